From an optimization exercise on the open Yosys and OpenROAD flow, aimed at small area; shortcuts taken in it are not production practice. RTL that was checked went through simulation tests only; none was proved equivalent to the original. The runs stand in the order in which they began. Some may have run side by side, so a run need not build on the results above it, and the first need not be the original design. Not every run is shown, and edits may drop behaviour that the tests do not exercise. No functional check of the RTL was part of runs 4 to 6, 16 and 17. Power and IR drop assume default switching activity.

==> flow/design.v <==
module UIController (
  input wire         Clock,
  input wire         Reset_n,
  input  wire [6:0]  REG,
  input  wire [9:0]  VALUE_D,
  output reg  [9:0]  VALUE_Q,
  input  wire        SET,
  input  wire        CLR,
  input  wire        INC,
  input  wire        DEC,
  output wire [8:0]  DISP_VMRK1,
  output wire [8:0]  DISP_VMRK2,
  output wire [8:0]  DISP_HMRK1,
  output wire [8:0]  DISP_HMRK2,
  output wire [1:0]  INPUT_SELECT,
  output wire [0:0]  ADC1_TDIV,
  output wire [1:0]  ADC1_VDIV,
  output wire [7:0]  ADC1_VSHIFT,
  output wire [13:0] ADC1_TRG_LVL,
  output wire [2:0]  ADC1_TRG_MODE,
  output wire [0:0]  ADC2_TDIV,
  output wire [1:0]  ADC2_VDIV,
  output wire [7:0]  ADC2_VSHIFT,
  output wire [13:0] ADC2_TRG_LVL,
  output wire [2:0]  ADC2_TRG_MODE,
  output wire [0:0]  DIG1_TDIV,
  output wire [7:0]  DIG1_VSHIFT,
  output wire [9:0]  DIG1_PAT,
  output wire [9:0]  DIG1_PDCC,
  output reg         DIG1_CFG,
  output wire [0:0] DIG1_TRG_LVL,
  output wire [2:0]  DIG1_TRG_MODE,
  output wire [0:0]  DIG2_TDIV,
  output wire [7:0]  DIG2_VSHIFT,
  output wire [9:0]  DIG2_PAT,
  output wire [9:0]  DIG2_PDCC,
  output reg         DIG2_CFG,
  output wire [0:0]  DIG2_TRG_LVL,
  output wire [2:0]  DIG2_TRG_MODE,
  output wire [0:0]  DIG3_TDIV,
  output wire [7:0]  DIG3_VSHIFT,
  output wire [9:0]  DIG3_PAT,
  output wire [9:0]  DIG3_PDCC,
  output reg         DIG3_CFG,
  output wire [0:0]  DIG3_TRG_LVL,
  output wire [2:0]  DIG3_TRG_MODE,
  output wire [0:0]  DIG4_TDIV,
  output wire [7:0]  DIG4_VSHIFT,
  output wire [9:0]  DIG4_PAT,
  output wire [9:0]  DIG4_PDCC,
  output reg         DIG4_CFG,
  output wire [0:0]  DIG4_TRG_LVL,
  output wire [2:0]  DIG4_TRG_MODE
);
  parameter NOREG             = 0,   
            DISP_VMRK1_REG    = 1,   
            DISP_VMRK2_REG    = 2,   
            DISP_VMRK_DIFF    = 3,   
            DISP_HMRK1_REG    = 4,   
            DISP_HMRK2_REG    = 5,   
            DISP_HMRK_DIFF    = 6,   
            INPUT_SELECT_REG  = 7,   
            ADC1_TDIV_REG     = 8,   
            ADC1_VDIV_REG     = 9,   
            ADC1_VSHIFT_REG   = 10,  
            ADC1_TRG_LVL_REG  = 11,  
            ADC1_TRG_MODE_REG = 12,  
            ADC2_TDIV_REG     = 13,  
            ADC2_VDIV_REG     = 14,  
            ADC2_VSHIFT_REG   = 15,  
            ADC2_TRG_LVL_REG  = 16,  
            ADC2_TRG_MODE_REG = 17,  
            DIG1_TDIV_REG     = 18,  
            DIG1_VSHIFT_REG   = 19,  
            DIG1_PAT_REG      = 20,  
            DIG1_PDCC_REG     = 21,  
            DIG1_TRG_LVL_REG  = 22,  
            DIG1_TRG_MODE_REG = 23,  
            DIG2_TDIV_REG     = 24,  
            DIG2_VSHIFT_REG   = 25,  
            DIG2_PAT_REG      = 26,  
            DIG2_PDCC_REG     = 27,  
            DIG2_TRG_LVL_REG  = 28,  
            DIG2_TRG_MODE_REG = 29,  
            DIG3_TDIV_REG     = 30,  
            DIG3_VSHIFT_REG   = 31,  
            DIG3_PAT_REG      = 32,  
            DIG3_PDCC_REG     = 33,  
            DIG3_TRG_LVL_REG  = 34,  
            DIG3_TRG_MODE_REG = 35,  
            DIG4_TDIV_REG     = 36,  
            DIG4_VSHIFT_REG   = 37,  
            DIG4_PAT_REG      = 38,  
            DIG4_PDCC_REG     = 39,  
            DIG4_TRG_LVL_REG  = 40,  
            DIG4_TRG_MODE_REG = 41;  
  reg INC_q, INC_d;
  reg INC_p;  
  reg DEC_q, DEC_d;
  reg DEC_p;  
  always @ ( INC, INC_q, DEC, DEC_q ) begin
    INC_p <= 1'b0;
    INC_d <= INC_q;
    if ( INC == 1'b1 )
      INC_d <= 1'b1;
    else if ( INC_q == 1'b1 ) begin
      INC_p <= 1;
      INC_d <= 1'b0;
    end
    DEC_p <= 1'b0;
    DEC_d <= DEC_q;
    if ( DEC == 1'b1 )
      DEC_d <= 1'b1;
    else if ( DEC_q == 1'b1 ) begin
      DEC_p <= 1'b1;
      DEC_d <= 1'b0;
    end
  end
  reg [8:0]  DISP_VMRK1_q, DISP_VMRK1_d;
  reg [8:0]  DISP_VMRK2_q, DISP_VMRK2_d;
  reg [8:0]  DISP_HMRK1_q, DISP_HMRK1_d;
  reg [8:0]  DISP_HMRK2_q, DISP_HMRK2_d;
  reg [1:0]  INPUT_SELECT_q, INPUT_SELECT_d;
  reg [0:0]  ADC1_TDIV_q, ADC1_TDIV_d;
  reg [1:0]  ADC1_VDIV_q, ADC1_VDIV_d;
  reg [7:0]  ADC1_VSHIFT_q, ADC1_VSHIFT_d;
  reg [9:0]  ADC1_TRG_LVL_q, ADC1_TRG_LVL_d;
  reg [2:0]  ADC1_TRG_MODE_q, ADC1_TRG_MODE_d;
  reg [0:0]  ADC2_TDIV_q, ADC2_TDIV_d;
  reg [1:0]  ADC2_VDIV_q, ADC2_VDIV_d;
  reg [7:0]  ADC2_VSHIFT_q, ADC2_VSHIFT_d;
  reg [9:0]  ADC2_TRG_LVL_q, ADC2_TRG_LVL_d;
  reg [2:0]  ADC2_TRG_MODE_q, ADC2_TRG_MODE_d;
  reg [0:0]  DIG1_TDIV_q, DIG1_TDIV_d;
  reg [7:0]  DIG1_VSHIFT_q, DIG1_VSHIFT_d;
  reg [9:0]  DIG1_PAT_q, DIG1_PAT_d;
  reg [9:0]  DIG1_PDCC_q, DIG1_PDCC_d;
  reg [0:0]  DIG1_TRG_LVL_q, DIG1_TRG_LVL_d;
  reg [2:0]  DIG1_TRG_MODE_q, DIG1_TRG_MODE_d;
  reg [0:0]  DIG2_TDIV_q, DIG2_TDIV_d;
  reg [7:0]  DIG2_VSHIFT_q, DIG2_VSHIFT_d;
  reg [9:0]  DIG2_PAT_q, DIG2_PAT_d;
  reg [9:0]  DIG2_PDCC_q, DIG2_PDCC_d;
  reg [0:0]  DIG2_TRG_LVL_q, DIG2_TRG_LVL_d;
  reg [2:0]  DIG2_TRG_MODE_q, DIG2_TRG_MODE_d;
  reg [0:0]  DIG3_TDIV_q, DIG3_TDIV_d;
  reg [7:0]  DIG3_VSHIFT_q, DIG3_VSHIFT_d;
  reg [9:0]  DIG3_PAT_q, DIG3_PAT_d;
  reg [9:0]  DIG3_PDCC_q, DIG3_PDCC_d;
  reg [0:0]  DIG3_TRG_LVL_q, DIG3_TRG_LVL_d;
  reg [2:0]  DIG3_TRG_MODE_q, DIG3_TRG_MODE_d;
  reg [0:0]  DIG4_TDIV_q, DIG4_TDIV_d;
  reg [7:0]  DIG4_VSHIFT_q, DIG4_VSHIFT_d;
  reg [9:0]  DIG4_PAT_q, DIG4_PAT_d;
  reg [9:0]  DIG4_PDCC_q, DIG4_PDCC_d;
  reg [0:0]  DIG4_TRG_LVL_q, DIG4_TRG_LVL_d;
  reg [2:0]  DIG4_TRG_MODE_q, DIG4_TRG_MODE_d;
  assign DISP_VMRK1 = DISP_VMRK1_q,
         DISP_VMRK2 = DISP_VMRK2_q,
         DISP_HMRK1 = DISP_HMRK1_q,
         DISP_HMRK2 = DISP_HMRK2_q,
         INPUT_SELECT = INPUT_SELECT_q,
         ADC1_TDIV = ADC1_TDIV_q,
         ADC1_VDIV = ADC1_VDIV_q,
         ADC1_VSHIFT = ADC1_VSHIFT_q,
         ADC1_TRG_LVL = { ADC1_TRG_LVL_q, 4'hF },
         ADC1_TRG_MODE = ADC1_TRG_MODE_q,
         ADC2_TDIV = ADC2_TDIV_q,
         ADC2_VDIV = ADC2_VDIV_q,
         ADC2_VSHIFT = ADC2_VSHIFT_q,
         ADC2_TRG_LVL = { ADC2_TRG_LVL_q, 4'hF },
         ADC2_TRG_MODE = ADC2_TRG_MODE_q,
         DIG1_TDIV = DIG1_TDIV_q,
         DIG1_VSHIFT = DIG1_VSHIFT_q,
         DIG1_PAT = DIG1_PAT_q,
         DIG1_PDCC = DIG1_PDCC_q,
         DIG1_TRG_LVL = DIG1_TRG_LVL_q,
         DIG1_TRG_MODE = DIG1_TRG_MODE_q,
         DIG2_TDIV = DIG2_TDIV_q,
         DIG2_VSHIFT = DIG2_VSHIFT_q,
         DIG2_PAT = DIG2_PAT_q,
         DIG2_PDCC = DIG2_PDCC_q,
         DIG2_TRG_LVL = DIG2_TRG_LVL_q,
         DIG2_TRG_MODE = DIG2_TRG_MODE_q,
         DIG3_TDIV = DIG3_TDIV_q,
         DIG3_VSHIFT = DIG3_VSHIFT_q,
         DIG3_PAT = DIG3_PAT_q,
         DIG3_PDCC = DIG3_PDCC_q,
         DIG3_TRG_LVL = DIG3_TRG_LVL_q,
         DIG3_TRG_MODE = DIG3_TRG_MODE_q,
         DIG4_TDIV = DIG4_TDIV_q,
         DIG4_VSHIFT = DIG4_VSHIFT_q,
         DIG4_PAT = DIG4_PAT_q,
         DIG4_PDCC = DIG4_PDCC_q,
         DIG4_TRG_LVL = DIG4_TRG_LVL_q,
         DIG4_TRG_MODE = DIG4_TRG_MODE_q;
  always @ (REG, VALUE_D, SET, CLR, INC_p, DEC_p,
            DISP_VMRK1_q, DISP_VMRK2_q, DISP_HMRK1_q, DISP_HMRK2_q,
            INPUT_SELECT_q,
            ADC1_TDIV_q, ADC1_VDIV_q, ADC1_VSHIFT_q, ADC1_TRG_LVL_q,
            ADC1_TRG_MODE_q,
            ADC2_TDIV_q, ADC2_VDIV_q, ADC2_VSHIFT_q, ADC2_TRG_LVL_q,
            ADC2_TRG_MODE_q,
            DIG1_TDIV_q, DIG1_VSHIFT_q, DIG1_PAT_q, DIG1_PDCC_q,
            DIG1_TRG_LVL_q, DIG1_TRG_MODE_q,
            DIG2_TDIV_q, DIG2_VSHIFT_q, DIG2_PAT_q, DIG2_PDCC_q,
            DIG2_TRG_LVL_q, DIG2_TRG_MODE_q,
            DIG3_TDIV_q, DIG3_VSHIFT_q, DIG3_PAT_q, DIG3_PDCC_q,
            DIG3_TRG_LVL_q, DIG3_TRG_MODE_q,
            DIG4_TDIV_q, DIG4_VSHIFT_q, DIG4_PAT_q, DIG4_PDCC_q,
            DIG4_TRG_LVL_q, DIG4_TRG_MODE_q ) begin
    VALUE_Q <= 'b0;
    DISP_VMRK1_d <= DISP_VMRK1_q;
    DISP_VMRK2_d <= DISP_VMRK2_q;
    DISP_HMRK1_d <= DISP_HMRK1_q;
    DISP_HMRK2_d <= DISP_HMRK2_q;
    INPUT_SELECT_d <= INPUT_SELECT_q;
    ADC1_TDIV_d <= ADC1_TDIV_q;
    ADC1_VDIV_d <= ADC1_VDIV_q;
    ADC1_VSHIFT_d <= ADC1_VSHIFT_q;
    ADC1_TRG_LVL_d <= ADC1_TRG_LVL_q;
    ADC1_TRG_MODE_d <= ADC1_TRG_MODE_q;
    ADC2_TDIV_d <= ADC2_TDIV_q;
    ADC2_VDIV_d <= ADC2_VDIV_q;
    ADC2_VSHIFT_d <= ADC2_VSHIFT_q;
    ADC2_TRG_LVL_d <= ADC2_TRG_LVL_q;
    ADC2_TRG_MODE_d <= ADC2_TRG_MODE_q;
    DIG1_TDIV_d <= DIG1_TDIV_q;
    DIG1_VSHIFT_d <= DIG1_VSHIFT_q;
    DIG1_PAT_d <= DIG1_PAT_q;
    DIG1_PDCC_d <= DIG1_PDCC_q;
    DIG1_TRG_LVL_d <= DIG1_TRG_LVL_q;
    DIG1_CFG <= 1'b0;
    DIG1_TRG_MODE_d <= DIG1_TRG_MODE_q;
    DIG2_TDIV_d <= DIG2_TDIV_q;
    DIG2_VSHIFT_d <= DIG2_VSHIFT_q;
    DIG2_PAT_d <= DIG2_PAT_q;
    DIG2_PDCC_d <= DIG2_PDCC_q;
    DIG2_TRG_LVL_d <= DIG2_TRG_LVL_q;
    DIG2_CFG <= 1'b0;
    DIG2_TRG_MODE_d <= DIG2_TRG_MODE_q;
    DIG3_TDIV_d <= DIG3_TDIV_q;
    DIG3_VSHIFT_d <= DIG3_VSHIFT_q;
    DIG3_PAT_d <= DIG3_PAT_q;
    DIG3_PDCC_d <= DIG3_PDCC_q;
    DIG3_TRG_LVL_d <= DIG3_TRG_LVL_q;
    DIG3_CFG <= 1'b0;
    DIG3_TRG_MODE_d <= DIG3_TRG_MODE_q;
    DIG4_TDIV_d <= DIG4_TDIV_q;
    DIG4_VSHIFT_d <= DIG4_VSHIFT_q;
    DIG4_PAT_d <= DIG4_PAT_q;
    DIG4_PDCC_d <= DIG4_PDCC_q;
    DIG4_TRG_LVL_d <= DIG4_TRG_LVL_q;
    DIG4_CFG <= 1'b0;
    DIG4_TRG_MODE_d <= DIG4_TRG_MODE_q;
    case ( REG )
      DISP_VMRK1_REG : begin
        VALUE_Q <= { 1'b0, DISP_VMRK1_q };
        if ( SET == 1'b1 )
          DISP_VMRK1_d <= VALUE_D[8:0];
        if ( CLR == 1'b1 )
          DISP_VMRK1_d <= 'b0;
        if ( INC_p == 1'b1 )
          DISP_VMRK1_d <= DISP_VMRK1_q + 1; 
        if ( DEC_p == 1'b1 )
          DISP_VMRK1_d <= DISP_VMRK1_q - 1; 
      end
      DISP_VMRK2_REG : begin
        VALUE_Q <= { 1'b0, DISP_VMRK2_q };
        if ( SET == 1'b1 )
          DISP_VMRK2_d <= VALUE_D[8:0];
        if ( CLR == 1'b1 )
          DISP_VMRK2_d <= 'b0;
        if ( INC_p == 1'b1 )
          DISP_VMRK2_d <= DISP_VMRK2_q + 1; 
        if ( DEC_p == 1'b1 )
          DISP_VMRK2_d <= DISP_VMRK2_q - 1;
      end
      DISP_VMRK_DIFF : begin
        VALUE_Q <= { 1'b0, DISP_VMRK2_q - DISP_VMRK1_q };
      end
      DISP_HMRK1_REG : begin
        VALUE_Q <= { 1'b0, DISP_HMRK1_q };
        if ( SET == 1'b1 )
          DISP_HMRK1_d <= VALUE_D[8:0];
        if ( CLR == 1'b1 )
          DISP_HMRK1_d <= 'b0;
        if ( INC_p == 1'b1 )
          DISP_HMRK1_d <= DISP_HMRK1_q + 1; 
        if ( DEC_p == 1'b1 )
          DISP_HMRK1_d <= DISP_HMRK1_q - 1;
      end
      DISP_HMRK2_REG : begin
        VALUE_Q <= { 1'b0, DISP_HMRK2_q };
        if ( SET == 1'b1 )
          DISP_HMRK2_d <= VALUE_D[8:0];
        if ( CLR == 1'b1 )
          DISP_HMRK2_d <= 'b0;
        if ( INC_p == 1'b1 )
          DISP_HMRK2_d <= DISP_HMRK2_q + 1; 
        if ( DEC_p == 1'b1 )
          DISP_HMRK2_d <= DISP_HMRK2_q - 1;
      end
      DISP_HMRK_DIFF : begin
        VALUE_Q <= { 1'b0, DISP_HMRK2_q - DISP_HMRK1_q };
      end
      INPUT_SELECT_REG : begin
        VALUE_Q <= { 8'b0, INPUT_SELECT_q };
        if ( SET == 1'b1 )
          INPUT_SELECT_d <= VALUE_D[1:0];
        if ( CLR == 1'b1 )
          INPUT_SELECT_d <= 'b0;
        if ( INC_p == 1'b1 )
          INPUT_SELECT_d <= INPUT_SELECT_q + 1; 
        if ( DEC_p == 1'b1 )
          INPUT_SELECT_d <= INPUT_SELECT_q - 1;
      end
      ADC1_TDIV_REG : begin
        VALUE_Q <= { 9'b0, ADC1_TDIV_q };
        if ( SET == 1'b1 )
          ADC1_TDIV_d <= VALUE_D[0:0];
        if ( CLR == 1'b1 )
          ADC1_TDIV_d <= 'b0;
        if ( INC_p == 1'b1 )
          ADC1_TDIV_d <= ADC1_TDIV_q + 1; 
        if ( DEC_p == 1'b1 )
          ADC1_TDIV_d <= ADC1_TDIV_q - 1;
      end
      ADC1_VDIV_REG : begin
        VALUE_Q <= { 8'b0, ADC1_VDIV_q };
        if ( SET == 1'b1 )
          ADC1_VDIV_d <= VALUE_D[1:0];
        if ( CLR == 1'b1 )
          ADC1_VDIV_d <= 'b0;
        if ( INC_p == 1'b1 )
          ADC1_VDIV_d <= ADC1_VDIV_q + 1; 
        if ( DEC_p == 1'b1 )
          ADC1_VDIV_d <= ADC1_VDIV_q - 1;
      end
      ADC1_VSHIFT_REG : begin
        VALUE_Q <= { 2'b0, ADC1_VSHIFT_q };
        if ( SET == 1'b1 )
          ADC1_VSHIFT_d <= VALUE_D[7:0];
        if ( CLR == 1'b1 )
          ADC1_VSHIFT_d <= 120;
        if ( INC_p == 1'b1 )
          ADC1_VSHIFT_d <= ADC1_VSHIFT_q + 1; 
        if ( DEC_p == 1'b1 )
          ADC1_VSHIFT_d <= ADC1_VSHIFT_q - 1;
      end
      ADC1_TRG_LVL_REG : begin
        VALUE_Q <= { ADC1_TRG_LVL_q };
        if ( SET == 1'b1 )
          ADC1_TRG_LVL_d <= VALUE_D[9:0];
        if ( CLR == 1'b1 )
          ADC1_TRG_LVL_d <= 'b0;
        if ( INC_p == 1'b1 )
          ADC1_TRG_LVL_d <= ADC1_TRG_LVL_q + 4'h3; 
        if ( DEC_p == 1'b1 )
          ADC1_TRG_LVL_d <= ADC1_TRG_LVL_q - 4'h3;
      end
      ADC1_TRG_MODE_REG : begin
        VALUE_Q <= { 7'b0, ADC1_TRG_MODE_q };
        if ( SET == 1'b1 )
          ADC1_TRG_MODE_d <= VALUE_D[2:0];
        if ( CLR == 1'b1 )
          ADC1_TRG_MODE_d <= 'b0;
        if ( INC_p == 1'b1 )
          ADC1_TRG_MODE_d <= ADC1_TRG_MODE_q + 1; 
        if ( DEC_p == 1'b1 )
          ADC1_TRG_MODE_d <= ADC1_TRG_MODE_q - 1;
      end
      ADC2_TDIV_REG : begin
        VALUE_Q <= { 9'b0, ADC2_TDIV_q };
        if ( SET == 1'b1 )
          ADC2_TDIV_d <= VALUE_D[0:0];
        if ( CLR == 1'b1 )
          ADC2_TDIV_d <= 'b0;
        if ( INC_p == 1'b1 )
          ADC2_TDIV_d <= ADC2_TDIV_q + 1; 
        if ( DEC_p == 1'b1 )
          ADC2_TDIV_d <= ADC2_TDIV_q - 1;
      end
      ADC2_VDIV_REG : begin
        VALUE_Q <= { 8'b0, ADC2_VDIV_q };
        if ( SET == 1'b1 )
          ADC2_VDIV_d <= VALUE_D[1:0];
        if ( CLR == 1'b1 )
          ADC2_VDIV_d <= 'b0;
        if ( INC_p == 1'b1 )
          ADC2_VDIV_d <= ADC2_VDIV_q + 1; 
        if ( DEC_p == 1'b1 )
          ADC2_VDIV_d <= ADC2_VDIV_q - 1;
      end
      ADC2_VSHIFT_REG : begin
        VALUE_Q <= { 2'b0, ADC2_VSHIFT_q };
        if ( SET == 1'b1 )
          ADC2_VSHIFT_d <= VALUE_D[7:0];
        if ( CLR == 1'b1 )
          ADC2_VSHIFT_d <= 120;
        if ( INC_p == 1'b1 )
          ADC2_VSHIFT_d <= ADC2_VSHIFT_q + 1; 
        if ( DEC_p == 1'b1 )
          ADC2_VSHIFT_d <= ADC2_VSHIFT_q - 1;
      end
      ADC2_TRG_LVL_REG : begin
        VALUE_Q <= { ADC2_TRG_LVL_q };
        if ( SET == 1'b1 )
          ADC2_TRG_LVL_d <= VALUE_D[9:0];
        if ( CLR == 1'b1 )
          ADC2_TRG_LVL_d <= 'b0;
        if ( INC_p == 1'b1 )
          ADC2_TRG_LVL_d <= ADC2_TRG_LVL_q + 4'h3; 
        if ( DEC_p == 1'b1 )
          ADC2_TRG_LVL_d <= ADC2_TRG_LVL_q - 4'h3;
      end
      ADC2_TRG_MODE_REG : begin
        VALUE_Q <= { 7'b0, ADC2_TRG_MODE_q };
        if ( SET == 1'b1 )
          ADC2_TRG_MODE_d <= VALUE_D[2:0];
        if ( CLR == 1'b1 )
          ADC2_TRG_MODE_d <= 'b0;
        if ( INC_p == 1'b1 )
          ADC2_TRG_MODE_d <= ADC2_TRG_MODE_q + 1; 
        if ( DEC_p == 1'b1 )
          ADC2_TRG_MODE_d <= ADC2_TRG_MODE_q - 1;
      end
      DIG1_TDIV_REG : begin
        VALUE_Q <= { 9'b0, DIG1_TDIV_q };
        if ( SET == 1'b1 )
          DIG1_TDIV_d <= VALUE_D[0:0];
        if ( CLR == 1'b1 )
          DIG1_TDIV_d <= 'b0;
        if ( INC_p == 1'b1 )
          DIG1_TDIV_d <= DIG1_TDIV_q + 1; 
        if ( DEC_p == 1'b1 )
          DIG1_TDIV_d <= DIG1_TDIV_q - 1;
      end
      DIG1_VSHIFT_REG : begin
        VALUE_Q <= { 2'b0, DIG1_VSHIFT_q };
        if ( SET == 1'b1 )
          DIG1_VSHIFT_d <= VALUE_D[7:0];
        if ( CLR == 1'b1 )
          DIG1_VSHIFT_d <= 120;
        if ( INC_p == 1'b1 )
          DIG1_VSHIFT_d <= DIG1_VSHIFT_q + 1; 
        if ( DEC_p == 1'b1 )
          DIG1_VSHIFT_d <= DIG1_VSHIFT_q - 1;
      end
      DIG1_PAT_REG : begin
        VALUE_Q <= { DIG1_PAT_q };
        if ( SET == 1'b1 ) begin
          DIG1_PAT_d <= VALUE_D[9:0];
          DIG1_CFG <= 1'b1;
        end
        if ( CLR == 1'b1 ) begin
          DIG1_PAT_d <= 'b0;
          DIG1_CFG <= 1'b1;
        end
        if ( INC_p == 1'b1 )
          DIG1_PAT_d <= DIG1_PAT_q + 1; 
        if ( DEC_p == 1'b1 )
          DIG1_PAT_d <= DIG1_PAT_q - 1;
      end
      DIG1_PDCC_REG : begin
        VALUE_Q <= { DIG1_PDCC_q };
        if ( SET == 1'b1 ) begin
          DIG1_PDCC_d <= VALUE_D[9:0];
          DIG1_CFG <= 1'b1;
        end
        if ( CLR == 1'b1 ) begin
          DIG1_PDCC_d <= 'b0;
          DIG1_CFG <= 1'b1;
        end
        if ( INC_p == 1'b1 )
          DIG1_PDCC_d <= DIG1_PDCC_q + 1; 
        if ( DEC_p == 1'b1 )
          DIG1_PDCC_d <= DIG1_PDCC_q - 1;
      end
      DIG1_TRG_LVL_REG : begin
        VALUE_Q <= { 9'b0, DIG1_TRG_LVL_q };
        if ( SET == 1'b1 )
          DIG1_TRG_LVL_d <= VALUE_D[0];
        if ( CLR == 1'b1 )
          DIG1_TRG_LVL_d <= 'b0;
        if ( INC_p == 1'b1 )
          DIG1_TRG_LVL_d <= DIG1_TRG_LVL_q + 1; 
        if ( DEC_p == 1'b1 )
          DIG1_TRG_LVL_d <= DIG1_TRG_LVL_q - 1;
      end
      DIG1_TRG_MODE_REG : begin
        VALUE_Q <= { 7'b0, DIG1_TRG_MODE_q };
        if ( SET == 1'b1 )
          DIG1_TRG_MODE_d <= VALUE_D[2:0];
        if ( CLR == 1'b1 )
          DIG1_TRG_MODE_d <= 'b0;
        if ( INC_p == 1'b1 )
          DIG1_TRG_MODE_d <= DIG1_TRG_MODE_q + 1; 
        if ( DEC_p == 1'b1 )
          DIG1_TRG_MODE_d <= DIG1_TRG_MODE_q - 1;
      end
      DIG2_TDIV_REG : begin
        VALUE_Q <= { 9'b0, DIG2_TDIV_q };
        if ( SET == 1'b1 )
          DIG2_TDIV_d <= VALUE_D[0:0];
        if ( CLR == 1'b1 )
          DIG2_TDIV_d <= 'b0;
        if ( INC_p == 1'b1 )
          DIG2_TDIV_d <= DIG2_TDIV_q + 1; 
        if ( DEC_p == 1'b1 )
          DIG2_TDIV_d <= DIG2_TDIV_q - 1;
      end
      DIG2_VSHIFT_REG : begin
        VALUE_Q <= { 2'b0, DIG2_VSHIFT_q };
        if ( SET == 1'b1 )
          DIG2_VSHIFT_d <= VALUE_D[7:0];
        if ( CLR == 1'b1 )
          DIG2_VSHIFT_d <= 120;
        if ( INC_p == 1'b1 )
          DIG2_VSHIFT_d <= DIG2_VSHIFT_q + 1; 
        if ( DEC_p == 1'b1 )
          DIG2_VSHIFT_d <= DIG2_VSHIFT_q - 1;
      end
      DIG2_PAT_REG : begin
        VALUE_Q <= { DIG2_PAT_q };
        if ( SET == 1'b1 ) begin
          DIG2_PAT_d <= VALUE_D[9:0];
          DIG2_CFG <= 1'b1;
        end
        if ( CLR == 1'b1 ) begin
          DIG2_PAT_d <= 'b0;
          DIG2_CFG <= 1'b1;
        end
        if ( INC_p == 1'b1 )
          DIG2_PAT_d <= DIG2_PAT_q + 1; 
        if ( DEC_p == 1'b1 )
          DIG2_PAT_d <= DIG2_PAT_q - 1;
      end
      DIG2_PDCC_REG : begin
        VALUE_Q <= { DIG2_PDCC_q };
        if ( SET == 1'b1 ) begin
          DIG2_PDCC_d <= VALUE_D[9:0];
          DIG2_CFG <= 1'b1;
        end
        if ( CLR == 1'b1 ) begin
          DIG2_PDCC_d <= 'b0;
          DIG2_CFG <= 1'b1;
        end
        if ( INC_p == 1'b1 )
          DIG2_PDCC_d <= DIG2_PDCC_q + 1; 
        if ( DEC_p == 1'b1 )
          DIG2_PDCC_d <= DIG2_PDCC_q - 1;
      end
      DIG2_TRG_LVL_REG : begin
        VALUE_Q <= { 9'b0, DIG2_TRG_LVL_q };
        if ( SET == 1'b1 )
          DIG2_TRG_LVL_d <= VALUE_D[0];
        if ( CLR == 1'b1 )
          DIG2_TRG_LVL_d <= 'b0;
        if ( INC_p == 1'b1 )
          DIG2_TRG_LVL_d <= DIG2_TRG_LVL_q + 1; 
        if ( DEC_p == 1'b1 )
          DIG2_TRG_LVL_d <= DIG2_TRG_LVL_q - 1;
      end
      DIG2_TRG_MODE_REG : begin
        VALUE_Q <= { 7'b0, DIG2_TRG_MODE_q };
        if ( SET == 1'b1 )
          DIG2_TRG_MODE_d <= VALUE_D[2:0];
        if ( CLR == 1'b1 )
          DIG2_TRG_MODE_d <= 'b0;
        if ( INC_p == 1'b1 )
          DIG2_TRG_MODE_d <= DIG2_TRG_MODE_q + 1; 
        if ( DEC_p == 1'b1 )
          DIG2_TRG_MODE_d <= DIG2_TRG_MODE_q - 1;
      end
      DIG3_TDIV_REG : begin
        VALUE_Q <= { 9'b0, DIG3_TDIV_q };
        if ( SET == 1'b1 )
          DIG3_TDIV_d <= VALUE_D[0:0];
        if ( CLR == 1'b1 )
          DIG3_TDIV_d <= 'b0;
        if ( INC_p == 1'b1 )
          DIG3_TDIV_d <= DIG3_TDIV_q + 1; 
        if ( DEC_p == 1'b1 )
          DIG3_TDIV_d <= DIG3_TDIV_q - 1;
      end
      DIG3_VSHIFT_REG : begin
        VALUE_Q <= { 2'b0, DIG3_VSHIFT_q };
        if ( SET == 1'b1 )
          DIG3_VSHIFT_d <= VALUE_D[7:0];
        if ( CLR == 1'b1 )
          DIG3_VSHIFT_d <= 120;
        if ( INC_p == 1'b1 )
          DIG3_VSHIFT_d <= DIG3_VSHIFT_q + 1; 
        if ( DEC_p == 1'b1 )
          DIG3_VSHIFT_d <= DIG3_VSHIFT_q - 1;
      end
      DIG3_PAT_REG : begin
        VALUE_Q <= { DIG3_PAT_q };
        if ( SET == 1'b1 ) begin
          DIG3_PAT_d <= VALUE_D[9:0];
          DIG3_CFG <= 1'b1;
        end
        if ( CLR == 1'b1 ) begin
          DIG3_PAT_d <= 'b0;
          DIG3_CFG <= 1'b1;
        end
        if ( INC_p == 1'b1 )
          DIG3_PAT_d <= DIG3_PAT_q + 1; 
        if ( DEC_p == 1'b1 )
          DIG3_PAT_d <= DIG3_PAT_q - 1;
      end
      DIG3_PDCC_REG : begin
        VALUE_Q <= { DIG3_PDCC_q };
        if ( SET == 1'b1 ) begin
          DIG3_PDCC_d <= VALUE_D[9:0];
          DIG3_CFG <= 1'b1;
        end
        if ( CLR == 1'b1 ) begin
          DIG3_PDCC_d <= 'b0;
          DIG3_CFG <= 1'b1;
        end
        if ( INC_p == 1'b1 )
          DIG3_PDCC_d <= DIG3_PDCC_q + 1; 
        if ( DEC_p == 1'b1 )
          DIG3_PDCC_d <= DIG3_PDCC_q - 1;
      end
      DIG3_TRG_LVL_REG : begin
        VALUE_Q <= { 9'b0, DIG3_TRG_LVL_q };
        if ( SET == 1'b1 )
          DIG3_TRG_LVL_d <= VALUE_D[0];
        if ( CLR == 1'b1 )
          DIG3_TRG_LVL_d <= 'b0;
        if ( INC_p == 1'b1 )
          DIG3_TRG_LVL_d <= DIG3_TRG_LVL_q + 1; 
        if ( DEC_p == 1'b1 )
          DIG3_TRG_LVL_d <= DIG3_TRG_LVL_q - 1;
      end
      DIG3_TRG_MODE_REG : begin
        VALUE_Q <= { 7'b0, DIG3_TRG_MODE_q };
        if ( SET == 1'b1 )
          DIG3_TRG_MODE_d <= VALUE_D[2:0];
        if ( CLR == 1'b1 )
          DIG3_TRG_MODE_d <= 'b0;
        if ( INC_p == 1'b1 )
          DIG3_TRG_MODE_d <= DIG3_TRG_MODE_q + 1; 
        if ( DEC_p == 1'b1 )
          DIG3_TRG_MODE_d <= DIG3_TRG_MODE_q - 1;
      end
      DIG4_TDIV_REG : begin
        VALUE_Q <= { 9'b0, DIG4_TDIV_q };
        if ( SET == 1'b1 )
          DIG4_TDIV_d <= VALUE_D[0:0];
        if ( CLR == 1'b1 )
          DIG4_TDIV_d <= 'b0;
        if ( INC_p == 1'b1 )
          DIG4_TDIV_d <= DIG4_TDIV_q + 1; 
        if ( DEC_p == 1'b1 )
          DIG4_TDIV_d <= DIG4_TDIV_q - 1;
      end
      DIG4_VSHIFT_REG : begin
        VALUE_Q <= { 2'b0, DIG4_VSHIFT_q };
        if ( SET == 1'b1 )
          DIG4_VSHIFT_d <= VALUE_D[7:0];
        if ( CLR == 1'b1 )
          DIG4_VSHIFT_d <= 120;
        if ( INC_p == 1'b1 )
          DIG4_VSHIFT_d <= DIG4_VSHIFT_q + 1; 
        if ( DEC_p == 1'b1 )
          DIG4_VSHIFT_d <= DIG4_VSHIFT_q - 1;
      end
      DIG4_PAT_REG : begin
        VALUE_Q <= { DIG4_PAT_q };
        if ( SET == 1'b1 ) begin
          DIG4_PAT_d <= VALUE_D[9:0];
          DIG4_CFG <= 1'b1;
        end
        if ( CLR == 1'b1 )begin
          DIG4_PAT_d <= 'b0;
          DIG4_CFG <= 1'b1;
        end
        if ( INC_p == 1'b1 )
          DIG4_PAT_d <= DIG4_PAT_q + 1; 
        if ( DEC_p == 1'b1 )
          DIG4_PAT_d <= DIG4_PAT_q - 1;
      end
      DIG4_PDCC_REG : begin
        VALUE_Q <= { DIG4_PDCC_q };
        if ( SET == 1'b1 ) begin
          DIG4_PDCC_d <= VALUE_D[9:0];
          DIG4_CFG <= 1'b1;
        end
        if ( CLR == 1'b1 ) begin
          DIG4_PDCC_d <= 'b0;
          DIG4_CFG <= 1'b1;
        end
        if ( INC_p == 1'b1 )
          DIG4_PDCC_d <= DIG4_PDCC_q + 1; 
        if ( DEC_p == 1'b1 )
          DIG4_PDCC_d <= DIG4_PDCC_q - 1;
      end
      DIG4_TRG_LVL_REG : begin
        VALUE_Q <= { 9'b0, DIG4_TRG_LVL_q };
        if ( SET == 1'b1 )
          DIG4_TRG_LVL_d <= VALUE_D[0];
        if ( CLR == 1'b1 )
          DIG4_TRG_LVL_d <= 'b0;
        if ( INC_p == 1'b1 )
          DIG4_TRG_LVL_d <= DIG4_TRG_LVL_q + 1; 
        if ( DEC_p == 1'b1 )
          DIG4_TRG_LVL_d <= DIG4_TRG_LVL_q - 1;
      end
      DIG4_TRG_MODE_REG : begin
        VALUE_Q <= { 7'b0, DIG4_TRG_MODE_q };
        if ( SET == 1'b1 )
          DIG4_TRG_MODE_d <= VALUE_D[2:0];
        if ( CLR == 1'b1 )
          DIG4_TRG_MODE_d <= 'b0;
        if ( INC_p == 1'b1 )
          DIG4_TRG_MODE_d <= DIG4_TRG_MODE_q + 1; 
        if ( DEC_p == 1'b1 )
          DIG4_TRG_MODE_d <= DIG4_TRG_MODE_q - 1;
      end
      default : begin
      end
    endcase
  end
  always @ (posedge Clock or negedge Reset_n) begin
    if ( Reset_n == 1'b0 ) begin
      INC_q <= 1'b0;
      DEC_q <= 1'b0;
      DISP_VMRK1_q <= 'b0;
      DISP_VMRK2_q <= 'b0;
      DISP_HMRK1_q <= 'b0;
      DISP_HMRK2_q <= 'b0;
      INPUT_SELECT_q <= 'b0;
      ADC1_TDIV_q <= 'b0;
      ADC1_VDIV_q <= 'b0;
      ADC1_VSHIFT_q <= 120;
      ADC1_TRG_LVL_q <= 'b0;
      ADC1_TRG_MODE_q <= 'b0;
      ADC2_TDIV_q <= 'b0;
      ADC2_VDIV_q <= 'b0;
      ADC2_VSHIFT_q <= 120;
      ADC2_TRG_LVL_q <= 'b0;
      ADC2_TRG_MODE_q <= 'b0;
      DIG1_TDIV_q <= 'b0;
      DIG1_VSHIFT_q <= 120;
      DIG1_PAT_q <= 'b0;
      DIG1_PDCC_q <= 'b0;
      DIG1_TRG_LVL_q <= 'b0;
      DIG1_TRG_MODE_q <= 'b0;
      DIG2_TDIV_q <= 'b0;
      DIG2_VSHIFT_q <= 120;
      DIG2_PAT_q <= 'b0;
      DIG2_PDCC_q <= 'b0;
      DIG2_TRG_LVL_q <= 'b0;
      DIG2_TRG_MODE_q <= 'b0;
      DIG3_TDIV_q <= 'b0;
      DIG3_VSHIFT_q <= 120;
      DIG3_PAT_q <= 'b0;
      DIG3_PDCC_q <= 'b0;
      DIG3_TRG_LVL_q <= 'b0;
      DIG3_TRG_MODE_q <= 'b0;
      DIG4_TDIV_q <= 'b0;
      DIG4_VSHIFT_q <= 120;
      DIG4_PAT_q <= 'b0;
      DIG4_PDCC_q <= 'b0;
      DIG4_TRG_LVL_q <= 'b0;
      DIG4_TRG_MODE_q <= 'b0;
    end
    else begin
      INC_q <= INC_d;
      DEC_q <= DEC_d;
      DISP_VMRK1_q <= DISP_VMRK1_d;
      DISP_VMRK2_q <= DISP_VMRK2_d;
      DISP_HMRK1_q <= DISP_HMRK1_d;
      DISP_HMRK2_q <= DISP_HMRK2_d;
      INPUT_SELECT_q <= INPUT_SELECT_d;
      ADC1_TDIV_q <= ADC1_TDIV_d;
      ADC1_VDIV_q <= ADC1_VDIV_d;
      ADC1_VSHIFT_q <= ADC1_VSHIFT_d;
      ADC1_TRG_LVL_q <= ADC1_TRG_LVL_d;
      ADC1_TRG_MODE_q <= ADC1_TRG_MODE_d;
      ADC2_TDIV_q <= ADC2_TDIV_d;
      ADC2_VDIV_q <= ADC2_VDIV_d;
      ADC2_VSHIFT_q <= ADC2_VSHIFT_d;
      ADC2_TRG_LVL_q <= ADC2_TRG_LVL_d;
      ADC2_TRG_MODE_q <= ADC2_TRG_MODE_d;
      DIG1_TDIV_q <= DIG1_TDIV_d;
      DIG1_VSHIFT_q <= DIG1_VSHIFT_d;
      DIG1_PAT_q <= DIG1_PAT_d;
      DIG1_PDCC_q <= DIG1_PDCC_d;
      DIG1_TRG_LVL_q <= DIG1_TRG_LVL_d;
      DIG1_TRG_MODE_q <= DIG1_TRG_MODE_d;
      DIG2_TDIV_q <= DIG2_TDIV_d;
      DIG2_VSHIFT_q <= DIG2_VSHIFT_d;
      DIG2_PAT_q <= DIG2_PAT_d;
      DIG2_PDCC_q <= DIG2_PDCC_d;
      DIG2_TRG_LVL_q <= DIG2_TRG_LVL_d;
      DIG2_TRG_MODE_q <= DIG2_TRG_MODE_d;
      DIG3_TDIV_q <= DIG3_TDIV_d;
      DIG3_VSHIFT_q <= DIG3_VSHIFT_d;
      DIG3_PAT_q <= DIG3_PAT_d;
      DIG3_PDCC_q <= DIG3_PDCC_d;
      DIG3_TRG_LVL_q <= DIG3_TRG_LVL_d;
      DIG3_TRG_MODE_q <= DIG3_TRG_MODE_d;
      DIG4_TDIV_q <= DIG4_TDIV_d;
      DIG4_VSHIFT_q <= DIG4_VSHIFT_d;
      DIG4_PAT_q <= DIG4_PAT_d;
      DIG4_PDCC_q <= DIG4_PDCC_d;
      DIG4_TRG_LVL_q <= DIG4_TRG_LVL_d;
      DIG4_TRG_MODE_q <= DIG4_TRG_MODE_d;
    end
  end
endmodule
==> flow/run.sh <==
#!/bin/bash
# synth_recipe.tcl (not shown) runs the flow's synth.tcl, then flattens the netlist and writes it again
# the make line also repeats each setting of config.mk as NAME=value (left out here)
make -C /OpenROAD-flow-scripts/flow DESIGN_CONFIG=/design/flow/config.mk WORK_HOME=/design/flow/orfs CLKGATE_MAP_FILE= SYNTH_SCRIPT=/design/flow/synth_recipe.tcl finish
==> flow/config.mk <==
export PLATFORM = sky130hd
export DESIGN_NAME = UIController
export DESIGN_NICKNAME = UIController
export VERILOG_FILES = /design/flow/design.v
export SDC_FILE = /design/flow/constraint.sdc
export NUM_CORES = 4
export LEC_CHECK = 0
export CAP_MARGIN = 20
export CORE_MARGIN = 2
export CORE_UTILIZATION = 40
export PLACE_DENSITY = 0.6
export SLEW_MARGIN = 20
==> flow/constraint.sdc <==
create_clock -name core_clock -period 10.0 [get_ports {Clock}]
set_input_delay 2.0000 -clock core_clock [delete_from_list [all_inputs] [get_ports {Clock}]]
set_output_delay 2.0000 -clock core_clock [all_outputs]
set_load 0.01 [all_outputs]
==> reports/results.txt, run 1 <==
Result of the run: timing/DRC/antenna clean
Core outline area: 47,800 um2
Post-placement worst setup slack: 2370 ps
Input/output buffers: 254
Worst-Skew Late Latency: 590 ps
Fraction of layout cells with a size suffix above 1: 0.0640
Xor-xnor portion of the synthesized cell area: 0.0519
Clock power frac: 0.288
Element type at the critical path end: primary output
Relative max-transition margin: 0.179
CTS-repair resized insts: 0
Dpl hpwl: 66.8 mm
Clock tree root driver cell: sky130_fd_sc_hd__clkbuf_16
Final Hold Slack: 562 ps
Number of warnings reported in the yosys synthesis log: 1
Reported max-cap violation count: 0
Worst setup SP type: primary input
Count of placed standard cells in the final layout, fillers left out: 3,322
Share of the core filled with cells: 0.484
Adder-cell share of the synthesized area: 0.0459
Netlist area before placement: 19,400 um2
Number of top-level design ports: 263
Leakage power: 9.04 nW
Count of hold buffers inserted by post-cts repair: 0
Post-DR wirelength/cell: 28.7 um
Maximum frequency from static timing analysis: 127 MHz
Power, Total: 3.85 mW
Slowest cell on crit path: sky130_fd_sc_hd__nor4bb_4
Detailed-route DRC error count: 0
Number of antenna-violating nets in the routed design: 0
H-tree level count: 1
Sequential cell area in the final layout: 5540 um2
Main combinational cell family by area after synthesis: compound AO/OA/AOI/OAI gates
Distinct cells, synth: 85
Cell chain of the critical path: buf_2 -> buf_4 -> nor4bb_4 -> a22oi_1 -> a2111oi_0 -> a2111oi_0 -> nand3_1 -> clkdlybuf4s50_1
Synthesized area divided by synthesized cell count: 7.48 um2
Top delay family on crit path: buffers and inverters
Logic pwr share: 0.333
Number of synthesized register bits: 220
Post-route cell area: 23,200 um2
Flop pwr share: 0.379
Fraction of the yosys area taken by sequential cells: 0.285
Number of setup buffers added after CTS: 0
Critical Path RT: 8000 ps
Nets: 2,773
Final number of max-transition violations: 0
Post-layout minimum cycle time: 7850 ps
Share of the cycle needed by the critical path after routing: 0.785
Layout overhead on the synthesized area: 19.3%
Switching component of the power: 1.58 mW
Final-layout setup total negative slack: 0 ps
Number of enable flip-flop cells after synthesis: 0
Initial Util: 0.406
Cell type with the highest occurrence count on the critical path: sky130_fd_sc_hd__a2111oi_0
Average vias per placed instance: 6.77
Final wirelength: 95.4 mm
Number of global-route vias before repair: 20,224
Crit path buffers/inverters: 3
First-pass GRT wire length: 139 mm
Setup violation total in the final timing report: 0
Maximum single-stage delay on the critical path: 1030 ps
Gp weighted congestion: 0.994
Starting DRC count in detailed routing: 2,889
Total Die Area: 50,300 um2
Multi-input gate area: 12,600 um2
Power Internal: 2.27 mW
Antenna violations before repair: 3
Peak supply drop: 0.110 mV
Hold/Removal Path Class: reg2reg
Placed Area: 22,100 um2
Slew at the pin closest to its max-slew limit: 1230 ps
Die boundary height: 224 um
Overall track demand over capacity in global routing: 0.368
Prevailing post-synth register cell: sky130_fd_sc_hd__dfrtp_1
Number of failing hold endpoints at the final stage: 0
Simple-Gate Fraction of Synth Area: 0.219
Synthesized-area fraction occupied by ao, oa, aoi and oai cells: 0.312
Critical Path Fanout Max: 25
Post-route worst setup slack: 2150 ps
Width of the die: 224 um
Total power divided by cell area: 166 nW/um2
Clock skew after layout: 13.3 ps
Worst-path clk slew: 60 ps
Signal arrival time at the worst endpoint: 5850 ps
Overflow left after global routing: 0
CTS tree: yes
Number of optimization iterations in the first detailed-route pass: 9
Inserted Clock Buffers: 30
Layout filler cell count: 4,652
Via count: 22,475
Maximum root-to-sink buffer count: 3
Largest net degree at the start of global routing: 151
Share of synthesized area spent on multiplexers: 0.0144
Row Count: 80
Sinks on the clock net: 220
Switching Fraction: 0.410
Placed cell count: 3,263
Synthesized instance count: 2,597
Unrepaired setup endpoints after global routing: false
Share of async-settable or async-resettable flops after synthesis: 1.00
Critical path type: in2out
==> cells in the final DEF (no fill, tap or decap), types with 21 or more instances in the layout <==
| cell type | instances |
|---|---|
| sky130_fd_sc_hd__o22ai_1 | 24 |
| sky130_fd_sc_hd__nand3_1 | 117 |
| sky130_fd_sc_hd__xnor2_1 | 63 |
| sky130_fd_sc_hd__a22o_1 | 32 |
| sky130_fd_sc_hd__nor2_1 | 202 |
| sky130_fd_sc_hd__nor4_1 | 22 |
| sky130_fd_sc_hd__clkdlybuf4s50_1 | 249 |
| sky130_fd_sc_hd__xor2_1 | 52 |
| sky130_fd_sc_hd__o31ai_1 | 45 |
| sky130_fd_sc_hd__o21ai_0 | 242 |
| sky130_fd_sc_hd__o22a_1 | 36 |
| sky130_fd_sc_hd__and3_1 | 53 |
| sky130_fd_sc_hd__inv_1 | 103 |
| sky130_fd_sc_hd__buf_4 | 31 |
| sky130_fd_sc_hd__nor3_1 | 102 |
| sky130_fd_sc_hd__ha_1 | 68 |
| sky130_fd_sc_hd__dfrtp_1 | 196 |
| sky130_fd_sc_hd__nand2_1 | 226 |
| sky130_fd_sc_hd__or3_1 | 28 |
| sky130_fd_sc_hd__dfstp_2 | 24 |
| sky130_fd_sc_hd__a21oi_1 | 219 |
| sky130_fd_sc_hd__a22oi_1 | 49 |
| sky130_fd_sc_hd__o21a_1 | 21 |
| sky130_fd_sc_hd__a31oi_1 | 72 |
| sky130_fd_sc_hd__nand4_1 | 26 |
| sky130_fd_sc_hd__clkbuf_16 | 30 |
==> synthesized netlist by cell type (all sizes together), types with 52 or more instances <==
cell type    n  area [um2]
o21ai      246        1230
nand2      227         852
a21oi      222        1110
nor2       206         776
dfrtp      196        4900
clkbuf     184         692
nand3      117         586
inv        103         387
nor3       102         510
a31oi       77         497
ha          68         851
xnor2       63         552
buf         60         309
and3        53         332
xor2        52         455
==> power groups by stage <==
stage / Combinational (mW) / Sequential [mW] / Clock [mW]
after floorplan: 0.773 / 1.25 / 0
after global placement: 1.23 / 1.46 / 0
after detailed placement: 1.25 / 1.46 / 0
after CTS: 1.26 / 1.44 / 1.12
after global routing: 1.39 / 1.47 / 1.16
final: 1.28 / 1.46 / 1.11
==> final timing paths <==
check	start	end	slack, ps	cells past startpoint
min in group asynchronous	Reset_n	DIG1_PAT_q[4]$_DFFE_PN0P_	1390	1
setup / recovery	REG[2]	VALUE_Q[0]	2150	8
hold reg to reg	DIG3_TRG_MODE_q[1]$_DFFE_PN0P_	DIG3_TRG_MODE_q[1]$_DFFE_PN0P_	560	1
max in group asynchronous	Reset_n	DIG4_VSHIFT_q[1]$_DFFE_PN0P_	7350	2
setup reg to reg	DEC_q$_DFF_PN0_	DIG1_PDCC_q[7]$_DFFE_PN0P_	6580	7
hold / removal	DIG3_TRG_MODE_q[1]$_DFFE_PN0P_	DIG3_TRG_MODE_q[1]$_DFFE_PN0P_	560	1
==> kinds of logic (layout without fill, tap and decap cells) <==
logic type      after synthesis  after routing
fa+ha+maj                    70             70
other cells                   1             12
buf+inv                     348            447
xor+xnor                    115            115
simple gates                879            879
compound gates              938            938
flops                       220            220
mux                          26             26
==> state kept, by name, summed over array words and instances (netlist names), 9 cells and up <==
signal / cells
ADC1_TRG_LVL_q: 10
DISP_HMRK1_q: 9
DIG1_PAT_q: 10
ADC2_TRG_LVL_q: 10
DISP_HMRK2_q: 9
DIG3_PAT_q: 10
DIG2_PDCC_q: 10
DIG2_PAT_q: 10
DISP_VMRK2_q: 9
DISP_VMRK1_q: 9
DIG4_PDCC_q: 10
DIG3_PDCC_q: 10
DIG1_PDCC_q: 10
DIG4_PAT_q: 10
==> final cells by class <==
| cell class | instances | share of cell area |
|---|---|---|
| multi-input combinational | 2036 | 0.546 |
| tap | 615 | 0.0332 |
| antenna | 4 | 0.000432 |
| clock buffer | 49 | 0.0402 |
| inverter | 104 | 0.0168 |
| timing repair buffer | 288 | 0.122 |
| clock inverter | 6 | 0.00308 |
| sequential | 220 | 0.239 |
==> routing by layer <==
| layer | track usage | vias up | share of wire |
|---|---|---|---|
| li1 | - | 9737 | - |
| met1 | 0.529 | 11164 | 0.42 |
| met2 | 0.546 | 1362 | 0.43 |
| met3 | 0.0656 | 206 | 0.11 |
| met4 | 0.143 | 6 | 0.042 |
| met5 | 0 | - | 0.00037 |
==> run 2, diff against run 1 <==
==> flow/design.v (replaced) <==
module UIController (
  input wire         Clock,
  input wire         Reset_n,
  input  wire [6:0]  REG,
  input  wire [9:0]  VALUE_D,
  output reg  [9:0]  VALUE_Q,
  input  wire        SET,
  input  wire        CLR,
  input  wire        INC,
  input  wire        DEC,
  output wire [8:0]  DISP_VMRK1,
  output wire [8:0]  DISP_VMRK2,
  output wire [8:0]  DISP_HMRK1,
  output wire [8:0]  DISP_HMRK2,
  output wire [1:0]  INPUT_SELECT,
  output wire [0:0]  ADC1_TDIV,
  output wire [1:0]  ADC1_VDIV,
  output wire [7:0]  ADC1_VSHIFT,
  output wire [13:0] ADC1_TRG_LVL,
  output wire [2:0]  ADC1_TRG_MODE,
  output wire [0:0]  ADC2_TDIV,
  output wire [1:0]  ADC2_VDIV,
  output wire [7:0]  ADC2_VSHIFT,
  output wire [13:0] ADC2_TRG_LVL,
  output wire [2:0]  ADC2_TRG_MODE,
  output wire [0:0]  DIG1_TDIV,
  output wire [7:0]  DIG1_VSHIFT,
  output wire [9:0]  DIG1_PAT,
  output wire [9:0]  DIG1_PDCC,
  output reg         DIG1_CFG,
  output wire [0:0]  DIG1_TRG_LVL,
  output wire [2:0]  DIG1_TRG_MODE,
  output wire [0:0]  DIG2_TDIV,
  output wire [7:0]  DIG2_VSHIFT,
  output wire [9:0]  DIG2_PAT,
  output wire [9:0]  DIG2_PDCC,
  output reg         DIG2_CFG,
  output wire [0:0]  DIG2_TRG_LVL,
  output wire [2:0]  DIG2_TRG_MODE,
  output wire [0:0]  DIG3_TDIV,
  output wire [7:0]  DIG3_VSHIFT,
  output wire [9:0]  DIG3_PAT,
  output wire [9:0]  DIG3_PDCC,
  output reg         DIG3_CFG,
  output wire [0:0]  DIG3_TRG_LVL,
  output wire [2:0]  DIG3_TRG_MODE,
  output wire [0:0]  DIG4_TDIV,
  output wire [7:0]  DIG4_VSHIFT,
  output wire [9:0]  DIG4_PAT,
  output wire [9:0]  DIG4_PDCC,
  output reg         DIG4_CFG,
  output wire [0:0]  DIG4_TRG_LVL,
  output wire [2:0]  DIG4_TRG_MODE
);
  reg INC_q, DEC_q;
  wire INC_p = INC_q & ~INC;
  wire DEC_p = DEC_q & ~DEC;
  wire step  = INC_p | DEC_p;
  reg [8:0] DISP_VMRK1_q;
  reg [8:0] DISP_VMRK2_q;
  reg [8:0] DISP_HMRK1_q;
  reg [8:0] DISP_HMRK2_q;
  reg [1:0] INPUT_SELECT_q;
  reg [0:0] ADC1_TDIV_q;
  reg [1:0] ADC1_VDIV_q;
  reg [7:0] ADC1_VSHIFT_q;
  reg [9:0] ADC1_TRG_LVL_q;
  reg [2:0] ADC1_TRG_MODE_q;
  reg [0:0] ADC2_TDIV_q;
  reg [1:0] ADC2_VDIV_q;
  reg [7:0] ADC2_VSHIFT_q;
  reg [9:0] ADC2_TRG_LVL_q;
  reg [2:0] ADC2_TRG_MODE_q;
  reg [0:0] DIG1_TDIV_q;
  reg [7:0] DIG1_VSHIFT_q;
  reg [9:0] DIG1_PAT_q;
  reg [9:0] DIG1_PDCC_q;
  reg [0:0] DIG1_TRG_LVL_q;
  reg [2:0] DIG1_TRG_MODE_q;
  reg [0:0] DIG2_TDIV_q;
  reg [7:0] DIG2_VSHIFT_q;
  reg [9:0] DIG2_PAT_q;
  reg [9:0] DIG2_PDCC_q;
  reg [0:0] DIG2_TRG_LVL_q;
  reg [2:0] DIG2_TRG_MODE_q;
  reg [0:0] DIG3_TDIV_q;
  reg [7:0] DIG3_VSHIFT_q;
  reg [9:0] DIG3_PAT_q;
  reg [9:0] DIG3_PDCC_q;
  reg [0:0] DIG3_TRG_LVL_q;
  reg [2:0] DIG3_TRG_MODE_q;
  reg [0:0] DIG4_TDIV_q;
  reg [7:0] DIG4_VSHIFT_q;
  reg [9:0] DIG4_PAT_q;
  reg [9:0] DIG4_PDCC_q;
  reg [0:0] DIG4_TRG_LVL_q;
  reg [2:0] DIG4_TRG_MODE_q;
  assign DISP_VMRK1 = DISP_VMRK1_q;
  assign DISP_VMRK2 = DISP_VMRK2_q;
  assign DISP_HMRK1 = DISP_HMRK1_q;
  assign DISP_HMRK2 = DISP_HMRK2_q;
  assign INPUT_SELECT = INPUT_SELECT_q;
  assign ADC1_TDIV = ADC1_TDIV_q;
  assign ADC1_VDIV = ADC1_VDIV_q;
  assign ADC1_VSHIFT = ADC1_VSHIFT_q;
  assign ADC1_TRG_LVL = { ADC1_TRG_LVL_q, 4'hF };
  assign ADC1_TRG_MODE = ADC1_TRG_MODE_q;
  assign ADC2_TDIV = ADC2_TDIV_q;
  assign ADC2_VDIV = ADC2_VDIV_q;
  assign ADC2_VSHIFT = ADC2_VSHIFT_q;
  assign ADC2_TRG_LVL = { ADC2_TRG_LVL_q, 4'hF };
  assign ADC2_TRG_MODE = ADC2_TRG_MODE_q;
  assign DIG1_TDIV = DIG1_TDIV_q;
  assign DIG1_VSHIFT = DIG1_VSHIFT_q;
  assign DIG1_PAT = DIG1_PAT_q;
  assign DIG1_PDCC = DIG1_PDCC_q;
  assign DIG1_TRG_LVL = DIG1_TRG_LVL_q;
  assign DIG1_TRG_MODE = DIG1_TRG_MODE_q;
  assign DIG2_TDIV = DIG2_TDIV_q;
  assign DIG2_VSHIFT = DIG2_VSHIFT_q;
  assign DIG2_PAT = DIG2_PAT_q;
  assign DIG2_PDCC = DIG2_PDCC_q;
  assign DIG2_TRG_LVL = DIG2_TRG_LVL_q;
  assign DIG2_TRG_MODE = DIG2_TRG_MODE_q;
  assign DIG3_TDIV = DIG3_TDIV_q;
  assign DIG3_VSHIFT = DIG3_VSHIFT_q;
  assign DIG3_PAT = DIG3_PAT_q;
  assign DIG3_PDCC = DIG3_PDCC_q;
  assign DIG3_TRG_LVL = DIG3_TRG_LVL_q;
  assign DIG3_TRG_MODE = DIG3_TRG_MODE_q;
  assign DIG4_TDIV = DIG4_TDIV_q;
  assign DIG4_VSHIFT = DIG4_VSHIFT_q;
  assign DIG4_PAT = DIG4_PAT_q;
  assign DIG4_PDCC = DIG4_PDCC_q;
  assign DIG4_TRG_LVL = DIG4_TRG_LVL_q;
  assign DIG4_TRG_MODE = DIG4_TRG_MODE_q;
  reg [9:0] rd;
  reg       is_diff, lvl;
  reg [8:0] sub;
  always @(*) begin
    rd = 10'd0;
    is_diff = 1'b0;
    lvl = 1'b0;
    sub = 9'd0;
    case (REG)
      7'd1: rd = DISP_VMRK1_q;
      7'd2: rd = DISP_VMRK2_q;
      7'd4: rd = DISP_HMRK1_q;
      7'd5: rd = DISP_HMRK2_q;
      7'd7: rd = INPUT_SELECT_q;
      7'd8: rd = ADC1_TDIV_q;
      7'd9: rd = ADC1_VDIV_q;
      7'd10: rd = ADC1_VSHIFT_q;
      7'd11: begin rd = ADC1_TRG_LVL_q; lvl = 1'b1; end
      7'd12: rd = ADC1_TRG_MODE_q;
      7'd13: rd = ADC2_TDIV_q;
      7'd14: rd = ADC2_VDIV_q;
      7'd15: rd = ADC2_VSHIFT_q;
      7'd16: begin rd = ADC2_TRG_LVL_q; lvl = 1'b1; end
      7'd17: rd = ADC2_TRG_MODE_q;
      7'd18: rd = DIG1_TDIV_q;
      7'd19: rd = DIG1_VSHIFT_q;
      7'd20: rd = DIG1_PAT_q;
      7'd21: rd = DIG1_PDCC_q;
      7'd22: rd = DIG1_TRG_LVL_q;
      7'd23: rd = DIG1_TRG_MODE_q;
      7'd24: rd = DIG2_TDIV_q;
      7'd25: rd = DIG2_VSHIFT_q;
      7'd26: rd = DIG2_PAT_q;
      7'd27: rd = DIG2_PDCC_q;
      7'd28: rd = DIG2_TRG_LVL_q;
      7'd29: rd = DIG2_TRG_MODE_q;
      7'd30: rd = DIG3_TDIV_q;
      7'd31: rd = DIG3_VSHIFT_q;
      7'd32: rd = DIG3_PAT_q;
      7'd33: rd = DIG3_PDCC_q;
      7'd34: rd = DIG3_TRG_LVL_q;
      7'd35: rd = DIG3_TRG_MODE_q;
      7'd36: rd = DIG4_TDIV_q;
      7'd37: rd = DIG4_VSHIFT_q;
      7'd38: rd = DIG4_PAT_q;
      7'd39: rd = DIG4_PDCC_q;
      7'd40: rd = DIG4_TRG_LVL_q;
      7'd41: rd = DIG4_TRG_MODE_q;
      7'd3: begin rd = DISP_VMRK2_q; sub = DISP_VMRK1_q; is_diff = 1'b1; end
      7'd6: begin rd = DISP_HMRK2_q; sub = DISP_HMRK1_q; is_diff = 1'b1; end
      default: ;
    endcase
  end
  wire [9:0] kk  = is_diff ? {1'b1, ~sub} : (DEC_p ? ~{8'd0, lvl, 1'b1} : {8'd0, lvl, 1'b1});
  wire [9:0] sum = rd + kk + {9'd0, is_diff | DEC_p};
  always @(*) begin
    VALUE_Q = rd;
    if (is_diff) VALUE_Q[8:0] = sum[8:0];
  end
  wire [9:0] wd0 = step ? sum : (CLR ? 10'd0   : VALUE_D);
  wire [9:0] wd1 = step ? sum : (CLR ? 10'd120 : VALUE_D);
  wire       wr  = SET | CLR | step;
  always @(*) begin
    DIG1_CFG = (SET | CLR) & ((REG == 7'd20) | (REG == 7'd21));
    DIG2_CFG = (SET | CLR) & ((REG == 7'd26) | (REG == 7'd27));
    DIG3_CFG = (SET | CLR) & ((REG == 7'd32) | (REG == 7'd33));
    DIG4_CFG = (SET | CLR) & ((REG == 7'd38) | (REG == 7'd39));
  end
  always @(posedge Clock or negedge Reset_n) begin
    if (Reset_n == 1'b0) begin
      INC_q <= 1'b0;
      DEC_q <= 1'b0;
      DISP_VMRK1_q <= 9'd0;
      DISP_VMRK2_q <= 9'd0;
      DISP_HMRK1_q <= 9'd0;
      DISP_HMRK2_q <= 9'd0;
      INPUT_SELECT_q <= 2'd0;
      ADC1_TDIV_q <= 1'd0;
      ADC1_VDIV_q <= 2'd0;
      ADC1_VSHIFT_q <= 8'd120;
      ADC1_TRG_LVL_q <= 10'd0;
      ADC1_TRG_MODE_q <= 3'd0;
      ADC2_TDIV_q <= 1'd0;
      ADC2_VDIV_q <= 2'd0;
      ADC2_VSHIFT_q <= 8'd120;
      ADC2_TRG_LVL_q <= 10'd0;
      ADC2_TRG_MODE_q <= 3'd0;
      DIG1_TDIV_q <= 1'd0;
      DIG1_VSHIFT_q <= 8'd120;
      DIG1_PAT_q <= 10'd0;
      DIG1_PDCC_q <= 10'd0;
      DIG1_TRG_LVL_q <= 1'd0;
      DIG1_TRG_MODE_q <= 3'd0;
      DIG2_TDIV_q <= 1'd0;
      DIG2_VSHIFT_q <= 8'd120;
      DIG2_PAT_q <= 10'd0;
      DIG2_PDCC_q <= 10'd0;
      DIG2_TRG_LVL_q <= 1'd0;
      DIG2_TRG_MODE_q <= 3'd0;
      DIG3_TDIV_q <= 1'd0;
      DIG3_VSHIFT_q <= 8'd120;
      DIG3_PAT_q <= 10'd0;
      DIG3_PDCC_q <= 10'd0;
      DIG3_TRG_LVL_q <= 1'd0;
      DIG3_TRG_MODE_q <= 3'd0;
      DIG4_TDIV_q <= 1'd0;
      DIG4_VSHIFT_q <= 8'd120;
      DIG4_PAT_q <= 10'd0;
      DIG4_PDCC_q <= 10'd0;
      DIG4_TRG_LVL_q <= 1'd0;
      DIG4_TRG_MODE_q <= 3'd0;
    end else begin
      INC_q <= INC;
      DEC_q <= DEC;
      if (wr && REG == 7'd1) DISP_VMRK1_q <= wd0[8:0];
      if (wr && REG == 7'd2) DISP_VMRK2_q <= wd0[8:0];
      if (wr && REG == 7'd4) DISP_HMRK1_q <= wd0[8:0];
      if (wr && REG == 7'd5) DISP_HMRK2_q <= wd0[8:0];
      if (wr && REG == 7'd7) INPUT_SELECT_q <= wd0[1:0];
      if (wr && REG == 7'd8) ADC1_TDIV_q <= wd0[0:0];
      if (wr && REG == 7'd9) ADC1_VDIV_q <= wd0[1:0];
      if (wr && REG == 7'd10) ADC1_VSHIFT_q <= wd1[7:0];
      if (wr && REG == 7'd11) ADC1_TRG_LVL_q <= wd0[9:0];
      if (wr && REG == 7'd12) ADC1_TRG_MODE_q <= wd0[2:0];
      if (wr && REG == 7'd13) ADC2_TDIV_q <= wd0[0:0];
      if (wr && REG == 7'd14) ADC2_VDIV_q <= wd0[1:0];
      if (wr && REG == 7'd15) ADC2_VSHIFT_q <= wd1[7:0];
      if (wr && REG == 7'd16) ADC2_TRG_LVL_q <= wd0[9:0];
      if (wr && REG == 7'd17) ADC2_TRG_MODE_q <= wd0[2:0];
      if (wr && REG == 7'd18) DIG1_TDIV_q <= wd0[0:0];
      if (wr && REG == 7'd19) DIG1_VSHIFT_q <= wd1[7:0];
      if (wr && REG == 7'd20) DIG1_PAT_q <= wd0[9:0];
      if (wr && REG == 7'd21) DIG1_PDCC_q <= wd0[9:0];
      if (wr && REG == 7'd22) DIG1_TRG_LVL_q <= wd0[0:0];
      if (wr && REG == 7'd23) DIG1_TRG_MODE_q <= wd0[2:0];
      if (wr && REG == 7'd24) DIG2_TDIV_q <= wd0[0:0];
      if (wr && REG == 7'd25) DIG2_VSHIFT_q <= wd1[7:0];
      if (wr && REG == 7'd26) DIG2_PAT_q <= wd0[9:0];
      if (wr && REG == 7'd27) DIG2_PDCC_q <= wd0[9:0];
      if (wr && REG == 7'd28) DIG2_TRG_LVL_q <= wd0[0:0];
      if (wr && REG == 7'd29) DIG2_TRG_MODE_q <= wd0[2:0];
      if (wr && REG == 7'd30) DIG3_TDIV_q <= wd0[0:0];
      if (wr && REG == 7'd31) DIG3_VSHIFT_q <= wd1[7:0];
      if (wr && REG == 7'd32) DIG3_PAT_q <= wd0[9:0];
      if (wr && REG == 7'd33) DIG3_PDCC_q <= wd0[9:0];
      if (wr && REG == 7'd34) DIG3_TRG_LVL_q <= wd0[0:0];
      if (wr && REG == 7'd35) DIG3_TRG_MODE_q <= wd0[2:0];
      if (wr && REG == 7'd36) DIG4_TDIV_q <= wd0[0:0];
      if (wr && REG == 7'd37) DIG4_VSHIFT_q <= wd1[7:0];
      if (wr && REG == 7'd38) DIG4_PAT_q <= wd0[9:0];
      if (wr && REG == 7'd39) DIG4_PDCC_q <= wd0[9:0];
      if (wr && REG == 7'd40) DIG4_TRG_LVL_q <= wd0[0:0];
      if (wr && REG == 7'd41) DIG4_TRG_MODE_q <= wd0[2:0];
    end
  end
endmodule
==> run 2 against run 1 <==
Compared with the run above: critical path type unchanged; largest power group unchanged; register-to-register slack got worse by 1300 ps; highest routed layer is now met4; first-iteration DRC count fell by 63%; sequential power fell by 17%.
==> reports/results.txt, run 2 <==
Result of the run: timing/DRC/antenna clean
Nets: 1,469
Die boundary height: 170 um
Min-Delay Startpoint: DIG3_VSHIFT_q[6]$_DFFE_PN1P_
Worst-path clk slew: 60 ps
Number of antenna cells inserted: 0
Number of antenna-violating nets in the routed design: 0
Worst R2R Start: ADC2_TRG_MODE_q[0]$_DFFE_PN0P_
Clock skew after layout: 13.3 ps
CTS-repair resized insts: 0
Peak supply drop: 0.154 mV
Commonest cells post-synth: sky130_fd_sc_hd__dfrtp_1 (196), sky130_fd_sc_hd__nand2_1 (178), sky130_fd_sc_hd__o21ai_0 (144)
Share of the cycle needed by the critical path after routing: 0.944
Maximum root-to-sink buffer count: 3
Largest cells by area after synthesis: sky130_fd_sc_hd__dfrtp_1 (44%), sky130_fd_sc_hd__o21ai_0 (6.5%), sky130_fd_sc_hd__nand2_1 (6.1%)
Inserted Clock Buffers: 25
First-pass GRT wire length: 74.1 mm
Overall track demand over capacity in global routing: 0.352
Number of synthesized register bits: 220
Total power divided by cell area: 193 nW/um2
Most common cell after layout, fill and taps aside: sky130_fd_sc_hd__clkdlybuf4s50_1
Sinks on the clock net: 220
Critical path type: in2out
Most numerous cell in the Yosys netlist: sky130_fd_sc_hd__dfrtp_1
Critical Path Fanout Max: 16
Average vias per placed instance: 6.07
Share of the synthesized area in the top cell type: 0.445
Starting DRC count in detailed routing: 1,082
Dpl hpwl: 38.0 mm
Layout overhead on the synthesized area: 34.8%
Clock tree root driver cell: sky130_fd_sc_hd__clkbuf_16
Number of failing hold endpoints at the final stage: 0
Post-layout minimum cycle time: 9440 ps
Netlist area before placement: 11,000 um2
Signal arrival time at the worst endpoint: 7440 ps
Final wirelength: 51.0 mm
Final number of max-transition violations: 0
Post-DR wirelength/cell: 28.4 um
Setup violation total in the final timing report: 0
Number of global-route vias before repair: 10,570
Input/output buffers: 254
Post-placement worst setup slack: 699 ps
Maximum frequency from static timing analysis: 106 MHz
Overflow left after global routing: 0
Slew at the pin closest to its max-slew limit: 1150 ps
Initial Util: 0.408
Number of top-level design ports: 263
Core outline area: 27,000 um2
CTS tree: yes
Worst setup SP type: primary input
Share of async-settable or async-resettable flops after synthesis: 1.00
Fraction of layout cells with a size suffix above 1: 0.111
Final Hold Slack: 500 ps
Final-layout setup total negative slack: 0 ps
Unrepaired setup endpoints after global routing: false
Relative max-transition margin: 0.235
Width of the die: 170 um
Hold/Removal Path Class: reg2reg
Number of optimization iterations in the first detailed-route pass: 9
Gp weighted congestion: 0.992
Share of the core filled with cells: 0.550
Critical Path RT: 8000 ps
Row Count: 60
Distinct cells, synth: 77
Number of enable flip-flop cells after synthesis: 0
Number of warnings reported in the yosys synthesis log: 1
Leakage power: 6.07 nW
Antenna violations before repair: 1
Leading cell types in the layout, fill and taps excluded: sky130_fd_sc_hd__clkdlybuf4s50_1 (251), sky130_fd_sc_hd__dfrtp_1 (196), sky130_fd_sc_hd__nand2_1 (178), sky130_fd_sc_hd__o21ai_0 (143), sky130_fd_sc_hd__nor2_1 (110)
Total Die Area: 28,900 um2
Number of setup buffers added after CTS: 0
H-tree level count: 1
Count of hold buffers inserted by post-cts repair: 0
Biggest area consumer among synthesized cells: sky130_fd_sc_hd__dfrtp_1
Element type at the critical path end: primary output
Launching instance or port of the critical path: REG[4]
Detailed-route DRC error count: 0
Worst-Skew Late Latency: 540 ps
Largest net degree at the start of global routing: 97
Fraction of the yosys area taken by sequential cells: 0.502
Via count: 10,890
Synthesized area divided by synthesized cell count: 9.17 um2
Prevailing post-synth register cell: sky130_fd_sc_hd__dfrtp_1
Post-route worst setup slack: 559 ps
Reported max-cap violation count: 0
Synthesized instance count: 1,203
-- run 2: cell count changes after synthesis, sizes merged, moves of 40 or more --
| cell | before | now |
|---|---|---|
| xnor2 | 63 | 4 |
| ha | 68 | 8 |
| and3 | 53 | 13 |
| a21oi | 222 | 94 |
| o21ai | 246 | 151 |
| nand3 | 117 | 35 |
| nor3 | 102 | 28 |
| clkbuf | 184 | 59 |
| xor2 | 52 | 2 |
| nand2 | 227 | 178 |
| inv | 103 | 12 |
| nor2 | 206 | 115 |
| a31oi | 77 | 21 |
-- run 2: cell families after synthesis --
logic type	Yosys count	synth area share
muxes	31	0.0298
and+or+nand+nor	436	0.184
DFF	220	0.502
adders and majority gates	10	0.0127
AOI/OAI and AO/OA	389	0.220
other	1	0.000340
buffers and inverters	110	0.0468
xor gates and xnor gates	6	0.00476
-- run 2: final cells by class --
cell class / count / area [um2]
fillers: 2441 / 12200
well taps: 341 / 427
clock inverters: 12 / 169
multi-input cells: 880 / 5120
clock buffers: 33 / 726
flip-flops and latches: 220 / 5540
repair buffers: 296 / 2850
inverters: 13 / 48.8
-- run 2: report_power, final --
part	switching, mW	internal, mW
registers	0.179	1.03
logic	0.346	0.328
clock network	0.383	0.611
-- run 2: metal layers --
| metal | GRT usage | share of wire | vias up |
|---|---|---|---|
| li1 | - | - | 4810 |
| met1 | 0.502 | 0.43 | 5353 |
| met3 | 0.0579 | 0.084 | 89 |
| met2 | 0.554 | 0.46 | 638 |
| met4 | 0.103 | 0.028 | 0 |
| met5 | 0 | 0 | - |
-- run 2: critical path, cell delays in order --
cell	delay, ps
sky130_fd_sc_hd__clkdlybuf4s50_1	940
sky130_fd_sc_hd__or3b_1	550
sky130_fd_sc_hd__buf_4	230
sky130_fd_sc_hd__nor2_1	670
sky130_fd_sc_hd__nor2_1	140
sky130_fd_sc_hd__xnor2_1	160
sky130_fd_sc_hd__a222oi_1	450
sky130_fd_sc_hd__inv_1	130
sky130_fd_sc_hd__fa_1	460
sky130_fd_sc_hd__nor2b_1	130
sky130_fd_sc_hd__o21a_1	160
sky130_fd_sc_hd__o21ai_0	100
sky130_fd_sc_hd__a211oi_1	320
sky130_fd_sc_hd__o21ai_0	170
sky130_fd_sc_hd__and3_1	190
sky130_fd_sc_hd__a21o_1	150
sky130_fd_sc_hd__clkdlybuf4s50_1	470
-- run 2: worst paths after layout --
kind	cells past startpoint	slack, ps	endpoint
max	17	560	VALUE_Q[8]
min	2	500	DIG3_VSHIFT_q[6]$_DFFE_PN1P_
max reg2reg	15	5270	DIG3_VSHIFT_q[6]$_DFFE_PN1P_
min reg2reg	2	500	DIG3_VSHIFT_q[6]$_DFFE_PN1P_
max in group asynchronous	2	7090	DIG3_PAT_q[2]$_DFFE_PN0P_
min in group asynchronous	1	1480	ADC2_VSHIFT_q[2]$_DFFE_PN0P_
-- run 2: through the flow --
step / cells / cell area, um2 / power, mW
final: 1795 / 14900 / 2.88
after global routing: 1795 / 14900 / 2.98
after CTS: 1795 / 14900 / 2.88
after detailed placement: 1750 / 14000 / 1.89
after global placement: 1750 / 14000 / 1.88
after floorplan: 1210 / 11100 / 1.41
==> run 3, diff against run 2 <==
==> flow/flow/run.sh (new file) <==
#!/bin/bash
# Standard layout, with the port buffers made from the smallest buffer.
set -euo pipefail
export BUFFER_PORTS_ARGS="-buffer_cell sky130_fd_sc_hd__buf_1"
bash standard.sh finish > standard.log 2>&1
==> flow/standard.sh (new file) <==
#!/bin/bash
# synth_recipe.tcl (not shown) runs the flow's synth.tcl, then flattens the netlist and writes it again
# the make line also repeats each setting of config.mk as NAME=value (left out here)
make -C /OpenROAD-flow-scripts/flow DESIGN_CONFIG=/design/flow/config.mk WORK_HOME=/design/flow/orfs CLKGATE_MAP_FILE= SYNTH_SCRIPT=/design/flow/synth_recipe.tcl "${@:-finish}"
--- a/flow/config.mk
+++ b/flow/config.mk
@@ -8,5 +8,6 @@
 export CAP_MARGIN = 20
 export CORE_MARGIN = 2
-export CORE_UTILIZATION = 40
-export PLACE_DENSITY = 0.6
+export CORE_UTILIZATION = 60
+export CTS_BUF_LIST = sky130_fd_sc_hd__clkbuf_4
+export PLACE_DENSITY = 0.7
 export SLEW_MARGIN = 20
removed: flow/run.sh
==> run 3 against run 2 <==
Compared with the run above: fmax is 7.4% higher; synthesized cell count did not move; clock skew grew 39 ps.
==> reports/results.txt, run 3 <==
Result of the run: timing/DRC/antenna clean
Fraction of layout cells with a size suffix above 1: 0.131
Worst Hold Endpoint: DIG1_VSHIFT_q[6]$_DFFE_PN1P_
Inserted Clock Buffers: 55
Dpl hpwl: 31.4 mm
Relative max-transition margin: 0.247
Worst-path clk slew: 60 ps
Worst flop-to-flop path endpoint: DISP_HMRK1_q[6]$_DFFE_PN0P_
Number of optimization iterations in the first detailed-route pass: 8
Initial Util: 0.612
Biggest area consumer among synthesized cells: sky130_fd_sc_hd__dfrtp_1
Number of enable flip-flop cells after synthesis: 0
Final wirelength: 44.3 mm
Cell depth of the worst hold path: 2
Element type at the critical path end: primary output
Most numerous cell in the Yosys netlist: sky130_fd_sc_hd__dfrtp_1
Overflow left after global routing: 0
Maximum root-to-sink buffer count: 3
Commonest cells post-synth: sky130_fd_sc_hd__dfrtp_1 (196), sky130_fd_sc_hd__nand2_1 (178), sky130_fd_sc_hd__o21ai_0 (144)
Post-layout minimum cycle time: 8790 ps
Slew at the pin closest to its max-slew limit: 1120 ps
Worst setup SP type: primary input
Nets: 1,488
Final number of max-transition violations: 0
Min-Delay Startpoint: DIG1_VSHIFT_q[6]$_DFFE_PN1P_
Distinct cells, synth: 77
Critical Path RT: 8000 ps
Final-layout setup total negative slack: 0 ps
Overall track demand over capacity in global routing: 0.444
Peak supply drop: 0.178 mV
Worst-Skew Late Latency: 720 ps
Leading cell types in the layout, fill and taps excluded: sky130_fd_sc_hd__buf_1 (251), sky130_fd_sc_hd__dfrtp_1 (196), sky130_fd_sc_hd__nand2_1 (178), sky130_fd_sc_hd__o21ai_0 (143), sky130_fd_sc_hd__nor2_1 (110)
Number of setup buffers added after CTS: 0
Fraction of the yosys area taken by sequential cells: 0.502
Post-DR wirelength/cell: 25.6 um
Worst R2R Start: DIG4_PAT_q[0]$_DFFE_PN0P_
Number of antenna-violating nets in the routed design: 0
Netlist area before placement: 11,000 um2
Share of the core filled with cells: 0.717
Starting DRC count in detailed routing: 1,474
Layout overhead on the synthesized area: 17.1%
Hold/Removal Path Class: reg2reg
Core outline area: 18,000 um2
Sinks on the clock net: 220
Largest net degree at the start of global routing: 164
Reported max-cap violation count: 0
Layout filler cell count: 1,449
Total power divided by cell area: 193 nW/um2
Most common cell after layout, fill and taps aside: sky130_fd_sc_hd__buf_1
Antenna violations before repair: 2
Number of global-route vias before repair: 10,557
Setup violation total in the final timing report: 0
H-tree level count: 2
Detailed-route DRC error count: 0
Die boundary height: 140 um
Clock skew after layout: 52.2 ps
CTS tree: yes
Leakage power: 5.41 nW
Count of hold buffers inserted by post-cts repair: 0
Signal arrival time at the worst endpoint: 6790 ps
Input/output buffers: 254
Critical path type: in2out
FF-to-FF setup slack: 4880 ps
Critical Path Fanout Max: 18
Number of failing hold endpoints at the final stage: 0
Row Count: 49
CTS-repair resized insts: 0
Synthesized area divided by synthesized cell count: 9.17 um2
Gp weighted congestion: 1.07
Width of the die: 140 um
Number of synthesized register bits: 220
Number of warnings reported in the yosys synthesis log: 1
Total Die Area: 19,500 um2
Largest cells by area after synthesis: sky130_fd_sc_hd__dfrtp_1 (44%), sky130_fd_sc_hd__o21ai_0 (6.5%), sky130_fd_sc_hd__nand2_1 (6.1%)
Share of async-settable or async-resettable flops after synthesis: 1.00
Synthesized instance count: 1,203
Clock tree root driver cell: sky130_fd_sc_hd__clkbuf_4
Number of top-level design ports: 263
Average vias per placed instance: 6.54
Maximum frequency from static timing analysis: 114 MHz
Unrepaired setup endpoints after global routing: false
Via count: 11,342
Prevailing post-synth register cell: sky130_fd_sc_hd__dfrtp_1
First-pass GRT wire length: 64.8 mm
Number of cells on the worst reg-to-reg path: 16
Share of the cycle needed by the critical path after routing: 0.879
Share of the synthesized area in the top cell type: 0.445
==> run 3: how the worst max path moves through the flow <==
stage / startpoint / endpoint / slack (ps) / cells past startpoint
3_3_place_gp: REG[2] / VALUE_Q[8] / 1470 / 17
6_report: REG[4] / VALUE_Q[8] / 1210 / 17
5_1_grt: REG[4] / VALUE_Q[8] / 920 / 17
3_5_place_dp: REG[2] / VALUE_Q[8] / 1400 / 17
2_1_floorplan: REG[6] / VALUE_Q[8] / 2470 / 18
4_1_cts: REG[4] / VALUE_Q[8] / 1380 / 17
==> run 3: area by class of cell <==
type	count	area, um2	area share
Sequential cell	220	5540	0.428
Tap cell	229	287	0.0222
Timing Repair Buffer	285	1200	0.0933
Antenna cell	4	10.0	0.000775
Clock inverter	20	113	0.00872
Clock buffer	83	623	0.0482
Multi-Input combinational cell	880	5100	0.395
Inverter	13	48.8	0.00378
==> run 3: worst max-delay path, stage by stage <==
cell                       delay, ps
sky130_fd_sc_hd__buf_1           300
sky130_fd_sc_hd__or3_1           710
sky130_fd_sc_hd__nor2_2          790
sky130_fd_sc_hd__nand3_1         150
sky130_fd_sc_hd__a32o_1          290
sky130_fd_sc_hd__and3_1          190
sky130_fd_sc_hd__nor3b_1         180
sky130_fd_sc_hd__fa_1            430
sky130_fd_sc_hd__fa_1            490
sky130_fd_sc_hd__nor2b_1         130
sky130_fd_sc_hd__o21a_1          160
sky130_fd_sc_hd__o21ai_0          90
sky130_fd_sc_hd__a211oi_1        270
sky130_fd_sc_hd__o21ai_0         140
sky130_fd_sc_hd__and3_1          180
sky130_fd_sc_hd__a21o_1          150
sky130_fd_sc_hd__buf_1           130
==> run 3: metrics by stage <==
stage | power [mW] | worst slack [ps] | instances | area (um2) | hold slack (ps)
after floorplan | 1.41 | 2470 | 1210 | 11100 | 486
after global placement | 1.67 | 1470 | 1627 | 12100 | 477
after detailed placement | 1.68 | 1400 | 1627 | 12200 | 473
after CTS | 2.47 | 1380 | 1730 | 12900 | 483
after global routing | 2.58 | 921 | 1731 | 12900 | 503
final | 2.49 | 1210 | 1734 | 12900 | 482
==> run 3: cell families after synthesis <==
logic type,count (synthesis),synth area share
adders and majority gates,10,0.0127
muxes,31,0.0298
and+or+nand+nor,436,0.184
other,1,0.000340
AOI/OAI and AO/OA,389,0.220
buffers and inverters,110,0.0468
xor gates and xnor gates,6,0.00476
DFF,220,0.502
==> run 3: per-layer routing <==
layer  vias up  wire [um]  GRT usage
met4         0       2560      0.231
li1       4877          -          -
met3       170       5890      0.124
met2       913      19400      0.661
met5         -          0          0
met1      5382      16500      0.600
==> run 3: power breakdown <==
group / total (mW) / switching [mW] / internal, mW
combinational: 0.497 / 0.336 / 0.161
clock: 0.799 / 0.390 / 0.409
sequential: 1.19 / 0.163 / 1.03
total: 2.49 / 0.888 / 1.60
==> run 4, diff against run 3 <==
==> flow/design.v (replaced) <==
module UIController (
  input wire         Clock,
  input wire         Reset_n,
  input  wire [6:0]  REG,
  input  wire [9:0]  VALUE_D,
  output reg  [9:0]  VALUE_Q,
  input  wire        SET,
  input  wire        CLR,
  input  wire        INC,
  input  wire        DEC,
  output wire [8:0]  DISP_VMRK1,
  output wire [8:0]  DISP_VMRK2,
  output wire [8:0]  DISP_HMRK1,
  output wire [8:0]  DISP_HMRK2,
  output wire [1:0]  INPUT_SELECT,
  output wire [0:0]  ADC1_TDIV,
  output wire [1:0]  ADC1_VDIV,
  output wire [7:0]  ADC1_VSHIFT,
  output wire [13:0] ADC1_TRG_LVL,
  output wire [2:0]  ADC1_TRG_MODE,
  output wire [0:0]  ADC2_TDIV,
  output wire [1:0]  ADC2_VDIV,
  output wire [7:0]  ADC2_VSHIFT,
  output wire [13:0] ADC2_TRG_LVL,
  output wire [2:0]  ADC2_TRG_MODE,
  output wire [0:0]  DIG1_TDIV,
  output wire [7:0]  DIG1_VSHIFT,
  output wire [9:0]  DIG1_PAT,
  output wire [9:0]  DIG1_PDCC,
  output reg         DIG1_CFG,
  output wire [0:0]  DIG1_TRG_LVL,
  output wire [2:0]  DIG1_TRG_MODE,
  output wire [0:0]  DIG2_TDIV,
  output wire [7:0]  DIG2_VSHIFT,
  output wire [9:0]  DIG2_PAT,
  output wire [9:0]  DIG2_PDCC,
  output reg         DIG2_CFG,
  output wire [0:0]  DIG2_TRG_LVL,
  output wire [2:0]  DIG2_TRG_MODE,
  output wire [0:0]  DIG3_TDIV,
  output wire [7:0]  DIG3_VSHIFT,
  output wire [9:0]  DIG3_PAT,
  output wire [9:0]  DIG3_PDCC,
  output reg         DIG3_CFG,
  output wire [0:0]  DIG3_TRG_LVL,
  output wire [2:0]  DIG3_TRG_MODE,
  output wire [0:0]  DIG4_TDIV,
  output wire [7:0]  DIG4_VSHIFT,
  output wire [9:0]  DIG4_PAT,
  output wire [9:0]  DIG4_PDCC,
  output reg         DIG4_CFG,
  output wire [0:0]  DIG4_TRG_LVL,
  output wire [2:0]  DIG4_TRG_MODE
);
  reg INC_q, DEC_q;
  wire INC_p = INC_q & ~INC;
  wire DEC_p = DEC_q & ~DEC;
  wire step  = INC_p | DEC_p;
  wire wr    = SET | CLR | step;
  reg [8:0] DISP_VMRK1_q;
  reg [8:0] DISP_VMRK2_q;
  reg [8:0] DISP_HMRK1_q;
  reg [8:0] DISP_HMRK2_q;
  reg [1:0] INPUT_SELECT_q;
  reg [0:0] ADC1_TDIV_q;
  reg [1:0] ADC1_VDIV_q;
  reg [7:0] ADC1_VSHIFT_q;
  reg [9:0] ADC1_TRG_LVL_q;
  reg [2:0] ADC1_TRG_MODE_q;
  reg [0:0] ADC2_TDIV_q;
  reg [1:0] ADC2_VDIV_q;
  reg [7:0] ADC2_VSHIFT_q;
  reg [9:0] ADC2_TRG_LVL_q;
  reg [2:0] ADC2_TRG_MODE_q;
  reg [0:0] DIG1_TDIV_q;
  reg [7:0] DIG1_VSHIFT_q;
  reg [9:0] DIG1_PAT_q;
  reg [9:0] DIG1_PDCC_q;
  reg [0:0] DIG1_TRG_LVL_q;
  reg [2:0] DIG1_TRG_MODE_q;
  reg [0:0] DIG2_TDIV_q;
  reg [7:0] DIG2_VSHIFT_q;
  reg [9:0] DIG2_PAT_q;
  reg [9:0] DIG2_PDCC_q;
  reg [0:0] DIG2_TRG_LVL_q;
  reg [2:0] DIG2_TRG_MODE_q;
  reg [0:0] DIG3_TDIV_q;
  reg [7:0] DIG3_VSHIFT_q;
  reg [9:0] DIG3_PAT_q;
  reg [9:0] DIG3_PDCC_q;
  reg [0:0] DIG3_TRG_LVL_q;
  reg [2:0] DIG3_TRG_MODE_q;
  reg [0:0] DIG4_TDIV_q;
  reg [7:0] DIG4_VSHIFT_q;
  reg [9:0] DIG4_PAT_q;
  reg [9:0] DIG4_PDCC_q;
  reg [0:0] DIG4_TRG_LVL_q;
  reg [2:0] DIG4_TRG_MODE_q;
  assign DISP_VMRK1 = DISP_VMRK1_q;
  assign DISP_VMRK2 = DISP_VMRK2_q;
  assign DISP_HMRK1 = DISP_HMRK1_q;
  assign DISP_HMRK2 = DISP_HMRK2_q;
  assign INPUT_SELECT = INPUT_SELECT_q;
  assign ADC1_TDIV = ADC1_TDIV_q;
  assign ADC1_VDIV = ADC1_VDIV_q;
  assign ADC1_VSHIFT = ADC1_VSHIFT_q;
  assign ADC1_TRG_LVL = { ADC1_TRG_LVL_q, 4'hF };
  assign ADC1_TRG_MODE = ADC1_TRG_MODE_q;
  assign ADC2_TDIV = ADC2_TDIV_q;
  assign ADC2_VDIV = ADC2_VDIV_q;
  assign ADC2_VSHIFT = ADC2_VSHIFT_q;
  assign ADC2_TRG_LVL = { ADC2_TRG_LVL_q, 4'hF };
  assign ADC2_TRG_MODE = ADC2_TRG_MODE_q;
  assign DIG1_TDIV = DIG1_TDIV_q;
  assign DIG1_VSHIFT = DIG1_VSHIFT_q;
  assign DIG1_PAT = DIG1_PAT_q;
  assign DIG1_PDCC = DIG1_PDCC_q;
  assign DIG1_TRG_LVL = DIG1_TRG_LVL_q;
  assign DIG1_TRG_MODE = DIG1_TRG_MODE_q;
  assign DIG2_TDIV = DIG2_TDIV_q;
  assign DIG2_VSHIFT = DIG2_VSHIFT_q;
  assign DIG2_PAT = DIG2_PAT_q;
  assign DIG2_PDCC = DIG2_PDCC_q;
  assign DIG2_TRG_LVL = DIG2_TRG_LVL_q;
  assign DIG2_TRG_MODE = DIG2_TRG_MODE_q;
  assign DIG3_TDIV = DIG3_TDIV_q;
  assign DIG3_VSHIFT = DIG3_VSHIFT_q;
  assign DIG3_PAT = DIG3_PAT_q;
  assign DIG3_PDCC = DIG3_PDCC_q;
  assign DIG3_TRG_LVL = DIG3_TRG_LVL_q;
  assign DIG3_TRG_MODE = DIG3_TRG_MODE_q;
  assign DIG4_TDIV = DIG4_TDIV_q;
  assign DIG4_VSHIFT = DIG4_VSHIFT_q;
  assign DIG4_PAT = DIG4_PAT_q;
  assign DIG4_PDCC = DIG4_PDCC_q;
  assign DIG4_TRG_LVL = DIG4_TRG_LVL_q;
  assign DIG4_TRG_MODE = DIG4_TRG_MODE_q;
  wire [6:0] rn;
  UIC_inv g1 (REG[0], rn[0]);
  UIC_inv g2 (REG[1], rn[1]);
  UIC_inv g3 (REG[2], rn[2]);
  UIC_inv g4 (REG[3], rn[3]);
  UIC_inv g5 (REG[4], rn[4]);
  UIC_inv g6 (REG[5], rn[5]);
  UIC_inv g7 (REG[6], rn[6]);
  wire [7:0] an;   
  UIC_nand3 g8 (rn[0], rn[1], rn[2], an[0]);
  UIC_nand3 g9 (REG[0], rn[1], rn[2], an[1]);
  UIC_nand3 g10 (rn[0], REG[1], rn[2], an[2]);
  UIC_nand3 g11 (REG[0], REG[1], rn[2], an[3]);
  UIC_nand3 g12 (rn[0], rn[1], REG[2], an[4]);
  UIC_nand3 g13 (REG[0], rn[1], REG[2], an[5]);
  UIC_nand3 g14 (rn[0], REG[1], REG[2], an[6]);
  UIC_nand3 g15 (REG[0], REG[1], REG[2], an[7]);
  wire [5:0] bn;   
  UIC_nand4 g16 (rn[3], rn[4], rn[5], rn[6], bn[0]);
  UIC_nand4 g17 (REG[3], rn[4], rn[5], rn[6], bn[1]);
  UIC_nand4 g18 (rn[3], REG[4], rn[5], rn[6], bn[2]);
  UIC_nand4 g19 (REG[3], REG[4], rn[5], rn[6], bn[3]);
  UIC_nand4 g20 (rn[3], rn[4], REG[5], rn[6], bn[4]);
  UIC_nand4 g21 (REG[3], rn[4], REG[5], rn[6], bn[5]);
  wire [41:1] s;
  UIC_nor2 g22 (an[1], bn[0], s[1]);
  UIC_nor2 g23 (an[2], bn[0], s[2]);
  UIC_nor2 g24 (an[3], bn[0], s[3]);
  UIC_nor2 g25 (an[4], bn[0], s[4]);
  UIC_nor2 g26 (an[5], bn[0], s[5]);
  UIC_nor2 g27 (an[6], bn[0], s[6]);
  UIC_nor2 g28 (an[7], bn[0], s[7]);
  UIC_nor2 g29 (an[0], bn[1], s[8]);
  UIC_nor2 g30 (an[1], bn[1], s[9]);
  UIC_nor2 g31 (an[2], bn[1], s[10]);
  UIC_nor2 g32 (an[3], bn[1], s[11]);
  UIC_nor2 g33 (an[4], bn[1], s[12]);
  UIC_nor2 g34 (an[5], bn[1], s[13]);
  UIC_nor2 g35 (an[6], bn[1], s[14]);
  UIC_nor2 g36 (an[7], bn[1], s[15]);
  UIC_nor2 g37 (an[0], bn[2], s[16]);
  UIC_nor2 g38 (an[1], bn[2], s[17]);
  UIC_nor2 g39 (an[2], bn[2], s[18]);
  UIC_nor2 g40 (an[3], bn[2], s[19]);
  UIC_nor2 g41 (an[4], bn[2], s[20]);
  UIC_nor2 g42 (an[5], bn[2], s[21]);
  UIC_nor2 g43 (an[6], bn[2], s[22]);
  UIC_nor2 g44 (an[7], bn[2], s[23]);
  UIC_nor2 g45 (an[0], bn[3], s[24]);
  UIC_nor2 g46 (an[1], bn[3], s[25]);
  UIC_nor2 g47 (an[2], bn[3], s[26]);
  UIC_nor2 g48 (an[3], bn[3], s[27]);
  UIC_nor2 g49 (an[4], bn[3], s[28]);
  UIC_nor2 g50 (an[5], bn[3], s[29]);
  UIC_nor2 g51 (an[6], bn[3], s[30]);
  UIC_nor2 g52 (an[7], bn[3], s[31]);
  UIC_nor2 g53 (an[0], bn[4], s[32]);
  UIC_nor2 g54 (an[1], bn[4], s[33]);
  UIC_nor2 g55 (an[2], bn[4], s[34]);
  UIC_nor2 g56 (an[3], bn[4], s[35]);
  UIC_nor2 g57 (an[4], bn[4], s[36]);
  UIC_nor2 g58 (an[5], bn[4], s[37]);
  UIC_nor2 g59 (an[6], bn[4], s[38]);
  UIC_nor2 g60 (an[7], bn[4], s[39]);
  UIC_nor2 g61 (an[0], bn[5], s[40]);
  UIC_nor2 g62 (an[1], bn[5], s[41]);
  wire an23, s23, s56, is_diff, nodiff;
  UIC_nand2 g63 (rn[2], REG[1], an23);
  UIC_nor2 g64 (an23, bn[0], s23);
  UIC_or2 g65 (s[5], s[6], s56);
  UIC_or2 g66 (s[3], s[6], is_diff);
  UIC_inv g67 (is_diff, nodiff);
  wire [9:0] rd;
  wire rt0_0;
  UIC_aoi222 g68 (s[1], DISP_VMRK1_q[0], s23, DISP_VMRK2_q[0], s[4], DISP_HMRK1_q[0], rt0_0);
  wire rt0_1;
  UIC_aoi222 g69 (s56, DISP_HMRK2_q[0], s[7], INPUT_SELECT_q[0], s[8], ADC1_TDIV_q[0], rt0_1);
  wire rt0_2;
  UIC_aoi222 g70 (s[9], ADC1_VDIV_q[0], s[10], ADC1_VSHIFT_q[0], s[11], ADC1_TRG_LVL_q[0], rt0_2);
  wire rt0_3;
  UIC_aoi222 g71 (s[12], ADC1_TRG_MODE_q[0], s[13], ADC2_TDIV_q[0], s[14], ADC2_VDIV_q[0], rt0_3);
  wire rt0_4;
  UIC_aoi222 g72 (s[15], ADC2_VSHIFT_q[0], s[16], ADC2_TRG_LVL_q[0], s[17], ADC2_TRG_MODE_q[0], rt0_4);
  wire rt0_5;
  UIC_aoi222 g73 (s[18], DIG1_TDIV_q[0], s[19], DIG1_VSHIFT_q[0], s[20], DIG1_PAT_q[0], rt0_5);
  wire rt0_6;
  UIC_aoi222 g74 (s[21], DIG1_PDCC_q[0], s[22], DIG1_TRG_LVL_q[0], s[23], DIG1_TRG_MODE_q[0], rt0_6);
  wire rt0_7;
  UIC_aoi222 g75 (s[24], DIG2_TDIV_q[0], s[25], DIG2_VSHIFT_q[0], s[26], DIG2_PAT_q[0], rt0_7);
  wire rt0_8;
  UIC_aoi222 g76 (s[27], DIG2_PDCC_q[0], s[28], DIG2_TRG_LVL_q[0], s[29], DIG2_TRG_MODE_q[0], rt0_8);
  wire rt0_9;
  UIC_aoi222 g77 (s[30], DIG3_TDIV_q[0], s[31], DIG3_VSHIFT_q[0], s[32], DIG3_PAT_q[0], rt0_9);
  wire rt0_10;
  UIC_aoi222 g78 (s[33], DIG3_PDCC_q[0], s[34], DIG3_TRG_LVL_q[0], s[35], DIG3_TRG_MODE_q[0], rt0_10);
  wire rt0_11;
  UIC_aoi222 g79 (s[36], DIG4_TDIV_q[0], s[37], DIG4_VSHIFT_q[0], s[38], DIG4_PAT_q[0], rt0_11);
  wire rt0_12;
  UIC_aoi222 g80 (s[39], DIG4_PDCC_q[0], s[40], DIG4_TRG_LVL_q[0], s[41], DIG4_TRG_MODE_q[0], rt0_12);
  wire rp0_0;
  UIC_nand4 g81 (rt0_0, rt0_1, rt0_2, rt0_3, rp0_0);
  wire rp0_1;
  UIC_nand3 g82 (rt0_4, rt0_5, rt0_6, rp0_1);
  wire rp0_2;
  UIC_nand3 g83 (rt0_7, rt0_8, rt0_9, rp0_2);
  wire rp0_3;
  UIC_nand3 g84 (rt0_10, rt0_11, rt0_12, rp0_3);
  UIC_or4 g85 (rp0_0, rp0_1, rp0_2, rp0_3, rd[0]);
  wire rt1_0;
  UIC_aoi222 g86 (s[1], DISP_VMRK1_q[1], s23, DISP_VMRK2_q[1], s[4], DISP_HMRK1_q[1], rt1_0);
  wire rt1_1;
  UIC_aoi222 g87 (s56, DISP_HMRK2_q[1], s[7], INPUT_SELECT_q[1], s[9], ADC1_VDIV_q[1], rt1_1);
  wire rt1_2;
  UIC_aoi222 g88 (s[10], ADC1_VSHIFT_q[1], s[11], ADC1_TRG_LVL_q[1], s[12], ADC1_TRG_MODE_q[1], rt1_2);
  wire rt1_3;
  UIC_aoi222 g89 (s[14], ADC2_VDIV_q[1], s[15], ADC2_VSHIFT_q[1], s[16], ADC2_TRG_LVL_q[1], rt1_3);
  wire rt1_4;
  UIC_aoi222 g90 (s[17], ADC2_TRG_MODE_q[1], s[19], DIG1_VSHIFT_q[1], s[20], DIG1_PAT_q[1], rt1_4);
  wire rt1_5;
  UIC_aoi222 g91 (s[21], DIG1_PDCC_q[1], s[23], DIG1_TRG_MODE_q[1], s[25], DIG2_VSHIFT_q[1], rt1_5);
  wire rt1_6;
  UIC_aoi222 g92 (s[26], DIG2_PAT_q[1], s[27], DIG2_PDCC_q[1], s[29], DIG2_TRG_MODE_q[1], rt1_6);
  wire rt1_7;
  UIC_aoi222 g93 (s[31], DIG3_VSHIFT_q[1], s[32], DIG3_PAT_q[1], s[33], DIG3_PDCC_q[1], rt1_7);
  wire rt1_8;
  UIC_aoi222 g94 (s[35], DIG3_TRG_MODE_q[1], s[37], DIG4_VSHIFT_q[1], s[38], DIG4_PAT_q[1], rt1_8);
  wire rt1_9;
  UIC_nand2 g95 (s[39], DIG4_PDCC_q[1], rt1_9);
  wire rt1_10;
  UIC_nand2 g96 (s[41], DIG4_TRG_MODE_q[1], rt1_10);
  wire rp1_0;
  UIC_nand4 g97 (rt1_0, rt1_1, rt1_2, rt1_3, rp1_0);
  wire rp1_1;
  UIC_nand4 g98 (rt1_4, rt1_5, rt1_6, rt1_7, rp1_1);
  wire rp1_2;
  UIC_nand3 g99 (rt1_8, rt1_9, rt1_10, rp1_2);
  UIC_or3 g100 (rp1_0, rp1_1, rp1_2, rd[1]);
  wire rt2_0;
  UIC_aoi222 g101 (s[1], DISP_VMRK1_q[2], s23, DISP_VMRK2_q[2], s[4], DISP_HMRK1_q[2], rt2_0);
  wire rt2_1;
  UIC_aoi222 g102 (s56, DISP_HMRK2_q[2], s[10], ADC1_VSHIFT_q[2], s[11], ADC1_TRG_LVL_q[2], rt2_1);
  wire rt2_2;
  UIC_aoi222 g103 (s[12], ADC1_TRG_MODE_q[2], s[15], ADC2_VSHIFT_q[2], s[16], ADC2_TRG_LVL_q[2], rt2_2);
  wire rt2_3;
  UIC_aoi222 g104 (s[17], ADC2_TRG_MODE_q[2], s[19], DIG1_VSHIFT_q[2], s[20], DIG1_PAT_q[2], rt2_3);
  wire rt2_4;
  UIC_aoi222 g105 (s[21], DIG1_PDCC_q[2], s[23], DIG1_TRG_MODE_q[2], s[25], DIG2_VSHIFT_q[2], rt2_4);
  wire rt2_5;
  UIC_aoi222 g106 (s[26], DIG2_PAT_q[2], s[27], DIG2_PDCC_q[2], s[29], DIG2_TRG_MODE_q[2], rt2_5);
  wire rt2_6;
  UIC_aoi222 g107 (s[31], DIG3_VSHIFT_q[2], s[32], DIG3_PAT_q[2], s[33], DIG3_PDCC_q[2], rt2_6);
  wire rt2_7;
  UIC_aoi222 g108 (s[35], DIG3_TRG_MODE_q[2], s[37], DIG4_VSHIFT_q[2], s[38], DIG4_PAT_q[2], rt2_7);
  wire rt2_8;
  UIC_nand2 g109 (s[39], DIG4_PDCC_q[2], rt2_8);
  wire rt2_9;
  UIC_nand2 g110 (s[41], DIG4_TRG_MODE_q[2], rt2_9);
  wire rp2_0;
  UIC_nand4 g111 (rt2_0, rt2_1, rt2_2, rt2_3, rp2_0);
  wire rp2_1;
  UIC_nand3 g112 (rt2_4, rt2_5, rt2_6, rp2_1);
  wire rp2_2;
  UIC_nand3 g113 (rt2_7, rt2_8, rt2_9, rp2_2);
  UIC_or3 g114 (rp2_0, rp2_1, rp2_2, rd[2]);
  wire rt3_0;
  UIC_aoi222 g115 (s[1], DISP_VMRK1_q[3], s23, DISP_VMRK2_q[3], s[4], DISP_HMRK1_q[3], rt3_0);
  wire rt3_1;
  UIC_aoi222 g116 (s56, DISP_HMRK2_q[3], s[10], ADC1_VSHIFT_q[3], s[11], ADC1_TRG_LVL_q[3], rt3_1);
  wire rt3_2;
  UIC_aoi222 g117 (s[15], ADC2_VSHIFT_q[3], s[16], ADC2_TRG_LVL_q[3], s[19], DIG1_VSHIFT_q[3], rt3_2);
  wire rt3_3;
  UIC_aoi222 g118 (s[20], DIG1_PAT_q[3], s[21], DIG1_PDCC_q[3], s[25], DIG2_VSHIFT_q[3], rt3_3);
  wire rt3_4;
  UIC_aoi222 g119 (s[26], DIG2_PAT_q[3], s[27], DIG2_PDCC_q[3], s[31], DIG3_VSHIFT_q[3], rt3_4);
  wire rt3_5;
  UIC_aoi222 g120 (s[32], DIG3_PAT_q[3], s[33], DIG3_PDCC_q[3], s[37], DIG4_VSHIFT_q[3], rt3_5);
  wire rt3_6;
  UIC_nand2 g121 (s[38], DIG4_PAT_q[3], rt3_6);
  wire rt3_7;
  UIC_nand2 g122 (s[39], DIG4_PDCC_q[3], rt3_7);
  wire rp3_0;
  UIC_nand4 g123 (rt3_0, rt3_1, rt3_2, rt3_3, rp3_0);
  wire rp3_1;
  UIC_nand4 g124 (rt3_4, rt3_5, rt3_6, rt3_7, rp3_1);
  UIC_or2 g125 (rp3_0, rp3_1, rd[3]);
  wire rt4_0;
  UIC_aoi222 g126 (s[1], DISP_VMRK1_q[4], s23, DISP_VMRK2_q[4], s[4], DISP_HMRK1_q[4], rt4_0);
  wire rt4_1;
  UIC_aoi222 g127 (s56, DISP_HMRK2_q[4], s[10], ADC1_VSHIFT_q[4], s[11], ADC1_TRG_LVL_q[4], rt4_1);
  wire rt4_2;
  UIC_aoi222 g128 (s[15], ADC2_VSHIFT_q[4], s[16], ADC2_TRG_LVL_q[4], s[19], DIG1_VSHIFT_q[4], rt4_2);
  wire rt4_3;
  UIC_aoi222 g129 (s[20], DIG1_PAT_q[4], s[21], DIG1_PDCC_q[4], s[25], DIG2_VSHIFT_q[4], rt4_3);
  wire rt4_4;
  UIC_aoi222 g130 (s[26], DIG2_PAT_q[4], s[27], DIG2_PDCC_q[4], s[31], DIG3_VSHIFT_q[4], rt4_4);
  wire rt4_5;
  UIC_aoi222 g131 (s[32], DIG3_PAT_q[4], s[33], DIG3_PDCC_q[4], s[37], DIG4_VSHIFT_q[4], rt4_5);
  wire rt4_6;
  UIC_nand2 g132 (s[38], DIG4_PAT_q[4], rt4_6);
  wire rt4_7;
  UIC_nand2 g133 (s[39], DIG4_PDCC_q[4], rt4_7);
  wire rp4_0;
  UIC_nand4 g134 (rt4_0, rt4_1, rt4_2, rt4_3, rp4_0);
  wire rp4_1;
  UIC_nand4 g135 (rt4_4, rt4_5, rt4_6, rt4_7, rp4_1);
  UIC_or2 g136 (rp4_0, rp4_1, rd[4]);
  wire rt5_0;
  UIC_aoi222 g137 (s[1], DISP_VMRK1_q[5], s23, DISP_VMRK2_q[5], s[4], DISP_HMRK1_q[5], rt5_0);
  wire rt5_1;
  UIC_aoi222 g138 (s56, DISP_HMRK2_q[5], s[10], ADC1_VSHIFT_q[5], s[11], ADC1_TRG_LVL_q[5], rt5_1);
  wire rt5_2;
  UIC_aoi222 g139 (s[15], ADC2_VSHIFT_q[5], s[16], ADC2_TRG_LVL_q[5], s[19], DIG1_VSHIFT_q[5], rt5_2);
  wire rt5_3;
  UIC_aoi222 g140 (s[20], DIG1_PAT_q[5], s[21], DIG1_PDCC_q[5], s[25], DIG2_VSHIFT_q[5], rt5_3);
  wire rt5_4;
  UIC_aoi222 g141 (s[26], DIG2_PAT_q[5], s[27], DIG2_PDCC_q[5], s[31], DIG3_VSHIFT_q[5], rt5_4);
  wire rt5_5;
  UIC_aoi222 g142 (s[32], DIG3_PAT_q[5], s[33], DIG3_PDCC_q[5], s[37], DIG4_VSHIFT_q[5], rt5_5);
  wire rt5_6;
  UIC_nand2 g143 (s[38], DIG4_PAT_q[5], rt5_6);
  wire rt5_7;
  UIC_nand2 g144 (s[39], DIG4_PDCC_q[5], rt5_7);
  wire rp5_0;
  UIC_nand4 g145 (rt5_0, rt5_1, rt5_2, rt5_3, rp5_0);
  wire rp5_1;
  UIC_nand4 g146 (rt5_4, rt5_5, rt5_6, rt5_7, rp5_1);
  UIC_or2 g147 (rp5_0, rp5_1, rd[5]);
  wire rt6_0;
  UIC_aoi222 g148 (s[1], DISP_VMRK1_q[6], s23, DISP_VMRK2_q[6], s[4], DISP_HMRK1_q[6], rt6_0);
  wire rt6_1;
  UIC_aoi222 g149 (s56, DISP_HMRK2_q[6], s[10], ADC1_VSHIFT_q[6], s[11], ADC1_TRG_LVL_q[6], rt6_1);
  wire rt6_2;
  UIC_aoi222 g150 (s[15], ADC2_VSHIFT_q[6], s[16], ADC2_TRG_LVL_q[6], s[19], DIG1_VSHIFT_q[6], rt6_2);
  wire rt6_3;
  UIC_aoi222 g151 (s[20], DIG1_PAT_q[6], s[21], DIG1_PDCC_q[6], s[25], DIG2_VSHIFT_q[6], rt6_3);
  wire rt6_4;
  UIC_aoi222 g152 (s[26], DIG2_PAT_q[6], s[27], DIG2_PDCC_q[6], s[31], DIG3_VSHIFT_q[6], rt6_4);
  wire rt6_5;
  UIC_aoi222 g153 (s[32], DIG3_PAT_q[6], s[33], DIG3_PDCC_q[6], s[37], DIG4_VSHIFT_q[6], rt6_5);
  wire rt6_6;
  UIC_nand2 g154 (s[38], DIG4_PAT_q[6], rt6_6);
  wire rt6_7;
  UIC_nand2 g155 (s[39], DIG4_PDCC_q[6], rt6_7);
  wire rp6_0;
  UIC_nand4 g156 (rt6_0, rt6_1, rt6_2, rt6_3, rp6_0);
  wire rp6_1;
  UIC_nand4 g157 (rt6_4, rt6_5, rt6_6, rt6_7, rp6_1);
  UIC_or2 g158 (rp6_0, rp6_1, rd[6]);
  wire rt7_0;
  UIC_aoi222 g159 (s[1], DISP_VMRK1_q[7], s23, DISP_VMRK2_q[7], s[4], DISP_HMRK1_q[7], rt7_0);
  wire rt7_1;
  UIC_aoi222 g160 (s56, DISP_HMRK2_q[7], s[10], ADC1_VSHIFT_q[7], s[11], ADC1_TRG_LVL_q[7], rt7_1);
  wire rt7_2;
  UIC_aoi222 g161 (s[15], ADC2_VSHIFT_q[7], s[16], ADC2_TRG_LVL_q[7], s[19], DIG1_VSHIFT_q[7], rt7_2);
  wire rt7_3;
  UIC_aoi222 g162 (s[20], DIG1_PAT_q[7], s[21], DIG1_PDCC_q[7], s[25], DIG2_VSHIFT_q[7], rt7_3);
  wire rt7_4;
  UIC_aoi222 g163 (s[26], DIG2_PAT_q[7], s[27], DIG2_PDCC_q[7], s[31], DIG3_VSHIFT_q[7], rt7_4);
  wire rt7_5;
  UIC_aoi222 g164 (s[32], DIG3_PAT_q[7], s[33], DIG3_PDCC_q[7], s[37], DIG4_VSHIFT_q[7], rt7_5);
  wire rt7_6;
  UIC_nand2 g165 (s[38], DIG4_PAT_q[7], rt7_6);
  wire rt7_7;
  UIC_nand2 g166 (s[39], DIG4_PDCC_q[7], rt7_7);
  wire rp7_0;
  UIC_nand4 g167 (rt7_0, rt7_1, rt7_2, rt7_3, rp7_0);
  wire rp7_1;
  UIC_nand4 g168 (rt7_4, rt7_5, rt7_6, rt7_7, rp7_1);
  UIC_or2 g169 (rp7_0, rp7_1, rd[7]);
  wire rt8_0;
  UIC_aoi222 g170 (s[1], DISP_VMRK1_q[8], s23, DISP_VMRK2_q[8], s[4], DISP_HMRK1_q[8], rt8_0);
  wire rt8_1;
  UIC_aoi222 g171 (s56, DISP_HMRK2_q[8], s[11], ADC1_TRG_LVL_q[8], s[16], ADC2_TRG_LVL_q[8], rt8_1);
  wire rt8_2;
  UIC_aoi222 g172 (s[20], DIG1_PAT_q[8], s[21], DIG1_PDCC_q[8], s[26], DIG2_PAT_q[8], rt8_2);
  wire rt8_3;
  UIC_aoi222 g173 (s[27], DIG2_PDCC_q[8], s[32], DIG3_PAT_q[8], s[33], DIG3_PDCC_q[8], rt8_3);
  wire rt8_4;
  UIC_nand2 g174 (s[38], DIG4_PAT_q[8], rt8_4);
  wire rt8_5;
  UIC_nand2 g175 (s[39], DIG4_PDCC_q[8], rt8_5);
  wire rp8_0;
  UIC_nand3 g176 (rt8_0, rt8_1, rt8_2, rp8_0);
  wire rp8_1;
  UIC_nand3 g177 (rt8_3, rt8_4, rt8_5, rp8_1);
  UIC_or2 g178 (rp8_0, rp8_1, rd[8]);
  wire rt9_0;
  UIC_aoi222 g179 (s[11], ADC1_TRG_LVL_q[9], s[16], ADC2_TRG_LVL_q[9], s[20], DIG1_PAT_q[9], rt9_0);
  wire rt9_1;
  UIC_aoi222 g180 (s[21], DIG1_PDCC_q[9], s[26], DIG2_PAT_q[9], s[27], DIG2_PDCC_q[9], rt9_1);
  wire rt9_2;
  UIC_aoi222 g181 (s[32], DIG3_PAT_q[9], s[33], DIG3_PDCC_q[9], s[38], DIG4_PAT_q[9], rt9_2);
  wire rt9_3;
  UIC_nand2 g182 (s[39], DIG4_PDCC_q[9], rt9_3);
  UIC_nand4 g183 (rt9_0, rt9_1, rt9_2, rt9_3, rd[9]);
  wire lvl = s[11] | s[16];
  wire cin = is_diff | DEC_p;
  wire ncin;
  UIC_inv g184 (cin, ncin);
  wire [9:0] kk;
  wire [9:0] cy;
  wire [9:0] sum;
  assign kk[0] = is_diff ? ~((s[3] & DISP_VMRK1_q[0]) | (s[6] & DISP_HMRK1_q[0])) : ~DEC_p;
  assign kk[1] = is_diff ? ~((s[3] & DISP_VMRK1_q[1]) | (s[6] & DISP_HMRK1_q[1])) : (lvl ^ DEC_p);
  wire sub2;
  UIC_ao22 g185 (s[3], DISP_VMRK1_q[2], s[6], DISP_HMRK1_q[2], sub2);
  UIC_nor2 g186 (sub2, ncin, kk[2]);
  wire sub3;
  UIC_ao22 g187 (s[3], DISP_VMRK1_q[3], s[6], DISP_HMRK1_q[3], sub3);
  UIC_nor2 g188 (sub3, ncin, kk[3]);
  wire sub4;
  UIC_ao22 g189 (s[3], DISP_VMRK1_q[4], s[6], DISP_HMRK1_q[4], sub4);
  UIC_nor2 g190 (sub4, ncin, kk[4]);
  wire sub5;
  UIC_ao22 g191 (s[3], DISP_VMRK1_q[5], s[6], DISP_HMRK1_q[5], sub5);
  UIC_nor2 g192 (sub5, ncin, kk[5]);
  wire sub6;
  UIC_ao22 g193 (s[3], DISP_VMRK1_q[6], s[6], DISP_HMRK1_q[6], sub6);
  UIC_nor2 g194 (sub6, ncin, kk[6]);
  wire sub7;
  UIC_ao22 g195 (s[3], DISP_VMRK1_q[7], s[6], DISP_HMRK1_q[7], sub7);
  UIC_nor2 g196 (sub7, ncin, kk[7]);
  wire sub8;
  UIC_ao22 g197 (s[3], DISP_VMRK1_q[8], s[6], DISP_HMRK1_q[8], sub8);
  UIC_nor2 g198 (sub8, ncin, kk[8]);
  assign kk[9] = DEC_p;
  assign cy[0] = cin;
  UIC_fa a0 (.a(rd[0]), .b(kk[0]), .c(cy[0]), .s(sum[0]), .co(cy[1]));
  UIC_fa a1 (.a(rd[1]), .b(kk[1]), .c(cy[1]), .s(sum[1]), .co(cy[2]));
  UIC_fa a2 (.a(rd[2]), .b(kk[2]), .c(cy[2]), .s(sum[2]), .co(cy[3]));
  UIC_fa a3 (.a(rd[3]), .b(kk[3]), .c(cy[3]), .s(sum[3]), .co(cy[4]));
  UIC_fa a4 (.a(rd[4]), .b(kk[4]), .c(cy[4]), .s(sum[4]), .co(cy[5]));
  UIC_fa a5 (.a(rd[5]), .b(kk[5]), .c(cy[5]), .s(sum[5]), .co(cy[6]));
  UIC_fa a6 (.a(rd[6]), .b(kk[6]), .c(cy[6]), .s(sum[6]), .co(cy[7]));
  UIC_fa a7 (.a(rd[7]), .b(kk[7]), .c(cy[7]), .s(sum[7]), .co(cy[8]));
  UIC_fa a8 (.a(rd[8]), .b(kk[8]), .c(cy[8]), .s(sum[8]), .co(cy[9]));
  assign sum[9] = rd[9] ^ kk[9] ^ cy[9];
  always @(*) begin
    VALUE_Q[9] = rd[9];
  end
  wire vq0;
  UIC_ao22 g199 (is_diff, sum[0], nodiff, rd[0], vq0);
  wire vq1;
  UIC_ao22 g200 (is_diff, sum[1], nodiff, rd[1], vq1);
  wire vq2;
  UIC_ao22 g201 (is_diff, sum[2], nodiff, rd[2], vq2);
  wire vq3;
  UIC_ao22 g202 (is_diff, sum[3], nodiff, rd[3], vq3);
  wire vq4;
  UIC_ao22 g203 (is_diff, sum[4], nodiff, rd[4], vq4);
  wire vq5;
  UIC_ao22 g204 (is_diff, sum[5], nodiff, rd[5], vq5);
  wire vq6;
  UIC_ao22 g205 (is_diff, sum[6], nodiff, rd[6], vq6);
  wire vq7;
  UIC_ao22 g206 (is_diff, sum[7], nodiff, rd[7], vq7);
  wire vq8;
  UIC_ao22 g207 (is_diff, sum[8], nodiff, rd[8], vq8);
  always @(*) begin
    VALUE_Q[8:0] = {vq8, vq7, vq6, vq5, vq4, vq3, vq2, vq1, vq0};
  end
  wire nsc = ~(step | CLR);
  wire [9:0] wd0;
  UIC_ao22 g208 (step, sum[0], nsc, VALUE_D[0], wd0[0]);
  UIC_ao22 g209 (step, sum[1], nsc, VALUE_D[1], wd0[1]);
  UIC_ao22 g210 (step, sum[2], nsc, VALUE_D[2], wd0[2]);
  UIC_ao22 g211 (step, sum[3], nsc, VALUE_D[3], wd0[3]);
  UIC_ao22 g212 (step, sum[4], nsc, VALUE_D[4], wd0[4]);
  UIC_ao22 g213 (step, sum[5], nsc, VALUE_D[5], wd0[5]);
  UIC_ao22 g214 (step, sum[6], nsc, VALUE_D[6], wd0[6]);
  UIC_ao22 g215 (step, sum[7], nsc, VALUE_D[7], wd0[7]);
  UIC_ao22 g216 (step, sum[8], nsc, VALUE_D[8], wd0[8]);
  UIC_ao22 g217 (step, sum[9], nsc, VALUE_D[9], wd0[9]);
  wire [9:0] wd1 = step ? sum : (CLR ? 10'd120 : VALUE_D);
  always @(*) begin
    DIG1_CFG = (SET | CLR) & (s[20] | s[21]);
    DIG2_CFG = (SET | CLR) & (s[26] | s[27]);
    DIG3_CFG = (SET | CLR) & (s[32] | s[33]);
    DIG4_CFG = (SET | CLR) & (s[38] | s[39]);
  end
  wire DISP_VMRK1_wen, DISP_VMRK1_we;
  wire [8:0] DISP_VMRK1_d;
  UIC_nand2 g218 (s[1], wr, DISP_VMRK1_wen);
  UIC_inv g219 (DISP_VMRK1_wen, DISP_VMRK1_we);
  UIC_ao22 g220 (DISP_VMRK1_we, wd0[0], DISP_VMRK1_wen, DISP_VMRK1_q[0], DISP_VMRK1_d[0]);
  UIC_ao22 g221 (DISP_VMRK1_we, wd0[1], DISP_VMRK1_wen, DISP_VMRK1_q[1], DISP_VMRK1_d[1]);
  UIC_ao22 g222 (DISP_VMRK1_we, wd0[2], DISP_VMRK1_wen, DISP_VMRK1_q[2], DISP_VMRK1_d[2]);
  UIC_ao22 g223 (DISP_VMRK1_we, wd0[3], DISP_VMRK1_wen, DISP_VMRK1_q[3], DISP_VMRK1_d[3]);
  UIC_ao22 g224 (DISP_VMRK1_we, wd0[4], DISP_VMRK1_wen, DISP_VMRK1_q[4], DISP_VMRK1_d[4]);
  UIC_ao22 g225 (DISP_VMRK1_we, wd0[5], DISP_VMRK1_wen, DISP_VMRK1_q[5], DISP_VMRK1_d[5]);
  UIC_ao22 g226 (DISP_VMRK1_we, wd0[6], DISP_VMRK1_wen, DISP_VMRK1_q[6], DISP_VMRK1_d[6]);
  UIC_ao22 g227 (DISP_VMRK1_we, wd0[7], DISP_VMRK1_wen, DISP_VMRK1_q[7], DISP_VMRK1_d[7]);
  UIC_ao22 g228 (DISP_VMRK1_we, wd0[8], DISP_VMRK1_wen, DISP_VMRK1_q[8], DISP_VMRK1_d[8]);
  wire DISP_VMRK2_wen, DISP_VMRK2_we;
  wire [8:0] DISP_VMRK2_d;
  UIC_nand2 g229 (s[2], wr, DISP_VMRK2_wen);
  UIC_inv g230 (DISP_VMRK2_wen, DISP_VMRK2_we);
  UIC_ao22 g231 (DISP_VMRK2_we, wd0[0], DISP_VMRK2_wen, DISP_VMRK2_q[0], DISP_VMRK2_d[0]);
  UIC_ao22 g232 (DISP_VMRK2_we, wd0[1], DISP_VMRK2_wen, DISP_VMRK2_q[1], DISP_VMRK2_d[1]);
  UIC_ao22 g233 (DISP_VMRK2_we, wd0[2], DISP_VMRK2_wen, DISP_VMRK2_q[2], DISP_VMRK2_d[2]);
  UIC_ao22 g234 (DISP_VMRK2_we, wd0[3], DISP_VMRK2_wen, DISP_VMRK2_q[3], DISP_VMRK2_d[3]);
  UIC_ao22 g235 (DISP_VMRK2_we, wd0[4], DISP_VMRK2_wen, DISP_VMRK2_q[4], DISP_VMRK2_d[4]);
  UIC_ao22 g236 (DISP_VMRK2_we, wd0[5], DISP_VMRK2_wen, DISP_VMRK2_q[5], DISP_VMRK2_d[5]);
  UIC_ao22 g237 (DISP_VMRK2_we, wd0[6], DISP_VMRK2_wen, DISP_VMRK2_q[6], DISP_VMRK2_d[6]);
  UIC_ao22 g238 (DISP_VMRK2_we, wd0[7], DISP_VMRK2_wen, DISP_VMRK2_q[7], DISP_VMRK2_d[7]);
  UIC_ao22 g239 (DISP_VMRK2_we, wd0[8], DISP_VMRK2_wen, DISP_VMRK2_q[8], DISP_VMRK2_d[8]);
  wire DISP_HMRK1_wen, DISP_HMRK1_we;
  wire [8:0] DISP_HMRK1_d;
  UIC_nand2 g240 (s[4], wr, DISP_HMRK1_wen);
  UIC_inv g241 (DISP_HMRK1_wen, DISP_HMRK1_we);
  UIC_ao22 g242 (DISP_HMRK1_we, wd0[0], DISP_HMRK1_wen, DISP_HMRK1_q[0], DISP_HMRK1_d[0]);
  UIC_ao22 g243 (DISP_HMRK1_we, wd0[1], DISP_HMRK1_wen, DISP_HMRK1_q[1], DISP_HMRK1_d[1]);
  UIC_ao22 g244 (DISP_HMRK1_we, wd0[2], DISP_HMRK1_wen, DISP_HMRK1_q[2], DISP_HMRK1_d[2]);
  UIC_ao22 g245 (DISP_HMRK1_we, wd0[3], DISP_HMRK1_wen, DISP_HMRK1_q[3], DISP_HMRK1_d[3]);
  UIC_ao22 g246 (DISP_HMRK1_we, wd0[4], DISP_HMRK1_wen, DISP_HMRK1_q[4], DISP_HMRK1_d[4]);
  UIC_ao22 g247 (DISP_HMRK1_we, wd0[5], DISP_HMRK1_wen, DISP_HMRK1_q[5], DISP_HMRK1_d[5]);
  UIC_ao22 g248 (DISP_HMRK1_we, wd0[6], DISP_HMRK1_wen, DISP_HMRK1_q[6], DISP_HMRK1_d[6]);
  UIC_ao22 g249 (DISP_HMRK1_we, wd0[7], DISP_HMRK1_wen, DISP_HMRK1_q[7], DISP_HMRK1_d[7]);
  UIC_ao22 g250 (DISP_HMRK1_we, wd0[8], DISP_HMRK1_wen, DISP_HMRK1_q[8], DISP_HMRK1_d[8]);
  wire DISP_HMRK2_wen, DISP_HMRK2_we;
  wire [8:0] DISP_HMRK2_d;
  UIC_nand2 g251 (s[5], wr, DISP_HMRK2_wen);
  UIC_inv g252 (DISP_HMRK2_wen, DISP_HMRK2_we);
  UIC_ao22 g253 (DISP_HMRK2_we, wd0[0], DISP_HMRK2_wen, DISP_HMRK2_q[0], DISP_HMRK2_d[0]);
  UIC_ao22 g254 (DISP_HMRK2_we, wd0[1], DISP_HMRK2_wen, DISP_HMRK2_q[1], DISP_HMRK2_d[1]);
  UIC_ao22 g255 (DISP_HMRK2_we, wd0[2], DISP_HMRK2_wen, DISP_HMRK2_q[2], DISP_HMRK2_d[2]);
  UIC_ao22 g256 (DISP_HMRK2_we, wd0[3], DISP_HMRK2_wen, DISP_HMRK2_q[3], DISP_HMRK2_d[3]);
  UIC_ao22 g257 (DISP_HMRK2_we, wd0[4], DISP_HMRK2_wen, DISP_HMRK2_q[4], DISP_HMRK2_d[4]);
  UIC_ao22 g258 (DISP_HMRK2_we, wd0[5], DISP_HMRK2_wen, DISP_HMRK2_q[5], DISP_HMRK2_d[5]);
  UIC_ao22 g259 (DISP_HMRK2_we, wd0[6], DISP_HMRK2_wen, DISP_HMRK2_q[6], DISP_HMRK2_d[6]);
  UIC_ao22 g260 (DISP_HMRK2_we, wd0[7], DISP_HMRK2_wen, DISP_HMRK2_q[7], DISP_HMRK2_d[7]);
  UIC_ao22 g261 (DISP_HMRK2_we, wd0[8], DISP_HMRK2_wen, DISP_HMRK2_q[8], DISP_HMRK2_d[8]);
  wire INPUT_SELECT_wen, INPUT_SELECT_we;
  wire [1:0] INPUT_SELECT_d;
  UIC_nand2 g262 (s[7], wr, INPUT_SELECT_wen);
  UIC_inv g263 (INPUT_SELECT_wen, INPUT_SELECT_we);
  UIC_ao22 g264 (INPUT_SELECT_we, wd0[0], INPUT_SELECT_wen, INPUT_SELECT_q[0], INPUT_SELECT_d[0]);
  UIC_ao22 g265 (INPUT_SELECT_we, wd0[1], INPUT_SELECT_wen, INPUT_SELECT_q[1], INPUT_SELECT_d[1]);
  wire ADC1_TDIV_wen, ADC1_TDIV_we;
  wire [0:0] ADC1_TDIV_d;
  UIC_nand2 g266 (s[8], wr, ADC1_TDIV_wen);
  UIC_inv g267 (ADC1_TDIV_wen, ADC1_TDIV_we);
  UIC_ao22 g268 (ADC1_TDIV_we, wd0[0], ADC1_TDIV_wen, ADC1_TDIV_q[0], ADC1_TDIV_d[0]);
  wire ADC1_VDIV_wen, ADC1_VDIV_we;
  wire [1:0] ADC1_VDIV_d;
  UIC_nand2 g269 (s[9], wr, ADC1_VDIV_wen);
  UIC_inv g270 (ADC1_VDIV_wen, ADC1_VDIV_we);
  UIC_ao22 g271 (ADC1_VDIV_we, wd0[0], ADC1_VDIV_wen, ADC1_VDIV_q[0], ADC1_VDIV_d[0]);
  UIC_ao22 g272 (ADC1_VDIV_we, wd0[1], ADC1_VDIV_wen, ADC1_VDIV_q[1], ADC1_VDIV_d[1]);
  wire ADC1_VSHIFT_wen, ADC1_VSHIFT_we;
  wire [7:0] ADC1_VSHIFT_d;
  UIC_nand2 g273 (s[10], wr, ADC1_VSHIFT_wen);
  UIC_inv g274 (ADC1_VSHIFT_wen, ADC1_VSHIFT_we);
  UIC_ao22 g275 (ADC1_VSHIFT_we, wd1[0], ADC1_VSHIFT_wen, ADC1_VSHIFT_q[0], ADC1_VSHIFT_d[0]);
  UIC_ao22 g276 (ADC1_VSHIFT_we, wd1[1], ADC1_VSHIFT_wen, ADC1_VSHIFT_q[1], ADC1_VSHIFT_d[1]);
  UIC_ao22 g277 (ADC1_VSHIFT_we, wd1[2], ADC1_VSHIFT_wen, ADC1_VSHIFT_q[2], ADC1_VSHIFT_d[2]);
  UIC_ao22 g278 (ADC1_VSHIFT_we, wd1[3], ADC1_VSHIFT_wen, ADC1_VSHIFT_q[3], ADC1_VSHIFT_d[3]);
  UIC_ao22 g279 (ADC1_VSHIFT_we, wd1[4], ADC1_VSHIFT_wen, ADC1_VSHIFT_q[4], ADC1_VSHIFT_d[4]);
  UIC_ao22 g280 (ADC1_VSHIFT_we, wd1[5], ADC1_VSHIFT_wen, ADC1_VSHIFT_q[5], ADC1_VSHIFT_d[5]);
  UIC_ao22 g281 (ADC1_VSHIFT_we, wd1[6], ADC1_VSHIFT_wen, ADC1_VSHIFT_q[6], ADC1_VSHIFT_d[6]);
  UIC_ao22 g282 (ADC1_VSHIFT_we, wd1[7], ADC1_VSHIFT_wen, ADC1_VSHIFT_q[7], ADC1_VSHIFT_d[7]);
  wire ADC1_TRG_LVL_wen, ADC1_TRG_LVL_we;
  wire [9:0] ADC1_TRG_LVL_d;
  UIC_nand2 g283 (s[11], wr, ADC1_TRG_LVL_wen);
  UIC_inv g284 (ADC1_TRG_LVL_wen, ADC1_TRG_LVL_we);
  UIC_ao22 g285 (ADC1_TRG_LVL_we, wd0[0], ADC1_TRG_LVL_wen, ADC1_TRG_LVL_q[0], ADC1_TRG_LVL_d[0]);
  UIC_ao22 g286 (ADC1_TRG_LVL_we, wd0[1], ADC1_TRG_LVL_wen, ADC1_TRG_LVL_q[1], ADC1_TRG_LVL_d[1]);
  UIC_ao22 g287 (ADC1_TRG_LVL_we, wd0[2], ADC1_TRG_LVL_wen, ADC1_TRG_LVL_q[2], ADC1_TRG_LVL_d[2]);
  UIC_ao22 g288 (ADC1_TRG_LVL_we, wd0[3], ADC1_TRG_LVL_wen, ADC1_TRG_LVL_q[3], ADC1_TRG_LVL_d[3]);
  UIC_ao22 g289 (ADC1_TRG_LVL_we, wd0[4], ADC1_TRG_LVL_wen, ADC1_TRG_LVL_q[4], ADC1_TRG_LVL_d[4]);
  UIC_ao22 g290 (ADC1_TRG_LVL_we, wd0[5], ADC1_TRG_LVL_wen, ADC1_TRG_LVL_q[5], ADC1_TRG_LVL_d[5]);
  UIC_ao22 g291 (ADC1_TRG_LVL_we, wd0[6], ADC1_TRG_LVL_wen, ADC1_TRG_LVL_q[6], ADC1_TRG_LVL_d[6]);
  UIC_ao22 g292 (ADC1_TRG_LVL_we, wd0[7], ADC1_TRG_LVL_wen, ADC1_TRG_LVL_q[7], ADC1_TRG_LVL_d[7]);
  UIC_ao22 g293 (ADC1_TRG_LVL_we, wd0[8], ADC1_TRG_LVL_wen, ADC1_TRG_LVL_q[8], ADC1_TRG_LVL_d[8]);
  UIC_ao22 g294 (ADC1_TRG_LVL_we, wd0[9], ADC1_TRG_LVL_wen, ADC1_TRG_LVL_q[9], ADC1_TRG_LVL_d[9]);
  wire ADC1_TRG_MODE_wen, ADC1_TRG_MODE_we;
  wire [2:0] ADC1_TRG_MODE_d;
  UIC_nand2 g295 (s[12], wr, ADC1_TRG_MODE_wen);
  UIC_inv g296 (ADC1_TRG_MODE_wen, ADC1_TRG_MODE_we);
  UIC_ao22 g297 (ADC1_TRG_MODE_we, wd0[0], ADC1_TRG_MODE_wen, ADC1_TRG_MODE_q[0], ADC1_TRG_MODE_d[0]);
  UIC_ao22 g298 (ADC1_TRG_MODE_we, wd0[1], ADC1_TRG_MODE_wen, ADC1_TRG_MODE_q[1], ADC1_TRG_MODE_d[1]);
  UIC_ao22 g299 (ADC1_TRG_MODE_we, wd0[2], ADC1_TRG_MODE_wen, ADC1_TRG_MODE_q[2], ADC1_TRG_MODE_d[2]);
  wire ADC2_TDIV_wen, ADC2_TDIV_we;
  wire [0:0] ADC2_TDIV_d;
  UIC_nand2 g300 (s[13], wr, ADC2_TDIV_wen);
  UIC_inv g301 (ADC2_TDIV_wen, ADC2_TDIV_we);
  UIC_ao22 g302 (ADC2_TDIV_we, wd0[0], ADC2_TDIV_wen, ADC2_TDIV_q[0], ADC2_TDIV_d[0]);
  wire ADC2_VDIV_wen, ADC2_VDIV_we;
  wire [1:0] ADC2_VDIV_d;
  UIC_nand2 g303 (s[14], wr, ADC2_VDIV_wen);
  UIC_inv g304 (ADC2_VDIV_wen, ADC2_VDIV_we);
  UIC_ao22 g305 (ADC2_VDIV_we, wd0[0], ADC2_VDIV_wen, ADC2_VDIV_q[0], ADC2_VDIV_d[0]);
  UIC_ao22 g306 (ADC2_VDIV_we, wd0[1], ADC2_VDIV_wen, ADC2_VDIV_q[1], ADC2_VDIV_d[1]);
  wire ADC2_VSHIFT_wen, ADC2_VSHIFT_we;
  wire [7:0] ADC2_VSHIFT_d;
  UIC_nand2 g307 (s[15], wr, ADC2_VSHIFT_wen);
  UIC_inv g308 (ADC2_VSHIFT_wen, ADC2_VSHIFT_we);
  UIC_ao22 g309 (ADC2_VSHIFT_we, wd1[0], ADC2_VSHIFT_wen, ADC2_VSHIFT_q[0], ADC2_VSHIFT_d[0]);
  UIC_ao22 g310 (ADC2_VSHIFT_we, wd1[1], ADC2_VSHIFT_wen, ADC2_VSHIFT_q[1], ADC2_VSHIFT_d[1]);
  UIC_ao22 g311 (ADC2_VSHIFT_we, wd1[2], ADC2_VSHIFT_wen, ADC2_VSHIFT_q[2], ADC2_VSHIFT_d[2]);
  UIC_ao22 g312 (ADC2_VSHIFT_we, wd1[3], ADC2_VSHIFT_wen, ADC2_VSHIFT_q[3], ADC2_VSHIFT_d[3]);
  UIC_ao22 g313 (ADC2_VSHIFT_we, wd1[4], ADC2_VSHIFT_wen, ADC2_VSHIFT_q[4], ADC2_VSHIFT_d[4]);
  UIC_ao22 g314 (ADC2_VSHIFT_we, wd1[5], ADC2_VSHIFT_wen, ADC2_VSHIFT_q[5], ADC2_VSHIFT_d[5]);
  UIC_ao22 g315 (ADC2_VSHIFT_we, wd1[6], ADC2_VSHIFT_wen, ADC2_VSHIFT_q[6], ADC2_VSHIFT_d[6]);
  UIC_ao22 g316 (ADC2_VSHIFT_we, wd1[7], ADC2_VSHIFT_wen, ADC2_VSHIFT_q[7], ADC2_VSHIFT_d[7]);
  wire ADC2_TRG_LVL_wen, ADC2_TRG_LVL_we;
  wire [9:0] ADC2_TRG_LVL_d;
  UIC_nand2 g317 (s[16], wr, ADC2_TRG_LVL_wen);
  UIC_inv g318 (ADC2_TRG_LVL_wen, ADC2_TRG_LVL_we);
  UIC_ao22 g319 (ADC2_TRG_LVL_we, wd0[0], ADC2_TRG_LVL_wen, ADC2_TRG_LVL_q[0], ADC2_TRG_LVL_d[0]);
  UIC_ao22 g320 (ADC2_TRG_LVL_we, wd0[1], ADC2_TRG_LVL_wen, ADC2_TRG_LVL_q[1], ADC2_TRG_LVL_d[1]);
  UIC_ao22 g321 (ADC2_TRG_LVL_we, wd0[2], ADC2_TRG_LVL_wen, ADC2_TRG_LVL_q[2], ADC2_TRG_LVL_d[2]);
  UIC_ao22 g322 (ADC2_TRG_LVL_we, wd0[3], ADC2_TRG_LVL_wen, ADC2_TRG_LVL_q[3], ADC2_TRG_LVL_d[3]);
  UIC_ao22 g323 (ADC2_TRG_LVL_we, wd0[4], ADC2_TRG_LVL_wen, ADC2_TRG_LVL_q[4], ADC2_TRG_LVL_d[4]);
  UIC_ao22 g324 (ADC2_TRG_LVL_we, wd0[5], ADC2_TRG_LVL_wen, ADC2_TRG_LVL_q[5], ADC2_TRG_LVL_d[5]);
  UIC_ao22 g325 (ADC2_TRG_LVL_we, wd0[6], ADC2_TRG_LVL_wen, ADC2_TRG_LVL_q[6], ADC2_TRG_LVL_d[6]);
  UIC_ao22 g326 (ADC2_TRG_LVL_we, wd0[7], ADC2_TRG_LVL_wen, ADC2_TRG_LVL_q[7], ADC2_TRG_LVL_d[7]);
  UIC_ao22 g327 (ADC2_TRG_LVL_we, wd0[8], ADC2_TRG_LVL_wen, ADC2_TRG_LVL_q[8], ADC2_TRG_LVL_d[8]);
  UIC_ao22 g328 (ADC2_TRG_LVL_we, wd0[9], ADC2_TRG_LVL_wen, ADC2_TRG_LVL_q[9], ADC2_TRG_LVL_d[9]);
  wire ADC2_TRG_MODE_wen, ADC2_TRG_MODE_we;
  wire [2:0] ADC2_TRG_MODE_d;
  UIC_nand2 g329 (s[17], wr, ADC2_TRG_MODE_wen);
  UIC_inv g330 (ADC2_TRG_MODE_wen, ADC2_TRG_MODE_we);
  UIC_ao22 g331 (ADC2_TRG_MODE_we, wd0[0], ADC2_TRG_MODE_wen, ADC2_TRG_MODE_q[0], ADC2_TRG_MODE_d[0]);
  UIC_ao22 g332 (ADC2_TRG_MODE_we, wd0[1], ADC2_TRG_MODE_wen, ADC2_TRG_MODE_q[1], ADC2_TRG_MODE_d[1]);
  UIC_ao22 g333 (ADC2_TRG_MODE_we, wd0[2], ADC2_TRG_MODE_wen, ADC2_TRG_MODE_q[2], ADC2_TRG_MODE_d[2]);
  wire DIG1_TDIV_wen, DIG1_TDIV_we;
  wire [0:0] DIG1_TDIV_d;
  UIC_nand2 g334 (s[18], wr, DIG1_TDIV_wen);
  UIC_inv g335 (DIG1_TDIV_wen, DIG1_TDIV_we);
  UIC_ao22 g336 (DIG1_TDIV_we, wd0[0], DIG1_TDIV_wen, DIG1_TDIV_q[0], DIG1_TDIV_d[0]);
  wire DIG1_VSHIFT_wen, DIG1_VSHIFT_we;
  wire [7:0] DIG1_VSHIFT_d;
  UIC_nand2 g337 (s[19], wr, DIG1_VSHIFT_wen);
  UIC_inv g338 (DIG1_VSHIFT_wen, DIG1_VSHIFT_we);
  UIC_ao22 g339 (DIG1_VSHIFT_we, wd1[0], DIG1_VSHIFT_wen, DIG1_VSHIFT_q[0], DIG1_VSHIFT_d[0]);
  UIC_ao22 g340 (DIG1_VSHIFT_we, wd1[1], DIG1_VSHIFT_wen, DIG1_VSHIFT_q[1], DIG1_VSHIFT_d[1]);
  UIC_ao22 g341 (DIG1_VSHIFT_we, wd1[2], DIG1_VSHIFT_wen, DIG1_VSHIFT_q[2], DIG1_VSHIFT_d[2]);
  UIC_ao22 g342 (DIG1_VSHIFT_we, wd1[3], DIG1_VSHIFT_wen, DIG1_VSHIFT_q[3], DIG1_VSHIFT_d[3]);
  UIC_ao22 g343 (DIG1_VSHIFT_we, wd1[4], DIG1_VSHIFT_wen, DIG1_VSHIFT_q[4], DIG1_VSHIFT_d[4]);
  UIC_ao22 g344 (DIG1_VSHIFT_we, wd1[5], DIG1_VSHIFT_wen, DIG1_VSHIFT_q[5], DIG1_VSHIFT_d[5]);
  UIC_ao22 g345 (DIG1_VSHIFT_we, wd1[6], DIG1_VSHIFT_wen, DIG1_VSHIFT_q[6], DIG1_VSHIFT_d[6]);
  UIC_ao22 g346 (DIG1_VSHIFT_we, wd1[7], DIG1_VSHIFT_wen, DIG1_VSHIFT_q[7], DIG1_VSHIFT_d[7]);
  wire DIG1_PAT_wen, DIG1_PAT_we;
  wire [9:0] DIG1_PAT_d;
  UIC_nand2 g347 (s[20], wr, DIG1_PAT_wen);
  UIC_inv g348 (DIG1_PAT_wen, DIG1_PAT_we);
  UIC_ao22 g349 (DIG1_PAT_we, wd0[0], DIG1_PAT_wen, DIG1_PAT_q[0], DIG1_PAT_d[0]);
  UIC_ao22 g350 (DIG1_PAT_we, wd0[1], DIG1_PAT_wen, DIG1_PAT_q[1], DIG1_PAT_d[1]);
  UIC_ao22 g351 (DIG1_PAT_we, wd0[2], DIG1_PAT_wen, DIG1_PAT_q[2], DIG1_PAT_d[2]);
  UIC_ao22 g352 (DIG1_PAT_we, wd0[3], DIG1_PAT_wen, DIG1_PAT_q[3], DIG1_PAT_d[3]);
  UIC_ao22 g353 (DIG1_PAT_we, wd0[4], DIG1_PAT_wen, DIG1_PAT_q[4], DIG1_PAT_d[4]);
  UIC_ao22 g354 (DIG1_PAT_we, wd0[5], DIG1_PAT_wen, DIG1_PAT_q[5], DIG1_PAT_d[5]);
  UIC_ao22 g355 (DIG1_PAT_we, wd0[6], DIG1_PAT_wen, DIG1_PAT_q[6], DIG1_PAT_d[6]);
  UIC_ao22 g356 (DIG1_PAT_we, wd0[7], DIG1_PAT_wen, DIG1_PAT_q[7], DIG1_PAT_d[7]);
  UIC_ao22 g357 (DIG1_PAT_we, wd0[8], DIG1_PAT_wen, DIG1_PAT_q[8], DIG1_PAT_d[8]);
  UIC_ao22 g358 (DIG1_PAT_we, wd0[9], DIG1_PAT_wen, DIG1_PAT_q[9], DIG1_PAT_d[9]);
  wire DIG1_PDCC_wen, DIG1_PDCC_we;
  wire [9:0] DIG1_PDCC_d;
  UIC_nand2 g359 (s[21], wr, DIG1_PDCC_wen);
  UIC_inv g360 (DIG1_PDCC_wen, DIG1_PDCC_we);
  UIC_ao22 g361 (DIG1_PDCC_we, wd0[0], DIG1_PDCC_wen, DIG1_PDCC_q[0], DIG1_PDCC_d[0]);
  UIC_ao22 g362 (DIG1_PDCC_we, wd0[1], DIG1_PDCC_wen, DIG1_PDCC_q[1], DIG1_PDCC_d[1]);
  UIC_ao22 g363 (DIG1_PDCC_we, wd0[2], DIG1_PDCC_wen, DIG1_PDCC_q[2], DIG1_PDCC_d[2]);
  UIC_ao22 g364 (DIG1_PDCC_we, wd0[3], DIG1_PDCC_wen, DIG1_PDCC_q[3], DIG1_PDCC_d[3]);
  UIC_ao22 g365 (DIG1_PDCC_we, wd0[4], DIG1_PDCC_wen, DIG1_PDCC_q[4], DIG1_PDCC_d[4]);
  UIC_ao22 g366 (DIG1_PDCC_we, wd0[5], DIG1_PDCC_wen, DIG1_PDCC_q[5], DIG1_PDCC_d[5]);
  UIC_ao22 g367 (DIG1_PDCC_we, wd0[6], DIG1_PDCC_wen, DIG1_PDCC_q[6], DIG1_PDCC_d[6]);
  UIC_ao22 g368 (DIG1_PDCC_we, wd0[7], DIG1_PDCC_wen, DIG1_PDCC_q[7], DIG1_PDCC_d[7]);
  UIC_ao22 g369 (DIG1_PDCC_we, wd0[8], DIG1_PDCC_wen, DIG1_PDCC_q[8], DIG1_PDCC_d[8]);
  UIC_ao22 g370 (DIG1_PDCC_we, wd0[9], DIG1_PDCC_wen, DIG1_PDCC_q[9], DIG1_PDCC_d[9]);
  wire DIG1_TRG_LVL_wen, DIG1_TRG_LVL_we;
  wire [0:0] DIG1_TRG_LVL_d;
  UIC_nand2 g371 (s[22], wr, DIG1_TRG_LVL_wen);
  UIC_inv g372 (DIG1_TRG_LVL_wen, DIG1_TRG_LVL_we);
  UIC_ao22 g373 (DIG1_TRG_LVL_we, wd0[0], DIG1_TRG_LVL_wen, DIG1_TRG_LVL_q[0], DIG1_TRG_LVL_d[0]);
  wire DIG1_TRG_MODE_wen, DIG1_TRG_MODE_we;
  wire [2:0] DIG1_TRG_MODE_d;
  UIC_nand2 g374 (s[23], wr, DIG1_TRG_MODE_wen);
  UIC_inv g375 (DIG1_TRG_MODE_wen, DIG1_TRG_MODE_we);
  UIC_ao22 g376 (DIG1_TRG_MODE_we, wd0[0], DIG1_TRG_MODE_wen, DIG1_TRG_MODE_q[0], DIG1_TRG_MODE_d[0]);
  UIC_ao22 g377 (DIG1_TRG_MODE_we, wd0[1], DIG1_TRG_MODE_wen, DIG1_TRG_MODE_q[1], DIG1_TRG_MODE_d[1]);
  UIC_ao22 g378 (DIG1_TRG_MODE_we, wd0[2], DIG1_TRG_MODE_wen, DIG1_TRG_MODE_q[2], DIG1_TRG_MODE_d[2]);
  wire DIG2_TDIV_wen, DIG2_TDIV_we;
  wire [0:0] DIG2_TDIV_d;
  UIC_nand2 g379 (s[24], wr, DIG2_TDIV_wen);
  UIC_inv g380 (DIG2_TDIV_wen, DIG2_TDIV_we);
  UIC_ao22 g381 (DIG2_TDIV_we, wd0[0], DIG2_TDIV_wen, DIG2_TDIV_q[0], DIG2_TDIV_d[0]);
  wire DIG2_VSHIFT_wen, DIG2_VSHIFT_we;
  wire [7:0] DIG2_VSHIFT_d;
  UIC_nand2 g382 (s[25], wr, DIG2_VSHIFT_wen);
  UIC_inv g383 (DIG2_VSHIFT_wen, DIG2_VSHIFT_we);
  UIC_ao22 g384 (DIG2_VSHIFT_we, wd1[0], DIG2_VSHIFT_wen, DIG2_VSHIFT_q[0], DIG2_VSHIFT_d[0]);
  UIC_ao22 g385 (DIG2_VSHIFT_we, wd1[1], DIG2_VSHIFT_wen, DIG2_VSHIFT_q[1], DIG2_VSHIFT_d[1]);
  UIC_ao22 g386 (DIG2_VSHIFT_we, wd1[2], DIG2_VSHIFT_wen, DIG2_VSHIFT_q[2], DIG2_VSHIFT_d[2]);
  UIC_ao22 g387 (DIG2_VSHIFT_we, wd1[3], DIG2_VSHIFT_wen, DIG2_VSHIFT_q[3], DIG2_VSHIFT_d[3]);
  UIC_ao22 g388 (DIG2_VSHIFT_we, wd1[4], DIG2_VSHIFT_wen, DIG2_VSHIFT_q[4], DIG2_VSHIFT_d[4]);
  UIC_ao22 g389 (DIG2_VSHIFT_we, wd1[5], DIG2_VSHIFT_wen, DIG2_VSHIFT_q[5], DIG2_VSHIFT_d[5]);
  UIC_ao22 g390 (DIG2_VSHIFT_we, wd1[6], DIG2_VSHIFT_wen, DIG2_VSHIFT_q[6], DIG2_VSHIFT_d[6]);
  UIC_ao22 g391 (DIG2_VSHIFT_we, wd1[7], DIG2_VSHIFT_wen, DIG2_VSHIFT_q[7], DIG2_VSHIFT_d[7]);
  wire DIG2_PAT_wen, DIG2_PAT_we;
  wire [9:0] DIG2_PAT_d;
  UIC_nand2 g392 (s[26], wr, DIG2_PAT_wen);
  UIC_inv g393 (DIG2_PAT_wen, DIG2_PAT_we);
  UIC_ao22 g394 (DIG2_PAT_we, wd0[0], DIG2_PAT_wen, DIG2_PAT_q[0], DIG2_PAT_d[0]);
  UIC_ao22 g395 (DIG2_PAT_we, wd0[1], DIG2_PAT_wen, DIG2_PAT_q[1], DIG2_PAT_d[1]);
  UIC_ao22 g396 (DIG2_PAT_we, wd0[2], DIG2_PAT_wen, DIG2_PAT_q[2], DIG2_PAT_d[2]);
  UIC_ao22 g397 (DIG2_PAT_we, wd0[3], DIG2_PAT_wen, DIG2_PAT_q[3], DIG2_PAT_d[3]);
  UIC_ao22 g398 (DIG2_PAT_we, wd0[4], DIG2_PAT_wen, DIG2_PAT_q[4], DIG2_PAT_d[4]);
  UIC_ao22 g399 (DIG2_PAT_we, wd0[5], DIG2_PAT_wen, DIG2_PAT_q[5], DIG2_PAT_d[5]);
  UIC_ao22 g400 (DIG2_PAT_we, wd0[6], DIG2_PAT_wen, DIG2_PAT_q[6], DIG2_PAT_d[6]);
  UIC_ao22 g401 (DIG2_PAT_we, wd0[7], DIG2_PAT_wen, DIG2_PAT_q[7], DIG2_PAT_d[7]);
  UIC_ao22 g402 (DIG2_PAT_we, wd0[8], DIG2_PAT_wen, DIG2_PAT_q[8], DIG2_PAT_d[8]);
  UIC_ao22 g403 (DIG2_PAT_we, wd0[9], DIG2_PAT_wen, DIG2_PAT_q[9], DIG2_PAT_d[9]);
  wire DIG2_PDCC_wen, DIG2_PDCC_we;
  wire [9:0] DIG2_PDCC_d;
  UIC_nand2 g404 (s[27], wr, DIG2_PDCC_wen);
  UIC_inv g405 (DIG2_PDCC_wen, DIG2_PDCC_we);
  UIC_ao22 g406 (DIG2_PDCC_we, wd0[0], DIG2_PDCC_wen, DIG2_PDCC_q[0], DIG2_PDCC_d[0]);
  UIC_ao22 g407 (DIG2_PDCC_we, wd0[1], DIG2_PDCC_wen, DIG2_PDCC_q[1], DIG2_PDCC_d[1]);
  UIC_ao22 g408 (DIG2_PDCC_we, wd0[2], DIG2_PDCC_wen, DIG2_PDCC_q[2], DIG2_PDCC_d[2]);
  UIC_ao22 g409 (DIG2_PDCC_we, wd0[3], DIG2_PDCC_wen, DIG2_PDCC_q[3], DIG2_PDCC_d[3]);
  UIC_ao22 g410 (DIG2_PDCC_we, wd0[4], DIG2_PDCC_wen, DIG2_PDCC_q[4], DIG2_PDCC_d[4]);
  UIC_ao22 g411 (DIG2_PDCC_we, wd0[5], DIG2_PDCC_wen, DIG2_PDCC_q[5], DIG2_PDCC_d[5]);
  UIC_ao22 g412 (DIG2_PDCC_we, wd0[6], DIG2_PDCC_wen, DIG2_PDCC_q[6], DIG2_PDCC_d[6]);
  UIC_ao22 g413 (DIG2_PDCC_we, wd0[7], DIG2_PDCC_wen, DIG2_PDCC_q[7], DIG2_PDCC_d[7]);
  UIC_ao22 g414 (DIG2_PDCC_we, wd0[8], DIG2_PDCC_wen, DIG2_PDCC_q[8], DIG2_PDCC_d[8]);
  UIC_ao22 g415 (DIG2_PDCC_we, wd0[9], DIG2_PDCC_wen, DIG2_PDCC_q[9], DIG2_PDCC_d[9]);
  wire DIG2_TRG_LVL_wen, DIG2_TRG_LVL_we;
  wire [0:0] DIG2_TRG_LVL_d;
  UIC_nand2 g416 (s[28], wr, DIG2_TRG_LVL_wen);
  UIC_inv g417 (DIG2_TRG_LVL_wen, DIG2_TRG_LVL_we);
  UIC_ao22 g418 (DIG2_TRG_LVL_we, wd0[0], DIG2_TRG_LVL_wen, DIG2_TRG_LVL_q[0], DIG2_TRG_LVL_d[0]);
  wire DIG2_TRG_MODE_wen, DIG2_TRG_MODE_we;
  wire [2:0] DIG2_TRG_MODE_d;
  UIC_nand2 g419 (s[29], wr, DIG2_TRG_MODE_wen);
  UIC_inv g420 (DIG2_TRG_MODE_wen, DIG2_TRG_MODE_we);
  UIC_ao22 g421 (DIG2_TRG_MODE_we, wd0[0], DIG2_TRG_MODE_wen, DIG2_TRG_MODE_q[0], DIG2_TRG_MODE_d[0]);
  UIC_ao22 g422 (DIG2_TRG_MODE_we, wd0[1], DIG2_TRG_MODE_wen, DIG2_TRG_MODE_q[1], DIG2_TRG_MODE_d[1]);
  UIC_ao22 g423 (DIG2_TRG_MODE_we, wd0[2], DIG2_TRG_MODE_wen, DIG2_TRG_MODE_q[2], DIG2_TRG_MODE_d[2]);
  wire DIG3_TDIV_wen, DIG3_TDIV_we;
  wire [0:0] DIG3_TDIV_d;
  UIC_nand2 g424 (s[30], wr, DIG3_TDIV_wen);
  UIC_inv g425 (DIG3_TDIV_wen, DIG3_TDIV_we);
  UIC_ao22 g426 (DIG3_TDIV_we, wd0[0], DIG3_TDIV_wen, DIG3_TDIV_q[0], DIG3_TDIV_d[0]);
  wire DIG3_VSHIFT_wen, DIG3_VSHIFT_we;
  wire [7:0] DIG3_VSHIFT_d;
  UIC_nand2 g427 (s[31], wr, DIG3_VSHIFT_wen);
  UIC_inv g428 (DIG3_VSHIFT_wen, DIG3_VSHIFT_we);
  UIC_ao22 g429 (DIG3_VSHIFT_we, wd1[0], DIG3_VSHIFT_wen, DIG3_VSHIFT_q[0], DIG3_VSHIFT_d[0]);
  UIC_ao22 g430 (DIG3_VSHIFT_we, wd1[1], DIG3_VSHIFT_wen, DIG3_VSHIFT_q[1], DIG3_VSHIFT_d[1]);
  UIC_ao22 g431 (DIG3_VSHIFT_we, wd1[2], DIG3_VSHIFT_wen, DIG3_VSHIFT_q[2], DIG3_VSHIFT_d[2]);
  UIC_ao22 g432 (DIG3_VSHIFT_we, wd1[3], DIG3_VSHIFT_wen, DIG3_VSHIFT_q[3], DIG3_VSHIFT_d[3]);
  UIC_ao22 g433 (DIG3_VSHIFT_we, wd1[4], DIG3_VSHIFT_wen, DIG3_VSHIFT_q[4], DIG3_VSHIFT_d[4]);
  UIC_ao22 g434 (DIG3_VSHIFT_we, wd1[5], DIG3_VSHIFT_wen, DIG3_VSHIFT_q[5], DIG3_VSHIFT_d[5]);
  UIC_ao22 g435 (DIG3_VSHIFT_we, wd1[6], DIG3_VSHIFT_wen, DIG3_VSHIFT_q[6], DIG3_VSHIFT_d[6]);
  UIC_ao22 g436 (DIG3_VSHIFT_we, wd1[7], DIG3_VSHIFT_wen, DIG3_VSHIFT_q[7], DIG3_VSHIFT_d[7]);
  wire DIG3_PAT_wen, DIG3_PAT_we;
  wire [9:0] DIG3_PAT_d;
  UIC_nand2 g437 (s[32], wr, DIG3_PAT_wen);
  UIC_inv g438 (DIG3_PAT_wen, DIG3_PAT_we);
  UIC_ao22 g439 (DIG3_PAT_we, wd0[0], DIG3_PAT_wen, DIG3_PAT_q[0], DIG3_PAT_d[0]);
  UIC_ao22 g440 (DIG3_PAT_we, wd0[1], DIG3_PAT_wen, DIG3_PAT_q[1], DIG3_PAT_d[1]);
  UIC_ao22 g441 (DIG3_PAT_we, wd0[2], DIG3_PAT_wen, DIG3_PAT_q[2], DIG3_PAT_d[2]);
  UIC_ao22 g442 (DIG3_PAT_we, wd0[3], DIG3_PAT_wen, DIG3_PAT_q[3], DIG3_PAT_d[3]);
  UIC_ao22 g443 (DIG3_PAT_we, wd0[4], DIG3_PAT_wen, DIG3_PAT_q[4], DIG3_PAT_d[4]);
  UIC_ao22 g444 (DIG3_PAT_we, wd0[5], DIG3_PAT_wen, DIG3_PAT_q[5], DIG3_PAT_d[5]);
  UIC_ao22 g445 (DIG3_PAT_we, wd0[6], DIG3_PAT_wen, DIG3_PAT_q[6], DIG3_PAT_d[6]);
  UIC_ao22 g446 (DIG3_PAT_we, wd0[7], DIG3_PAT_wen, DIG3_PAT_q[7], DIG3_PAT_d[7]);
  UIC_ao22 g447 (DIG3_PAT_we, wd0[8], DIG3_PAT_wen, DIG3_PAT_q[8], DIG3_PAT_d[8]);
  UIC_ao22 g448 (DIG3_PAT_we, wd0[9], DIG3_PAT_wen, DIG3_PAT_q[9], DIG3_PAT_d[9]);
  wire DIG3_PDCC_wen, DIG3_PDCC_we;
  wire [9:0] DIG3_PDCC_d;
  UIC_nand2 g449 (s[33], wr, DIG3_PDCC_wen);
  UIC_inv g450 (DIG3_PDCC_wen, DIG3_PDCC_we);
  UIC_ao22 g451 (DIG3_PDCC_we, wd0[0], DIG3_PDCC_wen, DIG3_PDCC_q[0], DIG3_PDCC_d[0]);
  UIC_ao22 g452 (DIG3_PDCC_we, wd0[1], DIG3_PDCC_wen, DIG3_PDCC_q[1], DIG3_PDCC_d[1]);
  UIC_ao22 g453 (DIG3_PDCC_we, wd0[2], DIG3_PDCC_wen, DIG3_PDCC_q[2], DIG3_PDCC_d[2]);
  UIC_ao22 g454 (DIG3_PDCC_we, wd0[3], DIG3_PDCC_wen, DIG3_PDCC_q[3], DIG3_PDCC_d[3]);
  UIC_ao22 g455 (DIG3_PDCC_we, wd0[4], DIG3_PDCC_wen, DIG3_PDCC_q[4], DIG3_PDCC_d[4]);
  UIC_ao22 g456 (DIG3_PDCC_we, wd0[5], DIG3_PDCC_wen, DIG3_PDCC_q[5], DIG3_PDCC_d[5]);
  UIC_ao22 g457 (DIG3_PDCC_we, wd0[6], DIG3_PDCC_wen, DIG3_PDCC_q[6], DIG3_PDCC_d[6]);
  UIC_ao22 g458 (DIG3_PDCC_we, wd0[7], DIG3_PDCC_wen, DIG3_PDCC_q[7], DIG3_PDCC_d[7]);
  UIC_ao22 g459 (DIG3_PDCC_we, wd0[8], DIG3_PDCC_wen, DIG3_PDCC_q[8], DIG3_PDCC_d[8]);
  UIC_ao22 g460 (DIG3_PDCC_we, wd0[9], DIG3_PDCC_wen, DIG3_PDCC_q[9], DIG3_PDCC_d[9]);
  wire DIG3_TRG_LVL_wen, DIG3_TRG_LVL_we;
  wire [0:0] DIG3_TRG_LVL_d;
  UIC_nand2 g461 (s[34], wr, DIG3_TRG_LVL_wen);
  UIC_inv g462 (DIG3_TRG_LVL_wen, DIG3_TRG_LVL_we);
  UIC_ao22 g463 (DIG3_TRG_LVL_we, wd0[0], DIG3_TRG_LVL_wen, DIG3_TRG_LVL_q[0], DIG3_TRG_LVL_d[0]);
  wire DIG3_TRG_MODE_wen, DIG3_TRG_MODE_we;
  wire [2:0] DIG3_TRG_MODE_d;
  UIC_nand2 g464 (s[35], wr, DIG3_TRG_MODE_wen);
  UIC_inv g465 (DIG3_TRG_MODE_wen, DIG3_TRG_MODE_we);
  UIC_ao22 g466 (DIG3_TRG_MODE_we, wd0[0], DIG3_TRG_MODE_wen, DIG3_TRG_MODE_q[0], DIG3_TRG_MODE_d[0]);
  UIC_ao22 g467 (DIG3_TRG_MODE_we, wd0[1], DIG3_TRG_MODE_wen, DIG3_TRG_MODE_q[1], DIG3_TRG_MODE_d[1]);
  UIC_ao22 g468 (DIG3_TRG_MODE_we, wd0[2], DIG3_TRG_MODE_wen, DIG3_TRG_MODE_q[2], DIG3_TRG_MODE_d[2]);
  wire DIG4_TDIV_wen, DIG4_TDIV_we;
  wire [0:0] DIG4_TDIV_d;
  UIC_nand2 g469 (s[36], wr, DIG4_TDIV_wen);
  UIC_inv g470 (DIG4_TDIV_wen, DIG4_TDIV_we);
  UIC_ao22 g471 (DIG4_TDIV_we, wd0[0], DIG4_TDIV_wen, DIG4_TDIV_q[0], DIG4_TDIV_d[0]);
  wire DIG4_VSHIFT_wen, DIG4_VSHIFT_we;
  wire [7:0] DIG4_VSHIFT_d;
  UIC_nand2 g472 (s[37], wr, DIG4_VSHIFT_wen);
  UIC_inv g473 (DIG4_VSHIFT_wen, DIG4_VSHIFT_we);
  UIC_ao22 g474 (DIG4_VSHIFT_we, wd1[0], DIG4_VSHIFT_wen, DIG4_VSHIFT_q[0], DIG4_VSHIFT_d[0]);
  UIC_ao22 g475 (DIG4_VSHIFT_we, wd1[1], DIG4_VSHIFT_wen, DIG4_VSHIFT_q[1], DIG4_VSHIFT_d[1]);
  UIC_ao22 g476 (DIG4_VSHIFT_we, wd1[2], DIG4_VSHIFT_wen, DIG4_VSHIFT_q[2], DIG4_VSHIFT_d[2]);
  UIC_ao22 g477 (DIG4_VSHIFT_we, wd1[3], DIG4_VSHIFT_wen, DIG4_VSHIFT_q[3], DIG4_VSHIFT_d[3]);
  UIC_ao22 g478 (DIG4_VSHIFT_we, wd1[4], DIG4_VSHIFT_wen, DIG4_VSHIFT_q[4], DIG4_VSHIFT_d[4]);
  UIC_ao22 g479 (DIG4_VSHIFT_we, wd1[5], DIG4_VSHIFT_wen, DIG4_VSHIFT_q[5], DIG4_VSHIFT_d[5]);
  UIC_ao22 g480 (DIG4_VSHIFT_we, wd1[6], DIG4_VSHIFT_wen, DIG4_VSHIFT_q[6], DIG4_VSHIFT_d[6]);
  UIC_ao22 g481 (DIG4_VSHIFT_we, wd1[7], DIG4_VSHIFT_wen, DIG4_VSHIFT_q[7], DIG4_VSHIFT_d[7]);
  wire DIG4_PAT_wen, DIG4_PAT_we;
  wire [9:0] DIG4_PAT_d;
  UIC_nand2 g482 (s[38], wr, DIG4_PAT_wen);
  UIC_inv g483 (DIG4_PAT_wen, DIG4_PAT_we);
  UIC_ao22 g484 (DIG4_PAT_we, wd0[0], DIG4_PAT_wen, DIG4_PAT_q[0], DIG4_PAT_d[0]);
  UIC_ao22 g485 (DIG4_PAT_we, wd0[1], DIG4_PAT_wen, DIG4_PAT_q[1], DIG4_PAT_d[1]);
  UIC_ao22 g486 (DIG4_PAT_we, wd0[2], DIG4_PAT_wen, DIG4_PAT_q[2], DIG4_PAT_d[2]);
  UIC_ao22 g487 (DIG4_PAT_we, wd0[3], DIG4_PAT_wen, DIG4_PAT_q[3], DIG4_PAT_d[3]);
  UIC_ao22 g488 (DIG4_PAT_we, wd0[4], DIG4_PAT_wen, DIG4_PAT_q[4], DIG4_PAT_d[4]);
  UIC_ao22 g489 (DIG4_PAT_we, wd0[5], DIG4_PAT_wen, DIG4_PAT_q[5], DIG4_PAT_d[5]);
  UIC_ao22 g490 (DIG4_PAT_we, wd0[6], DIG4_PAT_wen, DIG4_PAT_q[6], DIG4_PAT_d[6]);
  UIC_ao22 g491 (DIG4_PAT_we, wd0[7], DIG4_PAT_wen, DIG4_PAT_q[7], DIG4_PAT_d[7]);
  UIC_ao22 g492 (DIG4_PAT_we, wd0[8], DIG4_PAT_wen, DIG4_PAT_q[8], DIG4_PAT_d[8]);
  UIC_ao22 g493 (DIG4_PAT_we, wd0[9], DIG4_PAT_wen, DIG4_PAT_q[9], DIG4_PAT_d[9]);
  wire DIG4_PDCC_wen, DIG4_PDCC_we;
  wire [9:0] DIG4_PDCC_d;
  UIC_nand2 g494 (s[39], wr, DIG4_PDCC_wen);
  UIC_inv g495 (DIG4_PDCC_wen, DIG4_PDCC_we);
  UIC_ao22 g496 (DIG4_PDCC_we, wd0[0], DIG4_PDCC_wen, DIG4_PDCC_q[0], DIG4_PDCC_d[0]);
  UIC_ao22 g497 (DIG4_PDCC_we, wd0[1], DIG4_PDCC_wen, DIG4_PDCC_q[1], DIG4_PDCC_d[1]);
  UIC_ao22 g498 (DIG4_PDCC_we, wd0[2], DIG4_PDCC_wen, DIG4_PDCC_q[2], DIG4_PDCC_d[2]);
  UIC_ao22 g499 (DIG4_PDCC_we, wd0[3], DIG4_PDCC_wen, DIG4_PDCC_q[3], DIG4_PDCC_d[3]);
  UIC_ao22 g500 (DIG4_PDCC_we, wd0[4], DIG4_PDCC_wen, DIG4_PDCC_q[4], DIG4_PDCC_d[4]);
  UIC_ao22 g501 (DIG4_PDCC_we, wd0[5], DIG4_PDCC_wen, DIG4_PDCC_q[5], DIG4_PDCC_d[5]);
  UIC_ao22 g502 (DIG4_PDCC_we, wd0[6], DIG4_PDCC_wen, DIG4_PDCC_q[6], DIG4_PDCC_d[6]);
  UIC_ao22 g503 (DIG4_PDCC_we, wd0[7], DIG4_PDCC_wen, DIG4_PDCC_q[7], DIG4_PDCC_d[7]);
  UIC_ao22 g504 (DIG4_PDCC_we, wd0[8], DIG4_PDCC_wen, DIG4_PDCC_q[8], DIG4_PDCC_d[8]);
  UIC_ao22 g505 (DIG4_PDCC_we, wd0[9], DIG4_PDCC_wen, DIG4_PDCC_q[9], DIG4_PDCC_d[9]);
  wire DIG4_TRG_LVL_wen, DIG4_TRG_LVL_we;
  wire [0:0] DIG4_TRG_LVL_d;
  UIC_nand2 g506 (s[40], wr, DIG4_TRG_LVL_wen);
  UIC_inv g507 (DIG4_TRG_LVL_wen, DIG4_TRG_LVL_we);
  UIC_ao22 g508 (DIG4_TRG_LVL_we, wd0[0], DIG4_TRG_LVL_wen, DIG4_TRG_LVL_q[0], DIG4_TRG_LVL_d[0]);
  wire DIG4_TRG_MODE_wen, DIG4_TRG_MODE_we;
  wire [2:0] DIG4_TRG_MODE_d;
  UIC_nand2 g509 (s[41], wr, DIG4_TRG_MODE_wen);
  UIC_inv g510 (DIG4_TRG_MODE_wen, DIG4_TRG_MODE_we);
  UIC_ao22 g511 (DIG4_TRG_MODE_we, wd0[0], DIG4_TRG_MODE_wen, DIG4_TRG_MODE_q[0], DIG4_TRG_MODE_d[0]);
  UIC_ao22 g512 (DIG4_TRG_MODE_we, wd0[1], DIG4_TRG_MODE_wen, DIG4_TRG_MODE_q[1], DIG4_TRG_MODE_d[1]);
  UIC_ao22 g513 (DIG4_TRG_MODE_we, wd0[2], DIG4_TRG_MODE_wen, DIG4_TRG_MODE_q[2], DIG4_TRG_MODE_d[2]);
  always @(posedge Clock or negedge Reset_n) begin
    if (Reset_n == 1'b0) begin
      INC_q <= 1'b0;
      DEC_q <= 1'b0;
      DISP_VMRK1_q <= 9'd0;
      DISP_VMRK2_q <= 9'd0;
      DISP_HMRK1_q <= 9'd0;
      DISP_HMRK2_q <= 9'd0;
      INPUT_SELECT_q <= 2'd0;
      ADC1_TDIV_q <= 1'd0;
      ADC1_VDIV_q <= 2'd0;
      ADC1_VSHIFT_q <= 8'd120;
      ADC1_TRG_LVL_q <= 10'd0;
      ADC1_TRG_MODE_q <= 3'd0;
      ADC2_TDIV_q <= 1'd0;
      ADC2_VDIV_q <= 2'd0;
      ADC2_VSHIFT_q <= 8'd120;
      ADC2_TRG_LVL_q <= 10'd0;
      ADC2_TRG_MODE_q <= 3'd0;
      DIG1_TDIV_q <= 1'd0;
      DIG1_VSHIFT_q <= 8'd120;
      DIG1_PAT_q <= 10'd0;
      DIG1_PDCC_q <= 10'd0;
      DIG1_TRG_LVL_q <= 1'd0;
      DIG1_TRG_MODE_q <= 3'd0;
      DIG2_TDIV_q <= 1'd0;
      DIG2_VSHIFT_q <= 8'd120;
      DIG2_PAT_q <= 10'd0;
      DIG2_PDCC_q <= 10'd0;
      DIG2_TRG_LVL_q <= 1'd0;
      DIG2_TRG_MODE_q <= 3'd0;
      DIG3_TDIV_q <= 1'd0;
      DIG3_VSHIFT_q <= 8'd120;
      DIG3_PAT_q <= 10'd0;
      DIG3_PDCC_q <= 10'd0;
      DIG3_TRG_LVL_q <= 1'd0;
      DIG3_TRG_MODE_q <= 3'd0;
      DIG4_TDIV_q <= 1'd0;
      DIG4_VSHIFT_q <= 8'd120;
      DIG4_PAT_q <= 10'd0;
      DIG4_PDCC_q <= 10'd0;
      DIG4_TRG_LVL_q <= 1'd0;
      DIG4_TRG_MODE_q <= 3'd0;
    end else begin
      INC_q <= INC;
      DEC_q <= DEC;
      DISP_VMRK1_q <= DISP_VMRK1_d;
      DISP_VMRK2_q <= DISP_VMRK2_d;
      DISP_HMRK1_q <= DISP_HMRK1_d;
      DISP_HMRK2_q <= DISP_HMRK2_d;
      INPUT_SELECT_q <= INPUT_SELECT_d;
      ADC1_TDIV_q <= ADC1_TDIV_d;
      ADC1_VDIV_q <= ADC1_VDIV_d;
      ADC1_VSHIFT_q <= ADC1_VSHIFT_d;
      ADC1_TRG_LVL_q <= ADC1_TRG_LVL_d;
      ADC1_TRG_MODE_q <= ADC1_TRG_MODE_d;
      ADC2_TDIV_q <= ADC2_TDIV_d;
      ADC2_VDIV_q <= ADC2_VDIV_d;
      ADC2_VSHIFT_q <= ADC2_VSHIFT_d;
      ADC2_TRG_LVL_q <= ADC2_TRG_LVL_d;
      ADC2_TRG_MODE_q <= ADC2_TRG_MODE_d;
      DIG1_TDIV_q <= DIG1_TDIV_d;
      DIG1_VSHIFT_q <= DIG1_VSHIFT_d;
      DIG1_PAT_q <= DIG1_PAT_d;
      DIG1_PDCC_q <= DIG1_PDCC_d;
      DIG1_TRG_LVL_q <= DIG1_TRG_LVL_d;
      DIG1_TRG_MODE_q <= DIG1_TRG_MODE_d;
      DIG2_TDIV_q <= DIG2_TDIV_d;
      DIG2_VSHIFT_q <= DIG2_VSHIFT_d;
      DIG2_PAT_q <= DIG2_PAT_d;
      DIG2_PDCC_q <= DIG2_PDCC_d;
      DIG2_TRG_LVL_q <= DIG2_TRG_LVL_d;
      DIG2_TRG_MODE_q <= DIG2_TRG_MODE_d;
      DIG3_TDIV_q <= DIG3_TDIV_d;
      DIG3_VSHIFT_q <= DIG3_VSHIFT_d;
      DIG3_PAT_q <= DIG3_PAT_d;
      DIG3_PDCC_q <= DIG3_PDCC_d;
      DIG3_TRG_LVL_q <= DIG3_TRG_LVL_d;
      DIG3_TRG_MODE_q <= DIG3_TRG_MODE_d;
      DIG4_TDIV_q <= DIG4_TDIV_d;
      DIG4_VSHIFT_q <= DIG4_VSHIFT_d;
      DIG4_PAT_q <= DIG4_PAT_d;
      DIG4_PDCC_q <= DIG4_PDCC_d;
      DIG4_TRG_LVL_q <= DIG4_TRG_LVL_d;
      DIG4_TRG_MODE_q <= DIG4_TRG_MODE_d;
    end
  end
endmodule
module UIC_fa (input wire a, input wire b, input wire c, output wire s, output wire co);
  assign {co, s} = a + b + c;
endmodule
module UIC_inv (input wire a, output wire y);
  assign y = ~a;
endmodule
module UIC_nand2 (input wire a, input wire b, output wire y);
  assign y = ~(a & b);
endmodule
module UIC_nand3 (input wire a, input wire b, input wire c, output wire y);
  assign y = ~(a & b & c);
endmodule
module UIC_nand4 (input wire a, input wire b, input wire c, input wire d, output wire y);
  assign y = ~(a & b & c & d);
endmodule
module UIC_nor2 (input wire a, input wire b, output wire y);
  assign y = ~(a | b);
endmodule
module UIC_or2 (input wire a, input wire b, output wire y);
  assign y = a | b;
endmodule
module UIC_or3 (input wire a, input wire b, input wire c, output wire y);
  assign y = a | b | c;
endmodule
module UIC_or4 (input wire a, input wire b, input wire c, input wire d, output wire y);
  assign y = a | b | c | d;
endmodule
module UIC_aoi222 (input wire a1, input wire a2, input wire b1, input wire b2, input wire c1, input wire c2, output wire y);
  assign y = ~((a1 & a2) | (b1 & b2) | (c1 & c2));
endmodule
module UIC_ao22 (input wire a1, input wire a2, input wire b1, input wire b2, output wire y);
  assign y = (a1 & a2) | (b1 & b2);
endmodule
==> flow/flow/run.sh (replaced) <==
#!/bin/bash
# Standard layout, with the port buffers made from the smallest buffer and
# a clock tree of fewer, larger clusters without dummy loads.
set -euo pipefail
export BUFFER_PORTS_ARGS="-buffer_cell sky130_fd_sc_hd__buf_1"
export CTS_ARGS="-sink_clustering_enable -sink_clustering_size 14 -sink_clustering_max_diameter 60 -buf_list sky130_fd_sc_hd__clkbuf_8 -dont_use_dummy_load -repair_clock_nets"
bash standard.sh finish > standard.log 2>&1
--- a/flow/config.mk
+++ b/flow/config.mk
@@ -9,5 +9,6 @@
 export CORE_MARGIN = 2
 export CORE_UTILIZATION = 60
-export CTS_BUF_LIST = sky130_fd_sc_hd__clkbuf_4
 export PLACE_DENSITY = 0.7
 export SLEW_MARGIN = 20
+export SYNTH_HIERARCHICAL = 1
+export SYNTH_MINIMUM_KEEP_SIZE = 0
==> run 4 against run 3 <==
Compared with the run above: wire length shrank 20%; via count decreased by 17%; sequential share of layout area increased by 5.2 points; synthesized cell count is 33% lower; clock skew down 21 ps; clock power is 44% lower; sequential cell count did not move; critical path type unchanged; largest power group unchanged.
==> reports/results.txt, run 4 <==
Synthesized-area fraction occupied by ao, oa, aoi and oai cells: 0.288
Cell type with the highest occurrence count on the critical path: sky130_fd_sc_hd__fa_1
Placed Area: 11,200 um2
Number of enable flip-flop cells after synthesis: 0
Most numerous cell in the Yosys netlist: sky130_fd_sc_hd__a22o_1
Relative max-transition margin: 0.171
Layout filler cell count: 1,216
Largest cells by area after synthesis: sky130_fd_sc_hd__dfrtp_1 (50%), sky130_fd_sc_hd__a22o_1 (22%), sky130_fd_sc_hd__a222oi_1 (6.8%)
Maximum single-stage delay on the critical path: 470 ps
Post-layout minimum cycle time: 9790 ps
Maximum frequency from static timing analysis: 102 MHz
Result of the run: timing/DRC/antenna clean
Final-layout setup total negative slack: 0 ps
Xor-xnor portion of the synthesized cell area: 0.00267
Leakage power: 5.52 nW
Total Die Area: 17,400 um2
Number of failing hold endpoints at the final stage: 0
Unrepaired setup endpoints after global routing: false
Number of setup buffers added after CTS: 0
Share of async-settable or async-resettable flops after synthesis: 1.00
Worst-path clk slew: 80 ps
Adder-cell share of the synthesized area: 0.0183
Fraction of the yosys area taken by sequential cells: 0.563
Overflow left after global routing: 0
Via count: 9,427
Reported max-cap violation count: 0
Layout overhead on the synthesized area: 17.2%
Slew at the pin closest to its max-slew limit: 1240 ps
Sinks on the clock net: 220
Power, Total: 1.85 mW
Critical Path RT: 8000 ps
Number of top-level design ports: 263
Synthesized instance count: 809
Antenna violations before repair: 0
Final wirelength: 35.5 mm
Count of hold buffers inserted by post-cts repair: 0
Cell chain of the critical path: clkbuf_2 -> inv_1 -> nand4_1 -> buf_4 -> nor2_1 -> a222oi_1 -> nand4_1 -> or4_4 -> fa_1 -> fa_1 -> fa_1 -> fa_1 -> fa_1 -> fa_1 -> fa_1 -> fa_1 -> fa_1 -> a22o_1 -> clkbuf_2
Multi-input gate area: 4000 um2
Distinct cells, synth: 27
Inserted Clock Buffers: 19
Input/output buffers: 254
Number of warnings reported in the yosys synthesis log: 7
Final number of max-transition violations: 0
H-tree level count: 1
Overall track demand over capacity in global routing: 0.398
First-pass GRT wire length: 52.7 mm
Netlist area before placement: 9830 um2
Detailed-route DRC error count: 0
Commonest cells post-synth: sky130_fd_sc_hd__a22o_1 (244), sky130_fd_sc_hd__dfrtp_1 (196), sky130_fd_sc_hd__a222oi_1 (67)
Final Hold Slack: 532 ps
Leading cell types in the layout, fill and taps excluded: sky130_fd_sc_hd__buf_1 (246), sky130_fd_sc_hd__a22o_1 (244), sky130_fd_sc_hd__dfrtp_1 (196), sky130_fd_sc_hd__a222oi_1 (67), sky130_fd_sc_hd__nor2_1 (64)
Main combinational cell family by area after synthesis: compound AO/OA/AOI/OAI gates
Clock skew after layout: 31.2 ps
Critical path type: in2out
Biggest area consumer among synthesized cells: sky130_fd_sc_hd__dfrtp_1
Critical Path Fanout Max: 5
Post-route worst setup slack: 215 ps
Worst setup SP type: primary input
Simple-Gate Fraction of Synth Area: 0.0811
Worst-Skew Late Latency: 530 ps
Core outline area: 15,900 um2
Nets: 1,141
CTS tree: yes
Total power divided by cell area: 160 nW/um2
Dpl hpwl: 25.4 mm
Hold/Removal Path Class: reg2reg
Most common cell after layout, fill and taps aside: sky130_fd_sc_hd__buf_1
Element type at the critical path end: primary output
Placed cell count: 1,304
Slowest cell on crit path: sky130_fd_sc_hd__or4_4
Row Count: 46
Peak supply drop: 0.126 mV
Post-DR wirelength/cell: 26.8 um
Share of the synthesized area in the top cell type: 0.499
Post-placement worst setup slack: 60.7 ps
Initial Util: 0.617
Fraction of layout cells with a size suffix above 1: 0.0912
Starting DRC count in detailed routing: 1,592
Sequential cell area in the final layout: 5540 um2
Share of synthesized area spent on multiplexers: 0.0102
Share of the core filled with cells: 0.723
Width of the die: 132 um
Clock tree root driver cell: sky130_fd_sc_hd__clkbuf_8
Count of placed standard cells in the final layout, fillers left out: 1,323
Number of antenna-violating nets in the routed design: 0
Number of antenna cells inserted: 0
Average vias per placed instance: 7.13
Number of synthesized register bits: 220
Share of the cycle needed by the critical path after routing: 0.979
Largest net degree at the start of global routing: 86
Number of optimization iterations in the first detailed-route pass: 7
Signal arrival time at the worst endpoint: 7790 ps
Setup violation total in the final timing report: 0
Post-route cell area: 11,500 um2
Synthesized area divided by synthesized cell count: 12.2 um2
Gp weighted congestion: 0.987
Maximum root-to-sink buffer count: 3
Prevailing post-synth register cell: sky130_fd_sc_hd__dfrtp_1
Die boundary height: 132 um
Number of global-route vias before repair: 8,546
## run 4: changes by cell type after synthesis, moves of 24 or more
cell	previous run	this run
sky130_fd_sc_hd__a21oi_1	93	0
sky130_fd_sc_hd__a22oi_1	28	2
sky130_fd_sc_hd__o21ai_0	144	1
sky130_fd_sc_hd__inv_1	12	54
sky130_fd_sc_hd__a222oi_1	6	67
sky130_fd_sc_hd__nand2_1	178	61
sky130_fd_sc_hd__a22o_1	5	244
sky130_fd_sc_hd__clkbuf_1	59	0
sky130_fd_sc_hd__nor3_1	24	0
sky130_fd_sc_hd__nor2_1	110	64
## run 4: final timing paths
path / from / end / slack, ps / cells past startpoint
min in group asynchronous: Reset_n / DIG1_TRG_MODE_q[1]$_DFF_PN0_ / 1600 / 1
max reg2reg: DIG1_PDCC_q[0]$_DFF_PN0_ / ADC2_TRG_LVL_q[9]$_DFF_PN0_ / 3510 / 16
max: REG[4] / VALUE_Q[8] / 210 / 19
max in group asynchronous: Reset_n / DISP_HMRK1_q[8]$_DFF_PN0_ / 6970 / 2
min: DISP_VMRK2_q[7]$_DFF_PN0_ / DISP_VMRK2_q[7]$_DFF_PN0_ / 530 / 1
min reg2reg: DISP_VMRK2_q[7]$_DFF_PN0_ / DISP_VMRK2_q[7]$_DFF_PN0_ / 530 / 1
## run 4: Yosys stat by module (local to each module, per instance)
module        area (um2)  cells inside  copies in the design  flip-flops and latches
UIC_ao22            8.76             1                   244                       0
UIC_aoi222          10.0             1                    67                       0
UIC_fa              20.0             1                     9                       0
UIC_inv             3.75             1                    48                       0
UIC_nand2           3.75             1                    57                       0
UIC_nand3           5.00             1                    16                       0
UIC_nand4           6.26             1                    21                       0
UIC_nor2            3.75             1                    49                       0
UIC_or2             6.26             1                     8                       0
UIC_or3             6.26             1                     2                       0
UIC_or4             7.51             1                     1                       0
UIController        5980           287                     1                     220
## run 4: cell type report
type / count / share of cell area
Clock buffer: 19 / 0.0227
Multi-Input combinational cell: 522 / 0.347
Tap cell: 216 / 0.0235
Sequential cell: 220 / 0.480
Inverter: 54 / 0.0176
Timing Repair Buffer: 292 / 0.109
## run 4: critical path, delay by kind of cell
kind                     cells  cell delay (ps)
AO/OA/AOI/OAI                2              680
adder cells (fa/ha/maj)      9             3680
buffers and inverters        4              520
AND/OR/NAND/NOR              4              910
## run 4: timing repair
item | CTS | global route
resized for setup | 0 | 12
setup endpoints to repair | 0 | 1
endpoints found under the hold margin | 0 | 0
## run 4: layer usage
| layer | GRT usage | part of all wire |
|---|---|---|
| met3 | 0.0750 | 0.13 |
| met4 | 0.152 | 0.038 |
| met2 | 0.567 | 0.43 |
| met1 | 0.610 | 0.40 |
| met5 | 0 | 0 |
## run 4: cell families after synthesis
| logic type | after synthesis |
|---|---|
| AOI/OAI and AO/OA | 315 |
| DFF | 220 |
| and+or+nand+nor | 179 |
| buffers and inverters | 74 |
| adders and majority gates | 9 |
| muxes | 8 |
| xor gates and xnor gates | 3 |
| other | 1 |
## run 4: power by group
group	total [mW]	internal, mW	switching [mW]	leakage (nW)
Combinational	0.318	0.115	0.203	2.46
Clock	0.449	0.171	0.278	0.137
Sequential	1.08	0.984	0.0940	2.92
==> run 5, diff against run 4 <==
==> flow/flow/run.sh (replaced) <==
#!/bin/bash
# Standard layout, with the port buffers made from the smallest buffer and
# a clock tree of fewer, larger clusters without dummy loads.
set -euo pipefail
export BUFFER_PORTS_ARGS="-buffer_cell sky130_fd_sc_hd__buf_1"
export CTS_ARGS="-sink_clustering_enable -sink_clustering_size 28 -sink_clustering_max_diameter 80 -buf_list sky130_fd_sc_hd__clkbuf_16 -dont_use_dummy_load -repair_clock_nets"
bash standard.sh finish > standard.log 2>&1
==> run 5 against run 4 <==
Compared with the run above: still clean; cell area grew 0.11%; sequential share of layout area shrank 0.052 points; register-to-register slack gained 60 ps; sequential power is essentially flat; cell count shrank 0.60%; wire length shrank 0.36%.
==> reports/results.txt, run 5 <==
Result of the run: timing/DRC/antenna clean
Number of top-level design ports: 263
Number of cells on the worst reg-to-reg path: 16
Dpl hpwl: 25.4 mm
Antenna violations before repair: 1
H-tree level count: 1
Final number of max-transition violations: 0
Total Die Area: 17,400 um2
Netlist area before placement: 9830 um2
Maximum single-stage delay on the critical path: 540 ps
Leakage power: 5.52 nW
Maximum frequency from static timing analysis: 102 MHz
Most common cell after layout, fill and taps aside: sky130_fd_sc_hd__buf_1
Multi-input gate area: 4000 um2
Cell type with the highest occurrence count on the critical path: sky130_fd_sc_hd__fa_1
Share of the cycle needed by the critical path after routing: 0.976
Biggest area consumer among synthesized cells: sky130_fd_sc_hd__dfrtp_1
Starting DRC count in detailed routing: 1,410
Peak supply drop: 0.104 mV
Top delay family on crit path: adder cells
Post-DR wirelength/cell: 26.9 um
Cell depth of the worst hold path: 1
Prevailing post-synth register cell: sky130_fd_sc_hd__dfrtp_1
Share of async-settable or async-resettable flops after synthesis: 1.00
Commonest cells post-synth: sky130_fd_sc_hd__a22o_1 (244), sky130_fd_sc_hd__dfrtp_1 (196), sky130_fd_sc_hd__a222oi_1 (67)
Number of failing hold endpoints at the final stage: 0
Fraction of layout cells with a size suffix above 1: 0.0837
Sequential cell area in the final layout: 5540 um2
Crit path buffers/inverters: 3
Number of synthesized register bits: 220
Detailed-route DRC error count: 0
Setup violation total in the final timing report: 0
Number of antenna cells inserted: 0
Synthesized instance count: 809
Cell chain of the critical path: buf_1 -> inv_1 -> nand4_1 -> nor2_1 -> a222oi_1 -> nand3_1 -> or4_4 -> fa_1 -> fa_1 -> fa_1 -> fa_1 -> fa_1 -> fa_1 -> fa_1 -> fa_1 -> fa_1 -> a22o_1 -> clkbuf_2
Leading cell types in the layout, fill and taps excluded: sky130_fd_sc_hd__buf_1 (247), sky130_fd_sc_hd__a22o_1 (244), sky130_fd_sc_hd__dfrtp_1 (196), sky130_fd_sc_hd__a222oi_1 (67), sky130_fd_sc_hd__nor2_1 (64)
Worst setup SP type: primary input
Average vias per placed instance: 7.07
Worst R2R Start: DIG1_PDCC_q[0]$_DFF_PN0_
Row Count: 46
Sinks on the clock net: 220
Worst Hold Endpoint: DIG3_PAT_q[4]$_DFF_PN0_
Inserted Clock Buffers: 11
Largest net degree at the start of global routing: 86
First-pass GRT wire length: 52.4 mm
CTS tree: yes
Signal arrival time at the worst endpoint: 7760 ps
Layout filler cell count: 1,215
Nets: 1,133
Number of optimization iterations in the first detailed-route pass: 9
Maximum root-to-sink buffer count: 3
Worst-Skew Late Latency: 480 ps
Worst-path clk slew: 90 ps
Most numerous cell in the Yosys netlist: sky130_fd_sc_hd__a22o_1
Relative max-transition margin: 0.187
Layout overhead on the synthesized area: 17.3%
Final Hold Slack: 534 ps
Slowest cell on crit path: sky130_fd_sc_hd__or4_4
Placed cell count: 1,304
Critical Path RT: 8000 ps
Slew at the pin closest to its max-slew limit: 1220 ps
Post-layout minimum cycle time: 9760 ps
Min-Delay Startpoint: DIG3_PAT_q[4]$_DFF_PN0_
Number of global-route vias before repair: 8,459
Core outline area: 15,900 um2
Number of warnings reported in the yosys synthesis log: 7
Reported max-cap violation count: 0
Element type at the critical path end: primary output
Final-layout setup total negative slack: 0 ps
Hold/Removal Path Class: reg2reg
Die boundary height: 132 um
Width of the die: 132 um
Number of enable flip-flop cells after synthesis: 0
Count of placed standard cells in the final layout, fillers left out: 1,315
Initial Util: 0.617
Fraction of the yosys area taken by sequential cells: 0.563
Largest cells by area after synthesis: sky130_fd_sc_hd__dfrtp_1 (50%), sky130_fd_sc_hd__a22o_1 (22%), sky130_fd_sc_hd__a222oi_1 (6.8%)
Launching instance or port of the critical path: REG[6]
Final wirelength: 35.3 mm
Worst flop-to-flop path endpoint: DIG3_PDCC_q[9]$_DFF_PN0_
Input/output buffers: 254
Critical Path Fanout Max: 8
Clock tree root driver cell: sky130_fd_sc_hd__clkbuf_16
Unrepaired setup endpoints after global routing: false
Total power divided by cell area: 162 nW/um2
Overall track demand over capacity in global routing: 0.397
Crit. path cell count: 18
FF-to-FF setup slack: 3570 ps
Distinct cells, synth: 27
Critical path type: in2out
Number of antenna-violating nets in the routed design: 0
Via count: 9,294
Clock skew after layout: 28.2 ps
Overflow left after global routing: 0
Number of setup buffers added after CTS: 0
Gp weighted congestion: 0.987
Synthesized area divided by synthesized cell count: 12.2 um2
Share of the synthesized area in the top cell type: 0.499
run 5: worst max path at each step:
stage / endpoint
finish: VALUE_Q[8]
global route: VALUE_Q[8]
CTS: VALUE_Q[8]
detailed placement: VALUE_Q[8]
global placement: VALUE_Q[8]
floorplan: VALUE_Q[8]
run 5: modules after synthesis, one instance, submodules excluded:
module,area [um2],copies in the design,flip-flops and latches
UIController,5980,1,220
UIC_fa,20.0,9,0
UIC_aoi222,10.0,67,0
UIC_ao22,8.76,244,0
UIC_or4,7.51,1,0
UIC_nand4,6.26,21,0
UIC_or2,6.26,8,0
UIC_or3,6.26,2,0
UIC_nand3,5.00,16,0
UIC_inv,3.75,48,0
UIC_nand2,3.75,57,0
UIC_nor2,3.75,49,0
run 5: timing repair:
item                                   CTS  global route
gates resized for setup                  0            11
hold buffers                             0             0
setup endpoints to repair                0             1
endpoints found under the hold margin    0             0
run 5: area by class of cell:
class,instances,area share
Multi-Input combinational cell,522,0.347
Tap cell,216,0.0234
Timing Repair Buffer,292,0.109
Clock buffer,11,0.0239
Sequential cell,220,0.480
Inverter,54,0.0176
run 5: worst register-to-register path: stages (launching register included):
cell                       delay [ps]
sky130_fd_sc_hd__dfrtp_1          460
sky130_fd_sc_hd__a222oi_1         370
sky130_fd_sc_hd__nand3_1          140
sky130_fd_sc_hd__or4_4            590
sky130_fd_sc_hd__fa_1             450
sky130_fd_sc_hd__fa_1             390
sky130_fd_sc_hd__fa_1             390
sky130_fd_sc_hd__fa_1             410
sky130_fd_sc_hd__fa_1             400
sky130_fd_sc_hd__fa_1             390
sky130_fd_sc_hd__fa_1             390
sky130_fd_sc_hd__fa_1             390
sky130_fd_sc_hd__fa_1             380
sky130_fd_sc_hd__xor2_1           170
sky130_fd_sc_hd__xnor2_1          140
sky130_fd_sc_hd__a22o_1           660
sky130_fd_sc_hd__a22o_1           270
run 5: power by group:
group / internal, mW / total, mW / switching [mW]
Sequential: 0.984 / 1.08 / 0.0941
Clock: 0.200 / 0.471 / 0.271
Combinational: 0.115 / 0.318 / 0.202
run 5: cells by family (layout without fill, tap and decap cells):
logic type               Yosys count  count (layout)  share of synthesized area
flip-flops                       220             220                      0.563
XOR/XNOR                           3               3                    0.00267
multiplexers                       8               8                     0.0102
adder cells (fa/ha/maj)            9               9                     0.0183
buffers and inverters             74             357                     0.0360
AO/OA/AOI/OAI                    315             315                      0.288
AND/OR/NAND/NOR                  179             179                     0.0811
other                              1               8                   0.000381
run 5: metal layers:
layer	global-route usage	share of wire	up-vias
met5	0	0	-
met4	0.150	0.039	0
met3	0.0857	0.14	90
met2	0.566	0.43	784
met1	0.600	0.39	4607
li1	-	-	3813
run 5: stage by stage:
stage	total power [mW]	cell area, um2	setup slack [ps]	utilization
after global routing	1.93	11500	16.6	0.724
final	1.87	11500	239	0.724
after floorplan	1.23	9860	316	-
after detailed placement	1.40	11200	60.7	0.704
after global placement	1.40	11200	204	0.704
after CTS	1.85	11500	24.5	0.721
==> run 6, diff against run 5 <==
==> flow/flow/run.sh (replaced) <==
#!/bin/bash
# Standard layout, with the port buffers made from the smallest buffer and
# a clock tree of fewer, larger clusters without dummy loads.
set -euo pipefail
export BUFFER_PORTS_ARGS="-buffer_cell sky130_fd_sc_hd__buf_1"
export CTS_ARGS="-sink_clustering_enable -sink_clustering_size 10 -sink_clustering_max_diameter 50 -buf_list sky130_fd_sc_hd__clkbuf_4 -dont_use_dummy_load -repair_clock_nets"
bash standard.sh finish > standard.log 2>&1
--- a/flow/config.mk
+++ b/flow/config.mk
@@ -9,4 +9,5 @@
 export CORE_MARGIN = 2
 export CORE_UTILIZATION = 60
+export GPL_TIMING_DRIVEN = 0
 export PLACE_DENSITY = 0.7
 export SLEW_MARGIN = 20
==> run 6 against run 5 <==
Compared with the run above: now fails the layout checks on negative setup slack; clock skew up 37 ps; global-route usage about the same; cell area up 1.6%; fmax down 2.7%; sequential power about the same; total power down 2.4%; critical endpoint unchanged.
==> reports/results.txt, run 6 <==
Leading cell types in the layout, fill and taps excluded: sky130_fd_sc_hd__buf_1 (245), sky130_fd_sc_hd__a22o_1 (242), sky130_fd_sc_hd__dfrtp_1 (196), sky130_fd_sc_hd__a222oi_1 (67), sky130_fd_sc_hd__nand2_1 (60)
Post-route worst setup slack: -28.2 ps
Share of the synthesized area in the top cell type: 0.499
Number of failing hold endpoints at the final stage: 0
Prevailing post-synth register cell: sky130_fd_sc_hd__dfrtp_1
Layout overhead on the synthesized area: 19.2%
Commonest cells post-synth: sky130_fd_sc_hd__a22o_1 (244), sky130_fd_sc_hd__dfrtp_1 (196), sky130_fd_sc_hd__a222oi_1 (67)
Distinct cells, synth: 27
Nets: 1,147
Largest net degree at the start of global routing: 38
Synthesized area divided by synthesized cell count: 12.2 um2
Maximum single-stage delay on the critical path: 620 ps
Worst flop-to-flop path endpoint: DIG2_PDCC_q[8]$_DFF_PN0_
CTS tree: yes
FF-to-FF setup slack: 3450 ps
Setup violation total in the final timing report: 1
Fraction of the yosys area taken by sequential cells: 0.563
Count of placed standard cells in the final layout, fillers left out: 1,331
Core outline area: 15,900 um2
Peak supply drop: 0.0894 mV
Most common cell after layout, fill and taps aside: sky130_fd_sc_hd__buf_1
Input/output buffers: 253
Slowest cell on crit path: sky130_fd_sc_hd__or4_4
Critical path type: in2out
Overflow left after global routing: 0
Starting DRC count in detailed routing: 1,515
Dpl hpwl: 25.1 mm
Detailed-route DRC error count: 0
Die boundary height: 132 um
Signal arrival time at the worst endpoint: 8030 ps
Result of the run: complete, but fails checks
Post-layout minimum cycle time: 10,030 ps
Final Hold Slack: 532 ps
Final number of max-transition violations: 0
Worst-path clk slew: 90 ps
Cell depth of the worst hold path: 1
Reported max-cap violation count: 0
Number of optimization iterations in the first detailed-route pass: 8
Largest cells by area after synthesis: sky130_fd_sc_hd__dfrtp_1 (50%), sky130_fd_sc_hd__a22o_1 (22%), sky130_fd_sc_hd__a222oi_1 (6.8%)
Share of async-settable or async-resettable flops after synthesis: 1.00
Initial Util: 0.617
First-pass GRT wire length: 52.6 mm
Number of global-route vias before repair: 8,652
Relative max-transition margin: 0.185
H-tree level count: 1
Critical Path Fanout Max: 10
Most numerous cell in the Yosys netlist: sky130_fd_sc_hd__a22o_1
Via count: 9,337
Placed cell count: 1,296
Number of synthesized register bits: 220
Fraction of layout cells with a size suffix above 1: 0.124
Final-layout setup total negative slack: -28.2 ps
Hold/Removal Path Class: reg2reg
Netlist area before placement: 9830 um2
Cell type with the highest occurrence count on the critical path: sky130_fd_sc_hd__fa_2
Number of top-level design ports: 263
Element type at the critical path end: primary output
Number of enable flip-flop cells after synthesis: 0
Min-Delay Startpoint: ADC2_TRG_LVL_q[1]$_DFF_PN0_
Number of warnings reported in the yosys synthesis log: 7
Final wirelength: 35.5 mm
Critical Path RT: 8000 ps
Synthesized instance count: 809
Worst setup SP type: primary input
Placed Area: 11,300 um2
Total Die Area: 17,400 um2
Worst-Skew Late Latency: 680 ps
Sinks on the clock net: 220
Number of antenna-violating nets in the routed design: 0
Count of hold buffers inserted by post-cts repair: 0
Number of cells on the worst reg-to-reg path: 15
Worst Hold Endpoint: ADC2_TRG_LVL_q[1]$_DFF_PN0_
Share of the core filled with cells: 0.735
Total power divided by cell area: 155 nW/um2
Maximum frequency from static timing analysis: 99.7 MHz
Clock skew after layout: 64.7 ps
Clock tree root driver cell: sky130_fd_sc_hd__clkbuf_4
Maximum root-to-sink buffer count: 3
Inserted Clock Buffers: 27
Average vias per placed instance: 7.02
Post-route cell area: 11,700 um2
Share of the cycle needed by the critical path after routing: 1.00
Overall track demand over capacity in global routing: 0.396
Row Count: 46
Width of the die: 132 um
Slew at the pin closest to its max-slew limit: 1190 ps
Worst R2R Start: DISP_VMRK1_q[0]$_DFF_PN0_
Biggest area consumer among synthesized cells: sky130_fd_sc_hd__dfrtp_1
Leakage power: 5.54 nW
Gp weighted congestion: 0.941
Antenna violations before repair: 3
Post-DR wirelength/cell: 26.7 um
Layout violations: negative setup slack
Cell chain of the critical path: buf_2 -> inv_1 -> nand3_2 -> nor2_2 -> a222oi_1 -> nand4_1 -> or4_4 -> fa_2 -> fa_2 -> fa_2 -> fa_2 -> fa_2 -> fa_2 -> fa_2 -> fa_2 -> fa_1 -> a22o_1 -> buf_4 -> buf_1
run 6: cell count changes in the layout (fill, tap and decap cells not counted), moves of 6 or more:
cell / delta
sky130_fd_sc_hd__clkbuf_4: +26
sky130_fd_sc_hd__buf_4: -14
sky130_fd_sc_hd__clkbuf_16: -11
sky130_fd_sc_hd__nor2_1: -9
sky130_fd_sc_hd__nor2_2: +9
sky130_fd_sc_hd__fa_1: -8
sky130_fd_sc_hd__fa_2: +8
sky130_fd_sc_hd__buf_12: +6
run 6: metal layers:
metal	share of wire	wire, um	track usage	up-vias
met4	0.048	1710	0.162	0
met3	0.13	4780	0.0930	119
met1	0.38	13600	0.575	4590
met2	0.43	15400	0.580	769
met5	0	0	0	-
li1	-	-	-	3859
run 6: kinds of logic after synthesis:
group           share of synthesized area
xor+xnor                          0.00267
other cells                      0.000381
mux                                0.0102
fa+ha+maj                          0.0183
buf+inv                            0.0360
compound gates                      0.288
simple gates                       0.0811
flops                               0.563
run 6: final cells by class:
class,count,area (um2)
Buffer,20,151
Tap cell,216,270
Inverter,54,203
Sequential cell,220,5540
Timing Repair Buffer,270,1270
Clock buffer,27,203
Antenna cell,2,5.00
Fill cell,1246,4230
Multi-Input combinational cell,522,4080
run 6: repair_timing:
action / CTS / global route
hold endpoints to repair: 0 / 0
setup endpoints to repair: 2 / 1
buffers inserted: 3 / 3
gates resized for setup: 22 / 19
pin swaps: 5 / 9
run 6: stage by stage:
step                      worst slack [ps]  power [mW]
after floorplan                        316        1.23
after global placement               -3400        1.39
after detailed placement              -731        1.41
after CTS                             21.3        1.80
after global routing                 -65.3        1.88
final                                -28.2        1.82
run 6: worst max-delay path by stage:
| stage | startpoint | to | slack [ps] | depth (start not counted) |
|---|---|---|---|---|
| after CTS | REG[6] | VALUE_Q[8] | 20 | 21 |
| after floorplan | REG[6] | VALUE_Q[8] | 320 | 18 |
| after global routing | REG[1] | VALUE_Q[8] | -70 | 20 |
| after detailed placement | REG[0] | VALUE_Q[8] | -730 | 20 |
| final | REG[1] | VALUE_Q[8] | -30 | 19 |
| after global placement | Reset_n | DISP_VMRK2_q[8]$_DFF_PN0_ | -3400 | 1 |
run 6: modules after synthesis, one instance, submodules excluded:
| module | cells | cell area (um2) |
|---|---|---|
| UIC_fa | 1 | 20.0 |
| UIC_or2 | 1 | 6.26 |
| UIC_or3 | 1 | 6.26 |
| UIC_nor2 | 1 | 3.75 |
| UIC_inv | 1 | 3.75 |
| UIC_aoi222 | 1 | 10.0 |
| UIC_nand4 | 1 | 6.26 |
| UIC_ao22 | 1 | 8.76 |
| UIController | 287 | 5980 |
| UIC_nand2 | 1 | 3.75 |
| UIC_or4 | 1 | 7.51 |
| UIC_nand3 | 1 | 5.00 |
run 6: critical path: cells and delay by family:
family,cells,cell delay (ps)
AOI/OAI and AO/OA,2,810
buffers and inverters,4,580
and+or+nand+nor,4,1270
adders and majority gates,9,3350
run 6: report_power, final:
group	switching (mW)	internal, mW	leakage, nW
sequential	0.0912	0.985	2.92
combinational	0.207	0.130	2.49
clock	0.285	0.124	0.124
total	0.583	1.24	5.54
==> run 7: too many edits to list; what changed since run 6 <==
flow/design.v: 1012 -> 1023 lines; modules unchanged: 11
  UIController: edited, 979 -> 990 lines, shown in part
==> module UIController, changes in run 7, first 34 of 691 lines <==
@@ -509,5 +509,16 @@
   UIC_ao22 g216 (step, sum[8], nsc, VALUE_D[8], wd0[8]);
   UIC_ao22 g217 (step, sum[9], nsc, VALUE_D[9], wd0[9]);
-  wire [9:0] wd1 = step ? sum : (CLR ? 10'd120 : VALUE_D);
+  wire clr1 = CLR & ~step;
+  wire [9:0] wd1;
+  assign wd1[0] = wd0[0];
+  assign wd1[1] = wd0[1];
+  assign wd1[2] = wd0[2];
+  UIC_or2 g218 (wd0[3], clr1, wd1[3]);
+  UIC_or2 g219 (wd0[4], clr1, wd1[4]);
+  UIC_or2 g220 (wd0[5], clr1, wd1[5]);
+  UIC_or2 g221 (wd0[6], clr1, wd1[6]);
+  assign wd1[7] = wd0[7];
+  assign wd1[8] = wd0[8];
+  assign wd1[9] = wd0[9];
   always @(*) begin
     DIG1_CFG = (SET | CLR) & (s[20] | s[21]);
@@ -518,376 +529,376 @@
   wire DISP_VMRK1_wen, DISP_VMRK1_we;
   wire [8:0] DISP_VMRK1_d;
-  UIC_nand2 g218 (s[1], wr, DISP_VMRK1_wen);
-  UIC_inv g219 (DISP_VMRK1_wen, DISP_VMRK1_we);
-  UIC_ao22 g220 (DISP_VMRK1_we, wd0[0], DISP_VMRK1_wen, DISP_VMRK1_q[0], DISP_VMRK1_d[0]);
-  UIC_ao22 g221 (DISP_VMRK1_we, wd0[1], DISP_VMRK1_wen, DISP_VMRK1_q[1], DISP_VMRK1_d[1]);
-  UIC_ao22 g222 (DISP_VMRK1_we, wd0[2], DISP_VMRK1_wen, DISP_VMRK1_q[2], DISP_VMRK1_d[2]);
-  UIC_ao22 g223 (DISP_VMRK1_we, wd0[3], DISP_VMRK1_wen, DISP_VMRK1_q[3], DISP_VMRK1_d[3]);
-  UIC_ao22 g224 (DISP_VMRK1_we, wd0[4], DISP_VMRK1_wen, DISP_VMRK1_q[4], DISP_VMRK1_d[4]);
-  UIC_ao22 g225 (DISP_VMRK1_we, wd0[5], DISP_VMRK1_wen, DISP_VMRK1_q[5], DISP_VMRK1_d[5]);
-  UIC_ao22 g226 (DISP_VMRK1_we, wd0[6], DISP_VMRK1_wen, DISP_VMRK1_q[6], DISP_VMRK1_d[6]);
-  UIC_ao22 g227 (DISP_VMRK1_we, wd0[7], DISP_VMRK1_wen, DISP_VMRK1_q[7], DISP_VMRK1_d[7]);
-  UIC_ao22 g228 (DISP_VMRK1_we, wd0[8], DISP_VMRK1_wen, DISP_VMRK1_q[8], DISP_VMRK1_d[8]);
+  UIC_nand2 g222 (s[1], wr, DISP_VMRK1_wen);
+  UIC_inv g223 (DISP_VMRK1_wen, DISP_VMRK1_we);
==> flow/flow/run.sh (replaced) <==
#!/bin/bash
# Standard layout, with the port buffers made from the smallest buffer and
# a clock tree of fewer, larger clusters without dummy loads.
set -euo pipefail
export BUFFER_PORTS_ARGS="-buffer_cell sky130_fd_sc_hd__buf_1"
export CTS_ARGS="-sink_clustering_enable -sink_clustering_size 14 -sink_clustering_max_diameter 60 -buf_list sky130_fd_sc_hd__clkbuf_8 -dont_use_dummy_load -repair_clock_nets"
bash standard.sh finish > standard.log 2>&1
--- a/flow/config.mk
+++ b/flow/config.mk
@@ -9,5 +9,4 @@
 export CORE_MARGIN = 2
 export CORE_UTILIZATION = 60
-export GPL_TIMING_DRIVEN = 0
 export PLACE_DENSITY = 0.7
 export SLEW_MARGIN = 20
==> run 7 against run 6 <==
Compared with the run above: fmax rose by 2.1%; sequential share of layout area grew 1.3 points; die area is 1.3% lower; now clean on timing, DRC and antenna; cell count shrank 1.8%; via count shrank 2.3%; setup slack improved by 210 ps; largest cell class unchanged; non-clock buffer count up 1; cell area down 2.7%; clock skew is 16 ps lower.
==> reports/results.txt, run 7 <==
Result of the run: timing/DRC/antenna clean
Largest cells by area after synthesis: sky130_fd_sc_hd__dfrtp_1 (51%), sky130_fd_sc_hd__a22o_1 (22%), sky130_fd_sc_hd__a222oi_1 (6.9%)
Layout overhead on the synthesized area: 17.6%
Number of antenna-violating nets in the routed design: 0
Largest net degree at the start of global routing: 170
Total power divided by cell area: 160 nW/um2
Overall track demand over capacity in global routing: 0.396
Switching component of the power: 0.562 mW
Final Hold Slack: 531 ps
Worst setup SP type: primary input
Dpl hpwl: 24.4 mm
Row Count: 46
Critical Path Fanout Max: 6
Reported max-cap violation count: 0
Input/output buffers: 254
Synthesized instance count: 792
Inserted Clock Buffers: 19
Core outline area: 15,800 um2
Slew at the pin closest to its max-slew limit: 1200 ps
Clock tree root driver cell: sky130_fd_sc_hd__clkbuf_8
Number of optimization iterations in the first detailed-route pass: 8
Final number of max-transition violations: 0
Commonest cells post-synth: sky130_fd_sc_hd__a22o_1 (244), sky130_fd_sc_hd__dfrtp_1 (196), sky130_fd_sc_hd__a222oi_1 (67)
Switching Fraction: 0.308
Synthesized area divided by synthesized cell count: 12.2 um2
Antenna violations before repair: 1
Netlist area before placement: 9700 um2
Critical path type: in2out
Power Internal: 1.26 mW
Number of antenna cells inserted: 0
Relative max-transition margin: 0.198
Overflow left after global routing: 0
Post-DR wirelength/cell: 26.7 um
Fraction of layout cells with a size suffix above 1: 0.0880
Number of top-level design ports: 263
Sinks on the clock net: 220
Initial Util: 0.613
Average vias per placed instance: 6.98
Clock power frac: 0.246
Share of async-settable or async-resettable flops after synthesis: 1.00
Fraction of the yosys area taken by sequential cells: 0.571
Setup violation total in the final timing report: 0
H-tree level count: 1
Maximum root-to-sink buffer count: 3
Starting DRC count in detailed routing: 1,514
Final-layout setup total negative slack: 0 ps
Nets: 1,125
Critical Path RT: 8000 ps
Number of enable flip-flop cells after synthesis: 0
Element type at the critical path end: primary output
Peak supply drop: 0.127 mV
Gp weighted congestion: 0.940
Total Die Area: 17,200 um2
Biggest area consumer among synthesized cells: sky130_fd_sc_hd__dfrtp_1
Number of global-route vias before repair: 8,423
Die boundary height: 131 um
Final wirelength: 34.8 mm
Number of warnings reported in the yosys synthesis log: 7
Distinct cells, synth: 24
Share of the synthesized area in the top cell type: 0.506
Signal arrival time at the worst endpoint: 7820 ps
Leading cell types in the layout, fill and taps excluded: sky130_fd_sc_hd__buf_1 (249), sky130_fd_sc_hd__a22o_1 (243), sky130_fd_sc_hd__dfrtp_1 (196), sky130_fd_sc_hd__a222oi_1 (67), sky130_fd_sc_hd__nand2_1 (61)
First-pass GRT wire length: 52.1 mm
Post-layout minimum cycle time: 9820 ps
Prevailing post-synth register cell: sky130_fd_sc_hd__dfrtp_1
Via count: 9,123
Maximum frequency from static timing analysis: 102 MHz
Count of hold buffers inserted by post-cts repair: 0
Logic pwr share: 0.163
Flop pwr share: 0.592
Clock skew after layout: 48.7 ps
CTS tree: yes
Hold/Removal Path Class: reg2reg
Number of synthesized register bits: 220
Worst-Skew Late Latency: 530 ps
Share of the cycle needed by the critical path after routing: 0.982
Leakage power: 5.44 nW
Detailed-route DRC error count: 0
Worst-path clk slew: 90 ps
Most numerous cell in the Yosys netlist: sky130_fd_sc_hd__a22o_1
Number of failing hold endpoints at the final stage: 0
Width of the die: 131 um
Most common cell after layout, fill and taps aside: sky130_fd_sc_hd__buf_1
[run 7: worst max-delay path, cell delays in order]
cell and delay, ps:
sky130_fd_sc_hd__buf_1 210, sky130_fd_sc_hd__inv_1 180, sky130_fd_sc_hd__nand3_2 200, sky130_fd_sc_hd__nor2_1 100
sky130_fd_sc_hd__a222oi_1 350, sky130_fd_sc_hd__nand3_1 150, sky130_fd_sc_hd__or4_4 600, sky130_fd_sc_hd__fa_1 450
sky130_fd_sc_hd__fa_1 400, sky130_fd_sc_hd__fa_1 390, sky130_fd_sc_hd__fa_1 390, sky130_fd_sc_hd__fa_1 390
sky130_fd_sc_hd__fa_1 390, sky130_fd_sc_hd__fa_1 380, sky130_fd_sc_hd__fa_1 410, sky130_fd_sc_hd__fa_1 480
sky130_fd_sc_hd__a22o_1 230, sky130_fd_sc_hd__clkbuf_2 120
[run 7: per-module statistics from Yosys (local to each module, per instance), excerpt]
module | cells inside | copies in the design
UIC_nand3 | 1 | 16
UIC_or2 | 1 | 12
UIC_aoi222 | 1 | 67
UIC_inv | 1 | 48
UIC_nand2 | 1 | 57
UIC_or4 | 1 | 1
UIC_nand4 | 1 | 21
UIC_nor2 | 1 | 49
UIC_ao22 | 1 | 244
[run 7: logic make-up after synthesis]
logic type / Yosys count / synth area share
flops: 220 / 0.571
xor+xnor: 3 / 0.00271
other cells: 1 / 0.000387
simple gates: 176 / 0.0812
compound gates: 315 / 0.293
buf+inv: 68 / 0.0333
fa+ha+maj: 9 / 0.0186
[run 7: per-stage QoR]
stage / setup WS (ps) / util / power [mW] / std cells / area [um2]
after floorplan: 316 / - / 1.22 / 799 / 9720
after global placement: 262 / 0.701 / 1.38 / 1287 / 11100
after detailed placement: 167 / 0.701 / 1.38 / 1287 / 11100
after CTS: 145 / 0.718 / 1.82 / 1306 / 11400
after global routing: -3.37 / 0.720 / 1.89 / 1307 / 11400
final: 180 / 0.720 / 1.82 / 1307 / 11400
[run 7: what timing repair did]
item	4_1_cts	5_1_grt
buffers inserted	0	1
setup endpoints to repair	0	1
hold endpoints to repair	0	0
resized for setup	0	11
[run 7: cell type report]
| class | count | area [um2] |
|---|---|---|
| sequential | 220 | 5540 |
| fill | 1225 | 4420 |
| multi-input combinational | 511 | 3900 |
| timing repair buffer | 291 | 1250 |
| tap | 216 | 270 |
| clock buffer | 19 | 262 |
| inverter | 50 | 188 |
[run 7: power by group through the flow]
stage	clock, mW	combinational (mW)	sequential [mW]
after floorplan	0	0.120	1.10
after global placement	0	0.288	1.09
after detailed placement	0	0.293	1.09
after CTS	0.448	0.294	1.07
after global routing	0.484	0.318	1.09
final	0.448	0.296	1.08
[run 7: path summary, 6_finish.rpt]
kind                                                    from                           end  slack (ps)  depth (start not counted)
worst max-delay path                                  REG[2]                    VALUE_Q[8]         180                         18
worst min-delay path            DIG1_TRG_MODE_q[2]$_DFF_PN0_  DIG1_TRG_MODE_q[2]$_DFF_PN0_         530                          1
worst max register to register      DIG1_PDCC_q[0]$_DFF_PN0_     DISP_VMRK1_q[8]$_DFF_PN0_        3540                         14
worst min register to register  DIG1_TRG_MODE_q[2]$_DFF_PN0_  DIG1_TRG_MODE_q[2]$_DFF_PN0_         530                          1
max in group asynchronous                            Reset_n     DISP_HMRK1_q[3]$_DFF_PN0_        7090                          2
min in group asynchronous                            Reset_n      DIG3_PDCC_q[5]$_DFF_PN0_        1550                          1
[run 7: routing by layer]
layer / global-route usage / vias to the layer above / routed length (um)
li1: - / 3773 / -
met1: 0.599 / 4479 / 13700
met2: 0.559 / 778 / 15000
met3: 0.106 / 93 / 4780
met4: 0.135 / 0 / 1360
met5: 0 / - / 0
==> run 8, diff against run 7 <==
--- a/flow/design.v
+++ b/flow/design.v
@@ -436,5 +436,4 @@
   UIC_inv g184 (cin, ncin);
   wire [9:0] kk;
-  wire [9:0] cy;
   wire [9:0] sum;
   assign kk[0] = is_diff ? ~((s[3] & DISP_VMRK1_q[0]) | (s[6] & DISP_HMRK1_q[0])) : ~DEC_p;
@@ -462,15 +461,5 @@
   UIC_nor2 g198 (sub8, ncin, kk[8]);
   assign kk[9] = DEC_p;
-  assign cy[0] = cin;
-  UIC_fa a0 (.a(rd[0]), .b(kk[0]), .c(cy[0]), .s(sum[0]), .co(cy[1]));
-  UIC_fa a1 (.a(rd[1]), .b(kk[1]), .c(cy[1]), .s(sum[1]), .co(cy[2]));
-  UIC_fa a2 (.a(rd[2]), .b(kk[2]), .c(cy[2]), .s(sum[2]), .co(cy[3]));
-  UIC_fa a3 (.a(rd[3]), .b(kk[3]), .c(cy[3]), .s(sum[3]), .co(cy[4]));
-  UIC_fa a4 (.a(rd[4]), .b(kk[4]), .c(cy[4]), .s(sum[4]), .co(cy[5]));
-  UIC_fa a5 (.a(rd[5]), .b(kk[5]), .c(cy[5]), .s(sum[5]), .co(cy[6]));
-  UIC_fa a6 (.a(rd[6]), .b(kk[6]), .c(cy[6]), .s(sum[6]), .co(cy[7]));
-  UIC_fa a7 (.a(rd[7]), .b(kk[7]), .c(cy[7]), .s(sum[7]), .co(cy[8]));
-  UIC_fa a8 (.a(rd[8]), .b(kk[8]), .c(cy[8]), .s(sum[8]), .co(cy[9]));
-  assign sum[9] = rd[9] ^ kk[9] ^ cy[9];
+  assign sum = rd + kk + {9'd0, cin};
   always @(*) begin
     VALUE_Q[9] = rd[9];
==> run 8 against run 7 <==
Compared with the run above: still clean; clock skew up 9.8 ps; via count up 2.4%; combinational power about the same; hold slack better by 2.7 ps; clock power up 2%; first-iteration DRC count up 4.8%; wire length up 0.44%; cell count up 1.5%; critical endpoint unchanged; largest cell class unchanged; largest power group unchanged; highest routed layer unchanged.
==> reports/results.txt, run 8 <==
Final number of max-transition violations: 0
Overall track demand over capacity in global routing: 0.392
Core outline area: 16,000 um2
Reported max-cap violation count: 0
Placed cell count: 1,305
Gp weighted congestion: 0.950
Width of the die: 132 um
Unrepaired setup endpoints after global routing: false
Distinct cells, synth: 29
First-pass GRT wire length: 52.6 mm
H-tree level count: 1
Count of placed standard cells in the final layout, fillers left out: 1,326
Share of the synthesized area in the top cell type: 0.497
Number of antenna-violating nets in the routed design: 0
Number of failing hold endpoints at the final stage: 0
Overflow left after global routing: 0
Commonest cells post-synth: sky130_fd_sc_hd__a22o_1 (244), sky130_fd_sc_hd__dfrtp_1 (196), sky130_fd_sc_hd__a222oi_1 (67)
Synthesized area divided by synthesized cell count: 11.9 um2
Biggest area consumer among synthesized cells: sky130_fd_sc_hd__dfrtp_1
Layout overhead on the synthesized area: 15.2%
Number of global-route vias before repair: 8,580
Most numerous cell in the Yosys netlist: sky130_fd_sc_hd__a22o_1
Number of enable flip-flop cells after synthesis: 0
Signal arrival time at the worst endpoint: 6080 ps
Critical path type: in2out
Total Die Area: 17,500 um2
Number of synthesized register bits: 220
Worst-Skew Late Latency: 540 ps
Final-layout setup total negative slack: 0 ps
CTS tree: yes
Leakage power: 5.39 nW
Top sig layer: met4
Detailed route wirelength on metal2: 15.5 mm
Antenna violations before repair: 1
Final Hold Slack: 534 ps
Clock skew after layout: 58.5 ps
Largest net degree at the start of global routing: 81
Number of optimization iterations in the first detailed-route pass: 10
Total power divided by cell area: 160 nW/um2
Critical Path Fanout Max: 11
Post-DR wirelength/cell: 26.4 um
Hold/Removal Path Class: reg2reg
Inserted Clock Buffers: 20
Relative max-transition margin: 0.211
Leading cell types in the layout, fill and taps excluded: sky130_fd_sc_hd__buf_1 (253), sky130_fd_sc_hd__a22o_1 (244), sky130_fd_sc_hd__dfrtp_1 (196), sky130_fd_sc_hd__a222oi_1 (67), sky130_fd_sc_hd__nor2_1 (64)
CTS-repair resized insts: 0
Result of the run: timing/DRC/antenna clean
Die boundary height: 132 um
Detailed-route DRC error count: 0
Fraction of the yosys area taken by sequential cells: 0.560
Row Count: 46
Via count: 9,339
Largest cells by area after synthesis: sky130_fd_sc_hd__dfrtp_1 (50%), sky130_fd_sc_hd__a22o_1 (22%), sky130_fd_sc_hd__a222oi_1 (6.8%)
Met1 Routed Length: 13.3 mm
Average vias per placed instance: 7.04
Setup violation total in the final timing report: 0
Maximum frequency from static timing analysis: 124 MHz
Dpl hpwl: 24.6 mm
Prevailing post-synth register cell: sky130_fd_sc_hd__dfrtp_1
Worst setup SP type: primary input
Worst-path clk slew: 80 ps
Count of hold buffers inserted by post-cts repair: 0
Slew at the pin closest to its max-slew limit: 1180 ps
Initial Util: 0.617
Peak supply drop: 0.127 mV
Routed wire length on met3: 4.89 mm
Maximum root-to-sink buffer count: 3
Critical Path RT: 8000 ps
Number of top-level design ports: 263
Input/output buffers: 254
Starting DRC count in detailed routing: 1,586
Number of warnings reported in the yosys synthesis log: 7
Post-layout minimum cycle time: 8080 ps
Sinks on the clock net: 220
Clock tree root driver cell: sky130_fd_sc_hd__clkbuf_8
Share of async-settable or async-resettable flops after synthesis: 1.00
Nets: 1,144
Final wirelength: 35.0 mm
Netlist area before placement: 9880 um2
Element type at the critical path end: primary output
Number of setup buffers added after CTS: 0
Synthesized instance count: 832
Power, Total: 1.83 mW
Most common cell after layout, fill and taps aside: sky130_fd_sc_hd__buf_1
Fraction of layout cells with a size suffix above 1: 0.0541
Share of the cycle needed by the critical path after routing: 0.808
## run 8: changes by cell type after synthesis, sizes merged, moves of 4 or more
cell,previous run,this run
a21oi,0,4
nand3,16,21
xnor2,2,9
ha,0,8
inv,50,56
nor2,60,64
fa,9,2
## run 8: worst paths after layout
| check | slack, ps | from | endpoint | depth (start not counted) |
|---|---|---|---|---|
| worst max-delay path | 1920 | REG[3] | VALUE_Q[8] | 17 |
| worst min-delay path | 530 | DIG4_PDCC_q[1]$_DFF_PN0_ | DIG4_PDCC_q[1]$_DFF_PN0_ | 1 |
| worst max register to register | 5520 | ADC1_TRG_MODE_q[0]$_DFF_PN0_ | DIG4_VSHIFT_q[5]$_DFF_PN1_ | 11 |
| worst min register to register | 530 | DIG4_PDCC_q[1]$_DFF_PN0_ | DIG4_PDCC_q[1]$_DFF_PN0_ | 1 |
| max in group asynchronous | 6760 | Reset_n | DIG2_TRG_MODE_q[1]$_DFF_PN0_ | 2 |
| min in group asynchronous | 1670 | Reset_n | DISP_HMRK2_q[4]$_DFF_PN0_ | 1 |
## run 8: area by class of cell
type                    instances  area, um2
multi-input cells             545       4020
clock buffers                  20        275
flip-flops and latches        220       5540
fillers                      1267       4620
diodes                          1       2.50
well taps                     216        270
repair buffers                268       1060
inverters                      56        210
## run 8: logic make-up (layout without fill, tap and decap cells)
kind of cell | count (synthesis) | in the layout | synth area share
other | 1 | 9 | 0.000380
buffers and inverters | 74 | 344 | 0.0350
DFF | 220 | 220 | 0.560
AOI/OAI and AO/OA | 328 | 328 | 0.296
adders and majority gates | 10 | 10 | 0.0142
xor gates and xnor gates | 10 | 10 | 0.00887
and+or+nand+nor | 189 | 189 | 0.0850
## run 8: worst max-delay path, cell delays in order
cell	delay, ps
sky130_fd_sc_hd__buf_1	150
sky130_fd_sc_hd__inv_1	90
sky130_fd_sc_hd__nand4_1	320
sky130_fd_sc_hd__nor2_1	270
sky130_fd_sc_hd__or2_1	410
sky130_fd_sc_hd__a222oi_1	380
sky130_fd_sc_hd__nand4_1	160
sky130_fd_sc_hd__or4_1	590
sky130_fd_sc_hd__fa_1	460
sky130_fd_sc_hd__inv_1	80
sky130_fd_sc_hd__fa_1	190
sky130_fd_sc_hd__nand2b_1	130
sky130_fd_sc_hd__a21oi_1	110
sky130_fd_sc_hd__a221oi_2	250
sky130_fd_sc_hd__xnor2_1	170
sky130_fd_sc_hd__a22o_1	170
sky130_fd_sc_hd__buf_1	150
## run 8: metrics by stage
| step | worst slack [ps] | util | cell area, um2 |
|---|---|---|---|
| 2_1_floorplan | 2650 | - | 9900 |
| 3_3_place_gp | 2080 | 0.694 | 11100 |
| 3_5_place_dp | 2000 | 0.694 | 11100 |
| 4_1_cts | 2000 | 0.711 | 11400 |
| 5_1_grt | 1690 | 0.711 | 11400 |
| 6_report | 1920 | 0.711 | 11400 |
## run 8: Yosys stat by module, one instance, submodules excluded, a selection
module,cells inside,cell area [um2],copies in the design
UIController,315,6190,1
UIC_aoi222,1,10.0,67
UIC_ao22,1,8.76,244
UIC_or4,1,7.51,1
UIC_or2,1,6.26,12
UIC_nand4,1,6.26,21
UIC_or3,1,6.26,2
UIC_nand3,1,5.00,16
UIC_inv,1,3.75,48
UIC_nor2,1,3.75,49
## run 8: per-layer routing
| metal | vias to the layer above | track usage |
|---|---|---|
| met2 | 791 | 0.576 |
| met4 | 0 | 0.130 |
| li1 | 3871 | - |
| met5 | - | 0 |
| met3 | 101 | 0.0938 |
| met1 | 4576 | 0.578 |
## run 8: where the power goes
part           switching (mW)  total [mW]  internal [mW]
sequential             0.0910        1.07          0.982
clock                   0.279       0.458          0.179
combinational           0.187       0.295          0.108
==> run 9, diff against run 8 <==
--- a/flow/config.mk
+++ b/flow/config.mk
@@ -9,4 +9,5 @@
 export CORE_MARGIN = 2
 export CORE_UTILIZATION = 60
+export GPL_TIMING_DRIVEN = 0
 export PLACE_DENSITY = 0.7
 export SLEW_MARGIN = 20
==> run 9 against run 8 <==
Compared with the run above: via count shrank 0.63%; die area is the same; hold slack lost 9.1 ps; sequential share of layout area shrank 0.95 points; cell count grew 0.90%; global-route usage shrank 0.60 points; clock-buffer cell count is the same; synthesized area is the same; largest power group unchanged.
==> reports/results.txt, run 9 <==
Gp weighted congestion: 0.900
Signal arrival time at the worst endpoint: 6510 ps
Leading cell types in the layout, fill and taps excluded: sky130_fd_sc_hd__buf_1 (253), sky130_fd_sc_hd__a22o_1 (240), sky130_fd_sc_hd__dfrtp_1 (196), sky130_fd_sc_hd__a222oi_1 (67), sky130_fd_sc_hd__nor2_1 (64)
Switching Fraction: 0.304
Largest net degree at the start of global routing: 35
Share of the synthesized area in the top cell type: 0.497
Share of synthesized area spent on multiplexers: 0
First-pass GRT wire length: 51.8 mm
Prevailing post-synth register cell: sky130_fd_sc_hd__dfrtp_1
Layout filler cell count: 1,270
Post-route worst setup slack: 1490 ps
Average vias per placed instance: 6.94
Nets: 1,157
Width of the die: 132 um
Number of synthesized register bits: 220
Met2 track demand over resource: 0.561
Commonest cells post-synth: sky130_fd_sc_hd__a22o_1 (244), sky130_fd_sc_hd__dfrtp_1 (196), sky130_fd_sc_hd__a222oi_1 (67)
Slew at the pin closest to its max-slew limit: 1130 ps
Fraction of layout cells with a size suffix above 1: 0.0695
Clock skew after layout: 31.3 ps
Overall track demand over capacity in global routing: 0.386
Main combinational cell family by area after synthesis: compound AO/OA/AOI/OAI gates
Distinct cells, synth: 29
CTS-repair resized insts: 0
Share of the cycle needed by the critical path after routing: 0.851
Placed Area: 11,300 um2
Final wirelength: 34.5 mm
Dpl hpwl: 24.4 mm
Largest cells by area after synthesis: sky130_fd_sc_hd__dfrtp_1 (50%), sky130_fd_sc_hd__a22o_1 (22%), sky130_fd_sc_hd__a222oi_1 (6.8%)
Core outline area: 16,000 um2
Maximum frequency from static timing analysis: 118 MHz
Result of the run: timing/DRC/antenna clean
Initial Util: 0.617
Most common cell after layout, fill and taps aside: sky130_fd_sc_hd__buf_1
Adder-cell share of the synthesized area: 0.0142
Sinks on the clock net: 220
Input/output buffers: 254
Number of warnings reported in the yosys synthesis log: 7
Final Hold Slack: 525 ps
Post-layout minimum cycle time: 8510 ps
Clock tree root driver cell: sky130_fd_sc_hd__clkbuf_8
Overflow left after global routing: 0
Number of enable flip-flop cells after synthesis: 0
Number of antenna-violating nets in the routed design: 0
GR met1 Demand/Resource: 0.577
Fraction of the yosys area taken by sequential cells: 0.560
Setup violation total in the final timing report: 0
Starting DRC count in detailed routing: 1,356
Simple-Gate Fraction of Synth Area: 0.0850
M3 GR Usage: 0.0711
Hold/Removal Path Class: reg2reg
Sequential cell area in the final layout: 5540 um2
Peak supply drop: 0.117 mV
Via count: 9,280
Die boundary height: 132 um
Logic pwr share: 0.169
Clock power frac: 0.251
Relative max-transition margin: 0.243
Element type at the critical path end: primary output
Layer with the highest usage after global routing: met1
Total Die Area: 17,500 um2
Xor-xnor portion of the synthesized cell area: 0.00887
Total power divided by cell area: 158 nW/um2
Reported max-cap violation count: 0
Number of failing hold endpoints at the final stage: 0
Critical Path RT: 8000 ps
Inserted Clock Buffers: 20
Number of optimization iterations in the first detailed-route pass: 10
H-tree level count: 1
Row Count: 46
Post-DR wirelength/cell: 25.8 um
Number of top-level design ports: 263
Biggest area consumer among synthesized cells: sky130_fd_sc_hd__dfrtp_1
Number of antenna cells inserted: 0
Post-route cell area: 11,600 um2
Final number of max-transition violations: 0
Maximum root-to-sink buffer count: 3
Critical path type: in2out
Synthesized instance count: 832
CTS tree: yes
Critical Path Fanout Max: 11
Flop pwr share: 0.580
Worst-path clk slew: 60 ps
Count of hold buffers inserted by post-cts repair: 0
Synthesized area divided by synthesized cell count: 11.9 um2
Leakage power: 5.50 nW
Number of global-route vias before repair: 8,576
Switching component of the power: 0.560 mW
Unrepaired setup endpoints after global routing: false
Worst-Skew Late Latency: 530 ps
Number of setup buffers added after CTS: 0
Netlist area before placement: 9880 um2
Power Internal: 1.28 mW
Share of async-settable or async-resettable flops after synthesis: 1.00
Most numerous cell in the Yosys netlist: sky130_fd_sc_hd__a22o_1
Multi-input gate area: 4030 um2
Layout overhead on the synthesized area: 17.5%
Worst setup SP type: primary input
Antenna violations before repair: 0
Synthesized-area fraction occupied by ao, oa, aoi and oai cells: 0.296
Post-placement worst setup slack: 1650 ps
Detailed-route DRC error count: 0
[run 9: changes by cell type in the layout (fill, tap and decap cells not counted), moves of 2 or more]
cell,delta
sky130_fd_sc_hd__buf_12,+7
sky130_fd_sc_hd__a22o_1,-4
sky130_fd_sc_hd__a22o_2,+4
sky130_fd_sc_hd__buf_4,+4
sky130_fd_sc_hd__buf_16,+2
[run 9: per-module statistics from Yosys, one instance, submodules excluded]
module	area [um2]	flip-flops and latches
UIC_nor2	3.75	0
UIC_nand3	5.00	0
UIC_inv	3.75	0
UIC_nand2	3.75	0
UIC_or2	6.26	0
UIC_ao22	8.76	0
UIC_or4	7.51	0
UIC_nand4	6.26	0
UIC_aoi222	10.0	0
UIController	6190	220
UIC_or3	6.26	0
[run 9: worst max-delay path: stages]
cell and delay, ps:
sky130_fd_sc_hd__buf_1 180, sky130_fd_sc_hd__inv_1 110, sky130_fd_sc_hd__nand3_1 320, sky130_fd_sc_hd__nor2_1 270
sky130_fd_sc_hd__or2_1 430, sky130_fd_sc_hd__a222oi_1 370, sky130_fd_sc_hd__nand4_1 180, sky130_fd_sc_hd__or4_1 640
sky130_fd_sc_hd__fa_1 480, sky130_fd_sc_hd__inv_1 90, sky130_fd_sc_hd__fa_1 210, sky130_fd_sc_hd__nand2b_1 150
sky130_fd_sc_hd__a21oi_1 110, sky130_fd_sc_hd__a221oi_2 270, sky130_fd_sc_hd__xnor2_1 210, sky130_fd_sc_hd__a22o_1 220
sky130_fd_sc_hd__buf_4 110, sky130_fd_sc_hd__buf_1 140
[run 9: metrics by stage]
| step | instances | total power, mW | util | TNS [ps] |
|---|---|---|---|---|
| finish | 1338 | 1.84 | 0.725 | 0 |
| global route | 1338 | 1.91 | 0.725 | 0 |
| CTS | 1338 | 1.83 | 0.725 | 0 |
| detailed placement | 1318 | 1.39 | 0.708 | 0 |
| global placement | 1309 | 1.37 | 0.695 | -650750 |
| floorplan | 839 | 1.22 | - | 0 |
[run 9: power groups by stage]
| stage | logic (mW) | registers (mW) | clock network [mW] |
|---|---|---|---|
| final | 0.311 | 1.07 | 0.462 |
| after global routing | 0.332 | 1.08 | 0.503 |
| after CTS | 0.309 | 1.06 | 0.462 |
| after detailed placement | 0.308 | 1.08 | 0 |
| after global placement | 0.290 | 1.08 | 0 |
| after floorplan | 0.124 | 1.10 | 0 |
[run 9: final timing paths]
| kind | start | end | slack, ps | cells after the start |
|---|---|---|---|---|
| setup / recovery | REG[0] | VALUE_Q[8] | 1490 | 18 |
| hold / removal | DIG2_PAT_q[7]$_DFF_PN0_ | DIG2_PAT_q[7]$_DFF_PN0_ | 520 | 1 |
| setup reg to reg | ADC2_VSHIFT_q[0]$_DFF_PN0_ | ADC1_VSHIFT_q[6]$_DFF_PN1_ | 5370 | 13 |
| hold reg to reg | DIG2_PAT_q[7]$_DFF_PN0_ | DIG2_PAT_q[7]$_DFF_PN0_ | 520 | 1 |
| max in group asynchronous | Reset_n | ADC2_VSHIFT_q[3]$_DFF_PN1_ | 7590 | 4 |
| min in group asynchronous | Reset_n | DIG4_PDCC_q[8]$_DFF_PN0_ | 1360 | 1 |
[run 9: area by class of cell]
cell class,instances,share of cell area
Buffer,18,0.0116
Clock buffer,20,0.0237
Inverter,56,0.0181
Multi-Input combinational cell,545,0.347
Sequential cell,220,0.477
Tap cell,216,0.0233
Timing Repair Buffer,263,0.0991
[run 9: cells by family (layout without fill, tap and decap cells)]
family,after synthesis,count (layout)
AOI/OAI and AO/OA,328,328
and+or+nand+nor,189,189
buffers and inverters,74,357
DFF,220,220
xor gates and xnor gates,10,10
other,1,8
adders and majority gates,10,10
[run 9: routing by layer]
| metal | vias up | wire length, um |
|---|---|---|
| met5 | - | 0 |
| met4 | 0 | 1520 |
| met3 | 97 | 4120 |
| met2 | 693 | 15000 |
| met1 | 4595 | 13800 |
| li1 | 3895 | - |
==> run 10, diff against run 9 <==
==> flow/flow/run.sh (replaced) <==
#!/bin/bash
# Standard layout, with the port buffers made from the smallest buffer,
# a clock tree of larger clusters without dummy loads, and one tie cell
# for the constant outputs.
set -euo pipefail
export BUFFER_PORTS_ARGS="-buffer_cell sky130_fd_sc_hd__buf_1"
export CTS_ARGS="-sink_clustering_enable -sink_clustering_size 9 -sink_clustering_max_diameter 45 -buf_list sky130_fd_sc_hd__clkbuf_4 -dont_use_dummy_load -repair_clock_nets"
export SKIP_REPAIR_TIE_FANOUT=1
bash standard.sh finish > standard.log 2>&1
--- a/flow/config.mk
+++ b/flow/config.mk
@@ -8,7 +8,7 @@
 export CAP_MARGIN = 20
 export CORE_MARGIN = 2
-export CORE_UTILIZATION = 60
+export CORE_UTILIZATION = 65
 export GPL_TIMING_DRIVEN = 0
-export PLACE_DENSITY = 0.7
+export PLACE_DENSITY = 0.75
 export SLEW_MARGIN = 20
 export SYNTH_HIERARCHICAL = 1
==> run 10 against run 9 <==
Compared with the run above: sequential share of layout area increased by 0.43 points; first-iteration DRC count grew 1.5%; via count rose by 2.2%; highest routed layer unchanged; largest power group unchanged; synthesized cell count unchanged; die area shrank 7.5%; critical path type unchanged; sequential cell count is the same.
==> reports/results.txt, run 10 <==
Nets: 1,160
Top delay family on crit path: simple AND/OR/NAND/NOR gates
Share of async-settable or async-resettable flops after synthesis: 1.00
Adder-cell share of the synthesized area: 0.0142
Placed Area: 11,300 um2
Count of hold buffers inserted by post-cts repair: 0
Xor-xnor portion of the synthesized cell area: 0.00887
Hold/Removal Path Class: reg2reg
Peak supply drop: 0.106 mV
Number of antenna-violating nets in the routed design: 0
Reported max-cap violation count: 0
Worst setup SP type: primary input
Relative max-transition margin: 0.191
Number of setup buffers added after CTS: 0
Share of the synthesized area in the top cell type: 0.497
H-tree level count: 1
Input/output buffers: 254
Crit path buffers/inverters: 5
Post-layout minimum cycle time: 8520 ps
Final wirelength: 34.5 mm
Width of the die: 127 um
Main combinational cell family by area after synthesis: compound AO/OA/AOI/OAI gates
Number of enable flip-flop cells after synthesis: 0
Number of top-level design ports: 263
CTS-repair resized insts: 0
Layout overhead on the synthesized area: 16.5%
Slew at the pin closest to its max-slew limit: 1210 ps
Starting DRC count in detailed routing: 1,376
Count of placed standard cells in the final layout, fillers left out: 1,314
Element type at the critical path end: primary output
Signal arrival time at the worst endpoint: 6520 ps
Critical Path RT: 8000 ps
Netlist area before placement: 9880 um2
Detailed-route DRC error count: 0
Fraction of the yosys area taken by sequential cells: 0.560
Setup violation total in the final timing report: 0
Synthesized area divided by synthesized cell count: 11.9 um2
Number of failing hold endpoints at the final stage: 0
Final-layout setup total negative slack: 0 ps
Distinct cells, synth: 29
Share of synthesized area spent on multiplexers: 0
Core outline area: 15,000 um2
Synthesized instance count: 832
Dpl hpwl: 24.4 mm
Final Hold Slack: 532 ps
Simple-Gate Fraction of Synth Area: 0.0850
Worst-path clk slew: 70 ps
CTS tree: yes
Antenna violations before repair: 1
Post-DR wirelength/cell: 26.3 um
Prevailing post-synth register cell: sky130_fd_sc_hd__dfrtp_1
Total power divided by cell area: 156 nW/um2
Maximum frequency from static timing analysis: 117 MHz
Share of the cycle needed by the critical path after routing: 0.852
Average vias per placed instance: 7.22
Critical Path Fanout Max: 11
Overall track demand over capacity in global routing: 0.416
Final number of max-transition violations: 0
Post-route cell area: 11,500 um2
First-pass GRT wire length: 51.2 mm
Total Die Area: 16,200 um2
Most common cell after layout, fill and taps aside: sky130_fd_sc_hd__buf_1
Layout filler cell count: 1,092
Synthesized-area fraction occupied by ao, oa, aoi and oai cells: 0.296
Inserted Clock Buffers: 30
Largest net degree at the start of global routing: 34
Clock tree root driver cell: sky130_fd_sc_hd__clkbuf_4
Leading cell types in the layout, fill and taps excluded: sky130_fd_sc_hd__buf_1 (253), sky130_fd_sc_hd__a22o_1 (241), sky130_fd_sc_hd__dfrtp_1 (196), sky130_fd_sc_hd__a222oi_1 (67), sky130_fd_sc_hd__nor2_1 (64)
Initial Util: 0.657
Maximum single-stage delay on the critical path: 640 ps
Gp weighted congestion: 0.937
Critical path type: in2out
Biggest area consumer among synthesized cells: sky130_fd_sc_hd__dfrtp_1
Result of the run: timing/DRC/antenna clean
Number of global-route vias before repair: 8,626
Row Count: 45
Worst-Skew Late Latency: 710 ps
Commonest cells post-synth: sky130_fd_sc_hd__a22o_1 (244), sky130_fd_sc_hd__dfrtp_1 (196), sky130_fd_sc_hd__a222oi_1 (67)
Leakage power: 5.47 nW
Number of synthesized register bits: 220
Placed cell count: 1,283
Largest cells by area after synthesis: sky130_fd_sc_hd__dfrtp_1 (50%), sky130_fd_sc_hd__a22o_1 (22%), sky130_fd_sc_hd__a222oi_1 (6.8%)
Fraction of layout cells with a size suffix above 1: 0.0773
Die boundary height: 127 um
Most numerous cell in the Yosys netlist: sky130_fd_sc_hd__a22o_1
Clock skew after layout: 93.0 ps
Cell chain of the critical path: buf_1 -> inv_1 -> nand4_1 -> nor2_1 -> or2_1 -> a222oi_1 -> nand4_1 -> or4_1 -> fa_1 -> inv_1 -> fa_1 -> nand2b_1 -> a21oi_1 -> a221oi_2 -> xnor2_1 -> a22o_1 -> buf_4 -> buf_1
Maximum root-to-sink buffer count: 3
Slowest cell on crit path: sky130_fd_sc_hd__or4_1
Sinks on the clock net: 220
Unrepaired setup endpoints after global routing: false
Number of warnings reported in the yosys synthesis log: 7
Overflow left after global routing: 0
Number of optimization iterations in the first detailed-route pass: 9
Via count: 9,483
Share of the core filled with cells: 0.765
[run 10: cell count changes in the layout (fill, tap and decap cells not counted)]
cell and change:
sky130_fd_sc_hd__clkbuf_4 +30, sky130_fd_sc_hd__diode_2 +1, sky130_fd_sc_hd__clkbuf_8 -20, sky130_fd_sc_hd__buf_12 -1, sky130_fd_sc_hd__a22o_2 -1, sky130_fd_sc_hd__conb_1 -7, sky130_fd_sc_hd__a22o_1 +1, sky130_fd_sc_hd__buf_16 +1
[run 10: Yosys stat by module, one instance, submodules excluded]
module | flip-flops and latches | cells
UIC_aoi222 | 0 | 1
UIC_nand4 | 0 | 1
UIC_or2 | 0 | 1
UIC_or3 | 0 | 1
UIC_ao22 | 0 | 1
UIC_nand3 | 0 | 1
UIC_inv | 0 | 1
UIC_or4 | 0 | 1
UIC_nor2 | 0 | 1
UIC_nand2 | 0 | 1
UIController | 220 | 315
[run 10: per-layer routing]
metal,part of all wire,up-vias,track usage
met2,0.44,794,0.587
met5,0,-,0
met1,0.38,4645,0.609
met4,0.050,0,0.189
li1,-,3919,-
met3,0.13,125,0.111
[run 10: worst reg2reg max path, stage by stage, from the launching register on]
cell and delay (ps):
sky130_fd_sc_hd__dfrtp_1 410, sky130_fd_sc_hd__a222oi_1 510, sky130_fd_sc_hd__nand3_1 250, sky130_fd_sc_hd__or4_1 660, sky130_fd_sc_hd__fa_1 480, sky130_fd_sc_hd__inv_1 80, sky130_fd_sc_hd__fa_1 190, sky130_fd_sc_hd__nand2b_1 140
sky130_fd_sc_hd__a21oi_1 100, sky130_fd_sc_hd__nor2_1 120, sky130_fd_sc_hd__xnor2_1 200, sky130_fd_sc_hd__a22o_1 790, sky130_fd_sc_hd__or2_1 440, sky130_fd_sc_hd__a22o_1 210
[run 10: through the flow]
step,setup WS [ps],power [mW]
global placement,-3160,1.37
CTS,1600,1.79
floorplan,2650,1.22
finish,1480,1.80
detailed placement,1610,1.39
global route,1200,1.86
[run 10: cell type report]
cell class,instances,area (um2),share of cell area
Multi-Input combinational cell,538,4000,0.348
Antenna cell,1,2.50,0.000218
Clock buffer,30,225,0.0196
Timing Repair Buffer,263,1160,0.101
Tap cell,188,235,0.0204
Buffer,18,135,0.0117
Inverter,56,210,0.0183
Sequential cell,220,5540,0.481
[run 10: cell families (layout without fill, tap and decap cells)]
logic type               Yosys count  in the layout
XOR/XNOR                          10             10
other                              1              2
flip-flops                       220            220
adder cells (fa/ha/maj)           10             10
AO/OA/AOI/OAI                    328            328
buffers and inverters             74            367
AND/OR/NAND/NOR                  189            189
[run 10: final timing paths]
path                                             from                          to  slack, ps  depth (start not counted)
setup / recovery                               REG[6]                  VALUE_Q[8]       1480                         18
hold / removal               DIG1_PDCC_q[1]$_DFF_PN0_    DIG1_PDCC_q[1]$_DFF_PN0_        530                          1
setup reg to reg           ADC2_VSHIFT_q[0]$_DFF_PN0_  ADC1_VSHIFT_q[6]$_DFF_PN1_       5300                         13
hold reg to reg              DIG1_PDCC_q[1]$_DFF_PN0_    DIG1_PDCC_q[1]$_DFF_PN0_        530                          1
max in group asynchronous                     Reset_n  DIG2_VSHIFT_q[3]$_DFF_PN1_       7370                          5
min in group asynchronous                     Reset_n  DIG4_VSHIFT_q[1]$_DFF_PN0_       1380                          1
[run 10: report_power, final]
part | total [mW] | internal, mW | leakage, nW | switching [mW]
Combinational | 0.310 | 0.118 | 2.41 | 0.192
Sequential | 1.07 | 0.982 | 2.92 | 0.0863
Clock | 0.420 | 0.137 | 0.138 | 0.283
==> run 11, diff against run 10 <==
--- a/flow/config.mk
+++ b/flow/config.mk
@@ -9,5 +9,4 @@
 export CORE_MARGIN = 2
 export CORE_UTILIZATION = 65
-export GPL_TIMING_DRIVEN = 0
 export PLACE_DENSITY = 0.75
 export SLEW_MARGIN = 20
==> run 11 against run 10 <==
Compared with the run above: clock power barely moved; sequential cell count is the same; via count shrank 0.35%; sequential power about the same.
==> reports/results.txt, run 11 <==
Result of the run: timing/DRC/antenna clean
Nets: 1,147
Signal arrival time at the worst endpoint: 6230 ps
Sinks on the clock net: 220
Input/output buffers: 254
Final wirelength: 34.5 mm
Gp weighted congestion: 0.933
Total power divided by cell area: 159 nW/um2
Placed cell count: 1,270
CTS tree: yes
Starting DRC count in detailed routing: 1,754
Number of antenna-violating nets in the routed design: 0
Share of the synthesized area in the top cell type: 0.497
Maximum frequency from static timing analysis: 122 MHz
Slowest cell on crit path: sky130_fd_sc_hd__or4_1
Prevailing post-synth register cell: sky130_fd_sc_hd__dfrtp_1
Inserted Clock Buffers: 30
Number of setup buffers added after CTS: 0
Fraction of layout cells with a size suffix above 1: 0.0638
Largest cells by area after synthesis: sky130_fd_sc_hd__dfrtp_1 (50%), sky130_fd_sc_hd__a22o_1 (22%), sky130_fd_sc_hd__a222oi_1 (6.8%)
Clock skew after layout: 46.7 ps
Initial Util: 0.657
Clock tree root driver cell: sky130_fd_sc_hd__clkbuf_4
Share of async-settable or async-resettable flops after synthesis: 1.00
Critical path type: in2out
Final number of max-transition violations: 0
Relative max-transition margin: 0.344
Overall track demand over capacity in global routing: 0.416
Number of synthesized register bits: 220
Power Internal: 1.23 mW
Worst-path clk slew: 90 ps
Element type at the critical path end: primary output
Flop pwr share: 0.599
Hold/Removal Path Class: reg2reg
Layout filler cell count: 1,121
Leakage power: 5.36 nW
Layout overhead on the synthesized area: 14.1%
Number of optimization iterations in the first detailed-route pass: 9
Commonest cells post-synth: sky130_fd_sc_hd__a22o_1 (244), sky130_fd_sc_hd__dfrtp_1 (196), sky130_fd_sc_hd__a222oi_1 (67)
Unrepaired setup endpoints after global routing: false
Reported max-cap violation count: 0
Critical Path RT: 8000 ps
Number of enable flip-flop cells after synthesis: 0
Number of warnings reported in the yosys synthesis log: 7
Critical Path Fanout Max: 11
Maximum single-stage delay on the critical path: 610 ps
Via count: 9,450
Average vias per placed instance: 7.26
Width of the die: 127 um
Slew at the pin closest to its max-slew limit: 984 ps
Leading cell types in the layout, fill and taps excluded: sky130_fd_sc_hd__buf_1 (253), sky130_fd_sc_hd__a22o_1 (243), sky130_fd_sc_hd__dfrtp_1 (196), sky130_fd_sc_hd__a222oi_1 (67), sky130_fd_sc_hd__nor2_1 (64)
Number of failing hold endpoints at the final stage: 0
Number of global-route vias before repair: 8,370
Clock power frac: 0.236
Worst-Skew Late Latency: 680 ps
Row Count: 45
Count of placed standard cells in the final layout, fillers left out: 1,301
Detailed-route DRC error count: 0
Switching component of the power: 0.565 mW
Biggest area consumer among synthesized cells: sky130_fd_sc_hd__dfrtp_1
Worst setup SP type: primary input
Core outline area: 15,000 um2
Number of top-level design ports: 263
Post-layout minimum cycle time: 8230 ps
Count of hold buffers inserted by post-cts repair: 0
Largest net degree at the start of global routing: 81
Switching Fraction: 0.315
Logic pwr share: 0.165
Distinct cells, synth: 29
Antenna violations before repair: 2
Cell chain of the critical path: buf_1 -> inv_1 -> nand4_1 -> nor2_1 -> or2_1 -> a222oi_1 -> nand4_1 -> or4_1 -> fa_1 -> inv_1 -> fa_1 -> nand2b_1 -> a21oi_1 -> a221oi_2 -> xnor2_1 -> a22o_1 -> buf_1
Share of the cycle needed by the critical path after routing: 0.823
Post-DR wirelength/cell: 26.5 um
Peak supply drop: 0.119 mV
Total Die Area: 16,200 um2
Synthesized area divided by synthesized cell count: 11.9 um2
Maximum root-to-sink buffer count: 3
Most common cell after layout, fill and taps aside: sky130_fd_sc_hd__buf_1
CTS-repair resized insts: 0
H-tree level count: 1
First-pass GRT wire length: 51.0 mm
Synthesized instance count: 832
Netlist area before placement: 9880 um2
Setup violation total in the final timing report: 0
Final Hold Slack: 525 ps
Die boundary height: 127 um
Most numerous cell in the Yosys netlist: sky130_fd_sc_hd__a22o_1
Overflow left after global routing: 0
Final-layout setup total negative slack: 0 ps
Dpl hpwl: 24.0 mm
Fraction of the yosys area taken by sequential cells: 0.560
Power, Total: 1.79 mW
-- run 11: per-layer routing --
layer  part of all wire  vias up  track usage
met2               0.44      847        0.596
li1                   -     3893            -
met3               0.15      121        0.100
met4              0.040        2        0.147
met5            0.00029        -            0
met1               0.38     4587        0.627
-- run 11: power by group through the flow --
stage | clock network [mW] | logic (mW) | registers, mW
after floorplan | 0 | 0.124 | 1.10
after global placement | 0 | 0.286 | 1.08
after detailed placement | 0 | 0.292 | 1.08
after CTS | 0.418 | 0.292 | 1.07
after global routing | 0.457 | 0.319 | 1.08
final | 0.422 | 0.296 | 1.07
-- run 11: modules after synthesis (local to each module, per instance) --
module | area [um2] | cells
UIC_inv | 3.75 | 1
UIC_aoi222 | 10.0 | 1
UIC_or2 | 6.26 | 1
UIC_nand2 | 3.75 | 1
UIC_ao22 | 8.76 | 1
UIC_nand4 | 6.26 | 1
UIC_nor2 | 3.75 | 1
UIC_nand3 | 5.00 | 1
UIC_or4 | 7.51 | 1
UIC_or3 | 6.26 | 1
UIController | 6190 | 315
-- run 11: stage by stage --
stage               utilization  setup WS, ps  cell area (um2)
finish                    0.750          1770            11300
global route              0.750          1560            11300
CTS                       0.749          1890            11300
detailed placement        0.734          1900            11000
global placement          0.734          2030            11000
floorplan                     -          2650             9880
-- run 11: cell families after synthesis --
| family | synth area share |
|---|---|
| compound gates | 0.296 |
| xor+xnor | 0.00887 |
| fa+ha+maj | 0.0142 |
| buf+inv | 0.0350 |
| flops | 0.560 |
| other cells | 0.000380 |
| simple gates | 0.0850 |
-- run 11: final timing paths --
kind | to | startpoint | cells past startpoint | slack (ps)
hold reg to reg | DIG4_PDCC_q[2]$_DFF_PN0_ | DIG4_PDCC_q[2]$_DFF_PN0_ | 1 | 520
hold / removal | DIG4_PDCC_q[2]$_DFF_PN0_ | DIG4_PDCC_q[2]$_DFF_PN0_ | 1 | 520
max in group asynchronous | ADC2_VDIV_q[1]$_DFF_PN0_ | Reset_n | 2 | 7010
setup / recovery | VALUE_Q[8] | REG[3] | 17 | 1770
min in group asynchronous | DIG3_PAT_q[6]$_DFF_PN0_ | Reset_n | 1 | 1460
setup reg to reg | ADC1_VSHIFT_q[4]$_DFF_PN1_ | ADC1_TRG_MODE_q[0]$_DFF_PN0_ | 13 | 5450
-- run 11: critical path, delay by kind of cell --
kind	cells	cell delay, ps
and+or+nand+nor	6	1940
AOI/OAI and AO/OA	4	950
adders and majority gates	2	660
buffers and inverters	4	490
xor gates and xnor gates	1	180
-- run 11: area by class of cell --
type                            count  area (um2)  share of cell area
Inverter                           56         210              0.0187
Sequential cell                   220        5540               0.491
Tap cell                          188         235              0.0209
Multi-Input combinational cell    538        4000               0.355
Timing Repair Buffer              268        1060              0.0943
Antenna cell                        1        2.50            0.000222
Clock buffer                       30         225              0.0200
==> run 12, diff against run 11 <==
--- a/flow/config.mk
+++ b/flow/config.mk
@@ -8,6 +8,6 @@
 export CAP_MARGIN = 20
 export CORE_MARGIN = 2
-export CORE_UTILIZATION = 65
-export PLACE_DENSITY = 0.75
+export CORE_UTILIZATION = 72
+export PLACE_DENSITY = 0.8
 export SLEW_MARGIN = 20
 export SYNTH_HIERARCHICAL = 1
==> run 12 against run 11 <==
Compared with the run above: sequential share of layout area increased by 0.24 points; still clean on timing, DRC and antenna; first-iteration DRC count up 19%; hold slack gained 14 ps; sequential power about the same; wire length rose by 7.4%; critical path type unchanged; critical path depth unchanged; die area down 9.4%; fmax rose by 0.27%; register-to-register slack got worse by 30 ps.
==> reports/results.txt, run 12 <==
Starting DRC count in detailed routing: 2,089
Dpl hpwl: 26.0 mm
Detailed route wirelength on metal2: 16.1 mm
Layout overhead on the synthesized area: 13.5%
CTS-repair resized insts: 0
Number of failing hold endpoints at the final stage: 0
Routed wire length on met3: 6.21 mm
Row Count: 42
Top sig layer: met4
Sinks on the clock net: 220
Clock tree root driver cell: sky130_fd_sc_hd__clkbuf_4
Synthesized area divided by synthesized cell count: 11.9 um2
Nets: 1,140
Average vias per placed instance: 7.83
H-tree level count: 1
Share of the synthesized area in the top cell type: 0.497
Synthesized-area fraction occupied by ao, oa, aoi and oai cells: 0.296
Largest net degree at the start of global routing: 159
Most common cell after layout, fill and taps aside: sky130_fd_sc_hd__buf_1
Slew at the pin closest to its max-slew limit: 1050 ps
Worst-Skew Late Latency: 710 ps
Synthesized instance count: 832
Die boundary height: 121 um
Most numerous cell in the Yosys netlist: sky130_fd_sc_hd__a22o_1
Result of the run: timing/DRC/antenna clean
Gp weighted congestion: 1.01
Critical Path RT: 8000 ps
Prevailing post-synth register cell: sky130_fd_sc_hd__dfrtp_1
Clock skew after layout: 118 ps
Number of top-level design ports: 263
Placed cell count: 1,253
Number of setup buffers added after CTS: 0
Setup violation total in the final timing report: 0
Core outline area: 13,300 um2
Overflow left after global routing: 0
Biggest area consumer among synthesized cells: sky130_fd_sc_hd__dfrtp_1
Number of synthesized register bits: 220
Maximum frequency from static timing analysis: 122 MHz
Reported max-cap violation count: 0
Number of warnings reported in the yosys synthesis log: 7
Peak supply drop: 0.150 mV
Leading cell types in the layout, fill and taps excluded: sky130_fd_sc_hd__buf_1 (253), sky130_fd_sc_hd__a22o_1 (243), sky130_fd_sc_hd__dfrtp_1 (196), sky130_fd_sc_hd__a222oi_1 (67), sky130_fd_sc_hd__nor2_1 (64)
Share of async-settable or async-resettable flops after synthesis: 1.00
Share of synthesized area spent on multiplexers: 0
Worst-path clk slew: 100 ps
CTS tree: yes
Overall track demand over capacity in global routing: 0.505
Post-layout minimum cycle time: 8210 ps
Commonest cells post-synth: sky130_fd_sc_hd__a22o_1 (244), sky130_fd_sc_hd__dfrtp_1 (196), sky130_fd_sc_hd__a222oi_1 (67)
Simple-Gate Fraction of Synth Area: 0.0850
Final number of max-transition violations: 0
Inserted Clock Buffers: 28
Xor-xnor portion of the synthesized cell area: 0.00887
Critical path type: in2out
Maximum root-to-sink buffer count: 3
Count of placed standard cells in the final layout, fillers left out: 1,282
Critical Path Fanout Max: 11
Post-route worst setup slack: 1790 ps
First-pass GRT wire length: 56.0 mm
Number of enable flip-flop cells after synthesis: 0
Placed Area: 11,000 um2
Main combinational cell family by area after synthesis: compound AO/OA/AOI/OAI gates
Total Die Area: 14,700 um2
Post-route cell area: 11,200 um2
Initial Util: 0.743
Hold/Removal Path Class: reg2reg
Unrepaired setup endpoints after global routing: false
Fraction of the yosys area taken by sequential cells: 0.560
Input/output buffers: 254
Post-placement worst setup slack: 1940 ps
Largest cells by area after synthesis: sky130_fd_sc_hd__dfrtp_1 (50%), sky130_fd_sc_hd__a22o_1 (22%), sky130_fd_sc_hd__a222oi_1 (6.8%)
Post-DR wirelength/cell: 28.9 um
Detailed-route DRC error count: 0
Width of the die: 121 um
Relative max-transition margin: 0.295
Worst setup SP type: primary input
Distinct cells, synth: 29
Netlist area before placement: 9880 um2
Via count: 10,041
Leakage power: 5.33 nW
Signal arrival time at the worst endpoint: 6210 ps
Number of global-route vias before repair: 9,534
Met1 Routed Length: 12.2 mm
Number of optimization iterations in the first detailed-route pass: 7
Final-layout setup total negative slack: 0 ps
Share of the cycle needed by the critical path after routing: 0.821
Total power divided by cell area: 161 nW/um2
Number of antenna-violating nets in the routed design: 0
Count of hold buffers inserted by post-cts repair: 0
Antenna violations before repair: 2
Adder-cell share of the synthesized area: 0.0142
Final wirelength: 37.1 mm
Fraction of layout cells with a size suffix above 1: 0.0579
Element type at the critical path end: primary output
## run 12: per-module statistics from Yosys (local to each module, per instance)
module | cells inside | times used
UIC_ao22 | 1 | 244
UIC_aoi222 | 1 | 67
UIC_inv | 1 | 48
UIC_nand2 | 1 | 57
UIC_nand3 | 1 | 16
UIC_nand4 | 1 | 21
UIC_nor2 | 1 | 49
UIC_or2 | 1 | 12
UIC_or3 | 1 | 2
UIC_or4 | 1 | 1
UIController | 315 | 1
## run 12: cells by family after synthesis
logic type | Yosys count
buffers and inverters | 74
AND/OR/NAND/NOR | 189
adder cells (fa/ha/maj) | 10
AO/OA/AOI/OAI | 328
flip-flops | 220
other | 1
XOR/XNOR | 10
## run 12: power by group
| part | switching [mW] | internal [mW] |
|---|---|---|
| Clock | 0.289 | 0.128 |
| Combinational | 0.197 | 0.109 |
| Sequential | 0.100 | 0.982 |
| Total | 0.587 | 1.22 |
## run 12: cell type report
type / count / area, um2
antenna: 1 / 2.50
timing repair buffer: 263 / 1040
fill: 752 / 2080
sequential: 220 / 5540
inverter: 56 / 210
clock buffer: 28 / 210
tap: 176 / 220
multi-input combinational: 538 / 4000
## run 12: per-layer routing
layer,track usage,vias up
li1,-,3877
met1,0.678,4738
met2,0.744,1170
met3,0.168,256
met4,0.254,0
met5,0,-
## run 12: worst max-delay path, stage by stage
cell	delay, ps
sky130_fd_sc_hd__buf_1	160
sky130_fd_sc_hd__inv_1	100
sky130_fd_sc_hd__nand4_1	340
sky130_fd_sc_hd__nor2_1	260
sky130_fd_sc_hd__or2_1	410
sky130_fd_sc_hd__a222oi_1	360
sky130_fd_sc_hd__nand4_1	180
sky130_fd_sc_hd__or4_1	620
sky130_fd_sc_hd__fa_1	470
sky130_fd_sc_hd__inv_1	80
sky130_fd_sc_hd__fa_1	200
sky130_fd_sc_hd__nand2b_1	130
sky130_fd_sc_hd__a21oi_1	110
sky130_fd_sc_hd__a221oi_2	250
sky130_fd_sc_hd__xnor2_1	180
sky130_fd_sc_hd__a22o_1	190
sky130_fd_sc_hd__buf_1	150
## run 12: metrics by stage
step	hold slack [ps]	power (mW)	utilization
6_report	538	1.81	0.843
5_1_grt	555	1.86	0.843
4_1_cts	534	1.78	0.843
3_5_place_dp	512	1.39	0.827
3_3_place_gp	506	1.37	0.827
2_1_floorplan	549	1.22	-
## run 12: worst paths after layout
kind	cells past startpoint	slack [ps]	endpoint	start
min in group asynchronous	1	1460	ADC1_TRG_LVL_q[2]$_DFF_PN0_	Reset_n
worst max-delay path	17	1790	VALUE_Q[8]	REG[3]
worst min-delay path	1	540	DIG2_VSHIFT_q[2]$_DFF_PN0_	DIG2_VSHIFT_q[2]$_DFF_PN0_
max in group asynchronous	2	7250	DIG1_PAT_q[1]$_DFF_PN0_	Reset_n
worst max register to register	13	5420	DIG4_VSHIFT_q[4]$_DFF_PN1_	ADC1_TRG_MODE_q[0]$_DFF_PN0_
worst min register to register	1	540	DIG2_VSHIFT_q[2]$_DFF_PN0_	DIG2_VSHIFT_q[2]$_DFF_PN0_
==> run 13, diff against run 12 <==
--- a/flow/design.v
+++ b/flow/design.v
@@ -461,5 +461,12 @@
   UIC_nor2 g198 (sub8, ncin, kk[8]);
   assign kk[9] = DEC_p;
-  assign sum = rd + kk + {9'd0, cin};
+  wire [5:0] cy;
+  assign cy[0] = cin;
+  UIC_fa a0 (.a(rd[0]), .b(kk[0]), .c(cy[0]), .s(sum[0]), .co(cy[1]));
+  UIC_fa a1 (.a(rd[1]), .b(kk[1]), .c(cy[1]), .s(sum[1]), .co(cy[2]));
+  UIC_fa a2 (.a(rd[2]), .b(kk[2]), .c(cy[2]), .s(sum[2]), .co(cy[3]));
+  UIC_fa a3 (.a(rd[3]), .b(kk[3]), .c(cy[3]), .s(sum[3]), .co(cy[4]));
+  UIC_fa a4 (.a(rd[4]), .b(kk[4]), .c(cy[4]), .s(sum[4]), .co(cy[5]));
+  assign sum[9:5] = rd[9:5] + kk[9:5] + {4'd0, cy[5]};
   always @(*) begin
     VALUE_Q[9] = rd[9];
--- a/flow/config.mk
+++ b/flow/config.mk
@@ -8,6 +8,6 @@
 export CAP_MARGIN = 20
 export CORE_MARGIN = 2
-export CORE_UTILIZATION = 72
-export PLACE_DENSITY = 0.8
+export CORE_UTILIZATION = 65
+export PLACE_DENSITY = 0.75
 export SLEW_MARGIN = 20
 export SYNTH_HIERARCHICAL = 1
==> run 13 against run 12 <==
Compared with the run above: register-to-register slack got worse by 1400 ps; sequential power is essentially flat; non-clock buffer count rose by 17.
==> reports/results.txt, run 13 <==
Dpl hpwl: 24.2 mm
Die boundary height: 127 um
Biggest area consumer among synthesized cells: sky130_fd_sc_hd__dfrtp_1
Post-route cell area: 11,200 um2
Overflow left after global routing: 0
Average vias per placed instance: 7.31
Number of synthesized register bits: 220
Signal arrival time at the worst endpoint: 7440 ps
Number of failing hold endpoints at the final stage: 0
Post-DR wirelength/cell: 26.8 um
Cell type with the highest occurrence count on the critical path: sky130_fd_sc_hd__fa_1
Min-Delay Startpoint: DIG3_PAT_q[7]$_DFF_PN0_
Gp weighted congestion: 0.940
Number of global-route vias before repair: 8,544
Number of setup buffers added after CTS: 0
Placed cell count: 1,251
Placed Area: 11,000 um2
Via count: 9,366
Maximum frequency from static timing analysis: 106 MHz
Synthesized instance count: 805
M3 GR Usage: 0.110
Clock tree root driver cell: sky130_fd_sc_hd__clkbuf_4
Met2 track demand over resource: 0.611
Setup violation total in the final timing report: 0
Critical Path RT: 8000 ps
Core outline area: 14,600 um2
Peak supply drop: 0.110 mV
Simple-Gate Fraction of Synth Area: 0.0820
Final wirelength: 34.3 mm
Unrepaired setup endpoints after global routing: false
Detailed-route DRC error count: 0
Slowest cell on crit path: sky130_fd_sc_hd__or4_1
Post-layout minimum cycle time: 9440 ps
Number of enable flip-flop cells after synthesis: 0
Maximum root-to-sink buffer count: 3
Maximum single-stage delay on the critical path: 610 ps
Synthesized area divided by synthesized cell count: 12.1 um2
Starting DRC count in detailed routing: 1,754
Share of synthesized area spent on multiplexers: 0
Largest net degree at the start of global routing: 65
Main combinational cell family by area after synthesis: compound AO/OA/AOI/OAI gates
Most numerous cell in the Yosys netlist: sky130_fd_sc_hd__a22o_1
Count of placed standard cells in the final layout, fillers left out: 1,282
Layout filler cell count: 1,049
Fraction of the yosys area taken by sequential cells: 0.567
Prevailing post-synth register cell: sky130_fd_sc_hd__dfrtp_1
Relative max-transition margin: 0.303
Most common cell after layout, fill and taps aside: sky130_fd_sc_hd__buf_1
Nets: 1,132
Total power divided by cell area: 160 nW/um2
Number of antenna-violating nets in the routed design: 0
Distinct cells, synth: 27
Leakage power: 5.38 nW
Critical Path Fanout Max: 9
Share of the core filled with cells: 0.771
Power, Total: 1.80 mW
CTS-repair resized insts: 0
Worst-Skew Late Latency: 730 ps
Netlist area before placement: 9770 um2
Worst-path clk slew: 100 ps
Final number of max-transition violations: 0
Inserted Clock Buffers: 30
Largest cells by area after synthesis: sky130_fd_sc_hd__dfrtp_1 (50%), sky130_fd_sc_hd__a22o_1 (22%), sky130_fd_sc_hd__a222oi_1 (6.9%)
Number of top-level design ports: 263
First-pass GRT wire length: 51.7 mm
Critical path type: in2out
Share of the synthesized area in the top cell type: 0.502
CTS tree: yes
Initial Util: 0.669
GR met1 Demand/Resource: 0.636
Overall track demand over capacity in global routing: 0.425
Total Die Area: 16,000 um2
Synthesized-area fraction occupied by ao, oa, aoi and oai cells: 0.293
Cell chain of the critical path: buf_1 -> inv_1 -> nand4_1 -> nor2_1 -> or2_1 -> a222oi_1 -> nand4_1 -> or4_1 -> fa_1 -> fa_1 -> fa_1 -> fa_1 -> fa_1 -> fa_1 -> a21o_1 -> a21oi_2 -> xnor2_1 -> a22o_1 -> buf_1
Post-placement worst setup slack: 598 ps
Number of optimization iterations in the first detailed-route pass: 10
Width of the die: 127 um
Slew at the pin closest to its max-slew limit: 1050 ps
Reported max-cap violation count: 0
Share of the cycle needed by the critical path after routing: 0.944
Number of warnings reported in the yosys synthesis log: 7
Final Hold Slack: 532 ps
Result of the run: timing/DRC/antenna clean
Leading cell types in the layout, fill and taps excluded: sky130_fd_sc_hd__buf_1 (253), sky130_fd_sc_hd__a22o_1 (243), sky130_fd_sc_hd__dfrtp_1 (196), sky130_fd_sc_hd__a222oi_1 (67), sky130_fd_sc_hd__nor2_1 (62)
Clock skew after layout: 129 ps
Input/output buffers: 254
Launching instance or port of the critical path: REG[3]
H-tree level count: 1
Layout overhead on the synthesized area: 15.1%
Fraction of layout cells with a size suffix above 1: 0.0784
Worst setup SP type: primary input
Worst R2R Start: ADC2_VSHIFT_q[0]$_DFF_PN0_
Antenna violations before repair: 2
Element type at the critical path end: primary output
Layer with the highest usage after global routing: met1
Final-layout setup total negative slack: 0 ps
Hold/Removal Path Class: reg2reg
Sinks on the clock net: 220
Xor-xnor portion of the synthesized cell area: 0.00525
Row Count: 44
Share of async-settable or async-resettable flops after synthesis: 1.00
Count of hold buffers inserted by post-cts repair: 0
Adder-cell share of the synthesized area: 0.0182
Post-route worst setup slack: 558 ps
Commonest cells post-synth: sky130_fd_sc_hd__a22o_1 (244), sky130_fd_sc_hd__dfrtp_1 (196), sky130_fd_sc_hd__a222oi_1 (67)
==> run 13: cell count changes after synthesis, sizes merged, moves of 5 or more <==
cell / before / now
fa: 2 / 7
ha: 8 / 3
nand3: 21 / 16
xnor2: 9 / 4
==> run 13: per-module statistics from Yosys (local to each module, per instance), a selection <==
module | cell area [um2] | times used
UIController | 5970 | 1
UIC_aoi222 | 10.0 | 67
UIC_ao22 | 8.76 | 244
UIC_or4 | 7.51 | 1
UIC_or3 | 6.26 | 2
UIC_or2 | 6.26 | 12
UIC_nand3 | 5.00 | 16
UIC_inv | 3.75 | 48
==> run 13: worst paths after layout <==
kind                                        endpoint  slack [ps]  depth (start not counted)
max                                       VALUE_Q[8]         560                         19
min                          DIG3_PAT_q[7]$_DFF_PN0_         530                          1
max reg2reg                DISP_HMRK2_q[8]$_DFF_PN0_        4060                         14
min reg2reg                  DIG3_PAT_q[7]$_DFF_PN0_         530                          1
max in group asynchronous      DIG3_TDIV_q$_DFF_PN0_        6800                          3
min in group asynchronous    DIG4_PAT_q[7]$_DFF_PN0_        1370                          1
==> run 13: cell type report <==
cell class	count	area (um2)	share of cell area
inverter	54	203	0.0180
multi-input combinational	513	3890	0.346
sequential	220	5540	0.492
clock buffer	30	225	0.0200
antenna	1	2.50	0.000223
timing repair buffer	280	1150	0.102
tap	184	230	0.0205
==> run 13: worst max-delay path: cells and delay by family <==
family | cells | cell delay, ps
AO/OA/AOI/OAI | 4 | 890
XOR/XNOR | 1 | 160
adder cells (fa/ha/maj) | 6 | 2490
buffers and inverters | 3 | 390
AND/OR/NAND/NOR | 5 | 1500
==> run 13: power by group <==
part	switching (mW)	internal (mW)	leakage [nW]	total [mW]
sequential	0.0962	0.982	2.92	1.08
clock	0.289	0.137	0.138	0.426
combinational	0.188	0.108	2.32	0.296
total	0.572	1.23	5.38	1.80
==> run 13: cell families after synthesis <==
logic type | count (synthesis)
XOR/XNOR | 5
AND/OR/NAND/NOR | 179
other | 1
buffers and inverters | 72
adder cells (fa/ha/maj) | 10
AO/OA/AOI/OAI | 318
flip-flops | 220
==> run 13: per-layer routing <==
layer	vias up	wire length, um
met1	4576	12800
met5	-	0
met2	877	15000
li1	3809	-
met3	104	5200
met4	0	1310
==> run 14, diff against run 13 <==
--- a/flow/design.v
+++ b/flow/design.v
@@ -461,12 +461,5 @@
   UIC_nor2 g198 (sub8, ncin, kk[8]);
   assign kk[9] = DEC_p;
-  wire [5:0] cy;
-  assign cy[0] = cin;
-  UIC_fa a0 (.a(rd[0]), .b(kk[0]), .c(cy[0]), .s(sum[0]), .co(cy[1]));
-  UIC_fa a1 (.a(rd[1]), .b(kk[1]), .c(cy[1]), .s(sum[1]), .co(cy[2]));
-  UIC_fa a2 (.a(rd[2]), .b(kk[2]), .c(cy[2]), .s(sum[2]), .co(cy[3]));
-  UIC_fa a3 (.a(rd[3]), .b(kk[3]), .c(cy[3]), .s(sum[3]), .co(cy[4]));
-  UIC_fa a4 (.a(rd[4]), .b(kk[4]), .c(cy[4]), .s(sum[4]), .co(cy[5]));
-  assign sum[9:5] = rd[9:5] + kk[9:5] + {4'd0, cy[5]};
+  assign sum = rd + kk + {9'd0, cin};
   always @(*) begin
     VALUE_Q[9] = rd[9];
--- a/flow/config.mk
+++ b/flow/config.mk
@@ -6,9 +6,9 @@
 export NUM_CORES = 4
 export LEC_CHECK = 0
-export CAP_MARGIN = 20
+export CAP_MARGIN = 5
 export CORE_MARGIN = 2
-export CORE_UTILIZATION = 65
-export PLACE_DENSITY = 0.75
-export SLEW_MARGIN = 20
+export CORE_UTILIZATION = 72
+export PLACE_DENSITY = 0.8
+export SLEW_MARGIN = 5
 export SYNTH_HIERARCHICAL = 1
 export SYNTH_MINIMUM_KEEP_SIZE = 0
==> run 14 against run 13 <==
Compared with the run above: first-iteration DRC count increased by 19%; largest power group unchanged; cell area decreased by 0.27%; still clean on timing, DRC and antenna; sequential share of layout area increased by 0.13 points; fmax increased by 15%; cell count unchanged; non-clock buffer count decreased by 17; utilization increased by 7.3 points; clock power decreased by 2%; synthesized cell count increased by 3.4%.
==> reports/results.txt, run 14 <==
Signal arrival time at the worst endpoint: 6210 ps
Dpl hpwl: 26.0 mm
Distinct cells, synth: 29
Prevailing post-synth register cell: sky130_fd_sc_hd__dfrtp_1
CTS-repair resized insts: 0
Worst-path clk slew: 100 ps
Worst-Skew Late Latency: 710 ps
Average vias per placed instance: 7.82
Maximum single-stage delay on the critical path: 610 ps
Number of antenna-violating nets in the routed design: 0
Maximum root-to-sink buffer count: 3
Main combinational cell family by area after synthesis: compound AO/OA/AOI/OAI gates
Number of synthesized register bits: 220
Hold/Removal Path Class: reg2reg
Number of top-level design ports: 263
Slew at the pin closest to its max-slew limit: 1350 ps
Relative max-transition margin: 0.101
Starting DRC count in detailed routing: 2,096
Via count: 10,030
Reported max-cap violation count: 0
Placed cell count: 1,253
Critical Path RT: 8000 ps
Result of the run: timing/DRC/antenna clean
Leading cell types in the layout, fill and taps excluded: sky130_fd_sc_hd__buf_1 (253), sky130_fd_sc_hd__a22o_1 (244), sky130_fd_sc_hd__dfrtp_1 (196), sky130_fd_sc_hd__a222oi_1 (67), sky130_fd_sc_hd__nor2_1 (64)
Synthesized area divided by synthesized cell count: 11.9 um2
Number of warnings reported in the yosys synthesis log: 7
Commonest cells post-synth: sky130_fd_sc_hd__a22o_1 (244), sky130_fd_sc_hd__dfrtp_1 (196), sky130_fd_sc_hd__a222oi_1 (67)
Overall track demand over capacity in global routing: 0.505
Input/output buffers: 254
Most common cell after layout, fill and taps aside: sky130_fd_sc_hd__buf_1
Post-layout minimum cycle time: 8210 ps
Total power divided by cell area: 161 nW/um2
Post-route worst setup slack: 1790 ps
Width of the die: 121 um
Initial Util: 0.743
Maximum frequency from static timing analysis: 122 MHz
Clock skew after layout: 116 ps
Inserted Clock Buffers: 28
Number of optimization iterations in the first detailed-route pass: 10
H-tree level count: 1
Adder-cell share of the synthesized area: 0.0142
Final wirelength: 37.0 mm
Largest net degree at the start of global routing: 159
Critical Path Fanout Max: 11
Post-DR wirelength/cell: 28.8 um
First-pass GRT wire length: 56.0 mm
Post-route cell area: 11,200 um2
Final number of max-transition violations: 0
Antenna violations before repair: 2
Final-layout setup total negative slack: 0 ps
Share of synthesized area spent on multiplexers: 0
Element type at the critical path end: primary output
Layout filler cell count: 753
Final Hold Slack: 535 ps
Detailed-route DRC error count: 0
Biggest area consumer among synthesized cells: sky130_fd_sc_hd__dfrtp_1
Largest cells by area after synthesis: sky130_fd_sc_hd__dfrtp_1 (50%), sky130_fd_sc_hd__a22o_1 (22%), sky130_fd_sc_hd__a222oi_1 (6.8%)
Netlist area before placement: 9880 um2
Total Die Area: 14,700 um2
Number of enable flip-flop cells after synthesis: 0
Leakage power: 5.33 nW
Critical path type: in2out
Fraction of layout cells with a size suffix above 1: 0.0570
Synthesized-area fraction occupied by ao, oa, aoi and oai cells: 0.296
Nets: 1,140
Layout overhead on the synthesized area: 13.5%
Number of global-route vias before repair: 9,534
Fraction of the yosys area taken by sequential cells: 0.560
Simple-Gate Fraction of Synth Area: 0.0850
Unrepaired setup endpoints after global routing: false
Count of hold buffers inserted by post-cts repair: 0
Count of placed standard cells in the final layout, fillers left out: 1,282
Multi-input gate area: 4000 um2
Gp weighted congestion: 1.01
CTS tree: yes
Row Count: 42
Worst setup SP type: primary input
Synthesized instance count: 832
Share of the core filled with cells: 0.843
Number of failing hold endpoints at the final stage: 0
Share of the synthesized area in the top cell type: 0.497
Placed Area: 11,000 um2
Number of setup buffers added after CTS: 0
Clock tree root driver cell: sky130_fd_sc_hd__clkbuf_4
Slowest cell on crit path: sky130_fd_sc_hd__or4_1
Setup violation total in the final timing report: 0
Overflow left after global routing: 0
Most numerous cell in the Yosys netlist: sky130_fd_sc_hd__a22o_1
Post-placement worst setup slack: 1940 ps
Power, Total: 1.81 mW
Core outline area: 13,300 um2
Cell chain of the critical path: buf_1 -> inv_1 -> nand4_1 -> nor2_1 -> or2_1 -> a222oi_1 -> nand4_1 -> or4_1 -> fa_1 -> inv_1 -> fa_1 -> nand2b_1 -> a21oi_1 -> a221oi_2 -> xnor2_1 -> a22o_1 -> buf_1
Peak supply drop: 0.150 mV
Sequential cell area in the final layout: 5540 um2
Share of async-settable or async-resettable flops after synthesis: 1.00
Share of the cycle needed by the critical path after routing: 0.821
Die boundary height: 121 um
Xor-xnor portion of the synthesized cell area: 0.00887
Sinks on the clock net: 220
-- run 14: cell types whose count changed in the layout (fill, tap and decap cells not counted), moves of 4 or more --
cell	previous run	this run
sky130_fd_sc_hd__a21oi_1	0	4
sky130_fd_sc_hd__nand3_1	16	21
sky130_fd_sc_hd__buf_4	26	8
sky130_fd_sc_hd__fa_1	7	2
sky130_fd_sc_hd__ha_1	3	8
sky130_fd_sc_hd__xnor2_1	3	9
-- run 14: cell families after synthesis --
group,count (synthesis)
compound gates,328
flops,220
simple gates,189
buf+inv,74
xor+xnor,10
fa+ha+maj,10
other cells,1
-- run 14: modules after synthesis, one instance, submodules excluded, a selection --
| module | copies in the design | area [um2] | flip-flops and latches | cells |
|---|---|---|---|---|
| UIC_nand4 | 21 | 6.26 | 0 | 1 |
| UIC_or3 | 2 | 6.26 | 0 | 1 |
| UIC_nor2 | 49 | 3.75 | 0 | 1 |
| UIC_aoi222 | 67 | 10.0 | 0 | 1 |
| UIC_ao22 | 244 | 8.76 | 0 | 1 |
| UIController | 1 | 6190 | 220 | 315 |
-- run 14: cell type report --
cell class                      instances  share of cell area
Antenna cell                            1            0.000223
Clock buffer                           28              0.0187
Multi-Input combinational cell        538               0.357
Inverter                               56              0.0187
Timing Repair Buffer                  263              0.0925
Tap cell                              176              0.0196
Sequential cell                       220               0.494
-- run 14: worst paths after layout --
path / from / to / slack, ps / depth (start not counted)
setup reg to reg: ADC2_VSHIFT_q[0]$_DFF_PN0_ / DIG4_VSHIFT_q[4]$_DFF_PN1_ / 5410 / 13
max in group asynchronous: Reset_n / ADC2_TRG_LVL_q[0]$_DFF_PN0_ / 7250 / 2
hold / removal: DIG4_TRG_MODE_q[2]$_DFF_PN0_ / DIG4_TRG_MODE_q[2]$_DFF_PN0_ / 540 / 1
setup / recovery: REG[3] / VALUE_Q[8] / 1790 / 17
hold reg to reg: DIG4_TRG_MODE_q[2]$_DFF_PN0_ / DIG4_TRG_MODE_q[2]$_DFF_PN0_ / 540 / 1
min in group asynchronous: Reset_n / ADC1_TRG_LVL_q[1]$_DFF_PN0_ / 1470 / 1
-- run 14: where the power goes --
group | switching (mW) | total (mW) | internal (mW)
Combinational | 0.197 | 0.306 | 0.109
Sequential | 0.100 | 1.08 | 0.982
Clock | 0.291 | 0.419 | 0.128
-- run 14: per-layer routing --
metal | track usage | vias to the layer above | wire length (um)
met3 | 0.168 | 248 | 6220
met2 | 0.744 | 1171 | 16000
met5 | 0 | - | 0
met1 | 0.678 | 4739 | 12100
met4 | 0.254 | 0 | 2590
li1 | - | 3872 | -
-- run 14: worst max-delay path, delay by kind of cell --
kind | cells | cell delay [ps]
buffers and inverters | 4 | 490
xor gates and xnor gates | 1 | 180
and+or+nand+nor | 6 | 1930
AOI/OAI and AO/OA | 4 | 910
adders and majority gates | 2 | 670
==> run 15, diff against run 14 <==
--- a/flow/design.v
+++ b/flow/design.v
@@ -461,5 +461,12 @@
   UIC_nor2 g198 (sub8, ncin, kk[8]);
   assign kk[9] = DEC_p;
-  assign sum = rd + kk + {9'd0, cin};
+  wire [5:0] cy;
+  assign cy[0] = cin;
+  UIC_fa a0 (.a(rd[0]), .b(kk[0]), .c(cy[0]), .s(sum[0]), .co(cy[1]));
+  UIC_fa a1 (.a(rd[1]), .b(kk[1]), .c(cy[1]), .s(sum[1]), .co(cy[2]));
+  UIC_fa a2 (.a(rd[2]), .b(kk[2]), .c(cy[2]), .s(sum[2]), .co(cy[3]));
+  UIC_fa a3 (.a(rd[3]), .b(kk[3]), .c(cy[3]), .s(sum[3]), .co(cy[4]));
+  UIC_fa a4 (.a(rd[4]), .b(kk[4]), .c(cy[4]), .s(sum[4]), .co(cy[5]));
+  assign sum[9:5] = rd[9:5] + kk[9:5] + {4'd0, cy[5]};
   always @(*) begin
     VALUE_Q[9] = rd[9];
==> run 15 against run 14 <==
Compared with the run above: still clean; via count shrank 4.4%; wire length shrank 7.2%; hold slack lost 2.7 ps; largest cell class unchanged; largest power group unchanged.
==> reports/results.txt, run 15 <==
Launching instance or port of the critical path: REG[6]
FF-to-FF setup slack: 4120 ps
Unrepaired setup endpoints after global routing: false
Number of warnings reported in the yosys synthesis log: 7
Synthesized instance count: 805
Netlist area before placement: 9770 um2
Share of async-settable or async-resettable flops after synthesis: 1.00
Result of the run: timing/DRC/antenna clean
Largest net degree at the start of global routing: 156
Fraction of layout cells with a size suffix above 1: 0.0724
Relative max-transition margin: 0.278
Setup violation total in the final timing report: 0
Synthesized area divided by synthesized cell count: 12.1 um2
Commonest cells post-synth: sky130_fd_sc_hd__a22o_1 (244), sky130_fd_sc_hd__dfrtp_1 (196), sky130_fd_sc_hd__a222oi_1 (67)
Largest cells by area after synthesis: sky130_fd_sc_hd__dfrtp_1 (50%), sky130_fd_sc_hd__a22o_1 (22%), sky130_fd_sc_hd__a222oi_1 (6.9%)
Layout filler cell count: 773
Dpl hpwl: 24.0 mm
Prevailing post-synth register cell: sky130_fd_sc_hd__dfrtp_1
Input/output buffers: 254
Clock tree root driver cell: sky130_fd_sc_hd__clkbuf_4
Final Hold Slack: 533 ps
Clock skew after layout: 35.5 ps
Detailed-route DRC error count: 0
Via count: 9,587
Worst flop-to-flop path endpoint: DIG4_VSHIFT_q[6]$_DFF_PN1_
Slew at the pin closest to its max-slew limit: 1080 ps
Placed cell count: 1,239
Final wirelength: 34.3 mm
Destination of the critical timing path: VALUE_Q[6]
Worst setup SP type: primary input
Biggest area consumer among synthesized cells: sky130_fd_sc_hd__dfrtp_1
CTS tree: yes
Starting DRC count in detailed routing: 2,144
Count of placed standard cells in the final layout, fillers left out: 1,268
Number of top-level design ports: 263
Layout overhead on the synthesized area: 14.7%
Initial Util: 0.738
Final number of max-transition violations: 0
Number of global-route vias before repair: 8,845
Critical path type: in2out
Row Count: 42
Total Die Area: 14,500 um2
Width of the die: 120 um
Distinct cells, synth: 27
Critical Path Fanout Max: 11
Number of failing hold endpoints at the final stage: 0
Total power divided by cell area: 159 nW/um2
Overall track demand over capacity in global routing: 0.469
Number of cells on the worst reg-to-reg path: 16
Hold/Removal Path Class: reg2reg
Share of the synthesized area in the top cell type: 0.502
First-pass GRT wire length: 51.3 mm
Leading cell types in the layout, fill and taps excluded: sky130_fd_sc_hd__buf_1 (253), sky130_fd_sc_hd__a22o_1 (244), sky130_fd_sc_hd__dfrtp_1 (196), sky130_fd_sc_hd__a222oi_1 (67), sky130_fd_sc_hd__nor2_1 (62)
Sequential cell area in the final layout: 5540 um2
Fraction of the yosys area taken by sequential cells: 0.567
Critical Path RT: 8000 ps
Number of setup buffers added after CTS: 0
Antenna violations before repair: 1
Worst-path clk slew: 100 ps
Nets: 1,126
Worst-Skew Late Latency: 680 ps
Count of hold buffers inserted by post-cts repair: 0
Die boundary height: 120 um
CTS-repair resized insts: 0
Number of synthesized register bits: 220
H-tree level count: 1
Signal arrival time at the worst endpoint: 7720 ps
Number of antenna-violating nets in the routed design: 0
Peak supply drop: 0.105 mV
Overflow left after global routing: 0
Sinks on the clock net: 220
Core outline area: 13,200 um2
Number of enable flip-flop cells after synthesis: 0
Inserted Clock Buffers: 28
Number of optimization iterations in the first detailed-route pass: 10
Leakage power: 5.35 nW
Average vias per placed instance: 7.56
Multi-input gate area: 3890 um2
Final-layout setup total negative slack: 0 ps
Element type at the critical path end: primary output
Worst R2R Start: ADC1_TRG_MODE_q[0]$_DFF_PN0_
Reported max-cap violation count: 0
Maximum root-to-sink buffer count: 3
Gp weighted congestion: 0.995
Most common cell after layout, fill and taps aside: sky130_fd_sc_hd__buf_1
Maximum frequency from static timing analysis: 103 MHz
Post-layout minimum cycle time: 9720 ps
Post-DR wirelength/cell: 27.1 um
Most numerous cell in the Yosys netlist: sky130_fd_sc_hd__a22o_1
Share of the cycle needed by the critical path after routing: 0.972
==> run 15: cell type report <==
cell class | instances | share of cell area
Multi-Input combinational cell | 513 | 0.348
Inverter | 54 | 0.0181
Antenna cell | 1 | 0.000223
Tap cell | 176 | 0.0197
Timing Repair Buffer | 276 | 0.101
Sequential cell | 220 | 0.494
Clock buffer | 28 | 0.0188
==> run 15: worst min-delay path by stage <==
stage	start	to	slack, ps	cells past startpoint
after global routing	DISP_HMRK2_q[2]$_DFF_PN0_	DISP_HMRK2_q[2]$_DFF_PN0_	550	1
after global placement	DIG1_VSHIFT_q[1]$_DFF_PN0_	DIG1_VSHIFT_q[1]$_DFF_PN0_	500	1
after detailed placement	DIG2_PAT_q[5]$_DFF_PN0_	DIG2_PAT_q[5]$_DFF_PN0_	510	1
after CTS	DIG2_PAT_q[5]$_DFF_PN0_	DIG2_PAT_q[5]$_DFF_PN0_	530	1
after floorplan	ADC1_VSHIFT_q[3]$_DFF_PN1_	ADC1_VSHIFT_q[3]$_DFF_PN1_	550	1
final	DIG1_VSHIFT_q[1]$_DFF_PN0_	DIG1_VSHIFT_q[1]$_DFF_PN0_	530	1
==> run 15: worst max-delay path: stages <==
cell and delay (ps):
sky130_fd_sc_hd__buf_1 140, sky130_fd_sc_hd__inv_1 130, sky130_fd_sc_hd__nand4_1 310, sky130_fd_sc_hd__nor2_1 240
sky130_fd_sc_hd__or2_1 410, sky130_fd_sc_hd__a222oi_1 370, sky130_fd_sc_hd__nand4_1 150, sky130_fd_sc_hd__or4_1 610
sky130_fd_sc_hd__fa_1 480, sky130_fd_sc_hd__fa_1 410, sky130_fd_sc_hd__fa_1 400, sky130_fd_sc_hd__fa_1 400
sky130_fd_sc_hd__fa_1 420, sky130_fd_sc_hd__fa_1 410, sky130_fd_sc_hd__inv_1 80, sky130_fd_sc_hd__fa_1 400
sky130_fd_sc_hd__inv_1 80, sky130_fd_sc_hd__a22o_1 130, sky130_fd_sc_hd__buf_1 150
==> run 15: modules after synthesis (local to each module, per instance) <==
| module | copies in the design | cells | area [um2] |
|---|---|---|---|
| UIC_or4 | 1 | 1 | 7.51 |
| UIC_nor2 | 49 | 1 | 3.75 |
| UIC_or2 | 12 | 1 | 6.26 |
| UIC_fa | 5 | 1 | 20.0 |
| UIController | 1 | 283 | 5970 |
| UIC_inv | 48 | 1 | 3.75 |
| UIC_or3 | 2 | 1 | 6.26 |
| UIC_aoi222 | 67 | 1 | 10.0 |
| UIC_ao22 | 244 | 1 | 8.76 |
| UIC_nand3 | 16 | 1 | 5.00 |
| UIC_nand4 | 21 | 1 | 6.26 |
| UIC_nand2 | 57 | 1 | 3.75 |
==> run 15: where the power goes <==
| part | switching [mW] | internal [mW] |
|---|---|---|
| clock network | 0.281 | 0.128 |
| logic | 0.190 | 0.108 |
| registers | 0.0965 | 0.982 |
| total | 0.568 | 1.22 |
==> run 15: metrics by stage <==
| stage | cell area [um2] | util | setup WS [ps] | power, mW |
|---|---|---|---|---|
| 2_1_floorplan | 9770 | - | 1100 | 1.22 |
| 3_3_place_gp | 11000 | 0.830 | 579 | 1.37 |
| 3_5_place_dp | 11000 | 0.830 | 427 | 1.38 |
| 4_1_cts | 11200 | 0.846 | 392 | 1.77 |
| 5_1_grt | 11200 | 0.846 | 58.0 | 1.84 |
| 6_report | 11200 | 0.846 | 282 | 1.79 |
==> run 15: logic make-up after synthesis <==
group,synth area share
DFF,0.567
adders and majority gates,0.0182
and+or+nand+nor,0.0820
other,0.000384
buffers and inverters,0.0346
xor gates and xnor gates,0.00525
AOI/OAI and AO/OA,0.293
==> run 15: layer usage <==
metal | GRT usage | part of all wire | vias to the layer above
li1 | - | - | 3799
met4 | 0.189 | 0.048 | 0
met1 | 0.668 | 0.34 | 4587
met2 | 0.688 | 0.44 | 1041
met3 | 0.138 | 0.17 | 160
met5 | 0 | 0 | -
--- run 16: outline of the changes from run 15 ---
flow/design.v: 1019 -> 1061 lines; modules unchanged: 11
  UIController: edited, 986 -> 1028 lines, shown in part
==> module UIController, changes in run 16, first 54 of 1183 lines <==
@@ -202,237 +202,279 @@
   UIC_nor2 g61 (an[0], bn[5], s[40]);
   UIC_nor2 g62 (an[1], bn[5], s[41]);
+  wire [41:1] sh;
+  UIC_nor2 g63 (an[1], bn[0], sh[1]);
+  UIC_nor2 g64 (an[2], bn[0], sh[2]);
+  assign sh[3] = s[3];
+  UIC_nor2 g65 (an[4], bn[0], sh[4]);
+  UIC_nor2 g66 (an[5], bn[0], sh[5]);
+  assign sh[6] = s[6];
+  assign sh[7] = s[7];
+  assign sh[8] = s[8];
+  assign sh[9] = s[9];
+  UIC_nor2 g67 (an[2], bn[1], sh[10]);
+  UIC_nor2 g68 (an[3], bn[1], sh[11]);
+  assign sh[12] = s[12];
+  assign sh[13] = s[13];
+  assign sh[14] = s[14];
+  UIC_nor2 g69 (an[7], bn[1], sh[15]);
+  UIC_nor2 g70 (an[0], bn[2], sh[16]);
+  assign sh[17] = s[17];
+  assign sh[18] = s[18];
+  UIC_nor2 g71 (an[3], bn[2], sh[19]);
+  UIC_nor2 g72 (an[4], bn[2], sh[20]);
+  UIC_nor2 g73 (an[5], bn[2], sh[21]);
+  assign sh[22] = s[22];
+  assign sh[23] = s[23];
+  assign sh[24] = s[24];
+  UIC_nor2 g74 (an[1], bn[3], sh[25]);
+  UIC_nor2 g75 (an[2], bn[3], sh[26]);
+  UIC_nor2 g76 (an[3], bn[3], sh[27]);
+  assign sh[28] = s[28];
+  assign sh[29] = s[29];
+  assign sh[30] = s[30];
+  UIC_nor2 g77 (an[7], bn[3], sh[31]);
+  UIC_nor2 g78 (an[0], bn[4], sh[32]);
+  UIC_nor2 g79 (an[1], bn[4], sh[33]);
+  assign sh[34] = s[34];
+  assign sh[35] = s[35];
+  assign sh[36] = s[36];
+  UIC_nor2 g80 (an[5], bn[4], sh[37]);
+  UIC_nor2 g81 (an[6], bn[4], sh[38]);
+  UIC_nor2 g82 (an[7], bn[4], sh[39]);
+  assign sh[40] = s[40];
+  assign sh[41] = s[41];
   wire an23, s23, s56, is_diff, nodiff;
-  UIC_nand2 g63 (rn[2], REG[1], an23);
-  UIC_nor2 g64 (an23, bn[0], s23);
-  UIC_or2 g65 (s[5], s[6], s56);
-  UIC_or2 g66 (s[3], s[6], is_diff);
-  UIC_inv g67 (is_diff, nodiff);
+  UIC_nand2 g83 (rn[2], REG[1], an23);
+  UIC_nor2 g84 (an23, bn[0], s23);
+  UIC_or2 g85 (s[5], s[6], s56);
==> run 16 against run 15 <==
Compared with the run above: fmax increased by 2.1%; clock skew grew 61 ps; non-clock buffer count fell by 9; cell area is 0.13% higher; sequential share of layout area fell by 0.066 points; largest power group unchanged; global-route usage is 1.5 points higher; clock-buffer cell count grew 2; sequential cell count did not move; largest cell class unchanged.
==> reports/results.txt, run 16 <==
Result of the run: timing/DRC/antenna clean
Clock skew after layout: 96.1 ps
Synthesized instance count: 823
Layout overhead on the synthesized area: 14.0%
Number of enable flip-flop cells after synthesis: 0
Clock power frac: 0.232
Post-route worst setup slack: 482 ps
Final Hold Slack: 541 ps
Most numerous cell in the Yosys netlist: sky130_fd_sc_hd__a22o_1
Final wirelength: 35.6 mm
Average vias per placed instance: 7.70
Placed Area: 11,000 um2
Overall track demand over capacity in global routing: 0.484
Switching component of the power: 0.582 mW
Post-layout minimum cycle time: 9520 ps
Input/output buffers: 254
Peak supply drop: 0.119 mV
Fraction of the yosys area taken by sequential cells: 0.563
Initial Util: 0.740
Worst-Skew Late Latency: 700 ps
Row Count: 42
Critical Path Fanout Max: 9
Final-layout setup total negative slack: 0 ps
Post-placement worst setup slack: 552 ps
Sequential cell area in the final layout: 5540 um2
Largest cells by area after synthesis: sky130_fd_sc_hd__dfrtp_1 (50%), sky130_fd_sc_hd__a22o_1 (22%), sky130_fd_sc_hd__a222oi_1 (6.8%)
Worst R2R Start: ADC1_TRG_MODE_q[0]$_DFF_PN0_
Reported max-cap violation count: 0
Fraction of layout cells with a size suffix above 1: 0.0653
Total power divided by cell area: 161 nW/um2
CTS-repair resized insts: 0
Number of setup buffers added after CTS: 0
Critical path type: in2out
Detailed-route DRC error count: 0
Netlist area before placement: 9830 um2
Critical Path RT: 8000 ps
Antenna violations before repair: 1
Final number of max-transition violations: 0
Number of synthesized register bits: 220
Setup violation total in the final timing report: 0
Commonest cells post-synth: sky130_fd_sc_hd__a22o_1 (244), sky130_fd_sc_hd__dfrtp_1 (196), sky130_fd_sc_hd__nor2_1 (80)
CTS tree: yes
Sinks on the clock net: 220
Leading cell types in the layout, fill and taps excluded: sky130_fd_sc_hd__buf_1 (253), sky130_fd_sc_hd__a22o_1 (244), sky130_fd_sc_hd__dfrtp_1 (196), sky130_fd_sc_hd__nor2_1 (80), sky130_fd_sc_hd__a222oi_1 (67)
Maximum frequency from static timing analysis: 105 MHz
Relative max-transition margin: 0.117
Prevailing post-synth register cell: sky130_fd_sc_hd__dfrtp_1
Post-route cell area: 11,200 um2
Distinct cells, synth: 27
Most common cell after layout, fill and taps aside: sky130_fd_sc_hd__buf_1
Multi-input gate area: 3960 um2
Post-DR wirelength/cell: 27.8 um
First-pass GRT wire length: 53.0 mm
Number of antenna-violating nets in the routed design: 0
Worst setup SP type: primary input
Unrepaired setup endpoints after global routing: false
Total Die Area: 14,600 um2
Die boundary height: 121 um
Width of the die: 121 um
Share of the cycle needed by the critical path after routing: 0.952
H-tree level count: 1
Count of hold buffers inserted by post-cts repair: 0
Starting DRC count in detailed routing: 2,057
Inserted Clock Buffers: 30
Biggest area consumer among synthesized cells: sky130_fd_sc_hd__dfrtp_1
Number of optimization iterations in the first detailed-route pass: 10
Hold/Removal Path Class: reg2reg
Switching Fraction: 0.322
Largest net degree at the start of global routing: 173
Power Internal: 1.23 mW
Share of async-settable or async-resettable flops after synthesis: 1.00
Core outline area: 13,300 um2
Number of warnings reported in the yosys synthesis log: 7
Share of the synthesized area in the top cell type: 0.499
Min-Delay Startpoint: DIG1_PDCC_q[6]$_DFF_PN0_
Gp weighted congestion: 1.04
Logic pwr share: 0.167
Number of failing hold endpoints at the final stage: 0
Slew at the pin closest to its max-slew limit: 1320 ps
Element type at the critical path end: primary output
Number of global-route vias before repair: 8,937
Overflow left after global routing: 0
Layout filler cell count: 779
Worst-path clk slew: 90 ps
Number of top-level design ports: 263
Launching instance or port of the critical path: REG[0]
Leakage power: 5.33 nW
Flop pwr share: 0.601
Dpl hpwl: 25.1 mm
Via count: 9,853
Signal arrival time at the worst endpoint: 7520 ps
Maximum root-to-sink buffer count: 3
Clock tree root driver cell: sky130_fd_sc_hd__clkbuf_4
Nets: 1,137
Synthesized area divided by synthesized cell count: 11.9 um2
==> run 16: cell count changes after synthesis, sizes merged <==
| cell | change |
|---|---|
| nor2 | +18 |
==> run 16: Yosys stat by module (local to each module, per instance), a selection <==
module | flip-flops and latches | cells inside
UIC_inv | 0 | 1
UIC_fa | 0 | 1
UIC_nand2 | 0 | 1
UIC_aoi222 | 0 | 1
UIC_or4 | 0 | 1
UIC_nand3 | 0 | 1
==> run 16: final timing paths <==
check	end	slack [ps]	cells after the start
max in group asynchronous	ADC1_TRG_LVL_q[7]$_DFF_PN0_	7220	2
max reg2reg	DISP_HMRK2_q[7]$_DFF_PN0_	3880	14
max	VALUE_Q[6]	480	19
min in group asynchronous	DIG3_TRG_MODE_q[0]$_DFF_PN0_	1400	1
min reg2reg	DIG1_PDCC_q[6]$_DFF_PN0_	540	1
min	DIG1_PDCC_q[6]$_DFF_PN0_	540	1
==> run 16: stage by stage <==
| stage | total power [mW] | instances | utilization |
|---|---|---|---|
| floorplan | 1.22 | 823 | - |
| global placement | 1.38 | 1248 | 0.826 |
| detailed placement | 1.39 | 1248 | 0.826 |
| CTS | 1.79 | 1278 | 0.843 |
| global route | 1.86 | 1279 | 0.843 |
| finish | 1.81 | 1279 | 0.843 |
==> run 16: power groups by stage <==
| stage | clock network [mW] | registers, mW | logic (mW) |
|---|---|---|---|
| CTS | 0.413 | 1.08 | 0.296 |
| floorplan | 0 | 1.10 | 0.122 |
| global placement | 0 | 1.09 | 0.285 |
| global route | 0.457 | 1.09 | 0.320 |
| finish | 0.420 | 1.09 | 0.302 |
| detailed placement | 0 | 1.09 | 0.295 |
==> run 16: metal layers <==
| layer | share of wire | up-vias | wire length (um) | global-route usage |
|---|---|---|---|---|
| met5 | 0 | - | 0 | 0 |
| met4 | 0.063 | 0 | 2240 | 0.220 |
| met1 | 0.33 | 4616 | 11700 | 0.671 |
| li1 | - | 3849 | - | - |
| met2 | 0.43 | 1164 | 15200 | 0.705 |
| met3 | 0.18 | 224 | 6420 | 0.156 |
==> run 16: final cells by class <==
cell class                      count  area share
Sequential cell                   220       0.494
Clock buffer                       30      0.0201
Timing Repair Buffer              267      0.0952
Inverter                           54      0.0181
Multi-Input combinational cell    531       0.353
Tap cell                          176      0.0196
Antenna cell                        1    0.000223
==> run 16: critical path, stage by stage <==
cell and delay [ps]:
sky130_fd_sc_hd__buf_1 210, sky130_fd_sc_hd__inv_1 130, sky130_fd_sc_hd__nand3_1 310, sky130_fd_sc_hd__nor2_1 100, sky130_fd_sc_hd__or2_1 360, sky130_fd_sc_hd__a222oi_1 360
sky130_fd_sc_hd__nand4_1 130, sky130_fd_sc_hd__or4_1 620, sky130_fd_sc_hd__fa_1 470, sky130_fd_sc_hd__fa_1 390, sky130_fd_sc_hd__fa_1 390, sky130_fd_sc_hd__fa_1 400
sky130_fd_sc_hd__fa_1 390, sky130_fd_sc_hd__fa_1 400, sky130_fd_sc_hd__inv_1 80, sky130_fd_sc_hd__fa_1 410, sky130_fd_sc_hd__inv_1 80, sky130_fd_sc_hd__a22o_1 140
sky130_fd_sc_hd__buf_1 150
==> run 16: cell families after synthesis <==
group / count (synthesis) / synth area share
XOR/XNOR: 5 / 0.00522
flip-flops: 220 / 0.563
other: 1 / 0.000381
AND/OR/NAND/NOR: 197 / 0.0883
AO/OA/AOI/OAI: 318 / 0.291
adder cells (fa/ha/maj): 10 / 0.0181
buffers and inverters: 72 / 0.0344
==> run 17, diff against run 16 <==
==> flow/design.v (replaced) <==
module UIController (
  input wire         Clock,
  input wire         Reset_n,
  input  wire [6:0]  REG,
  input  wire [9:0]  VALUE_D,
  output reg  [9:0]  VALUE_Q,
  input  wire        SET,
  input  wire        CLR,
  input  wire        INC,
  input  wire        DEC,
  output wire [8:0]  DISP_VMRK1,
  output wire [8:0]  DISP_VMRK2,
  output wire [8:0]  DISP_HMRK1,
  output wire [8:0]  DISP_HMRK2,
  output wire [1:0]  INPUT_SELECT,
  output wire [0:0]  ADC1_TDIV,
  output wire [1:0]  ADC1_VDIV,
  output wire [7:0]  ADC1_VSHIFT,
  output wire [13:0] ADC1_TRG_LVL,
  output wire [2:0]  ADC1_TRG_MODE,
  output wire [0:0]  ADC2_TDIV,
  output wire [1:0]  ADC2_VDIV,
  output wire [7:0]  ADC2_VSHIFT,
  output wire [13:0] ADC2_TRG_LVL,
  output wire [2:0]  ADC2_TRG_MODE,
  output wire [0:0]  DIG1_TDIV,
  output wire [7:0]  DIG1_VSHIFT,
  output wire [9:0]  DIG1_PAT,
  output wire [9:0]  DIG1_PDCC,
  output reg         DIG1_CFG,
  output wire [0:0]  DIG1_TRG_LVL,
  output wire [2:0]  DIG1_TRG_MODE,
  output wire [0:0]  DIG2_TDIV,
  output wire [7:0]  DIG2_VSHIFT,
  output wire [9:0]  DIG2_PAT,
  output wire [9:0]  DIG2_PDCC,
  output reg         DIG2_CFG,
  output wire [0:0]  DIG2_TRG_LVL,
  output wire [2:0]  DIG2_TRG_MODE,
  output wire [0:0]  DIG3_TDIV,
  output wire [7:0]  DIG3_VSHIFT,
  output wire [9:0]  DIG3_PAT,
  output wire [9:0]  DIG3_PDCC,
  output reg         DIG3_CFG,
  output wire [0:0]  DIG3_TRG_LVL,
  output wire [2:0]  DIG3_TRG_MODE,
  output wire [0:0]  DIG4_TDIV,
  output wire [7:0]  DIG4_VSHIFT,
  output wire [9:0]  DIG4_PAT,
  output wire [9:0]  DIG4_PDCC,
  output reg         DIG4_CFG,
  output wire [0:0]  DIG4_TRG_LVL,
  output wire [2:0]  DIG4_TRG_MODE
);
  reg INC_q, DEC_q;
  wire INC_p = INC_q & ~INC;
  wire DEC_p = DEC_q & ~DEC;
  wire step  = INC_p | DEC_p;
  wire wr    = SET | CLR | step;
  reg [8:0] DISP_VMRK1_q;
  reg [8:0] DISP_VMRK2_q;
  reg [8:0] DISP_HMRK1_q;
  reg [8:0] DISP_HMRK2_q;
  reg [1:0] INPUT_SELECT_q;
  reg [0:0] ADC1_TDIV_q;
  reg [1:0] ADC1_VDIV_q;
  reg [7:0] ADC1_VSHIFT_q;
  reg [9:0] ADC1_TRG_LVL_q;
  reg [2:0] ADC1_TRG_MODE_q;
  reg [0:0] ADC2_TDIV_q;
  reg [1:0] ADC2_VDIV_q;
  reg [7:0] ADC2_VSHIFT_q;
  reg [9:0] ADC2_TRG_LVL_q;
  reg [2:0] ADC2_TRG_MODE_q;
  reg [0:0] DIG1_TDIV_q;
  reg [7:0] DIG1_VSHIFT_q;
  reg [9:0] DIG1_PAT_q;
  reg [9:0] DIG1_PDCC_q;
  reg [0:0] DIG1_TRG_LVL_q;
  reg [2:0] DIG1_TRG_MODE_q;
  reg [0:0] DIG2_TDIV_q;
  reg [7:0] DIG2_VSHIFT_q;
  reg [9:0] DIG2_PAT_q;
  reg [9:0] DIG2_PDCC_q;
  reg [0:0] DIG2_TRG_LVL_q;
  reg [2:0] DIG2_TRG_MODE_q;
  reg [0:0] DIG3_TDIV_q;
  reg [7:0] DIG3_VSHIFT_q;
  reg [9:0] DIG3_PAT_q;
  reg [9:0] DIG3_PDCC_q;
  reg [0:0] DIG3_TRG_LVL_q;
  reg [2:0] DIG3_TRG_MODE_q;
  reg [0:0] DIG4_TDIV_q;
  reg [7:0] DIG4_VSHIFT_q;
  reg [9:0] DIG4_PAT_q;
  reg [9:0] DIG4_PDCC_q;
  reg [0:0] DIG4_TRG_LVL_q;
  reg [2:0] DIG4_TRG_MODE_q;
  assign DISP_VMRK1 = DISP_VMRK1_q;
  assign DISP_VMRK2 = DISP_VMRK2_q;
  assign DISP_HMRK1 = DISP_HMRK1_q;
  assign DISP_HMRK2 = DISP_HMRK2_q;
  assign INPUT_SELECT = INPUT_SELECT_q;
  assign ADC1_TDIV = ADC1_TDIV_q;
  assign ADC1_VDIV = ADC1_VDIV_q;
  assign ADC1_VSHIFT = ADC1_VSHIFT_q;
  assign ADC1_TRG_LVL = { ADC1_TRG_LVL_q, 4'hF };
  assign ADC1_TRG_MODE = ADC1_TRG_MODE_q;
  assign ADC2_TDIV = ADC2_TDIV_q;
  assign ADC2_VDIV = ADC2_VDIV_q;
  assign ADC2_VSHIFT = ADC2_VSHIFT_q;
  assign ADC2_TRG_LVL = { ADC2_TRG_LVL_q, 4'hF };
  assign ADC2_TRG_MODE = ADC2_TRG_MODE_q;
  assign DIG1_TDIV = DIG1_TDIV_q;
  assign DIG1_VSHIFT = DIG1_VSHIFT_q;
  assign DIG1_PAT = DIG1_PAT_q;
  assign DIG1_PDCC = DIG1_PDCC_q;
  assign DIG1_TRG_LVL = DIG1_TRG_LVL_q;
  assign DIG1_TRG_MODE = DIG1_TRG_MODE_q;
  assign DIG2_TDIV = DIG2_TDIV_q;
  assign DIG2_VSHIFT = DIG2_VSHIFT_q;
  assign DIG2_PAT = DIG2_PAT_q;
  assign DIG2_PDCC = DIG2_PDCC_q;
  assign DIG2_TRG_LVL = DIG2_TRG_LVL_q;
  assign DIG2_TRG_MODE = DIG2_TRG_MODE_q;
  assign DIG3_TDIV = DIG3_TDIV_q;
  assign DIG3_VSHIFT = DIG3_VSHIFT_q;
  assign DIG3_PAT = DIG3_PAT_q;
  assign DIG3_PDCC = DIG3_PDCC_q;
  assign DIG3_TRG_LVL = DIG3_TRG_LVL_q;
  assign DIG3_TRG_MODE = DIG3_TRG_MODE_q;
  assign DIG4_TDIV = DIG4_TDIV_q;
  assign DIG4_VSHIFT = DIG4_VSHIFT_q;
  assign DIG4_PAT = DIG4_PAT_q;
  assign DIG4_PDCC = DIG4_PDCC_q;
  assign DIG4_TRG_LVL = DIG4_TRG_LVL_q;
  assign DIG4_TRG_MODE = DIG4_TRG_MODE_q;
  wire [6:0] rn;
  UIC_inv g1 (REG[0], rn[0]);
  UIC_inv g2 (REG[1], rn[1]);
  UIC_inv g3 (REG[2], rn[2]);
  UIC_inv g4 (REG[3], rn[3]);
  UIC_inv g5 (REG[4], rn[4]);
  UIC_inv g6 (REG[5], rn[5]);
  UIC_inv g7 (REG[6], rn[6]);
  wire [7:0] an;   
  UIC_nand3 g8 (rn[0], rn[1], rn[2], an[0]);
  UIC_nand3 g9 (REG[0], rn[1], rn[2], an[1]);
  UIC_nand3 g10 (rn[0], REG[1], rn[2], an[2]);
  UIC_nand3 g11 (REG[0], REG[1], rn[2], an[3]);
  UIC_nand3 g12 (rn[0], rn[1], REG[2], an[4]);
  UIC_nand3 g13 (REG[0], rn[1], REG[2], an[5]);
  UIC_nand3 g14 (rn[0], REG[1], REG[2], an[6]);
  UIC_nand3 g15 (REG[0], REG[1], REG[2], an[7]);
  wire [5:0] bn;   
  UIC_nand4 g16 (rn[3], rn[4], rn[5], rn[6], bn[0]);
  UIC_nand4 g17 (REG[3], rn[4], rn[5], rn[6], bn[1]);
  UIC_nand4 g18 (rn[3], REG[4], rn[5], rn[6], bn[2]);
  UIC_nand4 g19 (REG[3], REG[4], rn[5], rn[6], bn[3]);
  UIC_nand4 g20 (rn[3], rn[4], REG[5], rn[6], bn[4]);
  UIC_nand4 g21 (REG[3], rn[4], REG[5], rn[6], bn[5]);
  wire [41:1] s;
  UIC_nor2 g22 (an[1], bn[0], s[1]);
  UIC_nor2 g23 (an[2], bn[0], s[2]);
  UIC_nor2 g24 (an[3], bn[0], s[3]);
  UIC_nor2 g25 (an[4], bn[0], s[4]);
  UIC_nor2 g26 (an[5], bn[0], s[5]);
  UIC_nor2 g27 (an[6], bn[0], s[6]);
  UIC_nor2 g28 (an[7], bn[0], s[7]);
  UIC_nor2 g29 (an[0], bn[1], s[8]);
  UIC_nor2 g30 (an[1], bn[1], s[9]);
  UIC_nor2 g31 (an[2], bn[1], s[10]);
  UIC_nor2 g32 (an[3], bn[1], s[11]);
  UIC_nor2 g33 (an[4], bn[1], s[12]);
  UIC_nor2 g34 (an[5], bn[1], s[13]);
  UIC_nor2 g35 (an[6], bn[1], s[14]);
  UIC_nor2 g36 (an[7], bn[1], s[15]);
  UIC_nor2 g37 (an[0], bn[2], s[16]);
  UIC_nor2 g38 (an[1], bn[2], s[17]);
  UIC_nor2 g39 (an[2], bn[2], s[18]);
  UIC_nor2 g40 (an[3], bn[2], s[19]);
  UIC_nor2 g41 (an[4], bn[2], s[20]);
  UIC_nor2 g42 (an[5], bn[2], s[21]);
  UIC_nor2 g43 (an[6], bn[2], s[22]);
  UIC_nor2 g44 (an[7], bn[2], s[23]);
  UIC_nor2 g45 (an[0], bn[3], s[24]);
  UIC_nor2 g46 (an[1], bn[3], s[25]);
  UIC_nor2 g47 (an[2], bn[3], s[26]);
  UIC_nor2 g48 (an[3], bn[3], s[27]);
  UIC_nor2 g49 (an[4], bn[3], s[28]);
  UIC_nor2 g50 (an[5], bn[3], s[29]);
  UIC_nor2 g51 (an[6], bn[3], s[30]);
  UIC_nor2 g52 (an[7], bn[3], s[31]);
  UIC_nor2 g53 (an[0], bn[4], s[32]);
  UIC_nor2 g54 (an[1], bn[4], s[33]);
  UIC_nor2 g55 (an[2], bn[4], s[34]);
  UIC_nor2 g56 (an[3], bn[4], s[35]);
  UIC_nor2 g57 (an[4], bn[4], s[36]);
  UIC_nor2 g58 (an[5], bn[4], s[37]);
  UIC_nor2 g59 (an[6], bn[4], s[38]);
  UIC_nor2 g60 (an[7], bn[4], s[39]);
  UIC_nor2 g61 (an[0], bn[5], s[40]);
  UIC_nor2 g62 (an[1], bn[5], s[41]);
  wire an23, s23, s56, is_diff, nodiff;
  UIC_nand2 g63 (rn[2], REG[1], an23);
  UIC_nor2 g64 (an23, bn[0], s23);
  UIC_or2 g65 (s[5], s[6], s56);
  UIC_or2 g66 (s[3], s[6], is_diff);
  UIC_inv g67 (is_diff, nodiff);
  wire [9:0] rd;
  wire rt0_0;
  UIC_aoi222 g68 (s[1], DISP_VMRK1_q[0], s23, DISP_VMRK2_q[0], s[4], DISP_HMRK1_q[0], rt0_0);
  wire rt0_1;
  UIC_aoi222 g69 (s56, DISP_HMRK2_q[0], s[7], INPUT_SELECT_q[0], s[8], ADC1_TDIV_q[0], rt0_1);
  wire rt0_2;
  UIC_aoi222 g70 (s[9], ADC1_VDIV_q[0], s[10], ADC1_VSHIFT_q[0], s[11], ADC1_TRG_LVL_q[0], rt0_2);
  wire rt0_3;
  UIC_aoi222 g71 (s[12], ADC1_TRG_MODE_q[0], s[13], ADC2_TDIV_q[0], s[14], ADC2_VDIV_q[0], rt0_3);
  wire rt0_4;
  UIC_aoi222 g72 (s[15], ADC2_VSHIFT_q[0], s[16], ADC2_TRG_LVL_q[0], s[17], ADC2_TRG_MODE_q[0], rt0_4);
  wire rt0_5;
  UIC_aoi222 g73 (s[18], DIG1_TDIV_q[0], s[19], DIG1_VSHIFT_q[0], s[20], DIG1_PAT_q[0], rt0_5);
  wire rt0_6;
  UIC_aoi222 g74 (s[21], DIG1_PDCC_q[0], s[22], DIG1_TRG_LVL_q[0], s[23], DIG1_TRG_MODE_q[0], rt0_6);
  wire rt0_7;
  UIC_aoi222 g75 (s[24], DIG2_TDIV_q[0], s[25], DIG2_VSHIFT_q[0], s[26], DIG2_PAT_q[0], rt0_7);
  wire rt0_8;
  UIC_aoi222 g76 (s[27], DIG2_PDCC_q[0], s[28], DIG2_TRG_LVL_q[0], s[29], DIG2_TRG_MODE_q[0], rt0_8);
  wire rt0_9;
  UIC_aoi222 g77 (s[30], DIG3_TDIV_q[0], s[31], DIG3_VSHIFT_q[0], s[32], DIG3_PAT_q[0], rt0_9);
  wire rt0_10;
  UIC_aoi222 g78 (s[33], DIG3_PDCC_q[0], s[34], DIG3_TRG_LVL_q[0], s[35], DIG3_TRG_MODE_q[0], rt0_10);
  wire rt0_11;
  UIC_aoi222 g79 (s[36], DIG4_TDIV_q[0], s[37], DIG4_VSHIFT_q[0], s[38], DIG4_PAT_q[0], rt0_11);
  wire rt0_12;
  UIC_aoi222 g80 (s[39], DIG4_PDCC_q[0], s[40], DIG4_TRG_LVL_q[0], s[41], DIG4_TRG_MODE_q[0], rt0_12);
  wire rp0_0;
  UIC_nand4 g81 (rt0_0, rt0_1, rt0_2, rt0_3, rp0_0);
  wire rp0_1;
  UIC_nand3 g82 (rt0_4, rt0_5, rt0_6, rp0_1);
  wire rp0_2;
  UIC_nand3 g83 (rt0_7, rt0_8, rt0_9, rp0_2);
  wire rp0_3;
  UIC_nand3 g84 (rt0_10, rt0_11, rt0_12, rp0_3);
  UIC_or4 g85 (rp0_0, rp0_1, rp0_2, rp0_3, rd[0]);
  wire rt1_0;
  UIC_aoi222 g86 (s[1], DISP_VMRK1_q[1], s23, DISP_VMRK2_q[1], s[4], DISP_HMRK1_q[1], rt1_0);
  wire rt1_1;
  UIC_aoi222 g87 (s56, DISP_HMRK2_q[1], s[7], INPUT_SELECT_q[1], s[9], ADC1_VDIV_q[1], rt1_1);
  wire rt1_2;
  UIC_aoi222 g88 (s[10], ADC1_VSHIFT_q[1], s[11], ADC1_TRG_LVL_q[1], s[12], ADC1_TRG_MODE_q[1], rt1_2);
  wire rt1_3;
  UIC_aoi222 g89 (s[14], ADC2_VDIV_q[1], s[15], ADC2_VSHIFT_q[1], s[16], ADC2_TRG_LVL_q[1], rt1_3);
  wire rt1_4;
  UIC_aoi222 g90 (s[17], ADC2_TRG_MODE_q[1], s[19], DIG1_VSHIFT_q[1], s[20], DIG1_PAT_q[1], rt1_4);
  wire rt1_5;
  UIC_aoi222 g91 (s[21], DIG1_PDCC_q[1], s[23], DIG1_TRG_MODE_q[1], s[25], DIG2_VSHIFT_q[1], rt1_5);
  wire rt1_6;
  UIC_aoi222 g92 (s[26], DIG2_PAT_q[1], s[27], DIG2_PDCC_q[1], s[29], DIG2_TRG_MODE_q[1], rt1_6);
  wire rt1_7;
  UIC_aoi222 g93 (s[31], DIG3_VSHIFT_q[1], s[32], DIG3_PAT_q[1], s[33], DIG3_PDCC_q[1], rt1_7);
  wire rt1_8;
  UIC_aoi222 g94 (s[35], DIG3_TRG_MODE_q[1], s[37], DIG4_VSHIFT_q[1], s[38], DIG4_PAT_q[1], rt1_8);
  wire rt1_9;
  UIC_nand2 g95 (s[39], DIG4_PDCC_q[1], rt1_9);
  wire rt1_10;
  UIC_nand2 g96 (s[41], DIG4_TRG_MODE_q[1], rt1_10);
  wire rp1_0;
  UIC_nand4 g97 (rt1_0, rt1_1, rt1_2, rt1_3, rp1_0);
  wire rp1_1;
  UIC_nand4 g98 (rt1_4, rt1_5, rt1_6, rt1_7, rp1_1);
  wire rp1_2;
  UIC_nand3 g99 (rt1_8, rt1_9, rt1_10, rp1_2);
  UIC_or3 g100 (rp1_0, rp1_1, rp1_2, rd[1]);
  wire rt2_0;
  UIC_aoi222 g101 (s[1], DISP_VMRK1_q[2], s23, DISP_VMRK2_q[2], s[4], DISP_HMRK1_q[2], rt2_0);
  wire rt2_1;
  UIC_aoi222 g102 (s56, DISP_HMRK2_q[2], s[10], ADC1_VSHIFT_q[2], s[11], ADC1_TRG_LVL_q[2], rt2_1);
  wire rt2_2;
  UIC_aoi222 g103 (s[12], ADC1_TRG_MODE_q[2], s[15], ADC2_VSHIFT_q[2], s[16], ADC2_TRG_LVL_q[2], rt2_2);
  wire rt2_3;
  UIC_aoi222 g104 (s[17], ADC2_TRG_MODE_q[2], s[19], DIG1_VSHIFT_q[2], s[20], DIG1_PAT_q[2], rt2_3);
  wire rt2_4;
  UIC_aoi222 g105 (s[21], DIG1_PDCC_q[2], s[23], DIG1_TRG_MODE_q[2], s[25], DIG2_VSHIFT_q[2], rt2_4);
  wire rt2_5;
  UIC_aoi222 g106 (s[26], DIG2_PAT_q[2], s[27], DIG2_PDCC_q[2], s[29], DIG2_TRG_MODE_q[2], rt2_5);
  wire rt2_6;
  UIC_aoi222 g107 (s[31], DIG3_VSHIFT_q[2], s[32], DIG3_PAT_q[2], s[33], DIG3_PDCC_q[2], rt2_6);
  wire rt2_7;
  UIC_aoi222 g108 (s[35], DIG3_TRG_MODE_q[2], s[37], DIG4_VSHIFT_q[2], s[38], DIG4_PAT_q[2], rt2_7);
  wire rt2_8;
  UIC_nand2 g109 (s[39], DIG4_PDCC_q[2], rt2_8);
  wire rt2_9;
  UIC_nand2 g110 (s[41], DIG4_TRG_MODE_q[2], rt2_9);
  wire rp2_0;
  UIC_nand4 g111 (rt2_0, rt2_1, rt2_2, rt2_3, rp2_0);
  wire rp2_1;
  UIC_nand3 g112 (rt2_4, rt2_5, rt2_6, rp2_1);
  wire rp2_2;
  UIC_nand3 g113 (rt2_7, rt2_8, rt2_9, rp2_2);
  UIC_or3 g114 (rp2_0, rp2_1, rp2_2, rd[2]);
  wire rt3_0;
  UIC_aoi222 g115 (s[1], DISP_VMRK1_q[3], s23, DISP_VMRK2_q[3], s[4], DISP_HMRK1_q[3], rt3_0);
  wire rt3_1;
  UIC_aoi222 g116 (s56, DISP_HMRK2_q[3], s[10], ADC1_VSHIFT_q[3], s[11], ADC1_TRG_LVL_q[3], rt3_1);
  wire rt3_2;
  UIC_aoi222 g117 (s[15], ADC2_VSHIFT_q[3], s[16], ADC2_TRG_LVL_q[3], s[19], DIG1_VSHIFT_q[3], rt3_2);
  wire rt3_3;
  UIC_aoi222 g118 (s[20], DIG1_PAT_q[3], s[21], DIG1_PDCC_q[3], s[25], DIG2_VSHIFT_q[3], rt3_3);
  wire rt3_4;
  UIC_aoi222 g119 (s[26], DIG2_PAT_q[3], s[27], DIG2_PDCC_q[3], s[31], DIG3_VSHIFT_q[3], rt3_4);
  wire rt3_5;
  UIC_aoi222 g120 (s[32], DIG3_PAT_q[3], s[33], DIG3_PDCC_q[3], s[37], DIG4_VSHIFT_q[3], rt3_5);
  wire rt3_6;
  UIC_nand2 g121 (s[38], DIG4_PAT_q[3], rt3_6);
  wire rt3_7;
  UIC_nand2 g122 (s[39], DIG4_PDCC_q[3], rt3_7);
  wire rp3_0;
  UIC_nand4 g123 (rt3_0, rt3_1, rt3_2, rt3_3, rp3_0);
  wire rp3_1;
  UIC_nand4 g124 (rt3_4, rt3_5, rt3_6, rt3_7, rp3_1);
  UIC_or2 g125 (rp3_0, rp3_1, rd[3]);
  wire rt4_0;
  UIC_aoi222 g126 (s[1], DISP_VMRK1_q[4], s23, DISP_VMRK2_q[4], s[4], DISP_HMRK1_q[4], rt4_0);
  wire rt4_1;
  UIC_aoi222 g127 (s56, DISP_HMRK2_q[4], s[10], ADC1_VSHIFT_q[4], s[11], ADC1_TRG_LVL_q[4], rt4_1);
  wire rt4_2;
  UIC_aoi222 g128 (s[15], ADC2_VSHIFT_q[4], s[16], ADC2_TRG_LVL_q[4], s[19], DIG1_VSHIFT_q[4], rt4_2);
  wire rt4_3;
  UIC_aoi222 g129 (s[20], DIG1_PAT_q[4], s[21], DIG1_PDCC_q[4], s[25], DIG2_VSHIFT_q[4], rt4_3);
  wire rt4_4;
  UIC_aoi222 g130 (s[26], DIG2_PAT_q[4], s[27], DIG2_PDCC_q[4], s[31], DIG3_VSHIFT_q[4], rt4_4);
  wire rt4_5;
  UIC_aoi222 g131 (s[32], DIG3_PAT_q[4], s[33], DIG3_PDCC_q[4], s[37], DIG4_VSHIFT_q[4], rt4_5);
  wire rt4_6;
  UIC_nand2 g132 (s[38], DIG4_PAT_q[4], rt4_6);
  wire rt4_7;
  UIC_nand2 g133 (s[39], DIG4_PDCC_q[4], rt4_7);
  wire rp4_0;
  UIC_nand4 g134 (rt4_0, rt4_1, rt4_2, rt4_3, rp4_0);
  wire rp4_1;
  UIC_nand4 g135 (rt4_4, rt4_5, rt4_6, rt4_7, rp4_1);
  UIC_or2 g136 (rp4_0, rp4_1, rd[4]);
  wire rt5_0;
  UIC_aoi222 g137 (s[1], DISP_VMRK1_q[5], s23, DISP_VMRK2_q[5], s[4], DISP_HMRK1_q[5], rt5_0);
  wire rt5_1;
  UIC_aoi222 g138 (s56, DISP_HMRK2_q[5], s[10], ADC1_VSHIFT_q[5], s[11], ADC1_TRG_LVL_q[5], rt5_1);
  wire rt5_2;
  UIC_aoi222 g139 (s[15], ADC2_VSHIFT_q[5], s[16], ADC2_TRG_LVL_q[5], s[19], DIG1_VSHIFT_q[5], rt5_2);
  wire rt5_3;
  UIC_aoi222 g140 (s[20], DIG1_PAT_q[5], s[21], DIG1_PDCC_q[5], s[25], DIG2_VSHIFT_q[5], rt5_3);
  wire rt5_4;
  UIC_aoi222 g141 (s[26], DIG2_PAT_q[5], s[27], DIG2_PDCC_q[5], s[31], DIG3_VSHIFT_q[5], rt5_4);
  wire rt5_5;
  UIC_aoi222 g142 (s[32], DIG3_PAT_q[5], s[33], DIG3_PDCC_q[5], s[37], DIG4_VSHIFT_q[5], rt5_5);
  wire rt5_6;
  UIC_nand2 g143 (s[38], DIG4_PAT_q[5], rt5_6);
  wire rt5_7;
  UIC_nand2 g144 (s[39], DIG4_PDCC_q[5], rt5_7);
  wire rp5_0;
  UIC_nand4 g145 (rt5_0, rt5_1, rt5_2, rt5_3, rp5_0);
  wire rp5_1;
  UIC_nand4 g146 (rt5_4, rt5_5, rt5_6, rt5_7, rp5_1);
  UIC_or2 g147 (rp5_0, rp5_1, rd[5]);
  wire rt6_0;
  UIC_aoi222 g148 (s[1], DISP_VMRK1_q[6], s23, DISP_VMRK2_q[6], s[4], DISP_HMRK1_q[6], rt6_0);
  wire rt6_1;
  UIC_aoi222 g149 (s56, DISP_HMRK2_q[6], s[10], ADC1_VSHIFT_q[6], s[11], ADC1_TRG_LVL_q[6], rt6_1);
  wire rt6_2;
  UIC_aoi222 g150 (s[15], ADC2_VSHIFT_q[6], s[16], ADC2_TRG_LVL_q[6], s[19], DIG1_VSHIFT_q[6], rt6_2);
  wire rt6_3;
  UIC_aoi222 g151 (s[20], DIG1_PAT_q[6], s[21], DIG1_PDCC_q[6], s[25], DIG2_VSHIFT_q[6], rt6_3);
  wire rt6_4;
  UIC_aoi222 g152 (s[26], DIG2_PAT_q[6], s[27], DIG2_PDCC_q[6], s[31], DIG3_VSHIFT_q[6], rt6_4);
  wire rt6_5;
  UIC_aoi222 g153 (s[32], DIG3_PAT_q[6], s[33], DIG3_PDCC_q[6], s[37], DIG4_VSHIFT_q[6], rt6_5);
  wire rt6_6;
  UIC_nand2 g154 (s[38], DIG4_PAT_q[6], rt6_6);
  wire rt6_7;
  UIC_nand2 g155 (s[39], DIG4_PDCC_q[6], rt6_7);
  wire rp6_0;
  UIC_nand4 g156 (rt6_0, rt6_1, rt6_2, rt6_3, rp6_0);
  wire rp6_1;
  UIC_nand4 g157 (rt6_4, rt6_5, rt6_6, rt6_7, rp6_1);
  UIC_or2 g158 (rp6_0, rp6_1, rd[6]);
  wire rt7_0;
  UIC_aoi222 g159 (s[1], DISP_VMRK1_q[7], s23, DISP_VMRK2_q[7], s[4], DISP_HMRK1_q[7], rt7_0);
  wire rt7_1;
  UIC_aoi222 g160 (s56, DISP_HMRK2_q[7], s[10], ADC1_VSHIFT_q[7], s[11], ADC1_TRG_LVL_q[7], rt7_1);
  wire rt7_2;
  UIC_aoi222 g161 (s[15], ADC2_VSHIFT_q[7], s[16], ADC2_TRG_LVL_q[7], s[19], DIG1_VSHIFT_q[7], rt7_2);
  wire rt7_3;
  UIC_aoi222 g162 (s[20], DIG1_PAT_q[7], s[21], DIG1_PDCC_q[7], s[25], DIG2_VSHIFT_q[7], rt7_3);
  wire rt7_4;
  UIC_aoi222 g163 (s[26], DIG2_PAT_q[7], s[27], DIG2_PDCC_q[7], s[31], DIG3_VSHIFT_q[7], rt7_4);
  wire rt7_5;
  UIC_aoi222 g164 (s[32], DIG3_PAT_q[7], s[33], DIG3_PDCC_q[7], s[37], DIG4_VSHIFT_q[7], rt7_5);
  wire rt7_6;
  UIC_nand2 g165 (s[38], DIG4_PAT_q[7], rt7_6);
  wire rt7_7;
  UIC_nand2 g166 (s[39], DIG4_PDCC_q[7], rt7_7);
  wire rp7_0;
  UIC_nand4 g167 (rt7_0, rt7_1, rt7_2, rt7_3, rp7_0);
  wire rp7_1;
  UIC_nand4 g168 (rt7_4, rt7_5, rt7_6, rt7_7, rp7_1);
  UIC_or2 g169 (rp7_0, rp7_1, rd[7]);
  wire rt8_0;
  UIC_aoi222 g170 (s[1], DISP_VMRK1_q[8], s23, DISP_VMRK2_q[8], s[4], DISP_HMRK1_q[8], rt8_0);
  wire rt8_1;
  UIC_aoi222 g171 (s56, DISP_HMRK2_q[8], s[11], ADC1_TRG_LVL_q[8], s[16], ADC2_TRG_LVL_q[8], rt8_1);
  wire rt8_2;
  UIC_aoi222 g172 (s[20], DIG1_PAT_q[8], s[21], DIG1_PDCC_q[8], s[26], DIG2_PAT_q[8], rt8_2);
  wire rt8_3;
  UIC_aoi222 g173 (s[27], DIG2_PDCC_q[8], s[32], DIG3_PAT_q[8], s[33], DIG3_PDCC_q[8], rt8_3);
  wire rt8_4;
  UIC_nand2 g174 (s[38], DIG4_PAT_q[8], rt8_4);
  wire rt8_5;
  UIC_nand2 g175 (s[39], DIG4_PDCC_q[8], rt8_5);
  wire rp8_0;
  UIC_nand3 g176 (rt8_0, rt8_1, rt8_2, rp8_0);
  wire rp8_1;
  UIC_nand3 g177 (rt8_3, rt8_4, rt8_5, rp8_1);
  UIC_or2 g178 (rp8_0, rp8_1, rd[8]);
  wire rt9_0;
  UIC_aoi222 g179 (s[11], ADC1_TRG_LVL_q[9], s[16], ADC2_TRG_LVL_q[9], s[20], DIG1_PAT_q[9], rt9_0);
  wire rt9_1;
  UIC_aoi222 g180 (s[21], DIG1_PDCC_q[9], s[26], DIG2_PAT_q[9], s[27], DIG2_PDCC_q[9], rt9_1);
  wire rt9_2;
  UIC_aoi222 g181 (s[32], DIG3_PAT_q[9], s[33], DIG3_PDCC_q[9], s[38], DIG4_PAT_q[9], rt9_2);
  wire rt9_3;
  UIC_nand2 g182 (s[39], DIG4_PDCC_q[9], rt9_3);
  UIC_nand4 g183 (rt9_0, rt9_1, rt9_2, rt9_3, rd[9]);
  wire lvl = s[11] | s[16];
  wire cin = is_diff | DEC_p;
  wire ncin;
  UIC_inv g184 (cin, ncin);
  wire [9:0] kk;
  wire [9:0] sum;
  assign kk[0] = is_diff ? ~((s[3] & DISP_VMRK1_q[0]) | (s[6] & DISP_HMRK1_q[0])) : ~DEC_p;
  assign kk[1] = is_diff ? ~((s[3] & DISP_VMRK1_q[1]) | (s[6] & DISP_HMRK1_q[1])) : (lvl ^ DEC_p);
  wire sub2;
  UIC_ao22 g185 (s[3], DISP_VMRK1_q[2], s[6], DISP_HMRK1_q[2], sub2);
  UIC_nor2 g186 (sub2, ncin, kk[2]);
  wire sub3;
  UIC_ao22 g187 (s[3], DISP_VMRK1_q[3], s[6], DISP_HMRK1_q[3], sub3);
  UIC_nor2 g188 (sub3, ncin, kk[3]);
  wire sub4;
  UIC_ao22 g189 (s[3], DISP_VMRK1_q[4], s[6], DISP_HMRK1_q[4], sub4);
  UIC_nor2 g190 (sub4, ncin, kk[4]);
  wire sub5;
  UIC_ao22 g191 (s[3], DISP_VMRK1_q[5], s[6], DISP_HMRK1_q[5], sub5);
  UIC_nor2 g192 (sub5, ncin, kk[5]);
  wire sub6;
  UIC_ao22 g193 (s[3], DISP_VMRK1_q[6], s[6], DISP_HMRK1_q[6], sub6);
  UIC_nor2 g194 (sub6, ncin, kk[6]);
  wire sub7;
  UIC_ao22 g195 (s[3], DISP_VMRK1_q[7], s[6], DISP_HMRK1_q[7], sub7);
  UIC_nor2 g196 (sub7, ncin, kk[7]);
  wire sub8;
  UIC_ao22 g197 (s[3], DISP_VMRK1_q[8], s[6], DISP_HMRK1_q[8], sub8);
  UIC_nor2 g198 (sub8, ncin, kk[8]);
  assign kk[9] = DEC_p;
  wire [7:0] cy;
  assign cy[0] = cin;
  UIC_fa a0 (.a(rd[0]), .b(kk[0]), .c(cy[0]), .s(sum[0]), .co(cy[1]));
  UIC_fa a1 (.a(rd[1]), .b(kk[1]), .c(cy[1]), .s(sum[1]), .co(cy[2]));
  UIC_fa a2 (.a(rd[2]), .b(kk[2]), .c(cy[2]), .s(sum[2]), .co(cy[3]));
  UIC_fa a3 (.a(rd[3]), .b(kk[3]), .c(cy[3]), .s(sum[3]), .co(cy[4]));
  UIC_fa a4 (.a(rd[4]), .b(kk[4]), .c(cy[4]), .s(sum[4]), .co(cy[5]));
  UIC_fa a5 (.a(rd[5]), .b(kk[5]), .c(cy[5]), .s(sum[5]), .co(cy[6]));
  UIC_fa a6 (.a(rd[6]), .b(kk[6]), .c(cy[6]), .s(sum[6]), .co(cy[7]));
  assign sum[9:7] = rd[9:7] + kk[9:7] + {2'd0, cy[7]};
  always @(*) begin
    VALUE_Q[9] = rd[9];
  end
  wire vq0;
  UIC_ao22 g199 (is_diff, sum[0], nodiff, rd[0], vq0);
  wire vq1;
  UIC_ao22 g200 (is_diff, sum[1], nodiff, rd[1], vq1);
  wire vq2;
  UIC_ao22 g201 (is_diff, sum[2], nodiff, rd[2], vq2);
  wire vq3;
  UIC_ao22 g202 (is_diff, sum[3], nodiff, rd[3], vq3);
  wire vq4;
  UIC_ao22 g203 (is_diff, sum[4], nodiff, rd[4], vq4);
  wire vq5;
  UIC_ao22 g204 (is_diff, sum[5], nodiff, rd[5], vq5);
  wire vq6;
  UIC_ao22 g205 (is_diff, sum[6], nodiff, rd[6], vq6);
  wire vq7;
  UIC_ao22 g206 (is_diff, sum[7], nodiff, rd[7], vq7);
  wire vq8;
  UIC_ao22 g207 (is_diff, sum[8], nodiff, rd[8], vq8);
  always @(*) begin
    VALUE_Q[8:0] = {vq8, vq7, vq6, vq5, vq4, vq3, vq2, vq1, vq0};
  end
  wire nsc = ~(step | CLR);
  wire [9:0] wd0;
  UIC_ao22 g208 (step, sum[0], nsc, VALUE_D[0], wd0[0]);
  UIC_ao22 g209 (step, sum[1], nsc, VALUE_D[1], wd0[1]);
  UIC_ao22 g210 (step, sum[2], nsc, VALUE_D[2], wd0[2]);
  UIC_ao22 g211 (step, sum[3], nsc, VALUE_D[3], wd0[3]);
  UIC_ao22 g212 (step, sum[4], nsc, VALUE_D[4], wd0[4]);
  UIC_ao22 g213 (step, sum[5], nsc, VALUE_D[5], wd0[5]);
  UIC_ao22 g214 (step, sum[6], nsc, VALUE_D[6], wd0[6]);
  UIC_ao22 g215 (step, sum[7], nsc, VALUE_D[7], wd0[7]);
  UIC_ao22 g216 (step, sum[8], nsc, VALUE_D[8], wd0[8]);
  UIC_ao22 g217 (step, sum[9], nsc, VALUE_D[9], wd0[9]);
  wire clr1 = CLR & ~step;
  wire [9:0] wd1;
  assign wd1[0] = wd0[0];
  assign wd1[1] = wd0[1];
  assign wd1[2] = wd0[2];
  UIC_or2 g218 (wd0[3], clr1, wd1[3]);
  UIC_or2 g219 (wd0[4], clr1, wd1[4]);
  UIC_or2 g220 (wd0[5], clr1, wd1[5]);
  UIC_or2 g221 (wd0[6], clr1, wd1[6]);
  assign wd1[7] = wd0[7];
  assign wd1[8] = wd0[8];
  assign wd1[9] = wd0[9];
  always @(*) begin
    DIG1_CFG = (SET | CLR) & (s[20] | s[21]);
    DIG2_CFG = (SET | CLR) & (s[26] | s[27]);
    DIG3_CFG = (SET | CLR) & (s[32] | s[33]);
    DIG4_CFG = (SET | CLR) & (s[38] | s[39]);
  end
  wire DISP_VMRK1_wen, DISP_VMRK1_we;
  wire [8:0] DISP_VMRK1_d;
  UIC_nand2 g222 (s[1], wr, DISP_VMRK1_wen);
  UIC_inv g223 (DISP_VMRK1_wen, DISP_VMRK1_we);
  UIC_ao22 g224 (DISP_VMRK1_we, wd0[0], DISP_VMRK1_wen, DISP_VMRK1_q[0], DISP_VMRK1_d[0]);
  UIC_ao22 g225 (DISP_VMRK1_we, wd0[1], DISP_VMRK1_wen, DISP_VMRK1_q[1], DISP_VMRK1_d[1]);
  UIC_ao22 g226 (DISP_VMRK1_we, wd0[2], DISP_VMRK1_wen, DISP_VMRK1_q[2], DISP_VMRK1_d[2]);
  UIC_ao22 g227 (DISP_VMRK1_we, wd0[3], DISP_VMRK1_wen, DISP_VMRK1_q[3], DISP_VMRK1_d[3]);
  UIC_ao22 g228 (DISP_VMRK1_we, wd0[4], DISP_VMRK1_wen, DISP_VMRK1_q[4], DISP_VMRK1_d[4]);
  UIC_ao22 g229 (DISP_VMRK1_we, wd0[5], DISP_VMRK1_wen, DISP_VMRK1_q[5], DISP_VMRK1_d[5]);
  UIC_ao22 g230 (DISP_VMRK1_we, wd0[6], DISP_VMRK1_wen, DISP_VMRK1_q[6], DISP_VMRK1_d[6]);
  UIC_ao22 g231 (DISP_VMRK1_we, wd0[7], DISP_VMRK1_wen, DISP_VMRK1_q[7], DISP_VMRK1_d[7]);
  UIC_ao22 g232 (DISP_VMRK1_we, wd0[8], DISP_VMRK1_wen, DISP_VMRK1_q[8], DISP_VMRK1_d[8]);
  wire DISP_VMRK2_wen, DISP_VMRK2_we;
  wire [8:0] DISP_VMRK2_d;
  UIC_nand2 g233 (s[2], wr, DISP_VMRK2_wen);
  UIC_inv g234 (DISP_VMRK2_wen, DISP_VMRK2_we);
  UIC_ao22 g235 (DISP_VMRK2_we, wd0[0], DISP_VMRK2_wen, DISP_VMRK2_q[0], DISP_VMRK2_d[0]);
  UIC_ao22 g236 (DISP_VMRK2_we, wd0[1], DISP_VMRK2_wen, DISP_VMRK2_q[1], DISP_VMRK2_d[1]);
  UIC_ao22 g237 (DISP_VMRK2_we, wd0[2], DISP_VMRK2_wen, DISP_VMRK2_q[2], DISP_VMRK2_d[2]);
  UIC_ao22 g238 (DISP_VMRK2_we, wd0[3], DISP_VMRK2_wen, DISP_VMRK2_q[3], DISP_VMRK2_d[3]);
  UIC_ao22 g239 (DISP_VMRK2_we, wd0[4], DISP_VMRK2_wen, DISP_VMRK2_q[4], DISP_VMRK2_d[4]);
  UIC_ao22 g240 (DISP_VMRK2_we, wd0[5], DISP_VMRK2_wen, DISP_VMRK2_q[5], DISP_VMRK2_d[5]);
  UIC_ao22 g241 (DISP_VMRK2_we, wd0[6], DISP_VMRK2_wen, DISP_VMRK2_q[6], DISP_VMRK2_d[6]);
  UIC_ao22 g242 (DISP_VMRK2_we, wd0[7], DISP_VMRK2_wen, DISP_VMRK2_q[7], DISP_VMRK2_d[7]);
  UIC_ao22 g243 (DISP_VMRK2_we, wd0[8], DISP_VMRK2_wen, DISP_VMRK2_q[8], DISP_VMRK2_d[8]);
  wire DISP_HMRK1_wen, DISP_HMRK1_we;
  wire [8:0] DISP_HMRK1_d;
  UIC_nand2 g244 (s[4], wr, DISP_HMRK1_wen);
  UIC_inv g245 (DISP_HMRK1_wen, DISP_HMRK1_we);
  UIC_ao22 g246 (DISP_HMRK1_we, wd0[0], DISP_HMRK1_wen, DISP_HMRK1_q[0], DISP_HMRK1_d[0]);
  UIC_ao22 g247 (DISP_HMRK1_we, wd0[1], DISP_HMRK1_wen, DISP_HMRK1_q[1], DISP_HMRK1_d[1]);
  UIC_ao22 g248 (DISP_HMRK1_we, wd0[2], DISP_HMRK1_wen, DISP_HMRK1_q[2], DISP_HMRK1_d[2]);
  UIC_ao22 g249 (DISP_HMRK1_we, wd0[3], DISP_HMRK1_wen, DISP_HMRK1_q[3], DISP_HMRK1_d[3]);
  UIC_ao22 g250 (DISP_HMRK1_we, wd0[4], DISP_HMRK1_wen, DISP_HMRK1_q[4], DISP_HMRK1_d[4]);
  UIC_ao22 g251 (DISP_HMRK1_we, wd0[5], DISP_HMRK1_wen, DISP_HMRK1_q[5], DISP_HMRK1_d[5]);
  UIC_ao22 g252 (DISP_HMRK1_we, wd0[6], DISP_HMRK1_wen, DISP_HMRK1_q[6], DISP_HMRK1_d[6]);
  UIC_ao22 g253 (DISP_HMRK1_we, wd0[7], DISP_HMRK1_wen, DISP_HMRK1_q[7], DISP_HMRK1_d[7]);
  UIC_ao22 g254 (DISP_HMRK1_we, wd0[8], DISP_HMRK1_wen, DISP_HMRK1_q[8], DISP_HMRK1_d[8]);
  wire DISP_HMRK2_wen, DISP_HMRK2_we;
  wire [8:0] DISP_HMRK2_d;
  UIC_nand2 g255 (s[5], wr, DISP_HMRK2_wen);
  UIC_inv g256 (DISP_HMRK2_wen, DISP_HMRK2_we);
  UIC_ao22 g257 (DISP_HMRK2_we, wd0[0], DISP_HMRK2_wen, DISP_HMRK2_q[0], DISP_HMRK2_d[0]);
  UIC_ao22 g258 (DISP_HMRK2_we, wd0[1], DISP_HMRK2_wen, DISP_HMRK2_q[1], DISP_HMRK2_d[1]);
  UIC_ao22 g259 (DISP_HMRK2_we, wd0[2], DISP_HMRK2_wen, DISP_HMRK2_q[2], DISP_HMRK2_d[2]);
  UIC_ao22 g260 (DISP_HMRK2_we, wd0[3], DISP_HMRK2_wen, DISP_HMRK2_q[3], DISP_HMRK2_d[3]);
  UIC_ao22 g261 (DISP_HMRK2_we, wd0[4], DISP_HMRK2_wen, DISP_HMRK2_q[4], DISP_HMRK2_d[4]);
  UIC_ao22 g262 (DISP_HMRK2_we, wd0[5], DISP_HMRK2_wen, DISP_HMRK2_q[5], DISP_HMRK2_d[5]);
  UIC_ao22 g263 (DISP_HMRK2_we, wd0[6], DISP_HMRK2_wen, DISP_HMRK2_q[6], DISP_HMRK2_d[6]);
  UIC_ao22 g264 (DISP_HMRK2_we, wd0[7], DISP_HMRK2_wen, DISP_HMRK2_q[7], DISP_HMRK2_d[7]);
  UIC_ao22 g265 (DISP_HMRK2_we, wd0[8], DISP_HMRK2_wen, DISP_HMRK2_q[8], DISP_HMRK2_d[8]);
  wire INPUT_SELECT_wen, INPUT_SELECT_we;
  wire [1:0] INPUT_SELECT_d;
  UIC_nand2 g266 (s[7], wr, INPUT_SELECT_wen);
  UIC_inv g267 (INPUT_SELECT_wen, INPUT_SELECT_we);
  UIC_ao22 g268 (INPUT_SELECT_we, wd0[0], INPUT_SELECT_wen, INPUT_SELECT_q[0], INPUT_SELECT_d[0]);
  UIC_ao22 g269 (INPUT_SELECT_we, wd0[1], INPUT_SELECT_wen, INPUT_SELECT_q[1], INPUT_SELECT_d[1]);
  wire ADC1_TDIV_wen, ADC1_TDIV_we;
  wire [0:0] ADC1_TDIV_d;
  UIC_nand2 g270 (s[8], wr, ADC1_TDIV_wen);
  UIC_inv g271 (ADC1_TDIV_wen, ADC1_TDIV_we);
  UIC_ao22 g272 (ADC1_TDIV_we, wd0[0], ADC1_TDIV_wen, ADC1_TDIV_q[0], ADC1_TDIV_d[0]);
  wire ADC1_VDIV_wen, ADC1_VDIV_we;
  wire [1:0] ADC1_VDIV_d;
  UIC_nand2 g273 (s[9], wr, ADC1_VDIV_wen);
  UIC_inv g274 (ADC1_VDIV_wen, ADC1_VDIV_we);
  UIC_ao22 g275 (ADC1_VDIV_we, wd0[0], ADC1_VDIV_wen, ADC1_VDIV_q[0], ADC1_VDIV_d[0]);
  UIC_ao22 g276 (ADC1_VDIV_we, wd0[1], ADC1_VDIV_wen, ADC1_VDIV_q[1], ADC1_VDIV_d[1]);
  wire ADC1_VSHIFT_wen, ADC1_VSHIFT_we;
  wire [7:0] ADC1_VSHIFT_d;
  UIC_nand2 g277 (s[10], wr, ADC1_VSHIFT_wen);
  UIC_inv g278 (ADC1_VSHIFT_wen, ADC1_VSHIFT_we);
  UIC_ao22 g279 (ADC1_VSHIFT_we, wd1[0], ADC1_VSHIFT_wen, ADC1_VSHIFT_q[0], ADC1_VSHIFT_d[0]);
  UIC_ao22 g280 (ADC1_VSHIFT_we, wd1[1], ADC1_VSHIFT_wen, ADC1_VSHIFT_q[1], ADC1_VSHIFT_d[1]);
  UIC_ao22 g281 (ADC1_VSHIFT_we, wd1[2], ADC1_VSHIFT_wen, ADC1_VSHIFT_q[2], ADC1_VSHIFT_d[2]);
  UIC_ao22 g282 (ADC1_VSHIFT_we, wd1[3], ADC1_VSHIFT_wen, ADC1_VSHIFT_q[3], ADC1_VSHIFT_d[3]);
  UIC_ao22 g283 (ADC1_VSHIFT_we, wd1[4], ADC1_VSHIFT_wen, ADC1_VSHIFT_q[4], ADC1_VSHIFT_d[4]);
  UIC_ao22 g284 (ADC1_VSHIFT_we, wd1[5], ADC1_VSHIFT_wen, ADC1_VSHIFT_q[5], ADC1_VSHIFT_d[5]);
  UIC_ao22 g285 (ADC1_VSHIFT_we, wd1[6], ADC1_VSHIFT_wen, ADC1_VSHIFT_q[6], ADC1_VSHIFT_d[6]);
  UIC_ao22 g286 (ADC1_VSHIFT_we, wd1[7], ADC1_VSHIFT_wen, ADC1_VSHIFT_q[7], ADC1_VSHIFT_d[7]);
  wire ADC1_TRG_LVL_wen, ADC1_TRG_LVL_we;
  wire [9:0] ADC1_TRG_LVL_d;
  UIC_nand2 g287 (s[11], wr, ADC1_TRG_LVL_wen);
  UIC_inv g288 (ADC1_TRG_LVL_wen, ADC1_TRG_LVL_we);
  UIC_ao22 g289 (ADC1_TRG_LVL_we, wd0[0], ADC1_TRG_LVL_wen, ADC1_TRG_LVL_q[0], ADC1_TRG_LVL_d[0]);
  UIC_ao22 g290 (ADC1_TRG_LVL_we, wd0[1], ADC1_TRG_LVL_wen, ADC1_TRG_LVL_q[1], ADC1_TRG_LVL_d[1]);
  UIC_ao22 g291 (ADC1_TRG_LVL_we, wd0[2], ADC1_TRG_LVL_wen, ADC1_TRG_LVL_q[2], ADC1_TRG_LVL_d[2]);
  UIC_ao22 g292 (ADC1_TRG_LVL_we, wd0[3], ADC1_TRG_LVL_wen, ADC1_TRG_LVL_q[3], ADC1_TRG_LVL_d[3]);
  UIC_ao22 g293 (ADC1_TRG_LVL_we, wd0[4], ADC1_TRG_LVL_wen, ADC1_TRG_LVL_q[4], ADC1_TRG_LVL_d[4]);
  UIC_ao22 g294 (ADC1_TRG_LVL_we, wd0[5], ADC1_TRG_LVL_wen, ADC1_TRG_LVL_q[5], ADC1_TRG_LVL_d[5]);
  UIC_ao22 g295 (ADC1_TRG_LVL_we, wd0[6], ADC1_TRG_LVL_wen, ADC1_TRG_LVL_q[6], ADC1_TRG_LVL_d[6]);
  UIC_ao22 g296 (ADC1_TRG_LVL_we, wd0[7], ADC1_TRG_LVL_wen, ADC1_TRG_LVL_q[7], ADC1_TRG_LVL_d[7]);
  UIC_ao22 g297 (ADC1_TRG_LVL_we, wd0[8], ADC1_TRG_LVL_wen, ADC1_TRG_LVL_q[8], ADC1_TRG_LVL_d[8]);
  UIC_ao22 g298 (ADC1_TRG_LVL_we, wd0[9], ADC1_TRG_LVL_wen, ADC1_TRG_LVL_q[9], ADC1_TRG_LVL_d[9]);
  wire ADC1_TRG_MODE_wen, ADC1_TRG_MODE_we;
  wire [2:0] ADC1_TRG_MODE_d;
  UIC_nand2 g299 (s[12], wr, ADC1_TRG_MODE_wen);
  UIC_inv g300 (ADC1_TRG_MODE_wen, ADC1_TRG_MODE_we);
  UIC_ao22 g301 (ADC1_TRG_MODE_we, wd0[0], ADC1_TRG_MODE_wen, ADC1_TRG_MODE_q[0], ADC1_TRG_MODE_d[0]);
  UIC_ao22 g302 (ADC1_TRG_MODE_we, wd0[1], ADC1_TRG_MODE_wen, ADC1_TRG_MODE_q[1], ADC1_TRG_MODE_d[1]);
  UIC_ao22 g303 (ADC1_TRG_MODE_we, wd0[2], ADC1_TRG_MODE_wen, ADC1_TRG_MODE_q[2], ADC1_TRG_MODE_d[2]);
  wire ADC2_TDIV_wen, ADC2_TDIV_we;
  wire [0:0] ADC2_TDIV_d;
  UIC_nand2 g304 (s[13], wr, ADC2_TDIV_wen);
  UIC_inv g305 (ADC2_TDIV_wen, ADC2_TDIV_we);
  UIC_ao22 g306 (ADC2_TDIV_we, wd0[0], ADC2_TDIV_wen, ADC2_TDIV_q[0], ADC2_TDIV_d[0]);
  wire ADC2_VDIV_wen, ADC2_VDIV_we;
  wire [1:0] ADC2_VDIV_d;
  UIC_nand2 g307 (s[14], wr, ADC2_VDIV_wen);
  UIC_inv g308 (ADC2_VDIV_wen, ADC2_VDIV_we);
  UIC_ao22 g309 (ADC2_VDIV_we, wd0[0], ADC2_VDIV_wen, ADC2_VDIV_q[0], ADC2_VDIV_d[0]);
  UIC_ao22 g310 (ADC2_VDIV_we, wd0[1], ADC2_VDIV_wen, ADC2_VDIV_q[1], ADC2_VDIV_d[1]);
  wire ADC2_VSHIFT_wen, ADC2_VSHIFT_we;
  wire [7:0] ADC2_VSHIFT_d;
  UIC_nand2 g311 (s[15], wr, ADC2_VSHIFT_wen);
  UIC_inv g312 (ADC2_VSHIFT_wen, ADC2_VSHIFT_we);
  UIC_ao22 g313 (ADC2_VSHIFT_we, wd1[0], ADC2_VSHIFT_wen, ADC2_VSHIFT_q[0], ADC2_VSHIFT_d[0]);
  UIC_ao22 g314 (ADC2_VSHIFT_we, wd1[1], ADC2_VSHIFT_wen, ADC2_VSHIFT_q[1], ADC2_VSHIFT_d[1]);
  UIC_ao22 g315 (ADC2_VSHIFT_we, wd1[2], ADC2_VSHIFT_wen, ADC2_VSHIFT_q[2], ADC2_VSHIFT_d[2]);
  UIC_ao22 g316 (ADC2_VSHIFT_we, wd1[3], ADC2_VSHIFT_wen, ADC2_VSHIFT_q[3], ADC2_VSHIFT_d[3]);
  UIC_ao22 g317 (ADC2_VSHIFT_we, wd1[4], ADC2_VSHIFT_wen, ADC2_VSHIFT_q[4], ADC2_VSHIFT_d[4]);
  UIC_ao22 g318 (ADC2_VSHIFT_we, wd1[5], ADC2_VSHIFT_wen, ADC2_VSHIFT_q[5], ADC2_VSHIFT_d[5]);
  UIC_ao22 g319 (ADC2_VSHIFT_we, wd1[6], ADC2_VSHIFT_wen, ADC2_VSHIFT_q[6], ADC2_VSHIFT_d[6]);
  UIC_ao22 g320 (ADC2_VSHIFT_we, wd1[7], ADC2_VSHIFT_wen, ADC2_VSHIFT_q[7], ADC2_VSHIFT_d[7]);
  wire ADC2_TRG_LVL_wen, ADC2_TRG_LVL_we;
  wire [9:0] ADC2_TRG_LVL_d;
  UIC_nand2 g321 (s[16], wr, ADC2_TRG_LVL_wen);
  UIC_inv g322 (ADC2_TRG_LVL_wen, ADC2_TRG_LVL_we);
  UIC_ao22 g323 (ADC2_TRG_LVL_we, wd0[0], ADC2_TRG_LVL_wen, ADC2_TRG_LVL_q[0], ADC2_TRG_LVL_d[0]);
  UIC_ao22 g324 (ADC2_TRG_LVL_we, wd0[1], ADC2_TRG_LVL_wen, ADC2_TRG_LVL_q[1], ADC2_TRG_LVL_d[1]);
  UIC_ao22 g325 (ADC2_TRG_LVL_we, wd0[2], ADC2_TRG_LVL_wen, ADC2_TRG_LVL_q[2], ADC2_TRG_LVL_d[2]);
  UIC_ao22 g326 (ADC2_TRG_LVL_we, wd0[3], ADC2_TRG_LVL_wen, ADC2_TRG_LVL_q[3], ADC2_TRG_LVL_d[3]);
  UIC_ao22 g327 (ADC2_TRG_LVL_we, wd0[4], ADC2_TRG_LVL_wen, ADC2_TRG_LVL_q[4], ADC2_TRG_LVL_d[4]);
  UIC_ao22 g328 (ADC2_TRG_LVL_we, wd0[5], ADC2_TRG_LVL_wen, ADC2_TRG_LVL_q[5], ADC2_TRG_LVL_d[5]);
  UIC_ao22 g329 (ADC2_TRG_LVL_we, wd0[6], ADC2_TRG_LVL_wen, ADC2_TRG_LVL_q[6], ADC2_TRG_LVL_d[6]);
  UIC_ao22 g330 (ADC2_TRG_LVL_we, wd0[7], ADC2_TRG_LVL_wen, ADC2_TRG_LVL_q[7], ADC2_TRG_LVL_d[7]);
  UIC_ao22 g331 (ADC2_TRG_LVL_we, wd0[8], ADC2_TRG_LVL_wen, ADC2_TRG_LVL_q[8], ADC2_TRG_LVL_d[8]);
  UIC_ao22 g332 (ADC2_TRG_LVL_we, wd0[9], ADC2_TRG_LVL_wen, ADC2_TRG_LVL_q[9], ADC2_TRG_LVL_d[9]);
  wire ADC2_TRG_MODE_wen, ADC2_TRG_MODE_we;
  wire [2:0] ADC2_TRG_MODE_d;
  UIC_nand2 g333 (s[17], wr, ADC2_TRG_MODE_wen);
  UIC_inv g334 (ADC2_TRG_MODE_wen, ADC2_TRG_MODE_we);
  UIC_ao22 g335 (ADC2_TRG_MODE_we, wd0[0], ADC2_TRG_MODE_wen, ADC2_TRG_MODE_q[0], ADC2_TRG_MODE_d[0]);
  UIC_ao22 g336 (ADC2_TRG_MODE_we, wd0[1], ADC2_TRG_MODE_wen, ADC2_TRG_MODE_q[1], ADC2_TRG_MODE_d[1]);
  UIC_ao22 g337 (ADC2_TRG_MODE_we, wd0[2], ADC2_TRG_MODE_wen, ADC2_TRG_MODE_q[2], ADC2_TRG_MODE_d[2]);
  wire DIG1_TDIV_wen, DIG1_TDIV_we;
  wire [0:0] DIG1_TDIV_d;
  UIC_nand2 g338 (s[18], wr, DIG1_TDIV_wen);
  UIC_inv g339 (DIG1_TDIV_wen, DIG1_TDIV_we);
  UIC_ao22 g340 (DIG1_TDIV_we, wd0[0], DIG1_TDIV_wen, DIG1_TDIV_q[0], DIG1_TDIV_d[0]);
  wire DIG1_VSHIFT_wen, DIG1_VSHIFT_we;
  wire [7:0] DIG1_VSHIFT_d;
  UIC_nand2 g341 (s[19], wr, DIG1_VSHIFT_wen);
  UIC_inv g342 (DIG1_VSHIFT_wen, DIG1_VSHIFT_we);
  UIC_ao22 g343 (DIG1_VSHIFT_we, wd1[0], DIG1_VSHIFT_wen, DIG1_VSHIFT_q[0], DIG1_VSHIFT_d[0]);
  UIC_ao22 g344 (DIG1_VSHIFT_we, wd1[1], DIG1_VSHIFT_wen, DIG1_VSHIFT_q[1], DIG1_VSHIFT_d[1]);
  UIC_ao22 g345 (DIG1_VSHIFT_we, wd1[2], DIG1_VSHIFT_wen, DIG1_VSHIFT_q[2], DIG1_VSHIFT_d[2]);
  UIC_ao22 g346 (DIG1_VSHIFT_we, wd1[3], DIG1_VSHIFT_wen, DIG1_VSHIFT_q[3], DIG1_VSHIFT_d[3]);
  UIC_ao22 g347 (DIG1_VSHIFT_we, wd1[4], DIG1_VSHIFT_wen, DIG1_VSHIFT_q[4], DIG1_VSHIFT_d[4]);
  UIC_ao22 g348 (DIG1_VSHIFT_we, wd1[5], DIG1_VSHIFT_wen, DIG1_VSHIFT_q[5], DIG1_VSHIFT_d[5]);
  UIC_ao22 g349 (DIG1_VSHIFT_we, wd1[6], DIG1_VSHIFT_wen, DIG1_VSHIFT_q[6], DIG1_VSHIFT_d[6]);
  UIC_ao22 g350 (DIG1_VSHIFT_we, wd1[7], DIG1_VSHIFT_wen, DIG1_VSHIFT_q[7], DIG1_VSHIFT_d[7]);
  wire DIG1_PAT_wen, DIG1_PAT_we;
  wire [9:0] DIG1_PAT_d;
  UIC_nand2 g351 (s[20], wr, DIG1_PAT_wen);
  UIC_inv g352 (DIG1_PAT_wen, DIG1_PAT_we);
  UIC_ao22 g353 (DIG1_PAT_we, wd0[0], DIG1_PAT_wen, DIG1_PAT_q[0], DIG1_PAT_d[0]);
  UIC_ao22 g354 (DIG1_PAT_we, wd0[1], DIG1_PAT_wen, DIG1_PAT_q[1], DIG1_PAT_d[1]);
  UIC_ao22 g355 (DIG1_PAT_we, wd0[2], DIG1_PAT_wen, DIG1_PAT_q[2], DIG1_PAT_d[2]);
  UIC_ao22 g356 (DIG1_PAT_we, wd0[3], DIG1_PAT_wen, DIG1_PAT_q[3], DIG1_PAT_d[3]);
  UIC_ao22 g357 (DIG1_PAT_we, wd0[4], DIG1_PAT_wen, DIG1_PAT_q[4], DIG1_PAT_d[4]);
  UIC_ao22 g358 (DIG1_PAT_we, wd0[5], DIG1_PAT_wen, DIG1_PAT_q[5], DIG1_PAT_d[5]);
  UIC_ao22 g359 (DIG1_PAT_we, wd0[6], DIG1_PAT_wen, DIG1_PAT_q[6], DIG1_PAT_d[6]);
  UIC_ao22 g360 (DIG1_PAT_we, wd0[7], DIG1_PAT_wen, DIG1_PAT_q[7], DIG1_PAT_d[7]);
  UIC_ao22 g361 (DIG1_PAT_we, wd0[8], DIG1_PAT_wen, DIG1_PAT_q[8], DIG1_PAT_d[8]);
  UIC_ao22 g362 (DIG1_PAT_we, wd0[9], DIG1_PAT_wen, DIG1_PAT_q[9], DIG1_PAT_d[9]);
  wire DIG1_PDCC_wen, DIG1_PDCC_we;
  wire [9:0] DIG1_PDCC_d;
  UIC_nand2 g363 (s[21], wr, DIG1_PDCC_wen);
  UIC_inv g364 (DIG1_PDCC_wen, DIG1_PDCC_we);
  UIC_ao22 g365 (DIG1_PDCC_we, wd0[0], DIG1_PDCC_wen, DIG1_PDCC_q[0], DIG1_PDCC_d[0]);
  UIC_ao22 g366 (DIG1_PDCC_we, wd0[1], DIG1_PDCC_wen, DIG1_PDCC_q[1], DIG1_PDCC_d[1]);
  UIC_ao22 g367 (DIG1_PDCC_we, wd0[2], DIG1_PDCC_wen, DIG1_PDCC_q[2], DIG1_PDCC_d[2]);
  UIC_ao22 g368 (DIG1_PDCC_we, wd0[3], DIG1_PDCC_wen, DIG1_PDCC_q[3], DIG1_PDCC_d[3]);
  UIC_ao22 g369 (DIG1_PDCC_we, wd0[4], DIG1_PDCC_wen, DIG1_PDCC_q[4], DIG1_PDCC_d[4]);
  UIC_ao22 g370 (DIG1_PDCC_we, wd0[5], DIG1_PDCC_wen, DIG1_PDCC_q[5], DIG1_PDCC_d[5]);
  UIC_ao22 g371 (DIG1_PDCC_we, wd0[6], DIG1_PDCC_wen, DIG1_PDCC_q[6], DIG1_PDCC_d[6]);
  UIC_ao22 g372 (DIG1_PDCC_we, wd0[7], DIG1_PDCC_wen, DIG1_PDCC_q[7], DIG1_PDCC_d[7]);
  UIC_ao22 g373 (DIG1_PDCC_we, wd0[8], DIG1_PDCC_wen, DIG1_PDCC_q[8], DIG1_PDCC_d[8]);
  UIC_ao22 g374 (DIG1_PDCC_we, wd0[9], DIG1_PDCC_wen, DIG1_PDCC_q[9], DIG1_PDCC_d[9]);
  wire DIG1_TRG_LVL_wen, DIG1_TRG_LVL_we;
  wire [0:0] DIG1_TRG_LVL_d;
  UIC_nand2 g375 (s[22], wr, DIG1_TRG_LVL_wen);
  UIC_inv g376 (DIG1_TRG_LVL_wen, DIG1_TRG_LVL_we);
  UIC_ao22 g377 (DIG1_TRG_LVL_we, wd0[0], DIG1_TRG_LVL_wen, DIG1_TRG_LVL_q[0], DIG1_TRG_LVL_d[0]);
  wire DIG1_TRG_MODE_wen, DIG1_TRG_MODE_we;
  wire [2:0] DIG1_TRG_MODE_d;
  UIC_nand2 g378 (s[23], wr, DIG1_TRG_MODE_wen);
  UIC_inv g379 (DIG1_TRG_MODE_wen, DIG1_TRG_MODE_we);
  UIC_ao22 g380 (DIG1_TRG_MODE_we, wd0[0], DIG1_TRG_MODE_wen, DIG1_TRG_MODE_q[0], DIG1_TRG_MODE_d[0]);
  UIC_ao22 g381 (DIG1_TRG_MODE_we, wd0[1], DIG1_TRG_MODE_wen, DIG1_TRG_MODE_q[1], DIG1_TRG_MODE_d[1]);
  UIC_ao22 g382 (DIG1_TRG_MODE_we, wd0[2], DIG1_TRG_MODE_wen, DIG1_TRG_MODE_q[2], DIG1_TRG_MODE_d[2]);
  wire DIG2_TDIV_wen, DIG2_TDIV_we;
  wire [0:0] DIG2_TDIV_d;
  UIC_nand2 g383 (s[24], wr, DIG2_TDIV_wen);
  UIC_inv g384 (DIG2_TDIV_wen, DIG2_TDIV_we);
  UIC_ao22 g385 (DIG2_TDIV_we, wd0[0], DIG2_TDIV_wen, DIG2_TDIV_q[0], DIG2_TDIV_d[0]);
  wire DIG2_VSHIFT_wen, DIG2_VSHIFT_we;
  wire [7:0] DIG2_VSHIFT_d;
  UIC_nand2 g386 (s[25], wr, DIG2_VSHIFT_wen);
  UIC_inv g387 (DIG2_VSHIFT_wen, DIG2_VSHIFT_we);
  UIC_ao22 g388 (DIG2_VSHIFT_we, wd1[0], DIG2_VSHIFT_wen, DIG2_VSHIFT_q[0], DIG2_VSHIFT_d[0]);
  UIC_ao22 g389 (DIG2_VSHIFT_we, wd1[1], DIG2_VSHIFT_wen, DIG2_VSHIFT_q[1], DIG2_VSHIFT_d[1]);
  UIC_ao22 g390 (DIG2_VSHIFT_we, wd1[2], DIG2_VSHIFT_wen, DIG2_VSHIFT_q[2], DIG2_VSHIFT_d[2]);
  UIC_ao22 g391 (DIG2_VSHIFT_we, wd1[3], DIG2_VSHIFT_wen, DIG2_VSHIFT_q[3], DIG2_VSHIFT_d[3]);
  UIC_ao22 g392 (DIG2_VSHIFT_we, wd1[4], DIG2_VSHIFT_wen, DIG2_VSHIFT_q[4], DIG2_VSHIFT_d[4]);
  UIC_ao22 g393 (DIG2_VSHIFT_we, wd1[5], DIG2_VSHIFT_wen, DIG2_VSHIFT_q[5], DIG2_VSHIFT_d[5]);
  UIC_ao22 g394 (DIG2_VSHIFT_we, wd1[6], DIG2_VSHIFT_wen, DIG2_VSHIFT_q[6], DIG2_VSHIFT_d[6]);
  UIC_ao22 g395 (DIG2_VSHIFT_we, wd1[7], DIG2_VSHIFT_wen, DIG2_VSHIFT_q[7], DIG2_VSHIFT_d[7]);
  wire DIG2_PAT_wen, DIG2_PAT_we;
  wire [9:0] DIG2_PAT_d;
  UIC_nand2 g396 (s[26], wr, DIG2_PAT_wen);
  UIC_inv g397 (DIG2_PAT_wen, DIG2_PAT_we);
  UIC_ao22 g398 (DIG2_PAT_we, wd0[0], DIG2_PAT_wen, DIG2_PAT_q[0], DIG2_PAT_d[0]);
  UIC_ao22 g399 (DIG2_PAT_we, wd0[1], DIG2_PAT_wen, DIG2_PAT_q[1], DIG2_PAT_d[1]);
  UIC_ao22 g400 (DIG2_PAT_we, wd0[2], DIG2_PAT_wen, DIG2_PAT_q[2], DIG2_PAT_d[2]);
  UIC_ao22 g401 (DIG2_PAT_we, wd0[3], DIG2_PAT_wen, DIG2_PAT_q[3], DIG2_PAT_d[3]);
  UIC_ao22 g402 (DIG2_PAT_we, wd0[4], DIG2_PAT_wen, DIG2_PAT_q[4], DIG2_PAT_d[4]);
  UIC_ao22 g403 (DIG2_PAT_we, wd0[5], DIG2_PAT_wen, DIG2_PAT_q[5], DIG2_PAT_d[5]);
  UIC_ao22 g404 (DIG2_PAT_we, wd0[6], DIG2_PAT_wen, DIG2_PAT_q[6], DIG2_PAT_d[6]);
  UIC_ao22 g405 (DIG2_PAT_we, wd0[7], DIG2_PAT_wen, DIG2_PAT_q[7], DIG2_PAT_d[7]);
  UIC_ao22 g406 (DIG2_PAT_we, wd0[8], DIG2_PAT_wen, DIG2_PAT_q[8], DIG2_PAT_d[8]);
  UIC_ao22 g407 (DIG2_PAT_we, wd0[9], DIG2_PAT_wen, DIG2_PAT_q[9], DIG2_PAT_d[9]);
  wire DIG2_PDCC_wen, DIG2_PDCC_we;
  wire [9:0] DIG2_PDCC_d;
  UIC_nand2 g408 (s[27], wr, DIG2_PDCC_wen);
  UIC_inv g409 (DIG2_PDCC_wen, DIG2_PDCC_we);
  UIC_ao22 g410 (DIG2_PDCC_we, wd0[0], DIG2_PDCC_wen, DIG2_PDCC_q[0], DIG2_PDCC_d[0]);
  UIC_ao22 g411 (DIG2_PDCC_we, wd0[1], DIG2_PDCC_wen, DIG2_PDCC_q[1], DIG2_PDCC_d[1]);
  UIC_ao22 g412 (DIG2_PDCC_we, wd0[2], DIG2_PDCC_wen, DIG2_PDCC_q[2], DIG2_PDCC_d[2]);
  UIC_ao22 g413 (DIG2_PDCC_we, wd0[3], DIG2_PDCC_wen, DIG2_PDCC_q[3], DIG2_PDCC_d[3]);
  UIC_ao22 g414 (DIG2_PDCC_we, wd0[4], DIG2_PDCC_wen, DIG2_PDCC_q[4], DIG2_PDCC_d[4]);
  UIC_ao22 g415 (DIG2_PDCC_we, wd0[5], DIG2_PDCC_wen, DIG2_PDCC_q[5], DIG2_PDCC_d[5]);
  UIC_ao22 g416 (DIG2_PDCC_we, wd0[6], DIG2_PDCC_wen, DIG2_PDCC_q[6], DIG2_PDCC_d[6]);
  UIC_ao22 g417 (DIG2_PDCC_we, wd0[7], DIG2_PDCC_wen, DIG2_PDCC_q[7], DIG2_PDCC_d[7]);
  UIC_ao22 g418 (DIG2_PDCC_we, wd0[8], DIG2_PDCC_wen, DIG2_PDCC_q[8], DIG2_PDCC_d[8]);
  UIC_ao22 g419 (DIG2_PDCC_we, wd0[9], DIG2_PDCC_wen, DIG2_PDCC_q[9], DIG2_PDCC_d[9]);
  wire DIG2_TRG_LVL_wen, DIG2_TRG_LVL_we;
  wire [0:0] DIG2_TRG_LVL_d;
  UIC_nand2 g420 (s[28], wr, DIG2_TRG_LVL_wen);
  UIC_inv g421 (DIG2_TRG_LVL_wen, DIG2_TRG_LVL_we);
  UIC_ao22 g422 (DIG2_TRG_LVL_we, wd0[0], DIG2_TRG_LVL_wen, DIG2_TRG_LVL_q[0], DIG2_TRG_LVL_d[0]);
  wire DIG2_TRG_MODE_wen, DIG2_TRG_MODE_we;
  wire [2:0] DIG2_TRG_MODE_d;
  UIC_nand2 g423 (s[29], wr, DIG2_TRG_MODE_wen);
  UIC_inv g424 (DIG2_TRG_MODE_wen, DIG2_TRG_MODE_we);
  UIC_ao22 g425 (DIG2_TRG_MODE_we, wd0[0], DIG2_TRG_MODE_wen, DIG2_TRG_MODE_q[0], DIG2_TRG_MODE_d[0]);
  UIC_ao22 g426 (DIG2_TRG_MODE_we, wd0[1], DIG2_TRG_MODE_wen, DIG2_TRG_MODE_q[1], DIG2_TRG_MODE_d[1]);
  UIC_ao22 g427 (DIG2_TRG_MODE_we, wd0[2], DIG2_TRG_MODE_wen, DIG2_TRG_MODE_q[2], DIG2_TRG_MODE_d[2]);
  wire DIG3_TDIV_wen, DIG3_TDIV_we;
  wire [0:0] DIG3_TDIV_d;
  UIC_nand2 g428 (s[30], wr, DIG3_TDIV_wen);
  UIC_inv g429 (DIG3_TDIV_wen, DIG3_TDIV_we);
  UIC_ao22 g430 (DIG3_TDIV_we, wd0[0], DIG3_TDIV_wen, DIG3_TDIV_q[0], DIG3_TDIV_d[0]);
  wire DIG3_VSHIFT_wen, DIG3_VSHIFT_we;
  wire [7:0] DIG3_VSHIFT_d;
  UIC_nand2 g431 (s[31], wr, DIG3_VSHIFT_wen);
  UIC_inv g432 (DIG3_VSHIFT_wen, DIG3_VSHIFT_we);
  UIC_ao22 g433 (DIG3_VSHIFT_we, wd1[0], DIG3_VSHIFT_wen, DIG3_VSHIFT_q[0], DIG3_VSHIFT_d[0]);
  UIC_ao22 g434 (DIG3_VSHIFT_we, wd1[1], DIG3_VSHIFT_wen, DIG3_VSHIFT_q[1], DIG3_VSHIFT_d[1]);
  UIC_ao22 g435 (DIG3_VSHIFT_we, wd1[2], DIG3_VSHIFT_wen, DIG3_VSHIFT_q[2], DIG3_VSHIFT_d[2]);
  UIC_ao22 g436 (DIG3_VSHIFT_we, wd1[3], DIG3_VSHIFT_wen, DIG3_VSHIFT_q[3], DIG3_VSHIFT_d[3]);
  UIC_ao22 g437 (DIG3_VSHIFT_we, wd1[4], DIG3_VSHIFT_wen, DIG3_VSHIFT_q[4], DIG3_VSHIFT_d[4]);
  UIC_ao22 g438 (DIG3_VSHIFT_we, wd1[5], DIG3_VSHIFT_wen, DIG3_VSHIFT_q[5], DIG3_VSHIFT_d[5]);
  UIC_ao22 g439 (DIG3_VSHIFT_we, wd1[6], DIG3_VSHIFT_wen, DIG3_VSHIFT_q[6], DIG3_VSHIFT_d[6]);
  UIC_ao22 g440 (DIG3_VSHIFT_we, wd1[7], DIG3_VSHIFT_wen, DIG3_VSHIFT_q[7], DIG3_VSHIFT_d[7]);
  wire DIG3_PAT_wen, DIG3_PAT_we;
  wire [9:0] DIG3_PAT_d;
  UIC_nand2 g441 (s[32], wr, DIG3_PAT_wen);
  UIC_inv g442 (DIG3_PAT_wen, DIG3_PAT_we);
  UIC_ao22 g443 (DIG3_PAT_we, wd0[0], DIG3_PAT_wen, DIG3_PAT_q[0], DIG3_PAT_d[0]);
  UIC_ao22 g444 (DIG3_PAT_we, wd0[1], DIG3_PAT_wen, DIG3_PAT_q[1], DIG3_PAT_d[1]);
  UIC_ao22 g445 (DIG3_PAT_we, wd0[2], DIG3_PAT_wen, DIG3_PAT_q[2], DIG3_PAT_d[2]);
  UIC_ao22 g446 (DIG3_PAT_we, wd0[3], DIG3_PAT_wen, DIG3_PAT_q[3], DIG3_PAT_d[3]);
  UIC_ao22 g447 (DIG3_PAT_we, wd0[4], DIG3_PAT_wen, DIG3_PAT_q[4], DIG3_PAT_d[4]);
  UIC_ao22 g448 (DIG3_PAT_we, wd0[5], DIG3_PAT_wen, DIG3_PAT_q[5], DIG3_PAT_d[5]);
  UIC_ao22 g449 (DIG3_PAT_we, wd0[6], DIG3_PAT_wen, DIG3_PAT_q[6], DIG3_PAT_d[6]);
  UIC_ao22 g450 (DIG3_PAT_we, wd0[7], DIG3_PAT_wen, DIG3_PAT_q[7], DIG3_PAT_d[7]);
  UIC_ao22 g451 (DIG3_PAT_we, wd0[8], DIG3_PAT_wen, DIG3_PAT_q[8], DIG3_PAT_d[8]);
  UIC_ao22 g452 (DIG3_PAT_we, wd0[9], DIG3_PAT_wen, DIG3_PAT_q[9], DIG3_PAT_d[9]);
  wire DIG3_PDCC_wen, DIG3_PDCC_we;
  wire [9:0] DIG3_PDCC_d;
  UIC_nand2 g453 (s[33], wr, DIG3_PDCC_wen);
  UIC_inv g454 (DIG3_PDCC_wen, DIG3_PDCC_we);
  UIC_ao22 g455 (DIG3_PDCC_we, wd0[0], DIG3_PDCC_wen, DIG3_PDCC_q[0], DIG3_PDCC_d[0]);
  UIC_ao22 g456 (DIG3_PDCC_we, wd0[1], DIG3_PDCC_wen, DIG3_PDCC_q[1], DIG3_PDCC_d[1]);
  UIC_ao22 g457 (DIG3_PDCC_we, wd0[2], DIG3_PDCC_wen, DIG3_PDCC_q[2], DIG3_PDCC_d[2]);
  UIC_ao22 g458 (DIG3_PDCC_we, wd0[3], DIG3_PDCC_wen, DIG3_PDCC_q[3], DIG3_PDCC_d[3]);
  UIC_ao22 g459 (DIG3_PDCC_we, wd0[4], DIG3_PDCC_wen, DIG3_PDCC_q[4], DIG3_PDCC_d[4]);
  UIC_ao22 g460 (DIG3_PDCC_we, wd0[5], DIG3_PDCC_wen, DIG3_PDCC_q[5], DIG3_PDCC_d[5]);
  UIC_ao22 g461 (DIG3_PDCC_we, wd0[6], DIG3_PDCC_wen, DIG3_PDCC_q[6], DIG3_PDCC_d[6]);
  UIC_ao22 g462 (DIG3_PDCC_we, wd0[7], DIG3_PDCC_wen, DIG3_PDCC_q[7], DIG3_PDCC_d[7]);
  UIC_ao22 g463 (DIG3_PDCC_we, wd0[8], DIG3_PDCC_wen, DIG3_PDCC_q[8], DIG3_PDCC_d[8]);
  UIC_ao22 g464 (DIG3_PDCC_we, wd0[9], DIG3_PDCC_wen, DIG3_PDCC_q[9], DIG3_PDCC_d[9]);
  wire DIG3_TRG_LVL_wen, DIG3_TRG_LVL_we;
  wire [0:0] DIG3_TRG_LVL_d;
  UIC_nand2 g465 (s[34], wr, DIG3_TRG_LVL_wen);
  UIC_inv g466 (DIG3_TRG_LVL_wen, DIG3_TRG_LVL_we);
  UIC_ao22 g467 (DIG3_TRG_LVL_we, wd0[0], DIG3_TRG_LVL_wen, DIG3_TRG_LVL_q[0], DIG3_TRG_LVL_d[0]);
  wire DIG3_TRG_MODE_wen, DIG3_TRG_MODE_we;
  wire [2:0] DIG3_TRG_MODE_d;
  UIC_nand2 g468 (s[35], wr, DIG3_TRG_MODE_wen);
  UIC_inv g469 (DIG3_TRG_MODE_wen, DIG3_TRG_MODE_we);
  UIC_ao22 g470 (DIG3_TRG_MODE_we, wd0[0], DIG3_TRG_MODE_wen, DIG3_TRG_MODE_q[0], DIG3_TRG_MODE_d[0]);
  UIC_ao22 g471 (DIG3_TRG_MODE_we, wd0[1], DIG3_TRG_MODE_wen, DIG3_TRG_MODE_q[1], DIG3_TRG_MODE_d[1]);
  UIC_ao22 g472 (DIG3_TRG_MODE_we, wd0[2], DIG3_TRG_MODE_wen, DIG3_TRG_MODE_q[2], DIG3_TRG_MODE_d[2]);
  wire DIG4_TDIV_wen, DIG4_TDIV_we;
  wire [0:0] DIG4_TDIV_d;
  UIC_nand2 g473 (s[36], wr, DIG4_TDIV_wen);
  UIC_inv g474 (DIG4_TDIV_wen, DIG4_TDIV_we);
  UIC_ao22 g475 (DIG4_TDIV_we, wd0[0], DIG4_TDIV_wen, DIG4_TDIV_q[0], DIG4_TDIV_d[0]);
  wire DIG4_VSHIFT_wen, DIG4_VSHIFT_we;
  wire [7:0] DIG4_VSHIFT_d;
  UIC_nand2 g476 (s[37], wr, DIG4_VSHIFT_wen);
  UIC_inv g477 (DIG4_VSHIFT_wen, DIG4_VSHIFT_we);
  UIC_ao22 g478 (DIG4_VSHIFT_we, wd1[0], DIG4_VSHIFT_wen, DIG4_VSHIFT_q[0], DIG4_VSHIFT_d[0]);
  UIC_ao22 g479 (DIG4_VSHIFT_we, wd1[1], DIG4_VSHIFT_wen, DIG4_VSHIFT_q[1], DIG4_VSHIFT_d[1]);
  UIC_ao22 g480 (DIG4_VSHIFT_we, wd1[2], DIG4_VSHIFT_wen, DIG4_VSHIFT_q[2], DIG4_VSHIFT_d[2]);
  UIC_ao22 g481 (DIG4_VSHIFT_we, wd1[3], DIG4_VSHIFT_wen, DIG4_VSHIFT_q[3], DIG4_VSHIFT_d[3]);
  UIC_ao22 g482 (DIG4_VSHIFT_we, wd1[4], DIG4_VSHIFT_wen, DIG4_VSHIFT_q[4], DIG4_VSHIFT_d[4]);
  UIC_ao22 g483 (DIG4_VSHIFT_we, wd1[5], DIG4_VSHIFT_wen, DIG4_VSHIFT_q[5], DIG4_VSHIFT_d[5]);
  UIC_ao22 g484 (DIG4_VSHIFT_we, wd1[6], DIG4_VSHIFT_wen, DIG4_VSHIFT_q[6], DIG4_VSHIFT_d[6]);
  UIC_ao22 g485 (DIG4_VSHIFT_we, wd1[7], DIG4_VSHIFT_wen, DIG4_VSHIFT_q[7], DIG4_VSHIFT_d[7]);
  wire DIG4_PAT_wen, DIG4_PAT_we;
  wire [9:0] DIG4_PAT_d;
  UIC_nand2 g486 (s[38], wr, DIG4_PAT_wen);
  UIC_inv g487 (DIG4_PAT_wen, DIG4_PAT_we);
  UIC_ao22 g488 (DIG4_PAT_we, wd0[0], DIG4_PAT_wen, DIG4_PAT_q[0], DIG4_PAT_d[0]);
  UIC_ao22 g489 (DIG4_PAT_we, wd0[1], DIG4_PAT_wen, DIG4_PAT_q[1], DIG4_PAT_d[1]);
  UIC_ao22 g490 (DIG4_PAT_we, wd0[2], DIG4_PAT_wen, DIG4_PAT_q[2], DIG4_PAT_d[2]);
  UIC_ao22 g491 (DIG4_PAT_we, wd0[3], DIG4_PAT_wen, DIG4_PAT_q[3], DIG4_PAT_d[3]);
  UIC_ao22 g492 (DIG4_PAT_we, wd0[4], DIG4_PAT_wen, DIG4_PAT_q[4], DIG4_PAT_d[4]);
  UIC_ao22 g493 (DIG4_PAT_we, wd0[5], DIG4_PAT_wen, DIG4_PAT_q[5], DIG4_PAT_d[5]);
  UIC_ao22 g494 (DIG4_PAT_we, wd0[6], DIG4_PAT_wen, DIG4_PAT_q[6], DIG4_PAT_d[6]);
  UIC_ao22 g495 (DIG4_PAT_we, wd0[7], DIG4_PAT_wen, DIG4_PAT_q[7], DIG4_PAT_d[7]);
  UIC_ao22 g496 (DIG4_PAT_we, wd0[8], DIG4_PAT_wen, DIG4_PAT_q[8], DIG4_PAT_d[8]);
  UIC_ao22 g497 (DIG4_PAT_we, wd0[9], DIG4_PAT_wen, DIG4_PAT_q[9], DIG4_PAT_d[9]);
  wire DIG4_PDCC_wen, DIG4_PDCC_we;
  wire [9:0] DIG4_PDCC_d;
  UIC_nand2 g498 (s[39], wr, DIG4_PDCC_wen);
  UIC_inv g499 (DIG4_PDCC_wen, DIG4_PDCC_we);
  UIC_ao22 g500 (DIG4_PDCC_we, wd0[0], DIG4_PDCC_wen, DIG4_PDCC_q[0], DIG4_PDCC_d[0]);
  UIC_ao22 g501 (DIG4_PDCC_we, wd0[1], DIG4_PDCC_wen, DIG4_PDCC_q[1], DIG4_PDCC_d[1]);
  UIC_ao22 g502 (DIG4_PDCC_we, wd0[2], DIG4_PDCC_wen, DIG4_PDCC_q[2], DIG4_PDCC_d[2]);
  UIC_ao22 g503 (DIG4_PDCC_we, wd0[3], DIG4_PDCC_wen, DIG4_PDCC_q[3], DIG4_PDCC_d[3]);
  UIC_ao22 g504 (DIG4_PDCC_we, wd0[4], DIG4_PDCC_wen, DIG4_PDCC_q[4], DIG4_PDCC_d[4]);
  UIC_ao22 g505 (DIG4_PDCC_we, wd0[5], DIG4_PDCC_wen, DIG4_PDCC_q[5], DIG4_PDCC_d[5]);
  UIC_ao22 g506 (DIG4_PDCC_we, wd0[6], DIG4_PDCC_wen, DIG4_PDCC_q[6], DIG4_PDCC_d[6]);
  UIC_ao22 g507 (DIG4_PDCC_we, wd0[7], DIG4_PDCC_wen, DIG4_PDCC_q[7], DIG4_PDCC_d[7]);
  UIC_ao22 g508 (DIG4_PDCC_we, wd0[8], DIG4_PDCC_wen, DIG4_PDCC_q[8], DIG4_PDCC_d[8]);
  UIC_ao22 g509 (DIG4_PDCC_we, wd0[9], DIG4_PDCC_wen, DIG4_PDCC_q[9], DIG4_PDCC_d[9]);
  wire DIG4_TRG_LVL_wen, DIG4_TRG_LVL_we;
  wire [0:0] DIG4_TRG_LVL_d;
  UIC_nand2 g510 (s[40], wr, DIG4_TRG_LVL_wen);
  UIC_inv g511 (DIG4_TRG_LVL_wen, DIG4_TRG_LVL_we);
  UIC_ao22 g512 (DIG4_TRG_LVL_we, wd0[0], DIG4_TRG_LVL_wen, DIG4_TRG_LVL_q[0], DIG4_TRG_LVL_d[0]);
  wire DIG4_TRG_MODE_wen, DIG4_TRG_MODE_we;
  wire [2:0] DIG4_TRG_MODE_d;
  UIC_nand2 g513 (s[41], wr, DIG4_TRG_MODE_wen);
  UIC_inv g514 (DIG4_TRG_MODE_wen, DIG4_TRG_MODE_we);
  UIC_ao22 g515 (DIG4_TRG_MODE_we, wd0[0], DIG4_TRG_MODE_wen, DIG4_TRG_MODE_q[0], DIG4_TRG_MODE_d[0]);
  UIC_ao22 g516 (DIG4_TRG_MODE_we, wd0[1], DIG4_TRG_MODE_wen, DIG4_TRG_MODE_q[1], DIG4_TRG_MODE_d[1]);
  UIC_ao22 g517 (DIG4_TRG_MODE_we, wd0[2], DIG4_TRG_MODE_wen, DIG4_TRG_MODE_q[2], DIG4_TRG_MODE_d[2]);
  always @(posedge Clock or negedge Reset_n) begin
    if (Reset_n == 1'b0) begin
      INC_q <= 1'b0;
      DEC_q <= 1'b0;
      DISP_VMRK1_q <= 9'd0;
      DISP_VMRK2_q <= 9'd0;
      DISP_HMRK1_q <= 9'd0;
      DISP_HMRK2_q <= 9'd0;
      INPUT_SELECT_q <= 2'd0;
      ADC1_TDIV_q <= 1'd0;
      ADC1_VDIV_q <= 2'd0;
      ADC1_VSHIFT_q <= 8'd120;
      ADC1_TRG_LVL_q <= 10'd0;
      ADC1_TRG_MODE_q <= 3'd0;
      ADC2_TDIV_q <= 1'd0;
      ADC2_VDIV_q <= 2'd0;
      ADC2_VSHIFT_q <= 8'd120;
      ADC2_TRG_LVL_q <= 10'd0;
      ADC2_TRG_MODE_q <= 3'd0;
      DIG1_TDIV_q <= 1'd0;
      DIG1_VSHIFT_q <= 8'd120;
      DIG1_PAT_q <= 10'd0;
      DIG1_PDCC_q <= 10'd0;
      DIG1_TRG_LVL_q <= 1'd0;
      DIG1_TRG_MODE_q <= 3'd0;
      DIG2_TDIV_q <= 1'd0;
      DIG2_VSHIFT_q <= 8'd120;
      DIG2_PAT_q <= 10'd0;
      DIG2_PDCC_q <= 10'd0;
      DIG2_TRG_LVL_q <= 1'd0;
      DIG2_TRG_MODE_q <= 3'd0;
      DIG3_TDIV_q <= 1'd0;
      DIG3_VSHIFT_q <= 8'd120;
      DIG3_PAT_q <= 10'd0;
      DIG3_PDCC_q <= 10'd0;
      DIG3_TRG_LVL_q <= 1'd0;
      DIG3_TRG_MODE_q <= 3'd0;
      DIG4_TDIV_q <= 1'd0;
      DIG4_VSHIFT_q <= 8'd120;
      DIG4_PAT_q <= 10'd0;
      DIG4_PDCC_q <= 10'd0;
      DIG4_TRG_LVL_q <= 1'd0;
      DIG4_TRG_MODE_q <= 3'd0;
    end else begin
      INC_q <= INC;
      DEC_q <= DEC;
      DISP_VMRK1_q <= DISP_VMRK1_d;
      DISP_VMRK2_q <= DISP_VMRK2_d;
      DISP_HMRK1_q <= DISP_HMRK1_d;
      DISP_HMRK2_q <= DISP_HMRK2_d;
      INPUT_SELECT_q <= INPUT_SELECT_d;
      ADC1_TDIV_q <= ADC1_TDIV_d;
      ADC1_VDIV_q <= ADC1_VDIV_d;
      ADC1_VSHIFT_q <= ADC1_VSHIFT_d;
      ADC1_TRG_LVL_q <= ADC1_TRG_LVL_d;
      ADC1_TRG_MODE_q <= ADC1_TRG_MODE_d;
      ADC2_TDIV_q <= ADC2_TDIV_d;
      ADC2_VDIV_q <= ADC2_VDIV_d;
      ADC2_VSHIFT_q <= ADC2_VSHIFT_d;
      ADC2_TRG_LVL_q <= ADC2_TRG_LVL_d;
      ADC2_TRG_MODE_q <= ADC2_TRG_MODE_d;
      DIG1_TDIV_q <= DIG1_TDIV_d;
      DIG1_VSHIFT_q <= DIG1_VSHIFT_d;
      DIG1_PAT_q <= DIG1_PAT_d;
      DIG1_PDCC_q <= DIG1_PDCC_d;
      DIG1_TRG_LVL_q <= DIG1_TRG_LVL_d;
      DIG1_TRG_MODE_q <= DIG1_TRG_MODE_d;
      DIG2_TDIV_q <= DIG2_TDIV_d;
      DIG2_VSHIFT_q <= DIG2_VSHIFT_d;
      DIG2_PAT_q <= DIG2_PAT_d;
      DIG2_PDCC_q <= DIG2_PDCC_d;
      DIG2_TRG_LVL_q <= DIG2_TRG_LVL_d;
      DIG2_TRG_MODE_q <= DIG2_TRG_MODE_d;
      DIG3_TDIV_q <= DIG3_TDIV_d;
      DIG3_VSHIFT_q <= DIG3_VSHIFT_d;
      DIG3_PAT_q <= DIG3_PAT_d;
      DIG3_PDCC_q <= DIG3_PDCC_d;
      DIG3_TRG_LVL_q <= DIG3_TRG_LVL_d;
      DIG3_TRG_MODE_q <= DIG3_TRG_MODE_d;
      DIG4_TDIV_q <= DIG4_TDIV_d;
      DIG4_VSHIFT_q <= DIG4_VSHIFT_d;
      DIG4_PAT_q <= DIG4_PAT_d;
      DIG4_PDCC_q <= DIG4_PDCC_d;
      DIG4_TRG_LVL_q <= DIG4_TRG_LVL_d;
      DIG4_TRG_MODE_q <= DIG4_TRG_MODE_d;
    end
  end
endmodule
module UIC_fa (input wire a, input wire b, input wire c, output wire s, output wire co);
  assign {co, s} = a + b + c;
endmodule
module UIC_inv (input wire a, output wire y);
  assign y = ~a;
endmodule
module UIC_nand2 (input wire a, input wire b, output wire y);
  assign y = ~(a & b);
endmodule
module UIC_nand3 (input wire a, input wire b, input wire c, output wire y);
  assign y = ~(a & b & c);
endmodule
module UIC_nand4 (input wire a, input wire b, input wire c, input wire d, output wire y);
  assign y = ~(a & b & c & d);
endmodule
module UIC_nor2 (input wire a, input wire b, output wire y);
  assign y = ~(a | b);
endmodule
module UIC_or2 (input wire a, input wire b, output wire y);
  assign y = a | b;
endmodule
module UIC_or3 (input wire a, input wire b, input wire c, output wire y);
  assign y = a | b | c;
endmodule
module UIC_or4 (input wire a, input wire b, input wire c, input wire d, output wire y);
  assign y = a | b | c | d;
endmodule
module UIC_aoi222 (input wire a1, input wire a2, input wire b1, input wire b2, input wire c1, input wire c2, output wire y);
  assign y = ~((a1 & a2) | (b1 & b2) | (c1 & c2));
endmodule
module UIC_ao22 (input wire a1, input wire a2, input wire b1, input wire b2, output wire y);
  assign y = (a1 & a2) | (b1 & b2);
endmodule
==> run 17 against run 16 <==
Compared with the run above: still clean; sequential cell count is the same; utilization grew 0.95 points; fmax shrank 2.9%; cell count shrank 0.63%; non-clock buffer count grew 19; sequential power is essentially flat; via count shrank 2.7%; combinational power is essentially flat; critical path depth grew 1; cell area grew 0.32%; critical path type unchanged; highest routed layer unchanged.
==> reports/results.txt, run 17 <==
Result of the run: timing/DRC/antenna clean
Distinct cells, synth: 24
CTS tree: yes
Overall track demand over capacity in global routing: 0.489
Number of cells on the worst reg-to-reg path: 16
Critical Path RT: 8000 ps
Width of the die: 120 um
Cell chain of the critical path: buf_1 -> inv_1 -> nand3_1 -> nor2_1 -> a222oi_1 -> nand3_1 -> or4_4 -> fa_1 -> fa_1 -> fa_1 -> fa_1 -> fa_1 -> fa_1 -> fa_1 -> inv_1 -> fa_1 -> inv_1 -> fa_1 -> a22o_1 -> buf_1
Core outline area: 13,200 um2
Overflow left after global routing: 0
Prevailing post-synth register cell: sky130_fd_sc_hd__dfrtp_1
Maximum root-to-sink buffer count: 3
Peak supply drop: 0.125 mV
Worst setup SP type: primary input
Detailed-route DRC error count: 0
Share of async-settable or async-resettable flops after synthesis: 1.00
Gp weighted congestion: 0.939
Dpl hpwl: 24.8 mm
Most numerous cell in the Yosys netlist: sky130_fd_sc_hd__a22o_1
Starting DRC count in detailed routing: 2,108
Synthesized instance count: 797
Worst-Skew Late Latency: 700 ps
Biggest area consumer among synthesized cells: sky130_fd_sc_hd__dfrtp_1
Nets: 1,128
Slew at the pin closest to its max-slew limit: 1220 ps
Sinks on the clock net: 220
Post-DR wirelength/cell: 27.8 um
Unrepaired setup endpoints after global routing: false
Power, Total: 1.80 mW
Total power divided by cell area: 160 nW/um2
Slowest cell on crit path: sky130_fd_sc_hd__or4_4
Clock tree root driver cell: sky130_fd_sc_hd__clkbuf_4
Critical path type: in2out
Initial Util: 0.737
Maximum single-stage delay on the critical path: 490 ps
Antenna violations before repair: 1
Total Die Area: 14,400 um2
Fraction of the yosys area taken by sequential cells: 0.570
Number of global-route vias before repair: 8,855
Number of failing hold endpoints at the final stage: 0
Leakage power: 5.39 nW
Leading cell types in the layout, fill and taps excluded: sky130_fd_sc_hd__buf_1 (253), sky130_fd_sc_hd__a22o_1 (244), sky130_fd_sc_hd__dfrtp_1 (196), sky130_fd_sc_hd__a222oi_1 (67), sky130_fd_sc_hd__nand2_1 (61)
Die boundary height: 120 um
Number of top-level design ports: 263
Most common cell after layout, fill and taps aside: sky130_fd_sc_hd__buf_1
Input/output buffers: 254
Largest cells by area after synthesis: sky130_fd_sc_hd__dfrtp_1 (50%), sky130_fd_sc_hd__a22o_1 (22%), sky130_fd_sc_hd__a222oi_1 (6.9%)
H-tree level count: 1
Row Count: 42
Cell type with the highest occurrence count on the critical path: sky130_fd_sc_hd__fa_1
Average vias per placed instance: 7.54
Number of enable flip-flop cells after synthesis: 0
Relative max-transition margin: 0.186
Cell depth of the worst hold path: 1
Hold/Removal Path Class: reg2reg
Number of optimization iterations in the first detailed-route pass: 12
Number of synthesized register bits: 220
Signal arrival time at the worst endpoint: 7800 ps
Commonest cells post-synth: sky130_fd_sc_hd__a22o_1 (244), sky130_fd_sc_hd__dfrtp_1 (196), sky130_fd_sc_hd__a222oi_1 (67)
Count of hold buffers inserted by post-cts repair: 0
Maximum frequency from static timing analysis: 102 MHz
Element type at the critical path end: primary output
Layout overhead on the synthesized area: 15.8%
Critical Path Fanout Max: 5
Largest net degree at the start of global routing: 147
Clock skew after layout: 85.6 ps
Number of warnings reported in the yosys synthesis log: 7
Final number of max-transition violations: 0
Final-layout setup total negative slack: 0 ps
Synthesized area divided by synthesized cell count: 12.2 um2
Share of the synthesized area in the top cell type: 0.505
Number of antenna-violating nets in the routed design: 0
Setup violation total in the final timing report: 0
Reported max-cap violation count: 0
Via count: 9,588
First-pass GRT wire length: 53.1 mm
Worst-path clk slew: 100 ps
Share of the cycle needed by the critical path after routing: 0.980
Final wirelength: 35.3 mm
Fraction of layout cells with a size suffix above 1: 0.0850
Inserted Clock Buffers: 29
Netlist area before placement: 9720 um2
Post-layout minimum cycle time: 9800 ps
-- run 17: cells by family (layout without fill, tap and decap cells) --
group	after synthesis	after routing	synth area share
AOI/OAI and AO/OA	315	315	0.293
and+or+nand+nor	176	176	0.0810
other	1	2	0.000386
xor gates and xnor gates	3	3	0.00270
buffers and inverters	73	370	0.0352
DFF	220	220	0.570
adders and majority gates	9	9	0.0185
-- run 17: report_power, final --
group | switching, mW | leakage, nW | internal (mW)
clock | 0.279 | 0.133 | 0.132
sequential | 0.101 | 2.92 | 0.982
combinational | 0.193 | 2.33 | 0.109
-- run 17: metrics by stage --
stage / worst slack [ps] / util / instances / hold slack, ps / area, um2
after floorplan: 469 / - / 797 / 549 / 9720
after detailed placement: 200 / 0.835 / 1241 / 509 / 11000
after global routing: 4.73 / 0.853 / 1271 / 551 / 11300
final: 195 / 0.853 / 1271 / 533 / 11300
after CTS: 220 / 0.851 / 1270 / 531 / 11200
after global placement: 389 / 0.835 / 1241 / 505 / 11000
-- run 17: worst max-delay path: cells and delay by family --
kind                       cells  cell delay (ps)
adders and majority gates      9             3460
AOI/OAI and AO/OA              2              640
and+or+nand+nor                4             1070
buffers and inverters          5              640
-- run 17: final timing paths --
kind                                            start                         to  slack (ps)
setup / recovery                               REG[2]                 VALUE_Q[8]         200
hold / removal               DIG1_PDCC_q[5]$_DFF_PN0_   DIG1_PDCC_q[5]$_DFF_PN0_         530
setup reg to reg           ADC2_VSHIFT_q[0]$_DFF_PN0_  DISP_HMRK2_q[8]$_DFF_PN0_        3600
hold reg to reg              DIG1_PDCC_q[5]$_DFF_PN0_   DIG1_PDCC_q[5]$_DFF_PN0_         530
max in group asynchronous                     Reset_n    DIG2_PAT_q[5]$_DFF_PN0_        7170
min in group asynchronous                     Reset_n  DISP_HMRK1_q[1]$_DFF_PN0_        1530
-- run 17: per-layer routing --
layer | up-vias | part of all wire | routed length [um] | global-route usage
met4 | 0 | 0.057 | 2030 | 0.207
li1 | 3789 | - | - | -
met1 | 4546 | 0.33 | 11800 | 0.687
met3 | 179 | 0.17 | 6130 | 0.160
met2 | 1074 | 0.43 | 15400 | 0.711
met5 | - | 0 | 0 | 0
-- run 17: area by class of cell --
type                       instances  area (um2)
antenna                            1        2.50
clock buffer                      29         218
fill                             740        1940
inverter                          55         206
multi-input combinational        504        3860
sequential                       220        5540
tap                              176         220
timing repair buffer             286        1210
-- run 17: what timing repair did --
action / 4_1_cts / 5_1_grt
setup buffers: 0 / 0
endpoints found under the setup margin: 0 / 1
resized for setup: 0 / 4
-- run 17: Yosys stat by module (local to each module, per instance), excerpt --
module	cells	cell area, um2
UIC_nand2	1	3.75
UIC_or3	1	6.26
UIController	273	5880
UIC_nand3	1	5.00
UIC_nor2	1	3.75
UIC_or4	1	7.51
UIC_ao22	1	8.76
UIC_or2	1	6.26

==> static timing again, ports no longer ideal <==
How much do the figures lean on ideal ports? The routed layouts below were timed once more, with nothing changed but the port constraints.
Step 1, drivers: a clkbuf_16 drives Clock and a buf_2 each remaining input, both assumed.
Step 2 moves the port delays by t, midway between the first and last clock arrival at a register: inputs arrive t later, outputs are due t later. That takes back most of the time a late clock gives input paths.
Three values: ideal, step 1, step 2; two values: the first two.
| run | t, ns | slack for setup (ns) | hold WS [ns] |
|---|---|---|---|
| run 1 | 0.651 | 2.152 / 2.088 / 2.088 | 0.562 / 0.562 / 0.562 |
| run 2 | 0.583 | 0.559 / 0.520 / 0.520 | 0.500 / 0.500 / 0.500 |
| run 3 | 0.742 | 1.208 / 1.187 / 1.187 | 0.482 / 0.482 / 0.482 |
| run 4 | 0.554 | 0.215 / 0.188 / 0.188 | 0.532 / 0.532 / 0.532 |
| run 5 | 0.511 | 0.239 / 0.184 / 0.184 | 0.534 / 0.534 / 0.534 |
| run 6 | 0.686 | -0.028 / -0.079 / -0.079 | 0.532 / 0.532 / 0.532 |
| run 7 | 0.546 | 0.180 / 0.123 / 0.123 | 0.531 / 0.531 / 0.531 |
| run 8 | 0.552 | 1.919 / 1.897 / 1.897 | 0.534 / 0.534 / 0.534 |
| run 9 | 0.556 | 1.494 / 1.425 / 1.425 | 0.525 / 0.525 / 0.525 |
| run 10 | 0.701 | 1.483 / 1.435 / 1.435 | 0.532 / 0.532 / 0.532 |
| run 11 | 0.699 | 1.772 / 1.717 / 1.717 | 0.525 / 0.525 / 0.525 |
| run 12 | 0.695 | 1.794 / 1.761 / 1.761 | 0.538 / 0.538 / 0.538 |
| run 13 | 0.706 | 0.558 / 0.532 / 0.532 | 0.532 / 0.532 / 0.532 |
| run 14 | 0.695 | 1.789 / 1.756 / 1.756 | 0.535 / 0.535 / 0.535 |
| run 15 | 0.706 | 0.282 / 0.242 / 0.242 | 0.533 / 0.533 / 0.533 |
| run 16 | 0.697 | 0.482 / 0.431 / 0.431 | 0.541 / 0.541 / 0.541 |
| run 17 | 0.696 | 0.195 / 0.138 / 0.138 | 0.533 / 0.533 / 0.533 |
The setup slack of run 9, which loses most, moves by -0.069 ns with the drivers and by -0.069 ns with both steps.
